This design comes from an exercise in tuning for small area and a short achievable clock period on the open sky130 flow, not from production work. Where RTL was checked, it was by simulation tests only, not by an equivalence proof against the original. Order is by start time. A run may have started before the one above it ended, and the first run may already hold edits. Not every run is shown, and edits may drop behaviour that the tests do not exercise. No functional check of the RTL was part of runs 2 to 11, 14 to 19, 25 to 31, 37 and 38. No activity file was given, so power comes from the tool's default toggle rates.

$ cat config.mk
export PLATFORM = sky130hd
export DESIGN_NAME = FIR
export DESIGN_NICKNAME = FIR
export VERILOG_FILES = /design/flow/design.v
export SDC_FILE = /design/flow/constraint.sdc
export NUM_CORES = 4
export LEC_CHECK = 0
export CAP_MARGIN = 20
export CORE_MARGIN = 2
export CORE_UTILIZATION = 40
export SLEW_MARGIN = 20
$ cat constraint.sdc
create_clock -name core_clock -period 4.2 [get_ports {clk}]
set_input_delay 0.8400 -clock core_clock [delete_from_list [all_inputs] [get_ports {clk}]]
set_output_delay 0.8400 -clock core_clock [all_outputs]
set_load 0.01 [all_outputs]
$ cat design.v
`timescale 1ns / 1ps
module FIR #
(
    parameter inbit = 11,		 
    parameter outbit = 23,		
    parameter n=32
)
(
    input rst,
    input clk,
    input wire signed [inbit-1:0] infix,
    output reg signed [outbit-1:0] outfix
);
reg signed [outbit-1:0] mul [0:31];
reg signed [outbit-1:0] add [0:30];
integer  i;
wire signed [outbit-1:0] sh1,sh2,sh3,sh5;
wire signed [outbit-1:0] w0,w1,w2,w3,w4,w5,w6,w7,w8,w9,w10,w11,w12,w13,w14;  
assign sh1 = infix<<1;
assign sh2 = infix<<2;
assign sh3 = infix<<3;
assign sh5 = infix<<5;
assign w0 = infix; 
assign w1 = sh1; 
assign w2 = -infix; 
assign w3 = -sh1-infix;	 
assign w4 = sh2;  
assign w5 = sh1+infix;  
assign w6 = -sh2-infix;	 
assign w7 = -sh2-sh1;	 
assign w8 =sh2+infix;	 
assign w9 = sh3+sh2;	 
assign w10 = -sh1;		 
assign w11 = -(infix<<4) - (sh2 + sh1);	 
assign w12 = -sh3-infix;			 
assign w13 = (sh5)+(sh3+sh2)+(sh1+infix);		 
assign w14 = (infix<<6)+(sh5+sh2)+(sh1+infix);		 
always @(posedge clk) begin
    if (rst) begin
		outfix <= 0;
    end else begin 
		outfix <= mul[0] +add[0];
	end
end
always @(posedge clk) begin
    if (rst) begin
        for(i=0;i<32;i=i+1)
			mul[i] <= 0;
    end else begin 
        mul[0] <= w0;
        mul[1] <= w1;
		mul[2] <= w2;
		mul[3] <= w3;
		mul[4] <=0;
		mul[5] <= w4;
		mul[6] <= w5;
		mul[7] <= w6;
		mul[8] <= w7;
		mul[9] <= w8;
		mul[10] <= w9;
		mul[11] <= w10;
		mul[12] <= w11;
		mul[13] <= w12;
		mul[14] <= w13;
		mul[15] <= w14;
		mul[16] <= w14;
		mul[17] <= w13;
		mul[18] <= w12;
		mul[19] <= w11;
		mul[20] <= w10;
		mul[21] <= w9;
		mul[22] <= w8;
		mul[23] <= w7;
		mul[24] <= w6;
		mul[25] <= w5;
		mul[26] <= w4;
		mul[27] <= 0;
		mul[28] <= w3;
		mul[29] <= w2;
		mul[30] <= w1;
		mul[31] <= w0;
    end
end
always @(posedge clk) begin
    if (rst) begin
        for(i=0;i<31;i=i+1)
			add[i] <= 0;
    end else begin 
        add[0] <= mul[1]+add[1];
        add[1] <= mul[2]+add[2];
		add[2] <= mul[3]+add[3];
		add[3] <= add[4];
		add[4] <= mul[5]+add[5];
		add[5] <= mul[6]+add[6];
		add[6] <= mul[7]+add[7];
		add[7] <= mul[8]+add[8];
		add[8] <= mul[9]+add[9];
		add[9] <= mul[10]+add[10];
		add[10] <= mul[11]+add[11];
		add[11] <= mul[12]+add[12];
		add[12] <= mul[13]+add[13];
		add[13] <= mul[14]+add[14];
		add[14] <= mul[15]+add[15];
		add[15] <= mul[16]+add[16];
		add[16] <= mul[17]+add[17];
		add[17] <= mul[18]+add[18];
		add[18] <= mul[19]+add[19];
		add[19] <= mul[20]+add[20];
		add[20] <= mul[21]+add[21];
		add[21] <= mul[22]+add[22];
		add[22] <= mul[23]+add[23];
		add[23] <= mul[24]+add[24];
		add[24] <= mul[25]+add[25];
		add[25] <= mul[26]+add[26];
		add[26] <= add[27];
		add[27] <= mul[28]+add[28];
		add[28] <= mul[29]+add[29];
		add[29] <= mul[30]+add[30];
		add[30] <= mul[31];
    end
end
endmodule
$ cat run.sh
#!/bin/bash
# synth_recipe.tcl (not shown) runs the flow's synth.tcl, then flattens the netlist and writes it again
# the make line also repeats each setting of config.mk as NAME=value (left out here)
make -C /OpenROAD-flow-scripts/flow DESIGN_CONFIG=/design/flow/config.mk WORK_HOME=/design/flow/orfs CLKGATE_MAP_FILE= SYNTH_SCRIPT=/design/flow/synth_recipe.tcl finish
==> results.yml, run 1 <==
outcome:
  status: "timing/DRC/antenna clean"
routing:
  antenna_left: 0
  drc: 0
  dr.first_iter.drc_count: 2387
  firstDrtPassIters: 6
  routed_via_density: 5.331
  wire_per_inst_um: 18.64
  drt_wl_total_um: 158100
  dr_total_vias: 45210
sta:
  min_period_ns: 4.067
  clock.fmax_ghz: 0.2459
  slew_viol_final: 0
  fin_ws_ns: 0.1331
  tightest_slew_ns: 0.9878
  fin_crit_sh_pct: 96.83
  setup_viol: 0
  slew_headroom_pct: 34.15
  hold_viol: 0
  rsz0062_at_grt: "yes"
  skew_ns: 0.02536
finish:
  final_cells: 8481
  fin_area_sq_um: 63490
  fin_nets: 7446
  drive_gt1_share_pct: 9.240
  finish.utilization_pct: 46.75
  synthToLayoutAreaGrowth_pct: 15.68
placement:
  portBuffers: 35
  gp_congestion: 0.9227
  place_ws_ns: -1.092
  place_inst: 8276
  placement.cell_area_sq_um: 59550
  hpwl_um: 123400
yosys:
  synth_edf_count: 0
  async_flop_share_pct: 0
  avgSynthCellArea_sq_um: 8.749
  yosysSeqAreaShare_pct: 32.14
  yosys_warnings: 3
  synth_seq_cells: 881
  syn_area_sq_um: 54880
  synth.distinct_cells: 81
  ys.flop_type: "dfxtp_1"
  synthCells: 6273
clock_tree:
  clk_path_buf_depth: 3
  clkSlewWorstSetupHoldPaths_ns: 0.06
  cts_root_buf: "clkbuf_16"
  h-tree-depth: 3
  cts_tree: "yes"
  clk_latency_ns: 0.73
  cts.sink_count: 881
  cts_made_buffers: 103
  postCtsHoldBufs: 0
pwr:
  p_leak_nw: 29.63
  max-vdd-ir-drop_mv: 0.4013
  p_per_area_nw_per_um2: 536.0
  report.power.total_mw: 34.03
global_route:
  grt_pass1_wl_um: 247700
  grt_use_total_pct: 22.30
  grt_pass1_vias: 45620
  grt.busiest_layer: "met2"
  grt_antenna_before_repair: 0
  grtUsageMet1_pct: 26.20
  gr-usage-met2_pct: 40.93
  grt-ovfl-total: 0
  grt_max_degree: 197
  grtUsageMet3_pct: 2.689
min_path:
  hold_path.class: "flop to flop"
worst_setup_path:
  cp.arrival_ns: 4.66
  start_kind: "primary input"
  cp_max_fo: 3
  cp_data_required_time_ns: 4.79
  end_kind: "flop"
  critical_path_class: "primary input to flop"
floorplan:
  die_h_um: 374.4
  die_x_um: 374.4
  rows: 135
  initial_core_util_pct: 40.41
  ios: 36
  fp.coreArea_sq_um: 135800
  die_area_sq_um: 140200
flow_run:
  drv_cap: 0
critical path, cell delays in order:
cell and delay (ns):
buf_8 0.10, ha_4 0.16, fa_2 0.40, a21oi_2 0.15, nor2_1 0.07, nor2_2 0.17, xnor2_2 0.12, fa_2 0.58
inv_2 0.04, ha_4 0.22, fa_2 0.36, a21o_1 0.18, a21oi_2 0.16, nor2b_2 0.07, o21a_1 0.21, o41ai_4 0.33
o21a_1 0.23, o21bai_1 0.10, xnor2_1 0.13, nor2_1 0.05
metrics by stage:
step                hold WS [ns]  setup TNS [ns]
floorplan                 0.4138          -2.023
global placement          0.4144          -27.28
detailed placement        0.4231          -28.24
CTS                       0.4331               0
global route              0.4387        -0.02606
finish                    0.4321               0
Yosys cell counts (14+ instances only):
| master | number | share of area [%] |
|---|---|---|
| a211oi_1 | 63 | 0.86 |
| a21boi_0 | 14 | 0.19 |
| a21o_1 | 267 | 3.7 |
| a21oi_1 | 412 | 3.8 |
| a31o_2 | 15 | 0.24 |
| a31oi_1 | 58 | 0.66 |
| a41oi_1 | 16 | 0.26 |
| and2_1 | 53 | 0.60 |
| and3_1 | 50 | 0.57 |
| clkbuf_1 | 110 | 0.75 |
| dfxtp_1 | 881 | 32 |
| fa_1 | 68 | 2.5 |
| ha_1 | 753 | 17 |
| inv_1 | 250 | 1.7 |
| nand2_1 | 237 | 1.6 |
| nand2b_1 | 70 | 0.80 |
| nand3_1 | 112 | 1.0 |
| nand4_1 | 41 | 0.47 |
| nor2_1 | 932 | 6.4 |
| nor2b_1 | 214 | 2.4 |
| nor3_1 | 163 | 1.5 |
| nor4_1 | 15 | 0.17 |
| o211a_1 | 17 | 0.31 |
| o211ai_1 | 24 | 0.33 |
| o21a_1 | 91 | 1.2 |
| o21ai_0 | 304 | 2.8 |
| o21ai_1 | 32 | 0.29 |
| o21bai_1 | 64 | 0.88 |
| o31a_1 | 23 | 0.37 |
| o31ai_1 | 44 | 0.60 |
| or2_2 | 30 | 0.34 |
| or3_1 | 49 | 0.56 |
| xnor2_1 | 333 | 5.3 |
| xor2_1 | 269 | 4.3 |
final timing paths:
check	startpoint	endpoint	slack [ns]	cells after the start
hold reg to reg	add[27][16]	add[26][16]	0.43	1
setup / recovery	infix[0]	mul[16][16]	0.13	20
setup reg to reg	mul[16][0]	add[18][21]	0.27	12
hold / removal	add[27][16]	add[26][16]	0.43	1
power by group:
part	internal [mW]	total [mW]	switching [mW]
clock	5.84	9.71	3.87
combinational	5.82	13.2	7.37
sequential	10.2	11.1	0.969
total	21.8	34.0	12.2
sequential cells by signal (all words and copies together) (netlist names):
signal	flops
add	691
mul	167
outfix	23
layer usage:
layer  share of wire (%)  routed length [um]  vias to the layer above
met5                   0                   0                        -
met4                 4.1                6459                        0
met3                 3.2                5003                      305
met2                  50               78880                      741
li1                    -                   -                    22780
met1                  43               67740                    21380
cell type report:
type	count	area [sq um]
timing repair buffer	355	2818
fill	13090	72320
antenna	1	2.502
inverter	252	953.4
clock buffer	149	3110
tap	1781	2228
multi-input combinational	5019	36120
sequential	881	17640
clock inverter	43	616.8
cells in the final DEF, fill, tap and decap left out, types with 91 or more instances in the layout:
cell / Yosys / final
a21o_1: 267 / 267
a21oi_1: 412 / 402
buf_4: 0 / 314
clkbuf_16: 0 / 103
dfxtp_1: 881 / 880
ha_1: 753 / 741
inv_1: 250 / 245
nand2_1: 237 / 237
nand3_1: 112 / 112
nor2_1: 932 / 931
nor2b_1: 214 / 213
nor3_1: 163 / 163
o21a_1: 91 / 91
o21ai_0: 304 / 298
xnor2_1: 333 / 331
xor2_1: 269 / 267
kinds of logic after synthesis:
family	after synthesis	synth area share (%)
buffers and inverters	373	2.556
muxes	10	0.1892
xor gates and xnor gates	602	9.607
adders and majority gates	821	19.65
DFF	881	32.14
and+or+nand+nor	2008	17.08
AOI/OAI and AO/OA	1578	18.79
timing repair:
action,in CTS,in global routing
pin swaps,19,24
gates resized for setup,13,28
buffers inserted,8,4
setup endpoints to repair,12,10
## Run 2: large edit since run 1, in outline
design.v: 122 -> 3944 lines; modules unchanged: 0
  FIR: edited, 121 -> 3943 lines, shown in part
==> module FIR as of run 2, first 103 of 3943 lines <==
module FIR #
(
    parameter inbit = 11,
    parameter outbit = 23,
    parameter n=32
)
(
    input rst,
    input clk,
    input wire signed [inbit-1:0] infix,
    output reg signed [outbit-1:0] outfix
);
  wire [10:0] wi = rst ? 11'h400 : (infix ^ 11'h400);
  reg  [10:0] X;         
  reg         rstd;      
  reg  [11:0] U0;   
  reg  [11:0] U1;   
  reg  [11:0] U2;   
  reg  [11:0] U3;   
  reg  [11:0] U4;   
  reg  [11:0] U5;   
  reg  [11:0] U6;   
  reg  [11:0] U7;   
  reg  [11:0] U8;   
  reg  [11:0] U9;   
  reg  [11:0] U10;   
  reg  [11:0] U11;   
  reg  [11:0] U12;   
  reg  [11:0] U13;   
  reg  [11:0] U14;   
  reg  [11:0] U15;   
  reg  [11:0] U16;   
  reg  [11:0] U17;   
  reg  [11:0] U18;   
  reg  A0_0_0;
  reg  A0_0_1;
  reg  A0_1_0;
  reg  A0_1_1;
  reg  A0_2_0;
  reg  A0_3_0;
  reg  A0_4_0;
  reg  A0_4_1;
  reg  A0_5_0;
  reg  A0_5_1;
  reg  A0_6_0;
  reg  A0_6_1;
  reg  A0_7_0;
  reg  A0_7_1;
  reg  A0_8_0;
  reg  A0_8_1;
  reg  A0_9_0;
  reg  A0_9_1;
  reg  A0_10_0;
  reg  A0_10_1;
  reg  A0_11_0;
  reg  A0_11_1;
  reg  A0_12_0;
  reg  A0_12_1;
  reg  A0_13_0;
  reg  A0_13_1;
  reg  A0_14_0;
  reg  A0_14_1;
  reg  A0_15_0;
  reg  A0_15_1;
  reg  A0_16_0;
  reg  A0_16_1;
  reg  A0_17_0;
  reg  A0_17_1;
  reg  A0_18_0;
  reg  A0_18_1;
  reg  A0_19_0;
  reg  A0_19_1;
  reg  A1_0_0;
  reg  A1_0_1;
  reg  A1_1_0;
  reg  A1_1_1;
  reg  A1_2_0;
  reg  A1_2_1;
  reg  A1_3_0;
  reg  A1_4_0;
  reg  A1_4_1;
  reg  A1_5_0;
  reg  A1_6_0;
  reg  A1_6_1;
  reg  A1_7_0;
  reg  A1_7_1;
  reg  A1_8_0;
  reg  A1_8_1;
  reg  A1_9_0;
  reg  A1_9_1;
  reg  A1_10_0;
  reg  A1_10_1;
  reg  A1_11_0;
  reg  A1_11_1;
  reg  A1_12_0;
  reg  A1_12_1;
  reg  A1_13_0;
  reg  A1_13_1;
  reg  A1_14_0;
  reg  A1_14_1;
  reg  A1_15_0;
  reg  A1_15_1;
  reg  A1_16_0;
==> results.yml, run 2 <==
finish:
  finish.utilization_pct: 45.27
  synthToLayoutAreaGrowth_pct: 11.58
  final_cell_mix: "dfxtp_1 (669), inv_1 (609), fa_1 (534), nor2_1 (236), nand2b_1 (225)"
  top_register: "outfix"
  drive_gt1_share_pct: 7.393
  fin_nets: 3438
  antenna_cells: 0
  largest_reg_flops: 20
  final_common_cell: "dfxtp_1"
  fillers: 7188
sta:
  fin_ws_ns: 1.027
  skew_ns: 0.01593
  slew_viol_final: 0
  setup_viol: 0
  tightest_slew_ns: 1.116
  fin_setup_tns_ns: 0
  hold_viol: 0
  rsz0062_at_grt: "no"
  fin_crit_sh_pct: 75.55
  clock.fmax_ghz: 0.3152
  min_period_ns: 3.173
  slew_headroom_pct: 25.57
min_path:
  hold_path.class: "flop to flop"
  hp-start: "U16[4]"
global_route:
  grt_use_total_pct: 14.10
  grt_antenna_before_repair: 0
  grt_pass1_wl_um: 93870
  grt_pass1_vias: 19470
  grt_max_degree: 230
  grt-ovfl-total: 0
worst_setup_path:
  cp_max_fo: 115
  cp.arrival_ns: 3.65
  cp_data_required_time_ns: 4.68
  start_kind: "flop"
  worstSetupStartpoint: "rstd"
  end_kind: "flop"
  critical_path_class: "flop to flop"
  r2r-start: "rstd"
yosys:
  yosysSeqAreaShare_pct: 41.71
  async_flop_share_pct: 0
  synth.distinct_cells: 46
  ys_top_cells_by_count: "dfxtp_1 (670), inv_1 (609), fa_1 (534)"
  synth_most_common_cell: "dfxtp_1"
  ys_top_cells_by_area: "dfxtp_1 (42%), fa_1 (33%), inv_1 (7.1%)"
  synth_seq_cells: 670
  synth_edf_count: 0
  synth.largest_area_cell: "dfxtp_1"
  avgSynthCellArea_sq_um: 11.64
  synth_top_area_share_pct: 41.71
  syn_area_sq_um: 32160
  yosys_warnings: 1
  synthCells: 2763
  ys.flop_type: "dfxtp_1"
clock_tree:
  clk_path_buf_depth: 3
  clk_latency_ns: 0.61
  postCtsHoldBufs: 0
  cts_tree: "yes"
  cts_resized: 0
  h-tree-depth: 3
  cts_setup_buffers: 0
  cts_made_buffers: 70
  cts_root_buf: "clkbuf_16"
  cts.sink_count: 670
  clkSlewWorstSetupHoldPaths_ns: 0.06
routing:
  antenna_left: 0
  wire_per_inst_um: 13.70
  dr.first_iter.drc_count: 605
  firstDrtPassIters: 5
  drc: 0
  routed_via_density: 4.327
  dr_total_vias: 16890
  drt_wl_total_um: 53470
pwr:
  switching_power_mw: 4.189
  report.power.total_mw: 15.73
  seqPwrFrac_pct: 44.0
  p_leak_nw: 16.01
  internal_power_mw: 11.55
  p_comb_share_pct: 17.4
  max-vdd-ir-drop_mv: 0.2673
  p_clk_share_pct: 38.6
  p_per_area_nw_per_um2: 438.5
  p_sw_share_pct: 26.62
floorplan:
  die_h_um: 287.5
  ios: 36
  die_area_sq_um: 82680
  die_x_um: 287.5
  fp.coreArea_sq_um: 79260
  initial_core_util_pct: 40.57
  rows: 103
placement:
  gp_congestion: 0.8049
  place_ws_ns: 0.7010
  portBuffers: 35
  hpwl_um: 38670
outcome:
  status: "timing/DRC/antenna clean"
flow_run:
  drv_cap: 0
-- run 2: changes by cell type after synthesis, sizes merged, moves of 126 or more --
cell,previous run,this run
xnor2,333,10
nand2,237,19
ha,753,87
nand2b,70,225
fa,68,534
a21oi,412,21
a21o,267,8
nor3,163,10
dfxtp,881,670
o21ai,336,15
nor2b,215,89
inv,252,609
xor2,269,6
nor2,933,236
-- run 2: metal layers --
metal | track usage (%) | share of wire (%) | wire length, um | up-vias
met3 | 2.250 | 2.7 | 1448 | 102
met4 | 4.492 | 2.5 | 1352 | 0
met1 | 17.40 | 43 | 23230 | 8581
met5 | 0 | 0 | 0 | -
met2 | 25.17 | 51 | 27440 | 203
li1 | - | - | - | 8006
-- run 2: layout make-up --
type / count / area, sq um / area share (%)
tap: 1050 / 1314 / 3.661
multi-input combinational: 1408 / 16160 / 45.04
clock buffer: 104 / 2093 / 5.834
sequential: 670 / 13420 / 37.39
clock inverter: 18 / 157.7 / 0.4394
inverter: 609 / 2286 / 6.371
timing repair buffer: 45 / 451.7 / 1.259
-- run 2: critical path, stage by stage, from the launching register on --
cell	delay, ns
dfxtp_4	0.87
buf_12	0.41
nor2_1	0.14
fa_1	0.45
fa_1	0.54
inv_1	0.06
fa_1	0.46
-- run 2: cells by family after synthesis --
logic type                 after synthesis  share of synthesized area (%)
and+or+nand+nor                        694                          11.49
DFF                                    670                          41.71
muxes                                    7                         0.2257
buffers and inverters                  685                          8.030
AOI/OAI and AO/OA                       70                          1.479
adders and majority gates              621                          36.63
xor gates and xnor gates                16                         0.4358
-- run 2: per-stage QoR --
step | cell area [sq um] | std cells | hold slack (ns)
6_report | 35880 | 3904 | 0.3735
5_1_grt | 35880 | 3904 | 0.3848
4_1_cts | 35880 | 3904 | 0.3779
3_5_place_dp | 33630 | 3782 | 0.3639
3_3_place_gp | 33630 | 3782 | 0.3571
2_1_floorplan | 32160 | 2763 | 0.3557
-- run 2: worst paths after layout --
| check | endpoint | slack, ns | depth (start not counted) |
|---|---|---|---|
| worst max register to register | A9_12_1 | 1.03 | 6 |
| worst min-delay path | U17[4] | 0.37 | 1 |
| worst min register to register | U17[4] | 0.37 | 1 |
| worst max-delay path | A9_12_1 | 1.03 | 6 |
-- run 2: power by group through the flow --
stage / sequential (mW) / clock (mW) / combinational, mW
floorplan: 7.04 / 0 / 2.05
global placement: 7.06 / 0 / 2.63
detailed placement: 7.07 / 0 / 2.73
CTS: 6.93 / 6.26 / 2.75
global route: 6.96 / 6.51 / 3.17
finish: 6.92 / 6.08 / 2.74
==> run 3: changes to the inputs <==
--- a/config.mk
+++ b/config.mk
@@ -10,2 +10,3 @@
 export CORE_UTILIZATION = 40
+export SETUP_SLACK_MARGIN = 1.8
 export SLEW_MARGIN = 20
==> results.yml, run 3 <==
worst_setup_path:
  worst-r2r-setup-slack_ns: 1.54
  end_kind: "flop"
  cp.arrival_ns: 3.20
  r2r-end: "A9_9_1"
  r2r-start: "rstd"
  r2r_cells: 10
  cp_max_fo: 6
  start_kind: "flop"
  critical_path_class: "flop to flop"
  cp_data_required_time_ns: 4.74
pwr:
  p_comb_share_pct: 20.9
  switching_power_mw: 4.446
  seqPwrFrac_pct: 42.3
  p_sw_share_pct: 27.11
  p_clk_share_pct: 36.7
  internal_power_mw: 11.95
  report.power.total_mw: 16.40
  max-vdd-ir-drop_mv: 0.4512
  p_per_area_nw_per_um2: 414.3
  p_leak_nw: 17.18
sta:
  fin_setup_tns_ns: 0
  slew_headroom_pct: 36.23
  skew_ns: 0.02362
  rsz0062_at_grt: "yes"
  tightest_slew_ns: 0.9565
  setup_viol: 0
  fin_crit_sh_pct: 63.38
  hold_viol: 0
  clock.fmax_ghz: 0.3757
  min_period_ns: 2.662
  fin_ws_ns: 1.538
  slew_viol_final: 0
placement:
  placement.cell_area_sq_um: 33950
  hpwl_um: 38970
  portBuffers: 35
  place_ws_ns: 1.008
  gp_congestion: 0.8013
  place_inst: 3785
yosys:
  synthCells: 2763
  yosys_warnings: 1
  synth_mux_area_share_pct: 0.2257
  synth_seq_cells: 670
  synthAdderAreaFrac_pct: 36.63
  synth.distinct_cells: 46
  synth-compound-area-share_pct: 1.478
  synth.largest_area_cell: "dfxtp_1"
  synth_xor_area_share_pct: 0.4358
  yosysSeqAreaShare_pct: 41.71
  synth_top_area_share_pct: 41.71
  synth_most_common_cell: "dfxtp_1"
  syn_area_sq_um: 32160
  ys_top_cells_by_area: "dfxtp_1 (42%), fa_1 (33%), inv_1 (7.1%)"
  synth_edf_count: 0
  ys_top_cells_by_count: "dfxtp_1 (670), inv_1 (609), fa_1 (534)"
  avgSynthCellArea_sq_um: 11.64
  async_flop_share_pct: 0
  ys.flop_type: "dfxtp_1"
  yosys.area_share.simple_pct: 11.49
  synth_top_family_by_area: "adder cells"
finish:
  fin_nets: 3567
  final_cell_mix: "dfxtp_1 (641), inv_1 (498), fa_1 (331), nor2_1 (203), fa_2 (203)"
  multi_input_area_sq_um: 17860
  final_cells: 4023
  fin_area_sq_um: 39580
  seq_area_sq_um: 13480
  antenna_cells: 0
  fillers: 6722
  final_common_cell: "dfxtp_1"
  largest_reg_flops: 20
  drive_gt1_share_pct: 27.75
  top_register: "outfix"
  synthToLayoutAreaGrowth_pct: 23.08
outcome:
  status: "timing/DRC/antenna clean"
clock_tree:
  cts.sink_count: 670
  cts_made_buffers: 70
  clk_latency_ns: 0.60
  cts_root_buf: "clkbuf_16"
  cts_tree: "yes"
  clkSlewWorstSetupHoldPaths_ns: 0.06
  h-tree-depth: 3
  postCtsHoldBufs: 0
  clk_path_buf_depth: 3
routing:
  wire_per_inst_um: 15.07
  dr.first_iter.drc_count: 649
  antenna_left: 0
  drt_wl_total_um: 60620
  dr_total_vias: 17790
  routed_via_density: 4.421
  firstDrtPassIters: 5
  drc: 0
flow_run:
  drv_cap: 0
floorplan:
  ios: 36
  die_h_um: 287.5
  rows: 103
  die_area_sq_um: 82680
  die_x_um: 287.5
  initial_core_util_pct: 40.57
  fp.coreArea_sq_um: 79260
global_route:
  grt-ovfl-total: 0
  grt_pass1_vias: 20540
  grt_max_degree: 204
  grt_antenna_before_repair: 1
  grt_pass1_wl_um: 102800
  grt_use_total_pct: 15.71
min_path:
  hold_path.class: "flop to flop"
  min_to: "U17[4]"
  hold_depth: 1
  hp-start: "U16[4]"
==> run 3: routing by layer <==
| layer | global-route usage (%) | vias up | part of all wire [%] |
|---|---|---|---|
| li1 | - | 8299 | - |
| met1 | 19.78 | 9103 | 43 |
| met2 | 27.81 | 259 | 51 |
| met3 | 2.385 | 125 | 3.2 |
| met4 | 4.701 | 0 | 2.7 |
| met5 | 0 | - | 0 |
==> run 3: critical path: stages (launching register included) <==
cell and delay, ns:
dfxtp_4 0.36, buf_12 0.16, buf_12 0.14, buf_8 0.13
buf_16 0.14, buf_12 0.12, nand2b_4 0.13, fa_2 0.34
fa_2 0.54, inv_2 0.04, fa_2 0.51
==> run 3: final cells by class <==
class	instances	share of cell area [%]
timing repair buffer	174	6.133
inverter	609	5.870
sequential	670	34.05
clock buffer	99	5.083
multi-input combinational	1408	45.11
clock inverter	13	0.4331
tap	1050	3.319
==> run 3: what timing repair did <==
item                                    in CTS  in global routing
gates resized for setup                    368                218
gates cloned                                24                  0
endpoints found under the setup margin     276                216
buffers inserted                            83                 19
pin swaps                                  190                160
==> run 3: logic make-up (layout without fill, tap and decap cells) <==
group           Yosys count  count (layout)
simple gates            694             694
flops                   670             670
mux                       7               7
compound gates           70              70
xor+xnor                 16              16
buf+inv                 685             895
fa+ha+maj               621             621
==> run 3: worst max path at each step <==
stage | slack (ns) | startpoint | cells past startpoint | endpoint
after global routing | 1.49 | rstd | 9 | A1_5_0
final | 1.54 | rstd | 10 | A9_9_1
after global placement | 0.97 | infix[1] | 7 | A0_3_0
after detailed placement | 1.01 | infix[1] | 7 | A0_3_0
after CTS | 1.56 | rstd | 9 | A1_5_0
after floorplan | 1.25 | rst | 8 | A0_3_0
==> run 3: power by group through the flow <==
stage / sequential (mW) / combinational, mW / clock [mW]
after floorplan: 7.04 / 2.09 / 0
after global placement: 7.07 / 2.65 / 0
after detailed placement: 7.07 / 2.78 / 0
after CTS: 6.94 / 3.20 / 6.19
after global routing: 6.98 / 3.86 / 6.45
final: 6.94 / 3.43 / 6.03
==> run 3: stage by stage <==
stage	util (%)	hold WS (ns)
2_1_floorplan	-	0.3557
3_5_place_dp	42.84	0.3624
6_report	49.94	0.3705
3_3_place_gp	42.84	0.3567
4_1_cts	48.95	0.3741
5_1_grt	49.94	0.3819
==> run 4: changes to the inputs <==
--- a/config.mk
+++ b/config.mk
@@ -10,3 +10,3 @@
 export CORE_UTILIZATION = 40
-export SETUP_SLACK_MARGIN = 1.8
+export SETUP_SLACK_MARGIN = 2.1
 export SLEW_MARGIN = 20
==> results.yml, run 4 <==
pwr:
  max-vdd-ir-drop_mv: 0.3241
  internal_power_mw: 12.90
  p_leak_nw: 17.60
  report.power.total_mw: 17.73
  p_clk_share_pct: 38.6
  seqPwrFrac_pct: 39.2
  p_comb_share_pct: 22.2
  switching_power_mw: 4.835
  p_sw_share_pct: 27.27
  p_per_area_nw_per_um2: 432.8
sta:
  hold_viol: 0
  fin_crit_sh_pct: 63.40
  rsz0062_at_grt: "yes"
  clock.fmax_ghz: 0.3756
  slew_viol_final: 0
  fin_worst_hold_slack_ns: 0.3626
  tightest_slew_ns: 1.160
  fin_setup_tns_ns: 0
  min_period_ns: 2.663
  setup_viol: 0
  slew_headroom_pct: 22.65
  skew_ns: 0.01964
floorplan:
  fp.coreArea_sq_um: 79260
  initial_core_util_pct: 40.57
  die_x_um: 287.5
  rows: 103
  die_area_sq_um: 82680
  die_h_um: 287.5
  ios: 36
clock_tree:
  clkSlewWorstSetupHoldPaths_ns: 0.06
  cts_made_buffers: 73
  clk_path_buf_depth: 3
  postCtsHoldBufs: 0
  clk_latency_ns: 0.61
  cts.sink_count: 670
  h-tree-depth: 3
  cts_root_buf: "clkbuf_16"
  cts_tree: "yes"
yosys:
  yosysSeqAreaShare_pct: 41.71
  ys_top_cells_by_count: "dfxtp_1 (670), inv_1 (609), fa_1 (534)"
  ys_top_cells_by_area: "dfxtp_1 (42%), fa_1 (33%), inv_1 (7.1%)"
  synth.largest_area_cell: "dfxtp_1"
  syn_area_sq_um: 32160
  synth_edf_count: 0
  avgSynthCellArea_sq_um: 11.64
  ys.flop_type: "dfxtp_1"
  synth_top_area_share_pct: 41.71
  synthCells: 2763
  yosys_warnings: 1
  synth_most_common_cell: "dfxtp_1"
  async_flop_share_pct: 0
  synth.distinct_cells: 46
  synth_seq_cells: 670
finish:
  fin_nets: 3588
  largest_reg_flops: 20
  final_cell_mix: "dfxtp_1 (639), inv_1 (516), fa_1 (287), fa_2 (247), nor2_1 (169)"
  antenna_cells: 0
  drive_gt1_share_pct: 32.62
  final_cells: 4060
  final_common_cell: "dfxtp_1"
  synthToLayoutAreaGrowth_pct: 27.38
  fillers: 6682
  top_register: "outfix"
  finish.utilization_pct: 51.68
worst_setup_path:
  cp_max_fo: 8
  cp.arrival_ns: 3.15
  worstPathCellList: "buf_12, buf_6, buf_6, buf_16, nand2b_4, fa_2, inv_2, fa_2, fa_2"
  crit_family: "adder cells"
  start_kind: "flop"
  cp_data_required_time_ns: 4.68
  path_buf_inv: 5
  cpPeakStageDelay_ns: 0.53
  critical_path_class: "flop to flop"
  critPathSlowestCell: "fa_2"
  end_kind: "flop"
  crit_top_cell: "fa_2"
placement:
  gp_congestion: 0.8070
  hpwl_um: 40080
  place_inst: 3783
  portBuffers: 35
outcome:
  status: "timing/DRC/antenna clean"
routing:
  dr.first_iter.drc_count: 654
  antenna_left: 0
  dr_total_vias: 17830
  firstDrtPassIters: 5
  routed_via_density: 4.390
  wire_per_inst_um: 15.46
  drc: 0
  drt_wl_total_um: 62790
global_route:
  grt_max_degree: 217
  grt_pass1_vias: 20580
  grt_antenna_before_repair: 0
  grt-ovfl-total: 0
  grt_use_total_pct: 16.25
  grt_pass1_wl_um: 105800
flow_run:
  drv_cap: 0
min_path:
  hold_path.class: "flop to flop"
## run 4: cell types whose count changed in the layout (fill, tap and decap cells not counted), sizes merged
cell           before  now
clkdlybuf4s50      28    4
dlygate4sd2         4   21
buf               135  150
clkinv              7   15
clkbuf             99  105
bufinv              4    9
bufbuf              5    9
inv               602  606
clkdlybuf4s15       0    3
clkinvlp            9    7
dlymetal6s2s        2    3
## run 4: timing repair
item,4_1_cts,5_1_grt
gates resized for setup,371,130
gates cloned,26,0
buffers inserted,102,18
endpoints found under the setup margin,340,302
pin swaps,108,85
## run 4: power groups by stage
stage | Sequential [mW] | Clock, mW | Combinational (mW)
global route | 6.99 | 7.25 | 4.37
floorplan | 7.06 | 0 | 2.17
finish | 6.95 | 6.84 | 3.94
detailed placement | 7.08 | 0 | 2.84
global placement | 7.08 | 0 | 2.72
CTS | 6.94 | 7.00 | 3.45
## run 4: cell families after synthesis
group | after synthesis | synth area share [%]
muxes | 7 | 0.2257
and+or+nand+nor | 694 | 11.49
AOI/OAI and AO/OA | 70 | 1.479
buffers and inverters | 685 | 8.030
adders and majority gates | 621 | 36.63
xor gates and xnor gates | 16 | 0.4358
DFF | 670 | 41.71
## run 4: area by class of cell
class,count,area (sq um),area share (%)
clock inverter,28,379.1,0.9255
timing repair buffer,192,2698,6.585
tap,1050,1314,3.207
clock buffer,103,2205,5.382
multi-input combinational,1408,18570,45.34
inverter,609,2316,5.654
sequential,670,13480,32.91
## run 4: path summary, 6_finish.rpt
check,start,endpoint,slack [ns],depth (start not counted)
worst min-delay path,U17[3],U18[3],0.36,1
worst min register to register,U17[3],U18[3],0.36,1
worst max-delay path,rstd,A3_7_0,1.54,9
worst max register to register,rstd,A3_7_0,1.54,9
## run 4: through the flow
step	setup slack [ns]	area, sq um
after floorplan	1.246	33830
after global placement	0.9782	34840
after detailed placement	0.9550	34840
after CTS	1.545	40340
after global routing	1.468	40960
final	1.537	40960
## run 4: per-layer routing
| layer | up-vias | share of wire, % | track usage [%] | wire length, um |
|---|---|---|---|---|
| met4 | 0 | 2.6 | 4.583 | 1651 |
| met1 | 9112 | 42 | 19.98 | 26590 |
| li1 | 8348 | - | - | - |
| met5 | - | 0 | 0 | 0 |
| met3 | 121 | 2.7 | 2.345 | 1711 |
| met2 | 244 | 52 | 29.54 | 32840 |
--- run 5: outline of the changes from run 4 ---
design.v: 3944 -> 3220 lines; modules unchanged: 0
  FIR: edited, 3943 -> 3219 lines, not shown
--- a/config.mk
+++ b/config.mk
@@ -10,3 +10,3 @@
 export CORE_UTILIZATION = 40
-export SETUP_SLACK_MARGIN = 2.1
+export SETUP_SLACK_MARGIN = 1.8
 export SLEW_MARGIN = 20
==> results.yml, run 5 <==
min_path:
  hold_depth: 1
  min_to: "U17[4]"
  hp-start: "U16[4]"
  hold_path.class: "flop to flop"
yosys:
  yosysSeqAreaShare_pct: 39.81
  yosys_warnings: 1
  synth.largest_area_cell: "dfxtp_1"
  ys_top_cells_by_area: "dfxtp_1 (40%), fa_1 (32%), inv_1 (9.3%)"
  synthCells: 3025
  synth_top_area_share_pct: 39.81
  avgSynthCellArea_sq_um: 11.04
  ys.flop_type: "dfxtp_1"
  synth_edf_count: 0
  synth_most_common_cell: "inv_1"
  synth.distinct_cells: 53
  syn_area_sq_um: 33390
  ys_top_cells_by_count: "inv_1 (826), dfxtp_1 (664), fa_1 (533)"
  async_flop_share_pct: 0
  synth_seq_cells: 664
sta:
  fin_crit_sh_pct: 61.50
  fin_ws_ns: 1.617
  skew_ns: 0.01809
  slew_viol_final: 0
  min_period_ns: 2.583
  clock.fmax_ghz: 0.3871
  slew_headroom_pct: 35.02
  tightest_slew_ns: 0.9748
  rsz0062_at_grt: "yes"
  setup_viol: 0
  fin_setup_tns_ns: 0
  hold_viol: 0
routing:
  firstDrtPassIters: 5
  routed_via_density: 4.244
  antenna_left: 0
  wire_per_inst_um: 12.59
  dr_total_vias: 18050
  drt_wl_total_um: 53550
  dr.first_iter.drc_count: 567
  drc: 0
clock_tree:
  clkSlewWorstSetupHoldPaths_ns: 0.06
  clk_latency_ns: 0.59
  cts.sink_count: 664
  cts_made_buffers: 72
  cts_root_buf: "clkbuf_16"
  postCtsHoldBufs: 0
  cts_tree: "yes"
  clk_path_buf_depth: 3
  h-tree-depth: 3
floorplan:
  die_x_um: 292.9
  die_h_um: 292.9
  ios: 36
  fp.coreArea_sq_um: 82370
  die_area_sq_um: 85800
  initial_core_util_pct: 40.53
  rows: 105
worst_setup_path:
  worst-r2r-setup-slack_ns: 1.62
  cp_data_required_time_ns: 4.69
  cp.arrival_ns: 3.08
  start_kind: "flop"
  end_kind: "flop"
  r2r-end: "A5_7_0"
  r2r_cells: 7
  critical_path_class: "flop to flop"
  r2r-start: "U8[1]"
  cp_max_fo: 4
global_route:
  grt_pass1_wl_um: 94000
  grt_max_degree: 155
  grt_antenna_before_repair: 0
  grt_pass1_vias: 19640
  grt-ovfl-total: 0
  grt_use_total_pct: 13.54
finish:
  finish.utilization_pct: 46.71
  antenna_cells: 0
  drive_gt1_share_pct: 18.47
  top_register: "outfix"
  synthToLayoutAreaGrowth_pct: 15.24
  largest_reg_flops: 20
  final_common_cell: "inv_1"
  final_cell_mix: "inv_1 (757), dfxtp_1 (599), fa_1 (471), nor2b_1 (193), nor2_1 (184)"
  fin_nets: 3774
pwr:
  max-vdd-ir-drop_mv: 0.3249
  p_per_area_nw_per_um2: 428.6
  p_leak_nw: 17.17
placement:
  portBuffers: 35
  hpwl_um: 38300
  place_ws_ns: 0.7599
  gp_congestion: 0.7807
outcome:
  status: "timing/DRC/antenna clean"
flow_run:
  drv_cap: 0
## run 5: cell count changes after synthesis, sizes merged, moves of 8 or more
cell,before,now
nand2b,225,148
inv,609,826
nor2,236,184
or2,87,156
nor2b,89,194
mux2,2,10
## run 5: cells by family after synthesis
group	Yosys count	share of synthesized area (%)
compound gates	73	1.510
xor+xnor	14	0.3672
fa+ha+maj	627	35.48
buf+inv	907	10.24
flops	664	39.81
mux	11	0.3672
simple gates	729	12.23
## run 5: area by class of cell
| cell class | instances | area, sq um |
|---|---|---|
| Fill cell | 7605 | 43890 |
| Multi-Input combinational cell | 1454 | 17180 |
| Sequential cell | 664 | 13460 |
| Inverter | 826 | 3143 |
| Clock buffer | 110 | 2106 |
| Tap cell | 1070 | 1339 |
| Timing Repair Buffer | 116 | 1074 |
| Clock inverter | 14 | 173.9 |
## run 5: worst max-delay path by stage
stage,startpoint,endpoint,slack [ns],cells past startpoint
floorplan,infix[5],A0_7_0,1.50,7
global placement,infix[5],A0_7_0,0.76,8
detailed placement,infix[5],A0_7_0,0.76,8
CTS,U8[3],A5_7_0,1.57,7
global route,U8[3],A5_7_0,1.56,7
finish,U8[1],A5_7_0,1.62,7
## run 5: report_power, final
group          total [mW]  internal, mW  leakage, nW  switching, mW
sequential           6.79          6.65         5.41          0.147
combinational        3.54          1.77         10.6           1.77
clock                6.16          3.68         1.12           2.47
total                16.5          12.1         17.2           4.39
## run 5: stage by stage
step	instance area, sq um	power (mW)	hold slack [ns]	instances
after floorplan	33600	9.238	0.3557	3025
after global placement	35050	9.953	0.3569	4055
after detailed placement	35050	10.02	0.3644	4055
after CTS	37990	16.54	0.3727	4223
after global routing	38480	17.52	0.3784	4254
final	38480	16.49	0.3683	4254
## run 5: routing by layer
metal	wire, um	track usage (%)
met5	0	0
met2	26910	23.82
met3	1514	2.390
met4	1169	3.402
met1	23950	17.25
## run 5: what timing repair did
item | CTS | global route
buffers inserted | 44 | 31
setup endpoints to repair | 91 | 80
pin swaps | 29 | 42
resized for setup | 129 | 121
## run 5: critical path, stage by stage, from the launching register on
cell and delay, ns:
dfxtp_4 0.37, fa_2 0.35, fa_1 0.50, inv_2 0.04, fa_2 0.53, inv_2 0.04, fa_2 0.42, or2_4 0.23
==> run 6: changes to the inputs <==
--- a/config.mk
+++ b/config.mk
@@ -10,3 +10,3 @@
 export CORE_UTILIZATION = 40
-export SETUP_SLACK_MARGIN = 1.8
+export SETUP_SLACK_MARGIN = 2.1
 export SLEW_MARGIN = 20
==> results.yml, run 6 <==
outcome:
  status: "timing/DRC/antenna clean"
routing:
  routed_via_density: 4.235
  drc: 0
  wire_per_inst_um: 12.79
  dr_total_vias: 18390
  drt_wl_total_um: 55530
  antenna_left: 0
  dr.first_iter.drc_count: 553
  firstDrtPassIters: 4
global_route:
  grt_pass1_wl_um: 96080
  grt_pass1_vias: 20020
  grt_use_total_pct: 13.94
  grt-ovfl-total: 0
  gr-usage-met2_pct: 24.71
  grt.busiest_layer: "met2"
  grtUsageMet3_pct: 2.549
  grt_antenna_before_repair: 0
  grtUsageMet1_pct: 17.42
  grt_max_degree: 172
yosys:
  async_flop_share_pct: 0
  synthCells: 3025
  synth_mux_area_share_pct: 0.3672
  synth-compound-area-share_pct: 1.510
  yosysSeqAreaShare_pct: 39.81
  synth_xor_area_share_pct: 0.3672
  synth_top_area_share_pct: 39.81
  syn_area_sq_um: 33390
  synthAdderAreaFrac_pct: 35.48
  ys_top_cells_by_count: "inv_1 (826), dfxtp_1 (664), fa_1 (533)"
  synth_top_family_by_area: "adder cells"
  synth.distinct_cells: 53
  ys_top_cells_by_area: "dfxtp_1 (40%), fa_1 (32%), inv_1 (9.3%)"
  synth_most_common_cell: "inv_1"
  yosys.area_share.simple_pct: 12.23
  avgSynthCellArea_sq_um: 11.04
  ys.flop_type: "dfxtp_1"
  synth_seq_cells: 664
  synth_edf_count: 0
  yosys_warnings: 1
  synth.largest_area_cell: "dfxtp_1"
finish:
  fin_nets: 3852
  final_cell_mix: "inv_1 (616), dfxtp_1 (517), fa_1 (328), fa_2 (205), nor2_1 (183)"
  drive_gt1_share_pct: 33.65
  synthToLayoutAreaGrowth_pct: 21.65
  fillers: 7273
  antenna_cells: 0
  multi_input_area_sq_um: 18190
  top_register: "outfix"
  seq_area_sq_um: 13700
  final_common_cell: "inv_1"
  largest_reg_flops: 20
clock_tree:
  cts_root_buf: "clkbuf_16"
  clk_path_buf_depth: 3
  cts_made_buffers: 74
  clk_latency_ns: 0.61
  postCtsHoldBufs: 0
  cts.sink_count: 664
  h-tree-depth: 3
  cts_tree: "yes"
  clkSlewWorstSetupHoldPaths_ns: 0.06
pwr:
  max-vdd-ir-drop_mv: 0.3293
  p_per_area_nw_per_um2: 428.5
  p_leak_nw: 17.67
  report.power.total_mw: 17.41
floorplan:
  die_h_um: 292.9
  die_area_sq_um: 85800
  rows: 105
  fp.coreArea_sq_um: 82370
  die_x_um: 292.9
  ios: 36
  initial_core_util_pct: 40.53
placement:
  gp_congestion: 0.7652
  hpwl_um: 38400
  portBuffers: 35
sta:
  slew_headroom_pct: 31.28
  fin_setup_tns_ns: 0
  rsz0062_at_grt: "yes"
  slew_viol_final: 0
  clock.fmax_ghz: 0.3891
  skew_ns: 0.02298
  setup_viol: 0
  tightest_slew_ns: 1.031
  hold_viol: 0
  min_period_ns: 2.570
  fin_crit_sh_pct: 61.20
worst_setup_path:
  critical_path_class: "flop to flop"
  end_kind: "flop"
  cp.arrival_ns: 3.06
  worst-r2r-setup-slack_ns: 1.63
  start_kind: "flop"
  cp_max_fo: 4
  cp_data_required_time_ns: 4.69
min_path:
  hold_path.class: "flop to flop"
flow_run:
  drv_cap: 0
==> run 6: timing repair <==
| item | CTS | global route |
|---|---|---|
| endpoints found under the hold margin | 0 | 0 |
| pin swaps | 127 | 119 |
| resized for setup | 383 | 274 |
| setup endpoints to repair | 228 | 221 |
| setup buffers | 110 | 41 |
==> run 6: worst paths after layout <==
path / from / end / cells past startpoint
worst min-delay path: U13[7] / U14[7] / 1
worst max register to register: U8[3] / A5_7_0 / 7
worst max-delay path: U8[3] / A5_7_0 / 7
worst min register to register: U13[7] / U14[7] / 1
==> run 6: through the flow <==
stage               hold slack [ns]  utilization [%]  std cells  cell area (sq um)  setup slack [ns]
global route                 0.3755            49.31       4342              40620             1.579
finish                       0.3665            49.31       4342              40620             1.630
global placement             0.3571            43.28       4055              35650            0.7698
CTS                          0.3608            48.17       4301              39680             1.641
detailed placement           0.3607            43.28       4055              35650            0.7786
floorplan                    0.3557                -       3025              34200             1.501
==> run 6: layout make-up <==
type | count | share of cell area (%)
multi-input combinational | 1454 | 44.78
inverter | 826 | 7.916
timing repair buffer | 192 | 4.368
tap | 1070 | 3.296
clock inverter | 14 | 0.1817
clock buffer | 122 | 5.720
sequential | 664 | 33.73
==> run 6: cells by family (layout without fill, tap and decap cells) <==
group / after synthesis / count (layout)
DFF: 664 / 664
xor gates and xnor gates: 14 / 14
muxes: 11 / 11
and+or+nand+nor: 729 / 729
buffers and inverters: 907 / 1154
AOI/OAI and AO/OA: 73 / 73
adders and majority gates: 627 / 627
==> run 6: power breakdown <==
| part | internal [mW] | switching, mW |
|---|---|---|
| registers | 6.62 | 0.151 |
| clock network | 3.78 | 2.56 |
| logic | 2.24 | 2.05 |
| total | 12.6 | 4.77 |
==> run 6: worst max-delay path, cell delays in order, from the launching register on <==
cell,delay [ns]
dfxtp_4,0.37
fa_2,0.36
fa_1,0.48
inv_1,0.05
fa_2,0.52
inv_2,0.04
fa_2,0.42
or2_4,0.22
==> run 6: routing by layer <==
metal  wire (um)  share of wire [%]
met5           0                  0
met3        1615                2.9
met1       24340                 44
met4        1294                2.3
met2       28280                 51
==> run 7: too many edits to list; what changed since run 6 <==
design.v: 3220 -> 2645 lines; modules unchanged: 0
  FIR: edited, 3219 -> 2636 lines, not shown
  fa3: new, 4 lines
  ha2: new, 4 lines
==> module fa3 as of run 7 <==
module fa3 (input a, input b, input c, output s, output co);
  assign s = a ^ b ^ c;
  assign co = (a & b) | (a & c) | (b & c);
endmodule
==> module ha2 as of run 7 <==
module ha2 (input a, input b, output s, output co);
  assign s = a ^ b;
  assign co = a & b;
endmodule
--- a/config.mk
+++ b/config.mk
@@ -10,3 +10,3 @@
 export CORE_UTILIZATION = 40
-export SETUP_SLACK_MARGIN = 2.1
 export SLEW_MARGIN = 20
+export SYNTH_HIERARCHICAL = 1
==> results.yml, run 7 <==
outcome:
  status: "timing/DRC/antenna clean"
floorplan:
  initial_core_util_pct: 40.18
  ios: 36
  die_area_sq_um: 79680
  die_h_um: 282.3
  fp.coreArea_sq_um: 77080
  rows: 102
  die_x_um: 282.3
pwr:
  internal_power_mw: 12.09
  p_clk_share_pct: 40.2
  switching_power_mw: 4.203
  max-vdd-ir-drop_mv: 0.2629
  p_sw_share_pct: 25.80
  p_leak_nw: 13.86
  p_comb_share_pct: 17.9
  seqPwrFrac_pct: 41.9
  p_per_area_nw_per_um2: 466.6
yosys:
  synth-compound-area-share_pct: 1.596
  ys_top_cells_by_count: "dfxtp_1 (664), fa_1 (533), nor2b_1 (228)"
  synth_mux_area_share_pct: 0
  synth.largest_area_cell: "dfxtp_1"
  synth_top_family_by_area: "adder cells"
  yosys.area_share.simple_pct: 12.98
  synth_xor_area_share_pct: 0.6786
  synthAdderAreaFrac_pct: 38.41
  yosysSeqAreaShare_pct: 42.91
  synth_seq_cells: 664
  synth_top_area_share_pct: 42.91
  avgSynthCellArea_sq_um: 13.05
  async_flop_share_pct: 0
  synth.distinct_cells: 41
  syn_area_sq_um: 30970
  synthCells: 2374
  ys_top_cells_by_area: "dfxtp_1 (43%), fa_1 (34%), nor2b_1 (4.6%)"
  synth_edf_count: 0
  ys.flop_type: "dfxtp_1"
  yosys_warnings: 7
  synth_most_common_cell: "dfxtp_1"
clock_tree:
  cts_root_buf: "clkbuf_16"
  postCtsHoldBufs: 0
  clk_latency_ns: 0.61
  clk_path_buf_depth: 3
  cts_resized: 0
  h-tree-depth: 3
  cts_made_buffers: 72
  clkSlewWorstSetupHoldPaths_ns: 0.06
  cts.sink_count: 664
  cts_setup_buffers: 0
  cts_tree: "yes"
sta:
  slew_headroom_pct: 48.10
  fin_crit_sh_pct: 68.80
  fin_setup_tns_ns: 0
  hold_viol: 0
  rsz0062_at_grt: "no"
  setup_viol: 0
  tightest_slew_ns: 0.7785
  clock.fmax_ghz: 0.3461
  fin_ws_ns: 1.310
  skew_ns: 0.01786
  min_period_ns: 2.890
  slew_viol_final: 0
finish:
  synthToLayoutAreaGrowth_pct: 12.74
  final_cells: 3504
  largest_reg_flops: 20
  finish.utilization_pct: 45.30
  antenna_cells: 0
  fin_nets: 3055
  final_cell_mix: "dfxtp_1 (664), fa_1 (533), nor2b_1 (228), inv_1 (197), nor2_1 (145)"
  final_common_cell: "dfxtp_1"
  fillers: 6982
  top_register: "outfix"
  drive_gt1_share_pct: 8.929
placement:
  hpwl_um: 36650
  portBuffers: 35
  place_ws_ns: 0.9565
  gp_congestion: 0.7919
  place_inst: 3377
routing:
  antenna_left: 0
  wire_per_inst_um: 14.03
  firstDrtPassIters: 5
  drt_wl_total_um: 49150
  drc: 0
  dr_total_vias: 15260
  routed_via_density: 4.356
  drt-met1-wl_um: 20880
  wl_met3_um: 1653
  highest_layer: "met4"
  wl_met2_um: 25490
  dr.first_iter.drc_count: 490
worst_setup_path:
  end_kind: "flop"
  r2r-end: "A5_7_0"
  cp_data_required_time_ns: 4.69
  r2r_cells: 5
  r2r-start: "U8[2]"
  worst-r2r-setup-slack_ns: 1.31
  critical_path_class: "flop to flop"
  cp.arrival_ns: 3.38
  cp_max_fo: 7
  start_kind: "flop"
min_path:
  min_to: "U17[8]"
  hp-start: "U16[8]"
  hold_path.class: "flop to flop"
  hold_depth: 1
flow_run:
  drv_cap: 0
global_route:
  grt_pass1_wl_um: 85710
  grt-ovfl-total: 0
  grt_antenna_before_repair: 0
  grt_pass1_vias: 17660
  grt_use_total_pct: 13.62
  grt_max_degree: 128
==> run 7: cell count changes after synthesis, sizes merged, moves of 5 or more <==
cell,change
inv,-628
mux2,-10
nand2b,-33
nor2,-39
nor2b,+34
o21ai,-5
or2,+33
xor2,+6
==> run 7: critical path, stage by stage (launching register included) <==
cell and delay (ns):
dfxtp_1 0.68, fa_1 0.55, fa_1 0.43, fa_1 0.42
fa_1 0.42, or2_2 0.27
==> run 7: cells by family after synthesis <==
kind of cell	count (synthesis)
fa+ha+maj	631
flops	664
simple gates	709
buf+inv	278
xor+xnor	24
compound gates	68
==> run 7: final cells by class <==
cell class / instances / area [sq um] / area share (%)
clock inverter: 23 / 339.1 / 0.9709
timing repair buffer: 43 / 478.0 / 1.369
tap: 1040 / 1301 / 3.726
clock buffer: 104 / 2147 / 6.148
multi-input combinational: 1432 / 16620 / 47.59
sequential: 664 / 13290 / 38.06
inverter: 198 / 743.2 / 2.128
==> run 7: modules after synthesis, one instance, submodules excluded <==
| module | cells | copies in the design | area, sq um |
|---|---|---|---|
| fa3 | 1 | 531 | 20.02 |
| FIR | 1791 | 1 | 19690 |
| ha2 | 1 | 52 | 12.51 |
==> run 7: power groups by stage <==
stage / combinational, mW / clock [mW] / sequential (mW)
floorplan: 2.19 / 0 / 6.97
global placement: 2.86 / 0 / 6.97
detailed placement: 2.94 / 0 / 6.98
CTS: 2.97 / 6.74 / 6.84
global route: 3.35 / 7.02 / 6.87
finish: 2.92 / 6.55 / 6.83
==> run 7: worst max path at each step <==
| stage | startpoint | end | slack, ns | depth (start not counted) |
|---|---|---|---|---|
| 2_1_floorplan | infix[5] | A0_7_0 | 1.50 | 5 |
| 3_3_place_gp | infix[0] | U0[10] | 0.93 | 9 |
| 3_5_place_dp | infix[4] | A0_7_0 | 0.96 | 6 |
| 4_1_cts | U8[2] | A5_7_0 | 1.26 | 5 |
| 5_1_grt | U8[3] | A4_7_0 | 1.15 | 5 |
| 6_report | U8[2] | A5_7_0 | 1.31 | 5 |
==> run 7: metal layers <==
layer,vias to the layer above,track usage [%]
met1,7780,16.67
li1,7221,-
met5,-,0
met2,179,24.43
met3,84,2.693
met4,0,3.717
==> run 7: per-stage QoR <==
step | cell area (sq um) | power [mW] | hold slack [ns]
after floorplan | 30970 | 9.157 | 0.3557
after global placement | 32440 | 9.837 | 0.3583
after detailed placement | 32440 | 9.924 | 0.3646
after CTS | 34920 | 16.55 | 0.3767
after global routing | 34920 | 17.25 | 0.3840
final | 34920 | 16.29 | 0.3744
==> run 8: changes to the inputs <==
--- a/config.mk
+++ b/config.mk
@@ -10,2 +10,3 @@
 export CORE_UTILIZATION = 40
+export SETUP_SLACK_MARGIN = 1.9
 export SLEW_MARGIN = 20
==> results.yml, run 8 <==
outcome:
  status: "timing/DRC/antenna clean"
pwr:
  report.power.total_mw: 16.48
  p_leak_nw: 14.15
  p_per_area_nw_per_um2: 456.1
  max-vdd-ir-drop_mv: 0.2625
global_route:
  grt_pass1_vias: 17940
  grt_antenna_before_repair: 0
  grt_use_total_pct: 14.01
  grt_pass1_wl_um: 88450
  grt-ovfl-total: 0
  grt_max_degree: 123
finish:
  synthToLayoutAreaGrowth_pct: 16.63
  fillers: 6868
  fin_nets: 3113
  final_cell_mix: "dfxtp_1 (587), fa_1 (431), nor2b_1 (224), inv_1 (168), nor2_1 (142)"
  finish.utilization_pct: 46.86
  fin_area_sq_um: 36120
  drive_gt1_share_pct: 20.67
  top_register: "outfix"
  largest_reg_flops: 20
  antenna_cells: 0
  final_common_cell: "dfxtp_1"
routing:
  dr.first_iter.drc_count: 496
  firstDrtPassIters: 4
  antenna_left: 0
  routed_via_density: 4.376
  wire_per_inst_um: 14.28
  drt_wl_total_um: 50820
  dr_total_vias: 15580
  drc: 0
yosys:
  synth_seq_cells: 664
  yosys.area_share.simple_pct: 12.98
  avgSynthCellArea_sq_um: 13.05
  yosysSeqAreaShare_pct: 42.91
  synth_top_family_by_area: "adder cells"
  synth_xor_area_share_pct: 0.6786
  synthAdderAreaFrac_pct: 38.41
  synth.largest_area_cell: "dfxtp_1"
  synth_mux_area_share_pct: 0
  synth.distinct_cells: 41
  ys_top_cells_by_count: "dfxtp_1 (664), fa_1 (533), nor2b_1 (228)"
  yosys_warnings: 7
  ys.flop_type: "dfxtp_1"
  async_flop_share_pct: 0
  synth_top_area_share_pct: 42.91
  synth_most_common_cell: "dfxtp_1"
  syn_area_sq_um: 30970
  synth_edf_count: 0
  synth-compound-area-share_pct: 1.596
  synthCells: 2374
  ys_top_cells_by_area: "dfxtp_1 (43%), fa_1 (34%), nor2b_1 (4.6%)"
placement:
  placement.cell_area_sq_um: 32590
  gp_congestion: 0.8072
  place_ws_ns: 1.007
  hpwl_um: 36930
  portBuffers: 35
clock_tree:
  cts_tree: "yes"
  clk_path_buf_depth: 3
  cts.sink_count: 664
  clk_latency_ns: 0.61
  postCtsHoldBufs: 0
  cts_root_buf: "clkbuf_16"
  h-tree-depth: 3
  clkSlewWorstSetupHoldPaths_ns: 0.06
  cts_made_buffers: 71
sta:
  fin_setup_tns_ns: 0
  slew_viol_final: 0
  fin_crit_sh_pct: 60.52
  tightest_slew_ns: 0.8205
  skew_ns: 0.02618
  rsz0062_at_grt: "yes"
  clock.fmax_ghz: 0.3934
  min_period_ns: 2.542
  slew_headroom_pct: 45.30
  setup_viol: 0
  hold_viol: 0
  fin_ws_ns: 1.658
worst_setup_path:
  r2r_cells: 5
  worst-r2r-setup-slack_ns: 1.66
  critical_path_class: "flop to flop"
  cp_data_required_time_ns: 4.70
  cp_max_fo: 2
  end_kind: "flop"
  r2r-start: "U8[4]"
  r2r-end: "A4_7_0"
  cp.arrival_ns: 3.04
  start_kind: "flop"
flow_run:
  drv_cap: 0
floorplan:
  ios: 36
  die_h_um: 282.3
  initial_core_util_pct: 40.18
  fp.coreArea_sq_um: 77080
  die_area_sq_um: 79680
  rows: 102
  die_x_um: 282.3
min_path:
  min_to: "U17[2]"
  hold_path.class: "flop to flop"
  hold_depth: 1
  hp-start: "U16[2]"
-- run 8: through the flow --
| stage | std cells | hold slack (ns) |
|---|---|---|
| floorplan | 2374 | 0.3557 |
| global placement | 3378 | 0.3586 |
| detailed placement | 3378 | 0.3609 |
| CTS | 3543 | 0.3759 |
| global route | 3560 | 0.3881 |
| finish | 3560 | 0.3745 |
-- run 8: where the power goes --
group / internal (mW) / switching (mW) / leakage, nW / total, mW
Clock: 3.86 / 2.50 / 1.19 / 6.36
Combinational: 1.58 / 1.72 / 7.55 / 3.31
Sequential: 6.64 / 0.168 / 5.41 / 6.81
Total: 12.1 / 4.39 / 14.1 / 16.5
-- run 8: logic make-up after synthesis --
| group | after synthesis |
|---|---|
| compound gates | 68 |
| flops | 664 |
| fa+ha+maj | 631 |
| buf+inv | 278 |
| xor+xnor | 24 |
| simple gates | 709 |
-- run 8: cell type report --
cell class / count / area (sq um) / area share (%)
clock buffer: 109 / 2206 / 6.106
sequential: 664 / 13460 / 37.26
inverter: 198 / 782.0 / 2.165
timing repair buffer: 102 / 998.5 / 2.764
multi-input combinational: 1432 / 17190 / 47.59
tap: 1040 / 1301 / 3.602
clock inverter: 15 / 186.4 / 0.5161
-- run 8: worst max-delay path, cell delays in order (launching register included) --
cell     delay [ns]
dfxtp_4        0.35
fa_2           0.40
fa_1           0.49
fa_2           0.55
fa_2           0.42
or2_4          0.22
-- run 8: routing by layer --
layer / track usage (%) / wire length (um) / vias to the layer above / part of all wire [%]
li1: - / - / 7343 / -
met1: 17.08 / 21730 / 8004 / 43
met2: 25.50 / 26580 / 142 / 52
met3: 2.371 / 1244 / 91 / 2.4
met4: 3.894 / 1265 / 0 / 2.5
met5: 0 / 0 / - / 0
-- run 8: how the worst max path moves through the flow --
| stage | from | cells after the start | slack [ns] | to |
|---|---|---|---|---|
| 2_1_floorplan | infix[5] | 5 | 1.58 | A0_7_0 |
| 3_3_place_gp | infix[5] | 6 | 1.01 | A0_7_0 |
| 3_5_place_dp | infix[5] | 6 | 1.01 | A0_7_0 |
| 4_1_cts | U8[4] | 5 | 1.61 | A4_7_0 |
| 5_1_grt | U8[4] | 5 | 1.60 | A4_7_0 |
| 6_report | U8[4] | 5 | 1.66 | A4_7_0 |
-- run 8: repair_timing --
action / CTS / global route
pin swaps: 59 / 60
gates resized for setup: 159 / 128
setup buffers: 41 / 17
setup endpoints to repair: 123 / 114
-- run 8: per-module statistics from Yosys, one instance, submodules excluded --
module  cell area (sq um)  copies in the design
FIR                 19690                     1
fa3                 20.02                   531
ha2                 12.51                    52
## Run 9: large edit since run 8, in outline
design.v: 2645 -> 1566 lines; modules unchanged: 2
  FIR: edited, 2636 -> 1557 lines, not shown
--- a/config.mk
+++ b/config.mk
@@ -10,3 +10,3 @@
 export CORE_UTILIZATION = 40
-export SETUP_SLACK_MARGIN = 1.9
+export SETUP_SLACK_MARGIN = 2.0
 export SLEW_MARGIN = 20
==> results.yml, run 9 <==
outcome:
  status: "timing/DRC/antenna clean"
placement:
  placement.cell_area_sq_um: 32920
  portBuffers: 35
  gp_congestion: 0.7755
  hpwl_um: 35570
worst_setup_path:
  cp_max_fo: 3
  cpPeakStageDelay_ns: 0.36
  worstPathCellList: "inv_1, ha_1, inv_1, ha_4, or3_4, o22a_4, a311oi_4, o21bai_1, mux2_1"
  critPathSlowestCell: "or3_4"
  end_kind: "flop"
  critical_path_class: "flop to flop"
  cp.arrival_ns: 2.87
  cp_data_required_time_ns: 4.68
  path_buf_inv: 2
  crit_family: "compound AO/OA/AOI/OAI gates"
  worst-r2r-setup-slack_ns: 1.81
  crit_top_cell: "inv_1"
  start_kind: "flop"
sta:
  fin_setup_tns_ns: 0
  clock.fmax_ghz: 0.4186
  slew_headroom_pct: 35.30
  rsz0062_at_grt: "yes"
  fin_crit_sh_pct: 56.88
  min_period_ns: 2.389
  hold_viol: 0
  tightest_slew_ns: 0.9705
  fin_worst_hold_slack_ns: 0.3782
  skew_ns: 0.01623
  setup_viol: 0
  slew_viol_final: 0
global_route:
  grt_max_degree: 148
  grt_pass1_vias: 17350
  grt-ovfl-total: 0
  grt_antenna_before_repair: 0
  grt_use_total_pct: 13.03
  grt_pass1_wl_um: 84850
yosys:
  ys_top_cells_by_count: "dfxtp_1 (676), fa_1 (532), nor2b_1 (257)"
  ys_top_cells_by_area: "dfxtp_1 (43%), fa_1 (34%), nor2b_1 (5.1%)"
  synth.distinct_cells: 48
  yosysSeqAreaShare_pct: 43.14
  yosys_warnings: 7
  synth.largest_area_cell: "dfxtp_1"
  avgSynthCellArea_sq_um: 13.02
  synthCells: 2409
  async_flop_share_pct: 0
  syn_area_sq_um: 31370
  synth_seq_cells: 676
  ys.flop_type: "dfxtp_1"
  synth_edf_count: 0
  synth_most_common_cell: "dfxtp_1"
  synth_top_area_share_pct: 43.14
clock_tree:
  cts_made_buffers: 71
  clk_path_buf_depth: 3
  cts.sink_count: 676
  h-tree-depth: 3
  cts_root_buf: "clkbuf_16"
  cts_tree: "yes"
  clk_latency_ns: 0.61
  postCtsHoldBufs: 0
  clkSlewWorstSetupHoldPaths_ns: 0.06
floorplan:
  die_h_um: 284.0
  die_x_um: 284.0
  initial_core_util_pct: 40.43
  ios: 36
  die_area_sq_um: 80680
  fp.coreArea_sq_um: 77590
  rows: 102
routing:
  dr_total_vias: 15770
  firstDrtPassIters: 4
  drt_wl_total_um: 50520
  routed_via_density: 4.368
  drc: 0
  antenna_left: 0
  wire_per_inst_um: 14.00
  dr.first_iter.drc_count: 541
finish:
  fin_nets: 3156
  synthToLayoutAreaGrowth_pct: 17.41
  top_register: "outfix"
  final_cell_mix: "dfxtp_1 (583), fa_1 (448), nor2b_1 (253), inv_1 (166), or2_2 (154)"
  largest_reg_flops: 20
  fin_area_sq_um: 36830
  final_common_cell: "dfxtp_1"
  drive_gt1_share_pct: 24.76
  antenna_cells: 0
pwr:
  max-vdd-ir-drop_mv: 0.3425
  p_leak_nw: 14.55
  p_per_area_nw_per_um2: 469.2
flow_run:
  drv_cap: 0
min_path:
  hold_path.class: "flop to flop"
run 9: changes by cell type after synthesis, moves of 6 or more:
cell      previous run  this run
or2_1              100         0
a21oi_1             20        13
or2_2               89       181
dfxtp_1            664       676
a211oi_1             8         2
mux2_1               0         7
xnor2_1             13         7
nor2b_1            228       257
o21ai_1             10         4
run 9: path summary, 6_finish.rpt:
check,start,end,depth (start not counted)
setup / recovery,A0_4_0,outfix[15],9
hold / removal,U3[11],U4[11],1
setup reg to reg,A0_4_0,outfix[15],9
hold reg to reg,U3[11],U4[11],1
run 9: power by group:
part	switching [mW]	internal [mW]	total [mW]	leakage, nW
Sequential	0.211	6.85	7.06	5.52
Combinational	1.85	1.92	3.77	7.83
Clock	2.54	3.91	6.45	1.20
Total	4.61	12.7	17.3	14.6
run 9: layout make-up:
class                      instances  area, sq um
fill                            6882        40760
clock inverter                    24        300.3
timing repair buffer             114         1139
clock buffer                     106         2143
inverter                         197        739.5
sequential                       676        13770
multi-input combinational       1452        17440
tap                             1040         1301
run 9: what timing repair did:
action                                  4_1_cts  5_1_grt
endpoints found under the setup margin      144      120
buffers inserted                             45       24
gates resized for setup                     209      171
pin swaps                                    57       95
run 9: metal layers:
layer  up-vias  part of all wire (%)  global-route usage [%]
met5         -                     0                       0
met4         0                   2.6                   3.855
met3        87                   2.7                   2.460
met2       145                    51                   22.57
met1      8036                    43                   16.57
li1       7497                     -                       -
run 9: kinds of logic (layout without fill, tap and decap cells):
logic type | after synthesis | count (layout) | share of synthesized area [%]
and+or+nand+nor | 732 | 732 | 13.39
DFF | 676 | 676 | 43.14
adders and majority gates | 631 | 631 | 37.90
buffers and inverters | 281 | 441 | 3.398
AOI/OAI and AO/OA | 67 | 67 | 1.504
xor gates and xnor gates | 15 | 15 | 0.4188
muxes | 7 | 7 | 0.2513
run 9: Yosys stat by module, one instance, submodules excluded:
module  flops+latches  cell area [sq um]
fa3                 0              20.02
FIR               676              20100
ha2                 0              12.51
run 9: metrics by stage:
| stage | worst slack [ns] | utilization (%) | std cells | power (mW) |
|---|---|---|---|---|
| 2_1_floorplan | 1.683 | - | 2409 | 9.480 |
| 3_3_place_gp | 0.9089 | 42.43 | 3410 | 10.22 |
| 3_5_place_dp | 0.8822 | 42.43 | 3410 | 10.33 |
| 4_1_cts | 1.658 | 46.61 | 3585 | 17.19 |
| 5_1_grt | 1.718 | 47.47 | 3609 | 18.30 |
| 6_report | 1.811 | 47.47 | 3609 | 17.28 |
## Run 10: large edit since run 9, in outline
design.v: 1566 -> 1281 lines; modules unchanged: 2
  FIR: edited, 1557 -> 1272 lines, not shown
--- a/config.mk
+++ b/config.mk
@@ -10,3 +10,3 @@
 export CORE_UTILIZATION = 40
-export SETUP_SLACK_MARGIN = 2.0
+export SETUP_SLACK_MARGIN = 1.55
 export SLEW_MARGIN = 20
==> results.yml, run 10 <==
routing:
  wire_per_inst_um: 14.70
  firstDrtPassIters: 4
  dr.first_iter.drc_count: 566
  dr_total_vias: 14540
  antenna_left: 0
  drc: 0
  drt_wl_total_um: 48140
  routed_via_density: 4.441
placement:
  gp_congestion: 0.7926
  place_inst: 3128
  place_ws_ns: 0.8354
  hpwl_um: 34760
  placement.cell_area_sq_um: 30180
  portBuffers: 35
global_route:
  grt_pass1_vias: 16900
  grt_pass1_wl_um: 82460
  grt_max_degree: 145
  grt_antenna_before_repair: 0
  grt_use_total_pct: 13.95
  grt-ovfl-total: 0
yosys:
  synth_seq_cells: 589
  yosysSeqAreaShare_pct: 40.95
  synth.largest_area_cell: "dfxtp_1"
  async_flop_share_pct: 0
  syn_area_sq_um: 28800
  avgSynthCellArea_sq_um: 13.04
  synth.distinct_cells: 48
  synth_top_area_share_pct: 40.95
  ys_top_cells_by_count: "dfxtp_1 (589), fa_1 (535), inv_1 (209)"
  ys_top_cells_by_area: "dfxtp_1 (41%), fa_1 (37%), nor2b_1 (3.8%)"
  synthCells: 2209
  synth_most_common_cell: "dfxtp_1"
  ys.flop_type: "dfxtp_1"
  synth_edf_count: 0
  yosys_warnings: 7
floorplan:
  rows: 98
  ios: 36
  die_h_um: 272.3
  die_x_um: 272.3
  fp.coreArea_sq_um: 71360
  initial_core_util_pct: 40.35
  die_area_sq_um: 74150
finish:
  fin_nets: 2906
  largest_reg_flops: 20
  synthToLayoutAreaGrowth_pct: 14.77
  drive_gt1_share_pct: 19.87
  top_register: "outfix"
  antenna_cells: 0
  final_cells: 3275
  fin_area_sq_um: 33050
  finish.utilization_pct: 46.31
  final_cell_mix: "dfxtp_1 (508), fa_1 (450), inv_1 (195), nor2b_1 (173), nor2_1 (166)"
  final_common_cell: "dfxtp_1"
worst_setup_path:
  worstPathCellList: "buf_4, fa_2, fa_2, fa_1, fa_1, or2_2"
  end_kind: "flop"
  cp.arrival_ns: 3.14
  start_kind: "flop"
  path_buf_inv: 1
  crit_family: "adder cells"
  cp_data_required_time_ns: 4.67
  critPathSlowestCell: "fa_2"
  cpPeakStageDelay_ns: 0.55
  r2r-start: "U13[6]"
  critical_path_class: "flop to flop"
  worstSetupStartpoint: "U13[6]"
  cp_max_fo: 4
clock_tree:
  cts_root_buf: "clkbuf_16"
  cts_made_buffers: 66
  clk_latency_ns: 0.60
  postCtsHoldBufs: 0
  clk_path_buf_depth: 3
  cts_tree: "yes"
  clkSlewWorstSetupHoldPaths_ns: 0.06
  h-tree-depth: 3
  cts.sink_count: 589
flow_run:
  drv_cap: 0
min_path:
  hold_path.class: "flop to flop"
  hp-start: "U16[2]"
pwr:
  p_per_area_nw_per_um2: 457.7
  p_leak_nw: 13.10
  max-vdd-ir-drop_mv: 0.3406
sta:
  tightest_slew_ns: 0.8653
  fin_crit_sh_pct: 63.47
  fin_ws_ns: 1.534
  skew_ns: 0.02304
  setup_viol: 0
  rsz0062_at_grt: "yes"
  min_period_ns: 2.666
  slew_headroom_pct: 42.31
  hold_viol: 0
  slew_viol_final: 0
  clock.fmax_ghz: 0.3751
  fin_setup_tns_ns: 0
outcome:
  status: "timing/DRC/antenna clean"
==> run 10: final timing paths <==
| kind | to | cells after the start | slack (ns) |
|---|---|---|---|
| setup / recovery | A5_10_1 | 6 | 1.53 |
| setup reg to reg | A5_10_1 | 6 | 1.53 |
| hold / removal | U17[2] | 1 | 0.36 |
| hold reg to reg | U17[2] | 1 | 0.36 |
==> run 10: what timing repair did <==
item,4_1_cts,5_1_grt
gates resized for setup,121,99
pin swaps,22,41
setup endpoints to repair,59,62
hold endpoints to repair,0,0
buffers inserted,19,10
==> run 10: cell families after synthesis <==
family / synth area share, %
AO/OA/AOI/OAI: 1.634
XOR/XNOR: 0.6388
adder cells (fa/ha/maj): 40.80
buffers and inverters: 3.728
flip-flops: 40.95
multiplexers: 0.1130
AND/OR/NAND/NOR: 12.14
==> run 10: final cells by class <==
cell class	instances	area (sq um)
Fill cell	6342	38320
Timing Repair Buffer	71	699.4
Inverter	209	799.5
Sequential cell	589	11980
Tap cell	950	1189
Multi-Input combinational cell	1338	16200
Clock buffer	89	1848
Clock inverter	29	334.1
==> run 10: per-module statistics from Yosys (local to each module, per instance) <==
module / area, sq um / times used / cells / flip-flops and latches
FIR: 17690 / 1 / 1641 / 589
ha2: 12.51 / 35 / 1 / 0
fa3: 20.02 / 533 / 1 / 0
==> run 10: report_power, final <==
| group | internal, mW | switching (mW) |
|---|---|---|
| sequential | 5.93 | 0.151 |
| combinational | 1.62 | 1.68 |
| clock | 3.42 | 2.33 |
==> run 10: stage by stage <==
step	hold WS [ns]	power [mW]
6_report	0.3624	15.13
4_1_cts	0.3644	15.23
5_1_grt	0.3830	16.04
2_1_floorplan	0.3557	8.552
3_3_place_gp	0.3585	9.274
3_5_place_dp	0.3603	9.376
==> run 10: per-layer routing <==
metal | up-vias | GRT usage, % | wire length [um]
met5 | - | 0 | 0
met2 | 143 | 25.50 | 25470
li1 | 6774 | - | -
met3 | 82 | 2.707 | 1360
met1 | 7545 | 16.69 | 20260
met4 | 0 | 3.730 | 1043
--- run 11: outline of the changes from run 10 ---
design.v: 1281 -> 1325 lines; modules unchanged: 2
  FIR: edited, 1272 -> 1316 lines, not shown
--- a/config.mk
+++ b/config.mk
@@ -10,3 +10,3 @@
 export CORE_UTILIZATION = 40
-export SETUP_SLACK_MARGIN = 1.55
+export SETUP_SLACK_MARGIN = 1.6
 export SLEW_MARGIN = 20
==> results.yml, run 11 <==
outcome:
  status: "timing/DRC/antenna clean"
sta:
  tightest_slew_ns: 0.9724
  slew_viol_final: 0
  fin_setup_tns_ns: 0
  fin_crit_sh_pct: 64.31
  slew_headroom_pct: 35.18
  rsz0062_at_grt: "yes"
  hold_viol: 0
  setup_viol: 0
  clock.fmax_ghz: 0.3703
  skew_ns: 0.01971
  min_period_ns: 2.701
clock_tree:
  cts.sink_count: 593
  clkSlewWorstSetupHoldPaths_ns: 0.06
  cts_made_buffers: 69
  cts_tree: "yes"
  clk_path_buf_depth: 3
  h-tree-depth: 3
  cts_root_buf: "clkbuf_16"
  clk_latency_ns: 0.60
yosys:
  synth.largest_area_cell: "dfxtp_1"
  ys.flop_type: "dfxtp_1"
  synth_top_area_share_pct: 41.22
  synth.distinct_cells: 44
  ys_top_cells_by_area: "dfxtp_1 (41%), fa_1 (37%), nor2b_1 (3.3%)"
  synth_edf_count: 0
  synthCells: 2208
  syn_area_sq_um: 28800
  ys_top_cells_by_count: "dfxtp_1 (593), fa_1 (536), inv_1 (208)"
  async_flop_share_pct: 0
  yosys_warnings: 7
  synth_most_common_cell: "dfxtp_1"
  avgSynthCellArea_sq_um: 13.04
  yosysSeqAreaShare_pct: 41.22
  synth_seq_cells: 593
finish:
  largest_reg_flops: 20
  final_cell_mix: "dfxtp_1 (494), fa_1 (344), fa_2 (192), inv_1 (174), nor2_1 (170)"
  antenna_cells: 0
  fin_nets: 2938
  top_register: "outfix"
  synthToLayoutAreaGrowth_pct: 17.52
  finish.utilization_pct: 47.43
  drive_gt1_share_pct: 28.02
  final_common_cell: "dfxtp_1"
  final_cells: 3313
worst_setup_path:
  end_kind: "flop"
  cp.arrival_ns: 3.19
  r2r-end: "A3_11_1"
  cpPeakStageDelay_ns: 0.56
  cp_data_required_time_ns: 4.69
  start_kind: "flop"
  critical_path_class: "flop to flop"
  cp_max_fo: 5
  r2r_cells: 6
  worstPathCellList: "buf_12, fa_2, fa_2, fa_2, fa_1, or2_4"
  r2r-start: "U10[7]"
  crit_top_cell: "fa_2"
  critPathSlowestCell: "fa_2"
  worst-r2r-setup-slack_ns: 1.50
min_path:
  hold_depth: 1
  min_to: "U5[0]"
  hold_path.class: "flop to flop"
  hp-start: "U4[0]"
pwr:
  p_per_area_nw_per_um2: 428.5
  p_leak_nw: 13.06
  max-vdd-ir-drop_mv: 0.3202
  report.power.total_mw: 14.50
global_route:
  grt_pass1_vias: 17280
  grt_max_degree: 168
  grt_pass1_wl_um: 84640
  grt-ovfl-total: 0
  grt_antenna_before_repair: 0
  grt_use_total_pct: 14.41
flow_run:
  drv_cap: 0
routing:
  wire_per_inst_um: 14.91
  dr.first_iter.drc_count: 596
  drc: 0
  dr_total_vias: 14580
  firstDrtPassIters: 4
  antenna_left: 0
  drt_wl_total_um: 49410
  routed_via_density: 4.402
placement:
  portBuffers: 35
  place_inst: 3132
  hpwl_um: 35880
  gp_congestion: 0.8106
floorplan:
  initial_core_util_pct: 40.36
  ios: 36
  die_x_um: 272.3
  rows: 98
  die_h_um: 272.3
  fp.coreArea_sq_um: 71360
  die_area_sq_um: 74170
## run 11: changes by cell type after synthesis, moves of 6 or more
cell      delta
nand2_1      -6
nor2b_1     -20
ha_1         -7
o21ai_0      +9
a211oi_1     +6
or2_2       +25
## run 11: area by class of cell
cell class	instances	area, sq um
clock buffer	110	2126
clock inverter	11	137.6
fill	6312	37520
inverter	208	795.8
multi-input combinational	1339	16480
sequential	593	12090
tap	950	1189
timing repair buffer	102	1030
## run 11: metrics by stage
stage	hold WS [ns]	setup WS, ns	cell area [sq um]
detailed placement	0.3617	0.8525	30250
floorplan	0.3557	1.589	28880
global route	0.3785	1.441	33850
global placement	0.3601	0.8523	30250
CTS	0.3676	1.525	33330
finish	0.3629	1.499	33850
## run 11: repair_timing
item,CTS,global route
pin swaps,95,106
endpoints found under the setup margin,69,81
buffers inserted,42,18
hold buffers,0,0
cloned,0,0
hold endpoints to repair,0,0
resized for setup,219,164
## run 11: how the worst max path moves through the flow
| stage | from | to | slack [ns] | cells after the start |
|---|---|---|---|---|
| final | U10[7] | A3_11_1 | 1.50 | 6 |
| after global routing | U10[7] | A3_11_1 | 1.44 | 6 |
| after CTS | U10[5] | A3_7_1 | 1.52 | 6 |
| after detailed placement | infix[0] | U0[10] | 0.85 | 9 |
| after global placement | infix[0] | U0[10] | 0.85 | 9 |
| after floorplan | U10[6] | A6_7_1 | 1.59 | 5 |
## run 11: logic make-up after synthesis
group,share of synthesized area [%]
AO/OA/AOI/OAI,1.568
multiplexers,0.1564
adder cells (fa/ha/maj),40.56
flip-flops,41.22
buffers and inverters,3.649
XOR/XNOR,0.6082
AND/OR/NAND/NOR,12.23
other,0.01302
## run 11: per-layer routing
layer / vias up / GRT usage (%) / part of all wire [%]
li1: 6857 / - / -
met1: 7498 / 17.92 / 44
met2: 152 / 25.48 / 51
met3: 77 / 2.442 / 2.8
met4: 0 / 4.685 / 2.2
met5: - / 0 / 0
## run 11: Yosys stat by module (local to each module, per instance)
module | flip-flops and latches | times used | area (sq um) | cells
FIR | 593 | 1 | 17610 | 1634
ha2 | 0 | 40 | 12.51 | 1
fa3 | 0 | 534 | 20.02 | 1
## run 11: report_power, final
group | leakage [nW] | total [mW] | switching [mW] | internal, mW
clock | 1.11 | 5.90 | 2.31 | 3.59
sequential | 4.84 | 6.06 | 0.138 | 5.92
combinational | 7.11 | 2.55 | 1.29 | 1.25
## run 11: worst max-delay path, delay by kind of cell (launching register included)
kind                     cells  cell delay [ns]
buffers and inverters        1             0.13
adder cells (fa/ha/maj)      4             1.79
AND/OR/NAND/NOR              1             0.23
flip-flops                   1             0.43
## Run 12: large edit since run 11, in outline
design.v: 1325 -> 1703 lines; modules unchanged: 2
  FIR: edited, 1316 -> 1694 lines, not shown
--- a/config.mk
+++ b/config.mk
@@ -10,3 +10,3 @@
 export CORE_UTILIZATION = 40
-export SETUP_SLACK_MARGIN = 1.6
+export SETUP_SLACK_MARGIN = 2.0
 export SLEW_MARGIN = 20
==> results.yml, run 12 <==
finish:
  fillers: 7132
  fin_nets: 3178
  final_cell_mix: "dfxtp_1 (602), fa_1 (436), nor2b_1 (265), or2_2 (205), inv_1 (135)"
  drive_gt1_share_pct: 25.24
  largest_reg_flops: 20
  synthToLayoutAreaGrowth_pct: 15.52
  top_register: "outfix"
  final_common_cell: "dfxtp_1"
sta:
  slew_viol_final: 0
  min_period_ns: 2.281
  slew_headroom_pct: 53.28
  setup_viol: 0
  rsz0062_at_grt: "yes"
  hold_viol: 0
  skew_ns: 0.02435
  tightest_slew_ns: 0.7007
  fin_crit_sh_pct: 54.31
  fin_worst_hold_slack_ns: 0.3917
  clock.fmax_ghz: 0.4384
  fin_setup_tns_ns: 0
yosys:
  synth_seq_cells: 711
  synthCells: 2465
  synth_most_common_cell: "dfxtp_1"
  avgSynthCellArea_sq_um: 13.09
  yosysSeqAreaShare_pct: 44.12
  yosys_warnings: 7
  syn_area_sq_um: 32260
  ys_top_cells_by_count: "dfxtp_1 (711), fa_1 (533), nor2b_1 (265)"
  async_flop_share_pct: 0
  synth.largest_area_cell: "dfxtp_1"
  synth_edf_count: 0
  synth_top_area_share_pct: 44.12
  synth.distinct_cells: 44
  ys_top_cells_by_area: "dfxtp_1 (44%), fa_1 (33%), nor2b_1 (5.1%)"
  ys.flop_type: "dfxtp_1"
global_route:
  grt_pass1_wl_um: 89710
  grt_max_degree: 156
  grt_antenna_before_repair: 0
  grt_use_total_pct: 13.61
  grt-ovfl-total: 0
  grt_pass1_vias: 18570
min_path:
  hp-start: "U12[0]"
  hold_depth: 1
  min_to: "U13[0]"
  hold_path.class: "flop to flop"
worst_setup_path:
  cp.arrival_ns: 2.76
  start_kind: "flop"
  worst-r2r-setup-slack_ns: 1.92
  cp_max_fo: 4
  end_kind: "flop"
  r2r_cells: 6
  r2r-start: "U7[11]"
  cp_data_required_time_ns: 4.68
  critical_path_class: "flop to flop"
  r2r-end: "A4_13_1"
clock_tree:
  cts_made_buffers: 78
  h-tree-depth: 3
  cts_root_buf: "clkbuf_16"
  clkSlewWorstSetupHoldPaths_ns: 0.06
  postCtsHoldBufs: 0
  clk_latency_ns: 0.62
  clk_path_buf_depth: 3
  cts.sink_count: 711
  cts_tree: "yes"
floorplan:
  ios: 36
  fp.coreArea_sq_um: 80160
  rows: 104
  initial_core_util_pct: 40.25
  die_h_um: 288.0
  die_x_um: 288.0
  die_area_sq_um: 82950
placement:
  portBuffers: 35
  gp_congestion: 0.7947
  hpwl_um: 37600
routing:
  antenna_left: 0
  drt_wl_total_um: 52590
  firstDrtPassIters: 4
  routed_via_density: 4.437
  drc: 0
  dr.first_iter.drc_count: 602
  dr_total_vias: 16190
  wire_per_inst_um: 14.41
pwr:
  report.power.total_mw: 17.67
  max-vdd-ir-drop_mv: 0.2442
  p_per_area_nw_per_um2: 474.0
  p_leak_nw: 14.52
flow_run:
  drv_cap: 0
outcome:
  status: "timing/DRC/antenna clean"
run 12: cell types whose count changed after synthesis, moves of 11 or more:
cell / change
dfxtp_1: +118
nor2b_1: +112
nand2b_1: -25
inv_1: -33
nor2_1: -36
or2_2: +67
clkbuf_1: +11
ha_1: +28
run 12: power by group:
part	switching [mW]	total (mW)	internal (mW)
clock network	2.71	6.69	3.98
logic	1.63	3.33	1.69
registers	0.306	7.64	7.34
total	4.65	17.7	13.0
run 12: per-module statistics from Yosys (local to each module, per instance):
| module | flops+latches | times used |
|---|---|---|
| FIR | 711 | 1 |
| fa3 | 0 | 531 |
| ha2 | 0 | 70 |
run 12: final cells by class:
| class | instances | area (sq um) | share of cell area (%) |
|---|---|---|---|
| antenna | 2 | 5.005 | 0.01343 |
| clock buffer | 116 | 2305 | 6.184 |
| clock inverter | 23 | 227.7 | 0.6110 |
| inverter | 175 | 709.4 | 1.904 |
| multi-input combinational | 1497 | 17540 | 47.06 |
| sequential | 711 | 14520 | 38.95 |
| tap | 1060 | 1326 | 3.559 |
| timing repair buffer | 65 | 643.1 | 1.726 |
run 12: how the worst max path moves through the flow:
| stage | end | slack (ns) | startpoint |
|---|---|---|---|
| floorplan | U0[8] | 1.89 | infix[0] |
| global placement | U0[8] | 1.13 | infix[0] |
| detailed placement | U0[9] | 1.10 | infix[1] |
| CTS | outfix[18] | 1.86 | X[0] |
| global route | A5_12_1 | 1.87 | U7[11] |
| finish | A4_13_1 | 1.92 | U7[11] |
run 12: per-layer routing:
layer / track usage, % / wire (um)
met5: 0 / 0
met4: 4.780 / 1314
met3: 2.353 / 1771
met2: 24.49 / 27400
met1: 16.34 / 22110
run 12: stage by stage:
stage          instance area [sq um]  util (%)  setup slack (ns)  cells
3_5_place_dp                   33790     42.16             1.104   3485
2_1_floorplan                  32320         -             1.885   2466
5_1_grt                        37260     46.49             1.871   3647
6_report                       37270     46.50             1.919   3649
3_3_place_gp                   33790     42.16             1.132   3485
4_1_cts                        36850     45.98             1.856   3640
run 12: timing repair:
item,4_1_cts,5_1_grt
gates resized for setup,225,149
setup endpoints to repair,131,89
buffers inserted,16,7
pin swaps,20,67
run 12: cell families after synthesis:
family                   Yosys count  synth area share, %
XOR/XNOR                          20               0.5429
AND/OR/NAND/NOR                  764                13.62
adder cells (fa/ha/maj)          637                37.11
other                              1              0.01162
buffers and inverters            258                3.037
AO/OA/AOI/OAI                     69                1.396
multiplexers                       5               0.1745
flip-flops                       711                44.12
run 12: worst max-delay path, cell delays in order, from the launching register on:
cell and delay [ns]:
dfxtp_2 0.35, clkinvlp_4 0.19, buf_12 0.19, fa_2 0.34, fa_1 0.53, fa_2 0.42
nor2b_1 0.14
==> run 13: changes to the inputs <==
--- a/config.mk
+++ b/config.mk
@@ -13 +13,2 @@
 export SYNTH_HIERARCHICAL = 1
+export TNS_END_PERCENT = 10
==> results.yml, run 13 <==
finish:
  multi_input_area_sq_um: 17340
  seq_area_sq_um: 14330
  final_cell_mix: "dfxtp_1 (658), fa_1 (486), nor2b_1 (265), or2_2 (206), inv_1 (159)"
  top_register: "outfix"
  fillers: 7170
  fin_area_sq_um: 37000
  antenna_cells: 0
  fin_nets: 3197
  final_common_cell: "dfxtp_1"
  drive_gt1_share_pct: 20.23
  largest_reg_flops: 20
  synthToLayoutAreaGrowth_pct: 14.68
routing:
  dr_total_vias: 16200
  wire_per_inst_um: 14.33
  antenna_left: 0
  dr.first_iter.drc_count: 530
  drc: 0
  drt_wl_total_um: 52440
  routed_via_density: 4.425
  firstDrtPassIters: 4
worst_setup_path:
  cp_data_required_time_ns: 4.70
  end_kind: "flop"
  critical_path_class: "flop to flop"
  start_kind: "flop"
  cp_max_fo: 3
  r2r_cells: 4
  cp.arrival_ns: 2.86
pwr:
  switching_power_mw: 4.563
  p_comb_share_pct: 19.1
  p_clk_share_pct: 37.0
  internal_power_mw: 12.94
  p_per_area_nw_per_um2: 473.0
  seqPwrFrac_pct: 43.9
  max-vdd-ir-drop_mv: 0.2500
  p_leak_nw: 14.52
  p_sw_share_pct: 26.08
placement:
  portBuffers: 35
  placement.cell_area_sq_um: 33790
  gp_congestion: 0.7927
  hpwl_um: 38190
yosys:
  ys.flop_type: "dfxtp_1"
  yosys_warnings: 7
  ys_top_cells_by_area: "dfxtp_1 (44%), fa_1 (33%), nor2b_1 (5.1%)"
  synth_top_area_share_pct: 44.12
  synth_seq_cells: 711
  async_flop_share_pct: 0
  yosysSeqAreaShare_pct: 44.12
  synth.largest_area_cell: "dfxtp_1"
  ys_top_cells_by_count: "dfxtp_1 (711), fa_1 (533), nor2b_1 (265)"
  syn_area_sq_um: 32260
  synth_edf_count: 0
  synth_most_common_cell: "dfxtp_1"
  synth.distinct_cells: 44
  avgSynthCellArea_sq_um: 13.09
  synthCells: 2465
sta:
  slew_headroom_pct: 48.20
  tightest_slew_ns: 0.7770
  slew_viol_final: 0
  hold_viol: 0
  fin_crit_sh_pct: 56.23
  skew_ns: 0.02672
  clock.fmax_ghz: 0.4235
  fin_setup_tns_ns: 0
  min_period_ns: 2.361
  setup_viol: 0
  rsz0062_at_grt: "yes"
clock_tree:
  h-tree-depth: 3
  clk_path_buf_depth: 3
  cts.sink_count: 711
  clk_latency_ns: 0.61
  clkSlewWorstSetupHoldPaths_ns: 0.06
  cts_tree: "yes"
  cts_root_buf: "clkbuf_16"
  cts_made_buffers: 77
  postCtsHoldBufs: 0
floorplan:
  fp.coreArea_sq_um: 80160
  die_h_um: 288.0
  die_area_sq_um: 82950
  rows: 104
  die_x_um: 288.0
  initial_core_util_pct: 40.25
  ios: 36
min_path:
  hold_path.class: "flop to flop"
  hold_depth: 1
global_route:
  grt-ovfl-total: 0
  grt_max_degree: 123
  grt_pass1_wl_um: 91310
  grt_pass1_vias: 19030
  grt_use_total_pct: 13.81
  grt_antenna_before_repair: 1
flow_run:
  drv_cap: 0
outcome:
  status: "timing/DRC/antenna clean"
[run 13: cell counts after synthesis]
No cell type changed its count.
[run 13: Yosys stat by module, one instance, submodules excluded]
module | cells | copies in the design | area [sq um]
FIR | 1864 | 1 | 20760
fa3 | 1 | 531 | 20.02
ha2 | 1 | 70 | 12.51
[run 13: cell type report]
cell class                      instances  area share, %
Clock inverter                         19         0.3855
Sequential cell                       711          38.72
Tap cell                             1060          3.585
Timing Repair Buffer                   85          2.340
Inverter                              175          1.897
Multi-Input combinational cell       1497          46.86
Clock buffer                          113          6.205
[run 13: kinds of logic after synthesis]
family	count (synthesis)	synth area share (%)
compound gates	69	1.396
fa+ha+maj	637	37.11
flops	711	44.12
mux	5	0.1745
other cells	1	0.01162
simple gates	764	13.62
xor+xnor	20	0.5429
buf+inv	258	3.037
[run 13: power by group through the flow]
stage / sequential (mW) / combinational (mW) / clock, mW
after floorplan: 7.80 / 2.39 / 0
after global placement: 7.82 / 3.12 / 0
after detailed placement: 7.85 / 3.25 / 0
after CTS: 7.70 / 3.39 / 6.69
after global routing: 7.75 / 3.90 / 6.97
final: 7.68 / 3.35 / 6.47
[run 13: worst paths after layout]
kind,from,to,slack (ns)
setup reg to reg,U4[2],A11_7_1,1.84
hold reg to reg,U16[4],U17[4],0.39
hold / removal,U16[4],U17[4],0.39
setup / recovery,U4[2],A11_7_1,1.84
[run 13: what timing repair did]
action	CTS	global route
setup endpoints to repair	159	177
pin swaps	46	21
resized for setup	113	67
setup buffers	31	10
hold endpoints to repair	0	0
[run 13: metrics by stage]
step                      hold slack, ns  utilization, %  total power [mW]  instances  setup slack [ns]
after floorplan                   0.3701               -             10.18       2466             1.885
after global placement            0.3745           42.15             10.95       3487             1.067
after detailed placement          0.3790           42.15             11.09       3487             1.067
after CTS                         0.3954           45.87             17.78       3650             1.777
after global routing              0.4123           46.16             18.62       3660             1.768
final                             0.3923           46.16             17.50       3660             1.839
[run 13: layer usage]
layer,share of wire [%],vias to the layer above,routed length (um),GRT usage (%)
li1,-,7613,-,-
met1,42,8287,21810,16.33
met2,52,203,27510,25.16
met3,3.4,94,1795,2.441
met4,2.5,0,1328,4.767
met5,0,-,0,0
[run 13: worst max-delay path: stages (launching register included)]
cell,delay (ns)
dfxtp_1,0.55
fa_1,0.50
fa_1,0.51
fa_1,0.41
or2_2,0.27
--- run 14: outline of the changes from run 13 ---
design.v: 1703 -> 2410 lines; modules unchanged: 2
  FIR: edited, 1694 -> 2391 lines, not shown
  hb2: new, 4 lines
  rz: new, 3 lines
  rs: new, 3 lines
==> module hb2 as of run 14 <==
module hb2 (input a, input b, output s, output co);
  assign s = ~(a ^ b);
  assign co = a | b;
endmodule
==> module rz as of run 14 <==
module rz (input r, input a, output y);
  assign y = ~(r | a);
endmodule
==> module rs as of run 14 <==
module rs (input rn, input a, output y);
  assign y = ~(rn & a);
endmodule
--- a/config.mk
+++ b/config.mk
@@ -13,2 +13 @@
 export SYNTH_HIERARCHICAL = 1
-export TNS_END_PERCENT = 10
==> results.yml, run 14 <==
finish:
  antenna_cells: 0
  fillers: 6959
  finish.utilization_pct: 45.86
  final_cells: 3641
  largest_reg_flops: 20
  drive_gt1_share_pct: 10.80
  top_register: "outfix"
  final_cell_mix: "dfxtp_1 (633), fa_1 (533), nor2_1 (325), nand2_1 (314), inv_1 (214)"
  fin_nets: 3187
  final_common_cell: "dfxtp_1"
  synthToLayoutAreaGrowth_pct: 14.04
  fin_area_sq_um: 35410
floorplan:
  ios: 36
  rows: 102
  fp.coreArea_sq_um: 77210
  die_h_um: 282.6
  die_area_sq_um: 79880
  initial_core_util_pct: 40.22
  die_x_um: 282.6
sta:
  setup_viol: 0
  fin_ws_ns: 2.015
  skew_ns: 0.02209
  hold_viol: 0
  clock.fmax_ghz: 0.4576
  fin_crit_sh_pct: 52.03
  min_period_ns: 2.185
  slew_headroom_pct: 41.99
  fin_setup_tns_ns: 0
  fin_worst_hold_slack_ns: 0.3635
  rsz0062_at_grt: "yes"
  tightest_slew_ns: 0.8702
  slew_viol_final: 0
global_route:
  grt_antenna_before_repair: 0
  grt_pass1_wl_um: 102800
  grt_max_degree: 141
  grt_use_total_pct: 16.47
  grt_pass1_vias: 19340
  grt-ovfl-total: 0
outcome:
  status: "timing/DRC/antenna clean"
placement:
  place_inst: 3505
  place_ws_ns: 1.117
  portBuffers: 35
  placement.cell_area_sq_um: 32760
  gp_congestion: 0.8601
  hpwl_um: 42820
routing:
  dr.first_iter.drc_count: 758
  firstDrtPassIters: 4
  drc: 0
  antenna_left: 0
  routed_via_density: 4.558
  drt_wl_total_um: 59550
  dr_total_vias: 16600
  wire_per_inst_um: 16.36
clock_tree:
  cts.sink_count: 714
  clk_latency_ns: 0.60
  postCtsHoldBufs: 0
  clk_path_buf_depth: 3
  cts_made_buffers: 73
  clkSlewWorstSetupHoldPaths_ns: 0.06
  cts_tree: "yes"
  cts_root_buf: "clkbuf_16"
  h-tree-depth: 3
worst_setup_path:
  cp_data_required_time_ns: 4.69
  worstSetupStartpoint: "infix[5]"
  critical_path_class: "primary input to flop"
  end_kind: "flop"
  cp.arrival_ns: 2.67
  cp_max_fo: 5
  r2r-start: "A0_0_1"
  start_kind: "primary input"
min_path:
  hp-start: "A5_1_0"
  hold_path.class: "flop to flop"
pwr:
  p_leak_nw: 14.49
  max-vdd-ir-drop_mv: 0.2864
  p_per_area_nw_per_um2: 533.0
  report.power.total_mw: 18.87
yosys:
  syn_area_sq_um: 31050
  avgSynthCellArea_sq_um: 12.69
  yosys_warnings: 7
  synthCells: 2447
flow_run:
  drv_cap: 0
## run 14: cell type report
cell class | count | area, sq um | area share [%]
Clock buffer | 112 | 2228 | 6.293
Clock inverter | 21 | 195.2 | 0.5512
Inverter | 218 | 825.8 | 2.332
Multi-Input combinational cell | 1492 | 15990 | 45.14
Sequential cell | 714 | 14440 | 40.78
Tap cell | 1040 | 1301 | 3.675
Timing Repair Buffer | 44 | 435.4 | 1.230
## run 14: report_power, final
part           switching [mW]  internal [mW]  total (mW)
sequential              0.400           7.57        7.97
combinational            2.36           2.05        4.40
clock                    2.65           3.85        6.50
total                    5.41           13.5        18.9
## run 14: path summary, 6_finish.rpt
path	to	slack, ns	cells past startpoint
max	U0[9]	2.01	7
min	A4_1_0	0.36	1
min reg2reg	A4_1_0	0.36	1
max reg2reg	outfix[18]	2.02	9
## run 14: worst max-delay path, stage by stage
cell             delay, ns
clkdlybuf4s50_1       0.49
ha_2                  0.25
a2111oi_2             0.35
o21ai_1               0.14
nand3_2               0.11
o21a_1                0.15
mux2_2                0.35
## run 14: routing by layer
layer	share of wire, %	track usage (%)
met1	44	21.67
met3	3.0	2.412
met2	50	28.33
met4	2.5	4.694
met5	0	0
## run 14: repair_timing
action,in CTS,in global routing
pin swaps,4,10
endpoints found under the setup margin,144,41
resized for setup,108,42
setup buffers,1,2
==> run 15: changes to the inputs <==
--- a/config.mk
+++ b/config.mk
@@ -10,3 +10,3 @@
 export CORE_UTILIZATION = 40
-export SETUP_SLACK_MARGIN = 2.0
+export SETUP_SLACK_MARGIN = 2.1
 export SLEW_MARGIN = 20
==> results.yml, run 15 <==
sta:
  slew_headroom_pct: 36.20
  rsz0062_at_grt: "yes"
  setup_viol: 0
  fin_worst_hold_slack_ns: 0.3657
  clock.fmax_ghz: 0.4655
  fin_ws_ns: 2.052
  fin_setup_tns_ns: 0
  hold_viol: 0
  tightest_slew_ns: 0.9571
  fin_crit_sh_pct: 51.15
  skew_ns: 0.02161
  slew_viol_final: 0
  min_period_ns: 2.148
worst_setup_path:
  critical_path_class: "flop to flop"
  r2r-end: "outfix[18]"
  start_kind: "flop"
  cp_max_fo: 4
  r2r_cells: 9
  end_kind: "flop"
  cp.arrival_ns: 2.67
  r2r-start: "A0_0_0"
  worst-r2r-setup-slack_ns: 2.05
  cp_data_required_time_ns: 4.72
pwr:
  p_per_area_nw_per_um2: 526.5
  max-vdd-ir-drop_mv: 0.3100
  p_leak_nw: 14.66
finish:
  drive_gt1_share_pct: 14.74
  top_register: "outfix"
  largest_reg_flops: 20
  antenna_cells: 0
  final_cell_mix: "dfxtp_1 (603), fa_1 (506), nor2_1 (324), nand2_1 (312), inv_1 (214)"
  fin_nets: 3225
  final_common_cell: "dfxtp_1"
  synthToLayoutAreaGrowth_pct: 16.08
placement:
  hpwl_um: 42590
  gp_congestion: 0.8552
  place_ws_ns: 1.131
  portBuffers: 35
min_path:
  hold_path.class: "flop to flop"
  hp-start: "A5_0_1"
  min_to: "A4_0_1"
  hold_depth: 1
yosys:
  synthCells: 2447
  syn_area_sq_um: 31050
  yosys_warnings: 7
  avgSynthCellArea_sq_um: 12.69
floorplan:
  die_area_sq_um: 79880
  rows: 102
  ios: 36
  die_x_um: 282.6
  initial_core_util_pct: 40.22
  die_h_um: 282.6
  fp.coreArea_sq_um: 77210
outcome:
  status: "timing/DRC/antenna clean"
routing:
  routed_via_density: 4.535
  dr_total_vias: 16650
  firstDrtPassIters: 5
  antenna_left: 0
  drt_wl_total_um: 60190
  wire_per_inst_um: 16.39
  dr.first_iter.drc_count: 765
  drc: 0
global_route:
  grt_use_total_pct: 16.51
  grt_pass1_wl_um: 102600
  grt-ovfl-total: 0
  grt_pass1_vias: 19140
  grt_max_degree: 163
  grt_antenna_before_repair: 0
clock_tree:
  cts_root_buf: "clkbuf_16"
  h-tree-depth: 3
  clk_latency_ns: 0.60
  cts.sink_count: 714
  cts_tree: "yes"
  cts_made_buffers: 72
  clk_path_buf_depth: 3
  clkSlewWorstSetupHoldPaths_ns: 0.06
  postCtsHoldBufs: 0
flow_run:
  drv_cap: 0
==> run 15: cell count changes in the layout (fill, tap and decap cells not counted), sizes merged <==
cell	change
buf	+39
clkbuf	-4
clkdlybuf4s15	+4
dlygate4sd2	-4
clkdlybuf4s50	-3
bufinv	+2
clkinvlp	-2
inv	-2
dlymetal6s2s	+1
==> run 15: power breakdown <==
part	switching, mW	total (mW)	internal [mW]
Clock	2.64	6.43	3.79
Sequential	0.404	7.95	7.54
Combinational	2.42	4.60	2.18
==> run 15: metal layers <==
layer / track usage, % / part of all wire, % / wire, um / up-vias
met5: 0 / 0 / 0 / -
met4: 4.735 / 2.8 / 1674 / 0
met3: 3.097 / 3.7 / 2221 / 115
met2: 28.02 / 50 / 30010 / 225
met1: 21.60 / 44 / 26280 / 8608
li1: - / - / - / 7705
==> run 15: per-stage QoR <==
| stage | utilization [%] | instances | total power [mW] | instance area [sq um] |
|---|---|---|---|---|
| global route | 46.68 | 3672 | 20.28 | 36050 |
| global placement | 42.46 | 3507 | 12.42 | 32790 |
| detailed placement | 42.46 | 3507 | 12.50 | 32790 |
| floorplan | - | 2448 | 11.28 | 31170 |
| CTS | 46.07 | 3643 | 19.05 | 35570 |
| finish | 46.68 | 3672 | 18.98 | 36050 |
==> run 15: worst max path at each step <==
| stage | slack [ns] | start | end | cells past startpoint |
|---|---|---|---|---|
| after CTS | 1.93 | A0_0_0 | outfix[18] | 9 |
| after floorplan | 1.85 | infix[0] | U0[10] | 9 |
| after detailed placement | 1.13 | infix[0] | U0[10] | 10 |
| after global routing | 1.96 | A0_0_1 | outfix[18] | 9 |
| after global placement | 1.12 | infix[0] | U0[10] | 10 |
| final | 2.05 | A0_0_0 | outfix[18] | 9 |
==> run 15: repair_timing <==
action / in CTS / in global routing
setup buffers: 11 / 29
endpoints found under the setup margin: 212 / 113
gates resized for setup: 207 / 87
pin swaps: 15 / 28
==> run 15: area by class of cell <==
cell class              instances  area (sq um)
fillers                      6884         41170
multi-input cells            1492         16190
flip-flops and latches        714         14610
clock buffers                 106          2113
well taps                    1040          1301
inverters                     218         825.8
repair buffers                 83         763.2
clock inverters                19         245.2
==> run 15: worst max-delay path, stage by stage, from the launching register on <==
cell	delay (ns)
dfxtp_2	0.32
inv_2	0.04
ha_4	0.16
fa_2	0.37
a21oi_4	0.19
o21bai_4	0.11
a2111oi_4	0.39
nor2_2	0.10
o31a_1	0.25
nor3_1	0.13
==> run 16: too many edits to list; what changed since run 15 <==
design.v: 2410 -> 2416 lines; modules unchanged: 4
  FIR: edited, 2391 -> 2391 lines, not shown
  hb2: edited, 4 -> 4 lines
  xn2: new, 3 lines
  or2m: new, 3 lines
==> module hb2 as of run 16 <==
module hb2 (input a, input b, output s, output co);
  xn2 x (.a(a), .b(b), .y(s));
  or2m o (.a(a), .b(b), .y(co));
endmodule
==> module xn2 as of run 16 <==
module xn2 (input a, input b, output y);
  assign y = ~(a ^ b);
endmodule
==> module or2m as of run 16 <==
module or2m (input a, input b, output y);
  assign y = a | b;
endmodule
==> results.yml, run 16 <==
placement:
  place_inst: 3317
  portBuffers: 35
  hpwl_um: 42440
  gp_congestion: 0.8312
  place_ws_ns: 1.083
clock_tree:
  clk_latency_ns: 0.61
  cts_made_buffers: 74
  h-tree-depth: 3
  cts_tree: "yes"
  cts_root_buf: "clkbuf_16"
  clkSlewWorstSetupHoldPaths_ns: 0.06
  clk_path_buf_depth: 3
  cts.sink_count: 713
routing:
  dr.first_iter.drc_count: 704
  antenna_left: 0
  drt_wl_total_um: 59700
  dr_total_vias: 16240
  routed_via_density: 4.657
  firstDrtPassIters: 5
  drc: 0
  wire_per_inst_um: 17.12
finish:
  fin_nets: 3067
  final_cells: 3487
  drive_gt1_share_pct: 17.78
  final_common_cell: "dfxtp_1"
  antenna_cells: 0
  synthToLayoutAreaGrowth_pct: 16.50
  largest_reg_flops: 20
  top_register: "outfix"
  final_cell_mix: "dfxtp_1 (589), fa_1 (481), nor2_1 (307), nand2_1 (296), nor2b_1 (79)"
sta:
  fin_crit_sh_pct: 52.00
  fin_ws_ns: 2.016
  fin_setup_tns_ns: 0
  rsz0062_at_grt: "yes"
  tightest_slew_ns: 1.069
  skew_ns: 0.02442
  slew_viol_final: 0
  slew_headroom_pct: 28.75
  clock.fmax_ghz: 0.4579
  hold_viol: 0
  min_period_ns: 2.184
  setup_viol: 0
floorplan:
  rows: 101
  fp.coreArea_sq_um: 75820
  ios: 36
  die_x_um: 280.4
  initial_core_util_pct: 40.31
  die_h_um: 280.4
  die_area_sq_um: 78640
worst_setup_path:
  cp.arrival_ns: 2.64
  crit_top_cell: "fa_1"
  end_kind: "flop"
  crit_family: "adder cells"
  critPathSlowestCell: "fa_1"
  path_buf_inv: 0
  worstPathCellList: "fa_1, fa_1, fa_1, nor2_1"
  cpPeakStageDelay_ns: 0.57
  cp_data_required_time_ns: 4.65
  cp_max_fo: 5
  critical_path_class: "flop to flop"
  start_kind: "flop"
yosys:
  avgSynthCellArea_sq_um: 13.16
  syn_area_sq_um: 30570
  yosys_warnings: 7
  synthCells: 2322
min_path:
  hold_path.class: "flop to flop"
pwr:
  max-vdd-ir-drop_mv: 0.2698
  p_leak_nw: 13.75
  report.power.total_mw: 19.02
  p_per_area_nw_per_um2: 534.2
global_route:
  grt-ovfl-total: 0
  grt_max_degree: 181
  grt_pass1_wl_um: 102300
  grt_use_total_pct: 16.56
  grt_antenna_before_repair: 0
  grt_pass1_vias: 19070
outcome:
  status: "timing/DRC/antenna clean"
flow_run:
  drv_cap: 0
run 16: metal layers:
metal / vias to the layer above / track usage (%) / share of wire [%]
met5: - / 0 / 0
met4: 0 / 4.141 / 2.2
met3: 90 / 3.031 / 3.3
met2: 248 / 28.22 / 51
met1: 8455 / 21.82 / 44
li1: 7446 / - / -
run 16: area by class of cell:
cell class,instances,area (sq um)
flip-flops and latches,713,14620
clock buffers,111,2243
well taps,978,1224
clock inverters,21,229.0
fillers,6678,40210
repair buffers,81,742.0
multi-input cells,1524,16320
inverters,59,236.5
run 16: per-stage QoR:
step | hold slack, ns | area, sq um | util [%]
detailed placement | 0.3496 | 32170 | 42.43
CTS | 0.3643 | 35080 | 46.27
finish | 0.3629 | 35610 | 46.97
global route | 0.3732 | 35610 | 46.97
floorplan | 0.3434 | 30640 | -
global placement | 0.3460 | 32170 | 42.43
run 16: final timing paths:
kind                              from      to  slack (ns)  cells after the start
worst max-delay path             U6[5]  A4_8_1        2.02                      4
worst min-delay path            A7_0_0  A6_0_0        0.36                      1
worst max register to register   U6[5]  A4_8_1        2.02                      4
worst min register to register  A7_0_0  A6_0_0        0.36                      1
run 16: what timing repair did:
item / CTS / global route
pin swaps: 17 / 39
hold buffers: 0 / 0
setup buffers: 14 / 24
endpoints found under the setup margin: 204 / 96
gates resized for setup: 205 / 119
run 16: power breakdown:
part           internal, mW  leakage (nW)  switching, mW  total, mW
logic                  2.13          6.69           2.31       4.44
clock network          3.89          1.22           2.71       6.60
registers              7.54          5.85          0.439       7.98
run 16: worst register-to-register path, stage by stage (launching register included):
cell and delay [ns]:
dfxtp_4 0.39, fa_1 0.58, fa_1 0.45, fa_1 0.56, nor2_1 0.04
==> run 17: changes to the inputs <==
--- a/config.mk
+++ b/config.mk
@@ -10,3 +10,3 @@
 export CORE_UTILIZATION = 40
-export SETUP_SLACK_MARGIN = 2.1
+export SETUP_SLACK_MARGIN = 2.2
 export SLEW_MARGIN = 20
==> results.yml, run 17 <==
routing:
  dr.first_iter.drc_count: 619
  routed_via_density: 4.644
  firstDrtPassIters: 4
  drt_wl_total_um: 59680
  wire_per_inst_um: 16.99
  drc: 0
  antenna_left: 0
  dr_total_vias: 16310
clock_tree:
  cts_made_buffers: 73
  h-tree-depth: 3
  postCtsHoldBufs: 0
  clkSlewWorstSetupHoldPaths_ns: 0.06
  clk_path_buf_depth: 3
  cts_tree: "yes"
  cts.sink_count: 713
  cts_root_buf: "clkbuf_16"
  clk_latency_ns: 0.61
flow_run:
  drv_cap: 0
finish:
  fillers: 6639
  fin_area_sq_um: 36200
  top_register: "outfix"
  final_cells: 3513
  final_common_cell: "dfxtp_1"
  final_cell_mix: "dfxtp_1 (569), fa_1 (383), nor2_1 (306), nand2_1 (294), fa_2 (152)"
  antenna_cells: 0
  synthToLayoutAreaGrowth_pct: 18.43
  drive_gt1_share_pct: 24.81
  fin_nets: 3095
  largest_reg_flops: 20
yosys:
  syn_area_sq_um: 30570
  yosys_warnings: 7
  avgSynthCellArea_sq_um: 13.16
  synthCells: 2322
sta:
  slew_viol_final: 0
  fin_crit_sh_pct: 52.17
  fin_worst_hold_slack_ns: 0.3617
  min_period_ns: 2.191
  fin_ws_ns: 2.009
  clock.fmax_ghz: 0.4564
  hold_viol: 0
  rsz0062_at_grt: "yes"
  setup_viol: 0
  tightest_slew_ns: 0.8181
  fin_setup_tns_ns: 0
  skew_ns: 0.01929
  slew_headroom_pct: 45.46
global_route:
  grt_pass1_vias: 18970
  grt_antenna_before_repair: 0
  grt_pass1_wl_um: 102200
  grt-ovfl-total: 0
  grt_max_degree: 163
  grt_use_total_pct: 16.52
placement:
  place_inst: 3315
  hpwl_um: 42380
  placement.cell_area_sq_um: 32280
  place_ws_ns: 1.085
  gp_congestion: 0.8445
  portBuffers: 35
min_path:
  min_to: "A10_0_0"
  hp-start: "A11_0_1"
  hold_depth: 1
  hold_path.class: "flop to flop"
worst_setup_path:
  r2r-end: "outfix[14]"
  r2r_cells: 9
  cp_max_fo: 3
  worst-r2r-setup-slack_ns: 2.01
  end_kind: "flop"
  start_kind: "flop"
  r2r-start: "X[0]"
  critical_path_class: "flop to flop"
  cp_data_required_time_ns: 4.67
  cp.arrival_ns: 2.67
pwr:
  p_leak_nw: 13.79
  p_per_area_nw_per_um2: 532.9
  max-vdd-ir-drop_mv: 0.2963
outcome:
  status: "timing/DRC/antenna clean"
floorplan:
  die_x_um: 280.4
  initial_core_util_pct: 40.31
  die_h_um: 280.4
  fp.coreArea_sq_um: 75820
  rows: 101
  ios: 36
  die_area_sq_um: 78640
run 17: area by class of cell:
type                    instances  area, sq um  share of cell area [%]
multi-input cells            1524        16690                   46.12
flip-flops and latches        713        14670                   40.53
inverters                      59        236.5                  0.6533
clock buffers                 109         2203                   6.087
repair buffers                110        923.4                   2.551
well taps                     978         1224                   3.380
clock inverters                20        247.7                  0.6844
run 17: timing repair:
item | 4_1_cts | 5_1_grt
pin swaps | 49 | 93
buffers inserted | 42 | 27
resized for setup | 350 | 130
endpoints found under the setup margin | 204 | 137
run 17: layer usage:
metal	GRT usage, %	routed length [um]	vias up
met2	28.38	30480	190
met1	21.60	26280	8508
met4	4.497	1304	0
met3	2.781	1615	102
li1	-	-	7513
met5	0	0	-
run 17: through the flow:
step,util [%],power (mW)
finish,47.74,19.29
global route,47.74,20.58
CTS,46.92,19.25
detailed placement,42.57,12.52
global placement,42.57,12.39
floorplan,-,11.30
run 17: worst max path at each step:
| stage | endpoint | depth (start not counted) | startpoint |
|---|---|---|---|
| 6_report | outfix[14] | 9 | X[0] |
| 5_1_grt | outfix[14] | 9 | X[0] |
| 4_1_cts | outfix[18] | 8 | X[0] |
| 3_5_place_dp | U0[10] | 9 | infix[0] |
| 3_3_place_gp | U0[10] | 9 | infix[0] |
| 2_1_floorplan | U0[10] | 8 | infix[0] |
run 17: worst max-delay path: stages, from the launching register on:
cell and delay, ns:
dfxtp_4 0.35, ha_4 0.17, fa_2 0.37, a211oi_4 0.34, nor3_4 0.09, buf_6 0.14, o31ai_4 0.15, nand2b_1 0.14
a211oi_2 0.21, nor3_1 0.07
run 17: power by group:
group | total (mW) | switching, mW | internal (mW)
logic | 4.72 | 2.40 | 2.32
registers | 8.00 | 0.455 | 7.54
clock network | 6.57 | 2.68 | 3.89
==> run 18: changes to the inputs <==
--- a/design.v
+++ b/design.v
@@ -1899,5 +1899,449 @@
   rz g524 (.r(rst), .a(1'b1), .y(dA12_18_0));
-  wire [19:0] fs0 = {A0_19_0, A0_18_0, A0_17_0, A0_16_0, A0_15_0, A0_14_0, A0_13_0, A0_12_0, A0_11_0, A0_10_0, A0_9_0, A0_8_0, A0_7_0, A0_6_0, A0_5_0, A0_4_0, A0_3_0, A0_2_0, A0_1_0, A0_0_0};
-  wire [19:0] fs1 = {A0_19_1, A0_18_1, A0_17_1, A0_16_1, A0_15_1, A0_14_1, A0_13_1, A0_12_1, A0_11_1, A0_10_1, A0_9_1, A0_8_1, A0_7_1, A0_6_1, A0_5_1, A0_4_1, 1'b0, A0_2_1, A0_1_1, A0_0_1};
-  wire [19:0] fsum = fs0 + fs1;
+  wire [19:0] fsum;
+  wire kx1;
+  wire kg2;
+  wire kp3;
+  wire kx4;
+  wire kg5;
+  wire kp6;
+  wire kx7;
+  wire kg8;
+  wire kp9;
+  wire kx10;
+  wire kg11;
+  wire kp12;
+  wire kx13;
+  wire kg14;
+  wire kp15;
+  wire kx16;
+  wire kg17;
+  wire kp18;
+  wire kx19;
+  wire kg20;
+  wire kp21;
+  wire kx22;
+  wire kg23;
+  wire kp24;
+  wire kx25;
+  wire kg26;
+  wire kp27;
+  wire kx28;
+  wire kg29;
+  wire kp30;
+  wire kx31;
+  wire kg32;
+  wire kp33;
+  wire kx34;
+  wire kg35;
+  wire kp36;
+  wire kx37;
+  wire kg38;
+  wire kp39;
+  wire kx40;
+  wire kg41;
+  wire kp42;
+  wire kx43;
+  wire kg44;
+  wire kp45;
+  wire kx46;
+  wire kg47;
+  wire kp48;
+  wire kx49;
+  wire kg50;
+  wire kp51;
+  wire kx52;
+  wire kg53;
+  wire kp54;
+  wire kx55;
+  wire kg56;
+  wire kp57;
+  wire kg58;
+  wire kp59;
+  wire kg60;
+  wire kp61;
+  wire kg62;
+  wire kp63;
+  wire kg64;
+  wire kp65;
+  wire kg66;
+  wire kp67;
+  wire kg68;
+  wire kp69;
+  wire kg70;
+  wire kp71;
+  wire kg72;
+  wire kp73;
+  wire kg74;
+  wire kp75;
+  wire kg76;
+  wire kp77;
+  wire kg78;
+  wire kp79;
+  wire kg80;
+  wire kp81;
+  wire kg82;
+  wire kp83;
+  wire kg84;
+  wire kp85;
+  wire kg86;
+  wire kp87;
+  wire kp88;
+  wire kg89;
+  wire kp90;
+  wire kg91;
+  wire kp92;
+  wire kg93;
+  wire kp94;
+  wire kg95;
+  wire kp96;
+  wire kg97;
+  wire kp98;
+  wire kg99;
+  wire kp100;
+  wire kg101;
+  wire kp102;
+  wire kg103;
+  wire kp104;
+  wire kg105;
+  wire kp106;
+  wire kg107;
+  wire kp108;
+  wire kg109;
+  wire kp110;
+  wire kg111;
+  wire kp112;
+  wire kg113;
+  wire kp114;
+  wire kg115;
+  wire kp116;
+  wire kg117;
+  wire kp118;
+  wire kg119;
+  wire kp120;
+  wire kg121;
+  wire kp122;
+  wire kg123;
+  wire kp124;
+  wire kg125;
+  wire kp126;
+  wire kg127;
+  wire kp128;
+  wire kg129;
+  wire kp130;
+  wire kg131;
+  wire kp132;
+  wire kg133;
+  wire kp134;
+  wire kg135;
+  wire kp136;
+  wire kg137;
+  wire kp138;
+  wire kg139;
+  wire kp140;
+  wire kg141;
+  wire kp142;
+  wire kg143;
+  wire kp144;
+  wire kg145;
+  wire kp146;
+  wire kg147;
+  wire kp148;
+  wire kg149;
+  wire kp150;
+  wire kg151;
+  wire kp152;
+  wire kg153;
+  wire kp154;
+  wire kg155;
+  wire kp156;
+  wire kg157;
+  wire kp158;
+  wire kg159;
+  wire kp160;
+  wire kg161;
+  wire kp162;
+  wire kg163;
+  wire kp164;
+  wire kg165;
+  wire kp166;
+  wire kg167;
+  wire kp168;
+  wire kg169;
+  wire kp170;
+  wire kg171;
+  wire kp172;
+  wire kg173;
+  wire kp174;
+  wire kg175;
+  wire kp176;
+  wire kg177;
+  wire kp178;
+  wire kg179;
+  wire kp180;
+  wire kg181;
+  wire kp182;
+  wire kg183;
+  wire kp184;
+  wire kg185;
+  wire kp186;
+  wire kg187;
+  wire kp188;
+  wire kg189;
+  wire kp190;
+  wire kg191;
+  wire kp192;
+  wire kg193;
+  wire kp194;
+  assign fsum[0] = kx1;
+  wire ks195;
+  assign fsum[1] = ks195;
+  wire ks196;
+  assign fsum[2] = ks196;
+  wire ks197;
+  assign fsum[3] = ks197;
+  wire ks198;
+  assign fsum[4] = ks198;
+  wire ks199;
+  assign fsum[5] = ks199;
+  wire ks200;
+  assign fsum[6] = ks200;
+  wire ks201;
+  assign fsum[7] = ks201;
+  wire ks202;
+  assign fsum[8] = ks202;
+  wire ks203;
+  assign fsum[9] = ks203;
+  wire ks204;
+  assign fsum[10] = ks204;
+  wire ks205;
+  assign fsum[11] = ks205;
+  wire ks206;
+  assign fsum[12] = ks206;
+  wire ks207;
+  assign fsum[13] = ks207;
+  wire ks208;
+  assign fsum[14] = ks208;
+  wire ks209;
+  assign fsum[15] = ks209;
+  wire ks210;
+  assign fsum[16] = ks210;
+  wire ks211;
+  assign fsum[17] = ks211;
+  wire ks212;
+  assign fsum[18] = ks212;
+  wire ks213;
+  assign fsum[19] = ks213;
+  xr2 m1 (.a(A0_0_0), .b(A0_0_1), .y(kx1));
+  an2 m2 (.a(A0_0_0), .b(A0_0_1), .y(kg2));
+  or2m m3 (.a(A0_0_0), .b(A0_0_1), .y(kp3));
+  xr2 m4 (.a(A0_1_0), .b(A0_1_1), .y(kx4));
+  an2 m5 (.a(A0_1_0), .b(A0_1_1), .y(kg5));
+  or2m m6 (.a(A0_1_0), .b(A0_1_1), .y(kp6));
+  xr2 m7 (.a(A0_2_0), .b(A0_2_1), .y(kx7));
+  an2 m8 (.a(A0_2_0), .b(A0_2_1), .y(kg8));
+  or2m m9 (.a(A0_2_0), .b(A0_2_1), .y(kp9));
+  xr2 m10 (.a(A0_4_0), .b(A0_4_1), .y(kx10));
+  an2 m11 (.a(A0_4_0), .b(A0_4_1), .y(kg11));
+  or2m m12 (.a(A0_4_0), .b(A0_4_1), .y(kp12));
+  xr2 m13 (.a(A0_5_0), .b(A0_5_1), .y(kx13));
+  an2 m14 (.a(A0_5_0), .b(A0_5_1), .y(kg14));
+  or2m m15 (.a(A0_5_0), .b(A0_5_1), .y(kp15));
+  xr2 m16 (.a(A0_6_0), .b(A0_6_1), .y(kx16));
+  an2 m17 (.a(A0_6_0), .b(A0_6_1), .y(kg17));
+  or2m m18 (.a(A0_6_0), .b(A0_6_1), .y(kp18));
+  xr2 m19 (.a(A0_7_0), .b(A0_7_1), .y(kx19));
+  an2 m20 (.a(A0_7_0), .b(A0_7_1), .y(kg20));
+  or2m m21 (.a(A0_7_0), .b(A0_7_1), .y(kp21));
+  xr2 m22 (.a(A0_8_0), .b(A0_8_1), .y(kx22));
+  an2 m23 (.a(A0_8_0), .b(A0_8_1), .y(kg23));
+  or2m m24 (.a(A0_8_0), .b(A0_8_1), .y(kp24));
+  xr2 m25 (.a(A0_9_0), .b(A0_9_1), .y(kx25));
+  an2 m26 (.a(A0_9_0), .b(A0_9_1), .y(kg26));
+  or2m m27 (.a(A0_9_0), .b(A0_9_1), .y(kp27));
+  xr2 m28 (.a(A0_10_0), .b(A0_10_1), .y(kx28));
+  an2 m29 (.a(A0_10_0), .b(A0_10_1), .y(kg29));
+  or2m m30 (.a(A0_10_0), .b(A0_10_1), .y(kp30));
+  xr2 m31 (.a(A0_11_0), .b(A0_11_1), .y(kx31));
+  an2 m32 (.a(A0_11_0), .b(A0_11_1), .y(kg32));
+  or2m m33 (.a(A0_11_0), .b(A0_11_1), .y(kp33));
+  xr2 m34 (.a(A0_12_0), .b(A0_12_1), .y(kx34));
+  an2 m35 (.a(A0_12_0), .b(A0_12_1), .y(kg35));
+  or2m m36 (.a(A0_12_0), .b(A0_12_1), .y(kp36));
+  xr2 m37 (.a(A0_13_0), .b(A0_13_1), .y(kx37));
+  an2 m38 (.a(A0_13_0), .b(A0_13_1), .y(kg38));
+  or2m m39 (.a(A0_13_0), .b(A0_13_1), .y(kp39));
+  xr2 m40 (.a(A0_14_0), .b(A0_14_1), .y(kx40));
+  an2 m41 (.a(A0_14_0), .b(A0_14_1), .y(kg41));
+  or2m m42 (.a(A0_14_0), .b(A0_14_1), .y(kp42));
+  xr2 m43 (.a(A0_15_0), .b(A0_15_1), .y(kx43));
+  an2 m44 (.a(A0_15_0), .b(A0_15_1), .y(kg44));
+  or2m m45 (.a(A0_15_0), .b(A0_15_1), .y(kp45));
+  xr2 m46 (.a(A0_16_0), .b(A0_16_1), .y(kx46));
+  an2 m47 (.a(A0_16_0), .b(A0_16_1), .y(kg47));
+  or2m m48 (.a(A0_16_0), .b(A0_16_1), .y(kp48));
+  xr2 m49 (.a(A0_17_0), .b(A0_17_1), .y(kx49));
+  an2 m50 (.a(A0_17_0), .b(A0_17_1), .y(kg50));
+  or2m m51 (.a(A0_17_0), .b(A0_17_1), .y(kp51));
+  xr2 m52 (.a(A0_18_0), .b(A0_18_1), .y(kx52));
+  an2 m53 (.a(A0_18_0), .b(A0_18_1), .y(kg53));
+  or2m m54 (.a(A0_18_0), .b(A0_18_1), .y(kp54));
+  xr2 m55 (.a(A0_19_0), .b(A0_19_1), .y(kx55));
+  an2 m56 (.a(A0_19_0), .b(A0_19_1), .y(kg56));
+  or2m m57 (.a(A0_19_0), .b(A0_19_1), .y(kp57));
+  ao21 m58 (.a(kp57), .b(kg53), .c(kg56), .y(kg58));
+  an2 m59 (.a(kp57), .b(kp54), .y(kp59));
+  ao21 m60 (.a(kp54), .b(kg50), .c(kg53), .y(kg60));
+  an2 m61 (.a(kp54), .b(kp51), .y(kp61));
+  ao21 m62 (.a(kp51), .b(kg47), .c(kg50), .y(kg62));
+  an2 m63 (.a(kp51), .b(kp48), .y(kp63));
+  ao21 m64 (.a(kp48), .b(kg44), .c(kg47), .y(kg64));
+  an2 m65 (.a(kp48), .b(kp45), .y(kp65));
+  ao21 m66 (.a(kp45), .b(kg41), .c(kg44), .y(kg66));
+  an2 m67 (.a(kp45), .b(kp42), .y(kp67));
+  ao21 m68 (.a(kp42), .b(kg38), .c(kg41), .y(kg68));
+  an2 m69 (.a(kp42), .b(kp39), .y(kp69));
+  ao21 m70 (.a(kp39), .b(kg35), .c(kg38), .y(kg70));
+  an2 m71 (.a(kp39), .b(kp36), .y(kp71));
+  ao21 m72 (.a(kp36), .b(kg32), .c(kg35), .y(kg72));
+  an2 m73 (.a(kp36), .b(kp33), .y(kp73));
+  ao21 m74 (.a(kp33), .b(kg29), .c(kg32), .y(kg74));
+  an2 m75 (.a(kp33), .b(kp30), .y(kp75));
+  ao21 m76 (.a(kp30), .b(kg26), .c(kg29), .y(kg76));
+  an2 m77 (.a(kp30), .b(kp27), .y(kp77));
+  ao21 m78 (.a(kp27), .b(kg23), .c(kg26), .y(kg78));
+  an2 m79 (.a(kp27), .b(kp24), .y(kp79));
+  ao21 m80 (.a(kp24), .b(kg20), .c(kg23), .y(kg80));
+  an2 m81 (.a(kp24), .b(kp21), .y(kp81));
+  ao21 m82 (.a(kp21), .b(kg17), .c(kg20), .y(kg82));
+  an2 m83 (.a(kp21), .b(kp18), .y(kp83));
+  ao21 m84 (.a(kp18), .b(kg14), .c(kg17), .y(kg84));
+  an2 m85 (.a(kp18), .b(kp15), .y(kp85));
+  ao21 m86 (.a(kp15), .b(kg11), .c(kg14), .y(kg86));
+  an2 m87 (.a(kp15), .b(kp12), .y(kp87));
+  an2 m88 (.a(kp12), .b(A0_3_0), .y(kp88));
+  an2 m89 (.a(A0_3_0), .b(kg8), .y(kg89));
+  an2 m90 (.a(A0_3_0), .b(kp9), .y(kp90));
+  ao21 m91 (.a(kp9), .b(kg5), .c(kg8), .y(kg91));
+  an2 m92 (.a(kp9), .b(kp6), .y(kp92));
+  ao21 m93 (.a(kp6), .b(kg2), .c(kg5), .y(kg93));
+  an2 m94 (.a(kp6), .b(kp3), .y(kp94));
+  ao21 m95 (.a(kp59), .b(kg62), .c(kg58), .y(kg95));
+  an2 m96 (.a(kp59), .b(kp63), .y(kp96));
+  ao21 m97 (.a(kp61), .b(kg64), .c(kg60), .y(kg97));
+  an2 m98 (.a(kp61), .b(kp65), .y(kp98));
+  ao21 m99 (.a(kp63), .b(kg66), .c(kg62), .y(kg99));
+  an2 m100 (.a(kp63), .b(kp67), .y(kp100));
+  ao21 m101 (.a(kp65), .b(kg68), .c(kg64), .y(kg101));
+  an2 m102 (.a(kp65), .b(kp69), .y(kp102));
+  ao21 m103 (.a(kp67), .b(kg70), .c(kg66), .y(kg103));
+  an2 m104 (.a(kp67), .b(kp71), .y(kp104));
+  ao21 m105 (.a(kp69), .b(kg72), .c(kg68), .y(kg105));
+  an2 m106 (.a(kp69), .b(kp73), .y(kp106));
+  ao21 m107 (.a(kp71), .b(kg74), .c(kg70), .y(kg107));
+  an2 m108 (.a(kp71), .b(kp75), .y(kp108));
+  ao21 m109 (.a(kp73), .b(kg76), .c(kg72), .y(kg109));
+  an2 m110 (.a(kp73), .b(kp77), .y(kp110));
+  ao21 m111 (.a(kp75), .b(kg78), .c(kg74), .y(kg111));
+  an2 m112 (.a(kp75), .b(kp79), .y(kp112));
+  ao21 m113 (.a(kp77), .b(kg80), .c(kg76), .y(kg113));
+  an2 m114 (.a(kp77), .b(kp81), .y(kp114));
+  ao21 m115 (.a(kp79), .b(kg82), .c(kg78), .y(kg115));
+  an2 m116 (.a(kp79), .b(kp83), .y(kp116));
+  ao21 m117 (.a(kp81), .b(kg84), .c(kg80), .y(kg117));
+  an2 m118 (.a(kp81), .b(kp85), .y(kp118));
+  ao21 m119 (.a(kp83), .b(kg86), .c(kg82), .y(kg119));
+  an2 m120 (.a(kp83), .b(kp87), .y(kp120));
+  ao21 m121 (.a(kp85), .b(kg11), .c(kg84), .y(kg121));
+  an2 m122 (.a(kp85), .b(kp88), .y(kp122));
+  ao21 m123 (.a(kp87), .b(kg89), .c(kg86), .y(kg123));
+  an2 m124 (.a(kp87), .b(kp90), .y(kp124));
+  ao21 m125 (.a(kp88), .b(kg91), .c(kg11), .y(kg125));
+  an2 m126 (.a(kp88), .b(kp92), .y(kp126));
+  ao21 m127 (.a(kp90), .b(kg93), .c(kg89), .y(kg127));
+  an2 m128 (.a(kp90), .b(kp94), .y(kp128));
+  ao21 m129 (.a(kp92), .b(kg2), .c(kg91), .y(kg129));
+  an2 m130 (.a(kp92), .b(kp3), .y(kp130));
+  ao21 m131 (.a(kp96), .b(kg103), .c(kg95), .y(kg131));
+  an2 m132 (.a(kp96), .b(kp104), .y(kp132));
+  ao21 m133 (.a(kp98), .b(kg105), .c(kg97), .y(kg133));
+  an2 m134 (.a(kp98), .b(kp106), .y(kp134));
+  ao21 m135 (.a(kp100), .b(kg107), .c(kg99), .y(kg135));
+  an2 m136 (.a(kp100), .b(kp108), .y(kp136));
+  ao21 m137 (.a(kp102), .b(kg109), .c(kg101), .y(kg137));
+  an2 m138 (.a(kp102), .b(kp110), .y(kp138));
+  ao21 m139 (.a(kp104), .b(kg111), .c(kg103), .y(kg139));
+  an2 m140 (.a(kp104), .b(kp112), .y(kp140));
+  ao21 m141 (.a(kp106), .b(kg113), .c(kg105), .y(kg141));
+  an2 m142 (.a(kp106), .b(kp114), .y(kp142));
+  ao21 m143 (.a(kp108), .b(kg115), .c(kg107), .y(kg143));
+  an2 m144 (.a(kp108), .b(kp116), .y(kp144));
+  ao21 m145 (.a(kp110), .b(kg117), .c(kg109), .y(kg145));
+  an2 m146 (.a(kp110), .b(kp118), .y(kp146));
+  ao21 m147 (.a(kp112), .b(kg119), .c(kg111), .y(kg147));
+  an2 m148 (.a(kp112), .b(kp120), .y(kp148));
+  ao21 m149 (.a(kp114), .b(kg121), .c(kg113), .y(kg149));
+  an2 m150 (.a(kp114), .b(kp122), .y(kp150));
+  ao21 m151 (.a(kp116), .b(kg123), .c(kg115), .y(kg151));
+  an2 m152 (.a(kp116), .b(kp124), .y(kp152));
+  ao21 m153 (.a(kp118), .b(kg125), .c(kg117), .y(kg153));
+  an2 m154 (.a(kp118), .b(kp126), .y(kp154));
+  ao21 m155 (.a(kp120), .b(kg127), .c(kg119), .y(kg155));
+  an2 m156 (.a(kp120), .b(kp128), .y(kp156));
+  ao21 m157 (.a(kp122), .b(kg129), .c(kg121), .y(kg157));
+  an2 m158 (.a(kp122), .b(kp130), .y(kp158));
+  ao21 m159 (.a(kp124), .b(kg93), .c(kg123), .y(kg159));
+  an2 m160 (.a(kp124), .b(kp94), .y(kp160));
+  ao21 m161 (.a(kp126), .b(kg2), .c(kg125), .y(kg161));
+  an2 m162 (.a(kp126), .b(kp3), .y(kp162));
+  ao21 m163 (.a(kp132), .b(kg147), .c(kg131), .y(kg163));
+  an2 m164 (.a(kp132), .b(kp148), .y(kp164));
+  ao21 m165 (.a(kp134), .b(kg149), .c(kg133), .y(kg165));
+  an2 m166 (.a(kp134), .b(kp150), .y(kp166));
+  ao21 m167 (.a(kp136), .b(kg151), .c(kg135), .y(kg167));
+  an2 m168 (.a(kp136), .b(kp152), .y(kp168));
+  ao21 m169 (.a(kp138), .b(kg153), .c(kg137), .y(kg169));
+  an2 m170 (.a(kp138), .b(kp154), .y(kp170));
+  ao21 m171 (.a(kp140), .b(kg155), .c(kg139), .y(kg171));
+  an2 m172 (.a(kp140), .b(kp156), .y(kp172));
+  ao21 m173 (.a(kp142), .b(kg157), .c(kg141), .y(kg173));
+  an2 m174 (.a(kp142), .b(kp158), .y(kp174));
+  ao21 m175 (.a(kp144), .b(kg159), .c(kg143), .y(kg175));
+  an2 m176 (.a(kp144), .b(kp160), .y(kp176));
+  ao21 m177 (.a(kp146), .b(kg161), .c(kg145), .y(kg177));
+  an2 m178 (.a(kp146), .b(kp162), .y(kp178));
+  ao21 m179 (.a(kp148), .b(kg127), .c(kg147), .y(kg179));
+  an2 m180 (.a(kp148), .b(kp128), .y(kp180));
+  ao21 m181 (.a(kp150), .b(kg129), .c(kg149), .y(kg181));
+  an2 m182 (.a(kp150), .b(kp130), .y(kp182));
+  ao21 m183 (.a(kp152), .b(kg93), .c(kg151), .y(kg183));
+  an2 m184 (.a(kp152), .b(kp94), .y(kp184));
+  ao21 m185 (.a(kp154), .b(kg2), .c(kg153), .y(kg185));
+  an2 m186 (.a(kp154), .b(kp3), .y(kp186));
+  ao21 m187 (.a(kp164), .b(kg127), .c(kg163), .y(kg187));
+  an2 m188 (.a(kp164), .b(kp128), .y(kp188));
+  ao21 m189 (.a(kp166), .b(kg129), .c(kg165), .y(kg189));
+  an2 m190 (.a(kp166), .b(kp130), .y(kp190));
+  ao21 m191 (.a(kp168), .b(kg93), .c(kg167), .y(kg191));
+  an2 m192 (.a(kp168), .b(kp94), .y(kp192));
+  ao21 m193 (.a(kp170), .b(kg2), .c(kg169), .y(kg193));
+  an2 m194 (.a(kp170), .b(kp3), .y(kp194));
+  xr2 m195 (.a(kx4), .b(kg2), .y(ks195));
+  xr2 m196 (.a(kx7), .b(kg93), .y(ks196));
+  xr2 m197 (.a(A0_3_0), .b(kg129), .y(ks197));
+  xr2 m198 (.a(kx10), .b(kg127), .y(ks198));
+  xr2 m199 (.a(kx13), .b(kg161), .y(ks199));
+  xr2 m200 (.a(kx16), .b(kg159), .y(ks200));
+  xr2 m201 (.a(kx19), .b(kg157), .y(ks201));
+  xr2 m202 (.a(kx22), .b(kg155), .y(ks202));
+  xr2 m203 (.a(kx25), .b(kg185), .y(ks203));
+  xr2 m204 (.a(kx28), .b(kg183), .y(ks204));
+  xr2 m205 (.a(kx31), .b(kg181), .y(ks205));
+  xr2 m206 (.a(kx34), .b(kg179), .y(ks206));
+  xr2 m207 (.a(kx37), .b(kg177), .y(ks207));
+  xr2 m208 (.a(kx40), .b(kg175), .y(ks208));
+  xr2 m209 (.a(kx43), .b(kg173), .y(ks209));
+  xr2 m210 (.a(kx46), .b(kg171), .y(ks210));
+  xr2 m211 (.a(kx49), .b(kg193), .y(ks211));
+  xr2 m212 (.a(kx52), .b(kg191), .y(ks212));
+  xr2 m213 (.a(kx55), .b(kg189), .y(ks213));
   always @(posedge clk) begin
@@ -2410,2 +2854,11 @@
 endmodule
+module xr2 (input a, input b, output y);
+  assign y = a ^ b;
+endmodule
+module an2 (input a, input b, output y);
+  assign y = a & b;
+endmodule
+module ao21 (input a, input b, input c, output y);
+  assign y = (a & b) | c;
+endmodule
 module rz (input r, input a, output y);
--- a/config.mk
+++ b/config.mk
@@ -10,3 +10,3 @@
 export CORE_UTILIZATION = 40
-export SETUP_SLACK_MARGIN = 2.2
+export SETUP_SLACK_MARGIN = 2.1
 export SLEW_MARGIN = 20
==> results.yml, run 18 <==
worst_setup_path:
  end_kind: "flop"
  start_kind: "flop"
  critical_path_class: "flop to flop"
  r2r_cells: 7
  r2r-end: "U0[10]"
  cpPeakStageDelay_ns: 0.38
  worstSetupStartpoint: "X[0]"
  cp.arrival_ns: 2.65
  cp_max_fo: 3
  cp_data_required_time_ns: 4.69
  worst-r2r-setup-slack_ns: 2.04
  worstPathCellList: "ha_4, fa_2, a211o_1, a21oi_2, o21ai_2, a21oi_1, mux2_1"
  critPathSlowestCell: "fa_2"
  r2r-start: "X[0]"
clock_tree:
  cts_made_buffers: 75
  postCtsHoldBufs: 0
  clkSlewWorstSetupHoldPaths_ns: 0.06
  cts.sink_count: 713
  clk_path_buf_depth: 3
  cts_root_buf: "clkbuf_16"
  h-tree-depth: 3
  clk_latency_ns: 0.63
  cts_tree: "yes"
finish:
  final_common_cell: "dfxtp_1"
  final_cell_mix: "dfxtp_1 (586), fa_1 (485), nor2_1 (282), nand2_1 (280), nor2b_1 (96)"
  drive_gt1_share_pct: 16.39
  largest_reg_flops: 20
  synthToLayoutAreaGrowth_pct: 16.30
  top_register: "outfix"
  fin_area_sq_um: 36050
  fin_nets: 3084
floorplan:
  die_h_um: 282.4
  ios: 36
  fp.coreArea_sq_um: 77080
  rows: 102
  initial_core_util_pct: 40.21
  die_x_um: 282.4
  die_area_sq_um: 79730
global_route:
  grt_pass1_vias: 18900
  grt_antenna_before_repair: 1
  grt_use_total_pct: 16.50
  grt_max_degree: 169
  grt_pass1_wl_um: 102200
  grt-ovfl-total: 0
pwr:
  p_leak_nw: 14.21
  switching_power_mw: 5.437
  p_comb_share_pct: 23.3
  p_sw_share_pct: 27.91
  max-vdd-ir-drop_mv: 0.3225
  p_clk_share_pct: 35.6
  seqPwrFrac_pct: 41.0
  internal_power_mw: 14.04
  p_per_area_nw_per_um2: 540.4
yosys:
  synthCells: 2366
  yosys_warnings: 7
  syn_area_sq_um: 31000
  avgSynthCellArea_sq_um: 13.10
sta:
  fin_crit_sh_pct: 51.38
  rsz0062_at_grt: "yes"
  min_period_ns: 2.158
  skew_ns: 0.03107
  fin_ws_ns: 2.042
  setup_viol: 0
  tightest_slew_ns: 0.8788
  slew_headroom_pct: 41.41
  clock.fmax_ghz: 0.4634
  fin_setup_tns_ns: 0
  slew_viol_final: 0
  hold_viol: 0
placement:
  hpwl_um: 43910
  placement.cell_area_sq_um: 32720
  gp_congestion: 0.8460
  portBuffers: 35
  place_ws_ns: 1.055
outcome:
  status: "timing/DRC/antenna clean"
routing:
  dr.first_iter.drc_count: 731
  routed_via_density: 4.537
  drt_wl_total_um: 60410
  firstDrtPassIters: 5
  antenna_left: 0
  wire_per_inst_um: 16.85
  drc: 0
  dr_total_vias: 16270
min_path:
  hold_path.class: "flop to flop"
  min_to: "A6_0_0"
  hp-start: "A7_0_0"
  hold_depth: 1
flow_run:
  drv_cap: 0
## run 18: power by group through the flow
stage,sequential (mW),combinational [mW],clock (mW)
6_report,7.99,4.54,6.94
3_3_place_gp,8.18,4.55,0
2_1_floorplan,8.11,3.40,0
5_1_grt,8.10,5.30,7.40
4_1_cts,8.03,4.65,7.09
3_5_place_dp,8.20,4.63,0
## run 18: worst max-delay path by stage
stage                     endpoint  slack [ns]  cells after the start
after detailed placement    U0[10]        1.05                      8
after CTS                   U0[10]        1.99                      8
after global placement      U0[10]        1.07                      8
after global routing        U0[10]        2.01                      7
after floorplan             U0[10]        1.75                      7
final                       U0[10]        2.04                      7
## run 18: cell type report
class | count | area, sq um
Sequential cell | 713 | 14620
Antenna cell | 1 | 2.502
Clock buffer | 100 | 2135
Timing Repair Buffer | 68 | 635.6
Fill cell | 6904 | 41030
Inverter | 54 | 217.7
Tap cell | 1040 | 1301
Clock inverter | 33 | 460.4
Multi-Input combinational cell | 1577 | 16680
## run 18: through the flow
stage          hold WS [ns]  utilization, %  power [mW]  instances
2_1_floorplan        0.3434               -       11.51       2367
3_3_place_gp         0.3466           42.45       12.73       3425
3_5_place_dp         0.3492           42.45       12.83       3425
4_1_cts              0.3643           46.28       19.77       3566
5_1_grt              0.3793           46.77       20.80       3586
6_report             0.3627           46.77       19.48       3586
## run 18: timing repair
action,in CTS,in global routing
endpoints found under the setup margin,189,92
resized for setup,194,110
pin swaps,9,28
buffers inserted,8,19
## run 18: critical path, delay by kind of cell (launching register included)
kind | cells | cell delay [ns]
DFF | 1 | 0.36
muxes | 1 | 0.34
adders and majority gates | 2 | 0.55
AOI/OAI and AO/OA | 4 | 0.80
## run 18: layer usage
metal	track usage [%]	part of all wire [%]	wire length [um]
met2	27.66	50	29990
met5	0	0	0
met4	4.274	1.9	1157
met1	22.12	45	27370
met3	2.990	3.1	1890
==> run 19: changes to the inputs <==
--- a/config.mk
+++ b/config.mk
@@ -10,3 +10,3 @@
 export CORE_UTILIZATION = 40
-export SETUP_SLACK_MARGIN = 2.1
+export SETUP_SLACK_MARGIN = 2.3
 export SLEW_MARGIN = 20
==> results.yml, run 19 <==
outcome:
  status: "timing/DRC/antenna clean"
worst_setup_path:
  endpoint: "A6_7_1"
  cp_data_required_time_ns: 4.69
  worst-r2r-setup-slack_ns: 2.04
  r2r_cells: 4
  worstSetupStartpoint: "U11[3]"
  r2r-end: "A6_7_1"
  cp_max_fo: 4
  critical_path_class: "flop to flop"
  cp.arrival_ns: 2.64
  r2r-start: "U11[3]"
  start_kind: "flop"
  end_kind: "flop"
finish:
  antenna_cells: 0
  largest_reg_flops: 20
  seq_area_sq_um: 14730
  final_cell_mix: "dfxtp_1 (558), fa_1 (296), nand2_1 (280), nor2_1 (269), fa_2 (238)"
  final_cells: 3676
  fillers: 6757
  top_register: "outfix"
  fin_nets: 3173
  multi_input_area_sq_um: 17340
  synthToLayoutAreaGrowth_pct: 21.16
  final_common_cell: "dfxtp_1"
  fin_area_sq_um: 37550
  drive_gt1_share_pct: 29.78
global_route:
  grt_use_total_pct: 17.09
  grt-ovfl-total: 0
  grt_max_degree: 167
  grt_pass1_wl_um: 105300
  grt_antenna_before_repair: 0
  grt_pass1_vias: 19330
clock_tree:
  cts_root_buf: "clkbuf_16"
  h-tree-depth: 3
  clkSlewWorstSetupHoldPaths_ns: 0.06
  cts_tree: "yes"
  cts_made_buffers: 75
  clk_path_buf_depth: 3
  clk_latency_ns: 0.62
  cts.sink_count: 713
  postCtsHoldBufs: 0
sta:
  fin_worst_hold_slack_ns: 0.3619
  tightest_slew_ns: 0.8936
  rsz0062_at_grt: "yes"
  min_period_ns: 2.155
  slew_headroom_pct: 40.43
  clock.fmax_ghz: 0.4640
  fin_crit_sh_pct: 51.32
  setup_viol: 0
  skew_ns: 0.02022
  fin_setup_tns_ns: 0
  hold_viol: 0
  slew_viol_final: 0
routing:
  dr_total_vias: 16750
  drc: 0
  wire_per_inst_um: 17.09
  antenna_left: 0
  firstDrtPassIters: 4
  dr.first_iter.drc_count: 664
  routed_via_density: 4.555
  drt_wl_total_um: 62840
floorplan:
  ios: 36
  fp.coreArea_sq_um: 77080
  die_h_um: 282.4
  die_x_um: 282.4
  initial_core_util_pct: 40.21
  rows: 102
  die_area_sq_um: 79730
yosys:
  yosys_warnings: 7
  synthCells: 2366
  avgSynthCellArea_sq_um: 13.10
  syn_area_sq_um: 31000
placement:
  hpwl_um: 44390
  portBuffers: 35
  placement.cell_area_sq_um: 32960
  gp_congestion: 0.8289
  place_inst: 3426
pwr:
  report.power.total_mw: 19.73
  p_leak_nw: 14.57
  max-vdd-ir-drop_mv: 0.2964
  p_per_area_nw_per_um2: 525.3
min_path:
  hold_path.class: "flop to flop"
  hp-start: "A7_0_1"
flow_run:
  drv_cap: 0
run 19: final cells by class:
cell class,instances,area share (%)
Multi-Input combinational cell,1577,46.17
Sequential cell,713,39.22
Clock buffer,105,5.877
Timing Repair Buffer,157,3.831
Tap cell,1040,3.465
Clock inverter,30,0.8629
Inverter,54,0.5697
run 19: how the worst min path moves through the flow:
| stage | endpoint | slack, ns | cells past startpoint |
|---|---|---|---|
| final | A6_0_1 | 0.36 | 1 |
| after floorplan | A10_0_0 | 0.34 | 1 |
| after detailed placement | A6_0_0 | 0.35 | 1 |
| after global routing | A6_0_1 | 0.37 | 1 |
| after global placement | A9_17_0 | 0.35 | 1 |
| after CTS | A6_0_0 | 0.36 | 1 |
run 19: repair_timing:
item / CTS / global route
endpoints found under the setup margin: 249 / 247
setup buffers: 71 / 44
pin swaps: 121 / 136
endpoints found under the hold margin: 0 / 0
resized for setup: 435 / 144
run 19: per-layer routing:
| metal | wire (um) | part of all wire, % | global-route usage (%) |
|---|---|---|---|
| met5 | 0 | 0 | 0 |
| met4 | 1345 | 2.1 | 4.626 |
| met3 | 2075 | 3.3 | 2.808 |
| met2 | 31610 | 50 | 28.95 |
| met1 | 27810 | 44 | 22.77 |
run 19: critical path, cell delays in order, from the launching register on:
cell and delay (ns):
dfxtp_4 0.38, fa_1 0.59, fa_1 0.46, fa_2 0.55, nor2_1 0.04
run 19: power breakdown:
part / switching, mW / internal [mW]
registers: 0.476 / 7.53
clock network: 2.77 / 4.00
logic: 2.34 / 2.61
run 19: stage by stage:
step / worst slack, ns / util, %
floorplan: 1.747 / -
global placement: 1.083 / 42.75
detailed placement: 1.045 / 42.75
CTS: 2.068 / 47.74
global route: 2.018 / 48.72
finish: 2.045 / 48.72
==> run 20: changes to the inputs <==
--- a/design.v
+++ b/design.v
@@ -618,3 +618,3 @@
   wire dA12_9_1, dA12_10_0, dA12_10_1, dA12_11_0, dA12_11_1, dA12_12_0, dA12_12_1, dA12_13_0, dA12_14_0, dA12_15_0, dA12_16_0, dA12_17_0, dA12_18_0;
-  wire [11:0] v0 = {1'b0, wi} + {1'b0, X};    
+  wire [11:0] v0;    
   fa3 f0 (.a(U16[0]), .b(U17[0]), .c(U13[0]), .s(s1), .co(c2));
@@ -2094,41 +2094,154 @@
   wire kp194;
-  assign fsum[0] = kx1;
   wire ks195;
-  assign fsum[1] = ks195;
   wire ks196;
-  assign fsum[2] = ks196;
   wire ks197;
-  assign fsum[3] = ks197;
   wire ks198;
-  assign fsum[4] = ks198;
   wire ks199;
-  assign fsum[5] = ks199;
   wire ks200;
-  assign fsum[6] = ks200;
   wire ks201;
-  assign fsum[7] = ks201;
   wire ks202;
-  assign fsum[8] = ks202;
   wire ks203;
-  assign fsum[9] = ks203;
   wire ks204;
-  assign fsum[10] = ks204;
   wire ks205;
-  assign fsum[11] = ks205;
   wire ks206;
-  assign fsum[12] = ks206;
   wire ks207;
-  assign fsum[13] = ks207;
   wire ks208;
-  assign fsum[14] = ks208;
   wire ks209;
-  assign fsum[15] = ks209;
   wire ks210;
-  assign fsum[16] = ks210;
   wire ks211;
-  assign fsum[17] = ks211;
   wire ks212;
-  assign fsum[18] = ks212;
   wire ks213;
+  assign fsum[0] = kx1;
+  assign fsum[1] = ks195;
+  assign fsum[2] = ks196;
+  assign fsum[3] = ks197;
+  assign fsum[4] = ks198;
+  assign fsum[5] = ks199;
+  assign fsum[6] = ks200;
+  assign fsum[7] = ks201;
+  assign fsum[8] = ks202;
+  assign fsum[9] = ks203;
+  assign fsum[10] = ks204;
+  assign fsum[11] = ks205;
+  assign fsum[12] = ks206;
+  assign fsum[13] = ks207;
+  assign fsum[14] = ks208;
+  assign fsum[15] = ks209;
+  assign fsum[16] = ks210;
+  assign fsum[17] = ks211;
+  assign fsum[18] = ks212;
   assign fsum[19] = ks213;
+  wire kx214;
+  wire kg215;
+  wire kp216;
+  wire kx217;
+  wire kg218;
+  wire kp219;
+  wire kx220;
+  wire kg221;
+  wire kp222;
+  wire kx223;
+  wire kg224;
+  wire kp225;
+  wire kx226;
+  wire kg227;
+  wire kp228;
+  wire kx229;
+  wire kg230;
+  wire kp231;
+  wire kx232;
+  wire kg233;
+  wire kp234;
+  wire kx235;
+  wire kg236;
+  wire kp237;
+  wire kx238;
+  wire kg239;
+  wire kp240;
+  wire kx241;
+  wire kg242;
+  wire kp243;
+  wire kx244;
+  wire kg245;
+  wire kp246;
+  wire kg247;
+  wire kp248;
+  wire kg249;
+  wire kp250;
+  wire kg251;
+  wire kp252;
+  wire kg253;
+  wire kp254;
+  wire kg255;
+  wire kp256;
+  wire kg257;
+  wire kp258;
+  wire kg259;
+  wire kp260;
+  wire kg261;
+  wire kp262;
+  wire kg263;
+  wire kp264;
+  wire kg265;
+  wire kp266;
+  wire kg267;
+  wire kp268;
+  wire kg269;
+  wire kp270;
+  wire kg271;
+  wire kp272;
+  wire kg273;
+  wire kp274;
+  wire kg275;
+  wire kp276;
+  wire kg277;
+  wire kp278;
+  wire kg279;
+  wire kp280;
+  wire kg281;
+  wire kp282;
+  wire kg283;
+  wire kp284;
+  wire kg285;
+  wire kp286;
+  wire kg287;
+  wire kp288;
+  wire kg289;
+  wire kp290;
+  wire kg291;
+  wire kp292;
+  wire kg293;
+  wire kp294;
+  wire kg295;
+  wire kp296;
+  wire kg297;
+  wire kp298;
+  wire kg299;
+  wire kp300;
+  wire kg301;
+  wire kp302;
+  wire kg303;
+  wire kp304;
+  wire ks305;
+  wire ks306;
+  wire ks307;
+  wire ks308;
+  wire ks309;
+  wire ks310;
+  wire ks311;
+  wire ks312;
+  wire ks313;
+  wire ks314;
+  assign v0[0] = kx214;
+  assign v0[1] = ks305;
+  assign v0[2] = ks306;
+  assign v0[3] = ks307;
+  assign v0[4] = ks308;
+  assign v0[5] = ks309;
+  assign v0[6] = ks310;
+  assign v0[7] = ks311;
+  assign v0[8] = ks312;
+  assign v0[9] = ks313;
+  assign v0[10] = ks314;
+  assign v0[11] = kg299;
   xr2 m1 (.a(A0_0_0), .b(A0_0_1), .y(kx1));
@@ -2346,5 +2459,106 @@
   xr2 m213 (.a(kx55), .b(kg189), .y(ks213));
+  xr2 m214 (.a(wi[0]), .b(X[0]), .y(kx214));
+  an2 m215 (.a(wi[0]), .b(X[0]), .y(kg215));
+  or2m m216 (.a(wi[0]), .b(X[0]), .y(kp216));
+  xr2 m217 (.a(wi[1]), .b(X[1]), .y(kx217));
+  an2 m218 (.a(wi[1]), .b(X[1]), .y(kg218));
+  or2m m219 (.a(wi[1]), .b(X[1]), .y(kp219));
+  xr2 m220 (.a(wi[2]), .b(X[2]), .y(kx220));
+  an2 m221 (.a(wi[2]), .b(X[2]), .y(kg221));
+  or2m m222 (.a(wi[2]), .b(X[2]), .y(kp222));
+  xr2 m223 (.a(wi[3]), .b(X[3]), .y(kx223));
+  an2 m224 (.a(wi[3]), .b(X[3]), .y(kg224));
+  or2m m225 (.a(wi[3]), .b(X[3]), .y(kp225));
+  xr2 m226 (.a(wi[4]), .b(X[4]), .y(kx226));
+  an2 m227 (.a(wi[4]), .b(X[4]), .y(kg227));
+  or2m m228 (.a(wi[4]), .b(X[4]), .y(kp228));
+  xr2 m229 (.a(wi[5]), .b(X[5]), .y(kx229));
+  an2 m230 (.a(wi[5]), .b(X[5]), .y(kg230));
+  or2m m231 (.a(wi[5]), .b(X[5]), .y(kp231));
+  xr2 m232 (.a(wi[6]), .b(X[6]), .y(kx232));
+  an2 m233 (.a(wi[6]), .b(X[6]), .y(kg233));
+  or2m m234 (.a(wi[6]), .b(X[6]), .y(kp234));
+  xr2 m235 (.a(wi[7]), .b(X[7]), .y(kx235));
+  an2 m236 (.a(wi[7]), .b(X[7]), .y(kg236));
+  or2m m237 (.a(wi[7]), .b(X[7]), .y(kp237));
+  xr2 m238 (.a(wi[8]), .b(X[8]), .y(kx238));
+  an2 m239 (.a(wi[8]), .b(X[8]), .y(kg239));
+  or2m m240 (.a(wi[8]), .b(X[8]), .y(kp240));
+  xr2 m241 (.a(wi[9]), .b(X[9]), .y(kx241));
+  an2 m242 (.a(wi[9]), .b(X[9]), .y(kg242));
+  or2m m243 (.a(wi[9]), .b(X[9]), .y(kp243));
+  xr2 m244 (.a(wi[10]), .b(X[10]), .y(kx244));
+  an2 m245 (.a(wi[10]), .b(X[10]), .y(kg245));
+  or2m m246 (.a(wi[10]), .b(X[10]), .y(kp246));
+  ao21 m247 (.a(kp246), .b(kg242), .c(kg245), .y(kg247));
+  an2 m248 (.a(kp246), .b(kp243), .y(kp248));
+  ao21 m249 (.a(kp243), .b(kg239), .c(kg242), .y(kg249));
+  an2 m250 (.a(kp243), .b(kp240), .y(kp250));
+  ao21 m251 (.a(kp240), .b(kg236), .c(kg239), .y(kg251));
+  an2 m252 (.a(kp240), .b(kp237), .y(kp252));
+  ao21 m253 (.a(kp237), .b(kg233), .c(kg236), .y(kg253));
+  an2 m254 (.a(kp237), .b(kp234), .y(kp254));
+  ao21 m255 (.a(kp234), .b(kg230), .c(kg233), .y(kg255));
+  an2 m256 (.a(kp234), .b(kp231), .y(kp256));
+  ao21 m257 (.a(kp231), .b(kg227), .c(kg230), .y(kg257));
+  an2 m258 (.a(kp231), .b(kp228), .y(kp258));
+  ao21 m259 (.a(kp228), .b(kg224), .c(kg227), .y(kg259));
+  an2 m260 (.a(kp228), .b(kp225), .y(kp260));
+  ao21 m261 (.a(kp225), .b(kg221), .c(kg224), .y(kg261));
+  an2 m262 (.a(kp225), .b(kp222), .y(kp262));
+  ao21 m263 (.a(kp222), .b(kg218), .c(kg221), .y(kg263));
+  an2 m264 (.a(kp222), .b(kp219), .y(kp264));
+  ao21 m265 (.a(kp219), .b(kg215), .c(kg218), .y(kg265));
+  an2 m266 (.a(kp219), .b(kp216), .y(kp266));
+  ao21 m267 (.a(kp248), .b(kg251), .c(kg247), .y(kg267));
+  an2 m268 (.a(kp248), .b(kp252), .y(kp268));
+  ao21 m269 (.a(kp250), .b(kg253), .c(kg249), .y(kg269));
+  an2 m270 (.a(kp250), .b(kp254), .y(kp270));
+  ao21 m271 (.a(kp252), .b(kg255), .c(kg251), .y(kg271));
+  an2 m272 (.a(kp252), .b(kp256), .y(kp272));
+  ao21 m273 (.a(kp254), .b(kg257), .c(kg253), .y(kg273));
+  an2 m274 (.a(kp254), .b(kp258), .y(kp274));
+  ao21 m275 (.a(kp256), .b(kg259), .c(kg255), .y(kg275));
+  an2 m276 (.a(kp256), .b(kp260), .y(kp276));
+  ao21 m277 (.a(kp258), .b(kg261), .c(kg257), .y(kg277));
+  an2 m278 (.a(kp258), .b(kp262), .y(kp278));
+  ao21 m279 (.a(kp260), .b(kg263), .c(kg259), .y(kg279));
+  an2 m280 (.a(kp260), .b(kp264), .y(kp280));
+  ao21 m281 (.a(kp262), .b(kg265), .c(kg261), .y(kg281));
+  an2 m282 (.a(kp262), .b(kp266), .y(kp282));
+  ao21 m283 (.a(kp264), .b(kg215), .c(kg263), .y(kg283));
+  an2 m284 (.a(kp264), .b(kp216), .y(kp284));
+  ao21 m285 (.a(kp268), .b(kg275), .c(kg267), .y(kg285));
+  an2 m286 (.a(kp268), .b(kp276), .y(kp286));
+  ao21 m287 (.a(kp270), .b(kg277), .c(kg269), .y(kg287));
+  an2 m288 (.a(kp270), .b(kp278), .y(kp288));
+  ao21 m289 (.a(kp272), .b(kg279), .c(kg271), .y(kg289));
+  an2 m290 (.a(kp272), .b(kp280), .y(kp290));
+  ao21 m291 (.a(kp274), .b(kg281), .c(kg273), .y(kg291));
+  an2 m292 (.a(kp274), .b(kp282), .y(kp292));
+  ao21 m293 (.a(kp276), .b(kg283), .c(kg275), .y(kg293));
+  an2 m294 (.a(kp276), .b(kp284), .y(kp294));
+  ao21 m295 (.a(kp278), .b(kg265), .c(kg277), .y(kg295));
+  an2 m296 (.a(kp278), .b(kp266), .y(kp296));
+  ao21 m297 (.a(kp280), .b(kg215), .c(kg279), .y(kg297));
+  an2 m298 (.a(kp280), .b(kp216), .y(kp298));
+  ao21 m299 (.a(kp286), .b(kg283), .c(kg285), .y(kg299));
+  an2 m300 (.a(kp286), .b(kp284), .y(kp300));
+  ao21 m301 (.a(kp288), .b(kg265), .c(kg287), .y(kg301));
+  an2 m302 (.a(kp288), .b(kp266), .y(kp302));
+  ao21 m303 (.a(kp290), .b(kg215), .c(kg289), .y(kg303));
+  an2 m304 (.a(kp290), .b(kp216), .y(kp304));
+  xr2 m305 (.a(kx217), .b(kg215), .y(ks305));
+  xr2 m306 (.a(kx220), .b(kg265), .y(ks306));
+  xr2 m307 (.a(kx223), .b(kg283), .y(ks307));
+  xr2 m308 (.a(kx226), .b(kg281), .y(ks308));
+  xr2 m309 (.a(kx229), .b(kg297), .y(ks309));
+  xr2 m310 (.a(kx232), .b(kg295), .y(ks310));
+  xr2 m311 (.a(kx235), .b(kg293), .y(ks311));
+  xr2 m312 (.a(kx238), .b(kg291), .y(ks312));
+  xr2 m313 (.a(kx241), .b(kg303), .y(ks313));
+  xr2 m314 (.a(kx244), .b(kg301), .y(ks314));
   always @(posedge clk) begin
-    X <= rst ? 11'h400 : wi;
-    U0 <= rst ? 12'h800 : v0;
+    X <= {wi[10] | rst, wi[9:0] & {10{rstn}}};
+    U0 <= {v0[11] | rst, v0[10:0] & {11{rstn}}};
     U1 <= {dU1_11, dU1_10, dU1_9, dU1_8, dU1_7, dU1_6, dU1_5, dU1_4, dU1_3, dU1_2, dU1_1, dU1_0};
@@ -2833,3 +3047,3 @@
     A0_19_1 <= dA0_19_1;
-    outfix <= rst ? 0 : {{3{fsum[19]}}, fsum};
+    outfix <= {{3{fsum[19] & rstn}}, fsum & {20{rstn}}};
   end
--- a/config.mk
+++ b/config.mk
@@ -10,3 +10,3 @@
 export CORE_UTILIZATION = 40
-export SETUP_SLACK_MARGIN = 2.3
+export SETUP_SLACK_MARGIN = 2.1
 export SLEW_MARGIN = 20
==> results.yml, run 20 <==
outcome:
  status: "timing/DRC/antenna clean"
finish:
  largest_reg_flops: 20
  fin_nets: 3115
  top_register: "outfix"
  drive_gt1_share_pct: 11.75
  antenna_cells: 0
  final_cell_mix: "dfxtp_1 (598), fa_1 (499), nand2_1 (265), nor2_1 (259), or2_1 (124)"
  seq_area_sq_um: 14620
  synthToLayoutAreaGrowth_pct: 14.98
  fillers: 7031
  multi_input_area_sq_um: 16790
  final_cells: 3627
  final_common_cell: "dfxtp_1"
pwr:
  p_leak_nw: 14.42
  p_per_area_nw_per_um2: 533.3
  max-vdd-ir-drop_mv: 0.3246
placement:
  gp_congestion: 0.7953
  place_ws_ns: 1.341
  place_inst: 3466
  hpwl_um: 44340
  portBuffers: 35
worst_setup_path:
  cp_data_required_time_ns: 4.68
  cp_max_fo: 6
  cp.arrival_ns: 2.62
  start_kind: "flop"
  critical_path_class: "flop to flop"
  end_kind: "flop"
routing:
  antenna_left: 0
  dr.first_iter.drc_count: 782
  routed_via_density: 4.511
  firstDrtPassIters: 4
  dr_total_vias: 16360
  wire_per_inst_um: 16.99
  drc: 0
  drt_wl_total_um: 61630
floorplan:
  fp.coreArea_sq_um: 77590
  die_area_sq_um: 80710
  die_h_um: 284.1
  die_x_um: 284.1
  rows: 102
  initial_core_util_pct: 40.44
  ios: 36
sta:
  slew_viol_final: 0
  fin_setup_tns_ns: 0
  clock.fmax_ghz: 0.4674
  slew_headroom_pct: 31.65
  skew_ns: 0.03118
  setup_viol: 0
  tightest_slew_ns: 1.025
  min_period_ns: 2.140
  hold_viol: 0
  fin_crit_sh_pct: 50.94
  rsz0062_at_grt: "yes"
  fin_ws_ns: 2.060
yosys:
  synthCells: 2407
  yosys_warnings: 7
  avgSynthCellArea_sq_um: 13.04
  syn_area_sq_um: 31380
clock_tree:
  clkSlewWorstSetupHoldPaths_ns: 0.06
  clk_path_buf_depth: 3
  cts_tree: "yes"
  clk_latency_ns: 0.63
  postCtsHoldBufs: 0
  h-tree-depth: 3
  cts_root_buf: "clkbuf_16"
  cts.sink_count: 714
  cts_made_buffers: 75
global_route:
  grt-ovfl-total: 0
  grt_max_degree: 205
  grt_antenna_before_repair: 0
  grt_pass1_wl_um: 103600
  grt_use_total_pct: 16.38
  grt_pass1_vias: 19170
min_path:
  hold_path.class: "flop to flop"
flow_run:
  drv_cap: 0
## run 20: cell count changes in the layout (fill, tap and decap cells not counted), sizes merged, moves of 7 or more
cell	change
and2	+30
nor2	-24
xor2	+17
clkbuf	+7
ha	-10
or2	+24
buf	-111
a21o	+26
dlygate4sd2	+20
nand2	-15
nor2b	+23
## run 20: area by class of cell
class | count | share of cell area, %
Clock inverter | 23 | 0.9988
Timing Repair Buffer | 70 | 1.824
Clock buffer | 110 | 5.954
Multi-Input combinational cell | 1616 | 46.53
Inverter | 54 | 0.5722
Tap cell | 1040 | 3.607
Sequential cell | 714 | 40.51
## run 20: path summary, 6_finish.rpt
path | from | end | slack (ns) | cells after the start
max | U9[2] | A10_5_1 | 2.06 | 4
min | A12_18_0 | A11_18_0 | 0.36 | 1
max reg2reg | U9[2] | A10_5_1 | 2.06 | 4
min reg2reg | A12_18_0 | A11_18_0 | 0.36 | 1
## run 20: worst max-delay path: stages, from the launching register on
cell	delay, ns
dfxtp_4	0.40
fa_2	0.60
fa_2	0.45
fa_1	0.50
nor2_1	0.05
## run 20: per-layer routing
metal | part of all wire (%) | GRT usage, % | vias up
li1 | - | - | 7643
met1 | 45 | 21.54 | 8468
met2 | 50 | 28.44 | 170
met3 | 2.9 | 2.448 | 80
met4 | 2.1 | 4.079 | 0
met5 | 0 | 0 | -
## run 20: per-stage QoR
| step | utilization (%) | total power [mW] | instance area, sq um | hold WS [ns] |
|---|---|---|---|---|
| 2_1_floorplan | - | 11.55 | 31400 | 0.3434 |
| 3_3_place_gp | 42.50 | 12.76 | 32980 | 0.3449 |
| 3_5_place_dp | 42.50 | 12.86 | 32980 | 0.3516 |
| 4_1_cts | 46.05 | 19.58 | 35730 | 0.3665 |
| 5_1_grt | 46.50 | 20.60 | 36080 | 0.3737 |
| 6_report | 46.50 | 19.24 | 36080 | 0.3643 |
## run 20: where the power goes
group,internal (mW),switching [mW]
clock,3.95,2.76
sequential,7.55,0.500
combinational,2.29,2.19
total,13.8,5.45
## run 20: repair_timing
| action | in CTS | in global routing |
|---|---|---|
| pin swaps | 2 | 16 |
| gates resized for setup | 186 | 76 |
| buffers inserted | 3 | 25 |
| hold endpoints to repair | 0 | 0 |
| setup endpoints to repair | 194 | 82 |
==> run 21: changes to the inputs <==
--- a/config.mk
+++ b/config.mk
@@ -10,2 +10,4 @@
 export CORE_UTILIZATION = 40
+export CTS_BUF_LIST = sky130_fd_sc_hd__clkbuf_8
+export CTS_CLUSTER_SIZE = 16
 export SETUP_SLACK_MARGIN = 2.1
==> results.yml, run 21 <==
pwr:
  p_leak_nw: 14.58
  report.power.total_mw: 18.64
  max-vdd-ir-drop_mv: 0.2763
  p_per_area_nw_per_um2: 518.3
clock_tree:
  h-tree-depth: 3
  cts_made_buffers: 115
  clk_path_buf_depth: 3
  cts_tree: "yes"
  clkSlewWorstSetupHoldPaths_ns: 0.06
  cts_root_buf: "clkbuf_8"
  cts.sink_count: 714
  postCtsHoldBufs: 0
  clk_latency_ns: 0.73
yosys:
  syn_area_sq_um: 31380
  avgSynthCellArea_sq_um: 13.04
  synthCells: 2407
  yosys_warnings: 7
sta:
  min_period_ns: 2.131
  fin_worst_hold_slack_ns: 0.3629
  hold_viol: 0
  slew_headroom_pct: 28.85
  setup_viol: 0
  fin_setup_tns_ns: 0
  skew_ns: 0.05496
  tightest_slew_ns: 1.067
  clock.fmax_ghz: 0.4693
  slew_viol_final: 0
  fin_crit_sh_pct: 50.73
  rsz0062_at_grt: "yes"
  fin_ws_ns: 2.069
finish:
  fin_nets: 3158
  synthToLayoutAreaGrowth_pct: 14.60
  final_cells: 3705
  largest_reg_flops: 20
  fin_area_sq_um: 35960
  antenna_cells: 0
  final_cell_mix: "dfxtp_1 (594), fa_1 (494), nand2_1 (265), nor2_1 (259), clkbuf_8 (150)"
  top_register: "outfix"
  final_common_cell: "dfxtp_1"
  drive_gt1_share_pct: 14.71
  finish.utilization_pct: 46.35
global_route:
  grt-ovfl-total: 0
  grt_use_total_pct: 16.42
  grt_pass1_vias: 19490
  grt_antenna_before_repair: 1
  grt_max_degree: 205
  grt_pass1_wl_um: 104100
placement:
  place_inst: 3466
  placement.cell_area_sq_um: 32980
  place_ws_ns: 1.341
  portBuffers: 35
  gp_congestion: 0.7953
  hpwl_um: 44340
worst_setup_path:
  cp.arrival_ns: 2.68
  cpPeakStageDelay_ns: 0.58
  critPathSlowestCell: "fa_2"
  worstPathCellList: "fa_2, fa_1, fa_1, nor2_1"
  worst-r2r-setup-slack_ns: 2.07
  cp_max_fo: 6
  path_buf_inv: 0
  start_kind: "flop"
  crit_family: "adder cells"
  cp_data_required_time_ns: 4.75
  critical_path_class: "flop to flop"
  crit_top_cell: "fa_1"
  end_kind: "flop"
floorplan:
  fp.coreArea_sq_um: 77590
  initial_core_util_pct: 40.44
  die_area_sq_um: 80710
  die_x_um: 284.1
  ios: 36
  die_h_um: 284.1
  rows: 102
routing:
  drt-met1-wl_um: 27350
  wl_met2_um: 30930
  wire_per_inst_um: 16.69
  antenna_left: 0
  drc: 0
  routed_via_density: 4.478
  drt_wl_total_um: 61830
  dr.first_iter.drc_count: 633
  highest_layer: "met4"
  firstDrtPassIters: 5
  wl_met3_um: 2151
  dr_total_vias: 16590
flow_run:
  drv_cap: 0
outcome:
  status: "timing/DRC/antenna clean"
min_path:
  hold_path.class: "flop to flop"
## run 21: cell count changes in the layout (fill, tap and decap cells not counted), moves of 5 or more
cell / previous run / this run
clkbuf_8: 14 / 150
clkbuf_16: 75 / 0
inv_1: 52 / 91
dlygate4sd2_1: 26 / 1
buf_2: 0 / 23
clkbuf_1: 21 / 0
fa_1: 499 / 494
fa_2: 34 / 39
## run 21: worst paths after layout
| kind | start | to | cells past startpoint |
|---|---|---|---|
| worst max register to register | U9[5] | A10_8_1 | 4 |
| worst max-delay path | U9[5] | A10_8_1 | 4 |
| worst min-delay path | A5_0_0 | A4_0_0 | 1 |
| worst min register to register | A5_0_0 | A4_0_0 | 1 |
## run 21: repair_timing
item	CTS	global route
buffers inserted	3	28
gates resized for setup	255	75
setup endpoints to repair	192	79
pin swaps	3	28
## run 21: report_power, final
group          internal, mW  total, mW  switching, mW
combinational          2.27       4.46           2.18
clock                  3.38       6.12           2.74
sequential             7.56       8.06          0.503
## run 21: cell type report
cell class / count / area (sq um)
timing repair buffer: 73 / 611.8
clock buffer: 150 / 2064
sequential: 714 / 14630
multi-input combinational: 1616 / 16800
clock inverter: 58 / 350.3
tap: 1040 / 1301
inverter: 54 / 206.4
fill: 7098 / 41630
## run 21: metal layers
layer / global-route usage, % / vias up
met2: 28.16 / 215
met5: 0 / -
li1: - / 7744
met1: 21.30 / 8526
met3: 3.090 / 107
met4: 4.500 / 0
==> run 22: changes to the inputs <==
--- a/config.mk
+++ b/config.mk
@@ -9,5 +9,4 @@
 export CORE_MARGIN = 2
-export CORE_UTILIZATION = 40
-export CTS_BUF_LIST = sky130_fd_sc_hd__clkbuf_8
-export CTS_CLUSTER_SIZE = 16
+export CORE_UTILIZATION = 60
+export PLACE_DENSITY = 0.75
 export SETUP_SLACK_MARGIN = 2.1
==> results.yml, run 22 <==
outcome:
  status: "timing/DRC/antenna clean"
finish:
  final_cell_mix: "dfxtp_1 (605), fa_1 (500), nand2_1 (265), nor2_1 (258), or2_1 (124)"
  finish.utilization_pct: 68.83
  final_common_cell: "dfxtp_1"
  fin_nets: 3113
  top_register: "outfix"
  synthToLayoutAreaGrowth_pct: 12.98
  drive_gt1_share_pct: 11.38
  largest_reg_flops: 20
  fillers: 3501
routing:
  dr_total_vias: 16720
  wire_per_inst_um: 19.15
  antenna_left: 0
  drt_wl_total_um: 62350
  routed_via_density: 5.135
  drc: 0
  firstDrtPassIters: 5
  dr.first_iter.drc_count: 884
pwr:
  seqPwrFrac_pct: 42.6
  p_clk_share_pct: 33.4
  p_leak_nw: 14.32
  internal_power_mw: 13.58
  switching_power_mw: 5.355
  max-vdd-ir-drop_mv: 0.3410
  p_per_area_nw_per_um2: 534.0
  p_sw_share_pct: 28.28
  p_comb_share_pct: 24.0
global_route:
  grt_antenna_before_repair: 1
  grt_pass1_vias: 19080
  grt_use_total_pct: 24.91
  grt_pass1_wl_um: 101700
  grt-ovfl-total: 0
  grt_max_degree: 99
sta:
  slew_viol_final: 0
  setup_viol: 0
  min_period_ns: 2.124
  hold_viol: 0
  tightest_slew_ns: 1.016
  clock.fmax_ghz: 0.4709
  rsz0062_at_grt: "yes"
  fin_setup_tns_ns: 0
  skew_ns: 0.03318
  slew_headroom_pct: 32.28
  fin_worst_hold_slack_ns: 0.3613
  fin_crit_sh_pct: 50.56
yosys:
  synthCells: 2407
  yosys_warnings: 7
  avgSynthCellArea_sq_um: 13.04
  syn_area_sq_um: 31380
clock_tree:
  postCtsHoldBufs: 0
  clk_path_buf_depth: 3
  clk_latency_ns: 0.62
  clkSlewWorstSetupHoldPaths_ns: 0.06
  cts.sink_count: 714
  cts_root_buf: "clkbuf_16"
  cts_made_buffers: 72
  h-tree-depth: 3
  cts_tree: "yes"
min_path:
  hold_path.class: "flop to flop"
worst_setup_path:
  start_kind: "flop"
  cp.arrival_ns: 2.60
  worst-r2r-setup-slack_ns: 2.08
  critical_path_class: "flop to flop"
  cp_data_required_time_ns: 4.68
  cp_max_fo: 4
  end_kind: "flop"
floorplan:
  die_h_um: 232.7
  die_x_um: 232.7
  initial_core_util_pct: 60.92
  fp.coreArea_sq_um: 51510
  die_area_sq_um: 54140
  ios: 36
  rows: 83
placement:
  gp_congestion: 0.8692
  hpwl_um: 43120
  portBuffers: 35
flow_run:
  drv_cap: 0
-- run 22: timing repair --
action                     in CTS  in global routing
resized for setup             185                 79
gates cloned                    1                  0
pin swaps                      14                 20
setup endpoints to repair     418                165
setup buffers                   5                 21
-- run 22: worst paths after layout --
path,cells past startpoint,end,startpoint
worst max-delay path,4,A0_7_1,X[6]
worst min-delay path,1,A6_0_1,A7_0_1
worst max register to register,4,A0_7_1,X[6]
worst min register to register,1,A6_0_1,A7_0_1
-- run 22: power groups by stage --
stage	combinational [mW]	clock [mW]	sequential, mW
after floorplan	3.42	0	8.14
after global placement	4.44	0	8.22
after detailed placement	4.57	0	8.25
after CTS	4.60	6.43	8.09
after global routing	5.25	6.71	8.17
final	4.54	6.33	8.06
-- run 22: metrics by stage --
| stage | cells | power (mW) | cell area, sq um | setup slack (ns) |
|---|---|---|---|---|
| 3_5_place_dp | 3108 | 12.82 | 32510 | 1.314 |
| 2_1_floorplan | 2408 | 11.55 | 31400 | 0.4807 |
| 3_3_place_gp | 3108 | 12.66 | 32510 | 1.381 |
| 4_1_cts | 3234 | 19.12 | 35090 | 2.047 |
| 5_1_grt | 3256 | 20.13 | 35450 | 2.010 |
| 6_report | 3256 | 18.93 | 35450 | 2.076 |
-- run 22: critical path, stage by stage, from the launching register on --
cell and delay [ns]:
dfxtp_1 0.35, fa_1 0.45, fa_1 0.51, fa_1 0.47
or2_1 0.22
-- run 22: area by class of cell --
type | instances | area (sq um) | share of cell area (%)
antenna | 1 | 2.502 | 0.007058
clock buffer | 100 | 2081 | 5.869
clock inverter | 20 | 229.0 | 0.6458
inverter | 54 | 206.4 | 0.5823
multi-input combinational | 1616 | 16790 | 47.37
sequential | 714 | 14620 | 41.22
tap | 680 | 850.8 | 2.400
timing repair buffer | 70 | 669.4 | 1.888
timing repair inverter | 1 | 5.005 | 0.01412
-- run 22: per-layer routing --
layer / share of wire (%) / global-route usage, %
met5: 0 / 0
met4: 2.5 / 7.106
met3: 4.6 / 4.375
met2: 52 / 43.61
met1: 41 / 31.95
==> run 23: changes to the inputs <==
--- a/config.mk
+++ b/config.mk
@@ -9,4 +9,6 @@
 export CORE_MARGIN = 2
-export CORE_UTILIZATION = 60
-export PLACE_DENSITY = 0.75
+export CORE_UTILIZATION = 40
+export CTS_BUF_LIST = sky130_fd_sc_hd__clkbuf_16
+export CTS_CLUSTER_DIAMETER = 100
+export CTS_CLUSTER_SIZE = 25
 export SETUP_SLACK_MARGIN = 2.1
==> results.yml, run 23 <==
outcome:
  status: "timing/DRC/antenna clean"
finish:
  final_cell_mix: "dfxtp_1 (595), fa_1 (496), nand2_1 (265), nor2_1 (259), or2_1 (124)"
  synthToLayoutAreaGrowth_pct: 10.32
  top_register: "outfix"
  largest_reg_flops: 20
  drive_gt1_share_pct: 9.531
  antenna_cells: 0
  final_common_cell: "dfxtp_1"
  fin_nets: 3075
  fin_area_sq_um: 34620
  fillers: 7186
  finish.utilization_pct: 44.62
  final_cells: 3537
sta:
  min_period_ns: 2.129
  slew_headroom_pct: 36.87
  slew_viol_final: 0
  fin_crit_sh_pct: 50.68
  rsz0062_at_grt: "yes"
  fin_setup_tns_ns: 0
  clock.fmax_ghz: 0.4698
  hold_viol: 0
  tightest_slew_ns: 0.9469
  fin_ws_ns: 2.071
  setup_viol: 0
  skew_ns: 0.04325
yosys:
  syn_area_sq_um: 31380
  synthCells: 2407
  yosys_warnings: 7
  avgSynthCellArea_sq_um: 13.04
worst_setup_path:
  cp_max_fo: 5
  worstPathCellList: "fa_2, fa_2, fa_1, nor2_1"
  end_kind: "flop"
  cp_data_required_time_ns: 4.63
  start_kind: "flop"
  critPathSlowestCell: "fa_2"
  critical_path_class: "flop to flop"
  crit_family: "adder cells"
  cpPeakStageDelay_ns: 0.56
  path_buf_inv: 0
  crit_top_cell: "fa_2"
  cp.arrival_ns: 2.56
clock_tree:
  clkSlewWorstSetupHoldPaths_ns: 0.10
  cts_made_buffers: 36
  cts_root_buf: "clkbuf_16"
  h-tree-depth: 2
  clk_latency_ns: 0.59
  postCtsHoldBufs: 0
  clk_path_buf_depth: 3
  cts_tree: "yes"
  cts.sink_count: 714
routing:
  drt_wl_total_um: 60340
  dr_total_vias: 16100
  wire_per_inst_um: 17.06
  routed_via_density: 4.551
  firstDrtPassIters: 4
  drc: 0
  antenna_left: 0
  dr.first_iter.drc_count: 708
pwr:
  p_leak_nw: 13.69
  p_per_area_nw_per_um2: 473.3
  max-vdd-ir-drop_mv: 0.2908
placement:
  portBuffers: 35
  hpwl_um: 44340
  place_ws_ns: 1.341
  gp_congestion: 0.7953
  placement.cell_area_sq_um: 32980
  place_inst: 3466
floorplan:
  fp.coreArea_sq_um: 77590
  die_area_sq_um: 80710
  die_x_um: 284.1
  rows: 102
  initial_core_util_pct: 40.44
  ios: 36
  die_h_um: 284.1
global_route:
  grt_pass1_wl_um: 101600
  grt_pass1_vias: 18640
  grt_antenna_before_repair: 0
  grt-ovfl-total: 0
  grt_use_total_pct: 15.97
  grt_max_degree: 205
min_path:
  hold_path.class: "flop to flop"
flow_run:
  drv_cap: 0
## run 23: layout make-up
type / count / area [sq um] / share of cell area (%)
well taps: 1040 / 1301 / 3.759
inverters: 54 / 206.4 / 0.5963
flip-flops and latches: 714 / 14640 / 42.28
repair buffers: 69 / 644.4 / 1.861
multi-input cells: 1616 / 16800 / 48.52
clock buffers: 36 / 900.9 / 2.602
clock inverters: 8 / 130.1 / 0.3759
## run 23: repair_timing
item,CTS,global route
hold endpoints to repair,0,0
pin swaps,3,13
setup endpoints to repair,193,79
gates resized for setup,199,72
setup buffers,6,21
## run 23: path summary, 6_finish.rpt
| kind | start | endpoint | slack (ns) | cells after the start |
|---|---|---|---|---|
| setup / recovery | U4[10] | A3_10_1 | 2.07 | 4 |
| hold / removal | A7_19_0 | A6_19_0 | 0.37 | 1 |
| setup reg to reg | U4[10] | A3_10_1 | 2.07 | 4 |
| hold reg to reg | A7_19_0 | A6_19_0 | 0.37 | 1 |
## run 23: through the flow
step           power (mW)  hold slack [ns]
6_report            16.39           0.3709
2_1_floorplan       11.55           0.3434
4_1_cts             16.71           0.3706
5_1_grt             17.70           0.3834
3_5_place_dp        12.86           0.3516
3_3_place_gp        12.76           0.3449
## run 23: where the power goes
group / internal, mW / switching [mW] / leakage (nW)
logic: 2.29 / 2.18 / 7.33
clock network: 1.66 / 2.21 / 0.505
registers: 7.54 / 0.501 / 5.86
## run 23: layer usage
| metal | share of wire [%] | wire (um) | vias to the layer above | track usage [%] |
|---|---|---|---|---|
| met5 | 0 | 0 | - | 0 |
| met2 | 51 | 30580 | 152 | 28.17 |
| li1 | - | - | 7487 | - |
| met4 | 1.4 | 859 | 0 | 2.803 |
| met1 | 45 | 27050 | 8397 | 21.48 |
| met3 | 3.1 | 1846 | 60 | 1.806 |
==> run 24: changes to the inputs <==
--- a/config.mk
+++ b/config.mk
@@ -9,3 +9,3 @@
 export CORE_MARGIN = 2
-export CORE_UTILIZATION = 40
+export CORE_UTILIZATION = 60
 export CTS_BUF_LIST = sky130_fd_sc_hd__clkbuf_16
@@ -13,2 +13,3 @@
 export CTS_CLUSTER_SIZE = 25
+export PLACE_DENSITY = 0.75
 export SETUP_SLACK_MARGIN = 2.1
==> results.yml, run 24 <==
routing:
  routed_via_density: 5.166
  dr.first_iter.drc_count: 1032
  dr_total_vias: 16410
  drt_wl_total_um: 59360
  drc: 0
  wire_per_inst_um: 18.68
  firstDrtPassIters: 5
  antenna_left: 0
clock_tree:
  clk_latency_ns: 0.59
  postCtsHoldBufs: 0
  cts_tree: "yes"
  cts_made_buffers: 34
  clk_path_buf_depth: 3
  clkSlewWorstSetupHoldPaths_ns: 0.10
  h-tree-depth: 2
  cts_root_buf: "clkbuf_16"
  cts.sink_count: 714
placement:
  hpwl_um: 43120
  place_ws_ns: 1.314
  portBuffers: 35
  gp_congestion: 0.8692
  place_inst: 3108
finish:
  final_cells: 3177
  top_register: "outfix"
  largest_reg_flops: 20
  synthToLayoutAreaGrowth_pct: 8.756
  final_common_cell: "dfxtp_1"
  drive_gt1_share_pct: 9.535
  final_cell_mix: "dfxtp_1 (593), fa_1 (499), nand2_1 (265), nor2_1 (258), or2_1 (124)"
  fin_nets: 3079
global_route:
  grt_max_degree: 99
  gr-usage-met2_pct: 41.38
  grt_pass1_wl_um: 97680
  grt_pass1_vias: 18410
  grtUsageMet3_pct: 3.125
  grt-ovfl-total: 0
  grtUsageMet1_pct: 31.64
  grt.busiest_layer: "met2"
  grt_use_total_pct: 23.71
  grt_antenna_before_repair: 1
sta:
  tightest_slew_ns: 1.019
  rsz0062_at_grt: "yes"
  hold_viol: 0
  fin_crit_sh_pct: 52.12
  clock.fmax_ghz: 0.4568
  slew_headroom_pct: 32.04
  slew_viol_final: 0
  skew_ns: 0.03048
  fin_setup_tns_ns: 0
  setup_viol: 0
  fin_ws_ns: 2.011
  min_period_ns: 2.189
worst_setup_path:
  start_kind: "flop"
  crit_top_cell: "fa_1"
  cp_max_fo: 5
  critical_path_class: "flop to flop"
  path_buf_inv: 1
  critPathSlowestCell: "fa_1"
  cpPeakStageDelay_ns: 0.52
  cp_data_required_time_ns: 4.65
  worstPathCellList: "buf_4, fa_1, fa_1, fa_1, nor2_1"
  end_kind: "flop"
  crit_family: "adder cells"
  cp.arrival_ns: 2.64
floorplan:
  die_h_um: 232.7
  rows: 83
  ios: 36
  die_area_sq_um: 54140
  die_x_um: 232.7
  fp.coreArea_sq_um: 51510
  initial_core_util_pct: 60.92
pwr:
  max-vdd-ir-drop_mv: 0.3343
  p_per_area_nw_per_um2: 473.8
  p_leak_nw: 13.66
yosys:
  synthCells: 2407
  yosys_warnings: 7
  syn_area_sq_um: 31380
  avgSynthCellArea_sq_um: 13.04
outcome:
  status: "timing/DRC/antenna clean"
min_path:
  hold_path.class: "flop to flop"
flow_run:
  drv_cap: 0
-- run 24: final timing paths --
check / startpoint / end / slack (ns) / depth (start not counted)
worst min-delay path: A8_1_1 / A7_1_0 / 0.36 / 1
worst max register to register: U9[7] / A6_12_1 / 2.01 / 5
worst max-delay path: U9[7] / A6_12_1 / 2.01 / 5
worst min register to register: A8_1_1 / A7_1_0 / 0.36 / 1
-- run 24: layout make-up --
| cell class | instances | area, sq um |
|---|---|---|
| multi-input cells | 1616 | 16800 |
| repair buffers | 74 | 725.7 |
| fillers | 3723 | 17380 |
| flip-flops and latches | 714 | 14640 |
| repair inverters | 1 | 5.005 |
| diodes | 1 | 2.502 |
| clock inverters | 2 | 25.02 |
| well taps | 680 | 850.8 |
| clock buffers | 35 | 875.8 |
| inverters | 54 | 206.4 |
-- run 24: repair_timing --
item / in CTS / in global routing
pin swaps: 8 / 15
setup endpoints to repair: 431 / 169
gates cloned: 1 / 0
buffers inserted: 11 / 19
resized for setup: 181 / 96
-- run 24: power by group --
| part | switching, mW | internal (mW) | total [mW] | leakage, nW |
|---|---|---|---|---|
| Sequential | 0.494 | 7.54 | 8.03 | 5.86 |
| Combinational | 2.19 | 2.34 | 4.53 | 7.36 |
| Clock | 2.10 | 1.51 | 3.61 | 0.443 |
| Total | 4.78 | 11.4 | 16.2 | 13.7 |
-- run 24: through the flow --
step / cell area, sq um / hold slack (ns) / utilization [%] / total power, mW
global route: 34130 / 0.3766 / 66.26 / 17.35
detailed placement: 32510 / 0.3482 / 63.12 / 12.82
global placement: 32510 / 0.3445 / 63.12 / 12.66
floorplan: 31400 / 0.3434 / - / 11.55
CTS: 33740 / 0.3665 / 65.51 / 16.34
finish: 34130 / 0.3623 / 66.26 / 16.17
-- run 24: routing by layer --
layer  share of wire [%]  vias up  wire (um)
met4                 2.3        0       1385
met1                  42     8555      24790
met2                  52      285      30700
met3                 4.2       75       2484
li1                    -     7497          -
met5                   0        -          0
--- run 25: outline of the changes from run 24 ---
design.v: 3083 -> 3057 lines; modules unchanged: 10
  FIR: edited, 3049 -> 3023 lines, not shown
--- a/config.mk
+++ b/config.mk
@@ -9,7 +9,6 @@
 export CORE_MARGIN = 2
-export CORE_UTILIZATION = 60
+export CORE_UTILIZATION = 40
 export CTS_BUF_LIST = sky130_fd_sc_hd__clkbuf_16
-export CTS_CLUSTER_DIAMETER = 100
-export CTS_CLUSTER_SIZE = 25
-export PLACE_DENSITY = 0.75
+export CTS_CLUSTER_DIAMETER = 110
+export CTS_CLUSTER_SIZE = 32
 export SETUP_SLACK_MARGIN = 2.1
==> results.yml, run 25 <==
outcome:
  status: "timing/DRC/antenna clean"
floorplan:
  initial_core_util_pct: 40.37
  fp.coreArea_sq_um: 77340
  die_x_um: 283.4
  die_area_sq_um: 80310
  rows: 102
  ios: 36
  die_h_um: 283.4
flow_run:
  drv_cap: 0
pwr:
  p_per_area_nw_per_um2: 461.1
  report.power.total_mw: 15.81
  max-vdd-ir-drop_mv: 0.3355
  p_leak_nw: 13.61
finish:
  largest_reg_flops: 20
  seq_area_sq_um: 14500
  multi_input_area_sq_um: 16780
  fillers: 7105
  top_register: "outfix"
  synthToLayoutAreaGrowth_pct: 9.786
  final_cells: 3517
  final_cell_mix: "dfxtp_1 (586), fa_1 (498), nand2_1 (262), nor2_1 (254), or2_1 (124)"
  fin_nets: 3052
  drive_gt1_share_pct: 9.455
  final_common_cell: "dfxtp_1"
global_route:
  grt_pass1_wl_um: 100100
  grt_antenna_before_repair: 1
  grt_pass1_vias: 18290
  grt_max_degree: 195
  grt_use_total_pct: 15.78
  grt-ovfl-total: 0
routing:
  dr.first_iter.drc_count: 845
  antenna_left: 0
  dr_total_vias: 15840
  firstDrtPassIters: 4
  drt_wl_total_um: 59730
  drc: 0
  routed_via_density: 4.503
  wire_per_inst_um: 16.98
worst_setup_path:
  crit_family: "adder cells"
  critical_path_class: "flop to flop"
  cp.arrival_ns: 2.64
  path_buf_inv: 0
  cp_data_required_time_ns: 4.72
  crit_top_cell: "fa_1"
  worstPathCellList: "fa_2, fa_1, fa_1, nand2_1"
  cp_max_fo: 6
  start_kind: "flop"
  cpPeakStageDelay_ns: 0.58
  end_kind: "flop"
  critPathSlowestCell: "fa_2"
  worst-r2r-setup-slack_ns: 2.08
clock_tree:
  cts_tree: "yes"
  cts_root_buf: "clkbuf_16"
  cts.sink_count: 707
  clkSlewWorstSetupHoldPaths_ns: 0.12
  h-tree-depth: 1
  clk_path_buf_depth: 3
  clk_latency_ns: 0.62
  cts_made_buffers: 27
sta:
  setup_viol: 0
  fin_worst_hold_slack_ns: 0.3741
  rsz0062_at_grt: "yes"
  skew_ns: 0.02948
  slew_headroom_pct: 39.33
  fin_crit_sh_pct: 50.45
  min_period_ns: 2.119
  hold_viol: 0
  tightest_slew_ns: 0.9100
  slew_viol_final: 0
  fin_setup_tns_ns: 0
  fin_ws_ns: 2.081
  clock.fmax_ghz: 0.4720
yosys:
  ys.flop_type: "dfxtp_1"
  async_flop_share_pct: 0
  yosys_warnings: 7
  ys_top_cells_by_count: "dfxtp_1 (707), fa_1 (533), nand2_1 (262)"
  synth_seq_cells: 707
  synth_most_common_cell: "dfxtp_1"
  synth_top_area_share_pct: 45.33
  synth_edf_count: 0
  avgSynthCellArea_sq_um: 13.05
  ys_top_cells_by_area: "dfxtp_1 (45%), fa_1 (34%), nand2_1 (3.1%)"
  syn_area_sq_um: 31220
  synth.largest_area_cell: "dfxtp_1"
  yosysSeqAreaShare_pct: 45.33
  synthCells: 2393
  synth.distinct_cells: 19
placement:
  portBuffers: 35
  place_ws_ns: 1.330
  place_inst: 3453
  gp_congestion: 0.8020
  hpwl_um: 44050
min_path:
  hold_path.class: "flop to flop"
## run 25: timing repair
action | 4_1_cts | 5_1_grt
endpoints found under the setup margin | 203 | 97
setup buffers | 6 | 23
gates resized for setup | 194 | 94
hold buffers | 0 | 0
pin swaps | 3 | 10
## run 25: worst paths after layout
path	startpoint	depth (start not counted)	to
hold reg to reg	A10_18_0	1	A9_18_0
hold / removal	A10_18_0	1	A9_18_0
setup reg to reg	U8[5]	4	A4_7_1
setup / recovery	U8[5]	4	A4_7_1
## run 25: cell type report
type	instances	share of cell area (%)
Antenna cell	2	0.01460
Clock buffer	27	1.971
Clock inverter	6	0.2920
Inverter	54	0.6023
Multi-Input combinational cell	1609	48.96
Sequential cell	707	42.29
Tap cell	1040	3.796
Timing Repair Buffer	72	2.070
## run 25: stage by stage
stage	instance area, sq um	util, %
after global placement	32830	42.45
after CTS	33910	43.84
after floorplan	31240	-
after detailed placement	32830	42.45
after global routing	34280	44.32
final	34280	44.32
## run 25: report_power, final
| part | internal (mW) | switching [mW] | total, mW | leakage, nW |
|---|---|---|---|---|
| registers | 7.47 | 0.497 | 7.97 | 5.80 |
| logic | 2.30 | 2.17 | 4.47 | 7.44 |
| clock network | 1.27 | 2.10 | 3.37 | 0.378 |
## run 25: kinds of logic (layout without fill, tap and decap cells)
group	Yosys count	count (layout)	synth area share (%)
XOR/XNOR	92	92	2.581
flip-flops	707	707	45.33
other	1	4	0.01201
AO/OA/AOI/OAI	91	91	2.188
AND/OR/NAND/NOR	856	856	13.08
buffers and inverters	78	159	1.230
adder cells (fa/ha/maj)	568	568	35.58
## run 25: routing by layer
metal	track usage [%]	up-vias	share of wire [%]
met3	1.383	50	2.3
li1	-	7440	-
met1	21.55	8236	45
met5	0	-	0
met4	2.738	0	1.9
met2	27.79	112	51
## run 25: Yosys stat by module, one instance, submodules excluded, a selection
| module | flip-flops and latches | cells | area, sq um |
|---|---|---|---|
| xn2 | 0 | 1 | 8.758 |
| rz | 0 | 1 | 3.754 |
| rs | 0 | 1 | 3.754 |
| xr2 | 0 | 1 | 8.758 |
| or2m | 0 | 1 | 6.256 |
| fa3 | 0 | 1 | 20.02 |
| FIR | 707 | 981 | 15830 |
==> run 26: changes to the inputs <==
--- a/config.mk
+++ b/config.mk
@@ -11,4 +11,4 @@
 export CTS_BUF_LIST = sky130_fd_sc_hd__clkbuf_16
-export CTS_CLUSTER_DIAMETER = 110
-export CTS_CLUSTER_SIZE = 32
+export CTS_CLUSTER_DIAMETER = 100
+export CTS_CLUSTER_SIZE = 25
 export SETUP_SLACK_MARGIN = 2.1
==> results.yml, run 26 <==
sta:
  min_period_ns: 2.120
  skew_ns: 0.02173
  hold_viol: 0
  tightest_slew_ns: 0.9096
  fin_crit_sh_pct: 50.46
  fin_setup_tns_ns: 0
  clock.fmax_ghz: 0.4718
  slew_headroom_pct: 39.36
  setup_viol: 0
  slew_viol_final: 0
  rsz0062_at_grt: "yes"
yosys:
  ys.flop_type: "dfxtp_1"
  synth_seq_cells: 707
  synth_most_common_cell: "dfxtp_1"
  avgSynthCellArea_sq_um: 13.05
  ys_top_cells_by_count: "dfxtp_1 (707), fa_1 (533), nand2_1 (262)"
  yosys_warnings: 7
  async_flop_share_pct: 0
  synthCells: 2393
  ys_top_cells_by_area: "dfxtp_1 (45%), fa_1 (34%), nand2_1 (3.1%)"
  synth_edf_count: 0
  synth_top_area_share_pct: 45.33
  syn_area_sq_um: 31220
  synth.distinct_cells: 19
  yosysSeqAreaShare_pct: 45.33
  synth.largest_area_cell: "dfxtp_1"
clock_tree:
  cts.sink_count: 707
  h-tree-depth: 2
  cts_made_buffers: 36
  cts_tree: "yes"
  clkSlewWorstSetupHoldPaths_ns: 0.10
  clk_path_buf_depth: 3
  postCtsHoldBufs: 0
  cts_root_buf: "clkbuf_16"
  clk_latency_ns: 0.58
finish:
  final_cell_mix: "dfxtp_1 (585), fa_1 (496), nand2_1 (262), nor2_1 (254), or2_1 (124)"
  fin_area_sq_um: 34580
  finish.utilization_pct: 44.71
  fin_nets: 3068
  top_register: "outfix"
  largest_reg_flops: 20
  synthToLayoutAreaGrowth_pct: 10.76
  drive_gt1_share_pct: 10.03
  final_common_cell: "dfxtp_1"
placement:
  hpwl_um: 44050
  placement.cell_area_sq_um: 32830
  portBuffers: 35
  gp_congestion: 0.8020
worst_setup_path:
  critical_path_class: "flop to flop"
  start_kind: "flop"
  critPathSlowestCell: "fa_2"
  cp_data_required_time_ns: 4.67
  crit_top_cell: "fa_1"
  cp_max_fo: 6
  cpPeakStageDelay_ns: 0.58
  cp.arrival_ns: 2.59
  worstPathCellList: "fa_2, fa_1, fa_1, nand2_1"
  end_kind: "flop"
global_route:
  grt_antenna_before_repair: 1
  grt-ovfl-total: 0
  grt_use_total_pct: 15.97
  grt_max_degree: 195
  grt_pass1_vias: 18480
  grt_pass1_wl_um: 100800
pwr:
  max-vdd-ir-drop_mv: 0.2492
  p_per_area_nw_per_um2: 470.7
  p_leak_nw: 13.76
routing:
  drt_wl_total_um: 60090
  dr_total_vias: 15930
  firstDrtPassIters: 4
  dr.first_iter.drc_count: 695
  routed_via_density: 4.507
  drc: 0
  antenna_left: 0
  wire_per_inst_um: 17.00
min_path:
  hold_path.class: "flop to flop"
floorplan:
  die_h_um: 283.4
  die_area_sq_um: 80310
  ios: 36
  fp.coreArea_sq_um: 77340
  die_x_um: 283.4
  initial_core_util_pct: 40.37
  rows: 102
flow_run:
  drv_cap: 0
outcome:
  status: "timing/DRC/antenna clean"
[run 26: cell counts after synthesis]
Identical to the previous run, type by type.
[run 26: final timing paths]
check	end	start	slack [ns]	cells past startpoint
worst min register to register	A9_17_0	A10_17_0	0.37	1
worst min-delay path	A9_17_0	A10_17_0	0.37	1
worst max-delay path	A4_7_1	U8[5]	2.08	4
worst max register to register	A4_7_1	U8[5]	2.08	4
[run 26: cell type report]
class | count | area (sq um)
Multi-Input combinational cell | 1609 | 16790
Inverter | 54 | 206.4
Sequential cell | 707 | 14510
Antenna cell | 2 | 5.005
Timing Repair Buffer | 79 | 763.2
Tap cell | 1040 | 1301
Fill cell | 7082 | 42760
Clock inverter | 6 | 83.83
Clock buffer | 37 | 925.9
[run 26: layer usage]
layer,up-vias,track usage [%],routed length [um]
met5,-,0,0
met4,0,3.545,1169
met3,55,1.664,1317
met2,128,27.79,30270
met1,8267,21.62,27330
li1,7479,-,-
[run 26: cells by family (layout without fill, tap and decap cells)]
| logic type | after synthesis | count (layout) | synth area share [%] |
|---|---|---|---|
| compound gates | 91 | 91 | 2.188 |
| other cells | 1 | 4 | 0.01201 |
| fa+ha+maj | 568 | 568 | 35.58 |
| flops | 707 | 707 | 45.33 |
| buf+inv | 78 | 176 | 1.230 |
| xor+xnor | 92 | 92 | 2.581 |
| simple gates | 856 | 856 | 13.08 |
[run 26: worst max-delay path, delay by kind of cell, from the launching register on]
kind	cells	cell delay, ns
AND/OR/NAND/NOR	1	0.05
flip-flops	1	0.42
adder cells (fa/ha/maj)	3	1.53
[run 26: timing repair]
action	CTS	global route
cloned	0	0
buffers inserted	8	28
gates resized for setup	193	85
pin swaps	4	13
endpoints found under the setup margin	200	81
[run 26: modules after synthesis (local to each module, per instance), excerpt]
module	cells	flip-flops and latches	cell area, sq um
or2m	1	0	6.256
rz	1	0	3.754
ao21	1	0	7.507
xn2	1	0	8.758
fa3	1	0	20.02
xr2	1	0	8.758
ha2	1	0	12.51
an2	1	0	6.256
rs	1	0	3.754
FIR	981	707	15830
[run 26: stage by stage]
| step | setup WS (ns) | hold slack [ns] | std cells | power, mW |
|---|---|---|---|---|
| 2_1_floorplan | 0.3778 | 0.3434 | 2394 | 11.49 |
| 3_3_place_gp | 1.325 | 0.3449 | 3453 | 12.71 |
| 3_5_place_dp | 1.330 | 0.3492 | 3453 | 12.80 |
| 4_1_cts | 2.082 | 0.3724 | 3504 | 16.57 |
| 5_1_grt | 2.027 | 0.3807 | 3533 | 17.56 |
| 6_report | 2.080 | 0.3680 | 3534 | 16.28 |
[run 26: where the power goes]
group,total [mW],leakage [nW],switching (mW),internal (mW)
Sequential,7.96,5.80,0.492,7.47
Combinational,4.48,7.47,2.18,2.30
Clock,3.83,0.494,2.20,1.63
==> run 27: changes to the inputs <==
--- a/config.mk
+++ b/config.mk
@@ -12,3 +12,3 @@
 export CTS_CLUSTER_DIAMETER = 100
-export CTS_CLUSTER_SIZE = 25
+export CTS_CLUSTER_SIZE = 28
 export SETUP_SLACK_MARGIN = 2.1
==> results.yml, run 27 <==
sta:
  fin_setup_tns_ns: 0
  hold_viol: 0
  slew_viol_final: 0
  setup_viol: 0
  fin_worst_hold_slack_ns: 0.3723
  fin_ws_ns: 2.080
  min_period_ns: 2.120
  clock.fmax_ghz: 0.4717
  fin_crit_sh_pct: 50.48
  skew_ns: 0.02948
  tightest_slew_ns: 0.9031
  slew_headroom_pct: 39.79
  rsz0062_at_grt: "yes"
yosys:
  yosysSeqAreaShare_pct: 45.33
  avgSynthCellArea_sq_um: 13.05
  ys.flop_type: "dfxtp_1"
  async_flop_share_pct: 0
  ys_top_cells_by_count: "dfxtp_1 (707), fa_1 (533), nand2_1 (262)"
  synth_most_common_cell: "dfxtp_1"
  synthCells: 2393
  synth_edf_count: 0
  synth.distinct_cells: 19
  syn_area_sq_um: 31220
  synth_seq_cells: 707
  ys_top_cells_by_area: "dfxtp_1 (45%), fa_1 (34%), nand2_1 (3.1%)"
  synth.largest_area_cell: "dfxtp_1"
  synth_top_area_share_pct: 45.33
  yosys_warnings: 7
floorplan:
  ios: 36
  rows: 102
  die_h_um: 283.4
  fp.coreArea_sq_um: 77340
  die_area_sq_um: 80310
  die_x_um: 283.4
  initial_core_util_pct: 40.37
worst_setup_path:
  critical_path_class: "flop to flop"
  start_kind: "flop"
  r2r-end: "A4_7_1"
  worstPathCellList: "fa_2, fa_1, fa_1, nand2_1"
  r2r-start: "U8[5]"
  critPathSlowestCell: "fa_2"
  r2r_cells: 4
  crit_top_cell: "fa_1"
  cp_max_fo: 6
  worst-r2r-setup-slack_ns: 2.08
  end_kind: "flop"
  crit_family: "adder cells"
  cpPeakStageDelay_ns: 0.58
  cp_data_required_time_ns: 4.74
  path_buf_inv: 0
  cp.arrival_ns: 2.66
placement:
  hpwl_um: 44050
  gp_congestion: 0.8020
  portBuffers: 35
  place_ws_ns: 1.330
min_path:
  hold_depth: 1
  hp-start: "A10_18_0"
  min_to: "A9_18_0"
  hold_path.class: "flop to flop"
clock_tree:
  cts_tree: "yes"
  h-tree-depth: 1
  cts.sink_count: 707
  clkSlewWorstSetupHoldPaths_ns: 0.11
  postCtsHoldBufs: 0
  cts_root_buf: "clkbuf_16"
  cts_made_buffers: 31
  clk_latency_ns: 0.65
  clk_path_buf_depth: 3
finish:
  top_register: "outfix"
  largest_reg_flops: 20
  drive_gt1_share_pct: 10.21
  synthToLayoutAreaGrowth_pct: 10.37
  fillers: 7096
  final_cell_mix: "dfxtp_1 (586), fa_1 (496), nand2_1 (262), nor2_1 (254), or2_1 (124)"
  final_common_cell: "dfxtp_1"
  fin_nets: 3061
pwr:
  p_per_area_nw_per_um2: 463.2
  p_leak_nw: 13.69
  max-vdd-ir-drop_mv: 0.3368
routing:
  drc: 0
  dr.first_iter.drc_count: 763
  antenna_left: 0
  wire_per_inst_um: 16.91
  firstDrtPassIters: 4
  dr_total_vias: 15920
  drt_wl_total_um: 59680
  routed_via_density: 4.511
global_route:
  grt-ovfl-total: 0
  grt_use_total_pct: 15.76
  grt_antenna_before_repair: 1
  grt_pass1_wl_um: 100200
  grt_pass1_vias: 18340
  grt_max_degree: 195
outcome:
  status: "timing/DRC/antenna clean"
flow_run:
  drv_cap: 0
## run 27: cells by family after synthesis
| group | after synthesis | synth area share [%] |
|---|---|---|
| simple gates | 856 | 13.08 |
| flops | 707 | 45.33 |
| fa+ha+maj | 568 | 35.58 |
| xor+xnor | 92 | 2.581 |
| compound gates | 91 | 2.188 |
| buf+inv | 78 | 1.230 |
| other cells | 1 | 0.01201 |
## run 27: stage by stage
step | cell area, sq um | utilization (%) | instances | total power, mW
CTS | 34030 | 44.00 | 3501 | 16.29
global placement | 32830 | 42.45 | 3453 | 12.71
finish | 34460 | 44.56 | 3529 | 15.96
detailed placement | 32830 | 42.45 | 3453 | 12.80
global route | 34460 | 44.56 | 3529 | 17.26
floorplan | 31240 | - | 2394 | 11.49
## run 27: timing repair
item	4_1_cts	5_1_grt
buffers inserted	7	27
pin swaps	6	16
resized for setup	216	94
setup endpoints to repair	202	92
## run 27: routing by layer
| layer | wire, um | vias to the layer above | track usage [%] |
|---|---|---|---|
| li1 | - | 7466 | - |
| met3 | 1368 | 56 | 1.487 |
| met2 | 30080 | 122 | 27.69 |
| met4 | 1062 | 0 | 2.698 |
| met5 | 0 | - | 0 |
| met1 | 27170 | 8276 | 21.52 |
## run 27: final cells by class
class,count,area (sq um),area share [%]
Inverter,54,206.4,0.5991
Clock inverter,10,111.4,0.3231
Tap cell,1040,1301,3.776
Clock buffer,31,775.7,2.251
Antenna cell,1,2.502,0.007262
Sequential cell,707,14510,42.10
Multi-Input combinational cell,1609,16790,48.71
Timing Repair Buffer,77,768.2,2.229
## run 27: Yosys stat by module (local to each module, per instance), a selection
module	cells inside	flip-flops and latches	area [sq um]	times used
FIR	981	707	15830	1
or2m	1	0	6.256	54
ha2	1	0	12.51	29
ao21	1	0	7.507	91
xr2	1	0	8.758	62
fa3	1	0	20.02	533
rs	1	0	3.754	262
rz	1	0	3.754	256
xn2	1	0	8.758	30
an2	1	0	6.256	95
## run 27: worst max path at each step
stage                           from         end  slack, ns  depth (start not counted)
after global placement      infix[7]       U0[9]       1.32                          8
final                          U8[5]      A4_7_1       2.08                          4
after floorplan                  rst     A10_0_0       0.38                          5
after global routing           U8[5]      A4_7_1       2.04                          4
after detailed placement    infix[7]      U0[10]       1.33                          8
after CTS                 outfix[19]  outfix[21]       2.04                          1
## run 27: power by group
group,switching [mW],internal [mW],total (mW)
combinational,2.17,2.31,4.47
clock,2.15,1.38,3.52
sequential,0.496,7.47,7.96
==> run 28: changes to the inputs <==
--- a/config.mk
+++ b/config.mk
@@ -12,4 +12,4 @@
 export CTS_CLUSTER_DIAMETER = 100
-export CTS_CLUSTER_SIZE = 28
-export SETUP_SLACK_MARGIN = 2.1
+export CTS_CLUSTER_SIZE = 25
+export SETUP_SLACK_MARGIN = 2.0
 export SLEW_MARGIN = 20
==> results.yml, run 28 <==
outcome:
  status: "timing/DRC/antenna clean"
pwr:
  internal_power_mw: 11.36
  p_per_area_nw_per_um2: 476.1
  p_sw_share_pct: 29.79
  p_comb_share_pct: 27.3
  p_clk_share_pct: 23.3
  p_leak_nw: 13.64
  seqPwrFrac_pct: 49.4
  max-vdd-ir-drop_mv: 0.2652
  switching_power_mw: 4.818
sta:
  tightest_slew_ns: 1.048
  fin_crit_sh_pct: 51.86
  clock.fmax_ghz: 0.4591
  min_period_ns: 2.178
  setup_viol: 0
  skew_ns: 0.03279
  slew_headroom_pct: 30.15
  fin_setup_tns_ns: 0
  rsz0062_at_grt: "yes"
  hold_viol: 0
  slew_viol_final: 0
worst_setup_path:
  end_kind: "flop"
  path_buf_inv: 0
  critPathSlowestCell: "fa_1"
  worst-r2r-setup-slack_ns: 2.02
  worstPathCellList: "fa_1, fa_1, fa_1, nor2_1"
  start_kind: "flop"
  critical_path_class: "flop to flop"
  r2r-start: "U9[8]"
  r2r_cells: 4
  cp_max_fo: 6
  cp_data_required_time_ns: 4.65
  crit_family: "adder cells"
  cpPeakStageDelay_ns: 0.53
  r2r-end: "A10_11_1"
  crit_top_cell: "fa_1"
  cp.arrival_ns: 2.63
yosys:
  syn_area_sq_um: 31220
  ys_top_cells_by_area: "dfxtp_1 (45%), fa_1 (34%), nand2_1 (3.1%)"
  synth_most_common_cell: "dfxtp_1"
  yosysSeqAreaShare_pct: 45.33
  synth.largest_area_cell: "dfxtp_1"
  synth.distinct_cells: 19
  ys_top_cells_by_count: "dfxtp_1 (707), fa_1 (533), nand2_1 (262)"
  async_flop_share_pct: 0
  avgSynthCellArea_sq_um: 13.05
  synthCells: 2393
  synth_top_area_share_pct: 45.33
  yosys_warnings: 7
  synth_edf_count: 0
  synth_seq_cells: 707
  ys.flop_type: "dfxtp_1"
global_route:
  grt_max_degree: 164
  grt_pass1_vias: 18390
  grt_antenna_before_repair: 0
  grt-ovfl-total: 0
  grt_pass1_wl_um: 100600
  grt_use_total_pct: 15.93
clock_tree:
  clkSlewWorstSetupHoldPaths_ns: 0.10
  cts_made_buffers: 35
  cts_tree: "yes"
  cts.sink_count: 707
  clk_path_buf_depth: 3
  cts_root_buf: "clkbuf_16"
  cts_setup_buffers: 0
  clk_latency_ns: 0.59
  h-tree-depth: 2
floorplan:
  die_area_sq_um: 80310
  die_x_um: 283.4
  fp.coreArea_sq_um: 77340
  die_h_um: 283.4
  ios: 36
  initial_core_util_pct: 40.37
  rows: 102
finish:
  synthToLayoutAreaGrowth_pct: 8.808
  seq_area_sq_um: 14310
  drive_gt1_share_pct: 5.770
  fillers: 7137
  final_cells: 3501
  multi_input_area_sq_um: 16690
  final_common_cell: "dfxtp_1"
  final_cell_mix: "dfxtp_1 (621), fa_1 (533), nand2_1 (262), nor2_1 (256), or2_1 (124)"
  top_register: "outfix"
  largest_reg_flops: 20
  antenna_cells: 0
  fin_nets: 3034
placement:
  hpwl_um: 44530
  portBuffers: 35
  place_inst: 3456
  gp_congestion: 0.7919
routing:
  routed_via_density: 4.511
  dr_total_vias: 15790
  firstDrtPassIters: 5
  drc: 0
  dr.first_iter.drc_count: 725
  wire_per_inst_um: 17.01
  antenna_left: 0
  drt_wl_total_um: 59560
min_path:
  min_to: "A6_0_0"
  hold_depth: 1
  hold_path.class: "flop to flop"
  hp-start: "A7_0_0"
flow_run:
  drv_cap: 0
[run 28: changes by cell type in the layout (fill, tap and decap cells not counted), moves of 12 or more]
cell and change:
fa_2 -37, dfxtp_1 +35, dlygate4sd2_1 +21, dfxtp_2 +27, fa_1 +37, dfxtp_4 -62, clkdlybuf4s15_1 -12, buf_4 -27
[run 28: worst register-to-register path, delay by kind of cell (launching register included)]
kind	cells	cell delay, ns
flip-flops	1	0.51
adder cells (fa/ha/maj)	3	1.48
AND/OR/NAND/NOR	1	0.05
[run 28: cell type report]
type	count	area share, %
clock buffers	36	2.652
repair buffers	46	1.411
clock inverters	9	0.2578
flip-flops and latches	707	42.12
inverters	54	0.6077
multi-input cells	1609	49.13
well taps	1040	3.830
[run 28: cell families (layout without fill, tap and decap cells)]
| family | after synthesis | count (layout) | share of synthesized area, % |
|---|---|---|---|
| buffers and inverters | 78 | 145 | 1.230 |
| AND/OR/NAND/NOR | 856 | 856 | 13.08 |
| XOR/XNOR | 92 | 92 | 2.581 |
| adder cells (fa/ha/maj) | 568 | 568 | 35.58 |
| other | 1 | 2 | 0.01201 |
| AO/OA/AOI/OAI | 91 | 91 | 2.188 |
| flip-flops | 707 | 707 | 45.33 |
[run 28: power groups by stage]
stage / logic, mW / registers (mW) / clock network (mW)
2_1_floorplan: 3.42 / 8.07 / 0
3_3_place_gp: 4.53 / 8.17 / 0
3_5_place_dp: 4.58 / 8.20 / 0
4_1_cts: 4.56 / 8.04 / 3.92
5_1_grt: 5.18 / 8.11 / 4.16
6_report: 4.42 / 7.99 / 3.77
[run 28: per-stage QoR]
step | hold WS [ns] | total power, mW | util, % | cell area, sq um | worst slack [ns]
final | 0.3681 | 16.17 | 43.93 | 33970 | 2.022
after global routing | 0.3857 | 17.45 | 43.93 | 33970 | 1.973
after detailed placement | 0.3473 | 12.77 | 42.46 | 32840 | 1.411
after floorplan | 0.3434 | 11.49 | - | 31240 | 0.3778
after CTS | 0.3707 | 16.51 | 43.82 | 33890 | 2.002
after global placement | 0.3447 | 12.70 | 42.46 | 32840 | 1.377
[run 28: worst max path at each step]
stage                     startpoint  endpoint  slack [ns]  depth (start not counted)
after floorplan                  rst   A10_0_0        0.38                          5
final                          U9[8]  A10_11_1        2.02                          4
after global routing           U1[9]    A3_9_1        1.97                          4
after global placement     infix[10]   A0_10_1        1.38                          5
after CTS                      U8[7]    A3_9_1        2.00                          5
after detailed placement    infix[4]     U0[9]        1.41                          8
[run 28: modules after synthesis, one instance, submodules excluded, excerpt]
module,cell area [sq um],flip-flops and latches,copies in the design
FIR,15830,707,1
an2,6.256,0,95
ao21,7.507,0,91
fa3,20.02,0,533
ha2,12.51,0,29
or2m,6.256,0,54
rs,3.754,0,262
rz,3.754,0,256
xn2,8.758,0,30
xr2,8.758,0,62
[run 28: metal layers]
layer / share of wire [%] / track usage [%] / vias to the layer above
li1: - / - / 7409
met1: 45 / 21.20 / 8189
met2: 51 / 27.78 / 143
met3: 2.8 / 2.243 / 51
met4: 1.6 / 3.347 / 0
met5: 0 / 0 / -
[run 28: repair_timing]
action / in CTS / in global routing
setup endpoints to repair: 124 / 36
hold buffers: 0 / 0
gates resized for setup: 93 / 43
## Run 29: large edit since run 28, in outline
design.v: 3057 -> 2982 lines; modules unchanged: 10
  FIR: edited, 3023 -> 2948 lines, not shown
--- a/config.mk
+++ b/config.mk
@@ -13,3 +13,3 @@
 export CTS_CLUSTER_SIZE = 25
-export SETUP_SLACK_MARGIN = 2.0
+export SETUP_SLACK_MARGIN = 2.1
 export SLEW_MARGIN = 20
==> results.yml, run 29 <==
global_route:
  grt-ovfl-total: 0
  grt_pass1_vias: 18090
  grt_antenna_before_repair: 0
  grt_max_degree: 217
  grt_pass1_wl_um: 100400
  grt_use_total_pct: 16.90
yosys:
  ys.flop_type: "dfxtp_1"
  ys_top_cells_by_count: "dfxtp_1 (690), fa_1 (532), nand2_1 (274)"
  async_flop_share_pct: 0
  ys_top_cells_by_area: "dfxtp_1 (45%), fa_1 (35%), nand2_1 (3.4%)"
  synth_top_family_by_area: "adder cells"
  synth-compound-area-share_pct: 2.236
  synthAdderAreaFrac_pct: 36.30
  synth_xor_area_share_pct: 2.638
  synth.largest_area_cell: "dfxtp_1"
  synth_seq_cells: 690
  synthCells: 2327
  yosysSeqAreaShare_pct: 45.22
  yosys_warnings: 7
  yosys.area_share.simple_pct: 12.86
  synth.distinct_cells: 20
  synth_mux_area_share_pct: 0
  synth_edf_count: 0
  synth_top_area_share_pct: 45.22
  avgSynthCellArea_sq_um: 13.13
  synth_most_common_cell: "dfxtp_1"
  syn_area_sq_um: 30550
worst_setup_path:
  r2r-start: "U4[9]"
  end_kind: "flop"
  r2r-end: "A3_9_1"
  cp_max_fo: 3
  start_kind: "flop"
  critical_path_class: "flop to flop"
  r2r_cells: 5
  cp.arrival_ns: 2.62
  endpoint: "A3_9_1"
  cp_data_required_time_ns: 4.64
  worstSetupStartpoint: "U4[9]"
  worst-r2r-setup-slack_ns: 2.01
floorplan:
  initial_core_util_pct: 40.29
  fp.coreArea_sq_um: 75820
  rows: 101
  die_h_um: 280.3
  ios: 36
  die_area_sq_um: 78590
  die_x_um: 280.3
min_path:
  hold_path.class: "flop to flop"
finish:
  finish.utilization_pct: 44.96
  fin_nets: 3016
  final_cell_mix: "dfxtp_1 (563), fa_1 (430), nand2_1 (274), nor2_1 (251), nor2b_1 (106)"
  top_register: "outfix"
  final_common_cell: "dfxtp_1"
  synthToLayoutAreaGrowth_pct: 11.60
  largest_reg_flops: 20
  drive_gt1_share_pct: 16.48
  antenna_cells: 0
pwr:
  internal_power_mw: 11.03
  switching_power_mw: 4.572
  p_sw_share_pct: 29.31
  p_comb_share_pct: 26.7
  max-vdd-ir-drop_mv: 0.2534
  p_clk_share_pct: 24.2
  p_leak_nw: 13.40
  seqPwrFrac_pct: 49.2
  p_per_area_nw_per_um2: 457.6
sta:
  tightest_slew_ns: 1.045
  hold_viol: 0
  setup_viol: 0
  fin_setup_tns_ns: 0
  rsz0062_at_grt: "yes"
  clock.fmax_ghz: 0.4571
  slew_headroom_pct: 30.37
  min_period_ns: 2.188
  skew_ns: 0.02550
  fin_crit_sh_pct: 52.09
  slew_viol_final: 0
clock_tree:
  cts.sink_count: 690
  h-tree-depth: 2
  clk_path_buf_depth: 3
  clkSlewWorstSetupHoldPaths_ns: 0.10
  cts_tree: "yes"
  clk_latency_ns: 0.58
  cts_made_buffers: 34
  cts_root_buf: "clkbuf_16"
routing:
  drt_wl_total_um: 62690
  routed_via_density: 4.654
  drc: 0
  dr_total_vias: 15910
  antenna_left: 0
  firstDrtPassIters: 5
  wire_per_inst_um: 18.34
  dr.first_iter.drc_count: 857
flow_run:
  drv_cap: 0
placement:
  portBuffers: 35
  hpwl_um: 45710
  gp_congestion: 0.8017
outcome:
  status: "timing/DRC/antenna clean"
[run 29: per-layer routing]
layer,part of all wire [%],GRT usage [%]
met1,44,22.76
met2,50,28.58
met3,4.0,2.556
met4,2.4,4.429
met5,0,0
[run 29: power groups by stage]
stage	Combinational, mW	Clock (mW)	Sequential [mW]
6_report	4.16	3.77	7.67
5_1_grt	4.82	4.14	7.76
4_1_cts	4.22	3.90	7.70
3_5_place_dp	4.18	0	7.88
3_3_place_gp	4.11	0	7.86
2_1_floorplan	3.14	0	7.76
[run 29: cell families after synthesis]
| logic type | count (synthesis) |
|---|---|
| adders and majority gates | 567 |
| DFF | 690 |
| and+or+nand+nor | 838 |
| other | 1 |
| xor gates and xnor gates | 92 |
| buffers and inverters | 48 |
| AOI/OAI and AO/OA | 91 |
[run 29: layout make-up]
type                       instances  area, sq um
sequential                       690        14160
clock buffer                      35        875.8
clock inverter                     5        100.1
inverter                          27        120.1
fill                            6897        41730
multi-input combinational       1590        16790
timing repair buffer              93        818.3
tap                              978         1224
[run 29: Yosys stat by module, one instance, submodules excluded, excerpt]
| module | flops+latches | times used |
|---|---|---|
| rz | 0 | 251 |
| xr2 | 0 | 62 |
| ao21 | 0 | 91 |
| rs | 0 | 274 |
| fa3 | 0 | 532 |
| xn2 | 0 | 30 |
[run 29: critical path, cell delays in order (launching register included)]
cell and delay, ns:
dfxtp_4 0.39, buf_12 0.14, fa_2 0.52, fa_2 0.45
fa_1 0.50, nor2_1 0.05
[run 29: worst min-delay path by stage]
stage | from | end | slack (ns) | cells past startpoint
floorplan | A5_0_0 | A4_0_0 | 0.34 | 1
global placement | A10_18_0 | A9_18_0 | 0.35 | 1
detailed placement | A6_1_0 | A5_1_0 | 0.35 | 1
CTS | A10_18_0 | A9_18_0 | 0.37 | 1
global route | A10_18_0 | A9_18_0 | 0.39 | 1
finish | A10_18_0 | A9_18_0 | 0.37 | 1
[run 29: metrics by stage]
stage	area [sq um]	setup WS [ns]	cells	power (mW)	hold slack, ns
floorplan	30630	0.4141	2328	10.90	0.3434
global placement	32140	1.121	3326	11.97	0.3465
detailed placement	32140	1.099	3326	12.06	0.3498
CTS	33750	1.996	3397	15.82	0.3732
global route	34090	1.959	3418	16.72	0.3857
finish	34090	2.012	3418	15.60	0.3698
[run 29: repair_timing]
item | in CTS | in global routing
endpoints found under the setup margin | 224 | 217
resized for setup | 269 | 81
pin swaps | 34 | 61
hold buffers | 0 | 0
buffers inserted | 31 | 21
==> run 30: changes to the inputs <==
--- a/design.v
+++ b/design.v
@@ -1842,52 +1842,52 @@
   wire kg2;
-  wire kp3;
-  wire kx4;
-  wire kg5;
-  wire kp6;
+  wire kx3;
+  wire kg4;
+  wire kx5;
+  wire kg6;
   wire kx7;
   wire kg8;
-  wire kp9;
-  wire kx10;
-  wire kg11;
-  wire kp12;
+  wire kx9;
+  wire kg10;
+  wire kx11;
+  wire kg12;
   wire kx13;
   wire kg14;
-  wire kp15;
-  wire kx16;
-  wire kg17;
-  wire kp18;
+  wire kx15;
+  wire kg16;
+  wire kx17;
+  wire kg18;
   wire kx19;
   wire kg20;
-  wire kp21;
-  wire kx22;
-  wire kg23;
-  wire kp24;
+  wire kx21;
+  wire kg22;
+  wire kx23;
+  wire kg24;
   wire kx25;
   wire kg26;
-  wire kp27;
-  wire kx28;
-  wire kg29;
-  wire kp30;
+  wire kx27;
+  wire kg28;
+  wire kx29;
+  wire kg30;
   wire kx31;
   wire kg32;
-  wire kp33;
-  wire kx34;
-  wire kg35;
-  wire kp36;
-  wire kx37;
-  wire kg38;
-  wire kp39;
-  wire kx40;
+  wire kx33;
+  wire kg34;
+  wire kx35;
+  wire kg36;
+  wire kg37;
+  wire kp38;
+  wire kg39;
+  wire kp40;
   wire kg41;
   wire kp42;
-  wire kx43;
-  wire kg44;
-  wire kp45;
-  wire kx46;
+  wire kg43;
+  wire kp44;
+  wire kg45;
+  wire kp46;
   wire kg47;
   wire kp48;
-  wire kx49;
-  wire kg50;
-  wire kp51;
-  wire kx52;
+  wire kg49;
+  wire kp50;
+  wire kg51;
+  wire kp52;
   wire kg53;
@@ -1895,94 +1895,114 @@
   wire kg55;
-  wire kp56;
-  wire kg57;
-  wire kp58;
-  wire kg59;
-  wire kp60;
-  wire kg61;
-  wire kp62;
-  wire kg63;
-  wire kp64;
-  wire kg65;
-  wire kp66;
-  wire kg67;
-  wire kp68;
-  wire kg69;
-  wire kp70;
-  wire kg71;
-  wire kp72;
+  wire kg56;
+  wire kp57;
+  wire kg58;
+  wire kp59;
+  wire kg60;
+  wire kp61;
+  wire kg62;
+  wire kp63;
+  wire kg64;
+  wire kp65;
+  wire kg66;
+  wire kp67;
+  wire kg68;
+  wire kp69;
+  wire kg70;
+  wire kp71;
+  wire kg72;
   wire kg73;
-  wire kp74;
-  wire kg75;
-  wire kp76;
-  wire kg77;
-  wire kp78;
-  wire kg79;
-  wire kp80;
-  wire kg81;
-  wire kp82;
+  wire kg74;
+  wire kp75;
+  wire kg76;
+  wire kp77;
+  wire kg78;
+  wire kp79;
+  wire kg80;
+  wire kp81;
+  wire kg82;
   wire kg83;
-  wire kp84;
-  wire kp85;
+  wire kg84;
+  wire kg85;
   wire kg86;
-  wire kp87;
+  wire kg87;
   wire kg88;
-  wire kp89;
+  wire kg89;
   wire kg90;
-  wire kp91;
+  wire kg91;
   wire kg92;
-  wire kp93;
+  wire kg93;
   wire kg94;
-  wire kp95;
+  wire kg95;
   wire kg96;
-  wire kp97;
-  wire kg98;
-  wire kp99;
-  wire kg100;
-  wire kp101;
-  wire kg102;
-  wire kp103;
-  wire kg104;
-  wire kp105;
-  wire kg106;
-  wire kp107;
-  wire kg108;
-  wire kp109;
-  wire kg110;
-  wire kp111;
-  wire kg112;
-  wire kp113;
-  wire kg114;
-  wire kp115;
-  wire kg116;
-  wire kp117;
+  wire kg97;
+  wire ks98;
+  wire ks99;
+  wire ks100;
+  wire ks101;
+  wire ks102;
+  wire ks103;
+  wire ks104;
+  wire ks105;
+  wire ks106;
+  wire ks107;
+  wire ks108;
+  wire ks109;
+  wire ks110;
+  wire ks111;
+  wire ks112;
+  wire ks113;
+  wire ks114;
+  wire ks115;
+  wire ks116;
+  assign fsum[0] = kx1;
+  assign fsum[1] = ks98;
+  assign fsum[2] = ks99;
+  assign fsum[3] = ks100;
+  assign fsum[4] = ks101;
+  assign fsum[5] = ks102;
+  assign fsum[6] = ks103;
+  assign fsum[7] = ks104;
+  assign fsum[8] = ks105;
+  assign fsum[9] = ks106;
+  assign fsum[10] = ks107;
+  assign fsum[11] = ks108;
+  assign fsum[12] = ks109;
+  assign fsum[13] = ks110;
+  assign fsum[14] = ks111;
+  assign fsum[15] = ks112;
+  assign fsum[16] = ks113;
+  assign fsum[17] = ks114;
+  assign fsum[18] = ks115;
+  assign fsum[19] = ks116;
+  wire kx117;
   wire kg118;
-  wire kp119;
+  wire kx119;
   wire kg120;
-  wire kp121;
+  wire kx121;
   wire kg122;
-  wire kp123;
+  wire kx123;
   wire kg124;
-  wire kp125;
+  wire kx125;
   wire kg126;
-  wire kp127;
+  wire kx127;
   wire kg128;
-  wire kp129;
+  wire kx129;
   wire kg130;
-  wire kp131;
+  wire kx131;
   wire kg132;
-  wire kp133;
+  wire kx133;
   wire kg134;
-  wire kp135;
+  wire kx135;
   wire kg136;
-  wire kp137;
+  wire kx137;
   wire kg138;
-  wire kp139;
-  wire kg140;
-  wire kp141;
-  wire kg142;
-  wire kp143;
-  wire kg144;
-  wire kp145;
-  wire kg146;
-  wire kp147;
+  wire kg139;
+  wire kp140;
+  wire kg141;
+  wire kp142;
+  wire kg143;
+  wire kp144;
+  wire kg145;
+  wire kp146;
+  wire kg147;
   wire kg148;
@@ -1994,502 +2014,204 @@
   wire kg154;
-  wire kp155;
+  wire kg155;
   wire kg156;
-  wire kp157;
+  wire kg157;
   wire kg158;
-  wire kp159;
+  wire kg159;
   wire kg160;
-  wire kp161;
+  wire kg161;
   wire kg162;
-  wire kp163;
-  wire kg164;
-  wire kp165;
-  wire kg166;
-  wire kp167;
-  wire kg168;
-  wire kp169;
-  wire kg170;
-  wire kp171;
-  wire kg172;
-  wire kp173;
-  wire kg174;
-  wire kp175;
-  wire kg176;
-  wire kp177;
-  wire kg178;
-  wire kp179;
-  wire kg180;
-  wire kp181;
-  wire kg182;
-  wire kp183;
-  wire kg184;
-  wire kp185;
-  wire kg186;
-  wire kp187;
-  wire kg188;
-  wire kp189;
-  wire kg190;
-  wire kp191;
-  wire ks192;
-  wire ks193;
-  wire ks194;
-  wire ks195;
-  wire ks196;
-  wire ks197;
-  wire ks198;
-  wire ks199;
-  wire ks200;
-  wire ks201;
-  wire ks202;
-  wire ks203;
-  wire ks204;
-  wire ks205;
-  wire ks206;
-  wire ks207;
-  wire ks208;
-  wire ks209;
-  wire ks210;
-  assign fsum[0] = kx1;
-  assign fsum[1] = ks192;
-  assign fsum[2] = ks193;
-  assign fsum[3] = ks194;
-  assign fsum[4] = ks195;
-  assign fsum[5] = ks196;
-  assign fsum[6] = ks197;
-  assign fsum[7] = ks198;
-  assign fsum[8] = ks199;
-  assign fsum[9] = ks200;
-  assign fsum[10] = ks201;
-  assign fsum[11] = ks202;
-  assign fsum[12] = ks203;
-  assign fsum[13] = ks204;
-  assign fsum[14] = ks205;
-  assign fsum[15] = ks206;
-  assign fsum[16] = ks207;
-  assign fsum[17] = ks208;
-  assign fsum[18] = ks209;
-  assign fsum[19] = ks210;
-  wire kx211;
-  wire kg212;
-  wire kp213;
-  wire kx214;
-  wire kg215;
-  wire kp216;
-  wire kx217;
-  wire kg218;
-  wire kp219;
-  wire kx220;
-  wire kg221;
-  wire kp222;
-  wire kx223;
-  wire kg224;
-  wire kp225;
-  wire kx226;
-  wire kg227;
-  wire kp228;
-  wire kx229;
-  wire kg230;
-  wire kp231;
-  wire kx232;
-  wire kg233;
-  wire kp234;
-  wire kx235;
-  wire kg236;
-  wire kp237;
-  wire kx238;
-  wire kg239;
-  wire kp240;
-  wire kx241;
-  wire kg242;
-  wire kp243;
-  wire kg244;
-  wire kp245;
-  wire kg246;
-  wire kp247;
-  wire kg248;
-  wire kp249;
-  wire kg250;
-  wire kp251;
-  wire kg252;
-  wire kp253;
-  wire kg254;
-  wire kp255;
-  wire kg256;
-  wire kp257;
-  wire kg258;
-  wire kp259;
-  wire kg260;
-  wire kp261;
-  wire kg262;
-  wire kp263;
-  wire kg264;
-  wire kp265;
-  wire kg266;
-  wire kp267;
-  wire kg268;
-  wire kp269;
-  wire kg270;
-  wire kp271;
-  wire kg272;
-  wire kp273;
-  wire kg274;
-  wire kp275;
-  wire kg276;
-  wire kp277;
-  wire kg278;
-  wire kp279;
-  wire kg280;
-  wire kp281;
-  wire kg282;
-  wire kp283;
-  wire kg284;
-  wire kp285;
-  wire kg286;
-  wire kp287;
-  wire kg288;
-  wire kp289;
-  wire kg290;
-  wire kp291;
-  wire kg292;
-  wire kp293;
-  wire kg294;
-  wire kp295;
-  wire kg296;
-  wire kp297;
-  wire kg298;
-  wire kp299;
-  wire kg300;
-  wire kp301;
-  wire ks302;
-  wire ks303;
-  wire ks304;
-  wire ks305;
-  wire ks306;
-  wire ks307;
-  wire ks308;
-  wire ks309;
-  wire ks310;
-  wire ks311;
-  assign v0[0] = kx211;
-  assign v0[1] = ks302;
-  assign v0[2] = ks303;
-  assign v0[3] = ks304;
-  assign v0[4] = ks305;
-  assign v0[5] = ks306;
-  assign v0[6] = ks307;
-  assign v0[7] = ks308;
-  assign v0[8] = ks309;
-  assign v0[9] = ks310;
-  assign v0[10] = ks311;
-  assign v0[11] = kg296;
+  wire ks163;
+  wire ks164;
+  wire ks165;
+  wire ks166;
+  wire ks167;
+  wire ks168;
+  wire ks169;
+  wire ks170;
+  wire ks171;
+  wire ks172;
+  assign v0[0] = kx117;
+  assign v0[1] = ks163;
+  assign v0[2] = ks164;
+  assign v0[3] = ks165;
+  assign v0[4] = ks166;
+  assign v0[5] = ks167;
+  assign v0[6] = ks168;
+  assign v0[7] = ks169;
+  assign v0[8] = ks170;
+  assign v0[9] = ks171;
+  assign v0[10] = ks172;
+  assign v0[11] = kg160;
   xr2 m1 (.a(A0_0_0), .b(A0_0_1), .y(kx1));
   an2 m2 (.a(A0_0_0), .b(A0_0_1), .y(kg2));
-  or2m m3 (.a(A0_0_0), .b(A0_0_1), .y(kp3));
-  xr2 m4 (.a(A0_1_0), .b(A0_1_1), .y(kx4));
-  an2 m5 (.a(A0_1_0), .b(A0_1_1), .y(kg5));
-  or2m m6 (.a(A0_1_0), .b(A0_1_1), .y(kp6));
-  xr2 m7 (.a(A0_2_0), .b(A0_2_1), .y(kx7));
-  an2 m8 (.a(A0_2_0), .b(A0_2_1), .y(kg8));
-  or2m m9 (.a(A0_2_0), .b(A0_2_1), .y(kp9));
-  xr2 m10 (.a(A0_4_0), .b(A0_4_1), .y(kx10));
-  an2 m11 (.a(A0_4_0), .b(A0_4_1), .y(kg11));
-  or2m m12 (.a(A0_4_0), .b(A0_4_1), .y(kp12));
-  xr2 m13 (.a(A0_5_0), .b(A0_5_1), .y(kx13));
-  an2 m14 (.a(A0_5_0), .b(A0_5_1), .y(kg14));
-  or2m m15 (.a(A0_5_0), .b(A0_5_1), .y(kp15));
-  xr2 m16 (.a(A0_6_0), .b(A0_6_1), .y(kx16));
-  an2 m17 (.a(A0_6_0), .b(A0_6_1), .y(kg17));
-  or2m m18 (.a(A0_6_0), .b(A0_6_1), .y(kp18));
-  xr2 m19 (.a(A0_7_0), .b(A0_7_1), .y(kx19));
-  an2 m20 (.a(A0_7_0), .b(A0_7_1), .y(kg20));
-  or2m m21 (.a(A0_7_0), .b(A0_7_1), .y(kp21));
-  xr2 m22 (.a(A0_8_0), .b(A0_8_1), .y(kx22));
-  an2 m23 (.a(A0_8_0), .b(A0_8_1), .y(kg23));
-  or2m m24 (.a(A0_8_0), .b(A0_8_1), .y(kp24));
-  xr2 m25 (.a(A0_9_0), .b(A0_9_1), .y(kx25));
-  an2 m26 (.a(A0_9_0), .b(A0_9_1), .y(kg26));
-  or2m m27 (.a(A0_9_0), .b(A0_9_1), .y(kp27));
-  xr2 m28 (.a(A0_10_0), .b(A0_10_1), .y(kx28));
-  an2 m29 (.a(A0_10_0), .b(A0_10_1), .y(kg29));
-  or2m m30 (.a(A0_10_0), .b(A0_10_1), .y(kp30));
-  xr2 m31 (.a(A0_11_0), .b(A0_11_1), .y(kx31));
-  an2 m32 (.a(A0_11_0), .b(A0_11_1), .y(kg32));
-  or2m m33 (.a(A0_11_0), .b(A0_11_1), .y(kp33));
-  xr2 m34 (.a(A0_12_0), .b(A0_12_1), .y(kx34));
-  an2 m35 (.a(A0_12_0), .b(A0_12_1), .y(kg35));
-  or2m m36 (.a(A0_12_0), .b(A0_12_1), .y(kp36));
-  xr2 m37 (.a(A0_13_0), .b(A0_13_1), .y(kx37));
-  an2 m38 (.a(A0_13_0), .b(A0_13_1), .y(kg38));
-  or2m m39 (.a(A0_13_0), .b(A0_13_1), .y(kp39));
-  xr2 m40 (.a(A0_14_0), .b(A0_14_1), .y(kx40));
-  an2 m41 (.a(A0_14_0), .b(A0_14_1), .y(kg41));
-  or2m m42 (.a(A0_14_0), .b(A0_14_1), .y(kp42));
-  xr2 m43 (.a(A0_15_0), .b(A0_15_1), .y(kx43));
-  an2 m44 (.a(A0_15_0), .b(A0_15_1), .y(kg44));
-  or2m m45 (.a(A0_15_0), .b(A0_15_1), .y(kp45));
-  xr2 m46 (.a(A0_16_0), .b(A0_16_1), .y(kx46));
-  an2 m47 (.a(A0_16_0), .b(A0_16_1), .y(kg47));
-  or2m m48 (.a(A0_16_0), .b(A0_16_1), .y(kp48));
-  xr2 m49 (.a(A0_17_0), .b(A0_17_1), .y(kx49));
-  an2 m50 (.a(A0_17_0), .b(A0_17_1), .y(kg50));
-  or2m m51 (.a(A0_17_0), .b(A0_17_1), .y(kp51));
-  xr2 m52 (.a(A0_18_0), .b(A0_18_1), .y(kx52));
-  an2 m53 (.a(A0_18_0), .b(A0_18_1), .y(kg53));
-  or2m m54 (.a(A0_18_0), .b(A0_18_1), .y(kp54));
-  an2 m55 (.a(A0_19_0), .b(kg53), .y(kg55));
-  an2 m56 (.a(A0_19_0), .b(kp54), .y(kp56));
-  ao21 m57 (.a(kp54), .b(kg50), .c(kg53), .y(kg57));
-  an2 m58 (.a(kp54), .b(kp51), .y(kp58));
-  ao21 m59 (.a(kp51), .b(kg47), .c(kg50), .y(kg59));
-  an2 m60 (.a(kp51), .b(kp48), .y(kp60));
-  ao21 m61 (.a(kp48), .b(kg44), .c(kg47), .y(kg61));
-  an2 m62 (.a(kp48), .b(kp45), .y(kp62));
-  ao21 m63 (.a(kp45), .b(kg41), .c(kg44), .y(kg63));
-  an2 m64 (.a(kp45), .b(kp42), .y(kp64));
-  ao21 m65 (.a(kp42), .b(kg38), .c(kg41), .y(kg65));
-  an2 m66 (.a(kp42), .b(kp39), .y(kp66));
-  ao21 m67 (.a(kp39), .b(kg35), .c(kg38), .y(kg67));
-  an2 m68 (.a(kp39), .b(kp36), .y(kp68));
-  ao21 m69 (.a(kp36), .b(kg32), .c(kg35), .y(kg69));
-  an2 m70 (.a(kp36), .b(kp33), .y(kp70));
-  ao21 m71 (.a(kp33), .b(kg29), .c(kg32), .y(kg71));
-  an2 m72 (.a(kp33), .b(kp30), .y(kp72));
-  ao21 m73 (.a(kp30), .b(kg26), .c(kg29), .y(kg73));
-  an2 m74 (.a(kp30), .b(kp27), .y(kp74));
-  ao21 m75 (.a(kp27), .b(kg23), .c(kg26), .y(kg75));
-  an2 m76 (.a(kp27), .b(kp24), .y(kp76));
-  ao21 m77 (.a(kp24), .b(kg20), .c(kg23), .y(kg77));
-  an2 m78 (.a(kp24), .b(kp21), .y(kp78));
-  ao21 m79 (.a(kp21), .b(kg17), .c(kg20), .y(kg79));
-  an2 m80 (.a(kp21), .b(kp18), .y(kp80));
-  ao21 m81 (.a(kp18), .b(kg14), .c(kg17), .y(kg81));
-  an2 m82 (.a(kp18), .b(kp15), .y(kp82));
-  ao21 m83 (.a(kp15), .b(kg11), .c(kg14), .y(kg83));
-  an2 m84 (.a(kp15), .b(kp12), .y(kp84));
-  an2 m85 (.a(kp12), .b(A0_3_0), .y(kp85));
-  an2 m86 (.a(A0_3_0), .b(kg8), .y(kg86));
-  an2 m87 (.a(A0_3_0), .b(kp9), .y(kp87));
-  ao21 m88 (.a(kp9), .b(kg5), .c(kg8), .y(kg88));
-  an2 m89 (.a(kp9), .b(kp6), .y(kp89));
-  ao21 m90 (.a(kp6), .b(kg2), .c(kg5), .y(kg90));
-  an2 m91 (.a(kp6), .b(kp3), .y(kp91));
-  ao21 m92 (.a(kp56), .b(kg59), .c(kg55), .y(kg92));
-  an2 m93 (.a(kp56), .b(kp60), .y(kp93));
-  ao21 m94 (.a(kp58), .b(kg61), .c(kg57), .y(kg94));
-  an2 m95 (.a(kp58), .b(kp62), .y(kp95));
-  ao21 m96 (.a(kp60), .b(kg63), .c(kg59), .y(kg96));
-  an2 m97 (.a(kp60), .b(kp64), .y(kp97));
-  ao21 m98 (.a(kp62), .b(kg65), .c(kg61), .y(kg98));
-  an2 m99 (.a(kp62), .b(kp66), .y(kp99));
-  ao21 m100 (.a(kp64), .b(kg67), .c(kg63), .y(kg100));
-  an2 m101 (.a(kp64), .b(kp68), .y(kp101));
-  ao21 m102 (.a(kp66), .b(kg69), .c(kg65), .y(kg102));
-  an2 m103 (.a(kp66), .b(kp70), .y(kp103));
-  ao21 m104 (.a(kp68), .b(kg71), .c(kg67), .y(kg104));
-  an2 m105 (.a(kp68), .b(kp72), .y(kp105));
-  ao21 m106 (.a(kp70), .b(kg73), .c(kg69), .y(kg106));
-  an2 m107 (.a(kp70), .b(kp74), .y(kp107));
-  ao21 m108 (.a(kp72), .b(kg75), .c(kg71), .y(kg108));
-  an2 m109 (.a(kp72), .b(kp76), .y(kp109));
-  ao21 m110 (.a(kp74), .b(kg77), .c(kg73), .y(kg110));
-  an2 m111 (.a(kp74), .b(kp78), .y(kp111));
-  ao21 m112 (.a(kp76), .b(kg79), .c(kg75), .y(kg112));
-  an2 m113 (.a(kp76), .b(kp80), .y(kp113));
-  ao21 m114 (.a(kp78), .b(kg81), .c(kg77), .y(kg114));
-  an2 m115 (.a(kp78), .b(kp82), .y(kp115));
-  ao21 m116 (.a(kp80), .b(kg83), .c(kg79), .y(kg116));
-  an2 m117 (.a(kp80), .b(kp84), .y(kp117));
-  ao21 m118 (.a(kp82), .b(kg11), .c(kg81), .y(kg118));
-  an2 m119 (.a(kp82), .b(kp85), .y(kp119));
-  ao21 m120 (.a(kp84), .b(kg86), .c(kg83), .y(kg120));
-  an2 m121 (.a(kp84), .b(kp87), .y(kp121));
-  ao21 m122 (.a(kp85), .b(kg88), .c(kg11), .y(kg122));
-  an2 m123 (.a(kp85), .b(kp89), .y(kp123));
-  ao21 m124 (.a(kp87), .b(kg90), .c(kg86), .y(kg124));
-  an2 m125 (.a(kp87), .b(kp91), .y(kp125));
-  ao21 m126 (.a(kp89), .b(kg2), .c(kg88), .y(kg126));
-  an2 m127 (.a(kp89), .b(kp3), .y(kp127));
-  ao21 m128 (.a(kp93), .b(kg100), .c(kg92), .y(kg128));
-  an2 m129 (.a(kp93), .b(kp101), .y(kp129));
-  ao21 m130 (.a(kp95), .b(kg102), .c(kg94), .y(kg130));
-  an2 m131 (.a(kp95), .b(kp103), .y(kp131));
-  ao21 m132 (.a(kp97), .b(kg104), .c(kg96), .y(kg132));
-  an2 m133 (.a(kp97), .b(kp105), .y(kp133));
-  ao21 m134 (.a(kp99), .b(kg106), .c(kg98), .y(kg134));
-  an2 m135 (.a(kp99), .b(kp107), .y(kp135));
-  ao21 m136 (.a(kp101), .b(kg108), .c(kg100), .y(kg136));
-  an2 m137 (.a(kp101), .b(kp109), .y(kp137));
-  ao21 m138 (.a(kp103), .b(kg110), .c(kg102), .y(kg138));
-  an2 m139 (.a(kp103), .b(kp111), .y(kp139));
-  ao21 m140 (.a(kp105), .b(kg112), .c(kg104), .y(kg140));
-  an2 m141 (.a(kp105), .b(kp113), .y(kp141));
-  ao21 m142 (.a(kp107), .b(kg114), .c(kg106), .y(kg142));
-  an2 m143 (.a(kp107), .b(kp115), .y(kp143));
-  ao21 m144 (.a(kp109), .b(kg116), .c(kg108), .y(kg144));
-  an2 m145 (.a(kp109), .b(kp117), .y(kp145));
-  ao21 m146 (.a(kp111), .b(kg118), .c(kg110), .y(kg146));
-  an2 m147 (.a(kp111), .b(kp119), .y(kp147));
-  ao21 m148 (.a(kp113), .b(kg120), .c(kg112), .y(kg148));
-  an2 m149 (.a(kp113), .b(kp121), .y(kp149));
-  ao21 m150 (.a(kp115), .b(kg122), .c(kg114), .y(kg150));
-  an2 m151 (.a(kp115), .b(kp123), .y(kp151));
-  ao21 m152 (.a(kp117), .b(kg124), .c(kg116), .y(kg152));
-  an2 m153 (.a(kp117), .b(kp125), .y(kp153));
-  ao21 m154 (.a(kp119), .b(kg126), .c(kg118), .y(kg154));
-  an2 m155 (.a(kp119), .b(kp127), .y(kp155));
-  ao21 m156 (.a(kp121), .b(kg90), .c(kg120), .y(kg156));
-  an2 m157 (.a(kp121), .b(kp91), .y(kp157));
-  ao21 m158 (.a(kp123), .b(kg2), .c(kg122), .y(kg158));
-  an2 m159 (.a(kp123), .b(kp3), .y(kp159));
-  ao21 m160 (.a(kp129), .b(kg144), .c(kg128), .y(kg160));
-  an2 m161 (.a(kp129), .b(kp145), .y(kp161));
-  ao21 m162 (.a(kp131), .b(kg146), .c(kg130), .y(kg162));
-  an2 m163 (.a(kp131), .b(kp147), .y(kp163));
-  ao21 m164 (.a(kp133), .b(kg148), .c(kg132), .y(kg164));
-  an2 m165 (.a(kp133), .b(kp149), .y(kp165));
-  ao21 m166 (.a(kp135), .b(kg150), .c(kg134), .y(kg166));
-  an2 m167 (.a(kp135), .b(kp151), .y(kp167));
-  ao21 m168 (.a(kp137), .b(kg152), .c(kg136), .y(kg168));
-  an2 m169 (.a(kp137), .b(kp153), .y(kp169));
-  ao21 m170 (.a(kp139), .b(kg154), .c(kg138), .y(kg170));
-  an2 m171 (.a(kp139), .b(kp155), .y(kp171));
-  ao21 m172 (.a(kp141), .b(kg156), .c(kg140), .y(kg172));
-  an2 m173 (.a(kp141), .b(kp157), .y(kp173));
-  ao21 m174 (.a(kp143), .b(kg158), .c(kg142), .y(kg174));
-  an2 m175 (.a(kp143), .b(kp159), .y(kp175));
-  ao21 m176 (.a(kp145), .b(kg124), .c(kg144), .y(kg176));
-  an2 m177 (.a(kp145), .b(kp125), .y(kp177));
-  ao21 m178 (.a(kp147), .b(kg126), .c(kg146), .y(kg178));
-  an2 m179 (.a(kp147), .b(kp127), .y(kp179));
-  ao21 m180 (.a(kp149), .b(kg90), .c(kg148), .y(kg180));
-  an2 m181 (.a(kp149), .b(kp91), .y(kp181));
-  ao21 m182 (.a(kp151), .b(kg2), .c(kg150), .y(kg182));
-  an2 m183 (.a(kp151), .b(kp3), .y(kp183));
-  ao21 m184 (.a(kp161), .b(kg124), .c(kg160), .y(kg184));
-  an2 m185 (.a(kp161), .b(kp125), .y(kp185));
-  ao21 m186 (.a(kp163), .b(kg126), .c(kg162), .y(kg186));
-  an2 m187 (.a(kp163), .b(kp127), .y(kp187));
-  ao21 m188 (.a(kp165), .b(kg90), .c(kg164), .y(kg188));
-  an2 m189 (.a(kp165), .b(kp91), .y(kp189));
-  ao21 m190 (.a(kp167), .b(kg2), .c(kg166), .y(kg190));
-  an2 m191 (.a(kp167), .b(kp3), .y(kp191));
-  xr2 m192 (.a(kx4), .b(kg2), .y(ks192));
-  xr2 m193 (.a(kx7), .b(kg90), .y(ks193));
-  xr2 m194 (.a(A0_3_0), .b(kg126), .y(ks194));
-  xr2 m195 (.a(kx10), .b(kg124), .y(ks195));
-  xr2 m196 (.a(kx13), .b(kg158), .y(ks196));
-  xr2 m197 (.a(kx16), .b(kg156), .y(ks197));
-  xr2 m198 (.a(kx19), .b(kg154), .y(ks198));
-  xr2 m199 (.a(kx22), .b(kg152), .y(ks199));
-  xr2 m200 (.a(kx25), .b(kg182), .y(ks200));
-  xr2 m201 (.a(kx28), .b(kg180), .y(ks201));
-  xr2 m202 (.a(kx31), .b(kg178), .y(ks202));
-  xr2 m203 (.a(kx34), .b(kg176), .y(ks203));
-  xr2 m204 (.a(kx37), .b(kg174), .y(ks204));
-  xr2 m205 (.a(kx40), .b(kg172), .y(ks205));
-  xr2 m206 (.a(kx43), .b(kg170), .y(ks206));
-  xr2 m207 (.a(kx46), .b(kg168), .y(ks207));
-  xr2 m208 (.a(kx49), .b(kg190), .y(ks208));
-  xr2 m209 (.a(kx52), .b(kg188), .y(ks209));
-  xr2 m210 (.a(A0_19_0), .b(kg186), .y(ks210));
-  xr2 m211 (.a(wi[0]), .b(X[0]), .y(kx211));
-  an2 m212 (.a(wi[0]), .b(X[0]), .y(kg212));
-  or2m m213 (.a(wi[0]), .b(X[0]), .y(kp213));
-  xr2 m214 (.a(wi[1]), .b(X[1]), .y(kx214));
-  an2 m215 (.a(wi[1]), .b(X[1]), .y(kg215));
-  or2m m216 (.a(wi[1]), .b(X[1]), .y(kp216));
-  xr2 m217 (.a(wi[2]), .b(X[2]), .y(kx217));
-  an2 m218 (.a(wi[2]), .b(X[2]), .y(kg218));
-  or2m m219 (.a(wi[2]), .b(X[2]), .y(kp219));
-  xr2 m220 (.a(wi[3]), .b(X[3]), .y(kx220));
-  an2 m221 (.a(wi[3]), .b(X[3]), .y(kg221));
-  or2m m222 (.a(wi[3]), .b(X[3]), .y(kp222));
-  xr2 m223 (.a(wi[4]), .b(X[4]), .y(kx223));
-  an2 m224 (.a(wi[4]), .b(X[4]), .y(kg224));
-  or2m m225 (.a(wi[4]), .b(X[4]), .y(kp225));
-  xr2 m226 (.a(wi[5]), .b(X[5]), .y(kx226));
-  an2 m227 (.a(wi[5]), .b(X[5]), .y(kg227));
-  or2m m228 (.a(wi[5]), .b(X[5]), .y(kp228));
-  xr2 m229 (.a(wi[6]), .b(X[6]), .y(kx229));
-  an2 m230 (.a(wi[6]), .b(X[6]), .y(kg230));
-  or2m m231 (.a(wi[6]), .b(X[6]), .y(kp231));
-  xr2 m232 (.a(wi[7]), .b(X[7]), .y(kx232));
-  an2 m233 (.a(wi[7]), .b(X[7]), .y(kg233));
-  or2m m234 (.a(wi[7]), .b(X[7]), .y(kp234));
-  xr2 m235 (.a(wi[8]), .b(X[8]), .y(kx235));
-  an2 m236 (.a(wi[8]), .b(X[8]), .y(kg236));
-  or2m m237 (.a(wi[8]), .b(X[8]), .y(kp237));
-  xr2 m238 (.a(wi[9]), .b(X[9]), .y(kx238));
-  an2 m239 (.a(wi[9]), .b(X[9]), .y(kg239));
-  or2m m240 (.a(wi[9]), .b(X[9]), .y(kp240));
-  xr2 m241 (.a(wi[10]), .b(X[10]), .y(kx241));
-  an2 m242 (.a(wi[10]), .b(X[10]), .y(kg242));
-  or2m m243 (.a(wi[10]), .b(X[10]), .y(kp243));
-  ao21 m244 (.a(kp243), .b(kg239), .c(kg242), .y(kg244));
-  an2 m245 (.a(kp243), .b(kp240), .y(kp245));
-  ao21 m246 (.a(kp240), .b(kg236), .c(kg239), .y(kg246));
-  an2 m247 (.a(kp240), .b(kp237), .y(kp247));
-  ao21 m248 (.a(kp237), .b(kg233), .c(kg236), .y(kg248));
-  an2 m249 (.a(kp237), .b(kp234), .y(kp249));
-  ao21 m250 (.a(kp234), .b(kg230), .c(kg233), .y(kg250));
-  an2 m251 (.a(kp234), .b(kp231), .y(kp251));
-  ao21 m252 (.a(kp231), .b(kg227), .c(kg230), .y(kg252));
-  an2 m253 (.a(kp231), .b(kp228), .y(kp253));
-  ao21 m254 (.a(kp228), .b(kg224), .c(kg227), .y(kg254));
-  an2 m255 (.a(kp228), .b(kp225), .y(kp255));
-  ao21 m256 (.a(kp225), .b(kg221), .c(kg224), .y(kg256));
-  an2 m257 (.a(kp225), .b(kp222), .y(kp257));
-  ao21 m258 (.a(kp222), .b(kg218), .c(kg221), .y(kg258));
-  an2 m259 (.a(kp222), .b(kp219), .y(kp259));
-  ao21 m260 (.a(kp219), .b(kg215), .c(kg218), .y(kg260));
-  an2 m261 (.a(kp219), .b(kp216), .y(kp261));
-  ao21 m262 (.a(kp216), .b(kg212), .c(kg215), .y(kg262));
-  an2 m263 (.a(kp216), .b(kp213), .y(kp263));
-  ao21 m264 (.a(kp245), .b(kg248), .c(kg244), .y(kg264));
-  an2 m265 (.a(kp245), .b(kp249), .y(kp265));
-  ao21 m266 (.a(kp247), .b(kg250), .c(kg246), .y(kg266));
-  an2 m267 (.a(kp247), .b(kp251), .y(kp267));
-  ao21 m268 (.a(kp249), .b(kg252), .c(kg248), .y(kg268));
-  an2 m269 (.a(kp249), .b(kp253), .y(kp269));
-  ao21 m270 (.a(kp251), .b(kg254), .c(kg250), .y(kg270));
-  an2 m271 (.a(kp251), .b(kp255), .y(kp271));
-  ao21 m272 (.a(kp253), .b(kg256), .c(kg252), .y(kg272));
-  an2 m273 (.a(kp253), .b(kp257), .y(kp273));
-  ao21 m274 (.a(kp255), .b(kg258), .c(kg254), .y(kg274));
-  an2 m275 (.a(kp255), .b(kp259), .y(kp275));
-  ao21 m276 (.a(kp257), .b(kg260), .c(kg256), .y(kg276));
-  an2 m277 (.a(kp257), .b(kp261), .y(kp277));
-  ao21 m278 (.a(kp259), .b(kg262), .c(kg258), .y(kg278));
-  an2 m279 (.a(kp259), .b(kp263), .y(kp279));
-  ao21 m280 (.a(kp261), .b(kg212), .c(kg260), .y(kg280));
-  an2 m281 (.a(kp261), .b(kp213), .y(kp281));
-  ao21 m282 (.a(kp265), .b(kg272), .c(kg264), .y(kg282));
-  an2 m283 (.a(kp265), .b(kp273), .y(kp283));
-  ao21 m284 (.a(kp267), .b(kg274), .c(kg266), .y(kg284));
-  an2 m285 (.a(kp267), .b(kp275), .y(kp285));
-  ao21 m286 (.a(kp269), .b(kg276), .c(kg268), .y(kg286));
-  an2 m287 (.a(kp269), .b(kp277), .y(kp287));
-  ao21 m288 (.a(kp271), .b(kg278), .c(kg270), .y(kg288));
-  an2 m289 (.a(kp271), .b(kp279), .y(kp289));
-  ao21 m290 (.a(kp273), .b(kg280), .c(kg272), .y(kg290));
-  an2 m291 (.a(kp273), .b(kp281), .y(kp291));
-  ao21 m292 (.a(kp275), .b(kg262), .c(kg274), .y(kg292));
-  an2 m293 (.a(kp275), .b(kp263), .y(kp293));
-  ao21 m294 (.a(kp277), .b(kg212), .c(kg276), .y(kg294));
-  an2 m295 (.a(kp277), .b(kp213), .y(kp295));
-  ao21 m296 (.a(kp283), .b(kg280), .c(kg282), .y(kg296));
-  an2 m297 (.a(kp283), .b(kp281), .y(kp297));
-  ao21 m298 (.a(kp285), .b(kg262), .c(kg284), .y(kg298));
-  an2 m299 (.a(kp285), .b(kp263), .y(kp299));
-  ao21 m300 (.a(kp287), .b(kg212), .c(kg286), .y(kg300));
-  an2 m301 (.a(kp287), .b(kp213), .y(kp301));
-  xr2 m302 (.a(kx214), .b(kg212), .y(ks302));
-  xr2 m303 (.a(kx217), .b(kg262), .y(ks303));
-  xr2 m304 (.a(kx220), .b(kg280), .y(ks304));
-  xr2 m305 (.a(kx223), .b(kg278), .y(ks305));
-  xr2 m306 (.a(kx226), .b(kg294), .y(ks306));
-  xr2 m307 (.a(kx229), .b(kg292), .y(ks307));
-  xr2 m308 (.a(kx232), .b(kg290), .y(ks308));
-  xr2 m309 (.a(kx235), .b(kg288), .y(ks309));
-  xr2 m310 (.a(kx238), .b(kg300), .y(ks310));
-  xr2 m311 (.a(kx241), .b(kg298), .y(ks311));
+  xr2 m3 (.a(A0_1_0), .b(A0_1_1), .y(kx3));
+  an2 m4 (.a(A0_1_0), .b(A0_1_1), .y(kg4));
+  xr2 m5 (.a(A0_2_0), .b(A0_2_1), .y(kx5));
+  an2 m6 (.a(A0_2_0), .b(A0_2_1), .y(kg6));
+  xr2 m7 (.a(A0_4_0), .b(A0_4_1), .y(kx7));
+  an2 m8 (.a(A0_4_0), .b(A0_4_1), .y(kg8));
+  xr2 m9 (.a(A0_5_0), .b(A0_5_1), .y(kx9));
+  an2 m10 (.a(A0_5_0), .b(A0_5_1), .y(kg10));
+  xr2 m11 (.a(A0_6_0), .b(A0_6_1), .y(kx11));
+  an2 m12 (.a(A0_6_0), .b(A0_6_1), .y(kg12));
+  xr2 m13 (.a(A0_7_0), .b(A0_7_1), .y(kx13));
+  an2 m14 (.a(A0_7_0), .b(A0_7_1), .y(kg14));
+  xr2 m15 (.a(A0_8_0), .b(A0_8_1), .y(kx15));
+  an2 m16 (.a(A0_8_0), .b(A0_8_1), .y(kg16));
+  xr2 m17 (.a(A0_9_0), .b(A0_9_1), .y(kx17));
+  an2 m18 (.a(A0_9_0), .b(A0_9_1), .y(kg18));
+  xr2 m19 (.a(A0_10_0), .b(A0_10_1), .y(kx19));
+  an2 m20 (.a(A0_10_0), .b(A0_10_1), .y(kg20));
+  xr2 m21 (.a(A0_11_0), .b(A0_11_1), .y(kx21));
+  an2 m22 (.a(A0_11_0), .b(A0_11_1), .y(kg22));
+  xr2 m23 (.a(A0_12_0), .b(A0_12_1), .y(kx23));
+  an2 m24 (.a(A0_12_0), .b(A0_12_1), .y(kg24));
+  xr2 m25 (.a(A0_13_0), .b(A0_13_1), .y(kx25));
+  an2 m26 (.a(A0_13_0), .b(A0_13_1), .y(kg26));
+  xr2 m27 (.a(A0_14_0), .b(A0_14_1), .y(kx27));
+  an2 m28 (.a(A0_14_0), .b(A0_14_1), .y(kg28));
+  xr2 m29 (.a(A0_15_0), .b(A0_15_1), .y(kx29));
+  an2 m30 (.a(A0_15_0), .b(A0_15_1), .y(kg30));
+  xr2 m31 (.a(A0_16_0), .b(A0_16_1), .y(kx31));
+  an2 m32 (.a(A0_16_0), .b(A0_16_1), .y(kg32));
+  xr2 m33 (.a(A0_17_0), .b(A0_17_1), .y(kx33));
+  an2 m34 (.a(A0_17_0), .b(A0_17_1), .y(kg34));
+  xr2 m35 (.a(A0_18_0), .b(A0_18_1), .y(kx35));
+  an2 m36 (.a(A0_18_0), .b(A0_18_1), .y(kg36));
+  an2 m37 (.a(A0_19_0), .b(kg36), .y(kg37));
+  an2 m38 (.a(A0_19_0), .b(kx35), .y(kp38));
+  ao21 m39 (.a(kx33), .b(kg32), .c(kg34), .y(kg39));
+  an2 m40 (.a(kx33), .b(kx31), .y(kp40));
+  ao21 m41 (.a(kx29), .b(kg28), .c(kg30), .y(kg41));
+  an2 m42 (.a(kx29), .b(kx27), .y(kp42));
+  ao21 m43 (.a(kx25), .b(kg24), .c(kg26), .y(kg43));
+  an2 m44 (.a(kx25), .b(kx23), .y(kp44));
+  ao21 m45 (.a(kx21), .b(kg20), .c(kg22), .y(kg45));
+  an2 m46 (.a(kx21), .b(kx19), .y(kp46));
+  ao21 m47 (.a(kx17), .b(kg16), .c(kg18), .y(kg47));
+  an2 m48 (.a(kx17), .b(kx15), .y(kp48));
+  ao21 m49 (.a(kx13), .b(kg12), .c(kg14), .y(kg49));
+  an2 m50 (.a(kx13), .b(kx11), .y(kp50));
+  ao21 m51 (.a(kx9), .b(kg8), .c(kg10), .y(kg51));
+  an2 m52 (.a(kx9), .b(kx7), .y(kp52));
+  an2 m53 (.a(A0_3_0), .b(kg6), .y(kg53));
+  an2 m54 (.a(A0_3_0), .b(kx5), .y(kp54));
+  ao21 m55 (.a(kx3), .b(kg2), .c(kg4), .y(kg55));
+  ao21 m56 (.a(kp38), .b(kg39), .c(kg37), .y(kg56));
+  an2 m57 (.a(kp38), .b(kp40), .y(kp57));
+  ao21 m58 (.a(kx35), .b(kg39), .c(kg36), .y(kg58));
+  an2 m59 (.a(kx35), .b(kp40), .y(kp59));
+  ao21 m60 (.a(kp42), .b(kg43), .c(kg41), .y(kg60));
+  an2 m61 (.a(kp42), .b(kp44), .y(kp61));
+  ao21 m62 (.a(kx27), .b(kg43), .c(kg28), .y(kg62));
+  an2 m63 (.a(kx27), .b(kp44), .y(kp63));
+  ao21 m64 (.a(kp46), .b(kg47), .c(kg45), .y(kg64));
+  an2 m65 (.a(kp46), .b(kp48), .y(kp65));
+  ao21 m66 (.a(kx19), .b(kg47), .c(kg20), .y(kg66));
+  an2 m67 (.a(kx19), .b(kp48), .y(kp67));
+  ao21 m68 (.a(kp50), .b(kg51), .c(kg49), .y(kg68));
+  an2 m69 (.a(kp50), .b(kp52), .y(kp69));
+  ao21 m70 (.a(kx11), .b(kg51), .c(kg12), .y(kg70));
+  an2 m71 (.a(kx11), .b(kp52), .y(kp71));
+  ao21 m72 (.a(kp54), .b(kg55), .c(kg53), .y(kg72));
+  ao21 m73 (.a(kx5), .b(kg55), .c(kg6), .y(kg73));
+  ao21 m74 (.a(kp61), .b(kg64), .c(kg60), .y(kg74));
+  an2 m75 (.a(kp61), .b(kp65), .y(kp75));
+  ao21 m76 (.a(kp63), .b(kg64), .c(kg62), .y(kg76));
+  an2 m77 (.a(kp63), .b(kp65), .y(kp77));
+  ao21 m78 (.a(kp44), .b(kg64), .c(kg43), .y(kg78));
+  an2 m79 (.a(kp44), .b(kp65), .y(kp79));
+  ao21 m80 (.a(kx23), .b(kg64), .c(kg24), .y(kg80));
+  an2 m81 (.a(kx23), .b(kp65), .y(kp81));
+  ao21 m82 (.a(kp69), .b(kg72), .c(kg68), .y(kg82));
+  ao21 m83 (.a(kp71), .b(kg72), .c(kg70), .y(kg83));
+  ao21 m84 (.a(kp52), .b(kg72), .c(kg51), .y(kg84));
+  ao21 m85 (.a(kx7), .b(kg72), .c(kg8), .y(kg85));
+  ao21 m86 (.a(kp75), .b(kg82), .c(kg74), .y(kg86));
+  ao21 m87 (.a(kp77), .b(kg82), .c(kg76), .y(kg87));
+  ao21 m88 (.a(kp79), .b(kg82), .c(kg78), .y(kg88));
+  ao21 m89 (.a(kp81), .b(kg82), .c(kg80), .y(kg89));
+  ao21 m90 (.a(kp65), .b(kg82), .c(kg64), .y(kg90));
+  ao21 m91 (.a(kp67), .b(kg82), .c(kg66), .y(kg91));
+  ao21 m92 (.a(kp48), .b(kg82), .c(kg47), .y(kg92));
+  ao21 m93 (.a(kx15), .b(kg82), .c(kg16), .y(kg93));
+  ao21 m94 (.a(kp57), .b(kg86), .c(kg56), .y(kg94));
+  ao21 m95 (.a(kp59), .b(kg86), .c(kg58), .y(kg95));
+  ao21 m96 (.a(kp40), .b(kg86), .c(kg39), .y(kg96));
+  ao21 m97 (.a(kx31), .b(kg86), .c(kg32), .y(kg97));
+  xr2 m98 (.a(kx3), .b(kg2), .y(ks98));
+  xr2 m99 (.a(kx5), .b(kg55), .y(ks99));
+  xr2 m100 (.a(A0_3_0), .b(kg73), .y(ks100));
+  xr2 m101 (.a(kx7), .b(kg72), .y(ks101));
+  xr2 m102 (.a(kx9), .b(kg85), .y(ks102));
+  xr2 m103 (.a(kx11), .b(kg84), .y(ks103));
+  xr2 m104 (.a(kx13), .b(kg83), .y(ks104));
+  xr2 m105 (.a(kx15), .b(kg82), .y(ks105));
+  xr2 m106 (.a(kx17), .b(kg93), .y(ks106));
+  xr2 m107 (.a(kx19), .b(kg92), .y(ks107));
+  xr2 m108 (.a(kx21), .b(kg91), .y(ks108));
+  xr2 m109 (.a(kx23), .b(kg90), .y(ks109));
+  xr2 m110 (.a(kx25), .b(kg89), .y(ks110));
+  xr2 m111 (.a(kx27), .b(kg88), .y(ks111));
+  xr2 m112 (.a(kx29), .b(kg87), .y(ks112));
+  xr2 m113 (.a(kx31), .b(kg86), .y(ks113));
+  xr2 m114 (.a(kx33), .b(kg97), .y(ks114));
+  xr2 m115 (.a(kx35), .b(kg96), .y(ks115));
+  xr2 m116 (.a(A0_19_0), .b(kg95), .y(ks116));
+  xr2 m117 (.a(wi[0]), .b(X[0]), .y(kx117));
+  an2 m118 (.a(wi[0]), .b(X[0]), .y(kg118));
+  xr2 m119 (.a(wi[1]), .b(X[1]), .y(kx119));
+  an2 m120 (.a(wi[1]), .b(X[1]), .y(kg120));
+  xr2 m121 (.a(wi[2]), .b(X[2]), .y(kx121));
+  an2 m122 (.a(wi[2]), .b(X[2]), .y(kg122));
+  xr2 m123 (.a(wi[3]), .b(X[3]), .y(kx123));
+  an2 m124 (.a(wi[3]), .b(X[3]), .y(kg124));
+  xr2 m125 (.a(wi[4]), .b(X[4]), .y(kx125));
+  an2 m126 (.a(wi[4]), .b(X[4]), .y(kg126));
+  xr2 m127 (.a(wi[5]), .b(X[5]), .y(kx127));
+  an2 m128 (.a(wi[5]), .b(X[5]), .y(kg128));
+  xr2 m129 (.a(wi[6]), .b(X[6]), .y(kx129));
+  an2 m130 (.a(wi[6]), .b(X[6]), .y(kg130));
+  xr2 m131 (.a(wi[7]), .b(X[7]), .y(kx131));
+  an2 m132 (.a(wi[7]), .b(X[7]), .y(kg132));
+  xr2 m133 (.a(wi[8]), .b(X[8]), .y(kx133));
+  an2 m134 (.a(wi[8]), .b(X[8]), .y(kg134));
+  xr2 m135 (.a(wi[9]), .b(X[9]), .y(kx135));
+  an2 m136 (.a(wi[9]), .b(X[9]), .y(kg136));
+  xr2 m137 (.a(wi[10]), .b(X[10]), .y(kx137));
+  an2 m138 (.a(wi[10]), .b(X[10]), .y(kg138));
+  ao21 m139 (.a(kx135), .b(kg134), .c(kg136), .y(kg139));
+  an2 m140 (.a(kx135), .b(kx133), .y(kp140));
+  ao21 m141 (.a(kx131), .b(kg130), .c(kg132), .y(kg141));
+  an2 m142 (.a(kx131), .b(kx129), .y(kp142));
+  ao21 m143 (.a(kx127), .b(kg126), .c(kg128), .y(kg143));
+  an2 m144 (.a(kx127), .b(kx125), .y(kp144));
+  ao21 m145 (.a(kx123), .b(kg122), .c(kg124), .y(kg145));
+  an2 m146 (.a(kx123), .b(kx121), .y(kp146));
+  ao21 m147 (.a(kx119), .b(kg118), .c(kg120), .y(kg147));
+  ao21 m148 (.a(kx137), .b(kg139), .c(kg138), .y(kg148));
+  an2 m149 (.a(kx137), .b(kp140), .y(kp149));
+  ao21 m150 (.a(kp142), .b(kg143), .c(kg141), .y(kg150));
+  an2 m151 (.a(kp142), .b(kp144), .y(kp151));
+  ao21 m152 (.a(kx129), .b(kg143), .c(kg130), .y(kg152));
+  an2 m153 (.a(kx129), .b(kp144), .y(kp153));
+  ao21 m154 (.a(kp146), .b(kg147), .c(kg145), .y(kg154));
+  ao21 m155 (.a(kx121), .b(kg147), .c(kg122), .y(kg155));
+  ao21 m156 (.a(kp151), .b(kg154), .c(kg150), .y(kg156));
+  ao21 m157 (.a(kp153), .b(kg154), .c(kg152), .y(kg157));
+  ao21 m158 (.a(kp144), .b(kg154), .c(kg143), .y(kg158));
+  ao21 m159 (.a(kx125), .b(kg154), .c(kg126), .y(kg159));
+  ao21 m160 (.a(kp149), .b(kg156), .c(kg148), .y(kg160));
+  ao21 m161 (.a(kp140), .b(kg156), .c(kg139), .y(kg161));
+  ao21 m162 (.a(kx133), .b(kg156), .c(kg134), .y(kg162));
+  xr2 m163 (.a(kx119), .b(kg118), .y(ks163));
+  xr2 m164 (.a(kx121), .b(kg147), .y(ks164));
+  xr2 m165 (.a(kx123), .b(kg155), .y(ks165));
+  xr2 m166 (.a(kx125), .b(kg154), .y(ks166));
+  xr2 m167 (.a(kx127), .b(kg159), .y(ks167));
+  xr2 m168 (.a(kx129), .b(kg158), .y(ks168));
+  xr2 m169 (.a(kx131), .b(kg157), .y(ks169));
+  xr2 m170 (.a(kx133), .b(kg156), .y(ks170));
+  xr2 m171 (.a(kx135), .b(kg162), .y(ks171));
+  xr2 m172 (.a(kx137), .b(kg161), .y(ks172));
   always @(posedge clk) begin
==> results.yml, run 30 <==
sta:
  skew_ns: 0.01505
  tightest_slew_ns: 1.034
  clock.fmax_ghz: 0.4463
  hold_viol: 0
  fin_crit_sh_pct: 53.35
  min_period_ns: 2.241
  setup_viol: 0
  fin_worst_hold_slack_ns: 0.3684
  slew_headroom_pct: 31.06
  fin_setup_tns_ns: 0
  slew_viol_final: 0
  rsz0062_at_grt: "yes"
yosys:
  synth_xor_area_share_pct: 2.700
  synth_mux_area_share_pct: 0
  synth.largest_area_cell: "dfxtp_1"
  ys_top_cells_by_area: "dfxtp_1 (46%), fa_1 (36%), nand2_1 (3.4%)"
  ys_top_cells_by_count: "dfxtp_1 (690), fa_1 (532), nand2_1 (274)"
  synth_edf_count: 0
  avgSynthCellArea_sq_um: 13.43
  synth_most_common_cell: "dfxtp_1"
  synth.distinct_cells: 20
  yosys_warnings: 7
  syn_area_sq_um: 29850
  yosys.area_share.simple_pct: 11.78
  async_flop_share_pct: 0
  synthAdderAreaFrac_pct: 37.15
  synth-compound-area-share_pct: 1.333
  synth_top_family_by_area: "adder cells"
  ys.flop_type: "dfxtp_1"
  yosysSeqAreaShare_pct: 46.28
  synthCells: 2223
  synth_top_area_share_pct: 46.28
  synth_seq_cells: 690
floorplan:
  rows: 100
  die_x_um: 277.2
  ios: 36
  fp.coreArea_sq_um: 74200
  initial_core_util_pct: 40.23
  die_h_um: 277.2
  die_area_sq_um: 76820
min_path:
  hold_path.class: "flop to flop"
  hold_depth: 1
routing:
  firstDrtPassIters: 6
  drt_wl_total_um: 59710
  dr_total_vias: 15200
  dr.first_iter.drc_count: 669
  drc: 0
  routed_via_density: 4.603
  wire_per_inst_um: 18.09
  antenna_left: 0
clock_tree:
  h-tree-depth: 1
  cts_root_buf: "clkbuf_16"
  cts_tree: "yes"
  cts.sink_count: 690
  cts_made_buffers: 31
  clk_latency_ns: 0.61
  clk_path_buf_depth: 3
  clkSlewWorstSetupHoldPaths_ns: 0.10
worst_setup_path:
  cp_max_fo: 4
  cp.arrival_ns: 2.74
  cp_data_required_time_ns: 4.70
  start_kind: "primary input"
  end_kind: "flop"
  r2r_cells: 4
  critical_path_class: "primary input to flop"
finish:
  final_cells: 3301
  antenna_cells: 0
  top_register: "outfix"
  largest_reg_flops: 20
  fin_nets: 2910
  drive_gt1_share_pct: 16.94
  final_common_cell: "dfxtp_1"
  final_cell_mix: "dfxtp_1 (561), fa_1 (435), nand2_1 (274), nor2_1 (251), nor2b_1 (106)"
  synthToLayoutAreaGrowth_pct: 11.64
placement:
  gp_congestion: 0.8034
  hpwl_um: 44050
  portBuffers: 35
  place_inst: 3214
pwr:
  p_leak_nw: 12.95
  p_per_area_nw_per_um2: 444.3
  max-vdd-ir-drop_mv: 0.3071
flow_run:
  drv_cap: 0
global_route:
  grt_pass1_vias: 17810
  grt_pass1_wl_um: 100400
  grt_max_degree: 204
  grt_antenna_before_repair: 0
  grt_use_total_pct: 16.73
  grt-ovfl-total: 0
outcome:
  status: "timing/DRC/antenna clean"
run 30: critical path, stage by stage:
cell and delay [ns]:
dlygate4sd2_1 0.29, fa_2 0.36, fa_1 0.55, fa_2 0.43, or2_2 0.27
run 30: per-layer routing:
layer	GRT usage, %	vias up	share of wire, %
met5	0	-	0
met2	29.75	147	52
met1	21.43	8012	42
met3	2.092	78	2.5
met4	4.808	0	3.3
li1	-	6959	-
run 30: area by class of cell:
type,instances,area [sq um]
fill,6678,40870
multi-input combinational,1486,16090
clock buffer,31,775.7
timing repair buffer,94,893.4
clock inverter,4,67.56
tap,969,1212
inverter,27,111.4
sequential,690,14170
run 30: worst paths after layout:
check             startpoint     end  slack, ns
setup / recovery    infix[8]  A0_9_1       1.96
setup reg to reg       U0[6]  A0_6_1       1.99
hold reg to reg       A6_1_0  A5_1_0       0.37
hold / removal        A6_1_0  A5_1_0       0.37
run 30: what timing repair did:
action,in CTS,in global routing
hold buffers,0,0
buffers inserted,28,24
pin swaps,31,59
endpoints found under the setup margin,225,114
resized for setup,253,105
run 30: cells by family after synthesis:
| family | after synthesis |
|---|---|
| other cells | 1 |
| buf+inv | 48 |
| xor+xnor | 92 |
| simple gates | 772 |
| fa+ha+maj | 567 |
| flops | 690 |
| compound gates | 53 |
run 30: stage by stage:
stage | power [mW] | cell area, sq um | util [%] | setup WS [ns]
2_1_floorplan | 10.52 | 29930 | - | 0.4141
3_3_place_gp | 11.45 | 31490 | 42.44 | 1.137
3_5_place_dp | 11.53 | 31490 | 42.44 | 1.088
4_1_cts | 14.94 | 32910 | 44.36 | 1.968
5_1_grt | 15.91 | 33320 | 44.91 | 1.938
6_report | 14.81 | 33320 | 44.91 | 1.959
run 30: power breakdown:
group          switching [mW]  internal (mW)
combinational            1.77           1.97
sequential              0.403           7.21
clock                    2.01           1.45
run 30: Yosys stat by module (local to each module, per instance), a selection:
module	copies in the design	cells inside	cell area [sq um]	flops+latches
xr2	62	1	8.758	0
fa3	532	1	20.02	0
an2	56	1	6.256	0
ha2	29	1	12.51	0
or2m	26	1	6.256	0
FIR	1	910	15150	690
rz	251	1	3.754	0
==> run 31: changes to the inputs <==
--- a/design.v
+++ b/design.v
@@ -1895,13 +1895,13 @@
   wire kg55;
-  wire kg56;
-  wire kp57;
-  wire kg58;
-  wire kp59;
-  wire kg60;
-  wire kp61;
-  wire kg62;
-  wire kp63;
-  wire kg64;
-  wire kp65;
-  wire kg66;
+  wire kp56;
+  wire kg57;
+  wire kp58;
+  wire kg59;
+  wire kp60;
+  wire kg61;
+  wire kp62;
+  wire kg63;
+  wire kp64;
+  wire kg65;
+  wire kp66;
   wire kp67;
@@ -1913,87 +1913,67 @@
   wire kg73;
-  wire kg74;
-  wire kp75;
-  wire kg76;
-  wire kp77;
-  wire kg78;
-  wire kp79;
-  wire kg80;
-  wire kp81;
-  wire kg82;
+  wire kp74;
+  wire kg75;
+  wire kp76;
+  wire kg77;
+  wire kp78;
+  wire kg79;
+  wire kp80;
+  wire kg81;
+  wire kp82;
   wire kg83;
-  wire kg84;
+  wire kp84;
   wire kg85;
-  wire kg86;
+  wire kp86;
   wire kg87;
-  wire kg88;
+  wire kp88;
   wire kg89;
-  wire kg90;
+  wire kp90;
   wire kg91;
-  wire kg92;
+  wire kp92;
   wire kg93;
-  wire kg94;
+  wire kp94;
   wire kg95;
-  wire kg96;
+  wire kp96;
   wire kg97;
-  wire ks98;
-  wire ks99;
-  wire ks100;
-  wire ks101;
-  wire ks102;
-  wire ks103;
-  wire ks104;
-  wire ks105;
-  wire ks106;
-  wire ks107;
-  wire ks108;
-  wire ks109;
-  wire ks110;
-  wire ks111;
-  wire ks112;
-  wire ks113;
-  wire ks114;
-  wire ks115;
-  wire ks116;
-  assign fsum[0] = kx1;
-  assign fsum[1] = ks98;
-  assign fsum[2] = ks99;
-  assign fsum[3] = ks100;
-  assign fsum[4] = ks101;
-  assign fsum[5] = ks102;
-  assign fsum[6] = ks103;
-  assign fsum[7] = ks104;
-  assign fsum[8] = ks105;
-  assign fsum[9] = ks106;
-  assign fsum[10] = ks107;
-  assign fsum[11] = ks108;
-  assign fsum[12] = ks109;
-  assign fsum[13] = ks110;
-  assign fsum[14] = ks111;
-  assign fsum[15] = ks112;
-  assign fsum[16] = ks113;
-  assign fsum[17] = ks114;
-  assign fsum[18] = ks115;
-  assign fsum[19] = ks116;
-  wire kx117;
-  wire kg118;
-  wire kx119;
-  wire kg120;
-  wire kx121;
-  wire kg122;
-  wire kx123;
-  wire kg124;
-  wire kx125;
-  wire kg126;
-  wire kx127;
-  wire kg128;
-  wire kx129;
-  wire kg130;
-  wire kx131;
+  wire kp98;
+  wire kg99;
+  wire kp100;
+  wire kg101;
+  wire kp102;
+  wire kg103;
+  wire kp104;
+  wire kg105;
+  wire kg106;
+  wire kg107;
+  wire kp108;
+  wire kg109;
+  wire kp110;
+  wire kg111;
+  wire kp112;
+  wire kg113;
+  wire kp114;
+  wire kg115;
+  wire kp116;
+  wire kg117;
+  wire kp118;
+  wire kg119;
+  wire kp120;
+  wire kg121;
+  wire kp122;
+  wire kg123;
+  wire kp124;
+  wire kg125;
+  wire kp126;
+  wire kg127;
+  wire kp128;
+  wire kg129;
+  wire kp130;
+  wire kg131;
   wire kg132;
-  wire kx133;
+  wire kg133;
   wire kg134;
-  wire kx135;
-  wire kg136;
-  wire kx137;
-  wire kg138;
+  wire kg135;
+  wire kp136;
+  wire kg137;
+  wire kp138;
   wire kg139;
@@ -2003,21 +1983,21 @@
   wire kg143;
-  wire kp144;
+  wire kg144;
   wire kg145;
-  wire kp146;
+  wire kg146;
   wire kg147;
   wire kg148;
-  wire kp149;
+  wire kg149;
   wire kg150;
-  wire kp151;
+  wire kg151;
   wire kg152;
-  wire kp153;
+  wire kg153;
   wire kg154;
-  wire kg155;
-  wire kg156;
-  wire kg157;
-  wire kg158;
-  wire kg159;
-  wire kg160;
-  wire kg161;
-  wire kg162;
+  wire ks155;
+  wire ks156;
+  wire ks157;
+  wire ks158;
+  wire ks159;
+  wire ks160;
+  wire ks161;
+  wire ks162;
   wire ks163;
@@ -2032,14 +2012,115 @@
   wire ks172;
-  assign v0[0] = kx117;
-  assign v0[1] = ks163;
-  assign v0[2] = ks164;
-  assign v0[3] = ks165;
-  assign v0[4] = ks166;
-  assign v0[5] = ks167;
-  assign v0[6] = ks168;
-  assign v0[7] = ks169;
-  assign v0[8] = ks170;
-  assign v0[9] = ks171;
-  assign v0[10] = ks172;
-  assign v0[11] = kg160;
+  wire ks173;
+  assign fsum[0] = kx1;
+  assign fsum[1] = ks155;
+  assign fsum[2] = ks156;
+  assign fsum[3] = ks157;
+  assign fsum[4] = ks158;
+  assign fsum[5] = ks159;
+  assign fsum[6] = ks160;
+  assign fsum[7] = ks161;
+  assign fsum[8] = ks162;
+  assign fsum[9] = ks163;
+  assign fsum[10] = ks164;
+  assign fsum[11] = ks165;
+  assign fsum[12] = ks166;
+  assign fsum[13] = ks167;
+  assign fsum[14] = ks168;
+  assign fsum[15] = ks169;
+  assign fsum[16] = ks170;
+  assign fsum[17] = ks171;
+  assign fsum[18] = ks172;
+  assign fsum[19] = ks173;
+  wire kx174;
+  wire kg175;
+  wire kx176;
+  wire kg177;
+  wire kx178;
+  wire kg179;
+  wire kx180;
+  wire kg181;
+  wire kx182;
+  wire kg183;
+  wire kx184;
+  wire kg185;
+  wire kx186;
+  wire kg187;
+  wire kx188;
+  wire kg189;
+  wire kx190;
+  wire kg191;
+  wire kx192;
+  wire kg193;
+  wire kx194;
+  wire kg195;
+  wire kg196;
+  wire kp197;
+  wire kg198;
+  wire kp199;
+  wire kg200;
+  wire kp201;
+  wire kg202;
+  wire kp203;
+  wire kg204;
+  wire kp205;
+  wire kg206;
+  wire kp207;
+  wire kg208;
+  wire kp209;
+  wire kg210;
+  wire kp211;
+  wire kg212;
+  wire kp213;
+  wire kg214;
+  wire kg215;
+  wire kp216;
+  wire kg217;
+  wire kp218;
+  wire kg219;
+  wire kp220;
+  wire kg221;
+  wire kp222;
+  wire kg223;
+  wire kp224;
+  wire kg225;
+  wire kp226;
+  wire kg227;
+  wire kp228;
+  wire kg229;
+  wire kg230;
+  wire kg231;
+  wire kp232;
+  wire kg233;
+  wire kp234;
+  wire kg235;
+  wire kp236;
+  wire kg237;
+  wire kg238;
+  wire kg239;
+  wire kg240;
+  wire kg241;
+  wire kg242;
+  wire kg243;
+  wire ks244;
+  wire ks245;
+  wire ks246;
+  wire ks247;
+  wire ks248;
+  wire ks249;
+  wire ks250;
+  wire ks251;
+  wire ks252;
+  wire ks253;
+  assign v0[0] = kx174;
+  assign v0[1] = ks244;
+  assign v0[2] = ks245;
+  assign v0[3] = ks246;
+  assign v0[4] = ks247;
+  assign v0[5] = ks248;
+  assign v0[6] = ks249;
+  assign v0[7] = ks250;
+  assign v0[8] = ks251;
+  assign v0[9] = ks252;
+  assign v0[10] = ks253;
+  assign v0[11] = kg241;
   xr2 m1 (.a(A0_0_0), .b(A0_0_1), .y(kx1));
@@ -2082,136 +2163,217 @@
   an2 m38 (.a(A0_19_0), .b(kx35), .y(kp38));
-  ao21 m39 (.a(kx33), .b(kg32), .c(kg34), .y(kg39));
-  an2 m40 (.a(kx33), .b(kx31), .y(kp40));
-  ao21 m41 (.a(kx29), .b(kg28), .c(kg30), .y(kg41));
-  an2 m42 (.a(kx29), .b(kx27), .y(kp42));
-  ao21 m43 (.a(kx25), .b(kg24), .c(kg26), .y(kg43));
-  an2 m44 (.a(kx25), .b(kx23), .y(kp44));
-  ao21 m45 (.a(kx21), .b(kg20), .c(kg22), .y(kg45));
-  an2 m46 (.a(kx21), .b(kx19), .y(kp46));
-  ao21 m47 (.a(kx17), .b(kg16), .c(kg18), .y(kg47));
-  an2 m48 (.a(kx17), .b(kx15), .y(kp48));
-  ao21 m49 (.a(kx13), .b(kg12), .c(kg14), .y(kg49));
-  an2 m50 (.a(kx13), .b(kx11), .y(kp50));
-  ao21 m51 (.a(kx9), .b(kg8), .c(kg10), .y(kg51));
-  an2 m52 (.a(kx9), .b(kx7), .y(kp52));
-  an2 m53 (.a(A0_3_0), .b(kg6), .y(kg53));
-  an2 m54 (.a(A0_3_0), .b(kx5), .y(kp54));
-  ao21 m55 (.a(kx3), .b(kg2), .c(kg4), .y(kg55));
-  ao21 m56 (.a(kp38), .b(kg39), .c(kg37), .y(kg56));
-  an2 m57 (.a(kp38), .b(kp40), .y(kp57));
-  ao21 m58 (.a(kx35), .b(kg39), .c(kg36), .y(kg58));
-  an2 m59 (.a(kx35), .b(kp40), .y(kp59));
-  ao21 m60 (.a(kp42), .b(kg43), .c(kg41), .y(kg60));
-  an2 m61 (.a(kp42), .b(kp44), .y(kp61));
-  ao21 m62 (.a(kx27), .b(kg43), .c(kg28), .y(kg62));
-  an2 m63 (.a(kx27), .b(kp44), .y(kp63));
-  ao21 m64 (.a(kp46), .b(kg47), .c(kg45), .y(kg64));
-  an2 m65 (.a(kp46), .b(kp48), .y(kp65));
-  ao21 m66 (.a(kx19), .b(kg47), .c(kg20), .y(kg66));
-  an2 m67 (.a(kx19), .b(kp48), .y(kp67));
-  ao21 m68 (.a(kp50), .b(kg51), .c(kg49), .y(kg68));
-  an2 m69 (.a(kp50), .b(kp52), .y(kp69));
-  ao21 m70 (.a(kx11), .b(kg51), .c(kg12), .y(kg70));
-  an2 m71 (.a(kx11), .b(kp52), .y(kp71));
-  ao21 m72 (.a(kp54), .b(kg55), .c(kg53), .y(kg72));
-  ao21 m73 (.a(kx5), .b(kg55), .c(kg6), .y(kg73));
-  ao21 m74 (.a(kp61), .b(kg64), .c(kg60), .y(kg74));
-  an2 m75 (.a(kp61), .b(kp65), .y(kp75));
-  ao21 m76 (.a(kp63), .b(kg64), .c(kg62), .y(kg76));
-  an2 m77 (.a(kp63), .b(kp65), .y(kp77));
-  ao21 m78 (.a(kp44), .b(kg64), .c(kg43), .y(kg78));
-  an2 m79 (.a(kp44), .b(kp65), .y(kp79));
-  ao21 m80 (.a(kx23), .b(kg64), .c(kg24), .y(kg80));
-  an2 m81 (.a(kx23), .b(kp65), .y(kp81));
-  ao21 m82 (.a(kp69), .b(kg72), .c(kg68), .y(kg82));
-  ao21 m83 (.a(kp71), .b(kg72), .c(kg70), .y(kg83));
-  ao21 m84 (.a(kp52), .b(kg72), .c(kg51), .y(kg84));
-  ao21 m85 (.a(kx7), .b(kg72), .c(kg8), .y(kg85));
-  ao21 m86 (.a(kp75), .b(kg82), .c(kg74), .y(kg86));
-  ao21 m87 (.a(kp77), .b(kg82), .c(kg76), .y(kg87));
-  ao21 m88 (.a(kp79), .b(kg82), .c(kg78), .y(kg88));
-  ao21 m89 (.a(kp81), .b(kg82), .c(kg80), .y(kg89));
-  ao21 m90 (.a(kp65), .b(kg82), .c(kg64), .y(kg90));
-  ao21 m91 (.a(kp67), .b(kg82), .c(kg66), .y(kg91));
-  ao21 m92 (.a(kp48), .b(kg82), .c(kg47), .y(kg92));
-  ao21 m93 (.a(kx15), .b(kg82), .c(kg16), .y(kg93));
-  ao21 m94 (.a(kp57), .b(kg86), .c(kg56), .y(kg94));
-  ao21 m95 (.a(kp59), .b(kg86), .c(kg58), .y(kg95));
-  ao21 m96 (.a(kp40), .b(kg86), .c(kg39), .y(kg96));
-  ao21 m97 (.a(kx31), .b(kg86), .c(kg32), .y(kg97));
-  xr2 m98 (.a(kx3), .b(kg2), .y(ks98));
-  xr2 m99 (.a(kx5), .b(kg55), .y(ks99));
-  xr2 m100 (.a(A0_3_0), .b(kg73), .y(ks100));
-  xr2 m101 (.a(kx7), .b(kg72), .y(ks101));
-  xr2 m102 (.a(kx9), .b(kg85), .y(ks102));
-  xr2 m103 (.a(kx11), .b(kg84), .y(ks103));
-  xr2 m104 (.a(kx13), .b(kg83), .y(ks104));
-  xr2 m105 (.a(kx15), .b(kg82), .y(ks105));
-  xr2 m106 (.a(kx17), .b(kg93), .y(ks106));
-  xr2 m107 (.a(kx19), .b(kg92), .y(ks107));
-  xr2 m108 (.a(kx21), .b(kg91), .y(ks108));
-  xr2 m109 (.a(kx23), .b(kg90), .y(ks109));
-  xr2 m110 (.a(kx25), .b(kg89), .y(ks110));
-  xr2 m111 (.a(kx27), .b(kg88), .y(ks111));
-  xr2 m112 (.a(kx29), .b(kg87), .y(ks112));
-  xr2 m113 (.a(kx31), .b(kg86), .y(ks113));
-  xr2 m114 (.a(kx33), .b(kg97), .y(ks114));
-  xr2 m115 (.a(kx35), .b(kg96), .y(ks115));
-  xr2 m116 (.a(A0_19_0), .b(kg95), .y(ks116));
-  xr2 m117 (.a(wi[0]), .b(X[0]), .y(kx117));
-  an2 m118 (.a(wi[0]), .b(X[0]), .y(kg118));
-  xr2 m119 (.a(wi[1]), .b(X[1]), .y(kx119));
-  an2 m120 (.a(wi[1]), .b(X[1]), .y(kg120));
-  xr2 m121 (.a(wi[2]), .b(X[2]), .y(kx121));
-  an2 m122 (.a(wi[2]), .b(X[2]), .y(kg122));
-  xr2 m123 (.a(wi[3]), .b(X[3]), .y(kx123));
-  an2 m124 (.a(wi[3]), .b(X[3]), .y(kg124));
-  xr2 m125 (.a(wi[4]), .b(X[4]), .y(kx125));
-  an2 m126 (.a(wi[4]), .b(X[4]), .y(kg126));
-  xr2 m127 (.a(wi[5]), .b(X[5]), .y(kx127));
-  an2 m128 (.a(wi[5]), .b(X[5]), .y(kg128));
-  xr2 m129 (.a(wi[6]), .b(X[6]), .y(kx129));
-  an2 m130 (.a(wi[6]), .b(X[6]), .y(kg130));
-  xr2 m131 (.a(wi[7]), .b(X[7]), .y(kx131));
-  an2 m132 (.a(wi[7]), .b(X[7]), .y(kg132));
-  xr2 m133 (.a(wi[8]), .b(X[8]), .y(kx133));
-  an2 m134 (.a(wi[8]), .b(X[8]), .y(kg134));
-  xr2 m135 (.a(wi[9]), .b(X[9]), .y(kx135));
-  an2 m136 (.a(wi[9]), .b(X[9]), .y(kg136));
-  xr2 m137 (.a(wi[10]), .b(X[10]), .y(kx137));
-  an2 m138 (.a(wi[10]), .b(X[10]), .y(kg138));
-  ao21 m139 (.a(kx135), .b(kg134), .c(kg136), .y(kg139));
-  an2 m140 (.a(kx135), .b(kx133), .y(kp140));
-  ao21 m141 (.a(kx131), .b(kg130), .c(kg132), .y(kg141));
-  an2 m142 (.a(kx131), .b(kx129), .y(kp142));
-  ao21 m143 (.a(kx127), .b(kg126), .c(kg128), .y(kg143));
-  an2 m144 (.a(kx127), .b(kx125), .y(kp144));
-  ao21 m145 (.a(kx123), .b(kg122), .c(kg124), .y(kg145));
-  an2 m146 (.a(kx123), .b(kx121), .y(kp146));
-  ao21 m147 (.a(kx119), .b(kg118), .c(kg120), .y(kg147));
-  ao21 m148 (.a(kx137), .b(kg139), .c(kg138), .y(kg148));
-  an2 m149 (.a(kx137), .b(kp140), .y(kp149));
-  ao21 m150 (.a(kp142), .b(kg143), .c(kg141), .y(kg150));
-  an2 m151 (.a(kp142), .b(kp144), .y(kp151));
-  ao21 m152 (.a(kx129), .b(kg143), .c(kg130), .y(kg152));
-  an2 m153 (.a(kx129), .b(kp144), .y(kp153));
-  ao21 m154 (.a(kp146), .b(kg147), .c(kg145), .y(kg154));
-  ao21 m155 (.a(kx121), .b(kg147), .c(kg122), .y(kg155));
-  ao21 m156 (.a(kp151), .b(kg154), .c(kg150), .y(kg156));
-  ao21 m157 (.a(kp153), .b(kg154), .c(kg152), .y(kg157));
-  ao21 m158 (.a(kp144), .b(kg154), .c(kg143), .y(kg158));
-  ao21 m159 (.a(kx125), .b(kg154), .c(kg126), .y(kg159));
-  ao21 m160 (.a(kp149), .b(kg156), .c(kg148), .y(kg160));
-  ao21 m161 (.a(kp140), .b(kg156), .c(kg139), .y(kg161));
-  ao21 m162 (.a(kx133), .b(kg156), .c(kg134), .y(kg162));
-  xr2 m163 (.a(kx119), .b(kg118), .y(ks163));
-  xr2 m164 (.a(kx121), .b(kg147), .y(ks164));
-  xr2 m165 (.a(kx123), .b(kg155), .y(ks165));
-  xr2 m166 (.a(kx125), .b(kg154), .y(ks166));
-  xr2 m167 (.a(kx127), .b(kg159), .y(ks167));
-  xr2 m168 (.a(kx129), .b(kg158), .y(ks168));
-  xr2 m169 (.a(kx131), .b(kg157), .y(ks169));
-  xr2 m170 (.a(kx133), .b(kg156), .y(ks170));
-  xr2 m171 (.a(kx135), .b(kg162), .y(ks171));
-  xr2 m172 (.a(kx137), .b(kg161), .y(ks172));
+  ao21 m39 (.a(kx35), .b(kg34), .c(kg36), .y(kg39));
+  an2 m40 (.a(kx35), .b(kx33), .y(kp40));
+  ao21 m41 (.a(kx33), .b(kg32), .c(kg34), .y(kg41));
+  an2 m42 (.a(kx33), .b(kx31), .y(kp42));
+  ao21 m43 (.a(kx31), .b(kg30), .c(kg32), .y(kg43));
+  an2 m44 (.a(kx31), .b(kx29), .y(kp44));
+  ao21 m45 (.a(kx29), .b(kg28), .c(kg30), .y(kg45));
+  an2 m46 (.a(kx29), .b(kx27), .y(kp46));
+  ao21 m47 (.a(kx27), .b(kg26), .c(kg28), .y(kg47));
+  an2 m48 (.a(kx27), .b(kx25), .y(kp48));
+  ao21 m49 (.a(kx25), .b(kg24), .c(kg26), .y(kg49));
+  an2 m50 (.a(kx25), .b(kx23), .y(kp50));
+  ao21 m51 (.a(kx23), .b(kg22), .c(kg24), .y(kg51));
+  an2 m52 (.a(kx23), .b(kx21), .y(kp52));
+  ao21 m53 (.a(kx21), .b(kg20), .c(kg22), .y(kg53));
+  an2 m54 (.a(kx21), .b(kx19), .y(kp54));
+  ao21 m55 (.a(kx19), .b(kg18), .c(kg20), .y(kg55));
+  an2 m56 (.a(kx19), .b(kx17), .y(kp56));
+  ao21 m57 (.a(kx17), .b(kg16), .c(kg18), .y(kg57));
+  an2 m58 (.a(kx17), .b(kx15), .y(kp58));
+  ao21 m59 (.a(kx15), .b(kg14), .c(kg16), .y(kg59));
+  an2 m60 (.a(kx15), .b(kx13), .y(kp60));
+  ao21 m61 (.a(kx13), .b(kg12), .c(kg14), .y(kg61));
+  an2 m62 (.a(kx13), .b(kx11), .y(kp62));
+  ao21 m63 (.a(kx11), .b(kg10), .c(kg12), .y(kg63));
+  an2 m64 (.a(kx11), .b(kx9), .y(kp64));
+  ao21 m65 (.a(kx9), .b(kg8), .c(kg10), .y(kg65));
+  an2 m66 (.a(kx9), .b(kx7), .y(kp66));
+  an2 m67 (.a(kx7), .b(A0_3_0), .y(kp67));
+  an2 m68 (.a(A0_3_0), .b(kg6), .y(kg68));
+  an2 m69 (.a(A0_3_0), .b(kx5), .y(kp69));
+  ao21 m70 (.a(kx5), .b(kg4), .c(kg6), .y(kg70));
+  an2 m71 (.a(kx5), .b(kx3), .y(kp71));
+  ao21 m72 (.a(kx3), .b(kg2), .c(kg4), .y(kg72));
+  ao21 m73 (.a(kp38), .b(kg41), .c(kg37), .y(kg73));
+  an2 m74 (.a(kp38), .b(kp42), .y(kp74));
+  ao21 m75 (.a(kp40), .b(kg43), .c(kg39), .y(kg75));
+  an2 m76 (.a(kp40), .b(kp44), .y(kp76));
+  ao21 m77 (.a(kp42), .b(kg45), .c(kg41), .y(kg77));
+  an2 m78 (.a(kp42), .b(kp46), .y(kp78));
+  ao21 m79 (.a(kp44), .b(kg47), .c(kg43), .y(kg79));
+  an2 m80 (.a(kp44), .b(kp48), .y(kp80));
+  ao21 m81 (.a(kp46), .b(kg49), .c(kg45), .y(kg81));
+  an2 m82 (.a(kp46), .b(kp50), .y(kp82));
+  ao21 m83 (.a(kp48), .b(kg51), .c(kg47), .y(kg83));
+  an2 m84 (.a(kp48), .b(kp52), .y(kp84));
+  ao21 m85 (.a(kp50), .b(kg53), .c(kg49), .y(kg85));
+  an2 m86 (.a(kp50), .b(kp54), .y(kp86));
+  ao21 m87 (.a(kp52), .b(kg55), .c(kg51), .y(kg87));
+  an2 m88 (.a(kp52), .b(kp56), .y(kp88));
+  ao21 m89 (.a(kp54), .b(kg57), .c(kg53), .y(kg89));
+  an2 m90 (.a(kp54), .b(kp58), .y(kp90));
+  ao21 m91 (.a(kp56), .b(kg59), .c(kg55), .y(kg91));
+  an2 m92 (.a(kp56), .b(kp60), .y(kp92));
+  ao21 m93 (.a(kp58), .b(kg61), .c(kg57), .y(kg93));
+  an2 m94 (.a(kp58), .b(kp62), .y(kp94));
+  ao21 m95 (.a(kp60), .b(kg63), .c(kg59), .y(kg95));
+  an2 m96 (.a(kp60), .b(kp64), .y(kp96));
+  ao21 m97 (.a(kp62), .b(kg65), .c(kg61), .y(kg97));
+  an2 m98 (.a(kp62), .b(kp66), .y(kp98));
+  ao21 m99 (.a(kp64), .b(kg8), .c(kg63), .y(kg99));
+  an2 m100 (.a(kp64), .b(kp67), .y(kp100));
+  ao21 m101 (.a(kp66), .b(kg68), .c(kg65), .y(kg101));
+  an2 m102 (.a(kp66), .b(kp69), .y(kp102));
+  ao21 m103 (.a(kp67), .b(kg70), .c(kg8), .y(kg103));
+  an2 m104 (.a(kp67), .b(kp71), .y(kp104));
+  ao21 m105 (.a(kp69), .b(kg72), .c(kg68), .y(kg105));
+  ao21 m106 (.a(kp71), .b(kg2), .c(kg70), .y(kg106));
+  ao21 m107 (.a(kp74), .b(kg81), .c(kg73), .y(kg107));
+  an2 m108 (.a(kp74), .b(kp82), .y(kp108));
+  ao21 m109 (.a(kp76), .b(kg83), .c(kg75), .y(kg109));
+  an2 m110 (.a(kp76), .b(kp84), .y(kp110));
+  ao21 m111 (.a(kp78), .b(kg85), .c(kg77), .y(kg111));
+  an2 m112 (.a(kp78), .b(kp86), .y(kp112));
+  ao21 m113 (.a(kp80), .b(kg87), .c(kg79), .y(kg113));
+  an2 m114 (.a(kp80), .b(kp88), .y(kp114));
+  ao21 m115 (.a(kp82), .b(kg89), .c(kg81), .y(kg115));
+  an2 m116 (.a(kp82), .b(kp90), .y(kp116));
+  ao21 m117 (.a(kp84), .b(kg91), .c(kg83), .y(kg117));
+  an2 m118 (.a(kp84), .b(kp92), .y(kp118));
+  ao21 m119 (.a(kp86), .b(kg93), .c(kg85), .y(kg119));
+  an2 m120 (.a(kp86), .b(kp94), .y(kp120));
+  ao21 m121 (.a(kp88), .b(kg95), .c(kg87), .y(kg121));
+  an2 m122 (.a(kp88), .b(kp96), .y(kp122));
+  ao21 m123 (.a(kp90), .b(kg97), .c(kg89), .y(kg123));
+  an2 m124 (.a(kp90), .b(kp98), .y(kp124));
+  ao21 m125 (.a(kp92), .b(kg99), .c(kg91), .y(kg125));
+  an2 m126 (.a(kp92), .b(kp100), .y(kp126));
+  ao21 m127 (.a(kp94), .b(kg101), .c(kg93), .y(kg127));
+  an2 m128 (.a(kp94), .b(kp102), .y(kp128));
+  ao21 m129 (.a(kp96), .b(kg103), .c(kg95), .y(kg129));
+  an2 m130 (.a(kp96), .b(kp104), .y(kp130));
+  ao21 m131 (.a(kp98), .b(kg105), .c(kg97), .y(kg131));
+  ao21 m132 (.a(kp100), .b(kg106), .c(kg99), .y(kg132));
+  ao21 m133 (.a(kp102), .b(kg72), .c(kg101), .y(kg133));
+  ao21 m134 (.a(kp104), .b(kg2), .c(kg103), .y(kg134));
+  ao21 m135 (.a(kp108), .b(kg123), .c(kg107), .y(kg135));
+  an2 m136 (.a(kp108), .b(kp124), .y(kp136));
+  ao21 m137 (.a(kp110), .b(kg125), .c(kg109), .y(kg137));
+  an2 m138 (.a(kp110), .b(kp126), .y(kp138));
+  ao21 m139 (.a(kp112), .b(kg127), .c(kg111), .y(kg139));
+  an2 m140 (.a(kp112), .b(kp128), .y(kp140));
+  ao21 m141 (.a(kp114), .b(kg129), .c(kg113), .y(kg141));
+  an2 m142 (.a(kp114), .b(kp130), .y(kp142));
+  ao21 m143 (.a(kp116), .b(kg131), .c(kg115), .y(kg143));
+  ao21 m144 (.a(kp118), .b(kg132), .c(kg117), .y(kg144));
+  ao21 m145 (.a(kp120), .b(kg133), .c(kg119), .y(kg145));
+  ao21 m146 (.a(kp122), .b(kg134), .c(kg121), .y(kg146));
+  ao21 m147 (.a(kp124), .b(kg105), .c(kg123), .y(kg147));
+  ao21 m148 (.a(kp126), .b(kg106), .c(kg125), .y(kg148));
+  ao21 m149 (.a(kp128), .b(kg72), .c(kg127), .y(kg149));
+  ao21 m150 (.a(kp130), .b(kg2), .c(kg129), .y(kg150));
+  ao21 m151 (.a(kp136), .b(kg105), .c(kg135), .y(kg151));
+  ao21 m152 (.a(kp138), .b(kg106), .c(kg137), .y(kg152));
+  ao21 m153 (.a(kp140), .b(kg72), .c(kg139), .y(kg153));
+  ao21 m154 (.a(kp142), .b(kg2), .c(kg141), .y(kg154));
+  xr2 m155 (.a(kx3), .b(kg2), .y(ks155));
+  xr2 m156 (.a(kx5), .b(kg72), .y(ks156));
+  xr2 m157 (.a(A0_3_0), .b(kg106), .y(ks157));
+  xr2 m158 (.a(kx7), .b(kg105), .y(ks158));
+  xr2 m159 (.a(kx9), .b(kg134), .y(ks159));
+  xr2 m160 (.a(kx11), .b(kg133), .y(ks160));
+  xr2 m161 (.a(kx13), .b(kg132), .y(ks161));
+  xr2 m162 (.a(kx15), .b(kg131), .y(ks162));
+  xr2 m163 (.a(kx17), .b(kg150), .y(ks163));
+  xr2 m164 (.a(kx19), .b(kg149), .y(ks164));
+  xr2 m165 (.a(kx21), .b(kg148), .y(ks165));
+  xr2 m166 (.a(kx23), .b(kg147), .y(ks166));
+  xr2 m167 (.a(kx25), .b(kg146), .y(ks167));
+  xr2 m168 (.a(kx27), .b(kg145), .y(ks168));
+  xr2 m169 (.a(kx29), .b(kg144), .y(ks169));
+  xr2 m170 (.a(kx31), .b(kg143), .y(ks170));
+  xr2 m171 (.a(kx33), .b(kg154), .y(ks171));
+  xr2 m172 (.a(kx35), .b(kg153), .y(ks172));
+  xr2 m173 (.a(A0_19_0), .b(kg152), .y(ks173));
+  xr2 m174 (.a(wi[0]), .b(X[0]), .y(kx174));
+  an2 m175 (.a(wi[0]), .b(X[0]), .y(kg175));
+  xr2 m176 (.a(wi[1]), .b(X[1]), .y(kx176));
+  an2 m177 (.a(wi[1]), .b(X[1]), .y(kg177));
+  xr2 m178 (.a(wi[2]), .b(X[2]), .y(kx178));
+  an2 m179 (.a(wi[2]), .b(X[2]), .y(kg179));
+  xr2 m180 (.a(wi[3]), .b(X[3]), .y(kx180));
+  an2 m181 (.a(wi[3]), .b(X[3]), .y(kg181));
+  xr2 m182 (.a(wi[4]), .b(X[4]), .y(kx182));
+  an2 m183 (.a(wi[4]), .b(X[4]), .y(kg183));
+  xr2 m184 (.a(wi[5]), .b(X[5]), .y(kx184));
+  an2 m185 (.a(wi[5]), .b(X[5]), .y(kg185));
+  xr2 m186 (.a(wi[6]), .b(X[6]), .y(kx186));
+  an2 m187 (.a(wi[6]), .b(X[6]), .y(kg187));
+  xr2 m188 (.a(wi[7]), .b(X[7]), .y(kx188));
+  an2 m189 (.a(wi[7]), .b(X[7]), .y(kg189));
+  xr2 m190 (.a(wi[8]), .b(X[8]), .y(kx190));
+  an2 m191 (.a(wi[8]), .b(X[8]), .y(kg191));
+  xr2 m192 (.a(wi[9]), .b(X[9]), .y(kx192));
+  an2 m193 (.a(wi[9]), .b(X[9]), .y(kg193));
+  xr2 m194 (.a(wi[10]), .b(X[10]), .y(kx194));
+  an2 m195 (.a(wi[10]), .b(X[10]), .y(kg195));
+  ao21 m196 (.a(kx194), .b(kg193), .c(kg195), .y(kg196));
+  an2 m197 (.a(kx194), .b(kx192), .y(kp197));
+  ao21 m198 (.a(kx192), .b(kg191), .c(kg193), .y(kg198));
+  an2 m199 (.a(kx192), .b(kx190), .y(kp199));
+  ao21 m200 (.a(kx190), .b(kg189), .c(kg191), .y(kg200));
+  an2 m201 (.a(kx190), .b(kx188), .y(kp201));
+  ao21 m202 (.a(kx188), .b(kg187), .c(kg189), .y(kg202));
+  an2 m203 (.a(kx188), .b(kx186), .y(kp203));
+  ao21 m204 (.a(kx186), .b(kg185), .c(kg187), .y(kg204));
+  an2 m205 (.a(kx186), .b(kx184), .y(kp205));
+  ao21 m206 (.a(kx184), .b(kg183), .c(kg185), .y(kg206));
+  an2 m207 (.a(kx184), .b(kx182), .y(kp207));
+  ao21 m208 (.a(kx182), .b(kg181), .c(kg183), .y(kg208));
+  an2 m209 (.a(kx182), .b(kx180), .y(kp209));
+  ao21 m210 (.a(kx180), .b(kg179), .c(kg181), .y(kg210));
+  an2 m211 (.a(kx180), .b(kx178), .y(kp211));
+  ao21 m212 (.a(kx178), .b(kg177), .c(kg179), .y(kg212));
+  an2 m213 (.a(kx178), .b(kx176), .y(kp213));
+  ao21 m214 (.a(kx176), .b(kg175), .c(kg177), .y(kg214));
+  ao21 m215 (.a(kp197), .b(kg200), .c(kg196), .y(kg215));
+  an2 m216 (.a(kp197), .b(kp201), .y(kp216));
+  ao21 m217 (.a(kp199), .b(kg202), .c(kg198), .y(kg217));
+  an2 m218 (.a(kp199), .b(kp203), .y(kp218));
+  ao21 m219 (.a(kp201), .b(kg204), .c(kg200), .y(kg219));
+  an2 m220 (.a(kp201), .b(kp205), .y(kp220));
+  ao21 m221 (.a(kp203), .b(kg206), .c(kg202), .y(kg221));
+  an2 m222 (.a(kp203), .b(kp207), .y(kp222));
+  ao21 m223 (.a(kp205), .b(kg208), .c(kg204), .y(kg223));
+  an2 m224 (.a(kp205), .b(kp209), .y(kp224));
+  ao21 m225 (.a(kp207), .b(kg210), .c(kg206), .y(kg225));
+  an2 m226 (.a(kp207), .b(kp211), .y(kp226));
+  ao21 m227 (.a(kp209), .b(kg212), .c(kg208), .y(kg227));
+  an2 m228 (.a(kp209), .b(kp213), .y(kp228));
+  ao21 m229 (.a(kp211), .b(kg214), .c(kg210), .y(kg229));
+  ao21 m230 (.a(kp213), .b(kg175), .c(kg212), .y(kg230));
+  ao21 m231 (.a(kp216), .b(kg223), .c(kg215), .y(kg231));
+  an2 m232 (.a(kp216), .b(kp224), .y(kp232));
+  ao21 m233 (.a(kp218), .b(kg225), .c(kg217), .y(kg233));
+  an2 m234 (.a(kp218), .b(kp226), .y(kp234));
+  ao21 m235 (.a(kp220), .b(kg227), .c(kg219), .y(kg235));
+  an2 m236 (.a(kp220), .b(kp228), .y(kp236));
+  ao21 m237 (.a(kp222), .b(kg229), .c(kg221), .y(kg237));
+  ao21 m238 (.a(kp224), .b(kg230), .c(kg223), .y(kg238));
+  ao21 m239 (.a(kp226), .b(kg214), .c(kg225), .y(kg239));
+  ao21 m240 (.a(kp228), .b(kg175), .c(kg227), .y(kg240));
+  ao21 m241 (.a(kp232), .b(kg230), .c(kg231), .y(kg241));
+  ao21 m242 (.a(kp234), .b(kg214), .c(kg233), .y(kg242));
+  ao21 m243 (.a(kp236), .b(kg175), .c(kg235), .y(kg243));
+  xr2 m244 (.a(kx176), .b(kg175), .y(ks244));
+  xr2 m245 (.a(kx178), .b(kg214), .y(ks245));
+  xr2 m246 (.a(kx180), .b(kg230), .y(ks246));
+  xr2 m247 (.a(kx182), .b(kg229), .y(ks247));
+  xr2 m248 (.a(kx184), .b(kg240), .y(ks248));
+  xr2 m249 (.a(kx186), .b(kg239), .y(ks249));
+  xr2 m250 (.a(kx188), .b(kg238), .y(ks250));
+  xr2 m251 (.a(kx190), .b(kg237), .y(ks251));
+  xr2 m252 (.a(kx192), .b(kg243), .y(ks252));
+  xr2 m253 (.a(kx194), .b(kg242), .y(ks253));
   always @(posedge clk) begin
==> results.yml, run 31 <==
outcome:
  status: "timing/DRC/antenna clean"
finish:
  final_cell_mix: "dfxtp_1 (559), fa_1 (432), nand2_1 (274), nor2_1 (251), nor2b_1 (106)"
  drive_gt1_share_pct: 17.32
  fin_nets: 2999
  multi_input_area_sq_um: 16680
  top_register: "outfix"
  fillers: 6804
  seq_area_sq_um: 14150
  antenna_cells: 0
  largest_reg_flops: 20
  final_common_cell: "dfxtp_1"
  synthToLayoutAreaGrowth_pct: 12.20
placement:
  place_ws_ns: 1.094
  gp_congestion: 0.7971
  hpwl_um: 46320
  portBuffers: 35
yosys:
  async_flop_share_pct: 0
  yosysSeqAreaShare_pct: 45.47
  ys_top_cells_by_count: "dfxtp_1 (690), fa_1 (532), nand2_1 (274)"
  synth_edf_count: 0
  synth_most_common_cell: "dfxtp_1"
  synthCells: 2300
  synth.distinct_cells: 20
  avgSynthCellArea_sq_um: 13.21
  synth_top_area_share_pct: 45.47
  syn_area_sq_um: 30380
  ys_top_cells_by_area: "dfxtp_1 (45%), fa_1 (35%), nand2_1 (3.4%)"
  ys.flop_type: "dfxtp_1"
  synth.largest_area_cell: "dfxtp_1"
  synth_seq_cells: 690
  yosys_warnings: 7
sta:
  slew_viol_final: 0
  hold_viol: 0
  skew_ns: 0.03978
  setup_viol: 0
  rsz0062_at_grt: "yes"
  tightest_slew_ns: 0.7151
  clock.fmax_ghz: 0.4529
  fin_setup_tns_ns: 0
  min_period_ns: 2.208
  fin_worst_hold_slack_ns: 0.3672
  fin_ws_ns: 1.992
  fin_crit_sh_pct: 52.57
  slew_headroom_pct: 52.32
routing:
  dr.first_iter.drc_count: 759
  routed_via_density: 4.677
  firstDrtPassIters: 5
  antenna_left: 0
  drc: 0
  dr_total_vias: 15920
  drt_wl_total_um: 62810
  wire_per_inst_um: 18.46
min_path:
  hp-start: "A6_1_1"
  hold_path.class: "flop to flop"
  min_to: "A5_1_1"
  hold_depth: 1
floorplan:
  initial_core_util_pct: 40.20
  die_h_um: 279.6
  die_area_sq_um: 78170
  rows: 101
  die_x_um: 279.6
  fp.coreArea_sq_um: 75570
  ios: 36
pwr:
  max-vdd-ir-drop_mv: 0.2522
  p_leak_nw: 13.51
  p_per_area_nw_per_um2: 456.6
worst_setup_path:
  r2r-start: "U4[9]"
  cp_data_required_time_ns: 4.67
  cp_max_fo: 3
  path_buf_inv: 0
  critical_path_class: "flop to flop"
  worstPathCellList: "fa_1, fa_2, fa_2, or2_4"
  r2r_cells: 4
  end_kind: "flop"
  r2r-end: "A0_11_1"
  crit_family: "adder cells"
  critPathSlowestCell: "fa_2"
  cpPeakStageDelay_ns: 0.57
  start_kind: "flop"
  cp.arrival_ns: 2.68
  crit_top_cell: "fa_2"
  worst-r2r-setup-slack_ns: 1.99
clock_tree:
  cts_root_buf: "clkbuf_16"
  clk_path_buf_depth: 3
  cts.sink_count: 690
  clkSlewWorstSetupHoldPaths_ns: 0.10
  clk_latency_ns: 0.59
  h-tree-depth: 2
  cts_tree: "yes"
  cts_made_buffers: 34
flow_run:
  drv_cap: 0
global_route:
  grt_antenna_before_repair: 0
  grt-ovfl-total: 0
  grt_pass1_vias: 18330
  grt_use_total_pct: 17.12
  grt_pass1_wl_um: 102000
  grt_max_degree: 95
==> run 31: how the worst max path moves through the flow <==
stage,slack (ns),cells after the start,endpoint,startpoint
2_1_floorplan,0.41,4,A10_0_0,rst
3_3_place_gp,1.13,5,A0_9_1,infix[8]
3_5_place_dp,1.09,5,A0_10_1,infix[9]
4_1_cts,1.98,5,A0_8_1,infix[7]
5_1_grt,1.96,4,A0_8_1,U0[8]
6_report,1.99,4,A0_11_1,U4[9]
==> run 31: cell type report <==
type / count / area share, %
multi-input cells: 1563 / 48.94
flip-flops and latches: 690 / 41.51
well taps: 978 / 3.590
repair buffers: 103 / 2.801
clock buffers: 35 / 2.570
inverters: 27 / 0.3524
clock inverters: 7 / 0.2386
==> run 31: layer usage <==
metal	routed length, um	share of wire, %	GRT usage (%)
met5	0	0	0
met4	1234	2.0	3.853
met3	1888	3.0	2.302
met2	31400	50	29.17
met1	28290	45	23.35
==> run 31: timing repair <==
| action | CTS | global route |
|---|---|---|
| endpoints found under the setup margin | 220 | 119 |
| resized for setup | 243 | 108 |
| hold buffers | 0 | 0 |
| pin swaps | 20 | 77 |
| setup buffers | 37 | 23 |
==> run 31: report_power, final <==
| group | switching (mW) | internal [mW] | total, mW |
|---|---|---|---|
| Clock | 2.12 | 1.54 | 3.66 |
| Combinational | 2.06 | 2.18 | 4.24 |
| Sequential | 0.444 | 7.22 | 7.66 |
==> run 31: modules after synthesis (local to each module, per instance), a selection <==
module | cells inside | copies in the design | cell area [sq um]
FIR | 910 | 1 | 15150
an2 | 1 | 95 | 6.256
ao21 | 1 | 91 | 7.507
fa3 | 1 | 532 | 20.02
ha2 | 1 | 29 | 12.51
rs | 1 | 274 | 3.754
rz | 1 | 251 | 3.754
xn2 | 1 | 30 | 8.758
xr2 | 1 | 62 | 8.758
==> run 31: kinds of logic (layout without fill, tap and decap cells) <==
group                    after synthesis  count (layout)  share of synthesized area, %
other                                  1               2                       0.01234
adder cells (fa/ha/maj)              567             567                         36.50
AO/OA/AOI/OAI                         91              91                         2.249
flip-flops                           690             690                         45.47
buffers and inverters                 48             172                        0.7373
XOR/XNOR                              92              92                         2.652
AND/OR/NAND/NOR                      811             811                         12.38
==> run 31: stage by stage <==
| step | area [sq um] | power (mW) | utilization (%) | instances |
|---|---|---|---|---|
| 2_1_floorplan | 30460 | 10.91 | - | 2301 |
| 3_3_place_gp | 32010 | 12.01 | 42.36 | 3301 |
| 3_5_place_dp | 32010 | 12.12 | 42.36 | 3301 |
| 4_1_cts | 33590 | 15.73 | 44.45 | 3380 |
| 5_1_grt | 34090 | 16.74 | 45.10 | 3403 |
| 6_report | 34090 | 15.56 | 45.10 | 3403 |
==> run 32: too many edits to list; what changed since run 31 <==
design.v: 2866 -> 2782 lines; modules unchanged: 10
  FIR: edited, 2832 -> 2742 lines, not shown
  nr2: new, 3 lines
  iv: new, 3 lines
==> module nr2 as of run 32 <==
module nr2 (input a, input b, output y);
  assign y = ~(a | b);
endmodule
==> module iv as of run 32 <==
module iv (input a, output y);
  assign y = ~a;
endmodule
--- a/config.mk
+++ b/config.mk
@@ -12,3 +12,3 @@
 export CTS_CLUSTER_DIAMETER = 100
-export CTS_CLUSTER_SIZE = 25
+export CTS_CLUSTER_SIZE = 28
 export SETUP_SLACK_MARGIN = 2.1
==> results.yml, run 32 <==
outcome:
  status: "timing/DRC/antenna clean"
finish:
  final_common_cell: "dfxtp_1"
  antenna_cells: 0
  final_cell_mix: "dfxtp_1 (615), fa_1 (509), nor2_1 (280), nand2_1 (268), nor2b_1 (119)"
  drive_gt1_share_pct: 11.67
  synthToLayoutAreaGrowth_pct: 10.41
  finish.utilization_pct: 44.72
  fillers: 6800
  fin_area_sq_um: 33350
  largest_reg_flops: 20
  top_register: "outfix"
  fin_nets: 2944
yosys:
  synth_top_area_share_pct: 46.73
  yosys_warnings: 7
  synth.distinct_cells: 21
  ys_top_cells_by_count: "dfxtp_1 (705), fa_1 (534), nor2_1 (280)"
  ys.flop_type: "dfxtp_1"
  ys_top_cells_by_area: "dfxtp_1 (47%), fa_1 (35%), nor2_1 (3.5%)"
  synthCells: 2256
  synth.largest_area_cell: "dfxtp_1"
  syn_area_sq_um: 30200
  synth_seq_cells: 705
  synth_edf_count: 0
  yosysSeqAreaShare_pct: 46.73
  synth_most_common_cell: "dfxtp_1"
  avgSynthCellArea_sq_um: 13.39
  async_flop_share_pct: 0
routing:
  antenna_left: 0
  routed_via_density: 4.575
  drc: 0
  dr.first_iter.drc_count: 648
  wire_per_inst_um: 16.25
  firstDrtPassIters: 5
  dr_total_vias: 15260
  drt_wl_total_um: 54190
worst_setup_path:
  r2r_cells: 5
  cp_max_fo: 6
  cp_data_required_time_ns: 4.67
  critical_path_class: "flop to flop"
  cp.arrival_ns: 2.58
  end_kind: "flop"
  start_kind: "flop"
floorplan:
  die_x_um: 278.8
  die_area_sq_um: 77720
  fp.coreArea_sq_um: 74570
  die_h_um: 278.8
  ios: 36
  rows: 100
  initial_core_util_pct: 40.50
placement:
  hpwl_um: 38750
  portBuffers: 35
  gp_congestion: 0.7854
  placement.cell_area_sq_um: 31760
sta:
  fin_setup_tns_ns: 0
  rsz0062_at_grt: "yes"
  tightest_slew_ns: 0.8472
  slew_headroom_pct: 43.52
  skew_ns: 0.01930
  fin_crit_sh_pct: 50.31
  setup_viol: 0
  clock.fmax_ghz: 0.4732
  min_period_ns: 2.113
  slew_viol_final: 0
  hold_viol: 0
global_route:
  grt_pass1_wl_um: 95120
  grt_use_total_pct: 15.16
  grt_antenna_before_repair: 0
  grt-ovfl-total: 0
  grt_pass1_vias: 17750
  grt_max_degree: 155
pwr:
  p_sw_share_pct: 28.07
  p_clk_share_pct: 23.1
  p_leak_nw: 13.07
  p_comb_share_pct: 23.5
  internal_power_mw: 10.35
  p_per_area_nw_per_um2: 431.6
  switching_power_mw: 4.040
  seqPwrFrac_pct: 53.4
  max-vdd-ir-drop_mv: 0.3196
clock_tree:
  clk_latency_ns: 0.61
  postCtsHoldBufs: 0
  cts_root_buf: "clkbuf_16"
  clk_path_buf_depth: 3
  cts_tree: "yes"
  cts.sink_count: 705
  h-tree-depth: 1
  cts_made_buffers: 29
  clkSlewWorstSetupHoldPaths_ns: 0.11
min_path:
  hold_depth: 1
  hold_path.class: "flop to flop"
flow_run:
  drv_cap: 0
[run 32: what timing repair did]
item                       4_1_cts  5_1_grt
cloned                           0        1
setup endpoints to repair      237       81
pin swaps                        4       32
buffers inserted                 7       47
gates resized for setup        171       59
[run 32: Yosys stat by module (local to each module, per instance), excerpt]
module  cells inside  times used  flops+latches
nr2                1          18              0
xr2                1          62              0
fa3                1         534              0
xn2                1          29              0
iv                 1           2              0
rz                 1         262              0
ao21               1          53              0
[run 32: layout make-up]
cell class | instances | area [sq um] | share of cell area [%]
flip-flops and latches | 705 | 14380 | 43.13
inverters | 30 | 116.4 | 0.3489
clock inverters | 4 | 55.05 | 0.1651
repair buffers | 97 | 857.1 | 2.570
clock buffers | 29 | 725.7 | 2.176
multi-input cells | 1501 | 16000 | 47.98
well taps | 969 | 1212 | 3.636
[run 32: stage by stage]
stage / std cells / worst slack, ns / hold WS [ns] / total power [mW]
after global placement: 3247 / 1.304 / 0.3447 / 11.15
after detailed placement: 3247 / 1.310 / 0.3524 / 11.24
after floorplan: 2257 / 0.4688 / 0.3434 / 10.31
after CTS: 3287 / 2.091 / 0.3778 / 14.55
after global routing: 3335 / 2.020 / 0.3877 / 15.44
final: 3335 / 2.087 / 0.3706 / 14.39
[run 32: power groups by stage]
stage | Combinational, mW | Sequential, mW | Clock, mW
after floorplan | 2.48 | 7.84 | 0
after global placement | 3.26 | 7.89 | 0
after detailed placement | 3.33 | 7.90 | 0
after CTS | 3.35 | 7.72 | 3.48
after global routing | 3.95 | 7.79 | 3.70
final | 3.38 | 7.69 | 3.32
[run 32: layer usage]
metal	routed length (um)	GRT usage [%]	part of all wire [%]	up-vias
met2	27160	26.51	50	112
met1	25090	20.86	46	8040
met4	753	2.095	1.4	0
li1	-	-	-	7057
met3	1188	1.665	2.2	47
met5	0	0	0	-
[run 32: final timing paths]
kind               start     end  slack, ns
setup / recovery   U9[3]  A5_6_1       2.09
hold / removal    A5_2_1  A4_2_1       0.37
setup reg to reg   U9[3]  A5_6_1       2.09
hold reg to reg   A5_2_1  A4_2_1       0.37
[run 32: logic make-up after synthesis]
kind of cell	Yosys count	share of synthesized area [%]
xor gates and xnor gates	91	2.639
adders and majority gates	567	36.76
AOI/OAI and AO/OA	53	1.317
DFF	705	46.73
and+or+nand+nor	787	11.77
other	1	0.01242
buffers and inverters	52	0.7705
[run 32: critical path, cell delays in order (launching register included)]
cell	delay, ns
dfxtp_4	0.41
buf_4	0.15
fa_1	0.42
fa_1	0.46
fa_1	0.49
nand2_1	0.04
==> run 33: changes to the inputs <==
--- a/config.mk
+++ b/config.mk
@@ -12,3 +12,3 @@
 export CTS_CLUSTER_DIAMETER = 100
-export CTS_CLUSTER_SIZE = 28
+export CTS_CLUSTER_SIZE = 25
 export SETUP_SLACK_MARGIN = 2.1
==> results.yml, run 33 <==
outcome:
  status: "timing/DRC/antenna clean"
sta:
  tightest_slew_ns: 0.8538
  rsz0062_at_grt: "yes"
  setup_viol: 0
  fin_setup_tns_ns: 0
  clock.fmax_ghz: 0.4740
  hold_viol: 0
  slew_viol_final: 0
  skew_ns: 0.02079
  fin_ws_ns: 2.091
  min_period_ns: 2.110
  fin_worst_hold_slack_ns: 0.3669
  fin_crit_sh_pct: 50.23
  slew_headroom_pct: 43.08
yosys:
  synth.largest_area_cell: "dfxtp_1"
  syn_area_sq_um: 30200
  ys.flop_type: "dfxtp_1"
  synth_edf_count: 0
  synthCells: 2256
  synth_most_common_cell: "dfxtp_1"
  synth_seq_cells: 705
  async_flop_share_pct: 0
  ys_top_cells_by_area: "dfxtp_1 (47%), fa_1 (35%), nor2_1 (3.5%)"
  yosys_warnings: 7
  synth_top_area_share_pct: 46.73
  ys_top_cells_by_count: "dfxtp_1 (705), fa_1 (534), nor2_1 (280)"
  synth.distinct_cells: 21
  avgSynthCellArea_sq_um: 13.39
  yosysSeqAreaShare_pct: 46.73
min_path:
  hp-start: "A5_2_1"
  hold_path.class: "flop to flop"
clock_tree:
  h-tree-depth: 2
  cts_made_buffers: 34
  clk_latency_ns: 0.59
  clk_path_buf_depth: 3
  cts.sink_count: 705
  cts_tree: "yes"
  cts_root_buf: "clkbuf_16"
  clkSlewWorstSetupHoldPaths_ns: 0.10
  postCtsHoldBufs: 0
routing:
  dr.first_iter.drc_count: 587
  wire_per_inst_um: 16.26
  drt_wl_total_um: 54350
  drc: 0
  routed_via_density: 4.579
  firstDrtPassIters: 5
  antenna_left: 0
  dr_total_vias: 15300
floorplan:
  rows: 100
  initial_core_util_pct: 40.50
  ios: 36
  die_x_um: 278.8
  fp.coreArea_sq_um: 74570
  die_h_um: 278.8
  die_area_sq_um: 77720
global_route:
  grt_pass1_vias: 17870
  grtUsageMet1_pct: 21.01
  grt-ovfl-total: 0
  grt_use_total_pct: 15.38
  gr-usage-met2_pct: 26.38
  grt.busiest_layer: "met2"
  grt_pass1_wl_um: 95620
  grt_max_degree: 155
  grt_antenna_before_repair: 0
  grtUsageMet3_pct: 1.908
pwr:
  p_sw_share_pct: 27.94
  internal_power_mw: 10.61
  seqPwrFrac_pct: 52.2
  p_leak_nw: 13.16
  max-vdd-ir-drop_mv: 0.2929
  p_per_area_nw_per_um2: 439.1
  p_comb_share_pct: 22.6
  p_clk_share_pct: 25.2
  switching_power_mw: 4.115
  report.power.total_mw: 14.73
finish:
  finish.utilization_pct: 44.97
  final_common_cell: "dfxtp_1"
  fillers: 6780
  final_cell_mix: "dfxtp_1 (615), fa_1 (506), nor2_1 (280), nand2_1 (268), nor2b_1 (119)"
  antenna_cells: 0
  fin_nets: 2950
  drive_gt1_share_pct: 12.05
  largest_reg_flops: 20
  top_register: "outfix"
  synthToLayoutAreaGrowth_pct: 11.02
placement:
  gp_congestion: 0.7854
  hpwl_um: 38750
  portBuffers: 35
  place_ws_ns: 1.310
worst_setup_path:
  cp.arrival_ns: 2.57
  cp_max_fo: 7
  cp_data_required_time_ns: 4.66
  r2r-start: "U9[5]"
  critical_path_class: "flop to flop"
  end_kind: "flop"
  start_kind: "flop"
  worstSetupStartpoint: "U9[5]"
flow_run:
  drv_cap: 0
[run 33: cell counts after synthesis]
No cell type changed its count.
[run 33: per-stage QoR]
| stage | instances | cell area [sq um] |
|---|---|---|
| detailed placement | 3247 | 31760 |
| global placement | 3247 | 31760 |
| CTS | 3296 | 33040 |
| global route | 3342 | 33530 |
| floorplan | 2257 | 30220 |
| finish | 3342 | 33530 |
[run 33: path summary, 6_finish.rpt]
kind | endpoint | cells after the start | slack, ns
max | A6_8_1 | 4 | 2.09
min | A4_2_1 | 1 | 0.37
max reg2reg | A6_8_1 | 4 | 2.09
min reg2reg | A4_2_1 | 1 | 0.37
[run 33: critical path, cell delays in order (launching register included)]
cell and delay (ns):
dfxtp_4 0.42, fa_1 0.59, fa_2 0.46, fa_1 0.49, nor2_1 0.04
[run 33: power groups by stage]
stage | Clock [mW] | Sequential (mW) | Combinational, mW
finish | 3.71 | 7.69 | 3.33
global route | 4.09 | 7.79 | 3.91
CTS | 3.85 | 7.72 | 3.38
detailed placement | 0 | 7.90 | 3.33
global placement | 0 | 7.89 | 3.26
floorplan | 0 | 7.84 | 2.48
[run 33: repair_timing]
item                                    in CTS  in global routing
pin swaps                                    6                 30
setup buffers                               10                 46
gates resized for setup                    165                 65
endpoints found under the setup margin     238                 84
gates cloned                                 0                  0
[run 33: final cells by class]
| cell class | count | area, sq um | area share [%] |
|---|---|---|---|
| Multi-Input combinational cell | 1500 | 16000 | 47.71 |
| Sequential cell | 705 | 14390 | 42.91 |
| Tap cell | 969 | 1212 | 3.616 |
| Clock buffer | 37 | 925.9 | 2.761 |
| Timing Repair Buffer | 99 | 867.1 | 2.586 |
| Inverter | 30 | 116.4 | 0.3470 |
| Clock inverter | 2 | 25.02 | 0.07462 |
[run 33: cells by family after synthesis]
logic type	synth area share, %
simple gates	11.77
flops	46.73
fa+ha+maj	36.76
xor+xnor	2.639
compound gates	1.317
buf+inv	0.7705
other cells	0.01242
[run 33: routing by layer]
metal  vias to the layer above  wire length, um
li1                       7068                -
met1                      8065            24920
met2                       111            27190
met3                        58             1260
met4                         0              974
met5                         -                0
[run 33: per-module statistics from Yosys (local to each module, per instance), excerpt]
module / cell area (sq um) / flops+latches / times used / cells
FIR: 15500 / 705 / 1 / 936
ao21: 7.507 / 0 / 53 / 1
fa3: 20.02 / 0 / 534 / 1
ha2: 12.51 / 0 / 28 / 1
iv: 3.754 / 0 / 2 / 1
nr2: 3.754 / 0 / 18 / 1
or2m: 6.256 / 0 / 26 / 1
rs: 3.754 / 0 / 268 / 1
rz: 3.754 / 0 / 262 / 1
xn2: 8.758 / 0 / 29 / 1
xr2: 8.758 / 0 / 62 / 1
==> run 34: changes to the inputs <==
--- a/config.mk
+++ b/config.mk
@@ -7,3 +7,3 @@
 export LEC_CHECK = 0
-export CAP_MARGIN = 20
+export CAP_MARGIN = 0
 export CORE_MARGIN = 2
@@ -14,3 +14,3 @@
 export SETUP_SLACK_MARGIN = 2.1
-export SLEW_MARGIN = 20
+export SLEW_MARGIN = 0
 export SYNTH_HIERARCHICAL = 1
==> results.yml, run 34 <==
routing:
  wire_per_inst_um: 16.26
  firstDrtPassIters: 5
  routed_via_density: 4.579
  drt_wl_total_um: 54350
  drc: 0
  dr.first_iter.drc_count: 587
  antenna_left: 0
  dr_total_vias: 15300
global_route:
  grt_max_degree: 155
  grt_antenna_before_repair: 0
  grt_pass1_vias: 17870
  grt_use_total_pct: 15.38
  grt-ovfl-total: 0
  grt_pass1_wl_um: 95620
worst_setup_path:
  worstPathCellList: "fa_1, fa_2, fa_1, nor2_1"
  cp_max_fo: 7
  worst-r2r-setup-slack_ns: 2.09
  critPathSlowestCell: "fa_1"
  start_kind: "flop"
  cp.arrival_ns: 2.57
  end_kind: "flop"
  r2r-start: "U9[5]"
  worstSetupStartpoint: "U9[5]"
  crit_top_cell: "fa_1"
  cp_data_required_time_ns: 4.66
  critical_path_class: "flop to flop"
  cpPeakStageDelay_ns: 0.59
pwr:
  p_comb_share_pct: 22.6
  p_sw_share_pct: 27.94
  internal_power_mw: 10.61
  seqPwrFrac_pct: 52.2
  p_per_area_nw_per_um2: 439.1
  p_leak_nw: 13.16
  p_clk_share_pct: 25.2
  max-vdd-ir-drop_mv: 0.2929
  switching_power_mw: 4.115
yosys:
  synth_edf_count: 0
  ys_top_cells_by_area: "dfxtp_1 (47%), fa_1 (35%), nor2_1 (3.5%)"
  synth_top_family_by_area: "adder cells"
  async_flop_share_pct: 0
  synth.largest_area_cell: "dfxtp_1"
  ys.flop_type: "dfxtp_1"
  synthAdderAreaFrac_pct: 36.76
  yosysSeqAreaShare_pct: 46.73
  synth_seq_cells: 705
  avgSynthCellArea_sq_um: 13.39
  synth-compound-area-share_pct: 1.317
  synth_mux_area_share_pct: 0
  synth_top_area_share_pct: 46.73
  syn_area_sq_um: 30200
  synthCells: 2256
  yosys.area_share.simple_pct: 11.77
  synth.distinct_cells: 21
  synth_most_common_cell: "dfxtp_1"
  synth_xor_area_share_pct: 2.639
  ys_top_cells_by_count: "dfxtp_1 (705), fa_1 (534), nor2_1 (280)"
  yosys_warnings: 7
placement:
  portBuffers: 35
  gp_congestion: 0.7854
  hpwl_um: 38750
  placement.cell_area_sq_um: 31760
finish:
  drive_gt1_share_pct: 12.05
  top_register: "outfix"
  fin_area_sq_um: 33530
  final_cell_mix: "dfxtp_1 (615), fa_1 (506), nor2_1 (280), nand2_1 (268), nor2b_1 (119)"
  synthToLayoutAreaGrowth_pct: 11.02
  largest_reg_flops: 20
  antenna_cells: 0
  fin_nets: 2950
  final_common_cell: "dfxtp_1"
clock_tree:
  cts.sink_count: 705
  clk_path_buf_depth: 3
  clk_latency_ns: 0.59
  h-tree-depth: 2
  clkSlewWorstSetupHoldPaths_ns: 0.10
  cts_made_buffers: 34
  postCtsHoldBufs: 0
  cts_tree: "yes"
  cts_root_buf: "clkbuf_16"
sta:
  min_period_ns: 2.110
  tightest_slew_ns: 0.8538
  fin_setup_tns_ns: 0
  clock.fmax_ghz: 0.4740
  setup_viol: 0
  rsz0062_at_grt: "yes"
  hold_viol: 0
  fin_crit_sh_pct: 50.23
  slew_headroom_pct: 43.08
  slew_viol_final: 0
  skew_ns: 0.02079
floorplan:
  die_h_um: 278.8
  rows: 100
  fp.coreArea_sq_um: 74570
  ios: 36
  die_x_um: 278.8
  die_area_sq_um: 77720
  initial_core_util_pct: 40.50
outcome:
  status: "timing/DRC/antenna clean"
min_path:
  hold_path.class: "flop to flop"
  hp-start: "A5_2_1"
flow_run:
  drv_cap: 0
run 34: cell counts in the layout (fill, tap and decap cells not counted):
No cell type changed its count.
run 34: per-layer routing:
metal / GRT usage, % / wire length (um)
met5: 0 / 0
met4: 3.281 / 974
met3: 1.908 / 1260
met2: 26.38 / 27190
met1: 21.01 / 24920
run 34: area by class of cell:
cell class,instances,area (sq um)
clock buffer,37,925.9
clock inverter,2,25.02
fill,6780,41040
inverter,30,116.4
multi-input combinational,1500,16000
sequential,705,14390
tap,969,1212
timing repair buffer,99,867.1
run 34: path summary, 6_finish.rpt:
check / endpoint / cells after the start
setup / recovery: A6_8_1 / 4
hold / removal: A4_2_1 / 1
setup reg to reg: A6_8_1 / 4
hold reg to reg: A4_2_1 / 1
run 34: kinds of logic (layout without fill, tap and decap cells):
logic type / count (synthesis) / in the layout
AO/OA/AOI/OAI: 53 / 53
XOR/XNOR: 91 / 91
adder cells (fa/ha/maj): 567 / 567
buffers and inverters: 52 / 168
flip-flops: 705 / 705
other: 1 / 2
AND/OR/NAND/NOR: 787 / 787
run 34: per-module statistics from Yosys (local to each module, per instance), a selection:
module  cells inside  flops+latches  cell area, sq um  copies in the design
or2m               1              0             6.256                    26
rs                 1              0             3.754                   268
nr2                1              0             3.754                    18
fa3                1              0             20.02                   534
iv                 1              0             3.754                     2
ha2                1              0             12.51                    28
run 34: repair_timing:
item                                   in CTS  in global routing
cloned                                      0                  0
pin swaps                                   6                 30
endpoints found under the hold margin       0                  0
buffers inserted                           10                 46
setup endpoints to repair                 238                 84
gates resized for setup                   165                 65
run 34: stage by stage:
step	worst slack, ns	std cells	hold slack (ns)	util, %	total power [mW]
finish	2.091	3342	0.3669	44.97	14.73
global route	2.021	3342	0.3803	44.97	15.79
CTS	2.091	3296	0.3668	44.30	14.95
detailed placement	1.310	3247	0.3524	42.59	11.24
global placement	1.304	3247	0.3447	42.59	11.15
floorplan	0.4688	2257	0.3434	-	10.31
run 34: power by group through the flow:
stage	Sequential (mW)	Combinational, mW	Clock, mW
floorplan	7.84	2.48	0
global placement	7.89	3.26	0
detailed placement	7.90	3.33	0
CTS	7.72	3.38	3.85
global route	7.79	3.91	4.09
finish	7.69	3.33	3.71
run 34: worst max-delay path: cells and delay by family (launching register included):
| family | cells | cell delay (ns) |
|---|---|---|
| adders and majority gates | 3 | 1.54 |
| DFF | 1 | 0.42 |
| and+or+nand+nor | 1 | 0.04 |
==> run 35: changes to the inputs <==
--- a/config.mk
+++ b/config.mk
@@ -7,3 +7,3 @@
 export LEC_CHECK = 0
-export CAP_MARGIN = 0
+export CAP_MARGIN = 20
 export CORE_MARGIN = 2
@@ -13,4 +13,4 @@
 export CTS_CLUSTER_SIZE = 25
-export SETUP_SLACK_MARGIN = 2.1
-export SLEW_MARGIN = 0
+export SETUP_SLACK_MARGIN = 2.0
+export SLEW_MARGIN = 20
 export SYNTH_HIERARCHICAL = 1
==> results.yml, run 35 <==
global_route:
  grt_pass1_vias: 17750
  grt_pass1_wl_um: 96180
  grt_antenna_before_repair: 0
  grt_max_degree: 181
  grt_use_total_pct: 15.47
  grt-ovfl-total: 0
finish:
  synthToLayoutAreaGrowth_pct: 8.927
  final_cell_mix: "dfxtp_1 (636), fa_1 (534), nor2_1 (280), nand2_1 (268), nor2b_1 (119)"
  final_common_cell: "dfxtp_1"
  seq_area_sq_um: 14310
  drive_gt1_share_pct: 7.383
  fillers: 6804
  multi_input_area_sq_um: 15900
  antenna_cells: 0
  fin_nets: 2894
  largest_reg_flops: 20
  top_register: "outfix"
sta:
  skew_ns: 0.02298
  fin_ws_ns: 2.058
  tightest_slew_ns: 0.8946
  fin_crit_sh_pct: 51.01
  setup_viol: 0
  min_period_ns: 2.142
  rsz0062_at_grt: "yes"
  slew_headroom_pct: 40.36
  clock.fmax_ghz: 0.4668
  slew_viol_final: 0
  hold_viol: 0
  fin_setup_tns_ns: 0
floorplan:
  ios: 36
  fp.coreArea_sq_um: 74570
  initial_core_util_pct: 40.50
  die_area_sq_um: 77720
  die_x_um: 278.8
  rows: 100
  die_h_um: 278.8
clock_tree:
  cts_made_buffers: 34
  cts.sink_count: 705
  clkSlewWorstSetupHoldPaths_ns: 0.09
  cts_root_buf: "clkbuf_16"
  h-tree-depth: 2
  clk_latency_ns: 0.58
  postCtsHoldBufs: 0
  clk_path_buf_depth: 3
  cts_tree: "yes"
worst_setup_path:
  cp_data_required_time_ns: 4.65
  worst-r2r-setup-slack_ns: 2.06
  end_kind: "flop"
  cp.arrival_ns: 2.59
  endpoint: "A10_10_1"
  r2r-start: "U12[8]"
  critical_path_class: "flop to flop"
  worstSetupStartpoint: "U12[8]"
  cp_max_fo: 6
  start_kind: "flop"
  r2r-end: "A10_10_1"
  r2r_cells: 4
routing:
  routed_via_density: 4.518
  drt_wl_total_um: 53910
  dr_total_vias: 14840
  wire_per_inst_um: 16.41
  dr.first_iter.drc_count: 625
  antenna_left: 0
  drc: 0
  firstDrtPassIters: 6
yosys:
  syn_area_sq_um: 30200
  ys.flop_type: "dfxtp_1"
  ys_top_cells_by_area: "dfxtp_1 (47%), fa_1 (35%), nor2_1 (3.5%)"
  yosys_warnings: 7
  synth_edf_count: 0
  synth.distinct_cells: 21
  synth_seq_cells: 705
  synth_top_area_share_pct: 46.73
  synth.largest_area_cell: "dfxtp_1"
  synthCells: 2256
  async_flop_share_pct: 0
  avgSynthCellArea_sq_um: 13.39
  synth_most_common_cell: "dfxtp_1"
  yosysSeqAreaShare_pct: 46.73
  ys_top_cells_by_count: "dfxtp_1 (705), fa_1 (534), nor2_1 (280)"
outcome:
  status: "timing/DRC/antenna clean"
pwr:
  p_leak_nw: 12.91
  p_per_area_nw_per_um2: 442.1
  max-vdd-ir-drop_mv: 0.2558
placement:
  place_ws_ns: 1.277
  gp_congestion: 0.7792
  hpwl_um: 38890
  portBuffers: 35
min_path:
  hold_path.class: "flop to flop"
  hold_depth: 1
flow_run:
  drv_cap: 0
==> run 35: how the worst min path moves through the flow <==
| stage | from | to | slack [ns] |
|---|---|---|---|
| after floorplan | A12_16_0 | A11_16_0 | 0.34 |
| after global placement | A5_1_0 | A4_1_0 | 0.35 |
| after detailed placement | A12_18_0 | A11_18_0 | 0.35 |
| after CTS | A5_2_1 | A4_2_1 | 0.37 |
| after global routing | A9_0_0 | A8_0_0 | 0.39 |
| final | A6_0_0 | A5_0_0 | 0.37 |
==> run 35: stage by stage <==
step                      hold WS [ns]  cell area (sq um)  cells  power [mW]  util, %
final                           0.3718              32900   3285       14.55    44.12
after CTS                       0.3714              32770   3285       14.80    43.94
after global placement          0.3457              31770   3246       11.16    42.61
after floorplan                 0.3434              30220   2257       10.31        -
after detailed placement        0.3499              31770   3246       11.22    42.61
after global routing            0.3879              32900   3285       15.60    44.12
==> run 35: layout make-up <==
| class | instances | area share, % |
|---|---|---|
| Multi-Input combinational cell | 1500 | 48.32 |
| Clock inverter | 4 | 0.1635 |
| Sequential cell | 705 | 43.50 |
| Inverter | 30 | 0.3537 |
| Tap cell | 969 | 3.685 |
| Timing Repair Buffer | 43 | 1.392 |
| Clock buffer | 34 | 2.586 |
==> run 35: report_power, final <==
| group | leakage [nW] | switching (mW) | total [mW] | internal (mW) |
|---|---|---|---|---|
| Sequential | 5.76 | 0.372 | 7.69 | 7.32 |
| Combinational | 6.70 | 1.59 | 3.24 | 1.64 |
| Clock | 0.445 | 2.12 | 3.62 | 1.49 |
==> run 35: per-layer routing <==
metal,GRT usage (%),part of all wire [%]
met1,21.13,46
met2,26.59,50
met4,3.129,1.7
met3,1.966,2.5
met5,0,0
==> run 35: logic make-up (layout without fill, tap and decap cells) <==
| family | after synthesis | after routing | synth area share [%] |
|---|---|---|---|
| other | 1 | 2 | 0.01242 |
| xor gates and xnor gates | 91 | 91 | 2.639 |
| and+or+nand+nor | 787 | 787 | 11.77 |
| DFF | 705 | 705 | 46.73 |
| buffers and inverters | 52 | 111 | 0.7705 |
| adders and majority gates | 567 | 567 | 36.76 |
| AOI/OAI and AO/OA | 53 | 53 | 1.317 |
==> run 35: per-module statistics from Yosys (local to each module, per instance), a selection <==
module  cells inside  copies in the design
FIR              936                     1
ha2                1                    28
xr2                1                    62
ao21               1                    53
or2m               1                    26
rs                 1                   268
rz                 1                   262
iv                 1                     2
nr2                1                    18
==> run 35: critical path, cell delays in order (launching register included) <==
cell and delay [ns]:
dfxtp_2 0.51, fa_1 0.49, fa_1 0.46, fa_1 0.49, nor2_1 0.04
==> run 35: timing repair <==
item                       4_1_cts  5_1_grt
buffers inserted                 1        0
pin swaps                        1        0
gates resized for setup         99       51
setup endpoints to repair      175       58
==> run 36: changes to the inputs <==
--- a/config.mk
+++ b/config.mk
@@ -13,3 +13,3 @@
 export CTS_CLUSTER_SIZE = 25
-export SETUP_SLACK_MARGIN = 2.0
+export SETUP_SLACK_MARGIN = 1.9
 export SLEW_MARGIN = 20
==> results.yml, run 36 <==
outcome:
  status: "timing/DRC/antenna clean"
clock_tree:
  clkSlewWorstSetupHoldPaths_ns: 0.10
  postCtsHoldBufs: 0
  cts_tree: "yes"
  cts.sink_count: 705
  h-tree-depth: 2
  cts_root_buf: "clkbuf_16"
  clk_path_buf_depth: 3
  cts_made_buffers: 34
  clk_latency_ns: 0.59
yosys:
  synth_most_common_cell: "dfxtp_1"
  yosysSeqAreaShare_pct: 46.73
  avgSynthCellArea_sq_um: 13.39
  synthCells: 2256
  synth.distinct_cells: 21
  ys_top_cells_by_count: "dfxtp_1 (705), fa_1 (534), nor2_1 (280)"
  synth_seq_cells: 705
  yosys_warnings: 7
  synth_edf_count: 0
  synth.largest_area_cell: "dfxtp_1"
  syn_area_sq_um: 30200
  ys_top_cells_by_area: "dfxtp_1 (47%), fa_1 (35%), nor2_1 (3.5%)"
  synth_top_area_share_pct: 46.73
  ys.flop_type: "dfxtp_1"
  async_flop_share_pct: 0
floorplan:
  rows: 100
  fp.coreArea_sq_um: 74570
  die_x_um: 278.8
  die_h_um: 278.8
  die_area_sq_um: 77720
  initial_core_util_pct: 40.50
  ios: 36
sta:
  hold_viol: 0
  skew_ns: 0.02291
  rsz0062_at_grt: "yes"
  slew_headroom_pct: 36.89
  fin_crit_sh_pct: 53.22
  tightest_slew_ns: 0.9467
  clock.fmax_ghz: 0.4474
  setup_viol: 0
  fin_setup_tns_ns: 0
  min_period_ns: 2.235
  slew_viol_final: 0
global_route:
  grt_max_degree: 181
  grt_antenna_before_repair: 0
  grt_pass1_wl_um: 96170
  grt-ovfl-total: 0
  grt_use_total_pct: 15.47
  grt_pass1_vias: 17730
worst_setup_path:
  worst-r2r-setup-slack_ns: 1.96
  cp.arrival_ns: 2.70
  r2r-end: "A1_11_1"
  start_kind: "flop"
  r2r-start: "U0[10]"
  cp_data_required_time_ns: 4.67
  r2r_cells: 4
  critical_path_class: "flop to flop"
  cp_max_fo: 4
  end_kind: "flop"
finish:
  final_cell_mix: "dfxtp_1 (646), fa_1 (534), nor2_1 (280), nand2_1 (268), nor2b_1 (119)"
  synthToLayoutAreaGrowth_pct: 8.600
  largest_reg_flops: 20
  fin_area_sq_um: 32800
  final_common_cell: "dfxtp_1"
  fillers: 6828
  fin_nets: 2894
  seq_area_sq_um: 14190
  top_register: "outfix"
  antenna_cells: 0
  drive_gt1_share_pct: 6.995
  multi_input_area_sq_um: 15900
placement:
  placement.cell_area_sq_um: 31770
  hpwl_um: 38890
  portBuffers: 35
  gp_congestion: 0.7792
min_path:
  hold_path.class: "flop to flop"
  hold_depth: 1
  hp-start: "A6_0_0"
  min_to: "A5_0_0"
routing:
  antenna_left: 0
  dr.first_iter.drc_count: 635
  firstDrtPassIters: 4
  drt_wl_total_um: 53950
  dr_total_vias: 14870
  wire_per_inst_um: 16.42
  drc: 0
  routed_via_density: 4.527
pwr:
  p_leak_nw: 12.94
  p_per_area_nw_per_um2: 444.3
  max-vdd-ir-drop_mv: 0.2559
  report.power.total_mw: 14.57
flow_run:
  drv_cap: 0
run 36: cell counts after synthesis:
Identical to the previous run, type by type.
run 36: Yosys stat by module, one instance, submodules excluded, a selection:
module | copies in the design | cells | flops+latches | area, sq um
FIR | 1 | 936 | 705 | 15500
fa3 | 534 | 1 | 0 | 20.02
ha2 | 28 | 1 | 0 | 12.51
xn2 | 29 | 1 | 0 | 8.758
xr2 | 62 | 1 | 0 | 8.758
ao21 | 53 | 1 | 0 | 7.507
an2 | 38 | 1 | 0 | 6.256
or2m | 26 | 1 | 0 | 6.256
iv | 2 | 1 | 0 | 3.754
nr2 | 18 | 1 | 0 | 3.754
rs | 268 | 1 | 0 | 3.754
rz | 262 | 1 | 0 | 3.754
run 36: critical path: stages, from the launching register on:
cell and delay [ns]:
dfxtp_1 0.61, fa_1 0.53, fa_1 0.47, fa_1 0.49
nand2_1 0.04
run 36: through the flow:
step                cells  hold slack [ns]  utilization, %  worst slack, ns
floorplan            2257           0.3434               -           0.4688
global placement     3246           0.3457           42.61            1.311
detailed placement   3246           0.3499           42.61            1.277
CTS                  3284           0.3714           43.89            1.903
global route         3285           0.3879           43.99            1.888
finish               3285           0.3718           43.99            1.965
run 36: repair_timing:
action / 4_1_cts / 5_1_grt
gates resized for setup: 73 / 20
buffers inserted: 0 / 1
setup endpoints to repair: 107 / 17
run 36: layer usage:
metal / global-route usage, % / share of wire (%)
met1: 21.14 / 46
met2: 26.56 / 50
met3: 1.958 / 2.6
met4: 3.171 / 1.7
met5: 0 / 0
run 36: how the worst max path moves through the flow:
stage	startpoint	cells after the start	slack, ns	to
after floorplan	rst	4	0.47	A0_0_0
after global placement	infix[1]	8	1.31	U0[10]
after detailed placement	infix[1]	8	1.28	U0[10]
after CTS	outfix[14]	1	1.90	outfix[14]
after global routing	A0_2_1	8	1.89	outfix[19]
final	U0[10]	4	1.96	A1_11_1
run 36: cell type report:
cell class              instances  share of cell area [%]
well taps                     969                   3.696
multi-input cells            1500                   48.47
inverters                      30                  0.3547
clock buffers                  34                   2.594
repair buffers                 43                   1.465
clock inverters                 4                  0.1640
flip-flops and latches        705                   43.25
run 36: kinds of logic after synthesis:
kind of cell               Yosys count  synth area share, %
and+or+nand+nor                    787                11.77
xor gates and xnor gates            91                2.639
other                                1              0.01242
DFF                                705                46.73
buffers and inverters               52               0.7705
AOI/OAI and AO/OA                   53                1.317
adders and majority gates          567                36.76
run 36: report_power, final:
group	total (mW)	switching [mW]	internal, mW
Sequential	7.72	0.371	7.35
Combinational	3.23	1.59	1.64
Clock	3.62	2.13	1.49
==> run 37: too many edits to list; what changed since run 36 <==
design.v: 2782 -> 2758 lines; modules unchanged: 12
  FIR: edited, 2742 -> 2718 lines, not shown
--- a/config.mk
+++ b/config.mk
@@ -13,3 +13,3 @@
 export CTS_CLUSTER_SIZE = 25
-export SETUP_SLACK_MARGIN = 1.9
+export SETUP_SLACK_MARGIN = 2.08
 export SLEW_MARGIN = 20
==> results.yml, run 37 <==
finish:
  final_common_cell: "dfxtp_1"
  largest_reg_flops: 20
  finish.utilization_pct: 44.51
  final_cell_mix: "dfxtp_1 (608), fa_1 (513), nor2_1 (274), nand2_1 (265), nor2b_1 (119)"
  fin_nets: 2933
  top_register: "outfix"
  antenna_cells: 0
  drive_gt1_share_pct: 11.40
  synthToLayoutAreaGrowth_pct: 10.32
pwr:
  report.power.total_mw: 14.29
  max-vdd-ir-drop_mv: 0.2760
  p_leak_nw: 12.98
  p_per_area_nw_per_um2: 431.1
global_route:
  grt_pass1_wl_um: 96000
  grt_max_degree: 171
  grt_use_total_pct: 15.41
  grt_antenna_before_repair: 0
  grt_pass1_vias: 17790
  grt-ovfl-total: 0
worst_setup_path:
  cpPeakStageDelay_ns: 0.50
  critical_path_class: "flop to flop"
  end_kind: "flop"
  cp.arrival_ns: 2.61
  critPathSlowestCell: "fa_1"
  crit_top_cell: "fa_1"
  start_kind: "flop"
  worstPathCellList: "buf_4, fa_1, fa_1, fa_1, nor2_1"
  cp_max_fo: 6
  cp_data_required_time_ns: 4.68
min_path:
  hold_path.class: "flop to flop"
yosys:
  synthAdderAreaFrac_pct: 37.02
  async_flop_share_pct: 0
  ys.flop_type: "dfxtp_1"
  synth-compound-area-share_pct: 1.300
  synth_top_family_by_area: "adder cells"
  synth_mux_area_share_pct: 0
  yosys.area_share.simple_pct: 11.75
  synthCells: 2243
  avgSynthCellArea_sq_um: 13.39
  synth_top_area_share_pct: 46.45
  synth_xor_area_share_pct: 2.682
  ys_top_cells_by_area: "dfxtp_1 (46%), fa_1 (36%), nor2_1 (3.4%)"
  synth.distinct_cells: 21
  synth.largest_area_cell: "dfxtp_1"
  ys_top_cells_by_count: "dfxtp_1 (697), fa_1 (533), nor2_1 (274)"
  yosys_warnings: 7
  synth_most_common_cell: "dfxtp_1"
  yosysSeqAreaShare_pct: 46.45
  synth_seq_cells: 697
  synth_edf_count: 0
  syn_area_sq_um: 30040
floorplan:
  initial_core_util_pct: 40.35
  die_x_um: 278.0
  die_area_sq_um: 77310
  fp.coreArea_sq_um: 74450
  rows: 100
  die_h_um: 278.0
  ios: 36
clock_tree:
  cts_root_buf: "clkbuf_16"
  clk_latency_ns: 0.62
  cts_tree: "yes"
  h-tree-depth: 1
  cts_made_buffers: 31
  cts.sink_count: 697
  clk_path_buf_depth: 3
  clkSlewWorstSetupHoldPaths_ns: 0.10
sta:
  fin_ws_ns: 2.070
  fin_crit_sh_pct: 50.71
  min_period_ns: 2.130
  clock.fmax_ghz: 0.4695
  hold_viol: 0
  tightest_slew_ns: 0.9627
  fin_setup_tns_ns: 0
  setup_viol: 0
  skew_ns: 0.01435
  slew_viol_final: 0
  rsz0062_at_grt: "yes"
  slew_headroom_pct: 35.82
  fin_worst_hold_slack_ns: 0.3714
routing:
  drc: 0
  wire_per_inst_um: 16.32
  antenna_left: 0
  routed_via_density: 4.536
  dr.first_iter.drc_count: 675
  firstDrtPassIters: 5
  drt_wl_total_um: 54180
  dr_total_vias: 15050
outcome:
  status: "timing/DRC/antenna clean"
placement:
  place_ws_ns: 1.257
  portBuffers: 35
  hpwl_um: 39100
  gp_congestion: 0.7879
flow_run:
  drv_cap: 0
==> run 37: changes by cell type in the layout (fill, tap and decap cells not counted), sizes merged, moves of 2 or more <==
cell	before	now
nand2	268	265
nor2	280	274
clkdlybuf4s15	0	4
dfxtp	705	697
dlymetal6s2s	10	3
inv	32	30
clkdlybuf4s50	6	3
ha	33	36
dlygate4sd2	18	24
buf	9	62
clkbuf	34	31
==> run 37: cells by family after synthesis <==
kind of cell	Yosys count
AO/OA/AOI/OAI	52
AND/OR/NAND/NOR	779
flip-flops	697
XOR/XNOR	92
adder cells (fa/ha/maj)	569
buffers and inverters	53
other	1
==> run 37: metrics by stage <==
step                      cells  area (sq um)
after global placement     3234         31570
after floorplan            2244         30060
after global routing       3319         33140
after detailed placement   3234         31570
final                      3319         33140
after CTS                  3271         32620
==> run 37: layout make-up <==
cell class                      instances  area (sq um)
Tap cell                              969          1212
Clock buffer                           31         775.7
Fill cell                            6767         41310
Timing Repair Buffer                   96         823.3
Sequential cell                       697         14230
Clock inverter                          1         5.005
Inverter                               31         120.1
Multi-Input combinational cell       1494         15970
==> run 37: modules after synthesis, one instance, submodules excluded, a selection <==
module	cells	flip-flops and latches	times used	area, sq um
FIR	928	697	1	15340
an2	1	0	39	6.256
ha2	1	0	31	12.51
iv	1	0	3	3.754
nr2	1	0	17	3.754
or2m	1	0	26	6.256
rs	1	0	265	3.754
rz	1	0	257	3.754
xr2	1	0	62	8.758
==> run 37: power breakdown <==
group | internal, mW | leakage, nW | switching, mW
logic | 1.68 | 6.88 | 1.64
clock network | 1.32 | 0.386 | 2.03
registers | 7.24 | 5.71 | 0.378
total | 10.2 | 13.0 | 4.05
==> run 37: what timing repair did <==
| action | 4_1_cts | 5_1_grt |
|---|---|---|
| gates resized for setup | 167 | 60 |
| setup endpoints to repair | 228 | 77 |
| pin swaps | 1 | 40 |
| setup buffers | 5 | 48 |
| hold buffers | 0 | 0 |
==> run 37: final timing paths <==
kind / start / end / slack, ns / depth (start not counted)
hold reg to reg: A6_0_0 / A5_0_0 / 0.37 / 1
setup / recovery: U7[1] / A2_3_1 / 2.07 / 5
hold / removal: A6_0_0 / A5_0_0 / 0.37 / 1
setup reg to reg: U7[1] / A2_3_1 / 2.07 / 5
==> run 37: layer usage <==
metal  wire, um  global-route usage, %  vias to the layer above
li1           -                      -                     7024
met1      24600                  20.74                     7891
met2      27620                  27.39                       93
met3       1139                  1.788                       46
met4        818                  2.148                        0
met5          0                      0                        -
==> run 37: critical path: cells and delay by family, from the launching register on <==
family        cells  cell delay, ns
simple gates      1            0.05
flops             1            0.41
fa+ha+maj         3            1.39
buf+inv           1            0.15
==> run 38: changes to the inputs <==
--- a/config.mk
+++ b/config.mk
@@ -13,3 +13,3 @@
 export CTS_CLUSTER_SIZE = 25
-export SETUP_SLACK_MARGIN = 2.08
+export SETUP_SLACK_MARGIN = 2.05
 export SLEW_MARGIN = 20
==> results.yml, run 38 <==
outcome:
  status: "timing/DRC/antenna clean"
worst_setup_path:
  crit_top_cell: "fa_1"
  cp_data_required_time_ns: 4.71
  crit_family: "adder cells"
  worstPathCellList: "fa_1, fa_1, fa_1, nor2_1"
  cp.arrival_ns: 2.62
  r2r_cells: 4
  critical_path_class: "flop to flop"
  cp.depth: 4
  cpPeakStageDelay_ns: 0.60
  worst-r2r-setup-slack_ns: 2.08
  path_buf_inv: 0
  start_kind: "flop"
  cp_max_fo: 6
  critPathSlowestCell: "fa_1"
  end_kind: "flop"
floorplan:
  die_h_um: 278.0
  ios: 36
  die_area_sq_um: 77310
  rows: 100
  initial_core_util_pct: 40.35
  fp.coreArea_sq_um: 74450
  die_x_um: 278.0
pwr:
  p_clk_share_pct: 23.4
  max-vdd-ir-drop_mv: 0.4023
  p_comb_share_pct: 23.4
  p_per_area_nw_per_um2: 435.1
  seqPwrFrac_pct: 53.2
  internal_power_mw: 10.28
  p_leak_nw: 12.89
  p_sw_share_pct: 28.13
  report.power.total_mw: 14.31
  switching_power_mw: 4.025
finish:
  largest_reg_flops: 20
  fin_nets: 2905
  synthToLayoutAreaGrowth_pct: 9.463
  fin_area_sq_um: 32880
  drive_gt1_share_pct: 8.911
  final_common_cell: "dfxtp_1"
  top_register: "outfix"
  final_cell_mix: "dfxtp_1 (618), fa_1 (529), nor2_1 (274), nand2_1 (265), nor2b_1 (119)"
  antenna_cells: 0
  final_cells: 3292
global_route:
  grt_max_degree: 153
  grt_pass1_wl_um: 95540
  grt_antenna_before_repair: 0
  grt-ovfl-total: 0
  grt_use_total_pct: 15.37
  grt_pass1_vias: 17740
sta:
  clock.fmax_ghz: 0.4728
  fin_setup_tns_ns: 0
  setup_viol: 0
  hold_viol: 0
  min_period_ns: 2.115
  rsz0062_at_grt: "yes"
  tightest_slew_ns: 0.8673
  fin_crit_sh_pct: 50.36
  skew_ns: 0.02970
  slew_headroom_pct: 42.18
  fin_worst_hold_slack_ns: 0.3698
  slew_viol_final: 0
clock_tree:
  cts_made_buffers: 31
  h-tree-depth: 1
  postCtsHoldBufs: 0
  cts.sink_count: 697
  clk_latency_ns: 0.64
  clkSlewWorstSetupHoldPaths_ns: 0.10
  cts_tree: "yes"
  clk_path_buf_depth: 3
  cts_root_buf: "clkbuf_16"
flow_run:
  drv_cap: 0
routing:
  wire_per_inst_um: 16.38
  antenna_left: 0
  dr_total_vias: 15040
  drt-met1-wl_um: 24740
  wl_met2_um: 26770
  wl_met3_um: 1371
  drc: 0
  drt_wl_total_um: 53930
  highest_layer: "met4"
  routed_via_density: 4.569
  dr.first_iter.drc_count: 713
  firstDrtPassIters: 4
yosys:
  synthCells: 2243
  synth.distinct_cells: 21
  synth_edf_count: 0
  async_flop_share_pct: 0
  ys_top_cells_by_area: "dfxtp_1 (46%), fa_1 (36%), nor2_1 (3.4%)"
  ys_top_cells_by_count: "dfxtp_1 (697), fa_1 (533), nor2_1 (274)"
  synth_most_common_cell: "dfxtp_1"
  ys.flop_type: "dfxtp_1"
  synth_seq_cells: 697
  avgSynthCellArea_sq_um: 13.39
  synth.largest_area_cell: "dfxtp_1"
  yosys_warnings: 7
  synth_top_area_share_pct: 46.45
  yosysSeqAreaShare_pct: 46.45
  syn_area_sq_um: 30040
placement:
  hpwl_um: 39310
  placement.cell_area_sq_um: 31600
  place_inst: 3234
  portBuffers: 35
  gp_congestion: 0.7990
min_path:
  hold_depth: 1
  hold_path.class: "flop to flop"
-- run 38: routing by layer --
| metal | GRT usage (%) | vias to the layer above |
|---|---|---|
| met3 | 1.880 | 63 |
| met2 | 26.60 | 124 |
| met5 | 0 | - |
| met1 | 21.04 | 7895 |
| li1 | - | 6959 |
| met4 | 2.675 | 0 |
-- run 38: timing repair --
item	4_1_cts	5_1_grt
gates resized for setup	130	49
setup buffers	1	24
pin swaps	1	2
endpoints found under the setup margin	201	75
-- run 38: area by class of cell --
| cell class | instances | area (sq um) |
|---|---|---|
| Fill cell | 6761 | 41560 |
| Multi-Input combinational cell | 1494 | 15910 |
| Sequential cell | 697 | 14190 |
| Tap cell | 969 | 1212 |
| Clock buffer | 31 | 775.7 |
| Timing Repair Buffer | 68 | 654.4 |
| Inverter | 31 | 120.1 |
| Clock inverter | 2 | 13.76 |
-- run 38: cell families (layout without fill, tap and decap cells) --
kind of cell / Yosys count / count (layout) / share of synthesized area [%]
DFF: 697 / 697 / 46.45
other: 1 / 2 / 0.01248
buffers and inverters: 53 / 132 / 0.7872
xor gates and xnor gates: 92 / 92 / 2.682
adders and majority gates: 569 / 569 / 37.02
and+or+nand+nor: 779 / 779 / 11.75
AOI/OAI and AO/OA: 52 / 52 / 1.300
-- run 38: per-stage QoR --
stage	setup WS, ns	utilization [%]
final	2.085	44.17
after detailed placement	1.225	42.45
after global placement	1.296	42.45
after CTS	2.048	43.74
after global routing	2.034	44.17
after floorplan	0.4962	-
-- run 38: path summary, 6_finish.rpt --
kind                from  endpoint
hold reg to reg   A9_0_0    A8_0_0
hold / removal    A9_0_0    A8_0_0
setup reg to reg  U10[8]    A6_8_1
setup / recovery  U10[8]    A6_8_1
-- run 38: power groups by stage --
stage                     Clock [mW]  Combinational (mW)  Sequential [mW]
after floorplan                    0                2.48             7.76
after global placement             0                3.26             7.81
after detailed placement           0                3.35             7.82
after CTS                       3.48                3.36             7.65
after global routing            3.71                3.97             7.71
final                           3.34                3.35             7.61
-- run 38: modules after synthesis (local to each module, per instance), a selection --
module | flops+latches | copies in the design
FIR | 697 | 1
fa3 | 0 | 533
ha2 | 0 | 31
xn2 | 0 | 30
xr2 | 0 | 62
ao21 | 0 | 52
an2 | 0 | 39
or2m | 0 | 26
iv | 0 | 3
nr2 | 0 | 17
rs | 0 | 265
rz | 0 | 257
==> run 39: changes to the inputs <==
==> design.v: back to that of run 32 <==
==> results.yml, run 39 <==
floorplan:
  die_area_sq_um: 77720
  fp.coreArea_sq_um: 74570
  rows: 100
  initial_core_util_pct: 40.50
  ios: 36
  die_x_um: 278.8
  die_h_um: 278.8
yosys:
  synth-compound-area-share_pct: 1.317
  ys_top_cells_by_area: "dfxtp_1 (47%), fa_1 (35%), nor2_1 (3.5%)"
  synth_seq_cells: 705
  synth.distinct_cells: 21
  synth_xor_area_share_pct: 2.639
  synth.largest_area_cell: "dfxtp_1"
  ys_top_cells_by_count: "dfxtp_1 (705), fa_1 (534), nor2_1 (280)"
  synth_mux_area_share_pct: 0
  yosys.area_share.simple_pct: 11.77
  synth_top_area_share_pct: 46.73
  synthAdderAreaFrac_pct: 36.76
  yosys_warnings: 7
  syn_area_sq_um: 30200
  synth_edf_count: 0
  synth_most_common_cell: "dfxtp_1"
  async_flop_share_pct: 0
  synth_top_family_by_area: "adder cells"
  synthCells: 2256
  avgSynthCellArea_sq_um: 13.39
  ys.flop_type: "dfxtp_1"
  yosysSeqAreaShare_pct: 46.73
sta:
  tightest_slew_ns: 0.9117
  setup_viol: 0
  slew_headroom_pct: 39.22
  slew_viol_final: 0
  skew_ns: 0.02418
  clock.fmax_ghz: 0.4752
  fin_crit_sh_pct: 50.11
  fin_setup_tns_ns: 0
  min_period_ns: 2.105
  rsz0062_at_grt: "yes"
  fin_worst_hold_slack_ns: 0.3732
  hold_viol: 0
min_path:
  hold_path.class: "flop to flop"
finish:
  finish.utilization_pct: 44.35
  final_cells: 3301
  top_register: "outfix"
  final_cell_mix: "dfxtp_1 (628), fa_1 (533), nor2_1 (280), nand2_1 (268), nor2b_1 (119)"
  synthToLayoutAreaGrowth_pct: 9.503
  final_common_cell: "dfxtp_1"
  largest_reg_flops: 20
  antenna_cells: 0
  drive_gt1_share_pct: 8.533
  fin_nets: 2910
  fin_area_sq_um: 33070
global_route:
  grt_antenna_before_repair: 0
  grt_max_degree: 181
  grt_use_total_pct: 15.47
  grt_pass1_vias: 17740
  grt_pass1_wl_um: 96150
  grt-ovfl-total: 0
clock_tree:
  cts_made_buffers: 34
  clkSlewWorstSetupHoldPaths_ns: 0.10
  cts_root_buf: "clkbuf_16"
  cts_tree: "yes"
  clk_latency_ns: 0.59
  h-tree-depth: 2
  cts.sink_count: 705
  postCtsHoldBufs: 0
  clk_path_buf_depth: 3
pwr:
  max-vdd-ir-drop_mv: 0.2563
  p_per_area_nw_per_um2: 440.4
  p_leak_nw: 12.96
placement:
  hpwl_um: 38890
  portBuffers: 35
  gp_congestion: 0.7792
  placement.cell_area_sq_um: 31770
  place_inst: 3246
worst_setup_path:
  start_kind: "flop"
  cp.arrival_ns: 2.56
  cp_data_required_time_ns: 4.65
  cp_max_fo: 6
  critical_path_class: "flop to flop"
  end_kind: "flop"
outcome:
  status: "timing/DRC/antenna clean"
routing:
  firstDrtPassIters: 4
  dr_total_vias: 14980
  drc: 0
  wire_per_inst_um: 16.37
  antenna_left: 0
  routed_via_density: 4.539
  drt_wl_total_um: 54040
  dr.first_iter.drc_count: 669
flow_run:
  drv_cap: 0
[run 39: changes by cell type in the layout (fill, tap and decap cells not counted), sizes merged, moves of 2 or more]
cell / before / now
ha: 36 / 33
buf: 34 / 25
nand2: 265 / 268
clkbuf: 31 / 34
nor2: 274 / 280
dfxtp: 697 / 705
dlygate4sd2: 27 / 29
dlymetal6s2s: 4 / 2
[run 39: layout make-up]
type	instances	area, sq um
sequential	705	14360
inverter	30	116.4
multi-input combinational	1500	15920
clock inverter	4	53.80
fill	6795	41500
clock buffer	34	850.8
timing repair buffer	59	566.8
tap	969	1212
[run 39: per-stage QoR]
step	setup slack [ns]	power (mW)
6_report	2.095	14.56
5_1_grt	2.020	15.62
4_1_cts	2.002	14.78
3_5_place_dp	1.277	11.22
3_3_place_gp	1.311	11.16
2_1_floorplan	0.4688	10.31
[run 39: cells by family after synthesis]
family                   count (synthesis)
AND/OR/NAND/NOR                        787
flip-flops                             705
adder cells (fa/ha/maj)                567
XOR/XNOR                                91
AO/OA/AOI/OAI                           53
buffers and inverters                   52
other                                    1
[run 39: repair_timing]
action                                  in CTS  in global routing
pin swaps                                    1                  4
endpoints found under the setup margin     199                 61
gates resized for setup                    133                 43
buffers inserted                             1                 16
[run 39: worst max-delay path, stage by stage (launching register included)]
cell     delay, ns
dfxtp_4       0.42
fa_1          0.56
fa_1          0.43
fa_1          0.50
nand2_1       0.05
[run 39: where the power goes]
group	switching, mW	internal, mW	leakage [nW]
Sequential	0.372	7.31	5.77
Combinational	1.60	1.66	6.75
Clock	2.12	1.49	0.445
[run 39: worst paths after layout]
| path | startpoint | endpoint | slack [ns] | cells after the start |
|---|---|---|---|---|
| max reg2reg | U10[7] | A6_7_1 | 2.10 | 4 |
| max | U10[7] | A6_7_1 | 2.10 | 4 |
| min reg2reg | A4_0_0 | A3_0_0 | 0.37 | 1 |
| min | A4_0_0 | A3_0_0 | 0.37 | 1 |
[run 39: per-module statistics from Yosys, one instance, submodules excluded, a selection]
module | times used | flops+latches
ao21 | 53 | 0
an2 | 38 | 0
fa3 | 534 | 0
iv | 2 | 0
xn2 | 29 | 0
or2m | 26 | 0
rs | 268 | 0
rz | 262 | 0
nr2 | 18 | 0
ha2 | 28 | 0
[run 39: metal layers]
layer  vias to the layer above  GRT usage (%)  routed length (um)
met5                         -              0                   0
met4                         0          3.129                 916
met3                        58          1.966                1262
met2                       104          26.59               26900
met1                      7819          21.11               24960
li1                       7001              -                   -
==> run 40: changes to the inputs <==
--- a/config.mk
+++ b/config.mk
@@ -12,3 +12,3 @@
 export CTS_CLUSTER_DIAMETER = 100
-export CTS_CLUSTER_SIZE = 25
+export CTS_CLUSTER_SIZE = 28
 export SETUP_SLACK_MARGIN = 2.05
==> results.yml, run 40 <==
sta:
  slew_viol_final: 0
  tightest_slew_ns: 0.9994
  slew_headroom_pct: 33.37
  fin_ws_ns: 2.071
  rsz0062_at_grt: "yes"
  skew_ns: 0.02667
  fin_crit_sh_pct: 50.68
  min_period_ns: 2.129
  setup_viol: 0
  fin_setup_tns_ns: 0
  fin_worst_hold_slack_ns: 0.3747
  clock.fmax_ghz: 0.4698
  hold_viol: 0
worst_setup_path:
  path_buf_inv: 0
  crit_top_cell: "fa_1"
  worst-r2r-setup-slack_ns: 2.07
  worstPathCellList: "fa_1, fa_2, fa_1, nor2_1"
  cp_data_required_time_ns: 4.68
  critical_path_class: "flop to flop"
  cp.arrival_ns: 2.61
  start_kind: "flop"
  end_kind: "flop"
  cp_max_fo: 7
  crit_family: "adder cells"
  cpPeakStageDelay_ns: 0.56
  critPathSlowestCell: "fa_1"
outcome:
  status: "timing/DRC/antenna clean"
pwr:
  report.power.total_mw: 14.42
  p_per_area_nw_per_um2: 435.1
  max-vdd-ir-drop_mv: 0.2938
  p_leak_nw: 13.00
routing:
  drt-met1-wl_um: 24880
  highest_layer: "met4"
  routed_via_density: 4.530
  drt_wl_total_um: 54100
  antenna_left: 0
  drc: 0
  firstDrtPassIters: 4
  wl_met3_um: 1526
  wl_met2_um: 26920
  wire_per_inst_um: 16.34
  dr_total_vias: 15000
  dr.first_iter.drc_count: 652
floorplan:
  rows: 100
  die_x_um: 278.8
  ios: 36
  die_h_um: 278.8
  die_area_sq_um: 77720
  initial_core_util_pct: 40.50
  fp.coreArea_sq_um: 74570
yosys:
  async_flop_share_pct: 0
  yosys_warnings: 7
  yosysSeqAreaShare_pct: 46.73
  avgSynthCellArea_sq_um: 13.39
  ys_top_cells_by_area: "dfxtp_1 (47%), fa_1 (35%), nor2_1 (3.5%)"
  synth_seq_cells: 705
  synth_edf_count: 0
  ys_top_cells_by_count: "dfxtp_1 (705), fa_1 (534), nor2_1 (280)"
  synth.largest_area_cell: "dfxtp_1"
  synth_most_common_cell: "dfxtp_1"
  ys.flop_type: "dfxtp_1"
  synthCells: 2256
  syn_area_sq_um: 30200
  synth_top_area_share_pct: 46.73
  synth.distinct_cells: 21
placement:
  place_ws_ns: 1.277
  placement.cell_area_sq_um: 31770
  place_inst: 3246
  portBuffers: 35
  hpwl_um: 38890
  gp_congestion: 0.7792
global_route:
  grt-ovfl-total: 0
  grt_pass1_wl_um: 95770
  grt_max_degree: 181
  grt_antenna_before_repair: 0
  grt_use_total_pct: 15.30
  grt_pass1_vias: 17750
clock_tree:
  cts.sink_count: 705
  cts_root_buf: "clkbuf_16"
  clkSlewWorstSetupHoldPaths_ns: 0.11
  cts_tree: "yes"
  h-tree-depth: 1
  clk_path_buf_depth: 3
  cts_made_buffers: 29
  clk_latency_ns: 0.62
finish:
  top_register: "outfix"
  final_common_cell: "dfxtp_1"
  antenna_cells: 0
  fin_nets: 2918
  drive_gt1_share_pct: 9.440
  finish.utilization_pct: 44.44
  synthToLayoutAreaGrowth_pct: 9.731
  largest_reg_flops: 20
  final_cell_mix: "dfxtp_1 (626), fa_1 (523), nor2_1 (280), nand2_1 (268), nor2b_1 (119)"
  fillers: 6783
  final_cells: 3310
  fin_area_sq_um: 33140
min_path:
  hold_path.class: "flop to flop"
flow_run:
  drv_cap: 0
==> run 40: area by class of cell <==
class                      instances  area [sq um]  share of cell area [%]
sequential                       705         14360                   43.32
timing repair buffer              71         681.9                   2.057
tap                              969          1212                   3.658
multi-input combinational       1501         15960                   48.16
inverter                          30         116.4                  0.3511
clock buffer                      29         725.7                   2.190
clock inverter                     5         88.84                  0.2680
==> run 40: kinds of logic (layout without fill, tap and decap cells) <==
group	Yosys count	count (layout)	share of synthesized area (%)
and+or+nand+nor	787	787	11.77
adders and majority gates	567	567	36.76
other	1	2	0.01242
AOI/OAI and AO/OA	53	54	1.317
DFF	705	705	46.73
xor gates and xnor gates	91	91	2.639
buffers and inverters	52	135	0.7705
==> run 40: power breakdown <==
part           internal [mW]  switching [mW]  total [mW]
Combinational           1.68            1.64        3.32
Sequential              7.31           0.375        7.69
Clock                   1.38            2.03        3.41
==> run 40: path summary, 6_finish.rpt <==
path	cells past startpoint	end	startpoint
worst max-delay path	4	A6_11_1	U9[8]
worst min-delay path	1	A3_0_0	A4_0_0
worst max register to register	4	A6_11_1	U9[8]
worst min register to register	1	A3_0_0	A4_0_0
==> run 40: routing by layer <==
metal	track usage, %	vias up
met2	26.63	116
met3	1.874	46
met4	2.095	0
met1	21.05	7816
li1	-	7017
met5	0	-
==> run 40: repair_timing <==
item | in CTS | in global routing
gates cloned | 0 | 1
hold buffers | 0 | 0
setup buffers | 1 | 28
pin swaps | 1 | 8
setup endpoints to repair | 197 | 65
resized for setup | 132 | 59
==> run 40: modules after synthesis (local to each module, per instance), excerpt <==
module | times used | flip-flops and latches | cell area (sq um)
xr2 | 62 | 0 | 8.758
ha2 | 28 | 0 | 12.51
rs | 268 | 0 | 3.754
an2 | 38 | 0 | 6.256
xn2 | 29 | 0 | 8.758
nr2 | 18 | 0 | 3.754
rz | 262 | 0 | 3.754
iv | 2 | 0 | 3.754

[afterwards: timing with drivers on the ports]
The results above use ideal ports. As a check the final layouts listed here were re-extracted and re-timed, cells and wires unchanged. Step 1, drivers: a clkbuf_16 drives clk and a buf_2 each remaining input, both assumed. Step 2 moves the port delays by t, midway between the first and last clock arrival at a register: inputs arrive t later, outputs are due t later. That takes back most of the time a late clock gives input paths. Three values: ideal ports, drivers, drivers and shift; two values: the first two.
run	t, ns	setup WS [ns]	latest minus earliest clock arrival (ns)
run 1	0.794	0.133 / 0.167 / -0.627	0.032 / 0.032
run 2	0.655	1.027 / 1.027 / 0.700	0.019 / 0.019
run 3	0.649	1.538 / 1.538 / 1.133	0.025 / 0.025
run 4	0.660	1.537 / 1.537 / 1.130	0.024 / 0.024
run 5	0.648	1.617 / 1.617 / 1.205	0.024 / 0.024
run 6	0.660	1.630 / 1.630 / 1.105	0.024 / 0.024
run 7	0.653	1.310 / 1.310 / 0.945	0.023 / 0.023
run 8	0.655	1.658 / 1.658 / 1.140	0.029 / 0.029
run 9	0.656	1.811 / 1.811 / 1.387	0.020 / 0.020
run 10	0.651	1.534 / 1.534 / 0.984	0.023 / 0.023
run 11	0.644	1.499 / 1.499 / 1.027	0.022 / 0.022
run 12	0.669	1.919 / 1.919 / 1.434	0.026 / 0.026
run 13	0.658	1.839 / 1.829 / 1.268	0.028 / 0.028
run 14	0.650	2.015 / 2.024 / 1.400	0.029 / 0.030
run 15	0.657	2.052 / 2.052 / 1.480	0.029 / 0.029
run 16	0.657	2.016 / 2.016 / 1.392	0.028 / 0.027
run 17	0.663	2.009 / 2.009 / 1.408	0.031 / 0.031
run 18	0.674	2.042 / 2.042 / 1.416	0.032 / 0.032
run 19	0.669	2.045 / 2.045 / 1.505	0.022 / 0.022
run 20	0.678	2.060 / 2.060 / 1.459	0.033 / 0.033
run 21	0.760	2.069 / 2.069 / 1.364	0.055 / 0.055
run 22	0.659	2.076 / 2.076 / 1.492	0.036 / 0.035
run 23	0.633	2.071 / 2.071 / 1.547	0.048 / 0.047
run 24	0.629	2.011 / 2.011 / 1.518	0.032 / 0.032
run 25	0.668	2.081 / 2.081 / 1.555	0.035 / 0.034
run 26	0.631	2.080 / 2.080 / 1.592	0.028 / 0.028
run 27	0.692	2.080 / 2.080 / 1.499	0.045 / 0.045
run 28	0.636	2.022 / 2.022 / 1.452	0.040 / 0.040
run 29	0.629	2.012 / 2.012 / 1.408	0.031 / 0.031
run 30	0.665	1.959 / 1.991 / 1.337	0.015 / 0.015
run 31	0.629	1.992 / 1.992 / 1.387	0.043 / 0.043
run 32	0.656	2.087 / 2.087 / 1.539	0.020 / 0.020
run 33	0.633	2.091 / 2.090 / 1.560	0.029 / 0.029
run 34	0.633	2.091 / 2.090 / 1.560	0.029 / 0.029
run 35	0.632	2.058 / 2.058 / 1.562	0.029 / 0.030
run 36	0.632	1.965 / 1.965 / 1.403	0.030 / 0.030
run 37	0.677	2.070 / 2.070 / 1.509	0.018 / 0.017
run 38	0.679	2.085 / 2.071 / 1.557	0.031 / 0.031
run 39	0.633	2.095 / 2.083 / 1.561	0.031 / 0.031
run 40	0.667	2.071 / 2.071 / 1.559	0.029 / 0.029
Met with ideal ports but missed after step 2: setup timing in run 1. The setup slack of run 1, which loses most, moves by +0.034 ns with the drivers and by -0.760 ns with both steps.
